What follows belongs to an exercise in optimizing a design on an open flow for small area; a production flow would make more cautious choices.
Where RTL was checked, it was by simulation tests only, not by an equivalence proof against the original.
The runs stand in the order in which they began. Some may have run side by side, so a run need not build on the results above it, and the first need not be the original design.
Not every run is shown, and edits may drop behaviour that the tests do not exercise.
Function not checked in runs 2, 3, 5 to 15, 18 to 20, 24, 26, 27, 30 to 36, 40 to 42, 48, 50 and 53: the RTL went through the layout flow alone.
No activity file was given, so power comes from the tool's default toggle rates.

## flow/config.mk

```make
export PLATFORM = sky130hd
export DESIGN_NAME = cordic
export DESIGN_NICKNAME = cordic
export VERILOG_FILES = /design/flow/design.v
export SDC_FILE = /design/flow/constraint.sdc
export NUM_CORES = 4
export LEC_CHECK = 0
export CAP_MARGIN = 20
export CORE_MARGIN = 2
export CORE_UTILIZATION = 40
export PLACE_DENSITY = 0.6
export SLEW_MARGIN = 20
```

## flow/constraint.sdc

```tcl
create_clock -name core_clock -period 5.0 [get_ports {clock}]
set_input_delay 1.0000 -clock core_clock [delete_from_list [all_inputs] [get_ports {clock}]]
set_output_delay 1.0000 -clock core_clock [all_outputs]
set_load 0.01 [all_outputs]
```

## flow/design.v

```verilog
`timescale 1ns / 1ps
module rotator # (
    DATA_WIDTH = 12,
    ANGLE_WIDTH = 16,
    ITERATION = 0,
    TAN_ANGLE = 0
)
(
    input clock, 
    input reset,
    input [1:0] quarter_in,
    input signed [DATA_WIDTH:0] x_in,
    input signed [DATA_WIDTH:0] y_in,
    input signed [ANGLE_WIDTH:0] z_in,
    output [1:0] quarter_out,
    output signed [DATA_WIDTH:0] x_out,
    output signed [DATA_WIDTH:0] y_out,
    output signed [ANGLE_WIDTH:0] z_out
);
    function signed [DATA_WIDTH:0] shift_register(
        input signed [DATA_WIDTH:0] register, 
        input integer n
    );
        integer i;
        begin
            shift_register = register;
            for (i = 0; i < n; i++) begin
                shift_register = {register[DATA_WIDTH], shift_register[DATA_WIDTH:1]};
            end
        end
    endfunction
    logic signed [DATA_WIDTH:0] Xd, Yd;
    assign Xd = shift_register(x_in, ITERATION);
    assign Yd = shift_register(y_in, ITERATION);   
    logic signed [DATA_WIDTH:0] X, Y; 
    logic signed [ANGLE_WIDTH:0] Z; 
    logic [1:0] Q;
    always_ff @(posedge clock) begin
        Q <= quarter_in;
        if (z_in < 0) begin
            X <= x_in + Yd;
            Y <= y_in - Xd;
            Z <= z_in + TAN_ANGLE;
        end
        else begin
            X <= x_in - Yd;
            Y <= y_in + Xd;
            Z <= z_in - TAN_ANGLE;
        end   
    end    
    assign x_out = X;
    assign y_out = Y;
    assign z_out = Z;    
    assign quarter_out = Q;
endmodule
`timescale 1ns / 1ps
module cordic_chain #(
    DATA_WIDTH = 12,
    ANGLE_WIDTH = 16,
    ITERATIONS = 16
)
(
    input clock,
    input reset,
    input [1:0] quarter_in,
    input signed [DATA_WIDTH:0] x_in,
    input signed [DATA_WIDTH:0] y_in,
    input signed [DATA_WIDTH:0] angle_in,
    output signed [DATA_WIDTH:0] x_out,
    output signed [DATA_WIDTH:0] y_out, 
    output [1:0] quarter_out 
 );
    logic [1:0] quarters [ITERATIONS:0];
    logic signed [DATA_WIDTH:0] xs [ITERATIONS:0];
    logic signed [DATA_WIDTH:0] ys [ITERATIONS:0];
    logic signed [ANGLE_WIDTH:0] zs [ITERATIONS:0];   
    assign quarters[0] = quarter_in;
    assign xs[0] = x_in;
    assign ys[0] = y_in;
    assign zs[0] = {1'b0, angle_in[DATA_WIDTH-1:0], 4'b0000};
    function [ANGLE_WIDTH:0] tan_angle; 
        input [3:0] iteration;
        begin
            case (iteration)
            4'b0000: tan_angle = 17'd25736;  
            4'b0001: tan_angle = 17'd15192;  
            4'b0010: tan_angle = 17'd8028;  
            4'b0011: tan_angle = 17'd4074;  
            4'b0100: tan_angle = 17'd2045;  
            4'b0101: tan_angle = 17'd1024;  
            4'b0110: tan_angle = 17'd512;  
            4'b0111: tan_angle = 17'd256;  
            4'b1000: tan_angle = 17'd128;  
            4'b1001: tan_angle = 17'd64;  
            4'b1010: tan_angle = 17'd32;  
            4'b1011: tan_angle = 17'd16;  
            4'b1100: tan_angle = 17'd8;  
            4'b1101: tan_angle = 17'd4;  
            4'b1110: tan_angle = 17'd2;  
            4'b1111: tan_angle = 17'd1;  
            endcase
        end
    endfunction
    genvar i;
    generate 
    for (i = 0; i < ITERATIONS; i++) begin
        rotator # (
            .DATA_WIDTH(DATA_WIDTH),
            .ANGLE_WIDTH(ANGLE_WIDTH),
            .ITERATION(i),
            .TAN_ANGLE(tan_angle(i))
        ) rotator_dut (
            .clock(clock),
            .reset(reset),
            .quarter_in(quarters[i]),
            .x_in(xs[i]),
            .y_in(ys[i]),
            .z_in(zs[i]),
            .quarter_out(quarters[i+1]),
            .x_out(xs[i+1]),
            .y_out(ys[i+1]),
            .z_out(zs[i+1])        
        );   
    end
    endgenerate
    assign x_out = xs[ITERATIONS];
    assign y_out = ys[ITERATIONS];
    assign quarter_out = quarters[ITERATIONS];
endmodule
`timescale 1ns / 1ps
module quarter_selector # (
    DATA_WIDTH = 12
)
(
    input clock, 
    input reset,
    input [1:0] quarter,
    input signed [DATA_WIDTH:0] x_in,
    input signed [DATA_WIDTH:0] y_in,
    output signed [DATA_WIDTH:0] x_out,
    output signed [DATA_WIDTH:0] y_out
);
logic [DATA_WIDTH:0] x_up, x_down;
logic [DATA_WIDTH:0] y_up, y_down;
assign x_up = x_in + 13'h800;
assign x_down = 13'h800 - x_in;
assign y_up = y_in + 13'h800;
assign y_down = 13'h800 - y_in;
logic [DATA_WIDTH:0] X, Y;
always_ff @(posedge clock) begin
    if (reset) begin
        X <= '0;
        Y <= '0;    
    end
    else begin
        case (quarter)
            2'b00: begin
                X <= x_up;
                Y <= y_up; 
            end
            2'b01: begin
                X <= x_down;
                Y <= y_up;                        
            end
            2'b10: begin
                X <= x_down;
                Y <= y_down;                                    
            end
            2'b11: begin
                X <= x_up;
                Y <= y_down;                                               
            end
        endcase    
    end
end
assign x_out = X;
assign y_out = Y;
endmodule
`timescale 1ns / 1ps
module phase_controller # (
    PHASE_WIDTH = 13
) 
(
    input clock, 
    input reset,
    output [PHASE_WIDTH-1:0] phase,
    output [1:0] quadrant   
);
localparam frequence_fraction = 8'd56;
localparam frequence_reverse_fraction = 8'd100 - frequence_fraction;
localparam phase_90 = 13'd3216;
localparam base_step = 2'd1;
localparam extended_step = 2'd2;
typedef enum logic [1:0] {
    QUADRANT_I, 
    QUADRANT_II,
    QUADRANT_III,
    QUADRANT_IV
} quadrant_state;
logic [PHASE_WIDTH-1:0] phase_out;
logic inc_en; 
logic counter_reset;
logic [15:0] counter;
always_ff @(posedge clock) begin
    if (reset) begin
        counter <= '0;
        inc_en <= '0;
    end
    else if (counter_reset) begin
        counter <= '0;
    end
    else begin
        if (counter >= 8'd100) begin
            inc_en <= '1;
            counter <= counter - frequence_reverse_fraction;
        end
        else begin
            inc_en <= '0;
            counter <= counter + frequence_fraction;
        end
    end
end
quadrant_state quadrant_out;
logic [15:0] angle_counter;
assign quadrant = quadrant_out;
assign phase = phase_out;
always_ff @(posedge clock) begin
    if (reset) begin
        quadrant_out <= QUADRANT_I;
        phase_out <= '0;
        angle_counter <= '0;
    end
    else case (quadrant_out)
        QUADRANT_I: begin
            if (angle_counter >= phase_90) begin
                quadrant_out <= QUADRANT_II;
                angle_counter <= '0;                
            end
            else begin
                if (inc_en) begin
                    phase_out <= phase_out + extended_step;
                    angle_counter <= angle_counter + extended_step;
                end
                else begin
                    phase_out <= phase_out + base_step;
                    angle_counter <= angle_counter + base_step;
                end
            end
        end
        QUADRANT_II: begin
            if (angle_counter >= phase_90) begin
                quadrant_out <= QUADRANT_III;
                angle_counter <= '0;                
            end
            else begin
                if (inc_en) begin
                    phase_out <= phase_out - extended_step;
                    angle_counter <= angle_counter + extended_step;
                end
                else begin
                    phase_out <= phase_out - base_step;
                    angle_counter <= angle_counter + base_step;
                end
            end           
        end
        QUADRANT_III: begin
            if (angle_counter >= phase_90) begin
                quadrant_out <= QUADRANT_IV;
                angle_counter <= '0;                
            end
            else begin
                if (inc_en) begin
                    phase_out <= phase_out + extended_step;
                    angle_counter <= angle_counter + extended_step;
                end
                else begin
                    phase_out <= phase_out + base_step;
                    angle_counter <= angle_counter + base_step;
                end
            end        
        end
        QUADRANT_IV: begin
            if (angle_counter >= phase_90) begin
                quadrant_out <= QUADRANT_I;
                angle_counter <= '0;                
            end
            else begin
                if (inc_en) begin
                    phase_out <= phase_out - extended_step;
                    angle_counter <= angle_counter + extended_step;
                end
                else begin
                    phase_out <= phase_out - base_step;
                    angle_counter <= angle_counter + base_step;
                end
            end                                 
        end
    endcase
end
always_ff @(posedge clock) begin
    if (reset) begin
        counter_reset <= '0;
    end
    else if (angle_counter >= phase_90) begin
        counter_reset <= '1;
    end
    else begin
        counter_reset <= '0;
    end
end
endmodule
`timescale 1ns / 1ps
module cordic # (
    DATA_WIDTH = 12
)
(
    input clock,
    input reset,    
    output signed [DATA_WIDTH:0] sine,
    output signed [DATA_WIDTH:0] cosine
);
    localparam A = 16'h04DB;  
    logic [DATA_WIDTH:0] phase;
    logic [1:0] quarter;
    logic signed [DATA_WIDTH:0] x0;
    logic signed [DATA_WIDTH:0] y0;
    assign x0 = A;
    assign y0 = '0;
    phase_controller # (
        .PHASE_WIDTH(13)
    ) phase_controller_dut (
        .clock(clock),
        .reset(reset),
        .phase(phase),
        .quadrant(quarter)
    );
    logic signed [DATA_WIDTH:0] x_out;
    logic signed [DATA_WIDTH:0] y_out;
    logic [1:0] quarter_out;
    cordic_chain # (
        .DATA_WIDTH(12),
        .ANGLE_WIDTH(16),
        .ITERATIONS(16)
    ) cordic_chain_dut (
        .clock(clock),
        .reset(reset),
        .quarter_in(quarter),
        .x_in(x0),
        .y_in(y0),
        .angle_in(phase),        
        .x_out(x_out),
        .y_out(y_out),
        .quarter_out(quarter_out)        
    );
    quarter_selector # (
        .DATA_WIDTH(12)
    ) quarter_selector_dut (
        .clock(clock),
        .reset(reset),
        .quarter(quarter_out),
        .x_in(x_out),
        .y_in(y_out),
        .x_out(cosine),
        .y_out(sine)
    );
endmodule
```

## flow/run.sh

```bash
#!/bin/bash
# synth_recipe.tcl (not shown) runs the flow's synth.tcl, then flattens the netlist and writes it again
# the make line also repeats each setting of config.mk as NAME=value (left out here)
make -C /OpenROAD-flow-scripts/flow DESIGN_CONFIG=/design/flow/config.mk WORK_HOME=/design/flow/orfs CLKGATE_MAP_FILE= SYNTH_SCRIPT=/design/flow/synth_recipe.tcl finish
```

==> results of run 1 <==
[synthesized netlist by cell type, drive strengths merged (12+ instances only)]
| master | n | area [um2] |
|---|---|---|
| xnor2 | 344 | 3010 |
| o211ai | 17 | 128 |
| nand2b | 53 | 332 |
| o21ai | 220 | 1100 |
| or4 | 12 | 91.3 |
| o21a | 74 | 556 |
| mux2 | 14 | 158 |
| nor3 | 93 | 465 |
| nand4 | 18 | 113 |
| or3 | 35 | 219 |
| nor2 | 368 | 1380 |
| o41ai | 12 | 113 |
| a211oi | 62 | 465 |
| ha | 539 | 6740 |
| nor2b | 71 | 444 |
| mux2i | 27 | 270 |
| a21o | 109 | 818 |
| xor2 | 162 | 1420 |
| o21bai | 53 | 398 |
| inv | 242 | 908 |
| fa | 40 | 801 |
| and3 | 18 | 113 |
| o31ai | 20 | 150 |
| a2111oi | 16 | 143 |
| a311oi | 15 | 131 |
| dfxtp | 690 | 13800 |
| a31oi | 46 | 288 |
| nor4 | 19 | 119 |
| clkbuf | 52 | 195 |
| a21oi | 367 | 1840 |
| nand3 | 53 | 265 |
| o31a | 13 | 114 |
| nand2 | 172 | 646 |
[final timing paths]
path | startpoint | endpoint
worst max-delay path | cordic_chain_dut.genblk1[9].rotator_dut.Y[10] | cordic_chain_dut.genblk1[10].rotator_dut.X[12]
worst min-delay path | cordic_chain_dut.genblk1[8].rotator_dut.Z[5] | cordic_chain_dut.genblk1[9].rotator_dut.Z[5]
worst max register to register | cordic_chain_dut.genblk1[9].rotator_dut.Y[10] | cordic_chain_dut.genblk1[10].rotator_dut.X[12]
worst min register to register | cordic_chain_dut.genblk1[8].rotator_dut.Z[5] | cordic_chain_dut.genblk1[9].rotator_dut.Z[5]
[through the flow]
stage	std cells	hold slack, ps	worst slack [ps]
floorplan	4193	310	1740
global placement	5444	310	1700
detailed placement	5444	312	1670
CTS	5582	301	1660
global route	5582	300	1360
finish	5583	300	1670
[worst max-delay path, delay by kind of cell, from the launching register on]
family          cells  cell delay (ps)
xor+xnor            1              220
fa+ha+maj           3              720
flops               1              360
compound gates      5             1740
buf+inv             3              160
[layer usage]
layer  vias up  part of all wire [%]  wire length, um  track usage (%)
met5         -                     0                0                0
met4         0                   2.8             2190             4.74
met3       120                   2.9             2260             2.24
met2       335                    45            34600             25.6
met1     13100                    50            38600             21.0
li1      15000                     -                -                -
[registers in the layout, indices dropped and copies added (netlist names)]
| register | cells |
|---|---|
| phase_controller_dut.inc_en | 1 |
| phase_controller_dut.counter | 14 |
| cordic_chain_dut.genblk1.rotator_dut.Y | 185 |
| cordic_chain_dut.genblk1.rotator_dut.X | 185 |
| quarter_selector_dut.X | 13 |
| cordic_chain_dut.genblk1.rotator_dut.Q | 32 |
| phase_controller_dut.angle_counter | 16 |
| cordic_chain_dut.genblk1.rotator_dut.Z | 216 |
| phase_controller_dut.quadrant_out | 2 |
| phase_controller_dut.counter_reset | 1 |
| phase_controller_dut.phase_out | 12 |
| quarter_selector_dut.Y | 13 |
[cell type report]
| class | instances | area (um2) |
|---|---|---|
| Tap cell | 1276 | 1600 |
| Clock inverter | 30 | 335 |
| Clock buffer | 108 | 2280 |
| Inverter | 243 | 912 |
| Antenna cell | 1 | 2.50 |
| Fill cell | 9239 | 53300 |
| Sequential cell | 690 | 13800 |
| Timing Repair Buffer | 33 | 310 |
| Multi-Input combinational cell | 3202 | 24000 |
[cell families after synthesis]
group / count (synthesis) / synth area share (%)
flops: 690 / 35.5
compound gates: 1112 / 18.0
other cells: 1 / 0.00963
xor+xnor: 508 / 11.5
fa+ha+maj: 579 / 19.4
simple gates: 958 / 11.7
buf+inv: 301 / 2.90
mux: 41 / 1.10
==> summary.txt, run 1 <==
Drt
  – 1st-pass router iterations: 5
  – Avg WL per Cell: 13.9 um
  – Via density: 5.10
  – Via count: 28500
  – Final Routed Wirelength: 77700 um
  – Post-route ant nets: 0
  – Detailed Route Iter0 Violations: 1437
  – # DRC: 0

Floorplan
  – Die height: 316 um
  – Die footprint: 99900 um2
  – Placement Rows: 114
  – # IOs: 28
  – Core ar.: 96600 um2
  – Initial Utilization: 40.3%
  – Die width: 316 um

Timing
  – Worst slew pin tran: 951 ps
  – Clock skew: 30.5 ps
  – Final Hold Fails: 0
  – Endpoints failing setup: 0
  – Slew margin rel.: 34.8%
  – Tcrit/Tclk final: 66.7%
  – Final min period: 3330 ps
  – Setup_tns: 0 ps
  – Unrepaired setup endpoints after global routing: no
  – Max-slew violation count: 0
  – Max Clk Rate: 300 MHz

CTS
  – Cts bufs inserted: 77
  – CTS tree: yes
  – Longest Clk Path Bufs: 3
  – # hold bufs at CTS: 0
  – Setup Buffers After CTS: 0
  – Clk slew on worst S/H paths: 60 ps
  – CTS sink count: 690
  – H-Tree Depth: 3
  – Gates resized, CTS repair: 0
  – Clk Latency, worst-skew pair: 620 ps
  – Clock root buffer: clkbuf_16

Logic synthesis
  – Post-synth EDFFs: 0
  – Netlist cell types: 71
  – Seq/Total Area, Yosys: 35.5%
  – Synth Cell Area: 39000 um2
  – Synth Instances: 4190
  – Post-synthesis register bit count: 690
  – Async SR Flop Fraction: 0%
  – Synthesized area per cell: 9.30 um2
  – Yosys warning count: 27
  – Post-synth top flop: dfxtp_1

Cells and area
  – Commonest non-fill, non-tap cell in the layout: dfxtp_1
  – Fraction of layout cells with a size suffix above 1: 4.04%
  – Fin util: 44.8%
  – Most frequent cells in the layout: dfxtp_1, ha_1, nor2_1, a21oi_1, xnor2_1
  – Area grow syn2layout: 11.1%
  – Design area: 43300 um2
  – Nets: 4828

Placement
  – PortBufs: 27
  – Final GP Congestion: 0.839
  – Dpl cell area: 40700 um2
  – Final HPWL DP: 60300 um

Global routing
  – Largest net degree at the start of global routing: 45
  – Vias in the first global route: 27300
  – Initial antenna violation count: 1
  – Total GRT Usage: 15.5%
  – Global-route wire length before repair: 131000 um
  – Gr ovfl total: 0

Outcome
  – Status: complete, no violations

Worst setup path
  – CP peak stage delay: 610 ps
  – Crit-path max FO: 5
  – Crit end category: flip-flop
  – R2R depth: 12
  – Worst EP required: 5500 ps
  – Reg2reg setup slack: 1670 ps
  – Crit-path cells: inv_1, ha_1, inv_1, ha_1, inv_1, o21ai_0, ha_1, o21a_1, a2111oi_1, o41ai_1, a21oi_1, xnor3_1
  – Data arrival time of the worst path: 3840 ps
  – WS Path Type: reg -> reg
  – Worst setup SP type: flip-flop
  – CP max-delay cell: o21ai_0

Worst hold path
  – Hold Crit Depth: 0
  – Hold crit path type: reg -> reg

Flow run
  – Max-cap violations: 0
Power of run 1 is left out: the tool's default activity adds up to more than one toggle a clock period on the data nets, which glitch-free logic cannot reach.
==> run 2: too many edits to list; what changed since run 1 <==
flow/design.v: 366 -> 309 lines; modules unchanged: 0
  addsub: new, 20 lines, not shown
  addsmall: new, 33 lines, not shown
  addfast: new, 47 lines, not shown
  phase_controller: edited, 132 -> 49 lines, not shown
  cordic: edited, 54 -> 157 lines, shown in part
  removed: rotator, cordic_chain, quarter_selector
  code outside the modules changed too, not shown
==> module cordic, changes in run 2, first 28 of 209 lines <==
@@ -1,54 +1,157 @@
-module cordic # (
-    DATA_WIDTH = 12
-)
-(
+module cordic (
     input clock,
-    input reset,    
-    output signed [DATA_WIDTH:0] sine,
-    output signed [DATA_WIDTH:0] cosine
+    input reset,
+    output signed [12:0] sine,
+    output signed [12:0] cosine
 );
-    localparam A = 16'h04DB;  
-    logic [DATA_WIDTH:0] phase;
-    logic [1:0] quarter;
-    logic signed [DATA_WIDTH:0] x0;
-    logic signed [DATA_WIDTH:0] y0;
-    assign x0 = A;
-    assign y0 = '0;
-    phase_controller # (
-        .PHASE_WIDTH(13)
-    ) phase_controller_dut (
-        .clock(clock),
-        .reset(reset),
-        .phase(phase),
-        .quadrant(quarter)
==> summary.txt, run 2 <==
Logic synthesis
  – Seq/Total Area, Yosys: 19.1% (-16 points)
  – Dominant cells by area after synthesis: dfxtp_1, xnor2_1, fa_1
  – Async SR Flop Fraction: 0% (unchanged)
  – Synth Cell Area: 9110 um2 (-77%)
  – Top cell type's share of synthesized area: 19.1% (-16 points)
  – Top-count cell post-synth: xnor2_1
  – Yosys warning count: 17 (-37%)
  – Post-synth top flop: dfxtp_1
  – Post-synth EDFFs: 0 (unchanged)
  – Synthesized area per cell: 7.79 um2 (-16%)
  – Area leader, netlist: dfxtp_1
  – Synth Instances: 1170 (-72%)
  – Netlist cell types: 94 (+32%)
  – Post-synthesis register bit count: 87 (-87%)
  – Post-synth top cells: xnor2_1, nor2_1, dfxtp_1, nand2_1, a21oi_1

Timing
  – Clock skew: 8.01 ps (-22.5 ps)
  – Unrepaired setup endpoints after global routing: yes
  – Slew margin rel.: 26.8% (-8.0 points)
  – Max Clk Rate: 184 MHz (-39%)
  – Final Hold Fails: 0 (unchanged)
  – Worst slew pin tran: 1090 ps (+139 ps)
  – Tcrit/Tclk final: 109% (+42 points)
  – Final WS setup: -425 ps (-2090 ps)
  – Final min period: 5430 ps (+2090 ps)
  – Endpoints failing setup: 20 (+20)
  – Max-slew violation count: 0 (unchanged)

Cells and area
  – Non-Filler Instances: 1715 (-69%)
  – Nets: 1498 (-69%)
  – Largest regs: pc.p (12), x_r2 (12), y_r2 (12)
  – Commonest non-fill, non-tap cell in the layout: buf_4
  – Ant diodes: 0 (-1)
  – Most frequent cells in the layout: buf_4, xnor2_1, nor2_1, dfxtp_1, nand2_1
  – Area grow syn2layout: 42.3%
  – Fraction of layout cells with a size suffix above 1: 35.2% (+31 points)
  – Layout fillers: 2038 (-78%)

Worst setup path
  – CP max-delay cell: or4_4
  – Crit-path max FO: 8 (+3)
  – Crit end category: flip-flop
  – Data arrival time of the worst path: 5650 ps (+1810 ps)
  – WS Path Type: reg -> reg
  – CP bufs+invs: 2 (-1)
  – Cell family with the largest share of critical-path delay: simple AND/OR/NAND/NOR gates
  – Worst setup SP type: flip-flop
  – CP peak stage delay: 440 ps (-170 ps)
  – Worst EP required: 5220 ps (-280 ps)

Drt
  – Via count: 9254 (-68%)
  – Avg WL per Cell: 15.3 um (+10%)
  – 1st-pass router iterations: 6 (+1)
  – # DRC: 0 (unchanged)
  – Post-route ant nets: 0 (unchanged)
  – Detailed Route Iter0 Violations: 520 (-64%)
  – Final Routed Wirelength: 26300 um (-66%)
  – Via density: 5.40 (+5.8%)

CTS
  – CTS sink count: 87 (-87%)
  – Clk slew on worst S/H paths: 70 ps (about the same)
  – CTS tree: yes
  – H-Tree Depth: 3 (unchanged)
  – Clock root buffer: clkbuf_16
  – Clk Latency, worst-skew pair: 350 ps (-270 ps)
  – Cts bufs inserted: 9 (-88%)
  – Longest Clk Path Bufs: 2 (-1)

Flow run
  – Max-cap violations: 0 (unchanged)

Floorplan
  – Die width: 155 um (-51%)
  – Die footprint: 24000 um2 (-76%)
  – Initial Utilization: 40.5% (+0.15 points)
  – Placement Rows: 55 (-52%)
  – Die height: 155 um (-51%)
  – # IOs: 28 (unchanged)
  – Core ar.: 22500 um2 (-77%)

Outcome
  – Status: complete, but fails checks
  – SO Faults: setup timing

Global routing
  – Total GRT Usage: 21.2% (+5.6 points)
  – Vias in the first global route: 8670 (-68%)
  – Gr ovfl total: 0 (unchanged)
  – Initial antenna violation count: 0 (-1)
  – Global-route wire length before repair: 42100 um (-68%)
  – Largest net degree at the start of global routing: 38 (-16%)

Placement
  – Setup WS pre-CTS: -641 ps (-2310 ps)
  – Placed cell count: 1645 (-70%)
  – PortBufs: 25 (-7.4%)
  – Final GP Congestion: 0.925 (+10%)
  – Final HPWL DP: 19800 um (-67%)

Worst hold path
  – Hold crit path type: reg -> reg
==> run 2: cell count changes after synthesis, sizes merged, moves of 101 or more <==
cell,delta
a21oi,-288
xor2,-117
o21ai,-153
a21o,-101
xnor2,-233
inv,-172
dfxtp,-603
ha,-497
nor2,-265
==> run 2: layout make-up <==
| class | instances | area (um2) | area share (%) |
|---|---|---|---|
| clock buffer | 9 | 225 | 1.74 |
| clock inverter | 7 | 86.3 | 0.666 |
| inverter | 71 | 270 | 2.08 |
| multi-input combinational | 943 | 7740 | 59.7 |
| sequential | 87 | 1760 | 13.6 |
| tap | 285 | 357 | 2.75 |
| timing repair buffer | 313 | 2520 | 19.5 |
==> run 2: what timing repair did <==
| item | CTS | global route |
|---|---|---|
| hold buffers | 0 | 0 |
| setup endpoints to repair | 32 | 40 |
| resized for setup | 59 | 114 |
| endpoints found under the hold margin | 0 | 0 |
| pin swaps | 47 | 73 |
| buffers inserted | 35 | 20 |
| gates cloned | 0 | 1 |
==> run 2: worst paths after layout <==
check                           startpoint  endpoint  slack [ps]  cells past startpoint
worst min-delay path               q_r2[1]   q_r3[1]         320                      0
worst max register to register  dirs_r2[2]   y_r3[9]        -430                     26
worst min register to register     q_r2[1]   q_r3[1]         320                      0
worst max-delay path            dirs_r2[2]   y_r3[9]        -430                     26
==> run 2: cell families after synthesis <==
family | after synthesis | share of synthesized area, %
buf+inv | 141 | 6.47
fa+ha+maj | 71 | 12.1
compound gates | 300 | 22.5
xor+xnor | 156 | 15.3
simple gates | 393 | 22.1
flops | 87 | 19.1
mux | 21 | 2.33
other cells | 1 | 0.0412
==> run 2: per-stage QoR <==
stage / TNS [ps] / hold WS [ps] / utilization, % / cell area [um2]
2_1_floorplan: -6090 / 310 / - / 9510
3_3_place_gp: -5280 / 312 / 50.7 / 11400
3_5_place_dp: -7930 / 312 / 50.7 / 11400
4_1_cts: -3650 / 327 / 54.5 / 12300
5_1_grt: -10750 / 335 / 57.6 / 13000
6_report: -3490 / 323 / 57.6 / 13000
==> run 2: layer usage <==
metal | GRT usage (%) | wire length (um)
met2 | 38.1 | 13300
met1 | 26.5 | 11400
met5 | 0 | 0
met3 | 1.92 | 891
met4 | 7.54 | 647
Power of run 2 is left out for the same reason.
--- run 3: outline of the changes from run 2 ---
flow/design.v: 309 -> 262 lines; modules unchanged: 3
  cordic: edited, 157 -> 157 lines, not shown
  removed: addfast
==> summary.txt, run 3 <==
Worst hold path
  – Hold crit path type: reg -> reg
  – Hold path start: q_r2[1]
  – Worst Hold Path EP: q_r3[1]
  – Hold Crit Depth: 0 (unchanged)

Logic synthesis
  – Netlist cell types: 102 (+8.5%)
  – Synthesized area per cell: 8.35 um2 (+7.3%)
  – Synth Cell Area: 8780 um2 (-3.7%)
  – Top-count cell post-synth: xnor2_1
  – Dominant cells by area after synthesis: dfxtp_1, fa_1, xnor2_1
  – Synth Instances: 1051 (-10%)
  – Seq/Total Area, Yosys: 19.8% (+0.72 points)
  – Post-synth top flop: dfxtp_1
  – Post-synthesis register bit count: 87 (unchanged)
  – Post-synth EDFFs: 0 (unchanged)
  – Top cell type's share of synthesized area: 19.8% (+0.72 points)
  – Post-synth top cells: xnor2_1, dfxtp_1, nor2_1, nand2_1, a21oi_1
  – Async SR Flop Fraction: 0% (unchanged)
  – Area leader, netlist: dfxtp_1
  – Yosys warning count: 2 (-15)

CTS
  – Clk Latency, worst-skew pair: 350 ps (about the same)
  – Cts bufs inserted: 9 (unchanged)
  – H-Tree Depth: 3 (unchanged)
  – CTS sink count: 87 (unchanged)
  – Clock root buffer: clkbuf_16
  – Longest Clk Path Bufs: 2 (unchanged)
  – CTS tree: yes
  – Clk slew on worst S/H paths: 60 ps (about the same)

Timing
  – Unrepaired setup endpoints after global routing: yes
  – Max Clk Rate: 153 MHz (-17%)
  – Final min period: 6540 ps (+1120 ps)
  – Clock skew: 14.5 ps (+6.44 ps)
  – Hold Slack: 325 ps (+1.95 ps)
  – Final WS setup: -1540 ps (-1120 ps)
  – Max-slew violation count: 0 (unchanged)
  – Endpoints failing setup: 39 (+95%)
  – Slew margin rel.: 45.1% (+18 points)
  – Final Hold Fails: 0 (unchanged)
  – Tcrit/Tclk final: 131% (+22 points)
  – Worst slew pin tran: 818 ps (-272 ps)

Drt
  – 1st-pass router iterations: 5 (-1)
  – # DRC: 0 (unchanged)
  – Avg WL per Cell: 14.9 um (-2.4%)
  – Final Routed Wirelength: 23500 um (-10%)
  – Post-route ant nets: 0 (unchanged)
  – Detailed Route Iter0 Violations: 393 (-24%)
  – Via count: 8295 (-10%)
  – Via density: 5.27 (-2.3%)

Outcome
  – Status: complete, but fails checks
  – SO Faults: setup timing

Floorplan
  – # IOs: 28 (unchanged)
  – Die height: 152 um (-1.8%)
  – Initial Utilization: 40.5% (about the same)
  – Core ar.: 21700 um2 (-3.6%)
  – Die width: 152 um (-1.8%)
  – Placement Rows: 54 (-1.8%)
  – Tapcells: 280 (-1.8%)
  – Die footprint: 23100 um2 (-3.6%)

Cells and area
  – Multi-input combinational area share: 58.4% (-1.3 points)
  – Seq_cells: 87 (unchanged)
  – Fin util: 56.0% (-1.6 points)
  – Layout fillers: 1918 (-5.9%)
  – Buffering overhead: 19.8% (+0.30 points)
  – Commonest non-fill, non-tap cell in the layout: buf_4
  – Non-clk invs: 52 (-27%)
  – Ant diodes: 0 (unchanged)
  – Register fraction of the total cell area: 14.5% (+0.95 points)
  – Register area: 1770 um2 (+0.28%)
  – # clk buffers: 10 (+1)
  – ClkCell Share: 2.72% (+0.32 points)
  – Biggest Area Class: multi-input gates
  – Most frequent cells in the layout: buf_4, xnor2_1, dfxtp_1, nor2_1, nand2_1
  – Nets: 1348 (-10%)
  – Area grow syn2layout: 38.4%
  – Multi-input gate area: 7100 um2 (-8.3%)
  – Largest regs: pc.p (12), x_r2 (12), y_r2 (12)
  – Fraction of layout cells with a size suffix above 1: 37.7% (+2.6 points)
  – Repair and plain buffers: 300 (-4.2%)
  – Comb_multi_in: 838 (-11%)

Global routing
  – Global-route wire length before repair: 39300 um (-6.6%)
  – Gr ovfl total: 0 (unchanged)
  – Initial antenna violation count: 1 (+1)
  – Total GRT Usage: 20.3% (-0.94 points)
  – Largest net degree at the start of global routing: 22 (-42%)
  – Vias in the first global route: 8258 (-4.8%)

Placement
  – Final HPWL DP: 18000 um (-8.8%)
  – Setup WS pre-CTS: -1630 ps (-992 ps)
  – PortBufs: 25 (unchanged)
  – Final GP Congestion: 0.919 (-0.59%)

Worst setup path
  – WS Path Type: reg -> reg
  – CP peak stage delay: 430 ps (about the same)
  – R2R depth: 23 (-12%)
  – Data arrival time of the worst path: 6770 ps (+1120 ps)
  – Crit path top cell by count: fa_2
  – Worst reg2reg endpoint: x_r2[8]
  – Crit end category: flip-flop
  – Worst EP required: 5230 ps (about the same)
  – Reg2reg setup slack: -1540 ps (-1120 ps)
  – Worst setup SP type: flip-flop
  – Crit-path cells: buf_6, or3b_4, nor2_4, a211oi_4, xnor2_1, fa_2, fa_2, fa_2, fa_2, fa_2, o41ai_4, a2bb2oi_2, xor2_2, mux2_4, fa_2, fa_2, fa_2, fa_2, buf_4, or2_2, a21oi_2, a211oi_2, xnor2_1
  – R2r startpoint: dirs_r1[5]
  – CP max-delay cell: fa_2
  – Crit-path max FO: 6 (-2)

Flow run
  – Max-cap violations: 0 (unchanged)
[run 3: cell types whose count changed in the layout (fill, tap and decap cells not counted), moves of 8 or more]
| cell | delta |
|---|---|
| a21oi_2 | -15 |
| buf_4 | -17 |
| buf_6 | +8 |
| fa_2 | +16 |
| ha_1 | -21 |
| inv_1 | -26 |
| nand2_1 | -12 |
| nor2_1 | -25 |
| nor2b_1 | +8 |
| nor3_1 | -11 |
| o21ai_0 | -16 |
| xnor2_1 | -14 |
[run 3: stage by stage]
stage / instances / setup TNS (ps) / instance area [um2]
3_5_place_dp: 1520 / -44130 / 11100
5_1_grt: 1573 / -46820 / 12200
6_report: 1573 / -37120 / 12200
4_1_cts: 1570 / -35810 / 11900
2_1_floorplan: 1052 / -44730 / 9100
3_3_place_gp: 1520 / -41320 / 11100
[run 3: routing by layer]
layer	vias up	share of wire (%)	global-route usage, %
li1	4185	-	-
met1	3892	44	24.9
met2	169	51	36.4
met3	47	3.1	2.30
met4	2	2.7	7.43
met5	-	0.055	0
[run 3: logic make-up after synthesis]
kind of cell | synth area share (%)
fa+ha+maj | 11.9
other cells | 0.0427
flops | 19.8
compound gates | 19.9
mux | 3.51
simple gates | 22.3
xor+xnor | 15.8
buf+inv | 6.70
[run 3: worst max-delay path: cells and delay by family, from the launching register on]
kind | cells | cell delay (ps)
muxes | 1 | 320
and+or+nand+nor | 3 | 800
adders and majority gates | 9 | 3290
xor gates and xnor gates | 3 | 490
AOI/OAI and AO/OA | 5 | 860
buffers and inverters | 2 | 280
DFF | 1 | 390
[run 3: how the worst max path moves through the flow]
stage	startpoint	to	slack [ps]
2_1_floorplan	dirs_r1[7]	x_r2[11]	-1880
3_3_place_gp	dirs_r1[8]	x_r2[10]	-1510
3_5_place_dp	dirs_r1[5]	x_r2[10]	-1630
4_1_cts	dirs_r1[7]	x_r2[11]	-1460
5_1_grt	dirs_r1[6]	x_r2[10]	-1740
6_report	dirs_r1[5]	x_r2[8]	-1540
[run 3: timing repair]
| action | 4_1_cts | 5_1_grt |
|---|---|---|
| buffers inserted | 37 | 9 |
| pin swaps | 34 | 38 |
| hold buffers | 0 | 0 |
| setup endpoints to repair | 41 | 45 |
| cloned | 0 | 0 |
| resized for setup | 73 | 60 |
Power of run 3 is left out for the same reason.
==> run 4: too many edits to list; what changed since run 3 <==
flow/design.v: 262 -> 368 lines; modules unchanged: 2
  addfast: new, 47 lines, not shown
  phase_controller: edited, 49 -> 147 lines, shown in part
  cordic: edited, 157 -> 118 lines, not shown
==> module phase_controller, changes in run 4, first 27 of 155 lines <==
@@ -1,9 +1,10 @@
-module phase_controller #(
-    parameter PRE_ROLL = 1
-) (
+module phase_controller (
     input clock,
     input reset,
-    output [11:0] phase,
+    output [3:0] code,
+    output [7:0] w,
     output [1:0] quadrant
 );
+    logic [3:0] cd;
+    logic [7:0] wr;
     logic [5:0] c;
@@ -11,11 +12,98 @@
     logic [1:0] q;
-    logic [11:0] p;
-    wire pre  = &p[11:4];
-    wire ge25 = (c >= 6'd25);
-    logic [5:0] c_next;
-    logic [11:0] p_next;
-    addsub #(.W(6)) uc (.a(c), .b(ge25 ? 6'd11 : 6'd14), .sub(ge25), .s(c_next));
-    addsub #(.W(12)) up_ (.a(p), .b({10'd0, e, ~e}), .sub(q[0]), .s(p_next));
-    wire up   = ~q[0];
-    wire endq = up ? (p >= 12'd3216 && !pre) : (p <= 12'd1);
+    wire pre = (cd == 4'd0);
==> summary.txt, run 4 <==
Worst setup path
  – Worst EP required: 5210 ps (-20 ps)
  – Crit-path max FO: 11 (+5)
  – Worst setup SP type: flip-flop
  – CP peak stage delay: 460 ps (+30 ps)
  – WS Path Type: reg -> reg
  – Crit-path cells: buf_4, xnor2_1, ha_1, a31o_1, a21o_1, nand3_1, nor3_1, a21oi_1, xnor2_1, mux2_2, fa_1, nand3_1, nor4b_1, a211o_1, o41ai_1, or3_1, mux2i_1, xor2_1
  – Crit end category: flip-flop
  – Data arrival time of the worst path: 4780 ps (-1990 ps)
  – CP max-delay cell: fa_1

Timing
  – Final WS setup: 437 ps (+1980 ps)
  – Tcrit/Tclk final: 91.3% (-40 points)
  – Slew margin rel.: 37.1% (-8.0 points)
  – Unrepaired setup endpoints after global routing: no
  – Hold Slack: 324 ps (-1.47 ps)
  – Final min period: 4560 ps (-1980 ps)
  – Final Hold Fails: 0 (unchanged)
  – Setup_tns: 0 ps (+37120 ps)
  – Max Clk Rate: 219 MHz (+43%)
  – Worst slew pin tran: 942 ps (+124 ps)
  – Max-slew violation count: 0 (unchanged)
  – Endpoints failing setup: 0 (-100%)
  – Clock skew: 6.26 ps (-8.19 ps)

Global routing
  – Largest net degree at the start of global routing: 52 (+140%)
  – Gr ovfl total: 0 (unchanged)
  – Global-route wire length before repair: 38400 um (-2.3%)
  – Vias in the first global route: 7778 (-5.8%)
  – Initial antenna violation count: 0 (-1)
  – Total GRT Usage: 18.9% (-1.3 points)

Cells and area
  – Largest regs: x_r1 (12), y_r1 (12)
  – Nets: 1287 (-4.5%)
  – Most frequent cells in the layout: nor2_1, nand2_1, dfxtp_1, xnor2_1, a21oi_1
  – Fraction of layout cells with a size suffix above 1: 7.50% (-30 points)
  – Area grow syn2layout: 9.80%
  – Commonest non-fill, non-tap cell in the layout: nor2_1
  – Design area: 10400 um2 (-15%)
  – Ant diodes: 0 (unchanged)

CTS
  – CTS sink count: 102 (+17%)
  – Longest Clk Path Bufs: 2 (unchanged)
  – CTS tree: yes
  – Cts bufs inserted: 9 (unchanged)
  – Clk slew on worst S/H paths: 70 ps (about the same)
  – H-Tree Depth: 3 (unchanged)
  – Clk Latency, worst-skew pair: 340 ps (about the same)
  – Clock root buffer: clkbuf_16

Logic synthesis
  – Top cell type's share of synthesized area: 21.6% (+1.8 points)
  – Netlist cell types: 88 (-14%)
  – Seq/Total Area, Yosys: 21.6% (+1.8 points)
  – Post-synthesis register bit count: 102 (+17%)
  – Yosys warning count: 17 (+15)
  – Post-synth top cells: nor2_1, nand2_1, dfxtp_1, xnor2_1, a21oi_1
  – Dominant cells by area after synthesis: dfxtp_1, xnor2_1, xor2_1
  – Area leader, netlist: dfxtp_1
  – Synth Instances: 1228 (+17%)
  – Async SR Flop Fraction: 0% (unchanged)
  – Synthesized area per cell: 7.69 um2 (-8.0%)
  – Top-count cell post-synth: nor2_1
  – Post-synth EDFFs: 0 (unchanged)
  – Post-synth top flop: dfxtp_1
  – Synth Cell Area: 9440 um2 (+7.5%)

Outcome
  – Status: complete, no violations

Placement
  – PortBufs: 25 (unchanged)
  – Final GP Congestion: 0.966 (+5.1%)
  – Dpl cell area: 10000 um2 (-9.4%)
  – Final HPWL DP: 17600 um (-2.5%)
  – Setup WS pre-CTS: 376 ps (+2010 ps)

Drt
  – Via count: 8516 (+2.7%)
  – Avg WL per Cell: 14.8 um (-0.91%)
  – Via density: 5.51 (+4.5%)
  – # DRC: 0 (unchanged)
  – Post-route ant nets: 0 (unchanged)
  – Final Routed Wirelength: 22900 um (-2.7%)
  – 1st-pass router iterations: 6 (+1)
  – Detailed Route Iter0 Violations: 558 (+42%)

Worst hold path
  – Hold crit path type: reg -> reg

Floorplan
  – Die footprint: 24800 um2 (+7.3%)
  – Initial Utilization: 40.4% (about the same)
  – Die height: 158 um (+3.6%)
  – Core ar.: 23300 um2 (+7.6%)
  – Die width: 158 um (+3.6%)
  – Placement Rows: 56 (+3.7%)
  – # IOs: 28 (unchanged)

Power
  – Peak VDD IR: 0.000184 V
  – Pwr Density: 201 nW/um2
  – Power, Total: 2090 uW
  – Leak: 0.00427 uW

Flow run
  – Max-cap violations: 0 (unchanged)
[run 4: changes by cell type after synthesis, moves of 9 or more]
cell / change
nor2_1: +41
nand2_1: +39
ha_1: +27
a21oi_1: +23
fa_1: -21
o21ai_0: +21
xor2_1: +20
dfxtp_1: +15
nor2b_1: -15
nand3_1: +13
a21o_1: +9
clkbuf_1: +9
nor3b_1: -9
[run 4: worst paths after layout]
kind	slack (ps)	end	cells past startpoint	start
worst min-delay path	320	dirs_r2[1]	0	dirs_r1[1]
worst max-delay path	440	x_r3[10]	18	dirs_r2[1]
worst min register to register	320	dirs_r2[1]	0	dirs_r1[1]
worst max register to register	440	x_r3[10]	18	dirs_r2[1]
[run 4: worst max-delay path: cells and delay by family, from the launching register on]
family,cells,cell delay (ps)
AOI/OAI and AO/OA,5,1080
and+or+nand+nor,5,940
adders and majority gates,2,750
xor gates and xnor gates,3,660
muxes,2,470
DFF,1,350
buffers and inverters,1,190
[run 4: cell families (layout without fill, tap and decap cells)]
family,count (synthesis),count (layout),share of synthesized area [%]
flip-flops,102,102,21.6
other,1,2,0.0397
AND/OR/NAND/NOR,407,407,20.8
multiplexers,24,24,2.65
buffers and inverters,140,137,6.14
adder cells (fa/ha/maj),66,66,10.4
XOR/XNOR,165,165,15.8
AO/OA/AOI/OAI,323,323,22.5
[run 4: stage by stage]
step | util, % | cells
finish | 44.4 | 1545
global route | 44.4 | 1545
CTS | 44.2 | 1545
detailed placement | 42.9 | 1529
global placement | 42.9 | 1529
floorplan | - | 1229
[run 4: what timing repair did]
action | in CTS | in global routing
setup buffers | 0 | 0
resized for setup | 0 | 6
hold buffers | 0 | 0
endpoints found under the setup margin | 0 | 4
[run 4: area by class of cell]
class                           count  area [um2]
Fill cell                        2326       13000
Multi-Input combinational cell    987        6860
Sequential cell                   102        2040
Timing Repair Buffer               62         528
Tap cell                          319         399
Clock buffer                        9         225
Inverter                           59         224
Clock inverter                      7        81.3
[run 4: power by group]
part / internal [uW] / total, uW / switching (uW) / leakage, uW
sequential: 874 / 938 / 63.9 / 0.000825
combinational: 229 / 427 / 198 / 0.00330
clock: 395 / 723 / 327 / 0.000145
total: 1500 / 2090 / 590 / 0.00427
[run 4: per-layer routing]
layer	part of all wire [%]	wire [um]	vias up	GRT usage [%]
met2	46	10500	207	31.0
met4	2.4	547	0	7.10
met5	0	0	-	0
met1	47	10800	3943	25.6
met3	4.4	1010	41	2.33
li1	-	-	4325	-
==> run 5, diff against run 4 <==
--- a/flow/design.v
+++ b/flow/design.v
@@ -63,3 +63,3 @@
 );
-    localparam LG = (K + 1 > 8) ? 4 : (K + 1 > 4) ? 3 : (K + 1 > 2) ? 2 : 1;
+    localparam LG = $clog2(K + 1);
     logic [K-1:0] bb, pp, gg;
@@ -120,3 +120,3 @@
     logic [7:0] upw, dnw;              
-    assign up1 = ({8{cd == 0}} & 8'hd)
+    assign up1 = ({8{cd == 0}} & 8'he)
             | ({8{cd == 1}} & 8'h7e)
@@ -134,3 +134,3 @@
             | ({8{cd == 13}} & 8'h7e);
-    assign up2 = ({8{cd == 0}} & 8'hc)
+    assign up2 = ({8{cd == 0}} & 8'hd)
             | ({8{cd == 1}} & 8'h7d)
@@ -322,2 +322,5 @@
     addfast #(.W(12), .K(6)) uy7 (.a(12'(y6)), .b(6'(x6 >>> 6)), .sub(~dirs_a[4]), .s(y7));
+    logic signed [11:0] x8, y8;
+    addfast #(.W(12), .K(5)) ux8 (.a(12'(x7)), .b(5'(y7 >>> 7)), .sub(dirs_a[3]), .s(x8));
+    addfast #(.W(12), .K(5)) uy8 (.a(12'(y7)), .b(5'(x7 >>> 7)), .sub(~dirs_a[3]), .s(y8));
     logic [9:0] dirs_r1;
@@ -329,11 +332,11 @@
         q_r1 <= q;
-        x_r1 <= x7;
-        y_r1 <= y7;
+        x_r1 <= x8;
+        y_r1 <= y8;
     end
-    logic signed [11:0] x8, y8;
-    addfast #(.W(12), .K(5)) ux8 (.a(12'(x_r1)), .b(5'(y_r1 >>> 7)), .sub(dirs_r1[3]), .s(x8));
-    addfast #(.W(12), .K(5)) uy8 (.a(12'(y_r1)), .b(5'(x_r1 >>> 7)), .sub(~dirs_r1[3]), .s(y8));
     logic [10:0] x9, y9;
-    addfast #(.W(11), .K(4)) ux9 (.a(11'(x8)), .b(4'(y8 >>> 8)), .sub(dirs_r1[2]), .s(x9));
-    addfast #(.W(11), .K(4)) uy9 (.a(11'(y8)), .b(4'(x8 >>> 8)), .sub(~dirs_r1[2]), .s(y9));
+    addfast #(.W(11), .K(4)) ux9 (.a(11'(x_r1)), .b(4'(y_r1 >>> 8)), .sub(dirs_r1[2]), .s(x9));
+    addfast #(.W(11), .K(4)) uy9 (.a(11'(y_r1)), .b(4'(x_r1 >>> 8)), .sub(~dirs_r1[2]), .s(y9));
+    logic [10:0] x10, y10;
+    addfast #(.W(11), .K(3)) ux10 (.a(11'(x9)), .b(3'(y9 >> 9)), .sub(dirs_r1[1]), .s(x10));
+    addfast #(.W(11), .K(3)) uy10 (.a(11'(y9)), .b(3'(x9 >> 9)), .sub(~dirs_r1[1]), .s(y10));
     logic [9:0] dirs_r2;
@@ -345,24 +348,13 @@
         q_r2 <= q_r1;
-        x_r2 <= x9;
-        y_r2 <= y9;
+        x_r2 <= x10;
+        y_r2 <= y10;
     end
-    logic [10:0] x10, y10;
-    addfast #(.W(11), .K(3)) ux10 (.a(11'(x_r2)), .b(3'(y_r2 >> 9)), .sub(dirs_r2[1]), .s(x10));
-    addfast #(.W(11), .K(3)) uy10 (.a(11'(y_r2)), .b(3'(x_r2 >> 9)), .sub(~dirs_r2[1]), .s(y10));
     logic [10:0] x11, y11;
-    addfast #(.W(11), .K(2)) ux11 (.a(11'(x10)), .b(2'(y10 >> 10)), .sub(dirs_r2[0]), .s(x11));
-    addfast #(.W(11), .K(2)) uy11 (.a(11'(y10)), .b(2'(x10 >> 10)), .sub(~dirs_r2[0]), .s(y11));
-    logic [1:0] q_r3;
-    logic [10:0] x_r3;
-    logic [10:0] y_r3;
-    always_ff @(posedge clock) begin
-        q_r3 <= q_r2;
-        x_r3 <= x11;
-        y_r3 <= y11;
-    end
+    addfast #(.W(11), .K(2)) ux11 (.a(11'(x_r2)), .b(2'(y_r2 >> 10)), .sub(dirs_r2[0]), .s(x11));
+    addfast #(.W(11), .K(2)) uy11 (.a(11'(y_r2)), .b(2'(x_r2 >> 10)), .sub(~dirs_r2[0]), .s(y11));
     logic [10:0] xs, ys;
-    assign xs = x_r3[10:0];
-    assign ys = y_r3[10:0];
-    assign cosine = (q_r3[0] ^ q_r3[1]) ? {2'b00, 11'(-xs)} : {2'b01, xs};
-    assign sine = q_r3[1] ? {2'b00, 11'(-ys)} : {2'b01, ys};
+    assign xs = x11[10:0];
+    assign ys = y11[10:0];
+    assign cosine = (q_r2[0] ^ q_r2[1]) ? {2'b00, 11'(-xs)} : {2'b01, xs};
+    assign sine = q_r2[1] ? {2'b00, 11'(-ys)} : {2'b01, ys};
 endmodule
--- a/flow/config.mk
+++ b/flow/config.mk
@@ -10,2 +10,3 @@
 export CORE_UTILIZATION = 40
+export GPL_TIMING_DRIVEN = 0
 export PLACE_DENSITY = 0.6
==> summary.txt, run 5 <==
Outcome
  – Status: complete, but fails checks
  – SO Faults: setup timing

Timing
  – Slew margin rel.: 39.3% (+2.2 points)
  – Final min period: 5700 ps (+1130 ps)
  – Final Hold Fails: 0 (unchanged)
  – Clock skew: 18.7 ps (+12.4 ps)
  – Final WS setup: -696 ps (-1130 ps)
  – Unrepaired setup endpoints after global routing: yes
  – Setup_tns: -6480 ps (-6480 ps)
  – Tcrit/Tclk final: 114% (+23 points)
  – Endpoints failing setup: 16 (+16)
  – Hold Slack: 327 ps (+3.20 ps)
  – Max-slew violation count: 0 (unchanged)
  – Worst slew pin tran: 902 ps (-39.9 ps)
  – Max Clk Rate: 176 MHz (-20%)

Cells and area
  – Fraction of layout cells with a size suffix above 1: 20.9% (+13 points)
  – Commonest non-fill, non-tap cell in the layout: xnor2_1
  – Area grow syn2layout: 28.1%
  – Largest regs: x_r1 (12), y_r1 (12)
  – Nets: 1360 (+5.7%)
  – Most frequent cells in the layout: xnor2_1, nand2_1, nor2_1, buf_4, a21oi_1
  – Ant diodes: 0 (unchanged)
  – Non-Filler Instances: 1579 (+2.2%)

Power
  – Psw: 491 uW (-17%)
  – Pwr Density: 150 nW/um2 (-26%)
  – Combinational group share of total power: 22.0% (+1.5 points)
  – Switching Fraction: 28.9% (+0.68 points)
  – Peak VDD IR: 0.000143 V (-22%)
  – Internal Pwr Total: 1210 uW (-19%)
  – Clock network power share: 40.1% (+5.5 points)
  – Reg power frac: 37.9% (-7.0 points)
  – Leak: 0.00460 uW (+7.7%)

CTS
  – Clk slew on worst S/H paths: 80 ps (about the same)
  – Gates resized, CTS repair: 83 (+83)
  – CTS sink count: 76 (-25%)
  – Cts bufs inserted: 9 (unchanged)
  – Clock root buffer: clkbuf_16
  – # hold bufs at CTS: 0 (unchanged)
  – H-Tree Depth: 3 (unchanged)
  – Setup Buffers After CTS: 54 (+54)
  – CTS tree: yes
  – Longest Clk Path Bufs: 2 (unchanged)
  – Clk Latency, worst-skew pair: 350 ps (about the same)

Logic synthesis
  – Post-synth top flop: dfxtp_1
  – Netlist cell types: 94 (+6.8%)
  – Seq/Total Area, Yosys: 17.2% (-4.4 points)
  – Post-synth EDFFs: 0 (unchanged)
  – Synthesized area per cell: 7.57 um2 (-1.5%)
  – Post-synth top cells: xnor2_1, nand2_1, nor2_1, a21oi_1, dfxtp_1
  – Post-synthesis register bit count: 76 (-25%)
  – Area leader, netlist: dfxtp_1
  – Synth Cell Area: 8830 um2 (-6.4%)
  – Async SR Flop Fraction: 0% (unchanged)
  – Synth Instances: 1167 (-5.0%)
  – Yosys warning count: 17 (unchanged)
  – Dominant cells by area after synthesis: dfxtp_1, xnor2_1, ha_1
  – Top cell type's share of synthesized area: 17.2% (-4.4 points)
  – Top-count cell post-synth: xnor2_1

Drt
  – Post-route ant nets: 0 (unchanged)
  – Avg WL per Cell: 16.5 um (+11%)
  – # DRC: 0 (unchanged)
  – Final Routed Wirelength: 26000 um (+14%)
  – Via count: 8922 (+4.8%)
  – 1st-pass router iterations: 5 (-1)
  – Via density: 5.65 (+2.5%)
  – Detailed Route Iter0 Violations: 779 (+40%)

Placement
  – Final HPWL DP: 18500 um (+5.1%)
  – PortBufs: 25 (unchanged)
  – Placed cell count: 1473 (-3.7%)
  – Final GP Congestion: 0.944 (-2.2%)

Worst setup path
  – Crit end category: flip-flop
  – WS Path Type: reg -> reg
  – Data arrival time of the worst path: 5970 ps (+1190 ps)
  – Worst EP required: 5270 ps (+60 ps)
  – Crit-path max FO: 5 (-6)
  – Worst setup SP type: flip-flop

Global routing
  – Vias in the first global route: 8213 (+5.6%)
  – Initial antenna violation count: 0 (unchanged)
  – Total GRT Usage: 21.2% (+2.3 points)
  – Global-route wire length before repair: 41100 um (+7.1%)
  – Gr ovfl total: 0 (unchanged)
  – Largest net degree at the start of global routing: 20 (-62%)

Floorplan
  – Die width: 153 um (-3.2%)
  – # IOs: 28 (unchanged)
  – Core ar.: 21800 um2 (-6.8%)
  – Placement Rows: 54 (-3.6%)
  – Die footprint: 23300 um2 (-6.2%)
  – Initial Utilization: 40.6% (+0.16 points)
  – Die height: 153 um (-3.2%)

Flow run
  – Max-cap violations: 0 (unchanged)

Worst hold path
  – Hold crit path type: reg -> reg
[run 5: cell count changes after synthesis, sizes merged, moves of 7 or more]
cell,previous run,this run
clkbuf,48,37
dfxtp,102,76
inv,55,64
nand3,35,23
nor2,121,100
o211ai,8,15
xnor2,100,130
xor2,65,44
[run 5: stage by stage]
stage               total power [uW]  util (%)  worst slack, ps  cell area, um2
finish                          1700      52.0             -696           11300
global route                    1790      52.0             -869           11300
CTS                             1710      49.0             -561           10700
detailed placement              1020      44.1            -1300            9590
global placement                1020      44.1            -1310            9590
floorplan                        902         -             -499            8990
[run 5: power groups by stage]
stage          sequential [uW]  combinational (uW)  clock, uW
2_1_floorplan              652                 250          0
3_3_place_gp               657                 360          0
3_5_place_dp               658                 364          0
4_1_cts                    644                 366        699
5_1_grt                    646                 419        727
6_report                   643                 373        681
[run 5: cells by family after synthesis]
logic type / share of synthesized area [%]
AO/OA/AOI/OAI: 23.6
XOR/XNOR: 17.7
AND/OR/NAND/NOR: 21.1
flip-flops: 17.2
multiplexers: 2.85
buffers and inverters: 6.59
adder cells (fa/ha/maj): 10.9
other: 0.0424
[run 5: cell type report]
type / count / area [um2]
fill: 2054 / 10400
multi-input combinational: 957 / 7270
sequential: 76 / 1540
timing repair buffer: 120 / 1020
buffer: 66 / 587
tap: 280 / 350
inverter: 64 / 244
clock buffer: 9 / 225
clock inverter: 7 / 82.6
[run 5: path summary, 6_finish.rpt]
kind	start	endpoint	slack [ps]	cells past startpoint
min reg2reg	dirs_r1[0]	dirs_r2[0]	330	0
min	dirs_r1[0]	dirs_r2[0]	330	0
max	pc.cd[0]	x_r1[8]	-700	26
max reg2reg	pc.cd[0]	x_r1[8]	-700	26
[run 5: worst max-delay path, cell delays in order (launching register included)]
cell	delay, ps
dfxtp_4	360
buf_8	140
buf_8	130
nor2b_4	130
buf_6	110
o211ai_1	210
o2111ai_2	240
xnor2_2	210
ha_1	330
o21a_1	190
o211ai_1	190
and2_4	190
a211oi_4	40
or2_4	300
or3_4	370
mux2i_4	180
xnor2_2	160
xnor2_1	100
ha_1	340
o21a_1	120
o21a_1	180
o21ai_1	120
a21oi_1	50
or2_4	270
or4b_4	580
mux2i_2	200
xor2_1	160
[run 5: layer usage]
layer / share of wire, % / vias up / GRT usage [%]
met2: 48 / 384 / 36.1
met1: 42 / 4068 / 26.8
met5: 0 / - / 0
met3: 6.5 / 103 / 2.96
li1: - / 4367 / -
met4: 4.0 / 0 / 9.08
--- run 6: outline of the changes from run 5 ---
flow/design.v: 360 -> 429 lines; modules unchanged: 3
  addfast: edited, 47 -> 47 lines
  addfast2: new, 65 lines, not shown
  cordic: edited, 110 -> 114 lines, not shown
==> module addfast, changes in run 6 <==
@@ -9,3 +9,3 @@
 );
-    localparam LG = $clog2(K + 1);
+    localparam LG = (K + 1 > 8) ? 4 : (K + 1 > 4) ? 3 : (K + 1 > 2) ? 2 : 1;
     logic [K-1:0] bb, pp, gg;
--- a/flow/config.mk
+++ b/flow/config.mk
@@ -10,3 +10,2 @@
 export CORE_UTILIZATION = 40
-export GPL_TIMING_DRIVEN = 0
 export PLACE_DENSITY = 0.6
==> summary.txt, run 6 <==
Outcome
  – Status: complete, no violations

Power
  – Peak VDD IR: 0.000114 V (-20%)
  – Pwr Density: 154 nW/um2 (+2.6%)
  – Leak: 0.00444 uW (-3.6%)

Floorplan
  – Core ar.: 21700 um2 (-0.31%)
  – Placement Rows: 54 (unchanged)
  – Initial Utilization: 40.5% (-0.098 points)
  – Die width: 152 um (-0.27%)
  – Die footprint: 23200 um2 (-0.54%)
  – # IOs: 28 (unchanged)
  – Die height: 152 um (-0.27%)

Cells and area
  – Commonest non-fill, non-tap cell in the layout: xnor2_1
  – Ant diodes: 0 (unchanged)
  – Nets: 1226 (-9.9%)
  – Most frequent cells in the layout: xnor2_1, nor2_1, nand2_1, dfxtp_1, a21oi_1
  – Largest regs: x_r1 (12), y_r1 (12)
  – Area grow syn2layout: 13.8%
  – Fraction of layout cells with a size suffix above 1: 12.1% (-8.8 points)

Logic synthesis
  – Synthesized area per cell: 7.76 um2 (+2.5%)
  – Netlist cell types: 88 (-6.4%)
  – Synth Area in Compound Gates: 22.4% (-1.2 points)
  – Largest family of logic cells by synthesized area: compound AO/OA/AOI/OAI gates
  – Area leader, netlist: dfxtp_1
  – Synth Instances: 1132 (-3.0%)
  – Post-synth top cells: xnor2_1, nor2_1, nand2_1, dfxtp_1, a21oi_1
  – Mux cell area share after synthesis: 4.80% (+2.0 points)
  – Async SR Flop Fraction: 0% (unchanged)
  – Post-synth top flop: dfxtp_1
  – Simple-Gate Fraction of Synth Area: 21.1% (about the same)
  – Top-count cell post-synth: xnor2_1
  – Post-synthesis xor/xnor area fraction: 16.3% (-1.4 points)
  – Post-synthesis adder-cell area fraction: 11.6% (+0.63 points)
  – Post-synthesis register bit count: 78 (+2.6%)
  – Top cell type's share of synthesized area: 17.8% (+0.55 points)
  – Dominant cells by area after synthesis: dfxtp_1, xnor2_1, ha_1
  – Yosys warning count: 22 (+5)
  – Seq/Total Area, Yosys: 17.8% (+0.55 points)
  – Synth Cell Area: 8790 um2 (-0.55%)
  – Post-synth EDFFs: 0 (unchanged)

Drt
  – Via density: 5.46 (-3.3%)
  – Post-route ant nets: 0 (unchanged)
  – Final Routed Wirelength: 21700 um (-17%)
  – Detailed Route Iter0 Violations: 392 (-50%)
  – Avg WL per Cell: 15.1 um (-8.5%)
  – 1st-pass router iterations: 4 (-1)
  – # DRC: 0 (unchanged)
  – Via count: 7875 (-12%)

Worst setup path
  – CP bufs+invs: 2 (-1)
  – Data arrival time of the worst path: 3810 ps (-2160 ps)
  – R2r startpoint: dirs_r1[3]
  – Worst reg2reg endpoint: x_r2[10]
  – Reg2reg setup slack: 370 ps (+1070 ps)
  – WS Path Type: reg -> out
  – CP peak stage delay: 550 ps (-30 ps)
  – CP max-delay cell: clkdlybuf4s50_1
  – Worst EP required: 4000 ps (-1270 ps)
  – Crit-path max FO: 6 (+1)
  – Cell family with the largest share of critical-path delay: buffers and inverters
  – Crit end category: output pin
  – Crit-path cells: xor2_1, ha_1, nand2_1, o21ai_2, mux2i_1, buf_4, xnor2_2, nor2b_4, ha_1, a21o_1, a21oi_2, or2_4, nand2b_1, nand2_1, xnor2_1, clkdlybuf4s50_1
  – Worst setup SP type: flip-flop
  – R2R depth: 19 (-27%)

Worst hold path
  – Worst Hold Path EP: dirs_r2[0]
  – Hold crit path type: reg -> reg
  – Hold Crit Depth: 0 (unchanged)
  – Hold path start: dirs_r1[0]

Global routing
  – Initial antenna violation count: 0 (unchanged)
  – Global-route wire length before repair: 36500 um (-11%)
  – Largest net degree at the start of global routing: 51 (+160%)
  – Gr ovfl total: 0 (unchanged)
  – Vias in the first global route: 7494 (-8.8%)
  – Total GRT Usage: 18.6% (-2.6 points)

Timing
  – Slew margin rel.: 31.8% (-7.5 points)
  – Max-slew violation count: 0 (unchanged)
  – Final Hold Fails: 0 (unchanged)
  – Max Clk Rate: 208 MHz (+18%)
  – Final min period: 4810 ps (-882 ps)
  – Tcrit/Tclk final: 96.3% (-18 points)
  – Endpoints failing setup: 0 (-16)
  – Worst slew pin tran: 1020 ps (+119 ps)
  – Setup_tns: 0 ps (+6480 ps)
  – Clock skew: 8.77 ps (-9.92 ps)
  – Hold Slack: 326 ps (-1.09 ps)

CTS
  – CTS sink count: 78 (+2.6%)
  – Cts bufs inserted: 9 (unchanged)
  – # hold bufs at CTS: 0 (unchanged)
  – CTS tree: yes
  – H-Tree Depth: 3 (unchanged)
  – Clk slew on worst S/H paths: 60 ps (-20 ps)
  – Clk Latency, worst-skew pair: 340 ps (about the same)
  – Clock root buffer: clkbuf_16
  – Longest Clk Path Bufs: 2 (unchanged)

Flow run
  – Max-cap violations: 0 (unchanged)

Placement
  – Final GP Congestion: 0.879 (-6.9%)
  – Final HPWL DP: 16500 um (-11%)
  – PortBufs: 25 (unchanged)
run 6: repair_timing:
item | CTS | global route
endpoints found under the setup margin | 13 | 18
endpoints found under the hold margin | 0 | 0
cloned | 0 | 0
resized for setup | 13 | 32
pin swaps | 2 | 9
buffers inserted | 0 | 2
run 6: worst register-to-register path, delay by kind of cell, from the launching register on:
kind	cells	cell delay, ps
compound gates	6	1350
xor+xnor	4	630
fa+ha+maj	3	1050
buf+inv	1	170
flops	1	470
simple gates	5	860
run 6: how the worst max path moves through the flow:
stage               depth (start not counted)    endpoint       start  slack [ps]
global route                               17     sine[8]  dirs_r2[1]         -30
detailed placement                         17     sine[8]  dirs_r2[1]         -50
global placement                           17     sine[8]  dirs_r2[1]          60
finish                                     16     sine[4]  dirs_r2[1]         190
CTS                                        16  cosine[10]  dirs_r2[1]           2
floorplan                                  16    sine[10]  dirs_r2[1]           2
run 6: per-stage QoR:
| stage | utilization, % | cells | area, um2 | power, uW | setup slack (ps) |
|---|---|---|---|---|---|
| finish | 46.1 | 1441 | 10000 | 1540 | 185 |
| global route | 46.1 | 1441 | 10000 | 1600 | -29.7 |
| CTS | 45.7 | 1439 | 9900 | 1560 | 2.39 |
| detailed placement | 43.9 | 1423 | 9510 | 809 | -47.4 |
| global placement | 43.9 | 1423 | 9510 | 808 | 62.8 |
| floorplan | - | 1133 | 8790 | 751 | 2.14 |
run 6: area by class of cell:
| type | instances | area, um2 |
|---|---|---|
| clock inverter | 7 | 121 |
| tap | 280 | 350 |
| clock buffer | 9 | 225 |
| fill | 2144 | 11700 |
| sequential | 78 | 1570 |
| inverter | 56 | 210 |
| multi-input combinational | 926 | 6820 |
| timing repair buffer | 85 | 701 |
run 6: layer usage:
layer  global-route usage, %  wire length (um)  vias up  part of all wire [%]
li1                        -                 -     4058                     -
met4                    5.61               316        0                   1.5
met1                    25.2             10200     3602                    47
met2                    30.7             10200      191                    47
met3                    2.79               977       24                   4.5
met5                       0                 0        -                     0
run 6: cell families after synthesis:
logic type	count (synthesis)
AND/OR/NAND/NOR	368
AO/OA/AOI/OAI	283
XOR/XNOR	164
buffers and inverters	129
flip-flops	78
adder cells (fa/ha/maj)	68
multiplexers	41
other	1
run 6: report_power, final:
group / internal, uW / total (uW) / switching [uW]
clock network: 488 / 741 / 252
logic: 79.9 / 156 / 76.5
registers: 629 / 642 / 12.9
total: 1200 / 1540 / 342
==> run 7, diff against run 6 <==
--- a/flow/design.v
+++ b/flow/design.v
@@ -385,4 +385,4 @@
     logic signed [11:0] x7, y7;
-    addfast2 #(.W(12), .K(6)) ux7 (.a(12'(x6)), .b(6'(y6 >>> 6)), .sub(dirs_a[4]), .s(x7));
-    addfast2 #(.W(12), .K(6)) uy7 (.a(12'(y6)), .b(6'(x6 >>> 6)), .sub(~dirs_a[4]), .s(y7));
+    addsmall #(.W(12), .K(6)) ux7 (.a(12'(x6)), .b(6'(y6 >>> 6)), .sub(dirs_a[4]), .s(x7));
+    addsmall #(.W(12), .K(6)) uy7 (.a(12'(y6)), .b(6'(x6 >>> 6)), .sub(~dirs_a[4]), .s(y7));
     logic [9:0] dirs_r1;
@@ -398,4 +398,4 @@
     logic signed [11:0] x8, y8;
-    addfast2 #(.W(12), .K(5)) ux8 (.a(12'(x_r1)), .b(5'(y_r1 >>> 7)), .sub(dirs_r1[3]), .s(x8));
-    addfast2 #(.W(12), .K(5)) uy8 (.a(12'(y_r1)), .b(5'(x_r1 >>> 7)), .sub(~dirs_r1[3]), .s(y8));
+    addsmall #(.W(12), .K(5)) ux8 (.a(12'(x_r1)), .b(5'(y_r1 >>> 7)), .sub(dirs_r1[3]), .s(x8));
+    addsmall #(.W(12), .K(5)) uy8 (.a(12'(y_r1)), .b(5'(x_r1 >>> 7)), .sub(~dirs_r1[3]), .s(y8));
     logic [10:0] x9, y9;
==> summary.txt, run 7 <==
Timing
  – Worst slew pin tran: 1090 ps (+64.7 ps)
  – Tcrit/Tclk final: 98.1% (+1.8 points)
  – Max-slew violation count: 0 (unchanged)
  – Max Clk Rate: 204 MHz (-1.9%)
  – Unrepaired setup endpoints after global routing: yes
  – Clock skew: 12.7 ps (+3.91 ps)
  – Slew margin rel.: 27.1% (-4.7 points)
  – Endpoints failing setup: 0 (unchanged)
  – Final WS setup: 94.0 ps (-91.5 ps)
  – Final min period: 4910 ps (+91.5 ps)
  – Final Hold Fails: 0 (unchanged)

Global routing
  – Global-route wire length before repair: 34600 um (-5.4%)
  – Gr ovfl total: 0 (unchanged)
  – Initial antenna violation count: 0 (unchanged)
  – Total GRT Usage: 18.8% (+0.25 points)
  – Vias in the first global route: 7187 (-4.1%)
  – Largest net degree at the start of global routing: 37 (-27%)

Floorplan
  – Placement Rows: 52 (-3.7%)
  – Core ar.: 20400 um2 (-6.1%)
  – Die width: 148 um (-2.6%)
  – Die height: 148 um (-2.6%)
  – Initial Utilization: 40.9% (+0.38 points)
  – # IOs: 28 (unchanged)
  – Die footprint: 22000 um2 (-5.1%)

Drt
  – 1st-pass router iterations: 5 (+1)
  – Final Routed Wirelength: 21500 um (-1.0%)
  – Post-route ant nets: 0 (unchanged)
  – Via count: 7907 (+0.41%)
  – # DRC: 0 (unchanged)
  – Avg WL per Cell: 14.9 um (-0.96%)
  – Via density: 5.49 (+0.48%)
  – Detailed Route Iter0 Violations: 543 (+39%)

Logic synthesis
  – Top-count cell post-synth: xnor2_1
  – Post-synthesis adder-cell area fraction: 12.0% (+0.46 points)
  – Yosys warning count: 12 (-45%)
  – Post-synth top flop: dfxtp_1
  – Top cell type's share of synthesized area: 18.8% (+0.98 points)
  – Async SR Flop Fraction: 0% (unchanged)
  – Simple-Gate Fraction of Synth Area: 20.6% (-0.47 points)
  – Largest family of logic cells by synthesized area: simple AND/OR/NAND/NOR gates
  – Post-synth EDFFs: 0 (unchanged)
  – Seq/Total Area, Yosys: 18.8% (+0.98 points)
  – Dominant cells by area after synthesis: dfxtp_1, xnor2_1, fa_1
  – Post-synth top cells: xnor2_1, nor2_1, nand2_1, dfxtp_1, a21oi_1
  – Synth Instances: 1070 (-5.5%)
  – Post-synthesis xor/xnor area fraction: 17.5% (+1.2 points)
  – Post-synthesis register bit count: 78 (unchanged)
  – Mux cell area share after synthesis: 4.75% (-0.051 points)
  – Area leader, netlist: dfxtp_1
  – Synth Cell Area: 8330 um2 (-5.2%)
  – Synthesized area per cell: 7.78 um2 (+0.27%)
  – Synth Area in Compound Gates: 20.4% (-1.9 points)
  – Netlist cell types: 85 (-3.4%)

Cells and area
  – Fraction of layout cells with a size suffix above 1: 22.2% (+10 points)
  – Area grow syn2layout: 24.8%
  – Ant diodes: 0 (unchanged)
  – Largest regs: x_r1 (12), y_r1 (12)
  – Commonest non-fill, non-tap cell in the layout: buf_4
  – Most frequent cells in the layout: buf_4, xnor2_1, nor2_1, nand2_1, dfxtp_1
  – Fin util: 51.0% (+4.9 points)
  – Design area: 10400 um2 (+3.9%)
  – Nets: 1227 (+0.082%)

Power
  – Clock network power share: 45.9% (-2.2 points)
  – Psw: 330 uW (-3.5%)
  – Switching Fraction: 23.3% (+1.1 points)
  – Pwr Density: 136 nW/um2 (-11%)
  – Combinational group share of total power: 9.1% (-1.1 points)
  – Peak VDD IR: 0.000145 V (+28%)
  – Leak: 0.00422 uW (-4.8%)
  – Reg power frac: 45.0% (+3.3 points)
  – Internal Pwr Total: 1090 uW (-9.3%)

Placement
  – PortBufs: 25 (unchanged)
  – Setup WS pre-CTS: -171 ps (-124 ps)
  – Final HPWL DP: 16100 um (-2.7%)
  – Dpl cell area: 9530 um2 (+0.22%)
  – Final GP Congestion: 0.897 (+2.0%)

CTS
  – # hold bufs at CTS: 0 (unchanged)
  – Cts bufs inserted: 9 (unchanged)
  – Clk Latency, worst-skew pair: 340 ps (about the same)
  – Clock root buffer: clkbuf_16
  – H-Tree Depth: 3 (unchanged)
  – CTS sink count: 78 (unchanged)
  – Longest Clk Path Bufs: 2 (unchanged)
  – Clk slew on worst S/H paths: 60 ps (about the same)
  – CTS tree: yes

Worst setup path
  – WS Path Type: reg -> out
  – Data arrival time of the worst path: 3910 ps (+100 ps)
  – Crit end category: output pin
  – Worst EP required: 4000 ps (about the same)
  – Crit-path max FO: 6 (unchanged)
  – Worst setup SP type: flip-flop
  – Reg2reg setup slack: 260 ps (-110 ps)

Worst hold path
  – Hold crit path type: reg -> reg

Outcome
  – Status: complete, no violations

Flow run
  – Max-cap violations: 0 (unchanged)
-- run 7: cell count changes after synthesis, sizes merged, moves of 8 or more --
cell    delta
ha        -18
xor2      -17
xnor2     +15
fa        +10
o21ai     +10
a21oi      -9
a31oi      -9
and3       -9
nor2       +9
and2       -8
o211ai     -8
-- run 7: metrics by stage --
stage	setup TNS, ps	power, uW	hold slack, ps	cells
2_1_floorplan	-45.0	722	310	1071
3_3_place_gp	-78.7	767	312	1410
4_1_cts	-391	1420	329	1428
6_report	0	1420	325	1440
3_5_place_dp	-993	769	314	1410
5_1_grt	-635	1470	331	1440
-- run 7: metal layers --
metal  GRT usage, %  vias to the layer above  wire [um]
met5              0                        -          0
met4           5.05                        0        403
met3           1.93                       36       1110
met2           31.5                      231      10200
met1           26.0                     3680       9780
li1               -                     3960          -
-- run 7: power by group through the flow --
stage	Clock [uW]	Sequential, uW	Combinational, uW
floorplan	0	647	74.9
global placement	0	650	117
detailed placement	0	650	119
CTS	667	636	119
global route	691	637	142
finish	649	637	129
-- run 7: path summary, 6_finish.rpt --
| check | from | endpoint | cells after the start |
|---|---|---|---|
| hold reg to reg | q_r1[0] | q_r2[0] | 0 |
| setup reg to reg | dirs_r1[3] | x_r2[9] | 21 |
| hold / removal | q_r1[0] | q_r2[0] | 0 |
| setup / recovery | dirs_r2[1] | cosine[9] | 17 |
-- run 7: cells by family after synthesis --
group                    count (synthesis)
AND/OR/NAND/NOR                        351
AO/OA/AOI/OAI                          258
XOR/XNOR                               163
buffers and inverters                  122
flip-flops                              78
adder cells (fa/ha/maj)                 61
multiplexers                            36
other                                    1
-- run 7: area by class of cell --
type	count	area, um2
tap	270	338
timing repair buffer	154	1190
multi-input combinational	871	6800
inverter	51	194
sequential	78	1570
clock buffer	9	225
fill	1916	9970
clock inverter	7	78.8
-- run 7: critical path, stage by stage, from the launching register on --
cell and delay (ps):
dfxtp_2 330, buf_6 130, buf_6 130, xor2_2 180, buf_4 160, fa_1 520, xnor2_2 260, ha_4 240
a21o_1 180, a21oi_4 270, a211oi_2 60, o22a_1 260, o221ai_2 230, buf_4 160, nor3_2 40, a21oi_2 140
xor2_1 150, buf_2 150
-- run 7: timing repair --
action                     CTS  global route
pin swaps                    7            50
setup endpoints to repair   22            29
gates resized for setup     42           100
setup buffers                2            13
--- run 8: outline of the changes from run 7 ---
flow/design.v: 429 -> 468 lines; modules unchanged: 4
  phase_controller: edited, 147 -> 186 lines, shown in part
  cordic: edited, 114 -> 114 lines, not shown
==> module phase_controller, changes in run 8, first 15 of 143 lines <==
@@ -14,6 +14,6 @@
     wire up  = ~q[0];
-    wire endq = up ? (cd == 4'd14) && !wr[7] && (wr >= 8'h1d)
-                   : (cd == 4'd1) && wr[7] && (wr <= 8'he2);
-    logic [7:0] up1, up2, dn1, dn2;    
-    logic [7:0] upw, dnw;              
+    wire endq = up ? (cd == 4'd14) && (wr == 8'h1d || wr == 8'h1e)
+                   : (cd == 4'd1) && (wr == 8'he2 || wr == 8'he1);
+    logic [7:0] up1, dn1;                
+    logic [7:0] upw, upw1, dnw, dnw1;    
     assign up1 = ({8{cd == 0}} & 8'he)
@@ -32,16 +32,2 @@
             | ({8{cd == 13}} & 8'h7e);
-    assign up2 = ({8{cd == 0}} & 8'hd)
-            | ({8{cd == 1}} & 8'h7d)
--- a/flow/config.mk
+++ b/flow/config.mk
@@ -7,2 +7,3 @@
 export LEC_CHECK = 0
+export ABC_AREA = 1
 export CAP_MARGIN = 20
==> summary.txt, run 8 <==
Outcome
  – Status: complete, no violations

CTS
  – Clk slew on worst S/H paths: 60 ps (about the same)
  – Clock root buffer: clkbuf_16
  – CTS sink count: 76 (-2.6%)
  – CTS tree: yes
  – Longest Clk Path Bufs: 2 (unchanged)
  – Cts bufs inserted: 9 (unchanged)
  – H-Tree Depth: 3 (unchanged)
  – Clk Latency, worst-skew pair: 340 ps (about the same)

Floorplan
  – Die footprint: 22900 um2 (+4.4%)
  – # IOs: 28 (unchanged)
  – Core ar.: 21200 um2 (+3.9%)
  – Die height: 151 um (+2.2%)
  – Initial Utilization: 41.1% (+0.24 points)
  – Placement Rows: 53 (+1.9%)
  – Die width: 151 um (+2.2%)

Timing
  – Slew margin rel.: 47.0% (+20 points)
  – Final min period: 4670 ps (-239 ps)
  – Unrepaired setup endpoints after global routing: yes
  – Worst slew pin tran: 788 ps (-298 ps)
  – Final Hold Fails: 0 (unchanged)
  – Max-slew violation count: 0 (unchanged)
  – Tcrit/Tclk final: 93.3% (-4.8 points)
  – Endpoints failing setup: 0 (unchanged)
  – Clock skew: 12.4 ps (-0.316 ps)
  – Final WS setup: 333 ps (+239 ps)
  – Hold Slack: 327 ps (+1.43 ps)
  – Max Clk Rate: 214 MHz (+5.1%)

Power
  – Peak VDD IR: 0.000137 V (-5.9%)
  – Leak: 0.00550 uW (+30%)
  – Pwr Density: 141 nW/um2 (+3.4%)

Logic synthesis
  – Post-synthesis register bit count: 76 (-2.6%)
  – Dominant cells by area after synthesis: dfxtp_1, nand2_1, xor2_1
  – Seq/Total Area, Yosys: 17.5% (-1.3 points)
  – Post-synth top cells: nand2_1, inv_1, nor2_1, nand3_1, xor2_1
  – Async SR Flop Fraction: 0% (unchanged)
  – Synthesized area per cell: 6.45 um2 (-17%)
  – Top-count cell post-synth: nand2_1
  – Synth Instances: 1348 (+26%)
  – Netlist cell types: 57 (-33%)
  – Area leader, netlist: dfxtp_1
  – Top cell type's share of synthesized area: 17.5% (-1.3 points)
  – Synth Cell Area: 8700 um2 (+4.5%)
  – Post-synth top flop: dfxtp_1
  – Post-synth EDFFs: 0 (unchanged)
  – Yosys warning count: 22 (+10)

Global routing
  – Gr ovfl total: 0 (unchanged)
  – Initial antenna violation count: 0 (unchanged)
  – Total GRT Usage: 20.0% (+1.1 points)
  – Global-route wire length before repair: 36500 um (+5.5%)
  – Largest net degree at the start of global routing: 27 (-27%)
  – Vias in the first global route: 7648 (+6.4%)

Worst hold path
  – Hold Crit Depth: 0 (unchanged)
  – Hold crit path type: reg -> reg

Worst setup path
  – CP Capture Point: x_r1[10]
  – Worst reg2reg endpoint: x_r1[10]
  – CP max-delay cell: xnor3_2
  – Crit end category: flip-flop
  – Reg2reg setup slack: 330 ps (+70 ps)
  – Crit path top cell by count: nand2_1
  – R2R depth: 32 (+52%)
  – CP peak stage delay: 380 ps (-140 ps)
  – Data arrival time of the worst path: 4890 ps (+980 ps)
  – R2r startpoint: pc.cd[2]
  – Setup crit start: pc.cd[2]
  – WS Path Type: reg -> reg
  – Worst setup SP type: flip-flop
  – Worst EP required: 5220 ps (+1220 ps)
  – Crit-path max FO: 8 (+2)

Cells and area
  – Area grow syn2layout: 12.6%
  – Fin util: 46.3% (-4.7 points)
  – Largest regs: x_r1 (12), y_r1 (12)
  – Most frequent cells in the layout: nand2_1, inv_1, nor2_1, nand3_1, xor2_1
  – Fraction of layout cells with a size suffix above 1: 11.4% (-11 points)
  – Layout fillers: 2167 (+13%)
  – Nets: 1460 (+19%)
  – Commonest non-fill, non-tap cell in the layout: nand2_1
  – Ant diodes: 0 (unchanged)

Drt
  – Avg WL per Cell: 13.5 um (-9.7%)
  – WL met3: 989 um (-11%)
  – # DRC: 0 (unchanged)
  – Detailed Route Iter0 Violations: 410 (-24%)
  – Met2 WL post-DR: 10800 um (+5.7%)
  – Final Routed Wirelength: 22500 um (+4.9%)
  – 1st-pass router iterations: 5 (unchanged)
  – Via count: 8442 (+6.8%)
  – Via density: 5.05 (-8.1%)
  – Wl on met1: 9920 um (+1.5%)
  – Highest Signal Layer: met4
  – Post-route ant nets: 0 (unchanged)

Placement
  – Final HPWL DP: 18800 um (+17%)
  – Final GP Congestion: 0.970 (+8.2%)
  – PortBufs: 25 (unchanged)
  – Setup WS pre-CTS: -128 ps (+43.6 ps)

Flow run
  – Max-cap violations: 0 (unchanged)
run 8: worst max-delay path: cells and delay by family, from the launching register on:
| kind | cells | cell delay [ps] |
|---|---|---|
| AO/OA/AOI/OAI | 3 | 500 |
| adder cells (fa/ha/maj) | 2 | 640 |
| buffers and inverters | 7 | 730 |
| flip-flops | 1 | 340 |
| XOR/XNOR | 2 | 560 |
| AND/OR/NAND/NOR | 18 | 1760 |
run 8: area by class of cell:
type                            instances  area, um2  share of cell area, %
Clock inverter                          4       26.3                  0.268
Clock buffer                           11        243                   2.48
Inverter                              234        896                   9.15
Sequential cell                        76       1530                   15.6
Multi-Input combinational cell       1017       6270                   64.0
Timing Repair Buffer                   56        487                   4.97
Tap cell                              275        344                   3.51
run 8: metal layers:
layer  up-vias  track usage [%]
li1       4387                -
met1      3753             24.6
met2       238             35.0
met3        64             2.87
met4         0             8.08
met5         -                0
run 8: what timing repair did:
action,CTS,global route
hold buffers,0,0
resized for setup,2,30
endpoints found under the setup margin,9,20
cloned,0,0
pin swaps,0,1
hold endpoints to repair,0,0
buffers inserted,0,2
run 8: how the worst min path moves through the flow:
stage                          start      end
after detailed placement     q_r1[0]  q_r2[0]
after global routing         q_r1[1]  q_r2[1]
after CTS                    q_r1[0]  q_r2[0]
after global placement       q_r1[1]  q_r2[1]
final                        q_r1[1]  q_r2[1]
after floorplan           dirs_r1[0]  dirs_r2
run 8: kinds of logic after synthesis:
kind of cell             share of synthesized area [%]
flip-flops                                        17.5
adder cells (fa/ha/maj)                           11.2
buffers and inverters                             11.8
other                                           0.0431
AND/OR/NAND/NOR                                   36.0
XOR/XNOR                                          13.9
multiplexers                                     0.230
AO/OA/AOI/OAI                                     9.35
run 8: through the flow:
step / TNS, ps / std cells / total power, uW / cell area, um2
6_report: 0 / 1673 / 1380 / 9790
2_1_floorplan: 0 / 1349 / 754 / 8700
4_1_cts: 0 / 1671 / 1400 / 9660
3_3_place_gp: -1220 / 1656 / 807 / 9380
3_5_place_dp: -781 / 1656 / 810 / 9380
5_1_grt: -7.58 / 1673 / 1450 / 9790
run 8: power by group:
part	switching [uW]	total (uW)	leakage (uW)	internal (uW)
logic	83.1	158	0.00475	75.0
registers	14.2	638	0.000615	624
clock network	238	584	0.000131	345
total	336	1380	0.00550	1040
==> run 9, diff against run 8 <==
--- a/flow/design.v
+++ b/flow/design.v
@@ -424,7 +424,4 @@
     logic signed [11:0] x7, y7;
-    addfast2 #(.W(12), .K(6)) ux7 (.a(12'(x6)), .b(6'(y6 >>> 6)), .sub(dirs_a[4]), .s(x7));
-    addfast2 #(.W(12), .K(6)) uy7 (.a(12'(y6)), .b(6'(x6 >>> 6)), .sub(~dirs_a[4]), .s(y7));
-    logic signed [11:0] x8, y8;
-    addfast2 #(.W(12), .K(5)) ux8 (.a(12'(x7)), .b(5'(y7 >>> 7)), .sub(dirs_a[3]), .s(x8));
-    addfast2 #(.W(12), .K(5)) uy8 (.a(12'(y7)), .b(5'(x7 >>> 7)), .sub(~dirs_a[3]), .s(y8));
+    addsmall #(.W(12), .K(6)) ux7 (.a(12'(x6)), .b(6'(y6 >>> 6)), .sub(dirs_a[4]), .s(x7));
+    addsmall #(.W(12), .K(6)) uy7 (.a(12'(y6)), .b(6'(x6 >>> 6)), .sub(~dirs_a[4]), .s(y7));
     logic [9:0] dirs_r1;
@@ -436,11 +433,11 @@
         q_r1 <= q;
-        x_r1 <= x8;
-        y_r1 <= y8;
+        x_r1 <= x7;
+        y_r1 <= y7;
     end
+    logic signed [11:0] x8, y8;
+    addsmall #(.W(12), .K(5)) ux8 (.a(12'(x_r1)), .b(5'(y_r1 >>> 7)), .sub(dirs_r1[3]), .s(x8));
+    addsmall #(.W(12), .K(5)) uy8 (.a(12'(y_r1)), .b(5'(x_r1 >>> 7)), .sub(~dirs_r1[3]), .s(y8));
     logic [10:0] x9, y9;
-    addfast2 #(.W(11), .K(4)) ux9 (.a(11'(x_r1)), .b(4'(y_r1 >>> 8)), .sub(dirs_r1[2]), .s(x9));
-    addfast2 #(.W(11), .K(4)) uy9 (.a(11'(y_r1)), .b(4'(x_r1 >>> 8)), .sub(~dirs_r1[2]), .s(y9));
-    logic [10:0] x10, y10;
-    addfast2 #(.W(11), .K(3)) ux10 (.a(11'(x9)), .b(3'(y9 >> 9)), .sub(dirs_r1[1]), .s(x10));
-    addfast2 #(.W(11), .K(3)) uy10 (.a(11'(y9)), .b(3'(x9 >> 9)), .sub(~dirs_r1[1]), .s(y10));
+    addfast2 #(.W(11), .K(4)) ux9 (.a(11'(x8)), .b(4'(y8 >>> 8)), .sub(dirs_r1[2]), .s(x9));
+    addfast2 #(.W(11), .K(4)) uy9 (.a(11'(y8)), .b(4'(x8 >>> 8)), .sub(~dirs_r1[2]), .s(y9));
     logic [9:0] dirs_r2;
@@ -452,9 +449,12 @@
         q_r2 <= q_r1;
-        x_r2 <= x10;
-        y_r2 <= y10;
+        x_r2 <= x9;
+        y_r2 <= y9;
     end
+    logic [10:0] x10, y10;
+    addfast2 #(.W(11), .K(3)) ux10 (.a(11'(x_r2)), .b(3'(y_r2 >> 9)), .sub(dirs_r2[1]), .s(x10));
+    addfast2 #(.W(11), .K(3)) uy10 (.a(11'(y_r2)), .b(3'(x_r2 >> 9)), .sub(~dirs_r2[1]), .s(y10));
     wire mx = q_r2[0] ^ q_r2[1];
     wire my = q_r2[1];
-    wire bx = y_r2[10];
-    wire by = x_r2[10];
+    wire bx = y10[10];
+    wire by = x10[10];
     logic signed [2:0] ax, ay;
@@ -463,4 +463,4 @@
     logic [10:0] rx, ry;
-    addfast2 #(.W(11), .K(3)) ux11 (.a(x_r2 ^ {11{mx}}), .b(ax), .sub(1'b0), .s(rx));
-    addfast2 #(.W(11), .K(3)) uy11 (.a(y_r2 ^ {11{my}}), .b(ay), .sub(1'b0), .s(ry));
+    addfast2 #(.W(11), .K(3)) ux11 (.a(x10 ^ {11{mx}}), .b(ax), .sub(1'b0), .s(rx));
+    addfast2 #(.W(11), .K(3)) uy11 (.a(y10 ^ {11{my}}), .b(ay), .sub(1'b0), .s(ry));
     assign cosine = {1'b0, ~mx, rx};
==> summary.txt, run 9 <==
Floorplan
  – Die width: 151 um (-0.39%)
  – Die footprint: 22800 um2 (-0.77%)
  – Core ar.: 21100 um2 (-0.31%)
  – Die height: 151 um (-0.39%)
  – # IOs: 28 (unchanged)
  – Placement Rows: 53 (unchanged)
  – Initial Utilization: 40.9% (-0.20 points)

Worst setup path
  – Crit-path max FO: 6 (-2)
  – WS Path Type: reg -> out
  – Worst EP required: 4000 ps (-1220 ps)
  – Data arrival time of the worst path: 3780 ps (-1110 ps)
  – Worst setup SP type: flip-flop
  – Crit end category: output pin

Logic synthesis
  – Area leader, netlist: dfxtp_1
  – Post-synth EDFFs: 0 (unchanged)
  – Synthesized area per cell: 6.49 um2 (+0.55%)
  – Netlist cell types: 60 (+5.3%)
  – Seq/Total Area, Yosys: 18.1% (+0.60 points)
  – Post-synth top cells: nand2_1, inv_1, nor2_1, nand3_1, xor2_1
  – Post-synthesis register bit count: 78 (+2.6%)
  – Top cell type's share of synthesized area: 18.1% (+0.60 points)
  – Synth Cell Area: 8630 um2 (-0.79%)
  – Async SR Flop Fraction: 0% (unchanged)
  – Yosys warning count: 12 (-45%)
  – Dominant cells by area after synthesis: dfxtp_1, nand2_1, xor2_1
  – Synth Instances: 1330 (-1.3%)
  – Post-synth top flop: dfxtp_1
  – Top-count cell post-synth: nand2_1

Drt
  – Detailed Route Iter0 Violations: 493 (+20%)
  – Via density: 4.97 (-1.5%)
  – 1st-pass router iterations: 5 (unchanged)
  – # DRC: 0 (unchanged)
  – Avg WL per Cell: 13.2 um (-2.0%)
  – Final Routed Wirelength: 22400 um (-0.44%)
  – Via count: 8453 (+0.13%)
  – Post-route ant nets: 0 (unchanged)

Outcome
  – Status: complete, no violations

Global routing
  – Vias in the first global route: 7933 (+3.7%)
  – Total GRT Usage: 20.1% (+0.13 points)
  – Global-route wire length before repair: 37000 um (+1.5%)
  – Largest net degree at the start of global routing: 38 (+41%)
  – Gr ovfl total: 0 (unchanged)
  – Initial antenna violation count: 0 (unchanged)

Timing
  – Clock skew: 9.97 ps (-2.39 ps)
  – Slew margin rel.: 54.3% (+7.3 points)
  – Worst slew pin tran: 679 ps (-109 ps)
  – Final min period: 4780 ps (+110 ps)
  – Max Clk Rate: 209 MHz (-2.3%)
  – Final WS setup: 223 ps (-110 ps)
  – Endpoints failing setup: 0 (unchanged)
  – Tcrit/Tclk final: 95.5% (+2.2 points)
  – Final Hold Fails: 0 (unchanged)
  – Max-slew violation count: 0 (unchanged)

Placement
  – PortBufs: 25 (unchanged)
  – Final HPWL DP: 18300 um (-2.5%)
  – Dpl cell area: 9610 um2 (+2.5%)
  – Setup WS pre-CTS: -108 ps (+19.4 ps)
  – Final GP Congestion: 0.946 (-2.5%)

Cells and area
  – Commonest non-fill, non-tap cell in the layout: nand2_1
  – Most frequent cells in the layout: nand2_1, inv_1, nor2_1, nand3_1, xor2_1
  – Design area: 10200 um2 (+4.0%)
  – Largest regs: x_r1 (12), y_r1 (12)
  – Fraction of layout cells with a size suffix above 1: 15.9% (+4.5 points)
  – Nets: 1479 (+1.3%)
  – Ant diodes: 0 (unchanged)
  – Fin util: 48.3% (+2.0 points)
  – Area grow syn2layout: 18.0%

CTS
  – # hold bufs at CTS: 0 (unchanged)
  – Longest Clk Path Bufs: 2 (unchanged)
  – CTS tree: yes
  – Clk slew on worst S/H paths: 60 ps (about the same)
  – H-Tree Depth: 3 (unchanged)
  – Clock root buffer: clkbuf_16
  – Clk Latency, worst-skew pair: 340 ps (about the same)
  – Cts bufs inserted: 9 (unchanged)
  – CTS sink count: 78 (+2.6%)

Power
  – Pwr Density: 140 nW/um2 (-0.60%)
  – Leak: 0.00566 uW (+3.0%)
  – Peak VDD IR: 0.000147 V (+7.3%)

Flow run
  – Max-cap violations: 0 (unchanged)

Worst hold path
  – Hold crit path type: reg -> reg
==> run 9: changes by cell type after synthesis, moves of 7 or more <==
cell	change
nand2_1	+38
clkbuf_1	-8
fa_1	+10
inv_1	-7
buf_2	+9
ha_1	-17
nand3_1	+8
nor2_1	-29
==> run 9: per-stage QoR <==
step / cells / power (uW) / hold slack [ps] / setup TNS (ps)
CTS: 1694 / 1450 / 325 / 0
floorplan: 1331 / 726 / 310 / 0
global route: 1700 / 1490 / 326 / -44.5
finish: 1700 / 1430 / 326 / 0
detailed placement: 1678 / 763 / 313 / -295
global placement: 1678 / 761 / 313 / -9.06
==> run 9: timing repair <==
action | CTS | global route
endpoints found under the setup margin | 22 | 32
resized for setup | 10 | 59
setup buffers | 0 | 6
pin swaps | 1 | 19
endpoints found under the hold margin | 0 | 0
==> run 9: path summary, 6_finish.rpt <==
kind	end	cells after the start	from	slack, ps
worst max-delay path	sine[3]	20	dirs_r2[1]	220
worst min-delay path	dirs_r2[1]	0	dirs_r1[1]	330
worst min register to register	dirs_r2[1]	0	dirs_r1[1]	330
worst max register to register	y_r2[6]	28	y_r1[7]	280
==> run 9: critical path, cell delays in order, from the launching register on <==
cell and delay [ps]:
dfxtp_4 390, xor2_4 200, ha_1 220, a21oi_2 160, nand2_2 80, nand2_2 110, clkinv_2 100, nand2_1 90
nand3b_1 90, nand2_2 130, nor2_4 50, nand2_2 100, inv_1 50, ha_1 330, a21oi_1 150, nand2_1 130
nor2_4 140, buf_4 140, a21oi_1 60, a21oi_1 130, clkdlybuf4s50_1 560
==> run 9: power by group <==
part           internal, uW  total [uW]  switching, uW  leakage (uW)
registers               626         636           10.3      0.000632
clock network           400         677            278      0.000155
logic                  49.8         113           62.8       0.00487
==> run 9: logic make-up after synthesis <==
kind of cell | count (synthesis) | share of synthesized area [%]
fa+ha+maj | 57 | 11.1
buf+inv | 244 | 11.5
flops | 78 | 18.1
simple gates | 692 | 37.2
compound gates | 137 | 9.54
xor+xnor | 121 | 12.5
other cells | 1 | 0.0434
==> run 9: area by class of cell <==
type	count	area, um2
fill	2141	10900
multi-input combinational	1009	6240
sequential	78	1570
timing repair buffer	105	892
inverter	217	821
tap	275	344
clock buffer	9	225
clock inverter	7	87.6
==> run 9: metal layers <==
layer	GRT usage, %	part of all wire (%)
met1	24.9	45
met2	35.8	49
met3	2.86	3.7
met4	6.78	2.3
met5	0	0
==> run 10, diff against run 9 <==
==> flow/design.v: back to that of run 8 <==
--- a/flow/config.mk
+++ b/flow/config.mk
@@ -11,2 +11,4 @@
 export CORE_UTILIZATION = 40
+export CTS_BUF_LIST = sky130_fd_sc_hd__clkbuf_8
+export GPL_TIMING_DRIVEN = 0
 export PLACE_DENSITY = 0.6
==> summary.txt, run 10 <==
Cells and area
  – Fraction of layout cells with a size suffix above 1: 12.1% (-3.8 points)
  – Area grow syn2layout: 12.1%
  – Design area: 9760 um2 (-4.2%)
  – Non-Filler Instances: 1669 (-1.8%)
  – Most frequent cells in the layout: nand2_1, inv_1, nor2_1, nand3_1, xor2_1
  – Ant diodes: 0 (unchanged)
  – Nets: 1455 (-1.6%)
  – Commonest non-fill, non-tap cell in the layout: nand2_1
  – Largest regs: x_r1 (12), y_r1 (12)

Timing
  – Tcrit/Tclk final: 94.0% (-1.6 points)
  – Max Clk Rate: 213 MHz (+1.7%)
  – Final Hold Fails: 0 (unchanged)
  – Worst slew pin tran: 727 ps (+48.0 ps)
  – Endpoints failing setup: 0 (unchanged)
  – Final min period: 4700 ps (-79.1 ps)
  – Max-slew violation count: 0 (unchanged)
  – Clock skew: 23.6 ps (+13.6 ps)
  – Slew margin rel.: 51.1% (-3.2 points)

Worst setup path
  – Worst reg2reg endpoint: y_r1[3]
  – Crit path top cell by count: nand2_1
  – CP max-delay cell: fa_1
  – Crit-path max FO: 11 (+5)
  – Reg2reg setup slack: 300 ps (+20 ps)
  – CP peak stage delay: 470 ps (-90 ps)
  – R2r startpoint: pc.cd[0]
  – Worst setup SP type: flip-flop
  – Worst EP required: 5270 ps (+1270 ps)
  – Crit end category: flip-flop
  – Data arrival time of the worst path: 4960 ps (+1180 ps)
  – WS Path Type: reg -> reg
  – R2R depth: 30 (+7.1%)

Drt
  – Via density: 4.97 (about the same)
  – Post-route ant nets: 0 (unchanged)
  – # DRC: 0 (unchanged)
  – 1st-pass router iterations: 5 (unchanged)
  – Detailed Route Iter0 Violations: 393 (-20%)
  – Via count: 8298 (-1.8%)
  – Avg WL per Cell: 12.9 um (-2.2%)
  – Final Routed Wirelength: 21500 um (-4.0%)

Logic synthesis
  – Async SR Flop Fraction: 0% (unchanged)
  – Seq/Total Area, Yosys: 17.5% (-0.60 points)
  – Post-synth top cells: nand2_1, inv_1, nor2_1, nand3_1, xor2_1
  – Post-synthesis adder-cell area fraction: 11.2% (+0.056 points)
  – Largest family of logic cells by synthesized area: simple AND/OR/NAND/NOR gates
  – Netlist cell types: 57 (-5.0%)
  – Area leader, netlist: dfxtp_1
  – Synthesized area per cell: 6.45 um2 (-0.55%)
  – Top cell type's share of synthesized area: 17.5% (-0.60 points)
  – Simple-Gate Fraction of Synth Area: 36.0% (-1.1 points)
  – Synth Area in Compound Gates: 9.35% (-0.19 points)
  – Synth Cell Area: 8700 um2 (+0.80%)
  – Post-synthesis xor/xnor area fraction: 13.9% (+1.3 points)
  – Mux cell area share after synthesis: 0.230% (+0.23 points)
  – Top-count cell post-synth: nand2_1
  – Synth Instances: 1348 (+1.4%)
  – Post-synthesis register bit count: 76 (-2.6%)
  – Dominant cells by area after synthesis: dfxtp_1, nand2_1, xor2_1
  – Post-synth EDFFs: 0 (unchanged)
  – Yosys warning count: 22 (+10)
  – Post-synth top flop: dfxtp_1

CTS
  – H-Tree Depth: 3 (unchanged)
  – Clock root buffer: clkbuf_8
  – Longest Clk Path Bufs: 2 (unchanged)
  – Clk slew on worst S/H paths: 100 ps (+40 ps)
  – CTS tree: yes
  – CTS sink count: 76 (-2.6%)
  – # hold bufs at CTS: 0 (unchanged)
  – Cts bufs inserted: 9 (unchanged)
  – Clk Latency, worst-skew pair: 380 ps (+40 ps)

Placement
  – Final HPWL DP: 17800 um (-2.9%)
  – Placed cell count: 1648 (-1.8%)
  – Final GP Congestion: 0.919 (-2.9%)
  – PortBufs: 24 (-4.0%)
  – Dpl cell area: 9290 um2 (-3.4%)

Worst hold path
  – Hold Crit Depth: 0 (unchanged)
  – Worst Hold Path EP: q_r2[1]
  – Hold path start: q_r1[1]
  – Hold crit path type: reg -> reg

Flow run
  – Max-cap violations: 0 (unchanged)

Floorplan
  – Core ar.: 21200 um2 (+0.31%)
  – Die width: 151 um (+0.39%)
  – Die height: 151 um (+0.39%)
  – Placement Rows: 53 (unchanged)
  – Initial Utilization: 41.1% (+0.20 points)
  – Die footprint: 22900 um2 (+0.78%)
  – # IOs: 28 (unchanged)

Global routing
  – Gr ovfl total: 0 (unchanged)
  – Total GRT Usage: 19.7% (-0.41 points)
  – Initial antenna violation count: 0 (unchanged)
  – Global-route wire length before repair: 36600 um (-1.2%)
  – Vias in the first global route: 7910 (-0.29%)
  – Largest net degree at the start of global routing: 19 (-50%)

Power
  – Peak VDD IR: 0.0000971 V (-34%)
  – Leak: 0.00544 uW (-3.9%)
  – Pwr Density: 128 nW/um2 (-8.9%)

Outcome
  – Status: complete, no violations
run 10: changes by cell type in the layout (fill, tap and decap cells not counted), moves of 9 or more:
cell             delta
nor2_1             +26
inv_1               +9
dlymetal6s2s_1     -15
buf_4              -70
clkbuf_16           -9
nand2_1            -37
o21ai_0             +9
clkbuf_8            +9
ha_1               +17
clkdlybuf4s50_1    +14
run 10: per-stage QoR:
step / power (uW) / utilization, % / hold WS (ps) / setup slack [ps] / setup TNS, ps
floorplan: 754 / - / 310 / 628 / 0
CTS: 1270 / 44.9 / 337 / 45.6 / 0
global route: 1310 / 46.1 / 346 / -51.6 / -82.9
finish: 1250 / 46.1 / 336 / 302 / 0
detailed placement: 809 / 43.9 / 313 / -365 / -3790
global placement: 806 / 43.9 / 313 / -350 / -3720
run 10: worst max-delay path: cells and delay by family, from the launching register on:
family / cells / cell delay (ps)
compound gates: 1 / 200
xor+xnor: 2 / 380
fa+ha+maj: 3 / 1040
buf+inv: 8 / 700
flops: 1 / 390
simple gates: 16 / 1860
run 10: how the worst max path moves through the flow:
stage | start | end | slack [ps] | cells past startpoint
2_1_floorplan | pc.cd[1] | y_r1[5] | 630 | 24
6_report | pc.cd[0] | y_r1[3] | 300 | 30
3_5_place_dp | pc.cd[1] | y_r1[5] | -360 | 27
3_3_place_gp | pc.cd[1] | y_r1[5] | -350 | 27
4_1_cts | q_r2[1] | cosine[10] | 50 | 17
5_1_grt | pc.cd[2] | x_r1[6] | -50 | 34
run 10: routing by layer:
metal	part of all wire (%)	global-route usage [%]
met2	48	34.6
met3	4.0	2.66
met5	0	0
met1	46	24.9
met4	1.9	6.36
run 10: where the power goes:
group | switching [uW] | total [uW] | internal (uW) | leakage [uW]
logic | 83.7 | 159 | 75.2 | 0.00473
registers | 13.3 | 635 | 622 | 0.000615
clock network | 262 | 451 | 189 | 0.0000925
total | 359 | 1250 | 886 | 0.00544
run 10: area by class of cell:
type	count	area, um2
well taps	275	344
clock inverters	7	58.8
inverters	234	896
multi-input cells	1017	6380
flip-flops and latches	76	1530
clock buffers	9	124
fillers	2226	11400
plain buffers	21	143
repair buffers	30	285
run 10: repair_timing:
action	in CTS	in global routing
setup endpoints to repair	22	27
gates resized for setup	9	53
endpoints found under the hold margin	0	0
pin swaps	0	4
buffers inserted	0	6
--- run 11: outline of the changes from run 10 ---
flow/design.v: 468 -> 517 lines; modules unchanged: 5
  cordic: edited, 114 -> 163 lines, shown in part
==> module cordic as of run 11, first 18 of 163 lines <==
module cordic (
    input clock,
    input reset,
    output signed [12:0] sine,
    output signed [12:0] cosine
);
    logic [3:0] code;
    logic [7:0] w;
    logic [1:0] q;
    phase_controller pc (.clock(clock), .reset(reset), .code(code), .w(w), .quadrant(q));
    wire [9:0] dirs_a = {code, ~w[7], w[6:2]};
    logic signed [11:0] x7, y7;
    wire [5:0] ts = dirs_a[9:4];
    assign x7 = ({12{ts == 6'd5}} & 12'h7fd)
            | ({12{ts == 6'd6}} & 12'h7fd)
            | ({12{ts == 6'd7}} & 12'h7fb)
            | ({12{ts == 6'd8}} & 12'h7f4)
            | ({12{ts == 6'd9}} & 12'h7ee)
--- a/flow/config.mk
+++ b/flow/config.mk
@@ -11,4 +11,2 @@
 export CORE_UTILIZATION = 40
-export CTS_BUF_LIST = sky130_fd_sc_hd__clkbuf_8
-export GPL_TIMING_DRIVEN = 0
 export PLACE_DENSITY = 0.6
==> summary.txt, run 11 <==
Logic synthesis
  – Dominant cells by area after synthesis: dfxtp_1, nand2_1, inv_1
  – Area leader, netlist: dfxtp_1
  – Async SR Flop Fraction: 0% (unchanged)
  – Top-count cell post-synth: nand2_1
  – Synth Instances: 1335 (-0.96%)
  – Post-synth top cells: nand2_1, inv_1, nor2_1, nand3_1, dfxtp_1
  – Post-synthesis register bit count: 76 (unchanged)
  – Synthesized area per cell: 6.19 um2 (-4.2%)
  – Post-synth EDFFs: 0 (unchanged)
  – Top cell type's share of synthesized area: 18.4% (+0.94 points)
  – Yosys warning count: 2 (-91%)
  – Seq/Total Area, Yosys: 18.4% (+0.94 points)
  – Netlist cell types: 56 (-1.8%)
  – Synth Cell Area: 8260 um2 (-5.1%)
  – Post-synth top flop: dfxtp_1

Worst setup path
  – WS Path Type: reg -> reg
  – Crit end category: flip-flop
  – Crit path top cell by count: nand2_1
  – Crit-path cells: inv_1, ha_2, nand3_1, nor2_1, nor3_1, nand4_1, nor3_1, nand2_1, inv_1, nand2_1, nand2_1, fa_1, fa_1, fa_1, fa_1, nor2_1, nand4_1, nand2_1, nand2_1, xor2_1
  – Data arrival time of the worst path: 4920 ps (-40 ps)
  – Cell family with the largest share of critical-path delay: simple AND/OR/NAND/NOR gates
  – Worst setup SP type: flip-flop
  – Crit-path max FO: 6 (-5)
  – CP bufs+invs: 2 (-6)
  – CP max-delay cell: nor2_1
  – CP peak stage delay: 630 ps (+160 ps)
  – Worst EP required: 5220 ps (-50 ps)

Floorplan
  – Placement Rows: 52 (-1.9%)
  – Core ar.: 20200 um2 (-4.3%)
  – Initial Utilization: 40.8% (-0.31 points)
  – Die width: 148 um (-2.5%)
  – # IOs: 28 (unchanged)
  – Die footprint: 21800 um2 (-4.9%)
  – Die height: 148 um (-2.5%)

Power
  – Switching Fraction: 23.9% (-5.0 points)
  – Combinational group share of total power: 5.9% (-6.9 points)
  – Clock network power share: 48.5% (+12 points)
  – Power, Total: 1370 uW (+9.9%)
  – Internal Pwr Total: 1040 uW (+18%)
  – Peak VDD IR: 0.000136 V (+40%)
  – Psw: 327 uW (-9.1%)
  – Reg power frac: 45.6% (-5.4 points)
  – Leak: 0.00534 uW (-1.8%)
  – Pwr Density: 136 nW/um2 (+6.8%)

Drt
  – Final Routed Wirelength: 28500 um (+32%)
  – Via count: 8971 (+8.1%)
  – Post-route ant nets: 0 (unchanged)
  – # DRC: 0 (unchanged)
  – Avg WL per Cell: 16.3 um (+27%)
  – Detailed Route Iter0 Violations: 575 (+46%)
  – Via density: 5.15 (+3.5%)
  – 1st-pass router iterations: 5 (unchanged)

CTS
  – Longest Clk Path Bufs: 2 (unchanged)
  – Cts bufs inserted: 9 (unchanged)
  – Clock root buffer: clkbuf_16
  – Setup Buffers After CTS: 0 (unchanged)
  – Clk Latency, worst-skew pair: 340 ps (-40 ps)
  – CTS sink count: 76 (unchanged)
  – CTS tree: yes
  – # hold bufs at CTS: 0 (unchanged)
  – Clk slew on worst S/H paths: 70 ps (-30 ps)
  – H-Tree Depth: 3 (unchanged)

Global routing
  – Total GRT Usage: 26.5% (+6.8 points)
  – Largest net degree at the start of global routing: 25 (+6)
  – Global-route wire length before repair: 45100 um (+23%)
  – Gr ovfl total: 0 (unchanged)
  – Initial antenna violation count: 0 (unchanged)
  – Vias in the first global route: 8534 (+7.9%)

Placement
  – Final GP Congestion: 1.04 (+13%)
  – Placed cell count: 1727 (+4.8%)
  – PortBufs: 25 (+4.2%)
  – Final HPWL DP: 23900 um (+34%)
  – Setup WS pre-CTS: -37.2 ps (+327 ps)
  – Dpl cell area: 9640 um2 (+3.8%)

Timing
  – Setup_tns: 0 ps (unchanged)
  – Final Hold Fails: 0 (unchanged)
  – Slew margin rel.: 46.8% (-4.3 points)
  – Max-slew violation count: 0 (unchanged)
  – Worst slew pin tran: 795 ps (+68.6 ps)
  – Max Clk Rate: 212 MHz (-0.23%)
  – Hold Slack: 326 ps (-9.95 ps)
  – Clock skew: 12.9 ps (-10.7 ps)
  – Final min period: 4710 ps (+10.6 ps)
  – Endpoints failing setup: 0 (unchanged)
  – Final WS setup: 291 ps (-10.6 ps)
  – Tcrit/Tclk final: 94.2% (+0.21 points)

Cells and area
  – Commonest non-fill, non-tap cell in the layout: nand2_1
  – Non-Filler Instances: 1743 (+4.4%)
  – Most frequent cells in the layout: nand2_1, inv_1, nor2_1, buf_4, nand3_1
  – Layout fillers: 2126 (-4.5%)
  – Area grow syn2layout: 21.6%
  – Fin util: 49.6% (+3.5 points)
  – Nets: 1512 (+3.9%)
  – Ant diodes: 0 (unchanged)
  – Fraction of layout cells with a size suffix above 1: 15.2% (+3.1 points)
  – Largest regs: x_r1 (12), y_r1 (12)
  – Design area: 10000 um2 (+2.9%)

Flow run
  – Max-cap violations: 0 (unchanged)

Worst hold path
  – Hold crit path type: reg -> reg

Outcome
  – Status: complete, no violations
[run 11: cell types whose count changed after synthesis, sizes merged, moves of 9 or more]
| cell | change |
|---|---|
| nand3 | -12 |
| xor2 | -26 |
| ha | -28 |
| o21ai | +13 |
| inv | -22 |
| buf | +11 |
| nand2 | +9 |
| nand4 | +10 |
| nor2 | +25 |
[run 11: power groups by stage]
stage	Sequential (uW)	Combinational, uW	Clock (uW)
after floorplan	633	59.8	0
after global placement	637	80.7	0
after detailed placement	638	81.0	0
after CTS	624	81.3	679
after global routing	625	92.0	700
final	623	80.8	664
[run 11: repair_timing]
item | in CTS | in global routing
pin swaps | 0 | 2
resized for setup | 1 | 34
setup endpoints to repair | 2 | 22
[run 11: final cells by class]
class | count | area [um2] | area share [%]
Clock inverter | 7 | 75.1 | 0.748
Tap cell | 270 | 338 | 3.36
Inverter | 210 | 788 | 7.85
Timing Repair Buffer | 155 | 1240 | 12.3
Clock buffer | 9 | 225 | 2.24
Multi-Input combinational cell | 1016 | 5840 | 58.2
Sequential cell | 76 | 1530 | 15.2
[run 11: final timing paths]
check / start / end / slack, ps / cells past startpoint
setup / recovery: pc.cd[1] / x_r1[9] / 290 / 20
setup reg to reg: pc.cd[1] / x_r1[9] / 290 / 20
hold / removal: dirs_r1[0] / dirs_r2 / 330 / 0
hold reg to reg: dirs_r1[0] / dirs_r2 / 330 / 0
[run 11: worst register-to-register path: cells and delay by family, from the launching register on]
| kind | cells | cell delay (ps) |
|---|---|---|
| xor+xnor | 1 | 150 |
| simple gates | 12 | 1960 |
| fa+ha+maj | 5 | 1900 |
| buf+inv | 2 | 230 |
| flops | 1 | 340 |
[run 11: routing by layer]
metal,part of all wire (%),track usage [%]
met1,43,33.0
met2,47,46.3
met3,4.6,2.69
met4,4.8,12.1
met5,0,0
[run 11: cell families (layout without fill, tap and decap cells)]
kind of cell / after synthesis / after routing / share of synthesized area, %
XOR/XNOR: 111 / 111 / 11.8
buffers and inverters: 244 / 381 / 11.9
adder cells (fa/ha/maj): 42 / 42 / 9.00
multiplexers: 1 / 1 / 0.121
other: 1 / 2 / 0.0454
AND/OR/NAND/NOR: 707 / 707 / 38.1
flip-flops: 76 / 76 / 18.4
AO/OA/AOI/OAI: 153 / 153 / 10.6
==> run 12, diff against run 11 <==
--- a/flow/design.v
+++ b/flow/design.v
@@ -185,3 +185,3 @@
     logic [7:0] upw, upw1, dnw, dnw1;    
-    assign up1 = ({8{cd == 0}} & 8'he)
+    assign up1 = ({8{cd == 0}} & 8'hf)
             | ({8{cd == 1}} & 8'h7e)
@@ -476,8 +476,11 @@
     logic signed [11:0] x8, y8;
-    addsmall #(.W(12), .K(5)) ux8 (.a(12'(x7)), .b(5'(y7 >>> 7)), .sub(dirs_a[3]), .s(x8));
-    addsmall #(.W(12), .K(5)) uy8 (.a(12'(y7)), .b(5'(x7 >>> 7)), .sub(~dirs_a[3]), .s(y8));
+    addfast2 #(.W(12), .K(5)) ux8 (.a(12'(x7)), .b(5'(y7 >>> 7)), .sub(dirs_a[3]), .s(x8));
+    addfast2 #(.W(12), .K(5)) uy8 (.a(12'(y7)), .b(5'(x7 >>> 7)), .sub(~dirs_a[3]), .s(y8));
+    logic [10:0] x9, y9;
+    addfast2 #(.W(11), .K(4)) ux9 (.a(11'(x8)), .b(4'(y8 >>> 8)), .sub(dirs_a[2]), .s(x9));
+    addfast2 #(.W(11), .K(4)) uy9 (.a(11'(y8)), .b(4'(x8 >>> 8)), .sub(~dirs_a[2]), .s(y9));
     logic [9:0] dirs_r1;
     logic [1:0] q_r1;
-    logic signed [11:0] x_r1;
-    logic signed [11:0] y_r1;
+    logic [10:0] x_r1;
+    logic [10:0] y_r1;
     always_ff @(posedge clock) begin
@@ -485,31 +488,18 @@
         q_r1 <= q;
-        x_r1 <= x8;
-        y_r1 <= y8;
+        x_r1 <= x9;
+        y_r1 <= y9;
     end
-    logic [10:0] x9, y9;
-    addsmall #(.W(11), .K(4)) ux9 (.a(11'(x_r1)), .b(4'(y_r1 >>> 8)), .sub(dirs_r1[2]), .s(x9));
-    addsmall #(.W(11), .K(4)) uy9 (.a(11'(y_r1)), .b(4'(x_r1 >>> 8)), .sub(~dirs_r1[2]), .s(y9));
     logic [10:0] x10, y10;
-    addsmall #(.W(11), .K(3)) ux10 (.a(11'(x9)), .b(3'(y9 >> 9)), .sub(dirs_r1[1]), .s(x10));
-    addsmall #(.W(11), .K(3)) uy10 (.a(11'(y9)), .b(3'(x9 >> 9)), .sub(~dirs_r1[1]), .s(y10));
-    logic [9:0] dirs_r2;
-    logic [1:0] q_r2;
-    logic [10:0] x_r2;
-    logic [10:0] y_r2;
-    always_ff @(posedge clock) begin
-        dirs_r2 <= dirs_r1;
-        q_r2 <= q_r1;
-        x_r2 <= x10;
-        y_r2 <= y10;
-    end
-    wire mx = q_r2[0] ^ q_r2[1];
-    wire my = q_r2[1];
-    wire bx = y_r2[10];
-    wire by = x_r2[10];
+    addfast2 #(.W(11), .K(3)) ux10 (.a(11'(x_r1)), .b(3'(y_r1 >> 9)), .sub(dirs_r1[1]), .s(x10));
+    addfast2 #(.W(11), .K(3)) uy10 (.a(11'(y_r1)), .b(3'(x_r1 >> 9)), .sub(~dirs_r1[1]), .s(y10));
+    wire mx = q_r1[0] ^ q_r1[1];
+    wire my = q_r1[1];
+    wire bx = y10[10];
+    wire by = x10[10];
     logic signed [2:0] ax, ay;
-    assign ax = mx ? (dirs_r2[0] ? 3'd1 + {2'b00, bx} : 3'd1 - {2'b00, bx}) : (dirs_r2[0] ? 3'd0 - {2'b00, bx} : {2'b00, bx});
-    assign ay = my ? (dirs_r2[0] ? 3'd1 - {2'b00, by} : 3'd1 + {2'b00, by}) : (dirs_r2[0] ? {2'b00, by} : 3'd0 - {2'b00, by});
+    assign ax = mx ? (dirs_r1[0] ? 3'd1 + {2'b00, bx} : 3'd1 - {2'b00, bx}) : (dirs_r1[0] ? 3'd0 - {2'b00, bx} : {2'b00, bx});
+    assign ay = my ? (dirs_r1[0] ? 3'd1 - {2'b00, by} : 3'd1 + {2'b00, by}) : (dirs_r1[0] ? {2'b00, by} : 3'd0 - {2'b00, by});
     logic [10:0] rx, ry;
-    addsmall #(.W(11), .K(3)) ux11 (.a(x_r2 ^ {11{mx}}), .b(ax), .sub(1'b0), .s(rx));
-    addsmall #(.W(11), .K(3)) uy11 (.a(y_r2 ^ {11{my}}), .b(ay), .sub(1'b0), .s(ry));
+    addfast2 #(.W(11), .K(3)) ux11 (.a(x10 ^ {11{mx}}), .b(ax), .sub(1'b0), .s(rx));
+    addfast2 #(.W(11), .K(3)) uy11 (.a(y10 ^ {11{my}}), .b(ay), .sub(1'b0), .s(ry));
     assign cosine = {1'b0, ~mx, rx};
==> summary.txt, run 12 <==
Drt
  – Final Routed Wirelength: 34000 um (+19%)
  – Via count: 10600 (+18%)
  – Via density: 5.26 (+2.3%)
  – Post-route ant nets: 0 (unchanged)
  – Avg WL per Cell: 16.9 um (+3.5%)
  – Detailed Route Iter0 Violations: 889 (+55%)
  – 1st-pass router iterations: 5 (unchanged)
  – # DRC: 0 (unchanged)

Flow run
  – Max-cap violations: 0 (unchanged)

Cells and area
  – Fraction of layout cells with a size suffix above 1: 30.8% (+16 points)
  – Largest regs: x_r1 (11), y_r1 (11), pc.wr (8)
  – Multi-input gate area: 7100 um2 (+21%)
  – Most frequent cells in the layout: nand2_1, buf_4, inv_1, nor2_1, nand3_1
  – Non-Filler Instances: 2008 (+15%)
  – Area grow syn2layout: 42.7%
  – Register area: 980 um2 (-36%)
  – Commonest non-fill, non-tap cell in the layout: nand2_1
  – Ant diodes: 0 (unchanged)
  – Layout fillers: 2021 (-4.9%)
  – Nets: 1790 (+18%)

Logic synthesis
  – Yosys warning count: 17 (+15)
  – Synth Cell Area: 8340 um2 (+0.95%)
  – Top cell type's share of synthesized area: 15.6% (-2.8 points)
  – Synthesized area per cell: 5.81 um2 (-6.1%)
  – Top-count cell post-synth: nand2_1
  – Post-synthesis register bit count: 48 (-37%)
  – Synth Instances: 1435 (+7.5%)
  – Post-synth EDFFs: 0 (unchanged)
  – Post-synth top flop: dfxtp_1
  – Seq/Total Area, Yosys: 11.5% (-6.9 points)
  – Netlist cell types: 59 (+5.4%)
  – Dominant cells by area after synthesis: nand2_1, dfxtp_1, inv_1
  – Post-synth top cells: nand2_1, inv_1, nor2_1, nand3_1, xor2_1
  – Async SR Flop Fraction: 0% (unchanged)
  – Area leader, netlist: nand2_1

Global routing
  – Gr ovfl total: 0 (unchanged)
  – Total GRT Usage: 30.2% (+3.6 points)
  – Largest net degree at the start of global routing: 20 (-20%)
  – Global-route wire length before repair: 52000 um (+15%)
  – Initial antenna violation count: 0 (unchanged)
  – Vias in the first global route: 10100 (+18%)

Worst setup path
  – Worst EP required: 5200 ps (-20 ps)
  – CP peak stage delay: 390 ps (-240 ps)
  – Cell family with the largest share of critical-path delay: simple AND/OR/NAND/NOR gates
  – Crit path top cell by count: nand2_1
  – CP max-delay cell: dfxtp_4
  – Crit end category: flip-flop
  – Data arrival time of the worst path: 5110 ps (+190 ps)
  – CP bufs+invs: 6 (+4)
  – WS Path Type: reg -> reg
  – Crit-path max FO: 6 (unchanged)
  – Worst setup SP type: flip-flop

CTS
  – Clock root buffer: clkbuf_16
  – Clk Latency, worst-skew pair: 300 ps (-40 ps)
  – CTS sink count: 48 (-37%)
  – Cts bufs inserted: 5 (-4)
  – Clk slew on worst S/H paths: 70 ps (about the same)
  – H-Tree Depth: 2 (-1)
  – CTS tree: yes
  – # hold bufs at CTS: 0 (unchanged)
  – Longest Clk Path Bufs: 2 (unchanged)

Outcome
  – Status: complete, no violations

Floorplan
  – Initial Utilization: 40.9% (+0.13 points)
  – # IOs: 28 (unchanged)
  – Die height: 148 um (+0.46%)
  – Placement Rows: 52 (unchanged)
  – Core ar.: 20400 um2 (+0.64%)
  – Die width: 148 um (+0.46%)
  – Die footprint: 22000 um2 (+0.92%)

Timing
  – Final min period: 4910 ps (+204 ps)
  – Max-slew violation count: 0 (unchanged)
  – Slew margin rel.: 63.1% (+16 points)
  – Max Clk Rate: 204 MHz (-4.2%)
  – Endpoints failing setup: 0 (unchanged)
  – Final Hold Fails: 0 (unchanged)
  – Clock skew: 8.71 ps (-4.16 ps)
  – Tcrit/Tclk final: 98.3% (+4.1 points)
  – Unrepaired setup endpoints after global routing: yes
  – Worst slew pin tran: 552 ps (-243 ps)

Placement
  – PortBufs: 25 (unchanged)
  – Final HPWL DP: 28300 um (+19%)
  – Placed cell count: 1978 (+15%)
  – Final GP Congestion: 1.05 (+1.3%)

Worst hold path
  – Hold crit path type: reg -> reg
run 12: stage by stage:
stage	area (um2)	worst slack (ps)	hold WS, ps	utilization, %	setup TNS [ps]
floorplan	8340	157	331	-	0
global placement	10900	-408	338	53.3	-2840
detailed placement	10900	-389	348	53.3	-3330
CTS	11200	-6.36	360	54.9	-6.36
global route	11900	-246	368	58.4	-1630
finish	11900	87.0	360	58.4	0
run 12: layout make-up:
class / instances / area share [%]
clock buffers: 6 / 1.17
multi-input cells: 1143 / 59.7
well taps: 270 / 2.84
inverters: 220 / 7.03
flip-flops and latches: 48 / 8.24
repair buffers: 319 / 21.0
clock inverters: 2 / 0.126
run 12: worst paths after layout:
kind                                from  slack (ps)       to  depth (start not counted)
worst min register to register   pc.q[1]         360  q_r1[1]                          0
worst max register to register  pc.cd[0]          90  x_r1[6]                         33
worst max-delay path            pc.cd[0]          90  x_r1[6]                         33
worst min-delay path             pc.q[1]         360  q_r1[1]                          0
run 12: logic make-up (layout without fill, tap and decap cells):
logic type / count (synthesis) / after routing / share of synthesized area, %
simple gates: 857 / 857 / 47.5
buf+inv: 245 / 547 / 11.7
compound gates: 132 / 132 / 9.24
xor+xnor: 101 / 101 / 10.6
fa+ha+maj: 51 / 51 / 9.36
flops: 48 / 48 / 11.5
other cells: 1 / 2 / 0.0450
run 12: repair_timing:
action	in CTS	in global routing
endpoints found under the setup margin	30	33
resized for setup	49	166
pin swaps	16	65
setup buffers	5	17
run 12: metal layers:
metal | routed length [um] | track usage, %
met2 | 15800 | 50.9
met1 | 14300 | 38.2
met3 | 2130 | 4.33
met5 | 0 | 0
met4 | 1720 | 13.6
Power of run 12 is not shown: the default activity estimate is doubtful for this run.
==> run 13, diff against run 12 <==
==> flow/design.v: back to that of run 8 <==
--- a/flow/config.mk
+++ b/flow/config.mk
@@ -11,3 +11,5 @@
 export CORE_UTILIZATION = 40
-export PLACE_DENSITY = 0.6
+export CTS_BUF_LIST = sky130_fd_sc_hd__clkbuf_8
+export GPL_TIMING_DRIVEN = 0
+export PLACE_DENSITY = 0.8
 export SLEW_MARGIN = 20
==> summary.txt, run 13 <==
Outcome
  – Status: complete, no violations

Placement
  – Dpl cell area: 9290 um2 (-14%)
  – Final HPWL DP: 17500 um (-38%)
  – Final GP Congestion: 0.936 (-11%)
  – PortBufs: 24 (-4.0%)

Worst setup path
  – Worst setup SP type: flip-flop
  – Data arrival time of the worst path: 4970 ps (-140 ps)
  – Worst EP required: 5270 ps (+70 ps)
  – WS Path Type: reg -> reg
  – Crit-path max FO: 9 (+3)
  – Crit end category: flip-flop
  – Reg2reg setup slack: 300 ps (+210 ps)
  – CP peak stage delay: 370 ps (-20 ps)
  – CP max-delay cell: fa_1

Logic synthesis
  – Synth Cell Area: 8700 um2 (+4.4%)
  – Dominant cells by area after synthesis: dfxtp_1, nand2_1, xor2_1
  – Async SR Flop Fraction: 0% (unchanged)
  – Top-count cell post-synth: nand2_1
  – Post-synthesis register bit count: 76 (+58%)
  – Post-synth top flop: dfxtp_1
  – Area leader, netlist: dfxtp_1
  – Post-synth EDFFs: 0 (unchanged)
  – Post-synth top cells: nand2_1, inv_1, nor2_1, nand3_1, xor2_1
  – Netlist cell types: 57 (-3.4%)
  – Synthesized area per cell: 6.45 um2 (+11%)
  – Synth Instances: 1348 (-6.1%)
  – Yosys warning count: 22 (+5)
  – Top cell type's share of synthesized area: 17.5% (+1.9 points)
  – Seq/Total Area, Yosys: 17.5% (+6.0 points)

Timing
  – Setup_tns: 0 ps (unchanged)
  – Slew margin rel.: 50.8% (-12 points)
  – Worst slew pin tran: 732 ps (+180 ps)
  – Clock skew: 22.0 ps (+13.2 ps)
  – Final Hold Fails: 0 (unchanged)
  – Max-slew violation count: 0 (unchanged)
  – Final min period: 4700 ps (-213 ps)
  – Max Clk Rate: 213 MHz (+4.5%)
  – Endpoints failing setup: 0 (unchanged)
  – Hold Slack: 328 ps (-31.7 ps)
  – Tcrit/Tclk final: 94.0% (-4.3 points)

Floorplan
  – Initial Utilization: 41.1% (+0.19 points)
  – # IOs: 28 (unchanged)
  – Core ar.: 21200 um2 (+3.9%)
  – Die height: 151 um (+2.1%)
  – Placement Rows: 53 (+1.9%)
  – Die width: 151 um (+2.1%)
  – Die footprint: 22900 um2 (+4.2%)

Global routing
  – Top Usage Layer GRT: met2
  – Met2 Use GR: 33.6% (-17 points)
  – Met3 Usage GRT: 3.44% (-0.88 points)
  – Total GRT Usage: 19.0% (-11 points)
  – Vias in the first global route: 8081 (-20%)
  – Gr ovfl total: 0 (unchanged)
  – Initial antenna violation count: 0 (unchanged)
  – Met1 Use GR: 23.1% (-15 points)
  – Global-route wire length before repair: 35700 um (-31%)
  – Largest net degree at the start of global routing: 19 (-5.0%)

Drt
  – Detailed Route Iter0 Violations: 686 (-23%)
  – # DRC: 0 (unchanged)
  – 1st-pass router iterations: 6 (+1)
  – Via density: 5.14 (-2.4%)
  – Avg WL per Cell: 12.8 um (-24%)
  – Post-route ant nets: 0 (unchanged)
  – Via count: 8563 (-19%)
  – Final Routed Wirelength: 21300 um (-37%)

CTS
  – H-Tree Depth: 3 (+1)
  – Longest Clk Path Bufs: 2 (unchanged)
  – CTS sink count: 76 (+58%)
  – Clk Latency, worst-skew pair: 370 ps (+70 ps)
  – Cts bufs inserted: 9 (+4)
  – Clk slew on worst S/H paths: 90 ps (+20 ps)
  – Clock root buffer: clkbuf_8
  – CTS tree: yes
  – # hold bufs at CTS: 0 (unchanged)

Cells and area
  – Nets: 1453 (-19%)
  – Design area: 9740 um2 (-18%)
  – Fin util: 46.1% (-12 points)
  – Area grow syn2layout: 12.0%
  – Most frequent cells in the layout: nand2_1, inv_1, nor2_1, nand3_1, xor2_1
  – Commonest non-fill, non-tap cell in the layout: nand2_1
  – Largest regs: x_r1 (12), y_r1 (12)
  – Ant diodes: 0 (unchanged)
  – Fraction of layout cells with a size suffix above 1: 11.6% (-19 points)

Power
  – Leak: 0.00545 uW
  – Power, Total: 1290 uW
  – Peak VDD IR: 0.0000996 V
  – Pwr Density: 132 nW/um2

Worst hold path
  – Hold crit path type: reg -> reg

Flow run
  – Max-cap violations: 0 (unchanged)
## run 13: layer usage
metal	up-vias	part of all wire [%]
li1	4364	-
met3	58	5.9
met2	291	49
met4	0	2.7
met5	-	0
met1	3850	43
## run 13: stage by stage
step                      cells  worst slack (ps)
after CTS                  1663              24.1
after global routing       1667             -22.6
after global placement     1648              -241
after detailed placement   1648              -269
final                      1667               300
after floorplan            1349               628
## run 13: cells by family (layout without fill, tap and decap cells)
family,count (synthesis),after routing,synth area share [%]
simple gates,677,677,36.0
buf+inv,256,299,11.8
compound gates,141,141,9.35
xor+xnor,131,131,13.9
flops,76,76,17.5
fa+ha+maj,64,64,11.2
mux,2,2,0.230
other cells,1,2,0.0431
## run 13: worst paths after layout
check                           cells after the start     start       to
worst max-delay path                               31  pc.cd[2]  y_r1[4]
worst min-delay path                                0   q_r1[1]  q_r2[1]
worst max register to register                     31  pc.cd[2]  y_r1[4]
worst min register to register                      0   q_r1[1]  q_r2[1]
## run 13: what timing repair did
| action | 4_1_cts | 5_1_grt |
|---|---|---|
| setup buffers | 0 | 4 |
| pin swaps | 0 | 3 |
| gates resized for setup | 8 | 52 |
| setup endpoints to repair | 23 | 26 |
## run 13: cell type report
cell class | instances | area, um2
Sequential cell | 76 | 1530
Clock buffer | 11 | 151
Tap cell | 275 | 344
Timing Repair Buffer | 28 | 270
Buffer | 21 | 140
Clock inverter | 5 | 58.8
Inverter | 234 | 896
Fill cell | 2088 | 11400
Multi-Input combinational cell | 1017 | 6350
## run 13: report_power, final
| group | leakage [uW] | switching (uW) | internal [uW] |
|---|---|---|---|
| Clock | 0.000108 | 233 | 259 |
| Sequential | 0.000616 | 13.5 | 622 |
| Combinational | 0.00473 | 86.4 | 75.6 |
## run 13: worst max-delay path, delay by kind of cell (launching register included)
family | cells | cell delay, ps
simple gates | 17 | 2110
fa+ha+maj | 3 | 970
flops | 1 | 330
xor+xnor | 3 | 580
buf+inv | 8 | 620
==> run 14, diff against run 13 <==
--- a/flow/config.mk
+++ b/flow/config.mk
@@ -10,3 +10,3 @@
 export CORE_MARGIN = 2
-export CORE_UTILIZATION = 40
+export CORE_UTILIZATION = 60
 export CTS_BUF_LIST = sky130_fd_sc_hd__clkbuf_8
==> summary.txt, run 14 <==
CTS
  – Clk Latency, worst-skew pair: 370 ps (about the same)
  – H-Tree Depth: 3 (unchanged)
  – Clock root buffer: clkbuf_8
  – CTS tree: yes
  – Clk slew on worst S/H paths: 100 ps (about the same)
  – CTS sink count: 76 (unchanged)
  – # hold bufs at CTS: 0 (unchanged)
  – Longest Clk Path Bufs: 2 (unchanged)
  – Cts bufs inserted: 9 (unchanged)

Logic synthesis
  – Synth Area in Compound Gates: 9.35% (unchanged)
  – Post-synth EDFFs: 0 (unchanged)
  – Top cell type's share of synthesized area: 17.5% (unchanged)
  – Top-count cell post-synth: nand2_1
  – Post-synthesis register bit count: 76 (unchanged)
  – Synthesized area per cell: 6.45 um2 (unchanged)
  – Largest family of logic cells by synthesized area: simple AND/OR/NAND/NOR gates
  – Seq/Total Area, Yosys: 17.5% (unchanged)
  – Synth Cell Area: 8700 um2 (unchanged)
  – Synth Instances: 1348 (unchanged)
  – Post-synth top flop: dfxtp_1
  – Simple-Gate Fraction of Synth Area: 36.0% (unchanged)
  – Async SR Flop Fraction: 0% (unchanged)
  – Post-synthesis adder-cell area fraction: 11.2% (unchanged)
  – Yosys warning count: 22 (unchanged)
  – Post-synth top cells: nand2_1, inv_1, nor2_1, nand3_1, xor2_1
  – Post-synthesis xor/xnor area fraction: 13.9% (unchanged)
  – Dominant cells by area after synthesis: dfxtp_1, nand2_1, xor2_1
  – Mux cell area share after synthesis: 0.230% (unchanged)
  – Netlist cell types: 57 (unchanged)
  – Area leader, netlist: dfxtp_1

Global routing
  – Total GRT Usage: 28.2% (+9.3 points)
  – Vias in the first global route: 8131 (+0.62%)
  – Global-route wire length before repair: 36700 um (+2.9%)
  – Gr ovfl total: 0 (unchanged)
  – Largest net degree at the start of global routing: 19 (unchanged)
  – Initial antenna violation count: 0 (unchanged)

Floorplan
  – Die footprint: 15500 um2 (-33%)
  – Placement Rows: 44 (-17%)
  – # IOs: 28 (unchanged)
  – Die height: 124 um (-18%)
  – Initial Utilization: 60.6% (+19 points)
  – Core ar.: 14400 um2 (-32%)
  – Die width: 124 um (-18%)

Placement
  – Final GP Congestion: 0.989 (+5.7%)
  – Dpl cell area: 9180 um2 (-1.2%)
  – Placed cell count: 1557 (-5.5%)
  – PortBufs: 24 (unchanged)
  – Final HPWL DP: 17800 um (+1.7%)

Cells and area
  – Nets: 1458 (+0.34%)
  – Ant diodes: 0 (unchanged)
  – Area grow syn2layout: 12.0% (about the same)
  – Design area: 9740 um2 (about the same)
  – Largest regs: x_r1 (12), y_r1 (12)
  – Most frequent cells in the layout: nand2_1, inv_1, nor2_1, nand3_1, xor2_1
  – Commonest non-fill, non-tap cell in the layout: nand2_1
  – Non-Filler Instances: 1581 (-5.2%)
  – Fraction of layout cells with a size suffix above 1: 12.1% (+0.46 points)

Power
  – Leak: 0.00551 uW (+0.97%)
  – Pwr Density: 146 nW/um2 (+9.9%)
  – Peak VDD IR: 0.000122 V (+23%)
  – Power, Total: 1420 uW (+9.9%)

Worst hold path
  – Hold crit path type: reg -> reg

Timing
  – Final min period: 4720 ps (+19.4 ps)
  – Worst slew pin tran: 796 ps (+63.9 ps)
  – Clock skew: 21.1 ps (-0.816 ps)
  – Max Clk Rate: 212 MHz (-0.41%)
  – Final Hold Fails: 0 (unchanged)
  – Endpoints failing setup: 0 (unchanged)
  – Max-slew violation count: 0 (unchanged)
  – Setup_tns: 0 ps (unchanged)
  – Slew margin rel.: 46.9% (-3.8 points)
  – Tcrit/Tclk final: 94.4% (+0.39 points)

Drt
  – Via density: 5.44 (+5.9%)
  – 1st-pass router iterations: 5 (-1)
  – Via count: 8601 (+0.44%)
  – # DRC: 0 (unchanged)
  – Final Routed Wirelength: 22300 um (+4.6%)
  – Post-route ant nets: 0 (unchanged)
  – Avg WL per Cell: 14.1 um (+10%)
  – Detailed Route Iter0 Violations: 607 (-12%)

Worst setup path
  – Crit-path max FO: 9 (unchanged)
  – WS Path Type: reg -> reg
  – Data arrival time of the worst path: 4980 ps (about the same)
  – CP peak stage delay: 480 ps (+110 ps)
  – Worst EP required: 5260 ps (about the same)
  – Crit end category: flip-flop
  – Worst setup SP type: flip-flop
  – CP max-delay cell: fa_1
  – Crit path top cell by count: inv_1

Outcome
  – Status: complete, no violations

Flow run
  – Max-cap violations: 0 (unchanged)
==> run 14: power by group <==
group	internal (uW)	total [uW]	switching, uW
Clock	381	623	242
Combinational	75.3	160	85.0
Sequential	622	635	13.3
Total	1080	1420	340
==> run 14: worst paths after layout <==
kind | startpoint | endpoint | slack [ps] | cells after the start
max | pc.cd[2] | y_r1[3] | 280 | 31
min | q_r1[1] | q_r2[1] | 330 | 0
max reg2reg | pc.cd[2] | y_r1[3] | 280 | 31
min reg2reg | q_r1[1] | q_r2[1] | 330 | 0
==> run 14: layer usage <==
metal  track usage [%]  vias up  wire, um
met5                 0        -         0
met2              51.9      280     11300
met4              10.6        0       653
li1                  -     4381         -
met1              33.3     3883      9210
met3              3.65       57      1160
==> run 14: cells by family (layout without fill, tap and decap cells) <==
group           count (synthesis)  count (layout)
mux                             2               2
buf+inv                       256             304
compound gates                141             141
simple gates                  677             677
xor+xnor                      131             131
fa+ha+maj                      64              64
flops                          76              76
other cells                     1               2
==> run 14: layout make-up <==
class                      count  area, um2
clock inverter                 7        140
clock buffer                   9        124
inverter                     234        896
buffer                        21        143
multi-input combinational   1017       6370
sequential                    76       1530
timing repair buffer          33        308
fill                        1274       4630
tap                          184        230
==> run 14: critical path, delay by kind of cell, from the launching register on <==
family,cells,cell delay [ps]
simple gates,17,2140
fa+ha+maj,3,1070
buf+inv,9,660
xor+xnor,2,400
flops,1,340
==> run 14: metrics by stage <==
step	setup slack, ps	hold slack, ps	util (%)
floorplan	628	310	-
global placement	-305	311	63.9
detailed placement	-393	313	63.9
CTS	18.7	334	65.9
global route	-31.0	338	67.8
finish	280	333	67.8
==> run 14: timing repair <==
action,4_1_cts,5_1_grt
resized for setup,9,51
buffers inserted,0,9
endpoints found under the setup margin,22,26
pin swaps,0,5
--- run 15: outline of the changes from run 14 ---
flow/design.v: 468 -> 414 lines; modules unchanged: 4
  phase_controller: edited, 186 -> 49 lines, not shown
  cordic: edited, 114 -> 197 lines, shown in part
==> module cordic, changes in run 15, first 15 of 269 lines <==
@@ -6,75 +6,47 @@
 );
-    logic [3:0] code;
+    logic [11:0] p;
+    logic [1:0] q;
+    phase_controller #(.PRE_ROLL(15)) pc (.clock(clock), .reset(reset), .phase(p), .quadrant(q));
+    wire d1 = p >= 12'd1609;
+    wire d2 = d1 ? p >= 12'd2558 : p >= 12'd659;
+    logic d3, d4;
+    always_comb begin
+        case ({d1, d2})
+            2'd0: d3 = p >= 12'd158;
+            2'd1: d3 = p >= 12'd1161;
+            2'd2: d3 = p >= 12'd2057;
+            2'd3: d3 = p >= 12'd3060;
--- a/flow/config.mk
+++ b/flow/config.mk
@@ -10,6 +10,6 @@
 export CORE_MARGIN = 2
-export CORE_UTILIZATION = 60
+export CORE_UTILIZATION = 40
 export CTS_BUF_LIST = sky130_fd_sc_hd__clkbuf_8
 export GPL_TIMING_DRIVEN = 0
-export PLACE_DENSITY = 0.8
+export PLACE_DENSITY = 0.6
 export SLEW_MARGIN = 20
==> summary.txt, run 15 <==
Global routing
  – Met3 Usage GRT: 3.68% (+0.028 points)
  – Global-route wire length before repair: 37700 um (+2.6%)
  – Vias in the first global route: 7738 (-4.8%)
  – Initial antenna violation count: 0 (unchanged)
  – Met2 Use GR: 40.0% (-12 points)
  – Largest net degree at the start of global routing: 13 (-6)
  – Gr ovfl total: 0 (unchanged)
  – Met1 Use GR: 28.4% (-5.0 points)
  – Total GRT Usage: 23.4% (-4.8 points)
  – Top Usage Layer GRT: met2

Logic synthesis
  – Post-synth top flop: dfxtp_1
  – Async SR Flop Fraction: 0% (unchanged)
  – Top-count cell post-synth: nand2_1
  – Dominant cells by area after synthesis: dfxtp_1, nand2_1, inv_1
  – Synthesized area per cell: 6.14 um2 (-4.9%)
  – Seq/Total Area, Yosys: 15.9% (-1.6 points)
  – Post-synth EDFFs: 0 (unchanged)
  – Post-synthesis register bit count: 60 (-21%)
  – Netlist cell types: 48 (-16%)
  – Synth Cell Area: 7560 um2 (-13%)
  – Yosys warning count: 17 (-23%)
  – Top cell type's share of synthesized area: 15.9% (-1.6 points)
  – Area leader, netlist: dfxtp_1
  – Post-synth top cells: nand2_1, inv_1, nor2_1, nand3_1, xor2_1
  – Synth Instances: 1232 (-8.6%)

Timing
  – Final WS setup: -15.7 ps (-296 ps)
  – Endpoints failing setup: 4 (+4)
  – Hold Slack: 333 ps (+0.0630 ps)
  – Max Clk Rate: 199 MHz (-5.9%)
  – Max-slew violation count: 0 (unchanged)
  – Slew margin rel.: 58.3% (+11 points)
  – Unrepaired setup endpoints after global routing: yes
  – Worst slew pin tran: 623 ps (-173 ps)
  – Clock skew: 13.8 ps (-7.34 ps)
  – Final min period: 5020 ps (+296 ps)
  – Final Hold Fails: 0 (unchanged)
  – Tcrit/Tclk final: 100% (+5.9 points)

Worst setup path
  – Worst setup SP type: flip-flop
  – Reg2reg setup slack: -20 ps (-300 ps)
  – Crit-path max FO: 6 (-3)
  – Data arrival time of the worst path: 5300 ps (+320 ps)
  – CP Capture Point: y_r2[7]
  – Crit path top cell by count: nand2_4
  – R2R depth: 31 (unchanged)
  – CP max-delay cell: fa_2
  – Worst reg2reg endpoint: y_r2[7]
  – R2r startpoint: dirs_r1[5]
  – Setup crit start: dirs_r1[5]
  – WS Path Type: reg -> reg
  – Worst EP required: 5280 ps (+20 ps)
  – Crit end category: flip-flop
  – CP peak stage delay: 420 ps (-60 ps)

CTS
  – Clock root buffer: clkbuf_8
  – Clk Latency, worst-skew pair: 350 ps (-20 ps)
  – Cts bufs inserted: 9 (unchanged)
  – # hold bufs at CTS: 0 (unchanged)
  – CTS tree: yes
  – H-Tree Depth: 3 (unchanged)
  – Longest Clk Path Bufs: 2 (unchanged)
  – Clk slew on worst S/H paths: 70 ps (-30 ps)
  – CTS sink count: 60 (-21%)

Drt
  – Post-route ant nets: 0 (unchanged)
  – Via density: 5.41 (-0.61%)
  – Final Routed Wirelength: 24500 um (+9.6%)
  – # DRC: 0 (unchanged)
  – Via count: 8500 (-1.2%)
  – Detailed Route Iter0 Violations: 747 (+23%)
  – Avg WL per Cell: 15.6 um (+10%)
  – 1st-pass router iterations: 6 (+1)

Floorplan
  – Die footprint: 20000 um2 (+29%)
  – Die width: 141 um (+14%)
  – Placement Rows: 50 (+14%)
  – # IOs: 28 (unchanged)
  – Initial Utilization: 40.5% (-20 points)
  – Core ar.: 18600 um2 (+30%)
  – Die height: 141 um (+14%)

Placement
  – PortBufs: 25 (+4.2%)
  – Final HPWL DP: 18400 um (+3.5%)
  – Final GP Congestion: 1.05 (+6.2%)

Worst hold path
  – Worst Hold Path EP: q_r2[1]
  – Hold crit path type: reg -> reg
  – Hold path start: q_r1[1]
  – Hold Crit Depth: 0 (unchanged)

Cells and area
  – Largest regs: pc.p (12), x_r2 (11), y_r2 (11)
  – Largest register FFs: 12
  – Largest reg by FF count: pc.p
  – Commonest non-fill, non-tap cell in the layout: nand2_1
  – Ant diodes: 0 (unchanged)
  – Fraction of layout cells with a size suffix above 1: 27.4% (+15 points)
  – Nets: 1391 (-4.6%)
  – Most frequent cells in the layout: nand2_1, inv_1, nor2_1, nand3_1, xor2_1
  – Area grow syn2layout: 31.6%

Outcome
  – Status: complete, but fails checks
  – SO Faults: setup timing

Flow run
  – Max-cap violations: 0 (unchanged)
[run 15: changes by cell type after synthesis, sizes merged, moves of 9 or more]
cell / previous run / this run
nand3: 109 / 130
xnor2: 29 / 19
ha: 41 / 25
inv: 230 / 193
xor2: 100 / 75
o21ai: 61 / 35
clkbuf: 12 / 3
nand2: 309 / 332
dfxtp: 76 / 60
a21oi: 45 / 25
[run 15: area by class of cell]
type	count	area, um2
multi-input cells	964	6600
clock buffers	11	151
fillers	1834	8700
flip-flops and latches	60	1260
inverters	196	763
repair buffers	91	724
well taps	234	293
clock inverters	4	48.8
plain buffers	12	101
[run 15: through the flow]
stage | cell area, um2 | utilization, % | std cells | TNS, ps | setup slack (ps)
after floorplan | 7560 | - | 1233 | 0 | 127
after global placement | 8110 | 43.5 | 1492 | -15830 | -1070
after detailed placement | 8110 | 43.5 | 1492 | -16090 | -996
after CTS | 8840 | 47.4 | 1532 | -295 | -135
after global routing | 9940 | 53.3 | 1572 | -3050 | -285
final | 9940 | 53.3 | 1572 | -44.5 | -15.7
[run 15: layer usage]
| metal | share of wire [%] | wire length (um) | vias up |
|---|---|---|---|
| li1 | - | - | 4160 |
| met1 | 41 | 10000 | 3830 |
| met2 | 46 | 11300 | 380 |
| met3 | 6.7 | 1640 | 130 |
| met4 | 6.1 | 1500 | 0 |
| met5 | 0 | 0 | - |
[run 15: cells by family after synthesis]
family                     count (synthesis)  synth area share, %
AOI/OAI and AO/OA                         97                 7.55
xor gates and xnor gates                  94                 11.0
adders and majority gates                 55                 12.1
buffers and inverters                    209                 10.9
DFF                                       60                 15.9
muxes                                      1                0.132
other                                      1               0.0496
and+or+nand+nor                          715                 42.4
[run 15: worst max-delay path: cells and delay by family, from the launching register on]
family | cells | cell delay, ps
simple gates | 15 | 1790
fa+ha+maj | 3 | 1080
xor+xnor | 4 | 620
compound gates | 4 | 590
buf+inv | 5 | 450
flops | 1 | 400
[run 15: what timing repair did]
item                       4_1_cts  5_1_grt
pin swaps                       24       82
hold endpoints to repair         0        0
gates resized for setup        124      236
buffers inserted                25       41
setup endpoints to repair       39       38
Power of run 15 is left out: the tool's default activity adds up to more than one toggle a clock period on the data nets, which glitch-free logic cannot reach.
## Run 16: large edit since run 15, in outline
flow/design.v: 414 -> 493 lines; modules unchanged: 4
  phase_controller: edited, 49 -> 211 lines, shown in part
  cordic: edited, 197 -> 114 lines, not shown
==> module phase_controller, changes in run 16, first 24 of 215 lines <==
@@ -1,9 +1,10 @@
-module phase_controller #(
-    parameter PRE_ROLL = 1
-) (
+module phase_controller (
     input clock,
     input reset,
-    output [11:0] phase,
+    output [3:0] code,
+    output [7:0] w,
     output [1:0] quadrant
 );
+    logic [3:0] cd;
+    logic [7:0] wr;
     logic [5:0] c;
@@ -11,11 +12,166 @@
     logic [1:0] q;
-    logic [11:0] p;
-    wire pre  = &p[11:4];
-    wire ge25 = (c >= 6'd25);
+    wire pre = (cd == 4'd0);
+    wire up  = ~q[0];
+    wire endq = up ? (cd == 4'd14) && (wr == 8'h1d || wr == 8'h1e)
+                   : (cd == 4'd1) && (wr == 8'he2 || wr == 8'he1);
--- a/flow/config.mk
+++ b/flow/config.mk
@@ -13,3 +13,3 @@
 export GPL_TIMING_DRIVEN = 0
-export PLACE_DENSITY = 0.6
+export PLACE_DENSITY = 0.8
 export SLEW_MARGIN = 20
==> summary.txt, run 16 <==
Outcome
  – Status: complete, no violations

Drt
  – Final Routed Wirelength: 22400 um (-8.6%)
  – Via count: 8740 (+2.8%)
  – Detailed Route Iter0 Violations: 632 (-15%)
  – # DRC: 0 (unchanged)
  – Via density: 5.14 (-5.0%)
  – Avg WL per Cell: 13.1 um (-15%)
  – Post-route ant nets: 0 (unchanged)
  – 1st-pass router iterations: 7 (+1)

CTS
  – CTS tree: yes
  – Clock root buffer: clkbuf_8
  – CTS sink count: 76 (+27%)
  – Clk slew on worst S/H paths: 80 ps (about the same)
  – Clk Latency, worst-skew pair: 370 ps (+20 ps)
  – H-Tree Depth: 3 (unchanged)
  – Longest Clk Path Bufs: 2 (unchanged)
  – Cts bufs inserted: 9 (unchanged)
  – # hold bufs at CTS: 0 (unchanged)

Worst setup path
  – Crit-path max FO: 6 (unchanged)
  – Data arrival time of the worst path: 3700 ps (-1600 ps)
  – Worst EP required: 4000 ps (-1280 ps)
  – WS Path Type: reg -> out
  – Worst setup SP type: flip-flop
  – Crit end category: output pin

Worst hold path
  – Hold crit path type: reg -> reg

Logic synthesis
  – Post-synth top cells: nand2_1, inv_1, nor2_1, xor2_1, nand3_1
  – Seq/Total Area, Yosys: 17.2% (+1.3 points)
  – Area leader, netlist: dfxtp_1
  – Post-synthesis register bit count: 76 (+27%)
  – Top-count cell post-synth: nand2_1
  – Post-synth top flop: dfxtp_1
  – Netlist cell types: 63 (+31%)
  – Synthesized area per cell: 6.45 um2 (+5.2%)
  – Synth Instances: 1371 (+11%)
  – Yosys warning count: 22 (+5)
  – Dominant cells by area after synthesis: dfxtp_1, nand2_1, xor2_1
  – Post-synth EDFFs: 0 (unchanged)
  – Top cell type's share of synthesized area: 17.2% (+1.3 points)
  – Async SR Flop Fraction: 0% (unchanged)
  – Synth Cell Area: 8850 um2 (+17%)

Cells and area
  – Most frequent cells in the layout: nand2_1, inv_1, nor2_1, xor2_1, nand3_1
  – Ant diodes: 0 (unchanged)
  – Fin util: 45.6% (-7.8 points)
  – Area grow syn2layout: 12.0%
  – Non-Filler Instances: 1701 (+8.2%)
  – Fraction of layout cells with a size suffix above 1: 12.7% (-15 points)
  – Commonest non-fill, non-tap cell in the layout: nand2_1
  – Nets: 1476 (+6.1%)
  – Design area: 9910 um2 (-0.34%)
  – Largest regs: x_r1 (12), y_r1 (12)

Floorplan
  – Core ar.: 21800 um2 (+17%)
  – Die height: 153 um (+8.0%)
  – # IOs: 28 (unchanged)
  – Initial Utilization: 40.7% (+0.13 points)
  – Placement Rows: 54 (+8.0%)
  – Die footprint: 23300 um2 (+17%)
  – Die width: 153 um (+8.0%)

Power
  – Peak VDD IR: 0.000131 V
  – Leak: 0.00546 uW
  – Power, Total: 1320 uW
  – Pwr Density: 133 nW/um2

Timing
  – Final min period: 4700 ps (-313 ps)
  – Clock skew: 25.3 ps (+11.4 ps)
  – Setup_tns: 0 ps (+44.5 ps)
  – Worst slew pin tran: 754 ps (+132 ps)
  – Slew margin rel.: 49.7% (-8.6 points)
  – Tcrit/Tclk final: 94.1% (-6.3 points)
  – Hold Slack: 332 ps (-0.439 ps)
  – Final WS setup: 297 ps (+313 ps)
  – Max Clk Rate: 213 MHz (+6.7%)
  – Endpoints failing setup: 0 (-4)
  – Unrepaired setup endpoints after global routing: yes
  – Max-slew violation count: 0 (unchanged)
  – Final Hold Fails: 0 (unchanged)

Global routing
  – Largest net degree at the start of global routing: 14 (+1)
  – Total GRT Usage: 18.5% (-4.9 points)
  – Initial antenna violation count: 0 (unchanged)
  – Gr ovfl total: 0 (unchanged)
  – Global-route wire length before repair: 37000 um (-2.0%)
  – Vias in the first global route: 8111 (+4.8%)

Placement
  – PortBufs: 25 (unchanged)
  – Final HPWL DP: 18000 um (-2.3%)
  – Dpl cell area: 9450 um2 (+17%)
  – Final GP Congestion: 0.970 (-7.7%)
  – Placed cell count: 1677 (+12%)
  – Setup WS pre-CTS: -314 ps (+682 ps)

Flow run
  – Max-cap violations: 0 (unchanged)
[run 16: cell types whose count changed after synthesis, sizes merged, moves of 14 or more]
cell	previous run	this run
inv	193	233
o21ai	35	56
nand3	130	110
xor2	75	95
dfxtp	60	76
a21oi	25	40
nand4	31	46
nor2	155	170
xnor2	19	33
[run 16: cell type report]
class	instances	area, um2
Clock inverter	6	87.6
Buffer	21	144
Fill cell	2170	11800
Clock buffer	10	138
Timing Repair Buffer	34	320
Sequential cell	76	1520
Inverter	238	906
Tap cell	280	350
Multi-Input combinational cell	1036	6440
[run 16: power breakdown]
| part | leakage (uW) | switching, uW | internal [uW] |
|---|---|---|---|
| logic | 0.00473 | 80.3 | 73.8 |
| registers | 0.000614 | 10.9 | 623 |
| clock network | 0.000116 | 237 | 295 |
| total | 0.00546 | 329 | 991 |
[run 16: logic make-up (layout without fill, tap and decap cells)]
kind of cell	Yosys count	count (layout)	synth area share, %
AND/OR/NAND/NOR	713	713	38.9
buffers and inverters	260	309	11.8
AO/OA/AOI/OAI	133	133	8.81
XOR/XNOR	129	129	13.1
flip-flops	76	76	17.2
adder cells (fa/ha/maj)	58	58	10.1
other	1	2	0.0424
multiplexers	1	1	0.113
[run 16: worst max-delay path: stages, from the launching register on]
cell and delay, ps:
dfxtp_2 370, or2_2 320, nand2_1 140, buf_6 150, buf_4 110, xor2_1 160, inv_1 60, ha_1 190
inv_1 80, nor2_1 60, a211oi_2 160, nand2_1 110, inv_1 90, nand4_1 90, or2_2 310, nor2_1 110
nand2_1 100, nand2_1 80, xnor2_1 110, clkdlybuf4s50_1 540
[run 16: path summary, 6_finish.rpt]
kind / slack, ps / cells after the start / to / startpoint
worst max-delay path: 300 / 19 / cosine[9] / q_r2[1]
worst min-delay path: 330 / 0 / q_r2[1] / q_r1[1]
worst max register to register: 380 / 25 / x_r1[3] / pc.cd[2]
worst min register to register: 330 / 0 / q_r2[1] / q_r1[1]
[run 16: repair_timing]
action	4_1_cts	5_1_grt
buffers inserted	0	9
pin swaps	0	3
setup endpoints to repair	20	22
gates resized for setup	9	32
[run 16: metal layers]
layer / global-route usage [%] / wire length (um) / vias up
li1: - / - / 4461
met1: 23.2 / 9660 / 3969
met2: 33.2 / 11200 / 273
met3: 2.56 / 1130 / 37
met4: 5.34 / 420 / 0
met5: 0 / 0 / -
--- run 17: outline of the changes from run 16 ---
flow/design.v: 493 -> 542 lines; modules unchanged: 5
  cordic: edited, 114 -> 163 lines, shown in part
==> module cordic as of run 17, first 23 of 163 lines <==
module cordic (
    input clock,
    input reset,
    output signed [12:0] sine,
    output signed [12:0] cosine
);
    logic [3:0] code;
    logic [7:0] w;
    logic [1:0] q;
    phase_controller pc (.clock(clock), .reset(reset), .code(code), .w(w), .quadrant(q));
    wire [9:0] dirs_a = {code, ~w[7], w[6:2]};
    logic signed [11:0] x7, y7;
    wire [5:0] ts = dirs_a[9:4];
    assign x7 = ({12{ts == 6'd5}} & 12'h7fd)
            | ({12{ts == 6'd6}} & 12'h7fd)
            | ({12{ts == 6'd7}} & 12'h7fb)
            | ({12{ts == 6'd8}} & 12'h7f4)
            | ({12{ts == 6'd9}} & 12'h7ee)
            | ({12{ts == 6'd10}} & 12'h7e6)
            | ({12{ts == 6'd11}} & 12'h7dc)
            | ({12{ts == 6'd12}} & 12'h7ce)
            | ({12{ts == 6'd13}} & 12'h7c0)
            | ({12{ts == 6'd14}} & 12'h7b0)
==> summary.txt, run 17 <==
Logic synthesis
  – Post-synthesis adder-cell area fraction: 8.02% (-2.1 points)
  – Yosys warning count: 17 (-23%)
  – Post-synth top cells: nand2_1, nor2_1, inv_1, nand3_1, dfxtp_1
  – Synth Instances: 1420 (+3.6%)
  – Synthesized area per cell: 6.02 um2 (-6.7%)
  – Post-synth top flop: dfxtp_1
  – Largest family of logic cells by synthesized area: simple AND/OR/NAND/NOR gates
  – Post-synth EDFFs: 0 (unchanged)
  – Dominant cells by area after synthesis: dfxtp_1, nand2_1, nand3_1
  – Area leader, netlist: dfxtp_1
  – Seq/Total Area, Yosys: 17.8% (+0.59 points)
  – Top-count cell post-synth: nand2_1
  – Top cell type's share of synthesized area: 17.8% (+0.59 points)
  – Post-synthesis register bit count: 76 (unchanged)
  – Simple-Gate Fraction of Synth Area: 46.1% (+7.2 points)
  – Synth Area in Compound Gates: 7.86% (-0.95 points)
  – Mux cell area share after synthesis: 0.117% (+0.0039 points)
  – Post-synthesis xor/xnor area fraction: 8.81% (-4.3 points)
  – Async SR Flop Fraction: 0% (unchanged)
  – Netlist cell types: 51 (-19%)

Cells and area
  – Fraction of layout cells with a size suffix above 1: 8.77% (-3.9 points)
  – Seq_cells: 76 (unchanged)
  – Register area: 1520 um2 (-0.16%)
  – ClkCell Share: 2.05% (-0.23 points)
  – Register fraction of the total cell area: 16.3% (+0.88 points)
  – Area grow syn2layout: 9.39%
  – Nets: 1502 (+1.8%)
  – Buffering overhead: 4.51% (-0.18 points)
  – Non-Filler Instances: 1735 (+2.0%)
  – Most frequent cells in the layout: nand2_1, nor2_1, inv_1, nand3_1, dfxtp_1
  – Biggest Area Class: multi-input gates
  – Multi-input gate area: 6090 um2 (-5.5%)
  – Multi-input combinational area share: 65.1% (+0.066 points)
  – Comb_multi_in: 1105 (+6.7%)
  – Repair and plain buffers: 54 (-1.8%)
  – Largest regs: x_r1 (12), y_r1 (12)
  – Ant diodes: 0 (unchanged)
  – # clk buffers: 10 (unchanged)
  – Commonest non-fill, non-tap cell in the layout: nand2_1

Flow run
  – Max-cap violations: 0 (unchanged)

Worst setup path
  – Reg2reg setup slack: 480 ps (+100 ps)
  – Data arrival time of the worst path: 3690 ps (about the same)
  – CP Capture Point: cosine[10]
  – Crit end category: output pin
  – R2r startpoint: pc.q[0]
  – Worst reg2reg endpoint: pc.wr[6]
  – Crit-path max FO: 10 (+4)
  – WS Path Type: reg -> out
  – Worst EP required: 4000 ps (about the same)
  – R2R depth: 14 (-44%)
  – Worst setup SP type: flip-flop
  – Setup crit start: q_r2[1]

Timing
  – Unrepaired setup endpoints after global routing: no
  – Tcrit/Tclk final: 93.7% (-0.32 points)
  – Max Clk Rate: 213 MHz (+0.34%)
  – Final Hold Fails: 0 (unchanged)
  – Max-slew violation count: 0 (unchanged)
  – Endpoints failing setup: 0 (unchanged)
  – Slew margin rel.: 51.4% (+1.7 points)
  – Final min period: 4690 ps (-15.9 ps)
  – Worst slew pin tran: 729 ps (-25.2 ps)
  – Clock skew: 18.3 ps (-6.97 ps)
  – Setup_tns: 0 ps (unchanged)

CTS
  – CTS tree: yes
  – Setup Buffers After CTS: 0 (unchanged)
  – Longest Clk Path Bufs: 2 (unchanged)
  – Cts bufs inserted: 9 (unchanged)
  – Clk slew on worst S/H paths: 80 ps (about the same)
  – CTS sink count: 76 (unchanged)
  – Clock root buffer: clkbuf_8

Floorplan
  – Initial Utilization: 40.7% (about the same)
  – Placement Rows: 53 (-1.9%)
  – # IOs: 28 (unchanged)
  – Core ar.: 21000 um2 (-3.4%)
  – Die height: 150 um (-1.6%)
  – Tapcells: 275 (-1.8%)

Drt
  – Via count: 9427 (+7.9%)
  – Met2 WL post-DR: 12100 um (+8.0%)
  – Via density: 5.43 (+5.7%)
  – Wl on met1: 10700 um (+10%)
  – Final Routed Wirelength: 26300 um (+18%)
  – Detailed Route Iter0 Violations: 902 (+43%)
  – WL met3: 2150 um (+90%)
  – Post-route ant nets: 0 (unchanged)
  – Highest Signal Layer: met4
  – # DRC: 0 (unchanged)
  – Avg WL per Cell: 15.2 um (+15%)
  – 1st-pass router iterations: 6 (-1)

Power
  – Pwr Density: 123 nW/um2 (-7.3%)
  – Peak VDD IR: 0.0000952 V (-28%)
  – Leak: 0.00525 uW (-3.8%)

Outcome
  – Status: complete, no violations

Global routing
  – Vias in the first global route: 8782 (+8.3%)
  – Largest net degree at the start of global routing: 13 (-1)
  – Total GRT Usage: 24.0% (+5.5 points)
  – Initial antenna violation count: 0 (unchanged)
  – Gr ovfl total: 0 (unchanged)
  – Global-route wire length before repair: 43000 um (+16%)

Worst hold path
  – Hold crit path type: reg -> reg

Placement
  – PortBufs: 24 (-4.0%)
  – Final HPWL DP: 21200 um (+18%)
  – Final GP Congestion: 1.07 (+9.9%)
==> run 17: changes by cell type after synthesis, moves of 6 or more <==
cell and delta:
nor3_1 +10, buf_2 +9, o21ai_0 -7, nand3_1 +72, xor2_1 -31, xnor2_1 -9, nand3_2 -21, nor2_1 +35
a21oi_1 +9, ha_1 -10, inv_2 +6, nand2_1 +35, inv_1 -29
==> run 17: kinds of logic after synthesis <==
group                      count (synthesis)
buffers and inverters                    240
other                                      1
and+or+nand+nor                          852
DFF                                       76
muxes                                      1
adders and majority gates                 44
xor gates and xnor gates                  86
AOI/OAI and AO/OA                        120
==> run 17: worst min-delay path by stage <==
| stage | start | slack, ps | depth (start not counted) | endpoint |
|---|---|---|---|---|
| finish | q_r1[0] | 330 | 0 | q_r2[0] |
| global route | q_r1[1] | 340 | 0 | q_r2[1] |
| detailed placement | q_r1[0] | 310 | 0 | q_r2[0] |
| floorplan | dirs_r1[0] | 310 | 0 | dirs_r2 |
| global placement | q_r1[1] | 310 | 0 | q_r2[1] |
| CTS | q_r1[0] | 320 | 0 | q_r2[0] |
==> run 17: power breakdown <==
group	internal (uW)	switching [uW]	total, uW
Clock	239	224	463
Sequential	613	6.50	620
Combinational	32.3	40.4	72.7
==> run 17: what timing repair did <==
item / 4_1_cts / 5_1_grt
setup endpoints to repair: 0 / 5
hold buffers: 0 / 0
resized for setup: 0 / 6
==> run 17: worst max-delay path, cell delays in order, from the launching register on <==
cell             delay (ps)
dfxtp_1                 300
buf_2                   160
or2_2                   290
nand2_2                 120
buf_6                   180
xor2_1                  150
inv_1                    60
ha_1                    310
a21oi_1                 160
nand2_1                 120
nor2_2                  170
nand4_1                 140
nor2_1                  160
inv_1                    70
o21ai_0                 120
o21ai_0                 110
xor2_1                  150
clkdlybuf4s50_1         550
==> run 17: through the flow <==
step | total power (uW) | cell area [um2] | hold WS, ps | setup WS [ps] | util [%]
floorplan | 683 | 8560 | 310 | 973 | -
global placement | 704 | 9140 | 313 | 550 | 43.5
detailed placement | 707 | 9140 | 312 | 496 | 43.5
CTS | 1170 | 9330 | 321 | 87.8 | 44.4
global route | 1210 | 9360 | 342 | 9.85 | 44.5
finish | 1150 | 9360 | 329 | 313 | 44.5
==> run 17: per-layer routing <==
layer / track usage [%] / vias to the layer above
met5: 0 / -
met1: 29.3 / 4198
met2: 40.5 / 460
li1: - / 4659
met4: 12.6 / 0
met3: 3.97 / 110
## Run 18: large edit since run 17, in outline
flow/design.v: 542 -> 629 lines; modules unchanged: 4
  phase_controller: edited, 211 -> 211 lines
  cordic: edited, 163 -> 250 lines, shown in part
==> module phase_controller, changes in run 18 <==
@@ -18,3 +18,3 @@
     logic [7:0] upw, upw1, dnw, dnw1;    
-    assign up1 = ({8{cd == 0}} & 8'he)
+    assign up1 = ({8{cd == 0}} & 8'hf)
             | ({8{cd == 1}} & 8'h7e)
@@ -32,3 +32,3 @@
             | ({8{cd == 13}} & 8'h7e);
-    assign up2 = ({8{cd == 0}} & 8'hd)
+    assign up2 = ({8{cd == 0}} & 8'he)
             | ({8{cd == 1}} & 8'h7d)
==> module cordic as of run 18, first 13 of 250 lines <==
module cordic (
    input clock,
    input reset,
    output signed [12:0] sine,
    output signed [12:0] cosine
);
    logic [3:0] code;
    logic [7:0] w;
    logic [1:0] q;
    phase_controller pc (.clock(clock), .reset(reset), .code(code), .w(w), .quadrant(q));
    wire [9:0] dirs_a = {code, ~w[7], w[6:2]};
    logic signed [11:0] x8, y8;
    wire [6:0] ts = dirs_a[9:3];
==> summary.txt, run 18 <==
Outcome
  – Status: complete, but fails checks
  – SO Faults: setup timing

Logic synthesis
  – Seq/Total Area, Yosys: 11.7% (-6.1 points)
  – Yosys warning count: 12 (-5)
  – Post-synth top flop: dfxtp_1
  – Synth Instances: 1526 (+7.5%)
  – Async SR Flop Fraction: 0% (unchanged)
  – Dominant cells by area after synthesis: nand2_1, dfxtp_1, nor2_1
  – Synthesized area per cell: 5.38 um2 (-11%)
  – Top-count cell post-synth: nand2_1
  – Area leader, netlist: nand2_1
  – Post-synth top cells: nand2_1, nor2_1, inv_1, nand3_1, nor3_1
  – Post-synthesis register bit count: 48 (-37%)
  – Netlist cell types: 49 (-3.9%)
  – Post-synth EDFFs: 0 (unchanged)
  – Top cell type's share of synthesized area: 18.4% (+0.64 points)

Global routing
  – Gr ovfl total: 0 (unchanged)
  – Initial antenna violation count: 0 (unchanged)
  – Vias in the first global route: 10300 (+18%)
  – Global-route wire length before repair: 60400 um (+40%)
  – Total GRT Usage: 36.6% (+13 points)
  – Largest net degree at the start of global routing: 17 (+4)

Cells and area
  – Multi-input combinational area share: 70.2% (+5.2 points)
  – Biggest Area Class: multi-input gates
  – Buffering overhead: 5.74% (+1.2 points)
  – Repair and plain buffers: 69 (+28%)
  – Register area: 967 um2 (-36%)
  – Ant diodes: 0 (unchanged)
  – Non-Filler Instances: 1848 (+6.5%)
  – # clk buffers: 5 (-5)
  – Area grow syn2layout: 14.8%
  – Seq_cells: 48 (-37%)
  – Design area: 9420 um2 (+0.70%)
  – Largest regs: x_r1 (11), y_r1 (11), pc.wr (8)
  – ClkCell Share: 1.46% (-0.59 points)
  – Commonest non-fill, non-tap cell in the layout: nand2_1
  – Register fraction of the total cell area: 10.3% (-6.0 points)
  – Multi-input gate area: 6620 um2 (+8.7%)
  – Most frequent cells in the layout: nand2_1, nor2_1, inv_1, nand3_1, nand4_1
  – Fraction of layout cells with a size suffix above 1: 9.13% (+0.36 points)
  – Nets: 1611 (+7.3%)
  – Comb_multi_in: 1235 (+12%)

Placement
  – Setup WS pre-CTS: -291 ps (-787 ps)
  – PortBufs: 24 (unchanged)
  – Dpl cell area: 8790 um2 (-3.8%)
  – Final HPWL DP: 32100 um (+52%)
  – Final GP Congestion: 1.16 (+8.4%)

Worst setup path
  – WS Path Type: reg -> out
  – R2r startpoint: pc.cd[0]
  – Setup crit start: dirs_r1[1]
  – Crit end category: output pin
  – CP bufs+invs: 6 (+1)
  – Crit path top cell by count: nand2_1
  – Data arrival time of the worst path: 4010 ps (+320 ps)
  – Reg2reg setup slack: 190 ps (-290 ps)
  – Crit-path cells: buf_4, xor2_4, ha_4, nand3_1, nand2_2, nand2_4, inv_4, nand4_1, nand2_1, nand2_1, nand2_2, buf_4, xor2_1, ha_1, inv_1, nor2_1, a211oi_1, inv_1, nand2_1, or2_1, nand2_1, xor2_1, dlygate4sd2_1
  – Critical path depth in cells: 23 (+6)
  – Crit-path max FO: 5 (-5)
  – Worst EP required: 4000 ps (about the same)
  – Worst setup SP type: flip-flop
  – Cell family with the largest share of critical-path delay: simple AND/OR/NAND/NOR gates
  – R2R depth: 19 (+5)
  – CP Capture Point: sine[4]
  – CP peak stage delay: 390 ps (-160 ps)
  – Worst reg2reg endpoint: x_r1[7]
  – CP max-delay cell: dfxtp_4

Floorplan
  – Die height: 147 um (-2.0%)
  – Core ar.: 20200 um2 (-4.1%)
  – Initial Utilization: 40.7% (about the same)
  – Placement Rows: 52 (-1.9%)
  – # IOs: 28 (unchanged)
  – Tapcells: 270 (-1.8%)
  – Die width: 147 um

CTS
  – Longest Clk Path Bufs: 2 (unchanged)
  – Clock root buffer: clkbuf_8
  – CTS tree: yes
  – CTS sink count: 48 (-37%)
  – Clk slew on worst S/H paths: 90 ps (about the same)
  – # hold bufs at CTS: 0 (unchanged)
  – Cts bufs inserted: 5 (-4)

Timing
  – Clock skew: 21.8 ps (+3.48 ps)
  – Final Hold Fails: 0 (unchanged)
  – Final WS setup: -10.7 ps (-324 ps)
  – Max Clk Rate: 200 MHz (-6.5%)
  – Max-slew violation count: 0 (unchanged)
  – Slew margin rel.: 38.0% (-13 points)
  – Final min period: 5010 ps (+324 ps)
  – Unrepaired setup endpoints after global routing: yes
  – Tcrit/Tclk final: 100% (+6.5 points)
  – Worst slew pin tran: 921 ps (+192 ps)
  – Endpoints failing setup: 1 (+1)
  – Hold Slack: 374 ps (+45.6 ps)

Drt
  – Via count: 11400 (+21%)
  – Final Routed Wirelength: 41300 um (+57%)
  – Detailed Route Iter0 Violations: 1795 (+99%)
  – # DRC: 0 (unchanged)
  – Post-route ant nets: 0 (unchanged)
  – Via density: 6.17 (+14%)
  – Avg WL per Cell: 22.3 um (+47%)
  – 1st-pass router iterations: 9 (+3)

Flow run
  – Max-cap violations: 0 (unchanged)

Worst hold path
  – Hold crit path type: reg -> reg
==> run 18: cell count changes in the layout (fill, tap and decap cells not counted), sizes merged, moves of 6 or more <==
cell	before	now
buf	22	38
clkdlybuf4s50	24	8
dfxtp	76	48
dlymetal6s2s	0	9
ha	26	18
inv	210	216
nand2	355	409
nand3	164	139
nand4	47	63
nor2	210	262
nor3	47	67
nor4	14	37
or2	3	9
xor2	63	53
==> run 18: cells by family (layout without fill, tap and decap cells) <==
family	after synthesis	after routing	share of synthesized area, %
DFF	48	48	11.7
AOI/OAI and AO/OA	126	126	8.73
xor gates and xnor gates	74	74	7.90
other	1	2	0.0457
adders and majority gates	32	32	6.16
and+or+nand+nor	1001	1001	53.7
buffers and inverters	244	295	11.8
==> run 18: per-stage QoR <==
| step | setup TNS (ps) | util, % |
|---|---|---|
| floorplan | 0 | - |
| finish | -10.7 | 46.7 |
| detailed placement | -3750 | 43.6 |
| CTS | 0 | 45.1 |
| global route | -653 | 46.7 |
| global placement | -690 | 43.6 |
==> run 18: timing repair <==
action	4_1_cts	5_1_grt
setup endpoints to repair	19	31
resized for setup	36	78
setup buffers	6	13
pin swaps	8	18
endpoints found under the hold margin	0	0
==> run 18: worst register-to-register path: stages, from the launching register on <==
cell and delay [ps]:
dfxtp_1 500, clkinv_1 330, nand2_1 140, nor2_1 100
nand2_1 230, nand2_1 230, nor3_1 420, nand3_1 150
nor4_1 460, nand4_1 340, ha_1 390, nand3_1 80
nand2_1 100, fa_1 420, nor2_1 260, inv_1 110
nor2_1 160, nand2_1 70, nand2_1 80, xor2_1 160
==> run 18: worst min path at each step <==
stage	endpoint	depth (start not counted)	startpoint	slack [ps]
after floorplan	q_r1[1]	0	pc.q[1]	350
after global placement	q_r1[1]	0	pc.q[1]	350
after detailed placement	q_r1[1]	0	pc.q[1]	360
after CTS	q_r1[1]	0	pc.q[1]	380
after global routing	q_r1[1]	0	pc.q[1]	380
final	q_r1[1]	0	pc.q[1]	370
==> run 18: routing by layer <==
metal | routed length [um] | track usage (%) | part of all wire [%]
met1 | 14900 | 43.2 | 36
met2 | 18000 | 57.9 | 44
met3 | 4770 | 10.9 | 12
met4 | 3620 | 23.9 | 8.8
met5 | 0 | 0 | 0
Power of run 18 is not shown: the default activity estimate is doubtful for this run.
==> run 19, diff against run 18 <==
--- a/flow/design.v
+++ b/flow/design.v
@@ -185,3 +185,3 @@
     logic [7:0] upw, upw1, dnw, dnw1;    
-    assign up1 = ({8{cd == 0}} & 8'hf)
+    assign up1 = ({8{cd == 0}} & 8'he)
             | ({8{cd == 1}} & 8'h7e)
@@ -199,3 +199,3 @@
             | ({8{cd == 13}} & 8'h7e);
-    assign up2 = ({8{cd == 0}} & 8'he)
+    assign up2 = ({8{cd == 0}} & 8'hd)
             | ({8{cd == 1}} & 8'h7d)
@@ -600,9 +600,6 @@
             | ({12{ts == 7'd116}} & 12'h7fe);
-    logic [10:0] x9, y9;
-    addfast2 #(.W(11), .K(4)) ux9 (.a(11'(x8)), .b(4'(y8 >>> 8)), .sub(dirs_a[2]), .s(x9));
-    addfast2 #(.W(11), .K(4)) uy9 (.a(11'(y8)), .b(4'(x8 >>> 8)), .sub(~dirs_a[2]), .s(y9));
     logic [9:0] dirs_r1;
     logic [1:0] q_r1;
-    logic [10:0] x_r1;
-    logic [10:0] y_r1;
+    logic signed [11:0] x_r1;
+    logic signed [11:0] y_r1;
     always_ff @(posedge clock) begin
@@ -610,18 +607,31 @@
         q_r1 <= q;
-        x_r1 <= x9;
-        y_r1 <= y9;
+        x_r1 <= x8;
+        y_r1 <= y8;
     end
+    logic [10:0] x9, y9;
+    addfast2 #(.W(11), .K(4)) ux9 (.a(11'(x_r1)), .b(4'(y_r1 >>> 8)), .sub(dirs_r1[2]), .s(x9));
+    addfast2 #(.W(11), .K(4)) uy9 (.a(11'(y_r1)), .b(4'(x_r1 >>> 8)), .sub(~dirs_r1[2]), .s(y9));
     logic [10:0] x10, y10;
-    addfast2 #(.W(11), .K(3)) ux10 (.a(11'(x_r1)), .b(3'(y_r1 >> 9)), .sub(dirs_r1[1]), .s(x10));
-    addfast2 #(.W(11), .K(3)) uy10 (.a(11'(y_r1)), .b(3'(x_r1 >> 9)), .sub(~dirs_r1[1]), .s(y10));
-    wire mx = q_r1[0] ^ q_r1[1];
-    wire my = q_r1[1];
-    wire bx = y10[10];
-    wire by = x10[10];
+    addfast2 #(.W(11), .K(3)) ux10 (.a(11'(x9)), .b(3'(y9 >> 9)), .sub(dirs_r1[1]), .s(x10));
+    addfast2 #(.W(11), .K(3)) uy10 (.a(11'(y9)), .b(3'(x9 >> 9)), .sub(~dirs_r1[1]), .s(y10));
+    logic [9:0] dirs_r2;
+    logic [1:0] q_r2;
+    logic [10:0] x_r2;
+    logic [10:0] y_r2;
+    always_ff @(posedge clock) begin
+        dirs_r2 <= dirs_r1;
+        q_r2 <= q_r1;
+        x_r2 <= x10;
+        y_r2 <= y10;
+    end
+    wire mx = q_r2[0] ^ q_r2[1];
+    wire my = q_r2[1];
+    wire bx = y_r2[10];
+    wire by = x_r2[10];
     logic signed [2:0] ax, ay;
-    assign ax = mx ? (dirs_r1[0] ? 3'd1 + {2'b00, bx} : 3'd1 - {2'b00, bx}) : (dirs_r1[0] ? 3'd0 - {2'b00, bx} : {2'b00, bx});
-    assign ay = my ? (dirs_r1[0] ? 3'd1 - {2'b00, by} : 3'd1 + {2'b00, by}) : (dirs_r1[0] ? {2'b00, by} : 3'd0 - {2'b00, by});
+    assign ax = mx ? (dirs_r2[0] ? 3'd1 + {2'b00, bx} : 3'd1 - {2'b00, bx}) : (dirs_r2[0] ? 3'd0 - {2'b00, bx} : {2'b00, bx});
+    assign ay = my ? (dirs_r2[0] ? 3'd1 - {2'b00, by} : 3'd1 + {2'b00, by}) : (dirs_r2[0] ? {2'b00, by} : 3'd0 - {2'b00, by});
     logic [10:0] rx, ry;
-    addfast2 #(.W(11), .K(3)) ux11 (.a(x10 ^ {11{mx}}), .b(ax), .sub(1'b0), .s(rx));
-    addfast2 #(.W(11), .K(3)) uy11 (.a(y10 ^ {11{my}}), .b(ay), .sub(1'b0), .s(ry));
+    addfast2 #(.W(11), .K(3)) ux11 (.a(x_r2 ^ {11{mx}}), .b(ax), .sub(1'b0), .s(rx));
+    addfast2 #(.W(11), .K(3)) uy11 (.a(y_r2 ^ {11{my}}), .b(ay), .sub(1'b0), .s(ry));
     assign cosine = {1'b0, ~mx, rx};
==> summary.txt, run 19 <==
Drt
  – Met2 WL post-DR: 18400 um (+2.1%)
  – # DRC: 0 (unchanged)
  – Detailed Route Iter0 Violations: 1404 (-22%)
  – Wl on met1: 14500 um (-2.5%)
  – Post-route ant nets: 0 (unchanged)
  – Highest Signal Layer: met4
  – 1st-pass router iterations: 7 (-2)
  – Via density: 5.90 (-4.3%)
  – Final Routed Wirelength: 39900 um (-3.5%)
  – Avg WL per Cell: 22.2 um (-0.71%)
  – Via count: 10600 (-7.0%)
  – WL met3: 3400 um (-29%)

Worst setup path
  – Crit-path max FO: 10 (+5)
  – Worst setup SP type: flip-flop
  – Data arrival time of the worst path: 3660 ps (-350 ps)
  – Crit end category: output pin
  – WS Path Type: reg -> out
  – Worst EP required: 4000 ps (about the same)

CTS
  – Cts bufs inserted: 9 (+4)
  – CTS tree: yes
  – Clock root buffer: clkbuf_8
  – # hold bufs at CTS: 0 (unchanged)
  – H-Tree Depth: 3
  – CTS sink count: 74 (+54%)
  – Clk Latency, worst-skew pair: 350 ps
  – Longest Clk Path Bufs: 2 (unchanged)
  – Clk slew on worst S/H paths: 70 ps (-20 ps)

Global routing
  – Gr ovfl total: 0 (unchanged)
  – Vias in the first global route: 10100 (-2.2%)
  – Largest net degree at the start of global routing: 13 (-4)
  – Global-route wire length before repair: 59300 um (-1.8%)
  – Initial antenna violation count: 0 (unchanged)
  – Total GRT Usage: 35.8% (-0.89 points)

Cells and area
  – Area grow syn2layout: 10.1%
  – Ant diodes: 0 (unchanged)
  – Layout fillers: 2285
  – Nets: 1551 (-3.7%)
  – Fraction of layout cells with a size suffix above 1: 4.47% (-4.7 points)
  – Most frequent cells in the layout: nor2_1, nand2_1, inv_1, nand3_1, dfxtp_1
  – Commonest non-fill, non-tap cell in the layout: nor2_1
  – Fin util: 44.6% (-2.1 points)

Placement
  – Final GP Congestion: 1.13 (-2.0%)
  – Setup WS pre-CTS: 357 ps (+648 ps)
  – Final HPWL DP: 32100 um (about the same)
  – PortBufs: 24 (unchanged)

Outcome
  – Status: complete, no violations

Logic synthesis
  – Post-synth top flop: dfxtp_1
  – Dominant cells by area after synthesis: dfxtp_1, nor2_1, nand2_1
  – Top cell type's share of synthesized area: 17.4% (-0.99 points)
  – Post-synthesis register bit count: 74 (+54%)
  – Area leader, netlist: dfxtp_1
  – Netlist cell types: 54 (+10%)
  – Post-synth EDFFs: 0 (unchanged)
  – Top-count cell post-synth: nor2_1
  – Seq/Total Area, Yosys: 17.4% (+5.7 points)
  – Yosys warning count: 12 (unchanged)
  – Post-synth top cells: nor2_1, nand2_1, inv_1, nand3_1, dfxtp_1
  – Synth Cell Area: 8500 um2
  – Synthesized area per cell: 5.74 um2 (+6.7%)
  – Async SR Flop Fraction: 0% (unchanged)
  – Synth Instances: 1480 (-3.0%)

Timing
  – Setup_tns: 0 ps (+10.7 ps)
  – Final min period: 4660 ps (-346 ps)
  – Max-slew violation count: 0 (unchanged)
  – Slew margin rel.: 16.1% (-22 points)
  – Final Hold Fails: 0 (unchanged)
  – Worst slew pin tran: 1250 ps (+326 ps)
  – Final WS setup: 335 ps (+346 ps)
  – Unrepaired setup endpoints after global routing: no
  – Max Clk Rate: 214 MHz (+7.4%)
  – Tcrit/Tclk final: 93.3% (-6.9 points)
  – Endpoints failing setup: 0 (-1)
  – Clock skew: 9.88 ps (-11.9 ps)

Worst hold path
  – Hold crit path type: reg -> reg

Floorplan
  – Die height: 150 um (+1.7%)
  – Die footprint: 22400 um2
  – Core ar.: 21000 um2 (+3.9%)
  – Initial Utilization: 40.5% (-0.15 points)
  – # IOs: 28 (unchanged)
  – Placement Rows: 53 (+1.9%)
  – Die width: 150 um (+1.7%)

Flow run
  – Max-cap violations: 0 (unchanged)
-- run 19: changes by cell type after synthesis, moves of 6 or more --
cell	previous run	this run
o21ai_0	46	53
inv_2	12	6
inv_1	203	229
nand2_1	403	261
nor4_1	37	45
dfxtp_1	48	74
nand3_1	138	101
nor2_1	252	324
-- run 19: what timing repair did --
| item | CTS | global route |
|---|---|---|
| cloned | 0 | 0 |
| resized for setup | 1 | 8 |
| buffers inserted | 0 | 0 |
| setup endpoints to repair | 1 | 6 |
-- run 19: per-layer routing --
layer  GRT usage [%]  up-vias
met5               0        -
met2            61.1      696
li1                -     4916
met3            5.67      215
met4            25.8        0
met1            40.5     4774
-- run 19: critical path, cell delays in order, from the launching register on --
cell and delay (ps):
dfxtp_1 290, buf_2 160, or2_2 290, nand2_2 150, buf_6 190, xor2_1 150, inv_1 50, ha_1 320
nand2_1 80, nand2_1 40, a31oi_1 170, inv_1 70, nor2_2 140, nand3_2 120, nor2_2 120, nand2_1 70
o21ai_0 130, xor2_1 200, clkdlybuf4s50_1 560
-- run 19: logic make-up after synthesis --
group | count (synthesis) | synth area share (%)
other | 1 | 0.0441
adder cells (fa/ha/maj) | 32 | 5.95
flip-flops | 74 | 17.4
AND/OR/NAND/NOR | 893 | 46.7
AO/OA/AOI/OAI | 140 | 9.45
buffers and inverters | 261 | 12.2
XOR/XNOR | 79 | 8.23
-- run 19: through the flow --
step                instance area, um2  instances  hold WS (ps)
floorplan                         8500       1481           310
global placement                  9080       1780           311
detailed placement                9080       1780           312
CTS                               9300       1795           329
global route                      9350       1796           338
finish                            9350       1796           329
-- run 19: layout make-up --
class / instances / area (um2) / share of cell area, %
Clock buffer: 10 / 138 / 1.47
Buffer: 25 / 154 / 1.65
Timing Repair Buffer: 25 / 250 / 2.68
Inverter: 236 / 886 / 9.47
Tap cell: 275 / 344 / 3.68
Clock inverter: 5 / 78.8 / 0.843
Sequential cell: 74 / 1480 / 15.8
Multi-Input combinational cell: 1146 / 6020 / 64.4
-- run 19: final timing paths --
| path | from | to | slack, ps | depth (start not counted) |
|---|---|---|---|---|
| max reg2reg | pc.q[0] | pc.wr[6] | 600 | 16 |
| min reg2reg | dirs_r1[0] | dirs_r2 | 330 | 0 |
| min | dirs_r1[0] | dirs_r2 | 330 | 0 |
| max | q_r2[1] | cosine[8] | 340 | 18 |
Power of run 19 is not shown: the default activity estimate is doubtful for this run.
## Run 20: large edit since run 19, in outline
flow/design.v: 639 -> 542 lines; modules unchanged: 5
  cordic: edited, 260 -> 163 lines, shown in part
==> module cordic as of run 20, first 23 of 163 lines <==
module cordic (
    input clock,
    input reset,
    output signed [12:0] sine,
    output signed [12:0] cosine
);
    logic [3:0] code;
    logic [7:0] w;
    logic [1:0] q;
    phase_controller pc (.clock(clock), .reset(reset), .code(code), .w(w), .quadrant(q));
    wire [9:0] dirs_a = {code, ~w[7], w[6:2]};
    logic signed [11:0] x7, y7;
    wire [5:0] ts = dirs_a[9:4];
    assign x7 = ({12{ts == 6'd5}} & 12'h7fd)
            | ({12{ts == 6'd6}} & 12'h7fd)
            | ({12{ts == 6'd7}} & 12'h7fb)
            | ({12{ts == 6'd8}} & 12'h7f4)
            | ({12{ts == 6'd9}} & 12'h7ee)
            | ({12{ts == 6'd10}} & 12'h7e6)
            | ({12{ts == 6'd11}} & 12'h7dc)
            | ({12{ts == 6'd12}} & 12'h7ce)
            | ({12{ts == 6'd13}} & 12'h7c0)
            | ({12{ts == 6'd14}} & 12'h7b0)
==> summary.txt, run 20 <==
Placement
  – Dpl cell area: 8680 um2 (-4.4%)
  – Final HPWL DP: 21000 um (-35%)
  – Final GP Congestion: 1.06 (-6.1%)
  – PortBufs: 25 (+4.2%)

Drt
  – Detailed Route Iter0 Violations: 894 (-36%)
  – # DRC: 0 (unchanged)
  – Via density: 5.36 (-9.2%)
  – Final Routed Wirelength: 26100 um (-35%)
  – Post-route ant nets: 0 (unchanged)
  – Avg WL per Cell: 16.3 um (-27%)
  – 1st-pass router iterations: 6 (-1)
  – Via count: 8606 (-19%)

Floorplan
  – # IOs: 28 (unchanged)
  – Die height: 146 um (-2.3%)
  – Die width: 146 um (-2.3%)
  – Core ar.: 20000 um2 (-4.4%)
  – Die footprint: 21400 um2 (-4.6%)
  – Placement Rows: 52 (-1.9%)
  – Initial Utilization: 40.4% (-0.16 points)

Flow run
  – Max-cap violations: 0 (unchanged)

Cells and area
  – Layout fillers: 2108 (-7.7%)
  – Ant diodes: 0 (unchanged)
  – Commonest non-fill, non-tap cell in the layout: nand2_1
  – Most frequent cells in the layout: nand2_1, inv_1, nor2_1, nand3_1, dfxtp_1
  – Nets: 1373 (-11%)
  – Fin util: 45.4% (+0.76 points)
  – Design area: 9100 um2 (-2.7%)
  – Area grow syn2layout: 12.4%
  – Fraction of layout cells with a size suffix above 1: 11.5% (+7.1 points)

Logic synthesis
  – Synth Area in Compound Gates: 8.47% (-0.98 points)
  – Simple-Gate Fraction of Synth Area: 41.9% (-4.8 points)
  – Post-synthesis adder-cell area fraction: 8.38% (+2.4 points)
  – Yosys warning count: 12 (unchanged)
  – Dominant cells by area after synthesis: dfxtp_1, nand2_1, inv_1
  – Area leader, netlist: dfxtp_1
  – Netlist cell types: 54 (unchanged)
  – Post-synthesis register bit count: 74 (unchanged)
  – Synth Cell Area: 8090 um2 (-4.8%)
  – Synth Instances: 1290 (-13%)
  – Post-synthesis xor/xnor area fraction: 10.9% (+2.7 points)
  – Mux cell area share after synthesis: 0.124% (+0.12 points)
  – Post-synth EDFFs: 0 (unchanged)
  – Seq/Total Area, Yosys: 18.3% (+0.87 points)
  – Top cell type's share of synthesized area: 18.3% (+0.87 points)
  – Top-count cell post-synth: nand2_1
  – Async SR Flop Fraction: 0% (unchanged)
  – Synthesized area per cell: 6.27 um2 (+9.3%)
  – Post-synth top cells: nand2_1, inv_1, nor2_1, nand3_1, dfxtp_1
  – Largest family of logic cells by synthesized area: simple AND/OR/NAND/NOR gates
  – Post-synth top flop: dfxtp_1

Worst setup path
  – Data arrival time of the worst path: 5090 ps (+1430 ps)
  – Worst reg2reg endpoint: x_r1[9]
  – CP peak stage delay: 470 ps (-90 ps)
  – Crit path top cell by count: fa_1
  – WS Path Type: reg -> reg
  – Cell family with the largest share of critical-path delay: adder cells
  – Crit-path cells: inv_1, ha_1, nand3_2, nor2_2, inv_1, nand3_1, nor4_4, nand2_2, inv_1, nor2_1, nor2_1, fa_1, fa_1, fa_1, fa_1, nor2_2, nand3_1, o21ai_1, nand3_1, xnor2_1
  – Worst setup SP type: flip-flop
  – CP max-delay cell: nor2_2
  – R2R depth: 20 (+4)
  – CP bufs+invs: 3 (-2)
  – Worst EP required: 5230 ps (+1230 ps)
  – Reg2reg setup slack: 140 ps (-460 ps)
  – Crit-path max FO: 8 (-2)
  – Critical path depth in cells: 20 (+2)
  – Crit end category: flip-flop
  – R2r startpoint: pc.cd[0]

Global routing
  – Global-route wire length before repair: 41200 um (-30%)
  – Initial antenna violation count: 0 (unchanged)
  – Total GRT Usage: 24.1% (-12 points)
  – Vias in the first global route: 8048 (-20%)
  – Gr ovfl total: 0 (unchanged)
  – Largest net degree at the start of global routing: 14 (+1)

CTS
  – Clock root buffer: clkbuf_8
  – Clk slew on worst S/H paths: 90 ps (+20 ps)
  – Clk Latency, worst-skew pair: 360 ps (about the same)
  – CTS sink count: 74 (unchanged)
  – # hold bufs at CTS: 0 (unchanged)
  – H-Tree Depth: 3 (unchanged)
  – Longest Clk Path Bufs: 2 (unchanged)
  – Cts bufs inserted: 9 (unchanged)
  – CTS tree: yes

Timing
  – Worst slew pin tran: 1070 ps (-175 ps)
  – Endpoints failing setup: 0 (unchanged)
  – Unrepaired setup endpoints after global routing: no
  – Slew margin rel.: 26.7% (+11 points)
  – Tcrit/Tclk final: 97.2% (+3.9 points)
  – Setup_tns: 0 ps (unchanged)
  – Final Hold Fails: 0 (unchanged)
  – Max-slew violation count: 0 (unchanged)
  – Max Clk Rate: 206 MHz (-4.1%)
  – Clock skew: 21.8 ps (+12.0 ps)
  – Final min period: 4860 ps (+197 ps)

Power
  – Peak VDD IR: 0.000130 V
  – Leak: 0.00495 uW
  – Pwr Density: 146 nW/um2

Worst hold path
  – Hold crit path type: reg -> reg
  – Hold Crit Depth: 0 (unchanged)
  – Worst Hold Path EP: dirs_r2
  – Hold path start: dirs_r1[0]

Outcome
  – Status: complete, no violations
## run 20: how the worst max path moves through the flow
stage | end | start
2_1_floorplan | x_r1[9] | pc.cd[1]
3_3_place_gp | x_r1[9] | pc.cd[1]
3_5_place_dp | x_r1[9] | pc.cd[1]
4_1_cts | x_r1[9] | pc.cd[1]
5_1_grt | x_r1[9] | pc.cd[0]
6_report | x_r1[9] | pc.cd[0]
## run 20: final cells by class
type	instances	area (um2)	share of cell area (%)
multi-input cells	989	5780	63.5
flip-flops and latches	74	1480	16.3
inverters	202	767	8.43
well taps	270	338	3.71
repair buffers	28	273	3.00
plain buffers	26	196	2.16
clock inverters	7	141	1.55
clock buffers	9	124	1.36
## run 20: layer usage
layer	up-vias	routed length (um)	GRT usage (%)
li1	4227	-	-
met1	3862	10400	28.7
met2	415	12300	42.1
met3	102	1910	3.91
met4	0	1460	12.1
met5	-	0	0
## run 20: cells by family after synthesis
group / count (synthesis)
flops: 74
other cells: 1
buf+inv: 228
mux: 1
fa+ha+maj: 41
compound gates: 123
xor+xnor: 99
simple gates: 723
## run 20: repair_timing
item | CTS | global route
buffers inserted | 0 | 3
gates resized for setup | 7 | 25
setup endpoints to repair | 6 | 13
pin swaps | 0 | 3
## run 20: power by group
part,switching [uW],internal (uW),total [uW]
registers,7.95,602,609
logic,60.9,49.3,110
clock network,227,383,610
total,296,1030,1330
## run 20: metrics by stage
step / std cells / worst slack, ps / power (uW) / hold slack, ps
finish: 1605 / 138 / 1330 / 337
global route: 1605 / 8.04 / 1380 / 348
global placement: 1586 / -233 / 729 / 312
detailed placement: 1586 / -204 / 733 / 317
floorplan: 1291 / 864 / 697 / 310
CTS: 1602 / 11.4 / 1340 / 343
==> run 21, diff against run 20 <==
--- a/flow/design.v
+++ b/flow/design.v
@@ -501,4 +501,4 @@
     logic [10:0] x8, y8;
-    addsmall #(.W(11), .K(5)) ux8 (.a(11'(x7)), .b(5'(y7 >>> 7)), .sub(dirs_a[3]), .s(x8));
-    addsmall #(.W(11), .K(5)) uy8 (.a(11'(y7)), .b(5'(x7 >>> 7)), .sub(~dirs_a[3]), .s(y8));
+    addfast2 #(.W(11), .K(5)) ux8 (.a(11'(x7)), .b(5'(y7 >>> 7)), .sub(dirs_a[3]), .s(x8));
+    addfast2 #(.W(11), .K(5)) uy8 (.a(11'(y7)), .b(5'(x7 >>> 7)), .sub(~dirs_a[3]), .s(y8));
     logic [9:0] dirs_r1;
==> summary.txt, run 21 <==
Cells and area
  – Commonest non-fill, non-tap cell in the layout: nand2_1
  – Layout fillers: 2048 (-2.8%)
  – Area grow syn2layout: 9.62%
  – Non-Filler Instances: 1618 (+0.81%)
  – Ant diodes: 0 (unchanged)
  – Design area: 8790 um2 (-3.4%)
  – Nets: 1395 (+1.6%)
  – Fraction of layout cells with a size suffix above 1: 6.50% (-5.0 points)
  – Most frequent cells in the layout: nand2_1, inv_1, nor2_1, nand3_1, dfxtp_1

Logic synthesis
  – Synth Cell Area: 8020 um2 (-0.96%)
  – Netlist cell types: 51 (-5.6%)
  – Post-synth top cells: nand2_1, inv_1, nor2_1, nand3_1, dfxtp_1
  – Top cell type's share of synthesized area: 18.5% (+0.18 points)
  – Area leader, netlist: dfxtp_1
  – Seq/Total Area, Yosys: 18.5% (+0.18 points)
  – Dominant cells by area after synthesis: dfxtp_1, nand2_1, inv_1
  – Post-synthesis register bit count: 74 (unchanged)
  – Synth Area in Compound Gates: 9.52% (+1.0 points)
  – Synthesized area per cell: 6.10 um2 (-2.7%)
  – Top-count cell post-synth: nand2_1
  – Async SR Flop Fraction: 0% (unchanged)
  – Largest family of logic cells by synthesized area: simple AND/OR/NAND/NOR gates
  – Post-synth top flop: dfxtp_1
  – Post-synthesis xor/xnor area fraction: 10.4% (-0.52 points)
  – Post-synth EDFFs: 0 (unchanged)
  – Simple-Gate Fraction of Synth Area: 40.6% (-1.3 points)
  – Post-synthesis adder-cell area fraction: 8.71% (+0.33 points)
  – Yosys warning count: 17 (+5)
  – Synth Instances: 1313 (+1.8%)
  – Mux cell area share after synthesis: 0.125% (+0.0012 points)

Placement
  – PortBufs: 24 (-4.0%)
  – Final GP Congestion: 1.02 (-3.8%)
  – Final HPWL DP: 21200 um (+0.85%)
  – Placed cell count: 1603 (+1.1%)
  – Dpl cell area: 8590 um2 (-1.1%)

Timing
  – Final min period: 4740 ps (-117 ps)
  – Slew margin rel.: 47.4% (+21 points)
  – Setup_tns: 0 ps (unchanged)
  – Unrepaired setup endpoints after global routing: no
  – Endpoints failing setup: 0 (unchanged)
  – Max Clk Rate: 211 MHz (+2.5%)
  – Worst slew pin tran: 783 ps (-289 ps)
  – Tcrit/Tclk final: 94.9% (-2.3 points)
  – Final Hold Fails: 0 (unchanged)
  – Max-slew violation count: 0 (unchanged)
  – Clock skew: 25.5 ps (+3.64 ps)

CTS
  – Clk slew on worst S/H paths: 90 ps (about the same)
  – CTS sink count: 74 (unchanged)
  – Setup Buffers After CTS: 0 (unchanged)
  – CTS tree: yes
  – Cts bufs inserted: 9 (unchanged)
  – Clock root buffer: clkbuf_8
  – Clk Latency, worst-skew pair: 380 ps (+20 ps)
  – Longest Clk Path Bufs: 2 (unchanged)
  – H-Tree Depth: 3 (unchanged)

Global routing
  – Global-route wire length before repair: 41700 um (+1.2%)
  – Gr ovfl total: 0 (unchanged)
  – Largest net degree at the start of global routing: 16 (+2)
  – Initial antenna violation count: 0 (unchanged)
  – Vias in the first global route: 8196 (+1.8%)
  – Total GRT Usage: 24.7% (+0.60 points)

Worst setup path
  – Crit-path max FO: 10 (+2)
  – Crit end category: flip-flop
  – Worst setup SP type: flip-flop
  – Data arrival time of the worst path: 5040 ps (-50 ps)
  – Worst EP required: 5300 ps (+70 ps)
  – WS Path Type: reg -> reg

Drt
  – Detailed Route Iter0 Violations: 846 (-5.4%)
  – Final Routed Wirelength: 26300 um (+0.77%)
  – 1st-pass router iterations: 8 (+2)
  – # DRC: 0 (unchanged)
  – Avg WL per Cell: 16.2 um (about the same)
  – Via density: 5.48 (+2.1%)
  – Via count: 8859 (+2.9%)
  – Post-route ant nets: 0 (unchanged)

Floorplan
  – Die height: 146 um (-0.47%)
  – Initial Utilization: 40.9% (+0.53 points)
  – # IOs: 28 (unchanged)
  – Die footprint: 21200 um2 (-0.93%)
  – Core ar.: 19600 um2 (-2.2%)
  – Die width: 146 um (-0.47%)
  – Placement Rows: 51 (-1.9%)

Flow run
  – Max-cap violations: 0 (unchanged)

Outcome
  – Status: complete, no violations

Worst hold path
  – Hold crit path type: reg -> reg
## run 21: worst paths after layout
path | end | startpoint | slack [ps] | cells after the start
hold / removal | q_r2[1] | q_r1[1] | 330 | 0
setup reg to reg | pc.wr[7] | pc.q[0] | 260 | 14
hold reg to reg | q_r2[1] | q_r1[1] | 330 | 0
setup / recovery | pc.wr[7] | pc.q[0] | 260 | 14
## run 21: area by class of cell
class | instances | area (um2) | area share [%]
multi-input cells | 1001 | 5580 | 63.5
flip-flops and latches | 74 | 1480 | 16.9
inverters | 209 | 787 | 8.96
well taps | 265 | 332 | 3.77
repair buffers | 24 | 240 | 2.73
plain buffers | 29 | 185 | 2.11
clock buffers | 9 | 124 | 1.41
clock inverters | 7 | 58.8 | 0.669
## run 21: per-stage QoR
| stage | hold WS (ps) | utilization (%) | setup WS, ps |
|---|---|---|---|
| floorplan | 310 | - | 764 |
| global placement | 315 | 43.9 | 232 |
| detailed placement | 313 | 43.9 | 188 |
| CTS | 335 | 44.8 | 9.35 |
| global route | 340 | 44.8 | 5.27 |
| finish | 330 | 44.8 | 255 |
## run 21: logic make-up after synthesis
logic type / after synthesis
simple gates: 722
flops: 74
compound gates: 136
fa+ha+maj: 45
xor+xnor: 95
buf+inv: 239
other cells: 1
mux: 1
## run 21: timing repair
action | 4_1_cts | 5_1_grt
hold buffers | 0 | 0
endpoints found under the setup margin | 0 | 4
resized for setup | 0 | 7
## run 21: worst max-delay path: stages (launching register included)
cell	delay [ps]
dfxtp_1	650
clkbuf_2	350
clkbuf_1	480
xnor2_1	220
fa_1	220
inv_1	60
fa_1	410
fa_1	450
fa_1	430
fa_1	440
fa_1	380
or2_2	300
nand3_1	80
nand3_1	60
a21oi_1	140
## run 21: routing by layer
metal | vias to the layer above | track usage [%] | share of wire [%]
met4 | 0 | 14.3 | 6.3
li1 | 4326 | - | -
met3 | 105 | 3.54 | 7.0
met2 | 391 | 42.8 | 47
met5 | - | 0 | 0
met1 | 4037 | 29.2 | 40
Power of run 21 is not shown: the default activity estimate is doubtful for this run.
==> run 22, diff against run 21 <==
--- a/flow/config.mk
+++ b/flow/config.mk
@@ -11,3 +11,3 @@
 export CORE_UTILIZATION = 40
-export CTS_BUF_LIST = sky130_fd_sc_hd__clkbuf_8
+export CTS_BUF_LIST = sky130_fd_sc_hd__clkbuf_4 sky130_fd_sc_hd__clkbuf_8
 export GPL_TIMING_DRIVEN = 0
==> summary.txt, run 22 <==
Logic synthesis
  – Yosys warning count: 17 (unchanged)
  – Mux cell area share after synthesis: 0.125% (unchanged)
  – Post-synth EDFFs: 0 (unchanged)
  – Synth Area in Compound Gates: 9.52% (unchanged)
  – Top-count cell post-synth: nand2_1
  – Async SR Flop Fraction: 0% (unchanged)
  – Largest family of logic cells by synthesized area: simple AND/OR/NAND/NOR gates
  – Simple-Gate Fraction of Synth Area: 40.6% (unchanged)
  – Area leader, netlist: dfxtp_1
  – Synth Cell Area: 8020 um2 (unchanged)
  – Post-synth top flop: dfxtp_1
  – Post-synthesis adder-cell area fraction: 8.71% (unchanged)
  – Synth Instances: 1313 (unchanged)
  – Post-synthesis xor/xnor area fraction: 10.4% (unchanged)
  – Seq/Total Area, Yosys: 18.5% (unchanged)
  – Post-synth top cells: nand2_1, inv_1, nor2_1, nand3_1, dfxtp_1
  – Top cell type's share of synthesized area: 18.5% (unchanged)
  – Netlist cell types: 51 (unchanged)
  – Dominant cells by area after synthesis: dfxtp_1, nand2_1, inv_1
  – Synthesized area per cell: 6.10 um2 (unchanged)
  – Post-synthesis register bit count: 74 (unchanged)

Worst setup path
  – Critical path depth in cells: 14 (unchanged)
  – Crit-path cells: clkbuf_2, clkbuf_1, xnor2_1, fa_1, inv_1, fa_1, fa_1, fa_1, fa_1, fa_1, or2_2, nand3_1, nand3_1, a21oi_1
  – Data arrival time of the worst path: 5040 ps (about the same)
  – CP bufs+invs: 3 (unchanged)
  – Reg2reg setup slack: 260 ps (about the same)
  – Worst setup SP type: flip-flop
  – CP peak stage delay: 650 ps (about the same)
  – Cell family with the largest share of critical-path delay: adder cells
  – Crit-path max FO: 10 (unchanged)
  – R2R depth: 14 (unchanged)
  – CP max-delay cell: dfxtp_1
  – Crit path top cell by count: fa_1
  – Crit end category: flip-flop
  – WS Path Type: reg -> reg
  – Worst reg2reg endpoint: pc.wr[7]
  – R2r startpoint: pc.q[0]
  – Worst EP required: 5300 ps (about the same)

Floorplan
  – Die footprint: 21200 um2 (unchanged)
  – # IOs: 28 (unchanged)
  – Initial Utilization: 40.9% (unchanged)
  – Die height: 146 um (unchanged)
  – Core ar.: 19600 um2 (unchanged)
  – Die width: 146 um (unchanged)
  – Placement Rows: 51 (unchanged)

Timing
  – Final min period: 4740 ps (unchanged)
  – Final Hold Fails: 0 (unchanged)
  – Setup_tns: 0 ps (unchanged)
  – Max-slew violation count: 0 (unchanged)
  – Hold Slack: 330 ps (unchanged)
  – Max Clk Rate: 211 MHz (unchanged)
  – Slew margin rel.: 47.4% (unchanged)
  – Unrepaired setup endpoints after global routing: no
  – Endpoints failing setup: 0 (unchanged)
  – Final WS setup: 255 ps (unchanged)
  – Clock skew: 25.5 ps (unchanged)
  – Worst slew pin tran: 783 ps (unchanged)
  – Tcrit/Tclk final: 94.9% (unchanged)

CTS
  – Longest Clk Path Bufs: 2 (unchanged)
  – H-Tree Depth: 3 (unchanged)
  – Clk slew on worst S/H paths: 90 ps (about the same)
  – Cts bufs inserted: 9 (unchanged)
  – Clock root buffer: clkbuf_8
  – Clk Latency, worst-skew pair: 380 ps (about the same)
  – # hold bufs at CTS: 0 (unchanged)
  – CTS sink count: 74 (unchanged)
  – CTS tree: yes

Drt
  – # DRC: 0 (unchanged)
  – Via count: 8859 (unchanged)
  – Via density: 5.48 (unchanged)
  – Detailed Route Iter0 Violations: 846 (unchanged)
  – Final Routed Wirelength: 26300 um (unchanged)
  – Avg WL per Cell: 16.2 um (unchanged)
  – Post-route ant nets: 0 (unchanged)
  – 1st-pass router iterations: 8 (unchanged)

Cells and area
  – Layout fillers: 2048 (unchanged)
  – Commonest non-fill, non-tap cell in the layout: nand2_1
  – Ant diodes: 0 (unchanged)
  – Nets: 1395 (unchanged)
  – Fraction of layout cells with a size suffix above 1: 6.50% (unchanged)
  – Area grow syn2layout: 9.62% (unchanged)
  – Fin util: 44.8% (unchanged)
  – Most frequent cells in the layout: nand2_1, inv_1, nor2_1, nand3_1, dfxtp_1

Worst hold path
  – Hold path start: q_r1[1]
  – Worst Hold Path EP: q_r2[1]
  – Hold Crit Depth: 0 (unchanged)
  – Hold crit path type: reg -> reg

Global routing
  – Total GRT Usage: 24.7% (unchanged)
  – Global-route wire length before repair: 41700 um (unchanged)
  – Vias in the first global route: 8196 (unchanged)
  – Gr ovfl total: 0 (unchanged)
  – Largest net degree at the start of global routing: 16 (unchanged)
  – Initial antenna violation count: 0 (unchanged)

Placement
  – PortBufs: 24 (unchanged)
  – Final GP Congestion: 1.02 (unchanged)
  – Setup WS pre-CTS: 188 ps (unchanged)
  – Final HPWL DP: 21200 um (unchanged)

Flow run
  – Max-cap violations: 0 (unchanged)

Outcome
  – Status: complete, no violations
[run 22: cell counts in the layout (fill, tap and decap cells not counted)]
Identical to the previous run, type by type.
[run 22: final cells by class]
class | count | area (um2) | share of cell area (%)
Clock inverter | 7 | 58.8 | 0.669
Sequential cell | 74 | 1480 | 16.9
Buffer | 29 | 185 | 2.11
Inverter | 209 | 787 | 8.96
Timing Repair Buffer | 24 | 240 | 2.73
Tap cell | 265 | 332 | 3.77
Multi-Input combinational cell | 1001 | 5580 | 63.5
Clock buffer | 9 | 124 | 1.41
[run 22: stage by stage]
step	cells	area (um2)
after global placement	1603	8590
after CTS	1619	8770
after detailed placement	1603	8590
final	1618	8790
after global routing	1618	8790
after floorplan	1314	8020
[run 22: metal layers]
layer  track usage (%)  vias up  routed length, um
met4              14.3        0               1660
met5                 0        -                  0
met2              42.8      391              12400
met3              3.54      105               1830
li1                  -     4326                  -
met1              29.2     4037              10400
[run 22: how the worst max path moves through the flow]
stage	to	start
after floorplan	pc.wr[7]	pc.q[0]
after CTS	cosine[10]	q_r2[1]
final	pc.wr[7]	pc.q[0]
after detailed placement	pc.wr[7]	pc.q[0]
after global routing	pc.wr[7]	pc.q[0]
after global placement	pc.wr[7]	pc.q[0]
[run 22: logic make-up after synthesis]
kind of cell             Yosys count
buffers and inverters            239
multiplexers                       1
other                              1
XOR/XNOR                          95
adder cells (fa/ha/maj)           45
flip-flops                        74
AND/OR/NAND/NOR                  722
AO/OA/AOI/OAI                    136
[run 22: timing repair]
item	in CTS	in global routing
setup buffers	0	0
gates resized for setup	0	7
endpoints found under the setup margin	0	4
Power of run 22 is not shown: the default activity estimate is doubtful for this run.
==> run 23, diff against run 22 <==
--- a/flow/config.mk
+++ b/flow/config.mk
@@ -11,3 +11,5 @@
 export CORE_UTILIZATION = 40
-export CTS_BUF_LIST = sky130_fd_sc_hd__clkbuf_4 sky130_fd_sc_hd__clkbuf_8
+export CTS_BUF_LIST = sky130_fd_sc_hd__clkbuf_8
+export CTS_CLUSTER_DIAMETER = 150
+export CTS_CLUSTER_SIZE = 40
 export GPL_TIMING_DRIVEN = 0
==> summary.txt, run 23 <==
CTS
  – CTS tree: yes
  – CTS sink count: 74 (unchanged)
  – Clk Latency, worst-skew pair: 380 ps (about the same)
  – Longest Clk Path Bufs: 2 (unchanged)
  – Clk slew on worst S/H paths: 90 ps (about the same)
  – Clock root buffer: clkbuf_8
  – # hold bufs at CTS: 0 (unchanged)
  – Gates resized, CTS repair: 0 (unchanged)
  – H-Tree Depth: 3 (unchanged)
  – Setup Buffers After CTS: 0 (unchanged)
  – Cts bufs inserted: 9 (unchanged)

Worst setup path
  – R2r startpoint: pc.q[0]
  – CP peak stage delay: 650 ps (about the same)
  – Setup crit start: pc.q[0]
  – Crit path top cell by count: fa_1
  – CP bufs+invs: 3 (unchanged)
  – R2R depth: 14 (unchanged)
  – Reg2reg setup slack: 260 ps (about the same)
  – Data arrival time of the worst path: 5040 ps (about the same)
  – Worst setup SP type: flip-flop
  – Crit-path cells: clkbuf_2, clkbuf_1, xnor2_1, fa_1, inv_1, fa_1, fa_1, fa_1, fa_1, fa_1, or2_2, nand3_1, nand3_1, a21oi_1
  – Crit-path max FO: 10 (unchanged)
  – CP max-delay cell: dfxtp_1
  – Worst reg2reg endpoint: pc.wr[7]
  – WS Path Type: reg -> reg
  – Worst EP required: 5300 ps (about the same)
  – Crit end category: flip-flop
  – Cell family with the largest share of critical-path delay: adder cells

Drt
  – Post-route ant nets: 0 (unchanged)
  – # DRC: 0 (unchanged)
  – Avg WL per Cell: 16.2 um (unchanged)
  – Final Routed Wirelength: 26300 um (unchanged)
  – 1st-pass router iterations: 8 (unchanged)
  – Via density: 5.48 (unchanged)
  – Via count: 8859 (unchanged)
  – Detailed Route Iter0 Violations: 846 (unchanged)

Placement
  – PortBufs: 24 (unchanged)
  – Setup WS pre-CTS: 188 ps (unchanged)
  – Final HPWL DP: 21200 um (unchanged)
  – Final GP Congestion: 1.02 (unchanged)

Cells and area
  – Fin util: 44.8% (unchanged)
  – Register area: 1480 um2 (unchanged)
  – Layout fillers: 2048 (unchanged)
  – Most frequent cells in the layout: nand2_1, inv_1, nor2_1, nand3_1, dfxtp_1
  – Commonest non-fill, non-tap cell in the layout: nand2_1
  – Area grow syn2layout: 9.62% (unchanged)
  – Multi-input gate area: 5580 um2 (unchanged)
  – Ant diodes: 0 (unchanged)
  – Nets: 1395 (unchanged)
  – Fraction of layout cells with a size suffix above 1: 6.50% (unchanged)

Timing
  – Clock skew: 25.5 ps (unchanged)
  – Endpoints failing setup: 0 (unchanged)
  – Final min period: 4740 ps (unchanged)
  – Max-slew violation count: 0 (unchanged)
  – Setup_tns: 0 ps (unchanged)
  – Slew margin rel.: 47.4% (unchanged)
  – Unrepaired setup endpoints after global routing: no
  – Worst slew pin tran: 783 ps (unchanged)
  – Final WS setup: 255 ps (unchanged)
  – Final Hold Fails: 0 (unchanged)
  – Max Clk Rate: 211 MHz (unchanged)
  – Tcrit/Tclk final: 94.9% (unchanged)

Floorplan
  – # IOs: 28 (unchanged)
  – Die height: 146 um (unchanged)
  – Die width: 146 um (unchanged)
  – Core ar.: 19600 um2 (unchanged)
  – Placement Rows: 51 (unchanged)
  – Initial Utilization: 40.9% (unchanged)
  – Die footprint: 21200 um2 (unchanged)

Logic synthesis
  – Yosys warning count: 17 (unchanged)
  – Synthesized area per cell: 6.10 um2 (unchanged)
  – Top cell type's share of synthesized area: 18.5% (unchanged)
  – Area leader, netlist: dfxtp_1
  – Synth Area in Compound Gates: 9.52% (unchanged)
  – Async SR Flop Fraction: 0% (unchanged)
  – Synth Instances: 1313 (unchanged)
  – Seq/Total Area, Yosys: 18.5% (unchanged)
  – Largest family of logic cells by synthesized area: simple AND/OR/NAND/NOR gates
  – Post-synth EDFFs: 0 (unchanged)
  – Synth Cell Area: 8020 um2 (unchanged)
  – Post-synth top flop: dfxtp_1
  – Netlist cell types: 51 (unchanged)
  – Post-synth top cells: nand2_1, inv_1, nor2_1, nand3_1, dfxtp_1
  – Post-synthesis xor/xnor area fraction: 10.4% (unchanged)
  – Post-synthesis register bit count: 74 (unchanged)
  – Post-synthesis adder-cell area fraction: 8.71% (unchanged)
  – Simple-Gate Fraction of Synth Area: 40.6% (unchanged)
  – Dominant cells by area after synthesis: dfxtp_1, nand2_1, inv_1
  – Top-count cell post-synth: nand2_1
  – Mux cell area share after synthesis: 0.125% (unchanged)

Outcome
  – Status: complete, no violations

Global routing
  – Vias in the first global route: 8196 (unchanged)
  – Largest net degree at the start of global routing: 16 (unchanged)
  – Global-route wire length before repair: 41700 um (unchanged)
  – Initial antenna violation count: 0 (unchanged)
  – Total GRT Usage: 24.7% (unchanged)
  – Gr ovfl total: 0 (unchanged)

Worst hold path
  – Hold crit path type: reg -> reg
  – Worst Hold Path EP: q_r2[1]
  – Hold Crit Depth: 0 (unchanged)
  – Hold path start: q_r1[1]

Flow run
  – Max-cap violations: 0 (unchanged)
run 23: cell counts in the layout (fill, tap and decap cells not counted):
No cell type changed its count.
run 23: worst max path at each step:
stage                      end  cells after the start
global route          pc.wr[7]                     14
global placement      pc.wr[7]                     14
detailed placement    pc.wr[7]                     14
floorplan             pc.wr[7]                     14
finish                pc.wr[7]                     14
CTS                 cosine[10]                     18
run 23: cell families (layout without fill, tap and decap cells):
kind of cell	count (synthesis)	count (layout)
xor gates and xnor gates	95	95
buffers and inverters	239	278
and+or+nand+nor	722	722
DFF	74	74
other	1	2
AOI/OAI and AO/OA	136	136
adders and majority gates	45	45
muxes	1	1
run 23: routing by layer:
layer	part of all wire, %	vias to the layer above	global-route usage [%]	wire length, um
li1	-	4326	-	-
met1	40	4037	29.2	10400
met2	47	391	42.8	12400
met3	7.0	105	3.54	1830
met4	6.3	0	14.3	1660
met5	0	-	0	0
run 23: layout make-up:
cell class / instances / area share [%]
multi-input combinational: 1001 / 63.5
clock inverter: 7 / 0.669
inverter: 209 / 8.96
clock buffer: 9 / 1.41
tap: 265 / 3.77
sequential: 74 / 16.9
timing repair buffer: 24 / 2.73
buffer: 29 / 2.11
run 23: metrics by stage:
| step | instance area (um2) | instances | hold slack, ps |
|---|---|---|---|
| 2_1_floorplan | 8020 | 1314 | 310 |
| 3_3_place_gp | 8590 | 1603 | 315 |
| 3_5_place_dp | 8590 | 1603 | 313 |
| 4_1_cts | 8770 | 1619 | 335 |
| 5_1_grt | 8790 | 1618 | 340 |
| 6_report | 8790 | 1618 | 330 |
Power of run 23 is not shown: the default activity estimate is doubtful for this run.
--- run 24: outline of the changes from run 23 ---
flow/design.v: 542 -> 590 lines; modules unchanged: 4
  addfast3: new, 60 lines, not shown
  phase_controller: edited, 211 -> 211 lines, not shown
  cordic: edited, 163 -> 151 lines, shown in part
==> module cordic as of run 24, first 18 of 151 lines <==
module cordic (
    input clock,
    input reset,
    output signed [12:0] sine,
    output signed [12:0] cosine
);
    logic [3:0] code;
    logic [7:0] w;
    logic [1:0] q;
    phase_controller pc (.clock(clock), .reset(reset), .code(code), .w(w), .quadrant(q));
    wire [9:0] dirs_a = {code, ~w[7], w[6:2]};
    logic [10:0] x8, y8;
    wire [6:0] ts = dirs_a[9:3];
    wire sw = ts[6];
    wire [5:0] tj = ts[5:0] ^ {6{sw}};
    logic [10:0] ta, tb;
    assign ta = ({11{tj == 6'd11}} & 11'h7fe)
            | ({11{tj == 6'd12}} & 11'h7fd)
--- a/flow/config.mk
+++ b/flow/config.mk
@@ -12,4 +12,2 @@
 export CTS_BUF_LIST = sky130_fd_sc_hd__clkbuf_8
-export CTS_CLUSTER_DIAMETER = 150
-export CTS_CLUSTER_SIZE = 40
 export GPL_TIMING_DRIVEN = 0
==> summary.txt, run 24 <==
Timing
  – Final WS setup: 134 ps (-121 ps)
  – Final Hold Fails: 0 (unchanged)
  – Final min period: 4870 ps (+121 ps)
  – Max Clk Rate: 205 MHz (-2.5%)
  – Worst slew pin tran: 690 ps (-92.2 ps)
  – Max-slew violation count: 0 (unchanged)
  – Clock skew: 13.7 ps (-11.8 ps)
  – Slew margin rel.: 54.0% (+6.5 points)
  – Endpoints failing setup: 0 (unchanged)
  – Tcrit/Tclk final: 97.3% (+2.4 points)

Cells and area
  – Register area: 968 um2 (-35%)
  – Fraction of layout cells with a size suffix above 1: 12.5% (+6.0 points)
  – Layout fillers: 1827 (-11%)
  – Ant diodes: 0 (unchanged)
  – Nets: 1406 (+0.79%)
  – Area grow syn2layout: 16.0%
  – Multi-input gate area: 5920 um2 (+6.2%)
  – Most frequent cells in the layout: nand2_1, nor2_1, inv_1, nand3_1, xor2_1
  – Largest regs: x_r1 (11), y_r1 (11), pc.wr (8)
  – Commonest non-fill, non-tap cell in the layout: nand2_1

Worst setup path
  – Worst setup SP type: flip-flop
  – Crit end category: output pin
  – R2r startpoint: pc.cd[3]
  – Worst EP required: 4000 ps (-1300 ps)
  – Data arrival time of the worst path: 3870 ps (-1170 ps)
  – R2R depth: 25 (+11)
  – CP peak stage delay: 400 ps (-250 ps)
  – Reg2reg setup slack: 360 ps (+100 ps)
  – WS Path Type: reg -> out
  – Crit-path cells: xor2_4, ha_1, nand3_2, nand2_1, nor2_4, nand3_1, nand2_1, nand2_1, nand2_2, nor2_4, nand2_2, inv_1, ha_1, nand2_1, nor2_1, a211oi_1, inv_1, nor2_4, buf_4, nand3_1, nand2_1, xor2_1, clkbuf_2
  – Crit path top cell by count: nand2_1
  – Setup crit start: dirs_r1[1]
  – CP max-delay cell: dfxtp_4
  – CP Capture Point: sine[6]
  – Worst reg2reg endpoint: x_r1[6]
  – Crit-path max FO: 6 (-4)

Global routing
  – Largest net degree at the start of global routing: 17 (+1)
  – Global-route wire length before repair: 37600 um (-10%)
  – Total GRT Usage: 23.3% (-1.5 points)
  – Gr ovfl total: 0 (unchanged)
  – Vias in the first global route: 7733 (-5.6%)
  – Initial antenna violation count: 0 (unchanged)

Logic synthesis
  – Dominant cells by area after synthesis: nand2_1, dfxtp_1, nand3_1
  – Synth Cell Area: 7330 um2 (-8.6%)
  – Seq/Total Area, Yosys: 13.1% (-5.4 points)
  – Async SR Flop Fraction: 0% (unchanged)
  – Synth Instances: 1308 (-0.38%)
  – Post-synth top cells: nand2_1, nor2_1, inv_1, nand3_1, xor2_1
  – Synthesized area per cell: 5.60 um2 (-8.2%)
  – Post-synth top flop: dfxtp_1
  – Post-synthesis register bit count: 48 (-35%)
  – Yosys warning count: 12 (-5)
  – Area leader, netlist: nand2_1
  – Post-synth EDFFs: 0 (unchanged)
  – Top-count cell post-synth: nand2_1
  – Netlist cell types: 57 (+12%)
  – Top cell type's share of synthesized area: 23.1% (+4.6 points)

Floorplan
  – # IOs: 28 (unchanged)
  – Die footprint: 19400 um2 (-8.3%)
  – Placement Rows: 49 (-3.9%)
  – Core ar.: 18000 um2 (-8.3%)
  – Die width: 139 um (-4.3%)
  – Initial Utilization: 40.8% (-0.12 points)
  – Die height: 139 um (-4.3%)

Outcome
  – Status: complete, no violations

Placement
  – PortBufs: 25 (+4.2%)
  – Setup WS pre-CTS: -641 ps (-829 ps)
  – Final HPWL DP: 18400 um (-13%)
  – Final GP Congestion: 1.04 (+1.8%)

Drt
  – Via density: 5.44 (-0.66%)
  – Avg WL per Cell: 14.9 um (-8.5%)
  – Detailed Route Iter0 Violations: 752 (-11%)
  – Via count: 8686 (-2.0%)
  – Post-route ant nets: 0 (unchanged)
  – # DRC: 0 (unchanged)
  – 1st-pass router iterations: 8 (unchanged)
  – Final Routed Wirelength: 23700 um (-9.7%)

CTS
  – Clk Latency, worst-skew pair: 330 ps (-50 ps)
  – CTS tree: yes
  – # hold bufs at CTS: 0 (unchanged)
  – Cts bufs inserted: 5 (-4)
  – Longest Clk Path Bufs: 2 (unchanged)
  – H-Tree Depth: 2 (-1)
  – CTS sink count: 48 (-35%)
  – Clock root buffer: clkbuf_8
  – Clk slew on worst S/H paths: 100 ps (about the same)

Flow run
  – Max-cap violations: 0 (unchanged)

Worst hold path
  – Hold crit path type: reg -> reg
## run 24: area by class of cell
type,count,area share (%)
multi-input cells,1081,69.6
flip-flops and latches,48,11.4
inverters,153,6.81
repair buffers,52,5.59
well taps,229,3.37
plain buffers,26,1.84
clock buffers,5,0.809
clock inverters,3,0.544
## run 24: cell families (layout without fill, tap and decap cells)
group / after synthesis / in the layout / share of synthesized area (%)
simple gates: 857 / 857 / 50.7
buf+inv: 180 / 239 / 9.83
xor+xnor: 71 / 71 / 9.25
compound gates: 113 / 113 / 9.20
flops: 48 / 48 / 13.1
other cells: 1 / 2 / 0.0512
fa+ha+maj: 37 / 37 / 7.75
mux: 1 / 1 / 0.137
## run 24: per-layer routing
layer	vias to the layer above	global-route usage (%)	wire length, um
met5	-	0	0
met4	0	9.30	999
met3	88	2.89	1450
met2	397	39.7	11300
met1	3899	29.9	10000
li1	4302	-	-
## run 24: metrics by stage
stage          cells  TNS, ps  hold WS [ps]  util (%)  cell area (um2)
3_5_place_dp    1563    -7860           354      43.8             7870
2_1_floorplan   1309        0           331         -             7330
3_3_place_gp    1563    -7270           336      43.8             7870
4_1_cts         1573     -611           368      45.0             8090
5_1_grt         1597     -485           381      47.3             8500
6_report        1597        0           363      47.3             8500
## run 24: how the worst min path moves through the flow
stage | cells past startpoint | from | to
after floorplan | 0 | pc.q[1] | q_r1[1]
after global routing | 0 | pc.q[1] | q_r1[1]
after detailed placement | 0 | pc.q[1] | q_r1[1]
final | 0 | pc.q[1] | q_r1[1]
after global placement | 0 | pc.q[1] | q_r1[1]
after CTS | 0 | pc.q[1] | q_r1[1]
## run 24: timing repair
| item | CTS | global route |
|---|---|---|
| setup endpoints to repair | 31 | 30 |
| buffers inserted | 2 | 25 |
| cloned | 0 | 0 |
| pin swaps | 5 | 26 |
| gates resized for setup | 30 | 79 |
## run 24: critical path: cells and delay by family (launching register included)
kind            cells  cell delay (ps)
compound gates      1              170
xor+xnor            2              330
flops               1              400
simple gates       14             1500
buf+inv             4              500
fa+ha+maj           2              640
Power of run 24 is not shown: the default activity estimate is doubtful for this run.
==> run 25, diff against run 24 <==
--- a/flow/design.v
+++ b/flow/design.v
@@ -245,3 +245,3 @@
     logic [7:0] upw, upw1, dnw, dnw1;    
-    assign up1 = ({8{cd == 0}} & 8'hf)
+    assign up1 = ({8{cd == 0}} & 8'he)
             | ({8{cd == 1}} & 8'h7e)
@@ -259,3 +259,3 @@
             | ({8{cd == 13}} & 8'h7e);
-    assign up2 = ({8{cd == 0}} & 8'he)
+    assign up2 = ({8{cd == 0}} & 8'hd)
             | ({8{cd == 1}} & 8'h7d)
@@ -561,5 +561,2 @@
     assign y8 = sw ? ta : tb;
-    logic [10:0] x9, y9;
-    addfast2 #(.W(11), .K(4)) ux9 (.a(11'(x8)), .b(4'(y8 >> 8)), .sub(dirs_a[2]), .s(x9));
-    addfast2 #(.W(11), .K(4)) uy9 (.a(11'(y8)), .b(4'(x8 >> 8)), .sub(~dirs_a[2]), .s(y9));
     logic [9:0] dirs_r1;
@@ -571,18 +568,31 @@
         q_r1 <= q;
-        x_r1 <= x9;
-        y_r1 <= y9;
+        x_r1 <= x8;
+        y_r1 <= y8;
     end
+    logic [10:0] x9, y9;
+    addfast2 #(.W(11), .K(4)) ux9 (.a(11'(x_r1)), .b(4'(y_r1 >> 8)), .sub(dirs_r1[2]), .s(x9));
+    addfast2 #(.W(11), .K(4)) uy9 (.a(11'(y_r1)), .b(4'(x_r1 >> 8)), .sub(~dirs_r1[2]), .s(y9));
     logic [10:0] x10, y10;
-    addfast2 #(.W(11), .K(3)) ux10 (.a(11'(x_r1)), .b(3'(y_r1 >> 9)), .sub(dirs_r1[1]), .s(x10));
-    addfast2 #(.W(11), .K(3)) uy10 (.a(11'(y_r1)), .b(3'(x_r1 >> 9)), .sub(~dirs_r1[1]), .s(y10));
-    wire mx = q_r1[0] ^ q_r1[1];
-    wire my = q_r1[1];
-    wire bx = y10[10];
-    wire by = x10[10];
+    addfast2 #(.W(11), .K(3)) ux10 (.a(11'(x9)), .b(3'(y9 >> 9)), .sub(dirs_r1[1]), .s(x10));
+    addfast2 #(.W(11), .K(3)) uy10 (.a(11'(y9)), .b(3'(x9 >> 9)), .sub(~dirs_r1[1]), .s(y10));
+    logic [9:0] dirs_r2;
+    logic [1:0] q_r2;
+    logic [10:0] x_r2;
+    logic [10:0] y_r2;
+    always_ff @(posedge clock) begin
+        dirs_r2 <= dirs_r1;
+        q_r2 <= q_r1;
+        x_r2 <= x10;
+        y_r2 <= y10;
+    end
+    wire mx = q_r2[0] ^ q_r2[1];
+    wire my = q_r2[1];
+    wire bx = y_r2[10];
+    wire by = x_r2[10];
     logic signed [2:0] ax, ay;
-    assign ax = mx ? (dirs_r1[0] ? 3'd1 + {2'b00, bx} : 3'd1 - {2'b00, bx}) : (dirs_r1[0] ? 3'd0 - {2'b00, bx} : {2'b00, bx});
-    assign ay = my ? (dirs_r1[0] ? 3'd1 - {2'b00, by} : 3'd1 + {2'b00, by}) : (dirs_r1[0] ? {2'b00, by} : 3'd0 - {2'b00, by});
+    assign ax = mx ? (dirs_r2[0] ? 3'd1 + {2'b00, bx} : 3'd1 - {2'b00, bx}) : (dirs_r2[0] ? 3'd0 - {2'b00, bx} : {2'b00, bx});
+    assign ay = my ? (dirs_r2[0] ? 3'd1 - {2'b00, by} : 3'd1 + {2'b00, by}) : (dirs_r2[0] ? {2'b00, by} : 3'd0 - {2'b00, by});
     logic [10:0] rx, ry;
-    addfast2 #(.W(11), .K(3)) ux11 (.a(x10 ^ {11{mx}}), .b(ax), .sub(1'b0), .s(rx));
-    addfast2 #(.W(11), .K(3)) uy11 (.a(y10 ^ {11{my}}), .b(ay), .sub(1'b0), .s(ry));
+    addfast2 #(.W(11), .K(3)) ux11 (.a(x_r2 ^ {11{mx}}), .b(ax), .sub(1'b0), .s(rx));
+    addfast2 #(.W(11), .K(3)) uy11 (.a(y_r2 ^ {11{my}}), .b(ay), .sub(1'b0), .s(ry));
     assign cosine = {1'b0, ~mx, rx};
==> summary.txt, run 25 <==
Global routing
  – Largest net degree at the start of global routing: 12 (-5)
  – Initial antenna violation count: 0 (unchanged)
  – Gr ovfl total: 0 (unchanged)
  – Vias in the first global route: 7288 (-5.8%)
  – Total GRT Usage: 20.2% (-3.0 points)
  – Global-route wire length before repair: 33800 um (-10%)

Worst setup path
  – Worst setup SP type: flip-flop
  – CP peak stage delay: 550 ps (+150 ps)
  – Crit-path cells: clkbuf_1, or2_2, nand2_2, buf_6, xor2_1, inv_1, ha_1, nand2_1, nand2_1, a31oi_1, inv_1, nor2_1, inv_1, nor3_4, nand4_1, o21ai_2, xor2_1, clkdlybuf4s50_1
  – Data arrival time of the worst path: 3790 ps (-80 ps)
  – CP bufs+invs: 6 (+2)
  – Crit end category: output pin
  – Crit-path max FO: 10 (+4)
  – Worst EP required: 4000 ps (about the same)
  – Cell family with the largest share of critical-path delay: buffers and inverters
  – CP max-delay cell: clkdlybuf4s50_1
  – WS Path Type: reg -> out
  – Crit path top cell by count: inv_1

Floorplan
  – Die footprint: 19800 um2 (+2.0%)
  – Die height: 141 um (+1.0%)
  – Core ar.: 18500 um2 (+3.1%)
  – Die width: 141 um (+1.0%)
  – # IOs: 28 (unchanged)
  – Initial Utilization: 40.4% (-0.40 points)
  – Placement Rows: 50 (+2.0%)

Drt
  – # DRC: 0 (unchanged)
  – Via density: 5.39 (-0.97%)
  – Post-route ant nets: 0 (unchanged)
  – 1st-pass router iterations: 7 (-1)
  – Final Routed Wirelength: 20100 um (-15%)
  – Via count: 7993 (-8.0%)
  – Avg WL per Cell: 13.6 um (-8.6%)
  – Detailed Route Iter0 Violations: 792 (+5.3%)

Power
  – Reg power frac: 52.9%
  – Switching Fraction: 20.3%
  – Psw: 231 uW
  – Pwr Density: 138 nW/um2
  – Peak VDD IR: 0.000142 V
  – Leak: 0.00458 uW
  – Combinational group share of total power: 4.9%
  – Internal Pwr Total: 908 uW
  – Clock network power share: 42.2%

CTS
  – Clock root buffer: clkbuf_8
  – # hold bufs at CTS: 0 (unchanged)
  – Clk Latency, worst-skew pair: 340 ps (about the same)
  – H-Tree Depth: 3 (+1)
  – Cts bufs inserted: 9 (+4)
  – Clk slew on worst S/H paths: 70 ps (-30 ps)
  – CTS sink count: 74 (+54%)
  – Longest Clk Path Bufs: 2 (unchanged)
  – CTS tree: yes
  – Setup Buffers After CTS: 0 (-2)

Placement
  – Final GP Congestion: 1.03 (-1.4%)
  – Placed cell count: 1468 (-6.1%)
  – PortBufs: 24 (-4.0%)
  – Setup WS pre-CTS: 384 ps (+1030 ps)
  – Final HPWL DP: 16400 um (-11%)

Logic synthesis
  – Synth Cell Area: 7480 um2 (+2.1%)
  – Dominant cells by area after synthesis: dfxtp_1, nand2_1, inv_1
  – Post-synth top flop: dfxtp_1
  – Yosys warning count: 12 (unchanged)
  – Seq/Total Area, Yosys: 19.8% (+6.7 points)
  – Async SR Flop Fraction: 0% (unchanged)
  – Post-synth top cells: nand2_1, inv_1, nor2_1, nand3_1, dfxtp_1
  – Post-synth EDFFs: 0 (unchanged)
  – Top cell type's share of synthesized area: 19.8% (-3.3 points)
  – Area leader, netlist: dfxtp_1
  – Netlist cell types: 55 (-3.5%)
  – Synth Instances: 1209 (-7.6%)
  – Top-count cell post-synth: nand2_1
  – Post-synthesis register bit count: 74 (+54%)
  – Synthesized area per cell: 6.19 um2 (+10%)

Timing
  – Max Clk Rate: 209 MHz (+1.7%)
  – Final Hold Fails: 0 (unchanged)
  – Final min period: 4790 ps (-79.1 ps)
  – Max-slew violation count: 0 (unchanged)
  – Slew margin rel.: 48.7% (-5.3 points)
  – Worst slew pin tran: 759 ps (+69.0 ps)
  – Final WS setup: 213 ps (+79.1 ps)
  – Tcrit/Tclk final: 95.7% (-1.6 points)
  – Hold Slack: 330 ps (-33.7 ps)
  – Clock skew: 11.3 ps (-2.38 ps)
  – Endpoints failing setup: 0 (unchanged)

Worst hold path
  – Hold crit path type: reg -> reg

Cells and area
  – Fraction of layout cells with a size suffix above 1: 7.04% (-5.5 points)
  – Register area: 1480 um2 (+53%)
  – Nets: 1284 (-8.7%)
  – Layout fillers: 1920 (+5.1%)
  – Fin util: 44.6% (-2.8 points)
  – Ant diodes: 0 (unchanged)
  – Multi-input gate area: 5260 um2 (-11%)
  – Non-Filler Instances: 1484 (-7.1%)
  – Commonest non-fill, non-tap cell in the layout: nand2_1
  – Area grow syn2layout: 10.4%
  – Most frequent cells in the layout: nand2_1, inv_1, nor2_1, nand3_1, dfxtp_1

Outcome
  – Status: complete, no violations

Flow run
  – Max-cap violations: 0 (unchanged)
run 25: timing repair:
item	4_1_cts	5_1_grt
resized for setup	1	6
endpoints found under the setup margin	1	4
pin swaps	0	0
run 25: metal layers:
layer | global-route usage (%) | up-vias | share of wire (%)
met1 | 25.8 | 3519 | 42
met5 | 0 | - | 0
li1 | - | 3996 | -
met2 | 33.8 | 389 | 45
met4 | 9.37 | 0 | 4.4
met3 | 2.89 | 89 | 8.1
run 25: cells by family after synthesis:
kind of cell / synth area share, %
xor gates and xnor gates: 10.8
adders and majority gates: 7.59
and+or+nand+nor: 41.7
DFF: 19.8
buffers and inverters: 10.3
AOI/OAI and AO/OA: 9.80
other: 0.0501
run 25: power by group through the flow:
stage / clock network, uW / registers [uW] / logic, uW
6_report: 481 / 603 / 55.4
5_1_grt: 516 / 604 / 62.0
4_1_cts: 494 / 603 / 55.4
3_5_place_dp: 0 / 616 / 55.1
3_3_place_gp: 0 / 616 / 54.1
2_1_floorplan: 0 / 614 / 39.0
run 25: layout make-up:
type | instances | area share, %
flip-flops and latches | 74 | 17.9
clock inverters | 6 | 0.909
multi-input cells | 942 | 63.7
inverters | 167 | 7.59
repair buffers | 24 | 2.91
well taps | 234 | 3.55
clock buffers | 10 | 1.67
plain buffers | 27 | 1.77
run 25: worst register-to-register path, stage by stage, from the launching register on:
cell and delay (ps):
dfxtp_1 410, buf_2 230, inv_1 100, buf_2 210
buf_1 450, nor2_1 90, nor2_1 160, fa_1 200
inv_1 60, fa_1 420, fa_1 420, fa_1 420
fa_1 420, fa_1 410, xor2_1 170, nand2_1 60
nand2_1 50, nand2_1 50, a21oi_1 60
run 25: path summary, 6_finish.rpt:
check / start / cells past startpoint / end / slack [ps]
worst max register to register: pc.q[0] / 18 / pc.wr[7] / 460
worst min register to register: q_r1[1] / 0 / q_r2[1] / 330
worst min-delay path: q_r1[1] / 0 / q_r2[1] / 330
worst max-delay path: q_r2[1] / 18 / cosine[10] / 210
run 25: metrics by stage:
stage	total power (uW)	area [um2]	TNS (ps)
after floorplan	653	7480	0
after global placement	670	8020	0
after detailed placement	671	8020	0
after CTS	1150	8230	0
after global routing	1180	8260	-36.0
final	1140	8260	0
--- run 26: outline of the changes from run 25 ---
flow/design.v: 600 -> 689 lines; modules unchanged: 5
  phase_controller: edited, 211 -> 211 lines
  cordic: edited, 161 -> 250 lines, not shown
==> module phase_controller, changes in run 26 <==
@@ -18,3 +18,3 @@
     logic [7:0] upw, upw1, dnw, dnw1;    
-    assign up1 = ({8{cd == 0}} & 8'he)
+    assign up1 = ({8{cd == 0}} & 8'hf)
             | ({8{cd == 1}} & 8'h7e)
@@ -32,3 +32,3 @@
             | ({8{cd == 13}} & 8'h7e);
-    assign up2 = ({8{cd == 0}} & 8'hd)
+    assign up2 = ({8{cd == 0}} & 8'he)
             | ({8{cd == 1}} & 8'h7d)
==> summary.txt, run 26 <==
Logic synthesis
  – Top-count cell post-synth: nand2_1
  – Post-synth top flop: dfxtp_1
  – Area leader, netlist: nand2_1
  – Synthesized area per cell: 5.52 um2 (-11%)
  – Async SR Flop Fraction: 0% (unchanged)
  – Netlist cell types: 53 (-3.6%)
  – Dominant cells by area after synthesis: nand2_1, dfxtp_1, nand3_1
  – Synth Instances: 1350 (+12%)
  – Seq/Total Area, Yosys: 12.9% (-6.9 points)
  – Post-synth top cells: nand2_1, nor2_1, inv_1, nand3_1, nor3_1
  – Top cell type's share of synthesized area: 21.1% (+1.3 points)
  – Yosys warning count: 7 (-5)
  – Synth Cell Area: 7450 um2 (-0.38%)
  – Post-synth EDFFs: 0 (unchanged)
  – Post-synthesis register bit count: 48 (-35%)

Timing
  – Final Hold Fails: 0 (unchanged)
  – Tcrit/Tclk final: 98.7% (+2.9 points)
  – Worst slew pin tran: 1080 ps (+322 ps)
  – Final min period: 4930 ps (+147 ps)
  – Endpoints failing setup: 0 (unchanged)
  – Max-slew violation count: 0 (unchanged)
  – Slew margin rel.: 27.2% (-21 points)
  – Clock skew: 14.1 ps (+2.76 ps)
  – Final WS setup: 65.3 ps (-147 ps)
  – Max Clk Rate: 203 MHz (-3.0%)
  – Hold Slack: 378 ps (+47.9 ps)

Global routing
  – Total GRT Usage: 34.3% (+14 points)
  – Largest net degree at the start of global routing: 16 (+4)
  – Initial antenna violation count: 0 (unchanged)
  – Gr ovfl total: 0 (unchanged)
  – Vias in the first global route: 8935 (+23%)
  – Global-route wire length before repair: 51700 um (+53%)

Cells and area
  – Area grow syn2layout: 12.5%
  – Ant diodes: 0 (unchanged)
  – Fraction of layout cells with a size suffix above 1: 9.17% (+2.1 points)
  – Commonest non-fill, non-tap cell in the layout: nand2_1
  – Largest regs: x_r1 (11), y_r1 (11), pc.wr (8)
  – Non-Filler Instances: 1625 (+9.5%)
  – Most frequent cells in the layout: nand2_1, nor2_1, inv_1, nand3_1, nor3_1
  – Fin util: 46.2% (+1.6 points)
  – Nets: 1425 (+11%)

Outcome
  – Status: complete, no violations

CTS
  – Longest Clk Path Bufs: 2 (unchanged)
  – # hold bufs at CTS: 0 (unchanged)
  – Clock root buffer: clkbuf_8
  – Cts bufs inserted: 5 (-4)
  – Clk slew on worst S/H paths: 90 ps (+20 ps)
  – Clk Latency, worst-skew pair: 320 ps (-20 ps)
  – CTS tree: yes
  – H-Tree Depth: 2 (-1)
  – CTS sink count: 48 (-35%)

Drt
  – # DRC: 0 (unchanged)
  – Via density: 6.12 (+14%)
  – Final Routed Wirelength: 36100 um (+79%)
  – Avg WL per Cell: 22.2 um (+63%)
  – 1st-pass router iterations: 5 (-2)
  – Detailed Route Iter0 Violations: 1242 (+57%)
  – Via count: 9943 (+24%)
  – Post-route ant nets: 0 (unchanged)

Floorplan
  – Die footprint: 19700 um2 (-0.38%)
  – Die width: 140 um (-0.19%)
  – Die height: 140 um (-0.19%)
  – # IOs: 28 (unchanged)
  – Placement Rows: 49 (-2.0%)
  – Initial Utilization: 41.1% (+0.67 points)
  – Core ar.: 18100 um2 (-2.0%)

Worst setup path
  – CP bufs+invs: 6 (unchanged)
  – CP peak stage delay: 350 ps (-200 ps)
  – Crit path top cell by count: nand2_1
  – Cell family with the largest share of critical-path delay: simple AND/OR/NAND/NOR gates
  – CP max-delay cell: dfxtp_2
  – Crit-path max FO: 6 (-4)
  – Setup crit start: dirs_r1[1]
  – Critical path depth in cells: 25 (+7)
  – Worst setup SP type: flip-flop
  – Reg2reg setup slack: 320 ps (-140 ps)
  – R2R depth: 16 (-2)
  – WS Path Type: reg -> out
  – Worst reg2reg endpoint: pc.wr[7]
  – R2r startpoint: pc.q[0]
  – Crit end category: output pin
  – Data arrival time of the worst path: 3930 ps (+140 ps)
  – CP Capture Point: sine[9]
  – Worst EP required: 4000 ps (about the same)

Placement
  – Setup WS pre-CTS: -81.7 ps (-466 ps)
  – Final GP Congestion: 1.13 (+10%)
  – PortBufs: 25 (+4.2%)
  – Final HPWL DP: 28800 um (+75%)
  – Placed cell count: 1605 (+9.3%)

Flow run
  – Max-cap violations: 0 (unchanged)

Worst hold path
  – Hold crit path type: reg -> reg
run 26: cell types whose count changed in the layout (fill, tap and decap cells not counted), moves of 8 or more:
cell and change:
nand2_1 +106, nand3_1 +34, dfxtp_1 -27, nor2_1 +27, o21ai_0 -20, nor3_1 +17
inv_1 -16, clkdlybuf4s50_1 -15, nor4_1 +14, buf_4 +13, xor2_1 -13, nor2_2 +10
ha_1 -9, clkbuf_2 +8
run 26: cells by family after synthesis:
group / Yosys count / share of synthesized area (%)
fa+ha+maj: 28 / 5.71
other cells: 1 / 0.0503
flops: 48 / 12.9
simple gates: 901 / 53.9
xor+xnor: 70 / 8.43
buf+inv: 190 / 10.3
compound gates: 112 / 8.73
run 26: what timing repair did:
action                                 CTS  global route
buffers inserted                         7             6
endpoints found under the hold margin    0             0
pin swaps                                4             9
resized for setup                       26            47
setup endpoints to repair               16            18
run 26: final cells by class:
class | instances | area, um2
Fill cell | 1901 | 9760
Multi-Input combinational cell | 1113 | 5930
Sequential cell | 48 | 962
Inverter | 159 | 597
Timing Repair Buffer | 38 | 333
Tap cell | 229 | 287
Buffer | 30 | 176
Clock buffer | 6 | 82.6
Clock inverter | 2 | 13.8
run 26: routing by layer:
metal	global-route usage, %	vias up	part of all wire, %
li1	-	4530	-
met1	45.0	4555	40
met2	53.6	707	42
met3	11.4	151	13
met4	10.3	0	5.2
met5	0	-	0
run 26: worst register-to-register path, cell delays in order (launching register included):
cell and delay [ps]:
dfxtp_1 580, clkbuf_2 320, clkbuf_2 330, xnor2_1 190, fa_1 210, inv_1 60
fa_1 450, fa_1 460, fa_1 470, fa_1 460, fa_1 440, xnor2_1 140
xor2_1 150, a21oi_1 160, o21ai_1 80, nand2_1 60, inv_1 40
run 26: worst min-delay path by stage:
stage,start,end,depth (start not counted)
3_3_place_gp,pc.q[1],q_r1[1],0
5_1_grt,pc.q[1],q_r1[1],0
2_1_floorplan,pc.q[1],q_r1[1],0
4_1_cts,pc.q[1],q_r1[1],0
6_report,pc.q[1],q_r1[1],0
3_5_place_dp,pc.q[1],q_r1[1],0
run 26: stage by stage:
stage | TNS (ps) | area (um2)
after floorplan | 0 | 7450
after global placement | 0 | 7990
after detailed placement | -418 | 7990
after CTS | 0 | 8200
after global routing | -349 | 8380
final | 0 | 8380
Power of run 26 is not shown: the default activity estimate is doubtful for this run.
--- run 27: outline of the changes from run 26 ---
flow/design.v: 689 -> 646 lines; modules unchanged: 5
  phase_controller: edited, 211 -> 165 lines, shown in part
  cordic: edited, 250 -> 253 lines, not shown
==> module phase_controller as of run 27, first 26 of 165 lines <==
module phase_controller (
    input clock,
    input reset,
    output [3:0] code,
    output [7:0] w,
    output [1:0] quadrant
);
    logic [3:0] cd;
    logic [7:0] wr;
    logic [5:0] c;
    logic e, r;
    logic [1:0] q;
    wire pre = (cd == 4'd0);
    wire endq = (cd == 4'd14) && (wr == 8'h1d || wr == 8'h1e);
    logic [7:0] up1, up2;           
    logic [7:0] upw, upw1;          
    assign up1 = ({8{cd == 0}} & 8'hf)
            | ({8{cd == 1}} & 8'h7e)
            | ({8{cd == 2}} & 8'h7e)
            | ({8{cd == 3}} & 8'h76)
            | ({8{cd == 4}} & 8'h7f)
            | ({8{cd == 5}} & 8'h7e)
            | ({8{cd == 6}} & 8'h7f)
            | ({8{cd == 7}} & 8'h40)
            | ({8{cd == 8}} & 8'h7f)
            | ({8{cd == 9}} & 8'h7e)
==> summary.txt, run 27 <==
Worst hold path
  – Hold path start: pc.q[0]
  – Hold Crit Depth: 0 (unchanged)
  – Hold crit path type: reg -> reg
  – Worst Hold Path EP: q_r1[0]

Timing
  – Slew margin rel.: 40.7% (+13 points)
  – Final min period: 4830 ps (-102 ps)
  – Final WS setup: 167 ps (+102 ps)
  – Clock skew: 24.0 ps (+9.89 ps)
  – Endpoints failing setup: 0 (unchanged)
  – Tcrit/Tclk final: 96.7% (-2.0 points)
  – Final Hold Fails: 0 (unchanged)
  – Worst slew pin tran: 885 ps (-196 ps)
  – Max Clk Rate: 207 MHz (+2.1%)
  – Max-slew violation count: 0 (unchanged)

Floorplan
  – Placement Rows: 50 (+2.0%)
  – Die footprint: 20000 um2 (+1.3%)
  – Initial Utilization: 40.6% (-0.44 points)
  – Die width: 141 um (+0.63%)
  – Die height: 141 um (+0.63%)
  – # IOs: 28 (unchanged)
  – Core ar.: 18600 um2 (+2.4%)

Worst setup path
  – R2R depth: 18 (+2)
  – Worst reg2reg endpoint: y_r1[3]
  – WS Path Type: reg -> out
  – Crit end category: output pin
  – Worst EP required: 4000 ps (about the same)
  – R2r startpoint: pc.cd[0]
  – Worst setup SP type: flip-flop
  – Crit-path max FO: 5 (-1)
  – Reg2reg setup slack: 1180 ps (+860 ps)
  – Data arrival time of the worst path: 3830 ps (-100 ps)

Placement
  – Setup WS pre-CTS: -210 ps (-128 ps)
  – Placed cell count: 1560 (-2.8%)
  – Final GP Congestion: 1.16 (+2.2%)
  – Final HPWL DP: 29100 um (+0.99%)
  – PortBufs: 24 (-4.0%)
  – Dpl cell area: 8080 um2 (+1.2%)

Logic synthesis
  – Dominant cells by area after synthesis: nand2_1, dfxtp_1, nor2_1
  – Yosys warning count: 7 (unchanged)
  – Post-synth top flop: dfxtp_1
  – Async SR Flop Fraction: 0% (unchanged)
  – Synth Cell Area: 7550 um2 (+1.3%)
  – Area leader, netlist: nand2_1
  – Post-synthesis register bit count: 48 (unchanged)
  – Top-count cell post-synth: nand2_1
  – Post-synth EDFFs: 0 (unchanged)
  – Synth Instances: 1301 (-3.6%)
  – Top cell type's share of synthesized area: 18.1% (-3.0 points)
  – Post-synth top cells: nand2_1, nor2_1, inv_1, nand3_1, nor3_1
  – Netlist cell types: 57 (+7.5%)
  – Synthesized area per cell: 5.80 um2 (+5.1%)
  – Seq/Total Area, Yosys: 12.7% (-0.16 points)

Drt
  – Post-route ant nets: 0 (unchanged)
  – Final Routed Wirelength: 35600 um (-1.2%)
  – Via density: 5.93 (-3.0%)
  – Detailed Route Iter0 Violations: 1070 (-14%)
  – Via count: 9389 (-5.6%)
  – Avg WL per Cell: 22.5 um (+1.5%)
  – 1st-pass router iterations: 5 (unchanged)
  – # DRC: 0 (unchanged)

CTS
  – H-Tree Depth: 2 (unchanged)
  – CTS tree: yes
  – CTS sink count: 48 (unchanged)
  – Clk Latency, worst-skew pair: 340 ps (+20 ps)
  – Clock root buffer: clkbuf_8
  – Clk slew on worst S/H paths: 90 ps (about the same)
  – Cts bufs inserted: 5 (unchanged)
  – # hold bufs at CTS: 0 (unchanged)
  – Longest Clk Path Bufs: 2 (unchanged)

Cells and area
  – Nets: 1369 (-3.9%)
  – Commonest non-fill, non-tap cell in the layout: nand2_1
  – Fraction of layout cells with a size suffix above 1: 16.0% (+6.9 points)
  – Ant diodes: 0 (unchanged)
  – Non-Filler Instances: 1582 (-2.6%)
  – Area grow syn2layout: 12.9%
  – Design area: 8520 um2 (+1.7%)
  – Most frequent cells in the layout: nand2_1, nor2_1, inv_1, nand3_1, nor3_1
  – Largest regs: x_r1 (11), y_r1 (11), pc.wr (8)

Global routing
  – Largest net degree at the start of global routing: 17 (+1)
  – Vias in the first global route: 8701 (-2.6%)
  – Global-route wire length before repair: 52300 um (+1.1%)
  – Total GRT Usage: 35.0% (+0.65 points)
  – Initial antenna violation count: 0 (unchanged)
  – Gr ovfl total: 0 (unchanged)

Outcome
  – Status: complete, no violations

Flow run
  – Max-cap violations: 0 (unchanged)
-- run 27: routing by layer --
metal | GRT usage (%) | routed length [um] | part of all wire, % | vias to the layer above
li1 | - | - | - | 4350
met1 | 42.5 | 13800 | 39 | 4298
met2 | 57.4 | 16100 | 45 | 576
met3 | 6.18 | 3040 | 8.5 | 165
met4 | 21.9 | 2680 | 7.5 | 0
met5 | 0 | 0 | 0 | -
-- run 27: final cells by class --
class,instances,area (um2)
multi-input combinational,1058,5910
timing repair buffer,38,393
clock buffer,5,68.8
buffer,23,165
tap,234,293
fill,1960,10100
inverter,173,659
sequential,48,966
clock inverter,3,68.8
-- run 27: how the worst max path moves through the flow --
stage          cells after the start  slack, ps   endpoint  startpoint
2_1_floorplan                     20        750    sine[6]  dirs_r1[1]
5_1_grt                           22        -60    sine[5]  dirs_r1[1]
3_3_place_gp                      18        -40  cosine[7]  dirs_r1[1]
6_report                          16        170  cosine[1]  dirs_r1[1]
4_1_cts                           20       -130    sine[6]  dirs_r1[1]
3_5_place_dp                      19       -210  cosine[4]  dirs_r1[1]
-- run 27: worst max-delay path, stage by stage, from the launching register on --
cell and delay (ps):
dfxtp_4 400, buf_12 140, xnor2_4 140, ha_1 310, nand3_2 110, nand2_1 100, nor2_4 140, nand3_2 120
mux2i_4 230, xnor2_2 170, buf_4 170, xor2_1 190, ha_1 200, inv_1 60, fa_1 420, inv_1 60
clkdlybuf4s50_1 530
-- run 27: timing repair --
action                                  in CTS  in global routing
resized for setup                           19                 26
setup buffers                                6                  8
endpoints found under the setup margin      18                 17
pin swaps                                    5                  4
-- run 27: cell families (layout without fill, tap and decap cells) --
logic type	after synthesis	after routing	synth area share (%)
mux	1	1	0.133
flops	48	48	12.7
simple gates	868	868	57.1
fa+ha+maj	20	20	3.71
buf+inv	196	242	10.9
other cells	1	2	0.0497
xor+xnor	61	61	7.28
compound gates	106	106	8.12
-- run 27: metrics by stage --
stage	setup TNS (ps)	util, %	hold slack [ps]
floorplan	0	-	351
global placement	-139	43.5	355
detailed placement	-1780	43.5	360
CTS	-1020	45.0	380
global route	-62.1	45.9	388
finish	0	45.9	375
Power of run 27 is not shown: the default activity estimate is doubtful for this run.
==> run 28: too many edits to list; what changed since run 27 <==
flow/design.v: 646 -> 557 lines; modules unchanged: 5
  phase_controller: edited, 165 -> 165 lines
  cordic: edited, 253 -> 164 lines, not shown
==> module phase_controller, changes in run 28 <==
@@ -16,3 +16,3 @@
     logic [7:0] upw, upw1;          
-    assign up1 = ({8{cd == 0}} & 8'hf)
+    assign up1 = ({8{cd == 0}} & 8'he)
             | ({8{cd == 1}} & 8'h7e)
@@ -30,3 +30,3 @@
             | ({8{cd == 13}} & 8'h7e);
-    assign up2 = ({8{cd == 0}} & 8'he)
+    assign up2 = ({8{cd == 0}} & 8'hd)
             | ({8{cd == 1}} & 8'h7d)
==> summary.txt, run 28 <==
Outcome
  – Status: complete, no violations

Global routing
  – Total GRT Usage: 20.6% (-14 points)
  – Gr ovfl total: 0 (unchanged)
  – Largest net degree at the start of global routing: 14 (-3)
  – Vias in the first global route: 7127 (-18%)
  – Initial antenna violation count: 0 (unchanged)
  – Global-route wire length before repair: 33300 um (-36%)

Worst setup path
  – Worst setup SP type: flip-flop
  – Crit path top cell by count: nand2_1
  – Crit-path max FO: 10 (+5)
  – Worst EP required: 4000 ps (about the same)
  – Setup crit start: q_r2[1]
  – Crit end category: output pin
  – Cell family with the largest share of critical-path delay: simple AND/OR/NAND/NOR gates
  – WS Path Type: reg -> out
  – CP bufs+invs: 4 (-1)
  – Worst reg2reg endpoint: x_r2[5]
  – R2R depth: 21 (+3)
  – R2r startpoint: dirs_r1[2]
  – Crit-path cells: buf_2, or2_2, nand2_2, buf_6, xor2_1, inv_1, ha_1, nand2_1, nand2_1, a31oi_1, and2_4, nand4_1, nor2_1, nand2_1, a21oi_2, xor2_1, clkdlybuf4s50_1
  – CP Capture Point: cosine[10]
  – Data arrival time of the worst path: 3700 ps (-130 ps)
  – Critical path depth in cells: 17 (+1)
  – CP peak stage delay: 560 ps (+30 ps)
  – Reg2reg setup slack: 720 ps (-460 ps)
  – CP max-delay cell: clkdlybuf4s50_1

Drt
  – # DRC: 0 (unchanged)
  – 1st-pass router iterations: 5 (unchanged)
  – Final Routed Wirelength: 20000 um (-44%)
  – Via density: 5.28 (-11%)
  – Via count: 7705 (-18%)
  – Post-route ant nets: 0 (unchanged)
  – Detailed Route Iter0 Violations: 663 (-38%)
  – Avg WL per Cell: 13.7 um (-39%)

Logic synthesis
  – Synth Cell Area: 7330 um2 (-2.8%)
  – Post-synthesis register bit count: 74 (+54%)
  – Post-synth EDFFs: 0 (unchanged)
  – Netlist cell types: 55 (-3.5%)
  – Top cell type's share of synthesized area: 20.2% (+2.1 points)
  – Post-synth top cells: nand2_1, nor2_1, inv_1, nand3_1, dfxtp_1
  – Async SR Flop Fraction: 0% (unchanged)
  – Yosys warning count: 12 (+5)
  – Dominant cells by area after synthesis: dfxtp_1, nand2_1, nor2_1
  – Seq/Total Area, Yosys: 20.2% (+7.5 points)
  – Synth Instances: 1188 (-8.7%)
  – Area leader, netlist: dfxtp_1
  – Post-synth top flop: dfxtp_1
  – Top-count cell post-synth: nand2_1
  – Synthesized area per cell: 6.17 um2 (+6.4%)

CTS
  – CTS sink count: 74 (+54%)
  – H-Tree Depth: 3 (+1)
  – Clk slew on worst S/H paths: 80 ps (about the same)
  – Cts bufs inserted: 9 (+4)
  – CTS tree: yes
  – Clk Latency, worst-skew pair: 350 ps (about the same)
  – Longest Clk Path Bufs: 2 (unchanged)
  – Clock root buffer: clkbuf_8
  – Setup Buffers After CTS: 0 (-6)

Timing
  – Final min period: 4700 ps (-131 ps)
  – Clock skew: 16.3 ps (-7.70 ps)
  – Worst slew pin tran: 528 ps (-357 ps)
  – Final WS setup: 298 ps (+131 ps)
  – Setup_tns: 0 ps (unchanged)
  – Tcrit/Tclk final: 94.0% (-2.6 points)
  – Endpoints failing setup: 0 (unchanged)
  – Max Clk Rate: 213 MHz (+2.8%)
  – Hold Slack: 333 ps (-42.3 ps)
  – Max-slew violation count: 0 (unchanged)
  – Final Hold Fails: 0 (unchanged)
  – Slew margin rel.: 64.5% (+24 points)

Cells and area
  – Design area: 8130 um2 (-4.7%)
  – Ant diodes: 0 (unchanged)
  – Area grow syn2layout: 10.8%
  – Nets: 1255 (-8.3%)
  – Non-Filler Instances: 1459 (-7.8%)
  – Most frequent cells in the layout: nand2_1, nor2_1, inv_1, nand3_1, dfxtp_1
  – Commonest non-fill, non-tap cell in the layout: nand2_1
  – Fraction of layout cells with a size suffix above 1: 10.7% (-5.4 points)
  – Fin util: 45.2% (-0.65 points)

Worst hold path
  – Hold crit path type: reg -> reg

Placement
  – Dpl cell area: 7880 um2 (-2.6%)
  – Final GP Congestion: 1.06 (-8.2%)
  – Final HPWL DP: 16500 um (-43%)
  – Setup WS pre-CTS: 502 ps (+712 ps)
  – PortBufs: 25 (+4.2%)
  – Placed cell count: 1443 (-7.5%)

Floorplan
  – Die width: 139 um (-1.4%)
  – Die footprint: 19400 um2 (-2.7%)
  – Die height: 139 um (-1.4%)
  – # IOs: 28 (unchanged)
  – Core ar.: 18000 um2 (-3.3%)
  – Initial Utilization: 40.8% (+0.21 points)
  – Placement Rows: 49 (-2.0%)

Flow run
  – Max-cap violations: 0 (unchanged)
-- run 28: changes by cell type in the layout (fill, tap and decap cells not counted), moves of 15 or more --
cell	delta
nand2_1	-18
dlymetal6s2s_1	-15
nor2_4	-19
inv_2	-37
xnor2_1	+16
clkdlybuf4s50_1	+18
nor4_1	-17
nand4_1	-28
nor3_1	-26
dfxtp_1	+28
-- run 28: cell type report --
class,count,area [um2]
fillers,1877,9840
well taps,229,287
inverters,145,544
repair buffers,25,250
plain buffers,26,195
clock buffers,10,138
multi-input cells,944,5140
clock inverters,6,90.1
flip-flops and latches,74,1480
-- run 28: metal layers --
metal	up-vias	track usage, %	wire (um)
met4	0	10.5	863
met5	-	0	0
li1	3868	-	-
met3	84	3.92	1410
met2	353	34.8	9270
met1	3400	25.1	8430
-- run 28: logic make-up (layout without fill, tap and decap cells) --
logic type / count (synthesis) / count (layout) / share of synthesized area (%)
buffers and inverters: 171 / 212 / 10.0
multiplexers: 2 / 2 / 0.290
AO/OA/AOI/OAI: 96 / 96 / 7.86
XOR/XNOR: 88 / 88 / 11.1
other: 1 / 2 / 0.0511
AND/OR/NAND/NOR: 728 / 728 / 44.9
flip-flops: 74 / 74 / 20.2
adder cells (fa/ha/maj): 28 / 28 / 5.60
-- run 28: timing repair --
item / CTS / global route
gates resized for setup: 0 / 6
hold buffers: 0 / 0
setup endpoints to repair: 0 / 2
-- run 28: worst min path at each step --
stage                           from       to  cells past startpoint  slack [ps]
after floorplan           dirs_r1[0]  dirs_r2                      0         310
after global placement       q_r1[1]  q_r2[1]                      0         320
after detailed placement     q_r1[0]  q_r2[0]                      0         310
after CTS                    q_r1[0]  q_r2[0]                      0         330
after global routing         q_r1[0]  q_r2[0]                      0         330
final                        q_r1[0]  q_r2[0]                      0         330
-- run 28: worst reg2reg max path, stage by stage, from the launching register on --
cell and delay, ps:
dfxtp_1 310, buf_4 170, xnor2_1 300, ha_1 280
nand2_1 60, o21ai_0 160, fa_1 500, nor2_1 190
nand2_1 90, nor2_1 170, nand3_1 120, mux2i_1 190
xnor2_1 200, xor2_1 300, ha_1 300, nand4_1 90
nand2_1 90, nor2_1 260, o21ai_0 190, a21oi_1 150
nand2_1 60, nand2_1 60
Power of run 28 is not shown: the default activity estimate is doubtful for this run.
==> run 29, diff against run 28 <==
--- a/flow/design.v
+++ b/flow/design.v
@@ -532,4 +532,4 @@
     logic [10:0] x10, y10;
-    addfast2 #(.W(11), .K(3)) ux10 (.a(11'(x9)), .b(3'(y9 >> 9)), .sub(dirs_r1[1]), .s(x10));
-    addfast2 #(.W(11), .K(3)) uy10 (.a(11'(y9)), .b(3'(x9 >> 9)), .sub(~dirs_r1[1]), .s(y10));
+    addsmall #(.W(11), .K(3)) ux10 (.a(11'(x9)), .b(3'(y9 >> 9)), .sub(dirs_r1[1]), .s(x10));
+    addsmall #(.W(11), .K(3)) uy10 (.a(11'(y9)), .b(3'(x9 >> 9)), .sub(~dirs_r1[1]), .s(y10));
     logic [9:0] dirs_r2;
==> summary.txt, run 29 <==
Outcome
  – Status: complete, no violations

CTS
  – H-Tree Depth: 3 (unchanged)
  – CTS sink count: 74 (unchanged)
  – CTS tree: yes
  – # hold bufs at CTS: 0 (unchanged)
  – Clk slew on worst S/H paths: 80 ps (about the same)
  – Cts bufs inserted: 9 (unchanged)
  – Clock root buffer: clkbuf_8
  – Longest Clk Path Bufs: 2 (unchanged)
  – Clk Latency, worst-skew pair: 340 ps (about the same)

Drt
  – # DRC: 0 (unchanged)
  – Via density: 5.29 (about the same)
  – Detailed Route Iter0 Violations: 610 (-8.0%)
  – 1st-pass router iterations: 6 (+1)
  – Final Routed Wirelength: 19800 um (-0.88%)
  – Via count: 7352 (-4.6%)
  – Avg WL per Cell: 14.2 um (+4.0%)
  – Post-route ant nets: 0 (unchanged)

Timing
  – Clock skew: 12.2 ps (-4.06 ps)
  – Slew margin rel.: 58.4% (-6.1 points)
  – Final Hold Fails: 0 (unchanged)
  – Max Clk Rate: 217 MHz (+2.3%)
  – Tcrit/Tclk final: 92.0% (-2.1 points)
  – Final min period: 4600 ps (-104 ps)
  – Max-slew violation count: 0 (unchanged)
  – Hold Slack: 325 ps (-8.12 ps)
  – Final WS setup: 402 ps (+104 ps)
  – Setup_tns: 0 ps (unchanged)
  – Worst slew pin tran: 623 ps (+95.1 ps)
  – Endpoints failing setup: 0 (unchanged)

Logic synthesis
  – Post-synthesis xor/xnor area fraction: 11.7% (+0.61 points)
  – Dominant cells by area after synthesis: dfxtp_1, nand2_1, inv_1
  – Post-synth top flop: dfxtp_1
  – Async SR Flop Fraction: 0% (unchanged)
  – Synth Cell Area: 6960 um2 (-5.1%)
  – Post-synthesis register bit count: 74 (unchanged)
  – Synthesized area per cell: 6.18 um2 (+0.14%)
  – Post-synth EDFFs: 0 (unchanged)
  – Top cell type's share of synthesized area: 21.3% (+1.1 points)
  – Post-synth top cells: nand2_1, inv_1, nor2_1, nand3_1, dfxtp_1
  – Mux cell area share after synthesis: 0% (-0.29 points)
  – Seq/Total Area, Yosys: 21.3% (+1.1 points)
  – Simple-Gate Fraction of Synth Area: 38.7% (-6.3 points)
  – Synth Area in Compound Gates: 11.3% (+3.4 points)
  – Largest family of logic cells by synthesized area: simple AND/OR/NAND/NOR gates
  – Yosys warning count: 12 (unchanged)
  – Netlist cell types: 54 (-1.8%)
  – Top-count cell post-synth: nand2_1
  – Synth Instances: 1126 (-5.2%)
  – Area leader, netlist: dfxtp_1
  – Post-synthesis adder-cell area fraction: 5.75% (+0.16 points)

Worst setup path
  – R2R depth: 23 (+9.5%)
  – Crit path top cell by count: inv_1
  – Worst EP required: 4000 ps (about the same)
  – Worst setup SP type: flip-flop
  – CP peak stage delay: 540 ps (-20 ps)
  – Crit-path cells: or2_2, nand2_2, buf_8, xor2_1, inv_1, ha_1, nand2_1, nand2_1, a31oi_2, inv_1, nor2_1, nand3_1, nor2_1, inv_1, nor2_1, inv_1, nand2_1, xor2_1, clkdlybuf4s50_1
  – Crit-path max FO: 10 (unchanged)
  – Data arrival time of the worst path: 3600 ps (-100 ps)
  – Crit end category: output pin
  – Worst reg2reg endpoint: y_r2[10]
  – Reg2reg setup slack: 430 ps (-290 ps)
  – CP max-delay cell: clkdlybuf4s50_1
  – R2r startpoint: dirs_r1[2]
  – WS Path Type: reg -> out

Global routing
  – Met2 Use GR: 36.9% (+2.1 points)
  – Largest net degree at the start of global routing: 12 (-2)
  – Global-route wire length before repair: 32100 um (-3.8%)
  – Met1 Use GR: 27.1% (+2.0 points)
  – Top Usage Layer GRT: met2
  – Met3 Usage GRT: 3.17% (-0.75 points)
  – Initial antenna violation count: 0 (unchanged)
  – Gr ovfl total: 0 (unchanged)
  – Vias in the first global route: 6676 (-6.3%)
  – Total GRT Usage: 21.9% (+1.2 points)

Cells and area
  – Fraction of layout cells with a size suffix above 1: 8.23% (-2.4 points)
  – Area grow syn2layout: 11.2%
  – Ant diodes: 0 (unchanged)
  – Nets: 1190 (-5.2%)
  – Layout fillers: 1755 (-6.5%)
  – Design area: 7740 um2 (-4.7%)
  – Commonest non-fill, non-tap cell in the layout: nand2_1
  – Most frequent cells in the layout: nand2_1, inv_1, nor2_1, nand3_1, dfxtp_1

Flow run
  – Max-cap violations: 0 (unchanged)

Floorplan
  – Die width: 136 um (-2.5%)
  – Placement Rows: 48 (-2.0%)
  – Initial Utilization: 40.5% (-0.30 points)
  – # IOs: 28 (unchanged)
  – Core ar.: 17200 um2 (-4.4%)
  – Die height: 136 um (-2.5%)
  – Die footprint: 18500 um2 (-4.9%)

Power
  – Internal Pwr Total: 887 uW
  – Clock network power share: 41.7%

Placement
  – Dpl cell area: 7490 um2 (-4.9%)
  – Final GP Congestion: 1.05 (-1.4%)
  – Setup WS pre-CTS: 187 ps (-315 ps)
  – PortBufs: 24 (-4.0%)
  – Final HPWL DP: 16100 um (-2.3%)

Worst hold path
  – Hold Crit Depth: 0 (unchanged)
  – Hold path start: q_r1[0]
  – Hold crit path type: reg -> reg
  – Worst Hold Path EP: q_r2[0]
[run 29: cell types whose count changed after synthesis, moves of 5 or more]
cell      change
nor2_1        +8
nand3_1      -14
nand2_2      -11
o21ai_0      +15
nor2_2       -13
o211ai_1      +6
nand2_1      -53
inv_1        +18
xor2_1        +5
nor3_1       -10
[run 29: worst max-delay path: cells and delay by family, from the launching register on]
family,cells,cell delay [ps]
DFF,1,380
and+or+nand+nor,9,1130
AOI/OAI and AO/OA,1,190
buffers and inverters,6,950
adders and majority gates,1,330
xor gates and xnor gates,2,290
[run 29: cell type report]
class | count | area (um2) | area share (%)
clock buffers | 12 | 165 | 2.13
repair buffers | 25 | 251 | 3.25
multi-input cells | 862 | 4730 | 61.1
well taps | 225 | 282 | 3.64
inverters | 163 | 612 | 7.90
plain buffers | 27 | 183 | 2.36
flip-flops and latches | 74 | 1480 | 19.1
clock inverters | 3 | 38.8 | 0.501
[run 29: repair_timing]
item                                    in CTS  in global routing
pin swaps                                    0                  0
resized for setup                            4                 13
setup buffers                                0                  0
endpoints found under the setup margin       3                 10
[run 29: power groups by stage]
stage,Sequential [uW],Combinational [uW],Clock (uW)
2_1_floorplan,614,36.9,0
3_3_place_gp,615,51.4,0
3_5_place_dp,615,52.2,0
4_1_cts,602,52.4,481
5_1_grt,603,59.8,509
6_report,602,52.4,468
[run 29: per-stage QoR]
stage,cells,utilization [%]
after detailed placement,1377,43.6
after global routing,1391,45.1
after global placement,1376,43.6
final,1391,45.1
after floorplan,1127,-
after CTS,1392,44.9
[run 29: routing by layer]
metal	wire length [um]	part of all wire, %
met5	0	0
met3	1300	6.5
met1	8290	42
met2	9190	46
met4	1020	5.2
[run 29: worst max-delay path by stage]
stage	startpoint	to	slack, ps
6_report	q_r2[1]	cosine[7]	400
5_1_grt	dirs_r1[2]	x_r2[5]	30
4_1_cts	q_r2[1]	cosine[9]	4
3_5_place_dp	q_r2[1]	cosine[10]	190
3_3_place_gp	dirs_r1[2]	y_r2[10]	260
2_1_floorplan	dirs_r1[2]	y_r2[10]	720
==> run 30, diff against run 29 <==
--- a/flow/design.v
+++ b/flow/design.v
@@ -243,3 +243,3 @@
     logic [7:0] upw, upw1;          
-    assign up1 = ({8{cd == 0}} & 8'he)
+    assign up1 = ({8{cd == 0}} & 8'hf)
             | ({8{cd == 1}} & 8'h7e)
@@ -257,3 +257,3 @@
             | ({8{cd == 13}} & 8'h7e);
-    assign up2 = ({8{cd == 0}} & 8'hd)
+    assign up2 = ({8{cd == 0}} & 8'he)
             | ({8{cd == 1}} & 8'h7d)
@@ -518,2 +518,5 @@
     assign y8 = sw ? ta : tb;
+    logic [10:0] x9, y9;
+    addfast2 #(.W(11), .K(4)) ux9 (.a(11'(x8)), .b(4'(y8 >> 8)), .sub(dirs_a[2]), .s(x9));
+    addfast2 #(.W(11), .K(4)) uy9 (.a(11'(y8)), .b(4'(x8 >> 8)), .sub(~dirs_a[2]), .s(y9));
     logic [9:0] dirs_r1;
@@ -525,31 +528,18 @@
         q_r1 <= q;
-        x_r1 <= x8;
-        y_r1 <= y8;
+        x_r1 <= x9;
+        y_r1 <= y9;
     end
-    logic [10:0] x9, y9;
-    addfast2 #(.W(11), .K(4)) ux9 (.a(11'(x_r1)), .b(4'(y_r1 >> 8)), .sub(dirs_r1[2]), .s(x9));
-    addfast2 #(.W(11), .K(4)) uy9 (.a(11'(y_r1)), .b(4'(x_r1 >> 8)), .sub(~dirs_r1[2]), .s(y9));
     logic [10:0] x10, y10;
-    addsmall #(.W(11), .K(3)) ux10 (.a(11'(x9)), .b(3'(y9 >> 9)), .sub(dirs_r1[1]), .s(x10));
-    addsmall #(.W(11), .K(3)) uy10 (.a(11'(y9)), .b(3'(x9 >> 9)), .sub(~dirs_r1[1]), .s(y10));
-    logic [9:0] dirs_r2;
-    logic [1:0] q_r2;
-    logic [10:0] x_r2;
-    logic [10:0] y_r2;
-    always_ff @(posedge clock) begin
-        dirs_r2 <= dirs_r1;
-        q_r2 <= q_r1;
-        x_r2 <= x10;
-        y_r2 <= y10;
-    end
-    wire mx = q_r2[0] ^ q_r2[1];
-    wire my = q_r2[1];
-    wire bx = y_r2[10];
-    wire by = x_r2[10];
+    addfast2 #(.W(11), .K(3)) ux10 (.a(11'(x_r1)), .b(3'(y_r1 >> 9)), .sub(dirs_r1[1]), .s(x10));
+    addfast2 #(.W(11), .K(3)) uy10 (.a(11'(y_r1)), .b(3'(x_r1 >> 9)), .sub(~dirs_r1[1]), .s(y10));
+    wire mx = q_r1[0] ^ q_r1[1];
+    wire my = q_r1[1];
+    wire bx = y10[10];
+    wire by = x10[10];
     logic signed [2:0] ax, ay;
-    assign ax = mx ? (dirs_r2[0] ? 3'd1 + {2'b00, bx} : 3'd1 - {2'b00, bx}) : (dirs_r2[0] ? 3'd0 - {2'b00, bx} : {2'b00, bx});
-    assign ay = my ? (dirs_r2[0] ? 3'd1 - {2'b00, by} : 3'd1 + {2'b00, by}) : (dirs_r2[0] ? {2'b00, by} : 3'd0 - {2'b00, by});
+    assign ax = mx ? (dirs_r1[0] ? 3'd1 + {2'b00, bx} : 3'd1 - {2'b00, bx}) : (dirs_r1[0] ? 3'd0 - {2'b00, bx} : {2'b00, bx});
+    assign ay = my ? (dirs_r1[0] ? 3'd1 - {2'b00, by} : 3'd1 + {2'b00, by}) : (dirs_r1[0] ? {2'b00, by} : 3'd0 - {2'b00, by});
     logic [10:0] rx, ry;
-    addfast2 #(.W(11), .K(3)) ux11 (.a(x_r2 ^ {11{mx}}), .b(ax), .sub(1'b0), .s(rx));
-    addfast2 #(.W(11), .K(3)) uy11 (.a(y_r2 ^ {11{my}}), .b(ay), .sub(1'b0), .s(ry));
+    addfast2 #(.W(11), .K(3)) ux11 (.a(x10 ^ {11{mx}}), .b(ax), .sub(1'b0), .s(rx));
+    addfast2 #(.W(11), .K(3)) uy11 (.a(y10 ^ {11{my}}), .b(ay), .sub(1'b0), .s(ry));
     assign cosine = {1'b0, ~mx, rx};
==> summary.txt, run 30 <==
Cells and area
  – Layout fillers: 1642 (-6.4%)
  – Fin util: 50.0% (+5.0 points)
  – Area grow syn2layout: 22.7%
  – Commonest non-fill, non-tap cell in the layout: nand2_1
  – Fraction of layout cells with a size suffix above 1: 19.3% (+11 points)
  – Largest regs: x_r1 (11), y_r1 (11), pc.wr (8)
  – Non-Filler Instances: 1477 (+6.2%)
  – Ant diodes: 0 (unchanged)
  – Nets: 1286 (+8.1%)
  – Most frequent cells in the layout: nand2_1, nor2_1, inv_1, nand3_1, xor2_1

Logic synthesis
  – Post-synth top flop: dfxtp_1
  – Synthesized area per cell: 5.71 um2 (-7.7%)
  – Netlist cell types: 50 (-7.4%)
  – Area leader, netlist: nand2_1
  – Post-synthesis register bit count: 48 (-35%)
  – Top cell type's share of synthesized area: 18.8% (-2.4 points)
  – Seq/Total Area, Yosys: 14.3% (-7.0 points)
  – Top-count cell post-synth: nand2_1
  – Yosys warning count: 12 (unchanged)
  – Post-synth EDFFs: 0 (unchanged)
  – Synth Instances: 1181 (+4.9%)
  – Synth Cell Area: 6740 um2 (-3.2%)
  – Dominant cells by area after synthesis: nand2_1, dfxtp_1, xor2_1
  – Post-synth top cells: nand2_1, nor2_1, inv_1, nand3_1, xor2_1
  – Async SR Flop Fraction: 0% (unchanged)

Worst setup path
  – Reg2reg setup slack: 200 ps (-230 ps)
  – CP max-delay cell: dfxtp_4
  – Crit-path max FO: 5 (-5)
  – CP peak stage delay: 390 ps (-150 ps)
  – Worst EP required: 4000 ps (about the same)
  – WS Path Type: reg -> out
  – Worst setup SP type: flip-flop
  – Cell family with the largest share of critical-path delay: simple AND/OR/NAND/NOR gates
  – Data arrival time of the worst path: 4040 ps (+440 ps)
  – CP bufs+invs: 6 (unchanged)
  – Crit end category: output pin
  – Crit-path cells: buf_6, buf_6, xnor2_4, ha_4, nand3_4, a21oi_4, nand2_2, nor2_4, nand2_2, a21oi_2, xor2_2, buf_4, inv_2, nor2_4, ha_4, nand3_4, nand2_4, nor2_4, nand4_1, o21ai_2, inv_1, nand2_1, nand2_1, buf_6

CTS
  – Clk Latency, worst-skew pair: 320 ps (-20 ps)
  – Clock root buffer: clkbuf_8
  – # hold bufs at CTS: 0 (unchanged)
  – H-Tree Depth: 2 (-1)
  – CTS tree: yes
  – Clk slew on worst S/H paths: 90 ps (about the same)
  – Cts bufs inserted: 5 (-4)
  – Longest Clk Path Bufs: 2 (unchanged)
  – CTS sink count: 48 (-35%)

Timing
  – Final WS setup: -43.6 ps (-446 ps)
  – Clock skew: 14.4 ps (+2.21 ps)
  – Worst slew pin tran: 719 ps (+96.1 ps)
  – Tcrit/Tclk final: 101% (+8.9 points)
  – Max-slew violation count: 0 (unchanged)
  – Slew margin rel.: 51.7% (-6.7 points)
  – Endpoints failing setup: 1 (+1)
  – Max Clk Rate: 198 MHz (-8.8%)
  – Final Hold Fails: 0 (unchanged)
  – Final min period: 5040 ps (+446 ps)
  – Unrepaired setup endpoints after global routing: yes

Floorplan
  – Placement Rows: 47 (-2.1%)
  – # IOs: 28 (unchanged)
  – Die footprint: 17900 um2 (-3.1%)
  – Die width: 134 um (-1.6%)
  – Initial Utilization: 40.8% (+0.24 points)
  – Core ar.: 16500 um2 (-3.8%)
  – Die height: 134 um (-1.6%)

Placement
  – Placed cell count: 1427 (+3.6%)
  – Final HPWL DP: 16400 um (+2.1%)
  – Final GP Congestion: 1.05 (-0.33%)
  – PortBufs: 25 (+4.2%)

Flow run
  – Max-cap violations: 0 (unchanged)

Global routing
  – Total GRT Usage: 23.0% (+1.2 points)
  – Largest net degree at the start of global routing: 15 (+3)
  – Vias in the first global route: 7182 (+7.6%)
  – Gr ovfl total: 0 (unchanged)
  – Global-route wire length before repair: 34200 um (+6.6%)
  – Initial antenna violation count: 0 (unchanged)

Outcome
  – Status: complete, but fails checks
  – SO Faults: setup timing

Drt
  – Avg WL per Cell: 15.0 um (+5.3%)
  – Detailed Route Iter0 Violations: 744 (+22%)
  – Via count: 8100 (+10%)
  – 1st-pass router iterations: 7 (+1)
  – Via density: 5.48 (+3.8%)
  – Post-route ant nets: 0 (unchanged)
  – Final Routed Wirelength: 22100 um (+12%)
  – # DRC: 0 (unchanged)

Worst hold path
  – Hold crit path type: reg -> reg
[run 30: logic make-up after synthesis]
family	Yosys count	share of synthesized area [%]
xor gates and xnor gates	89	11.7
adders and majority gates	28	6.09
DFF	48	14.3
other	1	0.0557
and+or+nand+nor	722	46.8
AOI/OAI and AO/OA	118	10.4
buffers and inverters	174	10.5
muxes	1	0.149
[run 30: through the flow]
stage	setup slack [ps]	hold slack, ps	area [um2]	TNS, ps
CTS	-5.19	362	7710	-5.19
floorplan	450	331	6740	0
detailed placement	-563	345	7270	-10280
finish	-43.6	353	8270	-43.6
global route	-224	362	8270	-1570
global placement	-500	338	7270	-8470
[run 30: what timing repair did]
action / 4_1_cts / 5_1_grt
hold endpoints to repair: 0 / 0
gates resized for setup: 80 / 125
pin swaps: 22 / 45
gates cloned: 0 / 1
setup endpoints to repair: 34 / 34
setup buffers: 17 / 25
[run 30: cell type report]
type | count | area [um2] | share of cell area, %
Clock inverter | 3 | 38.8 | 0.469
Buffer | 25 | 156 | 1.89
Clock buffer | 5 | 68.8 | 0.832
Sequential cell | 48 | 976 | 11.8
Multi-Input combinational cell | 960 | 5640 | 68.3
Inverter | 149 | 559 | 6.76
Timing Repair Buffer | 67 | 549 | 6.64
Tap cell | 220 | 275 | 3.33
[run 30: worst paths after layout]
path / startpoint / to / depth (start not counted)
setup / recovery: dirs_r1[1] / cosine[10] / 24
setup reg to reg: pc.cd[1] / y_r1[4] / 28
hold reg to reg: pc.q[1] / q_r1[1] / 0
hold / removal: pc.q[1] / q_r1[1] / 0
[run 30: metal layers]
metal	part of all wire [%]	track usage, %	vias to the layer above	wire length (um)
met5	0	0	-	0
met4	3.9	8.75	0	860
met3	8.0	2.80	67	1770
met2	47	38.6	412	10300
met1	41	30.3	3657	9170
li1	-	-	3964	-
Power of run 30 is not shown: the default activity estimate is doubtful for this run.
==> run 31, diff against run 30 <==
--- a/flow/design.v
+++ b/flow/design.v
@@ -243,3 +243,3 @@
     logic [7:0] upw, upw1;          
-    assign up1 = ({8{cd == 0}} & 8'hf)
+    assign up1 = ({8{cd == 0}} & 8'he)
             | ({8{cd == 1}} & 8'h7e)
@@ -257,3 +257,3 @@
             | ({8{cd == 13}} & 8'h7e);
-    assign up2 = ({8{cd == 0}} & 8'he)
+    assign up2 = ({8{cd == 0}} & 8'hd)
             | ({8{cd == 1}} & 8'h7d)
@@ -518,5 +518,2 @@
     assign y8 = sw ? ta : tb;
-    logic [10:0] x9, y9;
-    addfast2 #(.W(11), .K(4)) ux9 (.a(11'(x8)), .b(4'(y8 >> 8)), .sub(dirs_a[2]), .s(x9));
-    addfast2 #(.W(11), .K(4)) uy9 (.a(11'(y8)), .b(4'(x8 >> 8)), .sub(~dirs_a[2]), .s(y9));
     logic [9:0] dirs_r1;
@@ -528,18 +525,31 @@
         q_r1 <= q;
-        x_r1 <= x9;
-        y_r1 <= y9;
+        x_r1 <= x8;
+        y_r1 <= y8;
     end
+    logic [10:0] x9, y9;
+    addfast #(.W(11), .K(4)) ux9 (.a(11'(x_r1)), .b(4'(y_r1 >> 8)), .sub(dirs_r1[2]), .s(x9));
+    addfast #(.W(11), .K(4)) uy9 (.a(11'(y_r1)), .b(4'(x_r1 >> 8)), .sub(~dirs_r1[2]), .s(y9));
     logic [10:0] x10, y10;
-    addfast2 #(.W(11), .K(3)) ux10 (.a(11'(x_r1)), .b(3'(y_r1 >> 9)), .sub(dirs_r1[1]), .s(x10));
-    addfast2 #(.W(11), .K(3)) uy10 (.a(11'(y_r1)), .b(3'(x_r1 >> 9)), .sub(~dirs_r1[1]), .s(y10));
-    wire mx = q_r1[0] ^ q_r1[1];
-    wire my = q_r1[1];
-    wire bx = y10[10];
-    wire by = x10[10];
+    addfast2 #(.W(11), .K(3)) ux10 (.a(11'(x9)), .b(3'(y9 >> 9)), .sub(dirs_r1[1]), .s(x10));
+    addfast2 #(.W(11), .K(3)) uy10 (.a(11'(y9)), .b(3'(x9 >> 9)), .sub(~dirs_r1[1]), .s(y10));
+    logic [9:0] dirs_r2;
+    logic [1:0] q_r2;
+    logic [10:0] x_r2;
+    logic [10:0] y_r2;
+    always_ff @(posedge clock) begin
+        dirs_r2 <= dirs_r1;
+        q_r2 <= q_r1;
+        x_r2 <= x10;
+        y_r2 <= y10;
+    end
+    wire mx = q_r2[0] ^ q_r2[1];
+    wire my = q_r2[1];
+    wire bx = y_r2[10];
+    wire by = x_r2[10];
     logic signed [2:0] ax, ay;
-    assign ax = mx ? (dirs_r1[0] ? 3'd1 + {2'b00, bx} : 3'd1 - {2'b00, bx}) : (dirs_r1[0] ? 3'd0 - {2'b00, bx} : {2'b00, bx});
-    assign ay = my ? (dirs_r1[0] ? 3'd1 - {2'b00, by} : 3'd1 + {2'b00, by}) : (dirs_r1[0] ? {2'b00, by} : 3'd0 - {2'b00, by});
+    assign ax = mx ? (dirs_r2[0] ? 3'd1 + {2'b00, bx} : 3'd1 - {2'b00, bx}) : (dirs_r2[0] ? 3'd0 - {2'b00, bx} : {2'b00, bx});
+    assign ay = my ? (dirs_r2[0] ? 3'd1 - {2'b00, by} : 3'd1 + {2'b00, by}) : (dirs_r2[0] ? {2'b00, by} : 3'd0 - {2'b00, by});
     logic [10:0] rx, ry;
-    addfast2 #(.W(11), .K(3)) ux11 (.a(x10 ^ {11{mx}}), .b(ax), .sub(1'b0), .s(rx));
-    addfast2 #(.W(11), .K(3)) uy11 (.a(y10 ^ {11{my}}), .b(ay), .sub(1'b0), .s(ry));
+    addfast2 #(.W(11), .K(3)) ux11 (.a(x_r2 ^ {11{mx}}), .b(ax), .sub(1'b0), .s(rx));
+    addfast2 #(.W(11), .K(3)) uy11 (.a(y_r2 ^ {11{my}}), .b(ay), .sub(1'b0), .s(ry));
     assign cosine = {1'b0, ~mx, rx};
==> summary.txt, run 31 <==
Outcome
  – Status: complete, no violations

Timing
  – Worst slew pin tran: 588 ps (-132 ps)
  – Unrepaired setup endpoints after global routing: no
  – Tcrit/Tclk final: 93.3% (-7.6 points)
  – Setup_tns: 0 ps (+43.6 ps)
  – Final Hold Fails: 0 (unchanged)
  – Clock skew: 14.3 ps (-0.133 ps)
  – Max Clk Rate: 214 MHz (+8.2%)
  – Final min period: 4660 ps (-381 ps)
  – Slew margin rel.: 60.8% (+9.1 points)
  – Endpoints failing setup: 0 (-1)
  – Max-slew violation count: 0 (unchanged)

Cells and area
  – Fraction of layout cells with a size suffix above 1: 9.44% (-9.8 points)
  – Area grow syn2layout: 10.9%
  – Ant diodes: 0 (unchanged)
  – Most frequent cells in the layout: nand2_1, inv_1, nor2_1, nand3_1, dfxtp_1
  – Nets: 1244 (-3.3%)
  – Commonest non-fill, non-tap cell in the layout: nand2_1
  – Layout fillers: 1868 (+14%)

Floorplan
  – # IOs: 28 (unchanged)
  – Core ar.: 17900 um2 (+8.3%)
  – Die height: 139 um (+3.9%)
  – Initial Utilization: 40.8% (about the same)
  – Die footprint: 19300 um2 (+8.0%)
  – Placement Rows: 49 (+4.3%)
  – Die width: 139 um (+3.9%)

Drt
  – Post-route ant nets: 0 (unchanged)
  – 1st-pass router iterations: 5 (-2)
  – Final Routed Wirelength: 19400 um (-12%)
  – Detailed Route Iter0 Violations: 576 (-23%)
  – # DRC: 0 (unchanged)
  – Avg WL per Cell: 13.4 um (-10%)
  – Via density: 5.19 (-5.4%)
  – Via count: 7507 (-7.3%)

Worst setup path
  – Data arrival time of the worst path: 3660 ps (-380 ps)
  – Worst setup SP type: flip-flop
  – Crit-path max FO: 10 (+5)
  – Crit end category: output pin
  – WS Path Type: reg -> out
  – Worst EP required: 4000 ps (about the same)

Logic synthesis
  – Top cell type's share of synthesized area: 20.3% (+1.5 points)
  – Synth Instances: 1178 (-0.25%)
  – Post-synthesis register bit count: 74 (+54%)
  – Seq/Total Area, Yosys: 20.3% (+6.0 points)
  – Synth Cell Area: 7300 um2 (+8.3%)
  – Dominant cells by area after synthesis: dfxtp_1, nand2_1, xor2_1
  – Netlist cell types: 50 (unchanged)
  – Post-synth top flop: dfxtp_1
  – Yosys warning count: 10 (-2)
  – Synthesized area per cell: 6.19 um2 (+8.6%)
  – Top-count cell post-synth: nand2_1
  – Post-synth EDFFs: 0 (unchanged)
  – Area leader, netlist: dfxtp_1
  – Async SR Flop Fraction: 0% (unchanged)
  – Post-synth top cells: nand2_1, inv_1, nor2_1, nand3_1, dfxtp_1

Placement
  – PortBufs: 25 (unchanged)
  – Final GP Congestion: 1.07 (+2.1%)
  – Final HPWL DP: 15700 um (-4.3%)

CTS
  – Setup Buffers After CTS: 0 (-17)
  – Clock root buffer: clkbuf_8
  – H-Tree Depth: 3 (+1)
  – # hold bufs at CTS: 0 (unchanged)
  – Clk slew on worst S/H paths: 70 ps (-20 ps)
  – Longest Clk Path Bufs: 2 (unchanged)
  – CTS sink count: 74 (+54%)
  – Cts bufs inserted: 9 (+4)
  – Clk Latency, worst-skew pair: 360 ps (+40 ps)
  – CTS tree: yes

Global routing
  – Gr ovfl total: 0 (unchanged)
  – Initial antenna violation count: 0 (unchanged)
  – Total GRT Usage: 20.0% (-3.1 points)
  – Global-route wire length before repair: 32400 um (-5.3%)
  – Largest net degree at the start of global routing: 13 (-2)
  – Vias in the first global route: 6985 (-2.7%)

Worst hold path
  – Hold crit path type: reg -> reg

Flow run
  – Max-cap violations: 0 (unchanged)
## run 31: routing by layer
layer,routed length (um),GRT usage (%)
met3,1510,3.80
met1,8360,25.3
met2,8840,32.9
met5,0,0
met4,725,9.25
## run 31: area by class of cell
cell class                 count  area [um2]  share of cell area [%]
tap                          229         287                    3.54
sequential                    74        1480                    18.3
clock inverter                 6         108                    1.33
inverter                     156         586                    7.24
multi-input combinational    924        5080                    62.8
timing repair buffer          25         253                    3.12
buffer                        24         175                    2.17
clock buffer                   9         124                    1.53
## run 31: final timing paths
| kind | startpoint | to | slack, ps | cells past startpoint |
|---|---|---|---|---|
| setup / recovery | q_r2[1] | cosine[9] | 340 | 18 |
| hold / removal | q_r1[1] | q_r2[1] | 330 | 0 |
| setup reg to reg | dirs_r1[2] | y_r2[9] | 470 | 24 |
| hold reg to reg | q_r1[1] | q_r2[1] | 330 | 0 |
## run 31: cells by family (layout without fill, tap and decap cells)
group	after synthesis	count (layout)	share of synthesized area, %
other	1	2	0.0514
and+or+nand+nor	695	695	43.6
buffers and inverters	181	220	10.4
xor gates and xnor gates	98	98	11.9
DFF	74	74	20.3
adders and majority gates	28	28	5.63
AOI/OAI and AO/OA	101	101	8.18
## run 31: per-stage QoR
stage / instances / cell area, um2 / util [%] / setup WS [ps] / hold slack, ps
6_report: 1447 / 8090 / 45.2 / 337 / 329
5_1_grt: 1447 / 8090 / 45.2 / 17.7 / 353
4_1_cts: 1448 / 8070 / 45.1 / 52.5 / 330
3_5_place_dp: 1433 / 7840 / 43.8 / 284 / 312
3_3_place_gp: 1433 / 7840 / 43.8 / 366 / 315
2_1_floorplan: 1179 / 7300 / - / 1040 / 310
## run 31: worst max-delay path, cell delays in order (launching register included)
cell and delay [ps]:
dfxtp_1 390, or2_2 330, nand2_4 110, buf_6 180
xor2_1 150, inv_1 50, ha_1 310, nand2_1 80
nand2_1 40, a31oi_1 190, inv_1 80, nor2_1 150
nand3b_1 140, nor2_1 110, nand2_1 70, nor2_1 120
o21bai_1 130, xnor2_1 130, clkdlybuf4s50_1 550
## run 31: timing repair
item | in CTS | in global routing
pin swaps | 0 | 0
cloned | 0 | 0
setup endpoints to repair | 2 | 7
resized for setup | 2 | 5
endpoints found under the hold margin | 0 | 0
Power of run 31 is not shown: the default activity estimate is doubtful for this run.
==> run 32, diff against run 31 <==
--- a/flow/design.v
+++ b/flow/design.v
@@ -529,7 +529,7 @@
     logic [10:0] x9, y9;
-    addfast #(.W(11), .K(4)) ux9 (.a(11'(x_r1)), .b(4'(y_r1 >> 8)), .sub(dirs_r1[2]), .s(x9));
-    addfast #(.W(11), .K(4)) uy9 (.a(11'(y_r1)), .b(4'(x_r1 >> 8)), .sub(~dirs_r1[2]), .s(y9));
+    addsmall #(.W(11), .K(4)) ux9 (.a(11'(x_r1)), .b(4'(y_r1 >> 8)), .sub(dirs_r1[2]), .s(x9));
+    addsmall #(.W(11), .K(4)) uy9 (.a(11'(y_r1)), .b(4'(x_r1 >> 8)), .sub(~dirs_r1[2]), .s(y9));
     logic [10:0] x10, y10;
-    addfast2 #(.W(11), .K(3)) ux10 (.a(11'(x9)), .b(3'(y9 >> 9)), .sub(dirs_r1[1]), .s(x10));
-    addfast2 #(.W(11), .K(3)) uy10 (.a(11'(y9)), .b(3'(x9 >> 9)), .sub(~dirs_r1[1]), .s(y10));
+    addsmall #(.W(11), .K(3)) ux10 (.a(11'(x9)), .b(3'(y9 >> 9)), .sub(dirs_r1[1]), .s(x10));
+    addsmall #(.W(11), .K(3)) uy10 (.a(11'(y9)), .b(3'(x9 >> 9)), .sub(~dirs_r1[1]), .s(y10));
     logic [9:0] dirs_r2;
==> summary.txt, run 32 <==
Floorplan
  – Core ar.: 17300 um2 (-3.4%)
  – Initial Utilization: 41.0% (+0.24 points)
  – Die height: 137 um (-1.4%)
  – Die footprint: 18800 um2 (-2.7%)
  – Die width: 137 um (-1.4%)
  – # IOs: 28 (unchanged)
  – Placement Rows: 48 (-2.0%)

Cells and area
  – Area grow syn2layout: 11.3%
  – Ant diodes: 0 (unchanged)
  – Commonest non-fill, non-tap cell in the layout: nand2_1
  – Multi-input gate area: 4940 um2 (-2.6%)
  – Non-Filler Instances: 1435 (-0.83%)
  – Fraction of layout cells with a size suffix above 1: 9.75% (+0.31 points)
  – Layout fillers: 1781 (-4.7%)
  – Nets: 1232 (-0.96%)
  – Most frequent cells in the layout: nand2_1, nor2_1, inv_1, dfxtp_1, nand3_1
  – Fin util: 45.6% (+0.42 points)
  – Register area: 1480 um2 (unchanged)

CTS
  – # hold bufs at CTS: 0 (unchanged)
  – Longest Clk Path Bufs: 2 (unchanged)
  – Cts bufs inserted: 9 (unchanged)
  – CTS tree: yes
  – Clk slew on worst S/H paths: 70 ps (about the same)
  – H-Tree Depth: 3 (unchanged)
  – CTS sink count: 74 (unchanged)
  – Clock root buffer: clkbuf_8
  – Clk Latency, worst-skew pair: 350 ps (about the same)

Drt
  – Avg WL per Cell: 13.4 um (-0.17%)
  – Via count: 7425 (-1.1%)
  – Final Routed Wirelength: 19200 um (-0.99%)
  – # DRC: 0 (unchanged)
  – 1st-pass router iterations: 6 (+1)
  – Detailed Route Iter0 Violations: 700 (+22%)
  – Post-route ant nets: 0 (unchanged)
  – Via density: 5.17 (-0.27%)

Worst setup path
  – Data arrival time of the worst path: 4920 ps (+1260 ps)
  – Reg2reg setup slack: 360 ps (-110 ps)
  – CP peak stage delay: 460 ps (-90 ps)
  – Worst setup SP type: flip-flop
  – CP max-delay cell: fa_1
  – Crit end category: flip-flop
  – CP bufs+invs: 9 (+5)
  – Crit path top cell by count: inv_1
  – Crit-path max FO: 10 (unchanged)
  – Worst EP required: 5280 ps (+1280 ps)
  – WS Path Type: reg -> reg
  – Cell family with the largest share of critical-path delay: adder cells

Power
  – Reg power frac: 57.7%
  – Combinational group share of total power: 5.3%
  – Clock network power share: 37.0%
  – Peak VDD IR: 0.000144 V
  – Psw: 234 uW
  – Internal Pwr Total: 805 uW
  – Leak: 0.00449 uW
  – Switching Fraction: 22.5%
  – Pwr Density: 132 nW/um2

Logic synthesis
  – Area leader, netlist: dfxtp_1
  – Post-synthesis adder-cell area fraction: 5.33% (-0.30 points)
  – Top cell type's share of synthesized area: 20.9% (+0.59 points)
  – Simple-Gate Fraction of Synth Area: 43.2% (-0.38 points)
  – Post-synth EDFFs: 0 (unchanged)
  – Synth Instances: 1168 (-0.85%)
  – Dominant cells by area after synthesis: dfxtp_1, nand2_1, xor2_1
  – Async SR Flop Fraction: 0% (unchanged)
  – Seq/Total Area, Yosys: 20.9% (+0.59 points)
  – Mux cell area share after synthesis: 0% (unchanged)
  – Yosys warning count: 7 (-3)
  – Post-synth top flop: dfxtp_1
  – Top-count cell post-synth: nand2_1
  – Largest family of logic cells by synthesized area: simple AND/OR/NAND/NOR gates
  – Synth Cell Area: 7090 um2 (-2.8%)
  – Post-synthesis xor/xnor area fraction: 11.5% (-0.40 points)
  – Post-synth top cells: nand2_1, nor2_1, inv_1, dfxtp_1, nand3_1
  – Synthesized area per cell: 6.07 um2 (-2.0%)
  – Synth Area in Compound Gates: 8.70% (+0.52 points)
  – Netlist cell types: 50 (unchanged)
  – Post-synthesis register bit count: 74 (unchanged)

Timing
  – Max-slew violation count: 0 (unchanged)
  – Worst slew pin tran: 747 ps (+159 ps)
  – Slew margin rel.: 49.7% (-11 points)
  – Final min period: 4640 ps (-17.9 ps)
  – Final Hold Fails: 0 (unchanged)
  – Max Clk Rate: 215 MHz (+0.38%)
  – Tcrit/Tclk final: 92.9% (-0.36 points)
  – Clock skew: 12.7 ps (-1.55 ps)
  – Endpoints failing setup: 0 (unchanged)

Outcome
  – Status: complete, no violations

Global routing
  – Largest net degree at the start of global routing: 12 (-1)
  – Gr ovfl total: 0 (unchanged)
  – Total GRT Usage: 21.1% (+1.2 points)
  – Global-route wire length before repair: 31800 um (-1.7%)
  – Vias in the first global route: 6841 (-2.1%)
  – Initial antenna violation count: 0 (unchanged)

Placement
  – Final GP Congestion: 0.994 (-6.9%)
  – Final HPWL DP: 15500 um (-1.3%)
  – PortBufs: 25 (unchanged)
  – Placed cell count: 1419 (-0.98%)

Worst hold path
  – Hold crit path type: reg -> reg

Flow run
  – Max-cap violations: 0 (unchanged)
## run 32: per-layer routing
metal | vias to the layer above | part of all wire, % | GRT usage (%)
met5 | - | 0 | 0
met4 | 0 | 3.1 | 8.59
met3 | 53 | 6.8 | 4.07
met2 | 297 | 46 | 35.8
met1 | 3323 | 44 | 26.2
li1 | 3752 | - | -
## run 32: kinds of logic (layout without fill, tap and decap cells)
| family | after synthesis | count (layout) |
|---|---|---|
| other | 1 | 2 |
| AO/OA/AOI/OAI | 109 | 109 |
| flip-flops | 74 | 74 |
| XOR/XNOR | 92 | 92 |
| buffers and inverters | 178 | 219 |
| AND/OR/NAND/NOR | 691 | 691 |
| adder cells (fa/ha/maj) | 23 | 23 |
## run 32: cell type report
type                            instances  share of cell area, %
Buffer                                 29                   2.47
Clock buffer                           10                   1.74
Clock inverter                          4                  0.270
Inverter                              148                   7.04
Multi-Input combinational cell        917                   62.7
Sequential cell                        74                   18.8
Tap cell                              225                   3.57
Timing Repair Buffer                   28                   3.46
## run 32: power by group through the flow
stage | logic (uW) | clock network, uW | registers (uW)
after floorplan | 37.0 | 0 | 612
after global placement | 52.9 | 0 | 613
after detailed placement | 53.9 | 0 | 613
after CTS | 53.9 | 396 | 600
after global routing | 61.5 | 422 | 600
final | 54.8 | 385 | 600
## run 32: per-stage QoR
stage | worst slack (ps) | hold WS [ps] | setup TNS (ps) | area [um2] | total power [uW]
global placement | -210 | 312 | -1040 | 7630 | 666
CTS | 17.9 | 331 | 0 | 7800 | 1050
global route | -49.2 | 335 | -52.1 | 7890 | 1080
finish | 355 | 328 | 0 | 7890 | 1040
detailed placement | -318 | 314 | -2150 | 7630 | 667
floorplan | 352 | 310 | 0 | 7090 | 649
## run 32: worst paths after layout
check / from / endpoint / depth (start not counted)
worst min register to register: dirs_r1[0] / dirs_r2 / 0
worst min-delay path: dirs_r1[0] / dirs_r2 / 0
worst max register to register: dirs_r1[2] / y_r2[10] / 26
worst max-delay path: dirs_r1[2] / y_r2[10] / 26
## run 32: what timing repair did
item	CTS	global route
hold endpoints to repair	0	0
pin swaps	0	1
setup buffers	0	3
endpoints found under the setup margin	11	17
gates resized for setup	4	20
==> run 33, diff against run 32 <==
--- a/flow/design.v
+++ b/flow/design.v
@@ -407,4 +407,10 @@
     wire [9:0] dirs_a = tie1 ? 10'b0100000010 : tie2 ? 10'b1100000010 : dirs_ac ^ {10{q[0]}};
+    logic [9:0] dirs_r1;
+    logic [1:0] q_r1;
+    always_ff @(posedge clock) begin
+        dirs_r1 <= dirs_a;
+        q_r1 <= q;
+    end
     logic [10:0] x8, y8;
-    wire [6:0] ts = dirs_a[9:3];
+    wire [6:0] ts = dirs_r1[9:3];
     wire sw = ts[6];
@@ -518,18 +524,5 @@
     assign y8 = sw ? ta : tb;
-    logic [9:0] dirs_r1;
-    logic [1:0] q_r1;
-    logic [10:0] x_r1;
-    logic [10:0] y_r1;
-    always_ff @(posedge clock) begin
-        dirs_r1 <= dirs_a;
-        q_r1 <= q;
-        x_r1 <= x8;
-        y_r1 <= y8;
-    end
     logic [10:0] x9, y9;
-    addsmall #(.W(11), .K(4)) ux9 (.a(11'(x_r1)), .b(4'(y_r1 >> 8)), .sub(dirs_r1[2]), .s(x9));
-    addsmall #(.W(11), .K(4)) uy9 (.a(11'(y_r1)), .b(4'(x_r1 >> 8)), .sub(~dirs_r1[2]), .s(y9));
-    logic [10:0] x10, y10;
-    addsmall #(.W(11), .K(3)) ux10 (.a(11'(x9)), .b(3'(y9 >> 9)), .sub(dirs_r1[1]), .s(x10));
-    addsmall #(.W(11), .K(3)) uy10 (.a(11'(y9)), .b(3'(x9 >> 9)), .sub(~dirs_r1[1]), .s(y10));
+    addfast #(.W(11), .K(4)) ux9 (.a(11'(x8)), .b(4'(y8 >> 8)), .sub(dirs_r1[2]), .s(x9));
+    addfast #(.W(11), .K(4)) uy9 (.a(11'(y8)), .b(4'(x8 >> 8)), .sub(~dirs_r1[2]), .s(y9));
     logic [9:0] dirs_r2;
@@ -541,9 +534,12 @@
         q_r2 <= q_r1;
-        x_r2 <= x10;
-        y_r2 <= y10;
+        x_r2 <= x9;
+        y_r2 <= y9;
     end
+    logic [10:0] x10, y10;
+    addfast2 #(.W(11), .K(3)) ux10 (.a(11'(x_r2)), .b(3'(y_r2 >> 9)), .sub(dirs_r2[1]), .s(x10));
+    addfast2 #(.W(11), .K(3)) uy10 (.a(11'(y_r2)), .b(3'(x_r2 >> 9)), .sub(~dirs_r2[1]), .s(y10));
     wire mx = q_r2[0] ^ q_r2[1];
     wire my = q_r2[1];
-    wire bx = y_r2[10];
-    wire by = x_r2[10];
+    wire bx = y10[10];
+    wire by = x10[10];
     logic signed [2:0] ax, ay;
@@ -552,4 +548,4 @@
     logic [10:0] rx, ry;
-    addfast2 #(.W(11), .K(3)) ux11 (.a(x_r2 ^ {11{mx}}), .b(ax), .sub(1'b0), .s(rx));
-    addfast2 #(.W(11), .K(3)) uy11 (.a(y_r2 ^ {11{my}}), .b(ay), .sub(1'b0), .s(ry));
+    addfast2 #(.W(11), .K(3)) ux11 (.a(x10 ^ {11{mx}}), .b(ax), .sub(1'b0), .s(rx));
+    addfast2 #(.W(11), .K(3)) uy11 (.a(y10 ^ {11{my}}), .b(ay), .sub(1'b0), .s(ry));
     assign cosine = {1'b0, ~mx, rx};
==> summary.txt, run 33 <==
Drt
  – 1st-pass router iterations: 5 (-1)
  – Final Routed Wirelength: 21400 um (+11%)
  – # DRC: 0 (unchanged)
  – Avg WL per Cell: 14.3 um (+6.9%)
  – Via density: 5.32 (+2.8%)
  – Detailed Route Iter0 Violations: 747 (+6.7%)
  – Post-route ant nets: 0 (unchanged)
  – Via count: 7938 (+6.9%)

Timing
  – Max Clk Rate: 204 MHz (-5.3%)
  – Clock skew: 7.41 ps (-5.32 ps)
  – Unrepaired setup endpoints after global routing: yes
  – Slew margin rel.: 54.4% (+4.6 points)
  – Worst slew pin tran: 685 ps (-62.5 ps)
  – Tcrit/Tclk final: 98.1% (+5.2 points)
  – Setup_tns: 0 ps (unchanged)
  – Max-slew violation count: 0 (unchanged)
  – Final Hold Fails: 0 (unchanged)
  – Final min period: 4900 ps (+259 ps)
  – Endpoints failing setup: 0 (unchanged)

Floorplan
  – Die height: 138 um (+0.50%)
  – Placement Rows: 48 (unchanged)
  – Die footprint: 19000 um2 (+0.99%)
  – Core ar.: 17400 um2 (+0.69%)
  – # IOs: 28 (unchanged)
  – Initial Utilization: 41.1% (+0.13 points)
  – Die width: 138 um (+0.50%)

Global routing
  – Vias in the first global route: 7243 (+5.9%)
  – Total GRT Usage: 22.9% (+1.8 points)
  – Initial antenna violation count: 0 (unchanged)
  – Largest net degree at the start of global routing: 12 (unchanged)
  – Global-route wire length before repair: 34700 um (+9.0%)
  – Gr ovfl total: 0 (unchanged)

Worst setup path
  – Crit-path cells: xnor2_2, ha_1, nand3_2, nand2_1, nor2_4, nand3_1, nand2_1, nand2_1, nand2_2, nor2_2, nand2_2, inv_1, ha_1, nand2_1, nor2_1, a211oi_2, inv_2, nand2_2, inv_2, nand3b_1, nand2_1, nand2_1, nand2_1, clkdlybuf4s50_1
  – Worst setup SP type: flip-flop
  – Crit path top cell by count: nand2_1
  – R2R depth: 29 (+12%)
  – WS Path Type: reg -> out
  – Worst EP required: 4000 ps (-1280 ps)
  – CP bufs+invs: 4 (-5)
  – CP max-delay cell: clkdlybuf4s50_1
  – Crit-path max FO: 6 (-4)
  – Cell family with the largest share of critical-path delay: simple AND/OR/NAND/NOR gates
  – Crit end category: output pin
  – Data arrival time of the worst path: 3900 ps (-1020 ps)
  – CP peak stage delay: 520 ps (+60 ps)
  – Critical path depth in cells: 24 (-7.7%)

Cells and area
  – Design area: 8200 um2 (+3.9%)
  – Nets: 1293 (+5.0%)
  – Most frequent cells in the layout: nand2_1, inv_1, nor2_1, nand3_1, dfxtp_1
  – Commonest non-fill, non-tap cell in the layout: nand2_1
  – Area grow syn2layout: 14.4%
  – Non-Filler Instances: 1493 (+4.0%)
  – Fin util: 47.1% (+1.4 points)
  – Largest regs: x_r2 (11), y_r2 (11), dirs_r1 (10)
  – Fraction of layout cells with a size suffix above 1: 14.0% (+4.3 points)
  – Ant diodes: 0 (unchanged)

Placement
  – Final HPWL DP: 16900 um (+8.8%)
  – Dpl cell area: 7700 um2 (+0.95%)
  – PortBufs: 25 (unchanged)
  – Final GP Congestion: 0.998 (+0.33%)
  – Placed cell count: 1460 (+2.9%)

Logic synthesis
  – Post-synthesis register bit count: 60 (-19%)
  – Yosys warning count: 10 (+3)
  – Post-synth top cells: nand2_1, inv_1, nor2_1, nand3_1, dfxtp_1
  – Netlist cell types: 57 (+14%)
  – Area leader, netlist: nand2_1
  – Synthesized area per cell: 5.92 um2 (-2.4%)
  – Dominant cells by area after synthesis: nand2_1, dfxtp_1, inv_1
  – Synth Cell Area: 7160 um2 (+1.0%)
  – Seq/Total Area, Yosys: 16.8% (-4.1 points)
  – Async SR Flop Fraction: 0% (unchanged)
  – Top-count cell post-synth: nand2_1
  – Post-synth EDFFs: 0 (unchanged)
  – Post-synth top flop: dfxtp_1
  – Synth Instances: 1209 (+3.5%)
  – Top cell type's share of synthesized area: 20.1% (-0.77 points)

CTS
  – # hold bufs at CTS: 0 (unchanged)
  – Clock root buffer: clkbuf_8
  – Clk Latency, worst-skew pair: 360 ps (about the same)
  – Longest Clk Path Bufs: 2 (unchanged)
  – CTS tree: yes
  – H-Tree Depth: 3 (unchanged)
  – Clk slew on worst S/H paths: 70 ps (about the same)
  – Cts bufs inserted: 9 (unchanged)
  – CTS sink count: 60 (-19%)

Flow run
  – Max-cap violations: 0 (unchanged)

Worst hold path
  – Hold Crit Depth: 0 (unchanged)
  – Hold crit path type: reg -> reg

Outcome
  – Status: complete, no violations
==> run 33: cell types whose count changed in the layout (fill, tap and decap cells not counted), sizes merged, moves of 10 or more <==
cell	delta
nand2	+50
xor2	-10
nor2	-15
dfxtp	-14
buf	+11
nand3	+29
clkdlybuf4s50	-15
o21ai	-13
nor4	+10
==> run 33: worst register-to-register path: cells and delay by family, from the launching register on <==
kind	cells	cell delay [ps]
AND/OR/NAND/NOR	17	1870
buffers and inverters	7	780
adder cells (fa/ha/maj)	2	730
AO/OA/AOI/OAI	2	450
flip-flops	1	310
XOR/XNOR	1	230
==> run 33: what timing repair did <==
item | CTS | global route
gates resized for setup | 28 | 33
setup endpoints to repair | 18 | 18
pin swaps | 9 | 9
buffers inserted | 7 | 10
==> run 33: kinds of logic after synthesis <==
logic type | synth area share, %
simple gates | 49.4
buf+inv | 10.3
compound gates | 8.05
xor+xnor | 9.48
flops | 16.8
fa+ha+maj | 5.73
mux | 0.279
other cells | 0.0524
==> run 33: layer usage <==
metal | global-route usage, % | part of all wire (%) | up-vias
met2 | 39.4 | 47 | 324
met1 | 28.4 | 42 | 3571
met3 | 3.53 | 6.8 | 72
met4 | 9.58 | 4.3 | 0
li1 | - | - | 3971
met5 | 0 | 0 | -
==> run 33: layout make-up <==
class                   count  area [um2]
fillers                  1777        9220
multi-input cells         976        5360
flip-flops and latches     60        1210
inverters                 150         573
repair buffers             42         358
well taps                 225         282
plain buffers              24         164
clock buffers              10         138
clock inverters             6         111
==> run 33: worst paths after layout <==
path / start / end / slack (ps)
setup / recovery: dirs_r2[1] / cosine[9] / 100
hold / removal: dirs_r1[1] / dirs_r2[1] / 320
setup reg to reg: dirs_r1[9] / x_r2[10] / 510
hold reg to reg: dirs_r1[1] / dirs_r2[1] / 320
==> run 33: per-stage QoR <==
| step | setup slack [ps] | hold slack (ps) |
|---|---|---|
| 5_1_grt | -207 | 336 |
| 2_1_floorplan | 867 | 310 |
| 4_1_cts | 1.23 | 325 |
| 6_report | 96.2 | 325 |
| 3_3_place_gp | -64.8 | 311 |
| 3_5_place_dp | -138 | 313 |
Power of run 33 is not shown: the default activity estimate is doubtful for this run.
==> run 34, diff against run 33 <==
--- a/flow/design.v
+++ b/flow/design.v
@@ -525,4 +525,4 @@
     logic [10:0] x9, y9;
-    addfast #(.W(11), .K(4)) ux9 (.a(11'(x8)), .b(4'(y8 >> 8)), .sub(dirs_r1[2]), .s(x9));
-    addfast #(.W(11), .K(4)) uy9 (.a(11'(y8)), .b(4'(x8 >> 8)), .sub(~dirs_r1[2]), .s(y9));
+    addfast2 #(.W(11), .K(4)) ux9 (.a(11'(x8)), .b(4'(y8 >> 8)), .sub(dirs_r1[2]), .s(x9));
+    addfast2 #(.W(11), .K(4)) uy9 (.a(11'(y8)), .b(4'(x8 >> 8)), .sub(~dirs_r1[2]), .s(y9));
     logic [9:0] dirs_r2;
==> summary.txt, run 34 <==
Worst setup path
  – Crit end category: output pin
  – CP max-delay cell: dfxtp_4
  – Data arrival time of the worst path: 3790 ps (-110 ps)
  – Worst setup SP type: flip-flop
  – Worst EP required: 4000 ps (about the same)
  – WS Path Type: reg -> out
  – Crit path top cell by count: nand2_1
  – Crit-path cells: buf_12, xor2_4, ha_2, a21oi_4, nand2_1, nor2_4, nand4_1, nand2_1, xnor2_2, nor2_2, nand2_2, inv_1, ha_4, nand2_1, nor2_1, a211oi_2, inv_1, nor2_4, buf_4, buf_4, nor2_1, o21a_1, dlygate4sd2_1
  – Cell family with the largest share of critical-path delay: simple AND/OR/NAND/NOR gates
  – CP bufs+invs: 6 (+2)
  – CP peak stage delay: 360 ps (-160 ps)
  – Crit-path max FO: 7 (+1)

Timing
  – Final min period: 4790 ps (-111 ps)
  – Worst slew pin tran: 1060 ps (+379 ps)
  – Clock skew: 12.4 ps (+4.98 ps)
  – Slew margin rel.: 27.2% (-27 points)
  – Endpoints failing setup: 0 (unchanged)
  – Setup_tns: 0 ps (unchanged)
  – Final Hold Fails: 0 (unchanged)
  – Tcrit/Tclk final: 95.8% (-2.2 points)
  – Max Clk Rate: 209 MHz (+2.3%)
  – Max-slew violation count: 0 (unchanged)

Cells and area
  – Design area: 8610 um2 (+5.0%)
  – Largest regs: x_r2 (11), y_r2 (11), dirs_r1 (10)
  – Most frequent cells in the layout: nand2_1, nor2_1, inv_1, nand3_1, dfxtp_1
  – Fraction of layout cells with a size suffix above 1: 13.1% (-0.93 points)
  – Fin util: 46.2% (-0.88 points)
  – Area grow syn2layout: 13.6%
  – Ant diodes: 0 (unchanged)
  – Commonest non-fill, non-tap cell in the layout: nand2_1
  – Nets: 1392 (+7.7%)
  – Layout fillers: 1933 (+8.8%)

Logic synthesis
  – Async SR Flop Fraction: 0% (unchanged)
  – Post-synth EDFFs: 0 (unchanged)
  – Synth Instances: 1312 (+8.5%)
  – Post-synthesis register bit count: 60 (unchanged)
  – Netlist cell types: 57 (unchanged)
  – Synthesized area per cell: 5.78 um2 (-2.5%)
  – Top-count cell post-synth: nand2_1
  – Yosys warning count: 12 (+2)
  – Seq/Total Area, Yosys: 15.8% (-0.92 points)
  – Dominant cells by area after synthesis: nand2_1, dfxtp_1, nor2_1
  – Area leader, netlist: nand2_1
  – Top cell type's share of synthesized area: 21.2% (+1.1 points)
  – Post-synth top cells: nand2_1, nor2_1, inv_1, nand3_1, dfxtp_1
  – Synth Cell Area: 7580 um2 (+5.8%)
  – Post-synth top flop: dfxtp_1

CTS
  – Longest Clk Path Bufs: 2 (unchanged)
  – CTS tree: yes
  – Cts bufs inserted: 9 (unchanged)
  – Clk Latency, worst-skew pair: 350 ps (about the same)
  – CTS sink count: 60 (unchanged)
  – Clk slew on worst S/H paths: 60 ps (about the same)
  – H-Tree Depth: 3 (unchanged)
  – Clock root buffer: clkbuf_8

Floorplan
  – Die width: 142 um (+2.8%)
  – Die height: 142 um (+2.8%)
  – Initial Utilization: 40.7% (-0.48 points)
  – Placement Rows: 50 (+4.2%)
  – Core ar.: 18600 um2 (+7.0%)
  – Die footprint: 20100 um2 (+5.6%)
  – # IOs: 28 (unchanged)

Global routing
  – Gr ovfl total: 0 (unchanged)
  – Vias in the first global route: 8067 (+11%)
  – Initial antenna violation count: 0 (unchanged)
  – Largest net degree at the start of global routing: 11 (-1)
  – Total GRT Usage: 23.5% (+0.61 points)
  – Global-route wire length before repair: 38200 um (+10%)

Placement
  – PortBufs: 24 (-4.0%)
  – Final HPWL DP: 18500 um (+9.3%)
  – Dpl cell area: 8120 um2 (+5.4%)
  – Final GP Congestion: 1.02 (+2.4%)

Drt
  – Avg WL per Cell: 14.8 um (+3.3%)
  – Via count: 8654 (+9.0%)
  – Final Routed Wirelength: 23700 um (+11%)
  – Detailed Route Iter0 Violations: 587 (-21%)
  – 1st-pass router iterations: 5 (unchanged)
  – Wl on met1: 9870 um (+10%)
  – Post-route ant nets: 0 (unchanged)
  – WL met3: 1790 um (+23%)
  – Via density: 5.41 (+1.7%)
  – Highest Signal Layer: met4
  – Met2 WL post-DR: 10800 um (+7.1%)
  – # DRC: 0 (unchanged)

Outcome
  – Status: complete, no violations

Flow run
  – Max-cap violations: 0 (unchanged)

Worst hold path
  – Hold crit path type: reg -> reg
-- run 34: cell count changes after synthesis, sizes merged, moves of 5 or more --
cell and delta:
nand2 +48, nand3 +11, nand4 -5, nor2 +43, o21ai +8, xor2 -7
-- run 34: per-stage QoR --
stage | hold slack, ps | instances | setup WS [ps]
finish | 330 | 1600 | 208
global route | 344 | 1600 | -29.7
CTS | 333 | 1595 | 6.04
detailed placement | 316 | 1571 | -248
global placement | 312 | 1571 | -91.1
floorplan | 310 | 1313 | 834
-- run 34: cell type report --
class	instances	area [um2]	area share [%]
Multi-Input combinational cell	1073	5810	67.5
Tap cell	234	293	3.40
Clock buffer	10	138	1.60
Buffer	26	191	2.22
Inverter	154	581	6.74
Timing Repair Buffer	38	340	3.95
Clock inverter	5	53.8	0.625
Sequential cell	60	1200	14.0
-- run 34: layer usage --
| layer | vias up | global-route usage, % |
|---|---|---|
| met1 | 3895 | 29.1 |
| met3 | 85 | 4.56 |
| li1 | 4288 | - |
| met4 | 0 | 11.8 |
| met5 | - | 0 |
| met2 | 386 | 39.1 |
-- run 34: path summary, 6_finish.rpt --
| check | start | endpoint | slack (ps) | cells past startpoint |
|---|---|---|---|---|
| min | q_r1[0] | q_r2[0] | 330 | 0 |
| min reg2reg | q_r1[0] | q_r2[0] | 330 | 0 |
| max reg2reg | dirs_r1[9] | y_r2[5] | 540 | 20 |
| max | dirs_r2[1] | sine[3] | 210 | 23 |
-- run 34: cell families (layout without fill, tap and decap cells) --
| group | count (synthesis) | in the layout | synth area share (%) |
|---|---|---|---|
| DFF | 60 | 60 | 15.8 |
| xor gates and xnor gates | 68 | 68 | 7.96 |
| other | 1 | 2 | 0.0495 |
| buffers and inverters | 180 | 233 | 10.0 |
| AOI/OAI and AO/OA | 116 | 116 | 8.95 |
| adders and majority gates | 28 | 28 | 5.42 |
| and+or+nand+nor | 859 | 859 | 51.8 |
-- run 34: repair_timing --
| action | in CTS | in global routing |
|---|---|---|
| hold buffers | 0 | 0 |
| gates resized for setup | 36 | 27 |
| buffers inserted | 9 | 5 |
| pin swaps | 7 | 5 |
| endpoints found under the setup margin | 16 | 27 |
Power of run 34 is not shown: the default activity estimate is doubtful for this run.
==> run 35, diff against run 34 <==
--- a/flow/design.v
+++ b/flow/design.v
@@ -407,10 +407,4 @@
     wire [9:0] dirs_a = tie1 ? 10'b0100000010 : tie2 ? 10'b1100000010 : dirs_ac ^ {10{q[0]}};
-    logic [9:0] dirs_r1;
-    logic [1:0] q_r1;
-    always_ff @(posedge clock) begin
-        dirs_r1 <= dirs_a;
-        q_r1 <= q;
-    end
     logic [10:0] x8, y8;
-    wire [6:0] ts = dirs_r1[9:3];
+    wire [6:0] ts = dirs_a[9:3];
     wire sw = ts[6];
@@ -524,5 +518,18 @@
     assign y8 = sw ? ta : tb;
+    logic [9:0] dirs_r1;
+    logic [1:0] q_r1;
+    logic [10:0] x_r1;
+    logic [10:0] y_r1;
+    always_ff @(posedge clock) begin
+        dirs_r1 <= dirs_a;
+        q_r1 <= q;
+        x_r1 <= x8;
+        y_r1 <= y8;
+    end
     logic [10:0] x9, y9;
-    addfast2 #(.W(11), .K(4)) ux9 (.a(11'(x8)), .b(4'(y8 >> 8)), .sub(dirs_r1[2]), .s(x9));
-    addfast2 #(.W(11), .K(4)) uy9 (.a(11'(y8)), .b(4'(x8 >> 8)), .sub(~dirs_r1[2]), .s(y9));
+    addfast #(.W(11), .K(4)) ux9 (.a(11'(x_r1)), .b(4'(y_r1 >> 8)), .sub(dirs_r1[2]), .s(x9));
+    addfast #(.W(11), .K(4)) uy9 (.a(11'(y_r1)), .b(4'(x_r1 >> 8)), .sub(~dirs_r1[2]), .s(y9));
+    logic [10:0] x10, y10;    
+    addfast2 #(.W(11), .K(3)) ux10 (.a(x9), .b({1'b0, y9[10:9]}), .sub(dirs_r1[1]), .s(x10));
+    addfast2 #(.W(11), .K(3)) uy10 (.a(y9), .b({1'b0, x9[10:9]}), .sub(~dirs_r1[1]), .s(y10));
     logic [9:0] dirs_r2;
@@ -531,2 +538,3 @@
     logic [10:0] y_r2;
+    logic [1:0] b10_r2;
     always_ff @(posedge clock) begin
@@ -536,16 +544,16 @@
         y_r2 <= y9;
+        b10_r2 <= {x10[10], y10[10]};
     end
-    logic [10:0] x10, y10;
-    addfast2 #(.W(11), .K(3)) ux10 (.a(11'(x_r2)), .b(3'(y_r2 >> 9)), .sub(dirs_r2[1]), .s(x10));
-    addfast2 #(.W(11), .K(3)) uy10 (.a(11'(y_r2)), .b(3'(x_r2 >> 9)), .sub(~dirs_r2[1]), .s(y10));
     wire mx = q_r2[0] ^ q_r2[1];
     wire my = q_r2[1];
-    wire bx = y10[10];
-    wire by = x10[10];
-    logic signed [2:0] ax, ay;
-    assign ax = mx ? (dirs_r2[0] ? 3'd1 + {2'b00, bx} : 3'd1 - {2'b00, bx}) : (dirs_r2[0] ? 3'd0 - {2'b00, bx} : {2'b00, bx});
-    assign ay = my ? (dirs_r2[0] ? 3'd1 - {2'b00, by} : 3'd1 + {2'b00, by}) : (dirs_r2[0] ? {2'b00, by} : 3'd0 - {2'b00, by});
+    wire x10b = b10_r2[1];
+    wire y10b = b10_r2[0];
+    logic [3:0] tx, ty, ax, ay;
+    assign tx = (dirs_r2[1] ? 4'd0 - {2'b00, y_r2[10:9]} : {2'b00, y_r2[10:9]}) + (dirs_r2[0] ? 4'd0 - {3'b000, y10b} : {3'b000, y10b});
+    assign ty = (dirs_r2[1] ? {2'b00, x_r2[10:9]} : 4'd0 - {2'b00, x_r2[10:9]}) + (dirs_r2[0] ? {3'b000, x10b} : 4'd0 - {3'b000, x10b});
+    assign ax = mx ? 4'd1 - tx : tx;
+    assign ay = my ? 4'd1 - ty : ty;
     logic [10:0] rx, ry;
-    addfast2 #(.W(11), .K(3)) ux11 (.a(x10 ^ {11{mx}}), .b(ax), .sub(1'b0), .s(rx));
-    addfast2 #(.W(11), .K(3)) uy11 (.a(y10 ^ {11{my}}), .b(ay), .sub(1'b0), .s(ry));
+    addfast2 #(.W(11), .K(4)) ux11 (.a(x_r2 ^ {11{mx}}), .b(ax), .sub(1'b0), .s(rx));
+    addfast2 #(.W(11), .K(4)) uy11 (.a(y_r2 ^ {11{my}}), .b(ay), .sub(1'b0), .s(ry));
     assign cosine = {1'b0, ~mx, rx};
==> summary.txt, run 35 <==
Worst setup path
  – Data arrival time of the worst path: 4080 ps (+290 ps)
  – Crit path top cell by count: nand2_1
  – R2R depth: 25 (+25%)
  – Worst setup SP type: flip-flop
  – WS Path Type: reg -> out
  – Crit-path cells: inv_2, ha_4, nand2_1, o21ai_2, inv_1, fa_2, xor2_2, ha_1, nor2_2, a21oi_2, ha_4, a21oi_2, nand2_1, fa_2, nor2_4, nand3_2, nor2_4, nand2_1, o21ai_2, xor2_1, buf_2
  – Crit-path max FO: 3 (-4)
  – CP max-delay cell: fa_2
  – CP peak stage delay: 400 ps (+40 ps)
  – Crit end category: output pin
  – Worst EP required: 4000 ps (about the same)

Logic synthesis
  – Synth Instances: 1108 (-16%)
  – Async SR Flop Fraction: 0% (unchanged)
  – Top-count cell post-synth: nand2_1
  – Netlist cell types: 47 (-18%)
  – Post-synth top flop: dfxtp_1
  – Post-synthesis register bit count: 77 (+28%)
  – Synth Cell Area: 6910 um2 (-8.8%)
  – Post-synth top cells: nand2_1, inv_1, nor2_1, dfxtp_1, nand3_1
  – Synthesized area per cell: 6.24 um2 (+8.0%)
  – Area leader, netlist: dfxtp_1
  – Yosys warning count: 15 (+3)
  – Post-synth EDFFs: 0 (unchanged)
  – Seq/Total Area, Yosys: 22.3% (+6.4 points)
  – Top cell type's share of synthesized area: 22.3% (+1.0 points)
  – Dominant cells by area after synthesis: dfxtp_1, nand2_1, inv_1

Floorplan
  – Die width: 135 um (-4.4%)
  – Die height: 135 um (-4.4%)
  – Initial Utilization: 40.4% (-0.26 points)
  – Die footprint: 18400 um2 (-8.5%)
  – # IOs: 28 (unchanged)
  – Core ar.: 17100 um2 (-8.2%)
  – Placement Rows: 48 (-4.0%)

Timing
  – Worst slew pin tran: 592 ps (-472 ps)
  – Final Hold Fails: 0 (unchanged)
  – Final min period: 5080 ps (+288 ps)
  – Final WS setup: -80.5 ps (-288 ps)
  – Unrepaired setup endpoints after global routing: yes
  – Max-slew violation count: 0 (unchanged)
  – Clock skew: 21.9 ps (+9.47 ps)
  – Max Clk Rate: 197 MHz (-5.7%)
  – Slew margin rel.: 60.5% (+33 points)
  – Endpoints failing setup: 1 (+1)
  – Tcrit/Tclk final: 102% (+5.8 points)
  – Hold Slack: 328 ps (-2.22 ps)

Placement
  – Setup WS pre-CTS: -476 ps (-229 ps)
  – Final GP Congestion: 1.01 (-1.5%)
  – PortBufs: 25 (+4.2%)
  – Final HPWL DP: 15500 um (-16%)
  – Dpl cell area: 7450 um2 (-8.2%)

Cells and area
  – Multi-input gate area: 4830 um2 (-17%)
  – Fin util: 46.1% (-0.093 points)
  – Most frequent cells in the layout: nand2_1, inv_1, nor2_1, nand3_1, dfxtp_1
  – Layout fillers: 1722 (-11%)
  – Nets: 1204 (-14%)
  – Ant diodes: 0 (unchanged)
  – Fraction of layout cells with a size suffix above 1: 12.3% (-0.83 points)
  – Register area: 1550 um2 (+28%)
  – Area grow syn2layout: 14.1%
  – Commonest non-fill, non-tap cell in the layout: nand2_1
  – Design area: 7890 um2 (-8.4%)

Global routing
  – Total GRT Usage: 21.5% (-2.1 points)
  – Largest net degree at the start of global routing: 12 (+1)
  – Vias in the first global route: 6776 (-16%)
  – Initial antenna violation count: 0 (unchanged)
  – Global-route wire length before repair: 31700 um (-17%)
  – Gr ovfl total: 0 (unchanged)

Drt
  – Final Routed Wirelength: 19600 um (-17%)
  – Detailed Route Iter0 Violations: 608 (+3.6%)
  – 1st-pass router iterations: 6 (+1)
  – # DRC: 0 (unchanged)
  – Via density: 5.30 (-2.0%)
  – Post-route ant nets: 0 (unchanged)
  – Via count: 7365 (-15%)
  – Avg WL per Cell: 14.1 um (-4.5%)

Outcome
  – SO Faults: setup timing
  – Status: complete, but fails checks

Worst hold path
  – Hold crit path type: reg -> reg
  – Hold Crit Depth: 0 (unchanged)

CTS
  – Longest Clk Path Bufs: 2 (unchanged)
  – CTS tree: yes
  – Clk Latency, worst-skew pair: 370 ps (+20 ps)
  – # hold bufs at CTS: 0 (unchanged)
  – CTS sink count: 77 (+28%)
  – Cts bufs inserted: 9 (unchanged)
  – H-Tree Depth: 3 (unchanged)
  – Clk slew on worst S/H paths: 70 ps (about the same)
  – Clock root buffer: clkbuf_8

Flow run
  – Max-cap violations: 0 (unchanged)
run 35: cell types whose count changed after synthesis, moves of 17 or more:
cell,before,now
nand3_1,113,75
dfxtp_1,60,77
nor2_2,23,3
nand2_2,34,14
nor2_1,162,123
nand2_1,429,305
run 35: cell type report:
type / instances / area share [%]
multi-input cells: 855 / 61.3
flip-flops and latches: 77 / 19.6
plain buffers: 24 / 1.84
clock inverters: 1 / 0.0635
well taps: 225 / 3.57
clock buffers: 13 / 2.27
repair buffers: 42 / 4.11
inverters: 153 / 7.28
run 35: worst max-delay path, delay by kind of cell, from the launching register on:
family	cells	cell delay, ps
compound gates	4	520
xor+xnor	2	330
fa+ha+maj	5	1570
buf+inv	3	290
flops	1	350
simple gates	7	670
run 35: layer usage:
| layer | GRT usage [%] | wire (um) | up-vias |
|---|---|---|---|
| met4 | 12.0 | 1010 | 0 |
| met3 | 3.11 | 1310 | 81 |
| met2 | 37.0 | 9300 | 340 |
| met1 | 25.6 | 8010 | 3277 |
| li1 | - | - | 3667 |
| met5 | 0 | 0 | - |
run 35: through the flow:
step / std cells / TNS (ps)
after floorplan: 1109 / 0
after global placement: 1359 / -2190
after detailed placement: 1359 / -3230
after CTS: 1386 / -109
after global routing: 1390 / -1340
final: 1390 / -80.5
run 35: kinds of logic after synthesis:
group | Yosys count | share of synthesized area [%]
compound gates | 118 | 9.81
flops | 77 | 22.3
fa+ha+maj | 40 | 8.32
other cells | 1 | 0.0542
xor+xnor | 84 | 10.7
buf+inv | 177 | 10.4
simple gates | 611 | 38.4
run 35: worst paths after layout:
check | start | end | slack (ps)
setup / recovery | y_r2[10] | cosine[10] | -80
hold / removal | dirs_r1[0] | dirs_r2[0] | 330
setup reg to reg | dirs_r1[2] | b10_r2[1] | 400
hold reg to reg | dirs_r1[0] | dirs_r2[0] | 330
run 35: repair_timing:
action,4_1_cts,5_1_grt
setup endpoints to repair,16,16
setup buffers,13,4
resized for setup,72,30
pin swaps,22,22
Power of run 35 is not shown: the default activity estimate is doubtful for this run.
==> run 36, diff against run 35 <==
--- a/flow/design.v
+++ b/flow/design.v
@@ -529,4 +529,4 @@
     logic [10:0] x9, y9;
-    addfast #(.W(11), .K(4)) ux9 (.a(11'(x_r1)), .b(4'(y_r1 >> 8)), .sub(dirs_r1[2]), .s(x9));
-    addfast #(.W(11), .K(4)) uy9 (.a(11'(y_r1)), .b(4'(x_r1 >> 8)), .sub(~dirs_r1[2]), .s(y9));
+    addfast2 #(.W(11), .K(4)) ux9 (.a(11'(x_r1)), .b(4'(y_r1 >> 8)), .sub(dirs_r1[2]), .s(x9));
+    addfast2 #(.W(11), .K(4)) uy9 (.a(11'(y_r1)), .b(4'(x_r1 >> 8)), .sub(~dirs_r1[2]), .s(y9));
     logic [10:0] x10, y10;    
==> summary.txt, run 36 <==
Timing
  – Setup_tns: -28.4 ps (+52.1 ps)
  – Hold Slack: 330 ps (+2.88 ps)
  – Worst slew pin tran: 927 ps (+335 ps)
  – Unrepaired setup endpoints after global routing: yes
  – Clock skew: 10.9 ps (-11.0 ps)
  – Slew margin rel.: 37.6% (-23 points)
  – Tcrit/Tclk final: 101% (-1.1 points)
  – Final Hold Fails: 0 (unchanged)
  – Final WS setup: -26.5 ps (+54.0 ps)
  – Endpoints failing setup: 2 (+1)
  – Max-slew violation count: 0 (unchanged)
  – Final min period: 5030 ps (-54.0 ps)
  – Max Clk Rate: 199 MHz (+1.1%)

Logic synthesis
  – Largest family of logic cells by synthesized area: simple AND/OR/NAND/NOR gates
  – Synth Instances: 1200 (+8.3%)
  – Synth Cell Area: 7350 um2 (+6.2%)
  – Seq/Total Area, Yosys: 21.0% (-1.3 points)
  – Simple-Gate Fraction of Synth Area: 43.2% (+4.8 points)
  – Netlist cell types: 47 (unchanged)
  – Synth Area in Compound Gates: 8.77% (-1.0 points)
  – Async SR Flop Fraction: 0% (unchanged)
  – Post-synthesis xor/xnor area fraction: 9.23% (-1.5 points)
  – Post-synth top cells: nand2_1, inv_1, nor2_1, nand3_1, dfxtp_1
  – Post-synth EDFFs: 0 (unchanged)
  – Dominant cells by area after synthesis: dfxtp_1, nand2_1, nand3_1
  – Top cell type's share of synthesized area: 21.0% (-1.3 points)
  – Post-synthesis register bit count: 77 (unchanged)
  – Mux cell area share after synthesis: 0% (unchanged)
  – Post-synthesis adder-cell area fraction: 7.84% (-0.49 points)
  – Synthesized area per cell: 6.12 um2 (-1.9%)
  – Post-synth top flop: dfxtp_1
  – Yosys warning count: 12 (-3)
  – Top-count cell post-synth: nand2_1
  – Area leader, netlist: dfxtp_1

Worst setup path
  – Crit-path max FO: 3 (unchanged)
  – Worst setup SP type: flip-flop
  – R2R depth: 21 (-16%)
  – Data arrival time of the worst path: 4030 ps (-50 ps)
  – WS Path Type: reg -> out
  – Worst reg2reg endpoint: b10_r2[1]
  – Reg2reg setup slack: 790 ps (+390 ps)
  – R2r startpoint: dirs_r1[2]
  – Worst EP required: 4000 ps (about the same)
  – Crit end category: output pin

Floorplan
  – Die footprint: 19500 um2 (+6.1%)
  – Die width: 140 um (+3.0%)
  – Core ar.: 18000 um2 (+4.9%)
  – Initial Utilization: 40.9% (+0.50 points)
  – # IOs: 28 (unchanged)
  – Die height: 140 um (+3.0%)
  – Placement Rows: 49 (+2.1%)

Global routing
  – Initial antenna violation count: 0 (unchanged)
  – Global-route wire length before repair: 34100 um (+7.5%)
  – Total GRT Usage: 21.2% (-0.30 points)
  – Vias in the first global route: 7228 (+6.7%)
  – Largest net degree at the start of global routing: 15 (+3)
  – Gr ovfl total: 0 (unchanged)

Cells and area
  – Most frequent cells in the layout: nand2_1, nor2_1, inv_1, nand3_1, dfxtp_1
  – Fin util: 46.3% (+0.26 points)
  – Ant diodes: 0 (unchanged)
  – Nets: 1297 (+7.7%)
  – Commonest non-fill, non-tap cell in the layout: nand2_1
  – Fraction of layout cells with a size suffix above 1: 12.6% (+0.34 points)
  – Non-Filler Instances: 1489 (+7.1%)
  – Layout fillers: 1763 (+2.4%)
  – Design area: 8320 um2 (+5.5%)
  – Area grow syn2layout: 13.3%

CTS
  – Clk slew on worst S/H paths: 70 ps (about the same)
  – Clk Latency, worst-skew pair: 370 ps (about the same)
  – CTS tree: yes
  – Cts bufs inserted: 9 (unchanged)
  – Longest Clk Path Bufs: 2 (unchanged)
  – CTS sink count: 77 (unchanged)
  – H-Tree Depth: 3 (unchanged)
  – Clock root buffer: clkbuf_8

Placement
  – Dpl cell area: 7880 um2 (+5.7%)
  – Setup WS pre-CTS: -578 ps (-101 ps)
  – Final HPWL DP: 16400 um (+6.1%)
  – Placed cell count: 1454 (+7.0%)
  – Final GP Congestion: 1.04 (+3.3%)
  – PortBufs: 24 (-4.0%)

Worst hold path
  – Hold crit path type: reg -> reg
  – Hold path start: q_r1[0]
  – Worst Hold Path EP: q_r2[0]
  – Hold Crit Depth: 0 (unchanged)

Drt
  – Avg WL per Cell: 14.1 um (about the same)
  – Post-route ant nets: 0 (unchanged)
  – Final Routed Wirelength: 21000 um (+7.1%)
  – Via count: 7977 (+8.3%)
  – Via density: 5.36 (+1.1%)
  – 1st-pass router iterations: 6 (unchanged)
  – Detailed Route Iter0 Violations: 956 (+57%)
  – # DRC: 0 (unchanged)

Outcome
  – Status: complete, but fails checks
  – SO Faults: setup timing

Flow run
  – Max-cap violations: 0 (unchanged)
-- run 36: changes by cell type in the layout (fill, tap and decap cells not counted), moves of 5 or more --
cell and delta:
nand2_1 +49, nand3b_1 +6, nor4_1 -5, nor2_1 +16, xor2_1 -6, nand3_1 +33
xnor2_1 -5, o21ai_0 +5, o211ai_1 +8, o31ai_1 -5, inv_1 -5
-- run 36: worst max-delay path: stages, from the launching register on --
cell	delay, ps
dfxtp_2	340
inv_2	50
ha_4	250
inv_2	30
o21ai_4	130
inv_2	60
fa_2	370
xor2_2	160
ha_1	270
nand2_1	60
o21ai_1	70
ha_1	340
a21oi_2	160
nand2_2	70
fa_2	370
nor2_4	140
nand4_1	140
nor2_1	130
nand2_1	80
o21ai_2	130
xor2_1	150
buf_2	150
-- run 36: per-layer routing --
metal / track usage (%) / share of wire, % / vias to the layer above / routed length [um]
li1: - / - / 3966 / -
met1: 26.2 / 41 / 3553 / 8720
met2: 35.6 / 47 / 385 / 9860
met3: 3.58 / 7.7 / 73 / 1620
met4: 10.3 / 4.0 / 0 / 845
met5: 0 / 0 / - / 0
-- run 36: cell type report --
cell class | count | area, um2 | area share [%]
tap | 229 | 287 | 3.44
clock inverter | 7 | 98.8 | 1.19
inverter | 149 | 559 | 6.72
sequential | 77 | 1550 | 18.6
clock buffer | 9 | 124 | 1.49
multi-input combinational | 949 | 5210 | 62.6
timing repair buffer | 43 | 328 | 3.94
buffer | 26 | 171 | 2.06
-- run 36: worst max-delay path by stage --
stage	start	depth (start not counted)	slack, ps	endpoint
2_1_floorplan	x_r2[9]	20	280	sine[10]
3_3_place_gp	x_r2[9]	20	-470	sine[10]
3_5_place_dp	x_r2[9]	21	-580	sine[10]
4_1_cts	x_r2[9]	21	-120	sine[10]
5_1_grt	x_r2[10]	21	-250	sine[9]
6_report	x_r2[9]	21	-30	sine[10]
-- run 36: what timing repair did --
action                                  CTS  global route
endpoints found under the setup margin   16            16
hold buffers                              0             0
setup buffers                            13             6
pin swaps                                21            20
resized for setup                        76            22
-- run 36: cells by family after synthesis --
kind of cell / count (synthesis)
AO/OA/AOI/OAI: 113
XOR/XNOR: 74
adder cells (fa/ha/maj): 40
buffers and inverters: 175
flip-flops: 77
other: 1
AND/OR/NAND/NOR: 720
Power of run 36 is not shown: the default activity estimate is doubtful for this run.
==> run 37, diff against run 36 <==
--- a/flow/design.v
+++ b/flow/design.v
@@ -531,5 +531,5 @@
     addfast2 #(.W(11), .K(4)) uy9 (.a(11'(y_r1)), .b(4'(x_r1 >> 8)), .sub(~dirs_r1[2]), .s(y9));
-    logic [10:0] x10, y10;    
-    addfast2 #(.W(11), .K(3)) ux10 (.a(x9), .b({1'b0, y9[10:9]}), .sub(dirs_r1[1]), .s(x10));
-    addfast2 #(.W(11), .K(3)) uy10 (.a(y9), .b({1'b0, x9[10:9]}), .sub(~dirs_r1[1]), .s(y10));
+    logic [10:0] x10, y10;
+    addsmall #(.W(11), .K(3)) ux10 (.a(11'(x9)), .b(3'(y9 >> 9)), .sub(dirs_r1[1]), .s(x10));
+    addsmall #(.W(11), .K(3)) uy10 (.a(11'(y9)), .b(3'(x9 >> 9)), .sub(~dirs_r1[1]), .s(y10));
     logic [9:0] dirs_r2;
@@ -538,3 +538,2 @@
     logic [10:0] y_r2;
-    logic [1:0] b10_r2;
     always_ff @(posedge clock) begin
@@ -542,5 +541,4 @@
         q_r2 <= q_r1;
-        x_r2 <= x9;
-        y_r2 <= y9;
-        b10_r2 <= {x10[10], y10[10]};
+        x_r2 <= x10;
+        y_r2 <= y10;
     end
@@ -548,12 +546,10 @@
     wire my = q_r2[1];
-    wire x10b = b10_r2[1];
-    wire y10b = b10_r2[0];
-    logic [3:0] tx, ty, ax, ay;
-    assign tx = (dirs_r2[1] ? 4'd0 - {2'b00, y_r2[10:9]} : {2'b00, y_r2[10:9]}) + (dirs_r2[0] ? 4'd0 - {3'b000, y10b} : {3'b000, y10b});
-    assign ty = (dirs_r2[1] ? {2'b00, x_r2[10:9]} : 4'd0 - {2'b00, x_r2[10:9]}) + (dirs_r2[0] ? {3'b000, x10b} : 4'd0 - {3'b000, x10b});
-    assign ax = mx ? 4'd1 - tx : tx;
-    assign ay = my ? 4'd1 - ty : ty;
+    wire bx = y_r2[10];
+    wire by = x_r2[10];
+    logic signed [2:0] ax, ay;
+    assign ax = mx ? (dirs_r2[0] ? 3'd1 + {2'b00, bx} : 3'd1 - {2'b00, bx}) : (dirs_r2[0] ? 3'd0 - {2'b00, bx} : {2'b00, bx});
+    assign ay = my ? (dirs_r2[0] ? 3'd1 - {2'b00, by} : 3'd1 + {2'b00, by}) : (dirs_r2[0] ? {2'b00, by} : 3'd0 - {2'b00, by});
     logic [10:0] rx, ry;
-    addfast2 #(.W(11), .K(4)) ux11 (.a(x_r2 ^ {11{mx}}), .b(ax), .sub(1'b0), .s(rx));
-    addfast2 #(.W(11), .K(4)) uy11 (.a(y_r2 ^ {11{my}}), .b(ay), .sub(1'b0), .s(ry));
+    addfast2 #(.W(11), .K(3)) ux11 (.a(x_r2 ^ {11{mx}}), .b(ax), .sub(1'b0), .s(rx));
+    addfast2 #(.W(11), .K(3)) uy11 (.a(y_r2 ^ {11{my}}), .b(ay), .sub(1'b0), .s(ry));
     assign cosine = {1'b0, ~mx, rx};
--- a/flow/config.mk
+++ b/flow/config.mk
@@ -13,3 +13,3 @@
 export GPL_TIMING_DRIVEN = 0
-export PLACE_DENSITY = 0.8
+export PLACE_DENSITY = 0.6
 export SLEW_MARGIN = 20
==> summary.txt, run 37 <==
Logic synthesis
  – Synth Instances: 1126 (-6.2%)
  – Area leader, netlist: dfxtp_1
  – Post-synthesis register bit count: 74 (-3.9%)
  – Post-synthesis xor/xnor area fraction: 11.7% (+2.5 points)
  – Post-synth top cells: nand2_1, inv_1, nor2_1, nand3_1, dfxtp_1
  – Top-count cell post-synth: nand2_1
  – Top cell type's share of synthesized area: 21.3% (+0.30 points)
  – Largest family of logic cells by synthesized area: simple AND/OR/NAND/NOR gates
  – Netlist cell types: 54 (+15%)
  – Seq/Total Area, Yosys: 21.3% (+0.30 points)
  – Async SR Flop Fraction: 0% (unchanged)
  – Synth Cell Area: 6960 um2 (-5.2%)
  – Post-synthesis adder-cell area fraction: 5.75% (-2.1 points)
  – Mux cell area share after synthesis: 0% (unchanged)
  – Simple-Gate Fraction of Synth Area: 38.7% (-4.5 points)
  – Post-synth EDFFs: 0 (unchanged)
  – Synth Area in Compound Gates: 11.3% (+2.5 points)
  – Yosys warning count: 12 (unchanged)
  – Synthesized area per cell: 6.18 um2 (+1.0%)
  – Post-synth top flop: dfxtp_1
  – Dominant cells by area after synthesis: dfxtp_1, nand2_1, inv_1

Global routing
  – Vias in the first global route: 6540 (-9.5%)
  – Total GRT Usage: 21.4% (+0.22 points)
  – Largest net degree at the start of global routing: 12 (-3)
  – Gr ovfl total: 0 (unchanged)
  – Global-route wire length before repair: 31500 um (-7.5%)
  – Initial antenna violation count: 0 (unchanged)

Drt
  – Detailed Route Iter0 Violations: 622 (-35%)
  – Via count: 7195 (-9.8%)
  – 1st-pass router iterations: 5 (-1)
  – Post-route ant nets: 0 (unchanged)
  – Final Routed Wirelength: 18900 um (-10%)
  – Via density: 5.17 (-3.6%)
  – Avg WL per Cell: 13.5 um (-4.1%)
  – # DRC: 0 (unchanged)

Floorplan
  – Die height: 136 um (-2.6%)
  – Placement Rows: 48 (-2.0%)
  – Initial Utilization: 40.5% (-0.36 points)
  – Die footprint: 18500 um2 (-5.1%)
  – Die width: 136 um (-2.6%)
  – Core ar.: 17200 um2 (-4.4%)
  – # IOs: 28 (unchanged)

CTS
  – CTS sink count: 74 (-3.9%)
  – CTS tree: yes
  – Clk Latency, worst-skew pair: 360 ps (about the same)
  – Clock root buffer: clkbuf_8
  – Clk slew on worst S/H paths: 80 ps (about the same)
  – Longest Clk Path Bufs: 2 (unchanged)
  – H-Tree Depth: 3 (unchanged)
  – Cts bufs inserted: 9 (unchanged)
  – Setup Buffers After CTS: 0 (-13)

Power
  – Peak VDD IR: 0.000103 V
  – Power, Total: 1040 uW
  – Leak: 0.00416 uW
  – Pwr Density: 136 nW/um2

Placement
  – Final GP Congestion: 1.12 (+7.4%)
  – Setup WS pre-CTS: 200 ps (+778 ps)
  – PortBufs: 24 (unchanged)
  – Final HPWL DP: 15200 um (-7.3%)

Cells and area
  – Commonest non-fill, non-tap cell in the layout: nand2_1
  – Nets: 1191 (-8.2%)
  – Ant diodes: 0 (unchanged)
  – Fraction of layout cells with a size suffix above 1: 8.13% (-4.5 points)
  – Fin util: 44.9% (-1.5 points)
  – Most frequent cells in the layout: nand2_1, inv_1, nor2_1, nand3_1, dfxtp_1
  – Area grow syn2layout: 10.7%

Timing
  – Max Clk Rate: 213 MHz (+6.8%)
  – Final Hold Fails: 0 (unchanged)
  – Worst slew pin tran: 619 ps (-308 ps)
  – Final min period: 4700 ps (-322 ps)
  – Clock skew: 12.4 ps (+1.50 ps)
  – Final WS setup: 295 ps (+322 ps)
  – Max-slew violation count: 0 (unchanged)
  – Tcrit/Tclk final: 94.1% (-6.4 points)
  – Slew margin rel.: 58.7% (+21 points)
  – Endpoints failing setup: 0 (-2)

Worst setup path
  – Worst setup SP type: flip-flop
  – Cell family with the largest share of critical-path delay: buffers and inverters
  – Crit-path max FO: 10 (+7)
  – Crit end category: output pin
  – Crit path top cell by count: inv_1
  – Data arrival time of the worst path: 3700 ps (-330 ps)
  – CP peak stage delay: 550 ps (+180 ps)
  – Setup crit start: q_r2[1]
  – CP bufs+invs: 7 (+3)
  – Reg2reg setup slack: 390 ps (-400 ps)
  – R2r startpoint: dirs_r1[2]
  – CP max-delay cell: clkdlybuf4s50_1
  – WS Path Type: reg -> out
  – Worst reg2reg endpoint: y_r2[10]
  – CP Capture Point: cosine[7]
  – Worst EP required: 4000 ps (about the same)
  – Critical path depth in cells: 20 (-4.8%)
  – Crit-path cells: clkbuf_1, or2_2, nand2_2, buf_8, xor2_1, inv_1, ha_1, nand2_1, nand2_1, a31oi_2, inv_1, nor2_1, nand3_1, nor2_1, inv_1, nor2_2, inv_1, nand2_1, xor2_1, clkdlybuf4s50_1
  – R2R depth: 23 (+9.5%)

Flow run
  – Max-cap violations: 0 (unchanged)

Worst hold path
  – Hold crit path type: reg -> reg

Outcome
  – Status: complete, no violations
-- run 37: per-stage QoR --
| step | hold slack [ps] | TNS, ps | instances | area [um2] |
|---|---|---|---|---|
| after detailed placement | 314 | 0 | 1377 | 7490 |
| after global routing | 337 | -6.43 | 1393 | 7710 |
| final | 329 | 0 | 1393 | 7710 |
| after global placement | 312 | 0 | 1376 | 7490 |
| after floorplan | 310 | 0 | 1127 | 6970 |
| after CTS | 331 | 0 | 1393 | 7670 |
-- run 37: cell families (layout without fill, tap and decap cells) --
kind of cell	count (synthesis)	after routing
other cells	1	2
fa+ha+maj	26	26
buf+inv	191	232
flops	74	74
xor+xnor	92	92
compound gates	129	129
simple gates	613	613
-- run 37: routing by layer --
metal,track usage (%),up-vias,part of all wire (%)
li1,-,3671,-
met1,28.4,3121,45
met2,33.3,324,43
met3,4.06,79,7.1
met4,10.4,0,4.5
met5,0,-,0
-- run 37: what timing repair did --
action                     CTS  global route
setup endpoints to repair    4             8
hold buffers                 0             0
gates resized for setup      5            13
pin swaps                    0             0
-- run 37: where the power goes --
| group | switching [uW] | leakage [uW] | internal (uW) | total [uW] |
|---|---|---|---|---|
| clock network | 205 | 0.0000996 | 185 | 390 |
| registers | 6.10 | 0.000597 | 596 | 602 |
| logic | 27.7 | 0.00347 | 24.6 | 52.3 |
| total | 239 | 0.00416 | 806 | 1040 |
-- run 37: cell type report --
type	instances	area, um2
plain buffers	28	186
clock buffers	10	138
repair buffers	25	251
fillers	1865	9470
well taps	225	282
multi-input cells	862	4730
flip-flops and latches	74	1480
clock inverters	6	26.3
inverters	163	612
-- run 37: worst min path at each step --
stage          startpoint  endpoint  slack (ps)  cells past startpoint
2_1_floorplan  dirs_r1[0]   dirs_r2         310                      0
3_3_place_gp      q_r1[1]   q_r2[1]         310                      0
3_5_place_dp      q_r1[1]   q_r2[1]         310                      0
4_1_cts           q_r1[0]   q_r2[0]         330                      0
5_1_grt        dirs_r1[0]   dirs_r2         340                      0
6_report       dirs_r1[0]   dirs_r2         330                      0
==> run 38, diff against run 37 <==
--- a/flow/config.mk
+++ b/flow/config.mk
@@ -12,4 +12,4 @@
 export CTS_BUF_LIST = sky130_fd_sc_hd__clkbuf_8
-export GPL_TIMING_DRIVEN = 0
-export PLACE_DENSITY = 0.6
+export GPL_TIMING_DRIVEN = 1
+export PLACE_DENSITY = 0.8
 export SLEW_MARGIN = 20
==> summary.txt, run 38 <==
Outcome
  – Status: complete, no violations

Timing
  – Final Hold Fails: 0 (unchanged)
  – Max-slew violation count: 0 (unchanged)
  – Max Clk Rate: 217 MHz (+1.9%)
  – Endpoints failing setup: 0 (unchanged)
  – Hold Slack: 336 ps (+6.99 ps)
  – Slew margin rel.: 49.0% (-9.6 points)
  – Final WS setup: 382 ps (+86.8 ps)
  – Worst slew pin tran: 765 ps (+145 ps)
  – Tcrit/Tclk final: 92.4% (-1.7 points)
  – Setup_tns: 0 ps (unchanged)
  – Unrepaired setup endpoints after global routing: no
  – Clock skew: 15.4 ps (+3.01 ps)
  – Final min period: 4620 ps (-86.8 ps)

Logic synthesis
  – Seq/Total Area, Yosys: 21.3% (unchanged)
  – Post-synthesis register bit count: 74 (unchanged)
  – Synthesized area per cell: 6.18 um2 (unchanged)
  – Netlist cell types: 54 (unchanged)
  – Yosys warning count: 12 (unchanged)
  – Synth Instances: 1126 (unchanged)
  – Dominant cells by area after synthesis: dfxtp_1, nand2_1, inv_1
  – Post-synth EDFFs: 0 (unchanged)
  – Top cell type's share of synthesized area: 21.3% (unchanged)
  – Area leader, netlist: dfxtp_1
  – Top-count cell post-synth: nand2_1
  – Post-synth top cells: nand2_1, inv_1, nor2_1, nand3_1, dfxtp_1
  – Async SR Flop Fraction: 0% (unchanged)
  – Synth Cell Area: 6960 um2 (unchanged)
  – Post-synth top flop: dfxtp_1

CTS
  – # hold bufs at CTS: 0 (unchanged)
  – Gates resized, CTS repair: 0 (-5)
  – H-Tree Depth: 3 (unchanged)
  – Cts bufs inserted: 9 (unchanged)
  – Longest Clk Path Bufs: 2 (unchanged)
  – Clk slew on worst S/H paths: 80 ps (about the same)
  – Setup Buffers After CTS: 0 (unchanged)
  – Clk Latency, worst-skew pair: 350 ps (about the same)
  – CTS sink count: 74 (unchanged)
  – Clock root buffer: clkbuf_8
  – CTS tree: yes

Worst setup path
  – Crit path top cell by count: nand2_1
  – Crit end category: flip-flop
  – Worst EP required: 5240 ps (+1240 ps)
  – Crit-path max FO: 10 (unchanged)
  – Data arrival time of the worst path: 4860 ps (+1160 ps)
  – Cell family with the largest share of critical-path delay: simple AND/OR/NAND/NOR gates
  – Crit-path cells: inv_1, o21ai_1, a21o_1, a21oi_1, fa_1, or2_2, nor3_1, nand3_1, o21ai_0, xor2_1, inv_1, nand2_1, nand2_1, fa_1, fa_1, nor2_1, nand3_1, nor2_1, nand2_1, nand2_1, a21oi_1, xnor2_1
  – CP peak stage delay: 470 ps (-80 ps)
  – WS Path Type: reg -> reg
  – CP bufs+invs: 2 (-5)
  – CP max-delay cell: fa_1
  – Worst setup SP type: flip-flop

Worst hold path
  – Hold crit path type: reg -> reg

Floorplan
  – Die footprint: 18500 um2 (unchanged)
  – Die height: 136 um (unchanged)
  – Placement Rows: 48 (unchanged)
  – # IOs: 28 (unchanged)
  – Core ar.: 17200 um2 (unchanged)
  – Die width: 136 um (unchanged)
  – Initial Utilization: 40.5% (unchanged)

Placement
  – Final GP Congestion: 1.05 (-6.2%)
  – Final HPWL DP: 15500 um (+1.5%)
  – Setup WS pre-CTS: 172 ps (-28.0 ps)
  – PortBufs: 25 (+4.2%)

Power
  – Clock network power share: 40.4% (+3.0 points)
  – Leak: 0.00402 uW (-3.4%)
  – Reg power frac: 55.0% (-2.6 points)
  – Pwr Density: 145 nW/um2 (+7.2%)
  – Switching Fraction: 22.0% (-0.87 points)
  – Psw: 241 uW (+0.97%)
  – Combinational group share of total power: 4.6% (-0.4 points)
  – Power, Total: 1100 uW (+5.0%)
  – Peak VDD IR: 0.0000947 V (-7.7%)
  – Internal Pwr Total: 856 uW (+6.2%)

Drt
  – # DRC: 0 (unchanged)
  – Detailed Route Iter0 Violations: 779 (+25%)
  – Via count: 7196 (+0.014%)
  – 1st-pass router iterations: 6 (+1)
  – Post-route ant nets: 0 (unchanged)
  – Final Routed Wirelength: 19300 um (+2.1%)
  – Avg WL per Cell: 14.1 um (+4.0%)
  – Via density: 5.26 (+1.8%)

Cells and area
  – Fraction of layout cells with a size suffix above 1: 6.82% (-1.3 points)
  – Area grow syn2layout: 8.48%
  – Commonest non-fill, non-tap cell in the layout: nand2_1
  – Fin util: 44.0% (-0.92 points)
  – Nets: 1167 (-2.0%)
  – Ant diodes: 0 (unchanged)
  – Most frequent cells in the layout: nand2_1, inv_1, nor2_1, nand3_1, dfxtp_1

Global routing
  – Initial antenna violation count: 0 (unchanged)
  – Largest net degree at the start of global routing: 35 (+23)
  – Vias in the first global route: 6729 (+2.9%)
  – Gr ovfl total: 0 (unchanged)
  – Total GRT Usage: 21.4% (about the same)
  – Global-route wire length before repair: 31700 um (+0.74%)

Flow run
  – Max-cap violations: 0 (unchanged)
[run 38: worst register-to-register path, stage by stage (launching register included)]
cell     delay [ps]
dfxtp_2         460
inv_1           150
o21ai_1         260
a21o_1          160
a21oi_1          90
fa_1            440
or2_2           320
nor3_1          210
nand3_1         120
o21ai_0         110
xor2_1          250
inv_1           110
nand2_1          80
nand2_1          60
fa_1            400
fa_1            480
nor2_1          190
nand3_1         130
nor2_1          150
nand2_1          70
nand2_1          60
a21oi_1          80
xnor2_1         120
[run 38: final timing paths]
path / startpoint / to / slack [ps] / cells past startpoint
worst max-delay path: dirs_r1[2] / y_r2[10] / 380 / 22
worst min-delay path: dirs_r1[0] / dirs_r2 / 340 / 0
worst max register to register: dirs_r1[2] / y_r2[10] / 380 / 22
worst min register to register: dirs_r1[0] / dirs_r2 / 340 / 0
[run 38: area by class of cell]
cell class	count	area [um2]
Multi-Input combinational cell	862	4710
Timing Repair Buffer	29	280
Clock inverter	5	47.5
Clock buffer	10	138
Sequential cell	74	1480
Fill cell	1808	9620
Inverter	163	612
Tap cell	225	282
[run 38: metrics by stage]
stage	instances	instance area, um2
after floorplan	1127	6970
after global placement	1353	7360
after detailed placement	1353	7360
after CTS	1368	7540
after global routing	1368	7550
final	1368	7550
[run 38: cells by family after synthesis]
logic type	after synthesis	synth area share (%)
flops	74	21.3
compound gates	129	11.3
buf+inv	191	11.3
other cells	1	0.0539
xor+xnor	92	11.7
fa+ha+maj	26	5.75
simple gates	613	38.7
[run 38: routing by layer]
layer  up-vias  track usage [%]  part of all wire [%]  routed length, um
met5         -                0                     0                  0
met4         0             11.1                   4.8                931
met3        69             3.65                   5.6               1090
met2       279             36.4                    46               8880
met1      3235             25.9                    43               8370
li1       3613                -                     -                  -
[run 38: power groups by stage]
stage | registers [uW] | logic (uW) | clock network (uW)
finish | 603 | 50.1 | 443
global route | 604 | 56.5 | 479
CTS | 603 | 50.3 | 453
detailed placement | 617 | 50.0 | 0
global placement | 616 | 48.9 | 0
floorplan | 614 | 36.9 | 0
==> run 39, diff against run 38 <==
--- a/flow/config.mk
+++ b/flow/config.mk
@@ -13,3 +13,3 @@
 export GPL_TIMING_DRIVEN = 1
-export PLACE_DENSITY = 0.8
+export PLACE_DENSITY = 0.6
 export SLEW_MARGIN = 20
==> summary.txt, run 39 <==
Timing
  – Slew margin rel.: 48.9% (-0.15 points)
  – Max Clk Rate: 220 MHz (+1.7%)
  – Worst slew pin tran: 767 ps (+2.31 ps)
  – Final Hold Fails: 0 (unchanged)
  – Setup_tns: 0 ps (unchanged)
  – Tcrit/Tclk final: 90.8% (-1.6 points)
  – Unrepaired setup endpoints after global routing: no
  – Endpoints failing setup: 0 (unchanged)
  – Clock skew: 12.2 ps (-3.20 ps)
  – Max-slew violation count: 0 (unchanged)
  – Final min period: 4540 ps (-77.5 ps)

Logic synthesis
  – Mux cell area share after synthesis: 0% (unchanged)
  – Post-synthesis xor/xnor area fraction: 11.7% (unchanged)
  – Synth Cell Area: 6960 um2 (unchanged)
  – Post-synth top cells: nand2_1, inv_1, nor2_1, nand3_1, dfxtp_1
  – Synth Instances: 1126 (unchanged)
  – Dominant cells by area after synthesis: dfxtp_1, nand2_1, inv_1
  – Synth Area in Compound Gates: 11.3% (unchanged)
  – Top cell type's share of synthesized area: 21.3% (unchanged)
  – Yosys warning count: 12 (unchanged)
  – Netlist cell types: 54 (unchanged)
  – Async SR Flop Fraction: 0% (unchanged)
  – Area leader, netlist: dfxtp_1
  – Seq/Total Area, Yosys: 21.3% (unchanged)
  – Largest family of logic cells by synthesized area: simple AND/OR/NAND/NOR gates
  – Post-synth top flop: dfxtp_1
  – Post-synthesis adder-cell area fraction: 5.75% (unchanged)
  – Simple-Gate Fraction of Synth Area: 38.7% (unchanged)
  – Synthesized area per cell: 6.18 um2 (unchanged)
  – Post-synth EDFFs: 0 (unchanged)
  – Top-count cell post-synth: nand2_1
  – Post-synthesis register bit count: 74 (unchanged)

Floorplan
  – Die width: 136 um (unchanged)
  – # IOs: 28 (unchanged)
  – Die footprint: 18500 um2 (unchanged)
  – Initial Utilization: 40.5% (unchanged)
  – Placement Rows: 48 (unchanged)
  – Core ar.: 17200 um2 (unchanged)
  – Die height: 136 um (unchanged)

Worst setup path
  – CP peak stage delay: 470 ps (about the same)
  – CP max-delay cell: fa_1
  – WS Path Type: reg -> reg
  – Crit path top cell by count: nand2_1
  – Cell family with the largest share of critical-path delay: adder cells
  – Worst EP required: 5230 ps (about the same)
  – Data arrival time of the worst path: 4770 ps (-90 ps)
  – Worst setup SP type: flip-flop
  – Crit end category: flip-flop
  – CP bufs+invs: 1 (-1)
  – Crit-path cells: xor2_1, ha_1, a21o_1, a21oi_1, fa_1, or2_2, nor3_1, nand3_1, o21ai_0, xor2_1, inv_1, nand2_1, nand2_1, fa_1, fa_1, nor2_1, nand3_1, nor2_1, nand2_1, nand2_1, a21oi_1, xnor2_1
  – Crit-path max FO: 10 (unchanged)

CTS
  – Cts bufs inserted: 9 (unchanged)
  – Clk slew on worst S/H paths: 70 ps (about the same)
  – # hold bufs at CTS: 0 (unchanged)
  – Clock root buffer: clkbuf_8
  – Longest Clk Path Bufs: 2 (unchanged)
  – H-Tree Depth: 3 (unchanged)
  – CTS tree: yes
  – CTS sink count: 74 (unchanged)
  – Clk Latency, worst-skew pair: 350 ps (about the same)

Global routing
  – Met2 Use GR: 35.5% (-0.90 points)
  – Top Usage Layer GRT: met2
  – Global-route wire length before repair: 31700 um (unchanged)
  – Vias in the first global route: 6324 (-6.0%)
  – Met3 Usage GRT: 2.20% (-1.5 points)
  – Gr ovfl total: 0 (unchanged)
  – Initial antenna violation count: 0 (unchanged)
  – Largest net degree at the start of global routing: 35 (unchanged)
  – Met1 Use GR: 28.4% (+2.5 points)
  – Total GRT Usage: 21.7% (+0.35 points)

Drt
  – # DRC: 0 (unchanged)
  – Via count: 6996 (-2.8%)
  – Post-route ant nets: 0 (unchanged)
  – Avg WL per Cell: 14.4 um (+2.0%)
  – Final Routed Wirelength: 19700 um (+2.0%)
  – Detailed Route Iter0 Violations: 565 (-27%)
  – Via density: 5.11 (-2.8%)
  – 1st-pass router iterations: 5 (-1)

Flow run
  – Max-cap violations: 0 (unchanged)

Power
  – Peak VDD IR: 0.000117 V (+24%)
  – Leak: 0.00403 uW (+0.17%)
  – Pwr Density: 152 nW/um2 (+4.5%)

Cells and area
  – Fraction of layout cells with a size suffix above 1: 6.82% (unchanged)
  – Ant diodes: 0 (unchanged)
  – Commonest non-fill, non-tap cell in the layout: nand2_1
  – Layout fillers: 1877 (+3.8%)
  – Most frequent cells in the layout: nand2_1, inv_1, nor2_1, nand3_1, dfxtp_1
  – Fin util: 44.1% (+0.12 points)
  – Nets: 1166 (-0.086%)
  – Area grow syn2layout: 8.77%

Placement
  – Final GP Congestion: 1.03 (-2.0%)
  – PortBufs: 25 (unchanged)
  – Final HPWL DP: 15900 um (+2.5%)

Outcome
  – Status: complete, no violations

Worst hold path
  – Hold crit path type: reg -> reg
[run 39: cell count changes in the layout (fill, tap and decap cells not counted), sizes merged]
cell / delta
buf: -1
bufinv: +1
clkbuf: -1
clkinv: +1
[run 39: what timing repair did]
action,4_1_cts,5_1_grt
setup buffers,0,0
endpoints found under the setup margin,0,7
gates resized for setup,0,5
[run 39: power breakdown]
part / switching [uW] / internal [uW]
Clock: 219 / 277
Combinational: 26.6 / 23.8
Sequential: 7.33 / 596
Total: 253 / 896
[run 39: cell families (layout without fill, tap and decap cells)]
logic type      Yosys count  after routing
simple gates            613            613
buf+inv                 191            207
compound gates          129            129
xor+xnor                 92             92
flops                    74             74
fa+ha+maj                26             26
other cells               1              2
[run 39: final timing paths]
path | slack, ps | cells past startpoint | from | endpoint
hold reg to reg | 330 | 0 | dirs_r1[0] | dirs_r2
setup / recovery | 460 | 22 | dirs_r1[2] | y_r2[10]
setup reg to reg | 460 | 22 | dirs_r1[2] | y_r2[10]
hold / removal | 330 | 0 | dirs_r1[0] | dirs_r2
[run 39: area by class of cell]
class | count | area (um2) | area share (%)
inverter | 163 | 612 | 8.08
tap | 225 | 282 | 3.72
clock buffer | 9 | 124 | 1.64
clock inverter | 7 | 86.3 | 1.14
multi-input combinational | 862 | 4710 | 62.2
timing repair buffer | 28 | 277 | 3.65
sequential | 74 | 1480 | 19.6
[run 39: metrics by stage]
step / area, um2 / hold WS [ps] / std cells / setup slack, ps / total power (uW)
6_report: 7570 / 330 / 1368 / 459 / 1150
5_1_grt: 7570 / 337 / 1368 / 3.16 / 1200
4_1_cts: 7560 / 332 / 1368 / 233 / 1160
2_1_floorplan: 6970 / 310 / 1127 / 715 / 650
3_3_place_gp: 7350 / 311 / 1352 / 290 / 667
3_5_place_dp: 7350 / 314 / 1352 / 262 / 667
[run 39: worst register-to-register path, delay by kind of cell, from the launching register on]
| kind | cells | cell delay, ps |
|---|---|---|
| fa+ha+maj | 4 | 1500 |
| buf+inv | 1 | 100 |
| simple gates | 10 | 1380 |
| xor+xnor | 3 | 620 |
| compound gates | 4 | 370 |
| flops | 1 | 450 |
[run 39: per-layer routing]
metal | vias up | wire length, um
li1 | 3624 | -
met1 | 3071 | 9030
met2 | 237 | 8770
met3 | 64 | 997
met4 | 0 | 870
met5 | - | 0
==> run 40, diff against run 39 <==
--- a/flow/design.v
+++ b/flow/design.v
@@ -529,7 +529,7 @@
     logic [10:0] x9, y9;
-    addfast2 #(.W(11), .K(4)) ux9 (.a(11'(x_r1)), .b(4'(y_r1 >> 8)), .sub(dirs_r1[2]), .s(x9));
-    addfast2 #(.W(11), .K(4)) uy9 (.a(11'(y_r1)), .b(4'(x_r1 >> 8)), .sub(~dirs_r1[2]), .s(y9));
-    logic [10:0] x10, y10;
-    addsmall #(.W(11), .K(3)) ux10 (.a(11'(x9)), .b(3'(y9 >> 9)), .sub(dirs_r1[1]), .s(x10));
-    addsmall #(.W(11), .K(3)) uy10 (.a(11'(y9)), .b(3'(x9 >> 9)), .sub(~dirs_r1[1]), .s(y10));
+    addfast #(.W(11), .K(4)) ux9 (.a(11'(x_r1)), .b(4'(y_r1 >> 8)), .sub(dirs_r1[2]), .s(x9));
+    addfast #(.W(11), .K(4)) uy9 (.a(11'(y_r1)), .b(4'(x_r1 >> 8)), .sub(~dirs_r1[2]), .s(y9));
+    logic [10:0] x10, y10;    
+    addfast2 #(.W(11), .K(3)) ux10 (.a(x9), .b({1'b0, y9[10:9]}), .sub(dirs_r1[1]), .s(x10));
+    addfast2 #(.W(11), .K(3)) uy10 (.a(y9), .b({1'b0, x9[10:9]}), .sub(~dirs_r1[1]), .s(y10));
     logic [9:0] dirs_r2;
@@ -538,2 +538,3 @@
     logic [10:0] y_r2;
+    logic [1:0] b10_r2;
     always_ff @(posedge clock) begin
@@ -541,4 +542,5 @@
         q_r2 <= q_r1;
-        x_r2 <= x10;
-        y_r2 <= y10;
+        x_r2 <= x9;
+        y_r2 <= y9;
+        b10_r2 <= {x10[10], y10[10]};
     end
@@ -546,10 +548,12 @@
     wire my = q_r2[1];
-    wire bx = y_r2[10];
-    wire by = x_r2[10];
-    logic signed [2:0] ax, ay;
-    assign ax = mx ? (dirs_r2[0] ? 3'd1 + {2'b00, bx} : 3'd1 - {2'b00, bx}) : (dirs_r2[0] ? 3'd0 - {2'b00, bx} : {2'b00, bx});
-    assign ay = my ? (dirs_r2[0] ? 3'd1 - {2'b00, by} : 3'd1 + {2'b00, by}) : (dirs_r2[0] ? {2'b00, by} : 3'd0 - {2'b00, by});
+    wire x10b = b10_r2[1];
+    wire y10b = b10_r2[0];
+    logic [3:0] tx, ty, ax, ay;
+    assign tx = (dirs_r2[1] ? 4'd0 - {2'b00, y_r2[10:9]} : {2'b00, y_r2[10:9]}) + (dirs_r2[0] ? 4'd0 - {3'b000, y10b} : {3'b000, y10b});
+    assign ty = (dirs_r2[1] ? {2'b00, x_r2[10:9]} : 4'd0 - {2'b00, x_r2[10:9]}) + (dirs_r2[0] ? {3'b000, x10b} : 4'd0 - {3'b000, x10b});
+    assign ax = mx ? 4'd1 - tx : tx;
+    assign ay = my ? 4'd1 - ty : ty;
     logic [10:0] rx, ry;
-    addfast2 #(.W(11), .K(3)) ux11 (.a(x_r2 ^ {11{mx}}), .b(ax), .sub(1'b0), .s(rx));
-    addfast2 #(.W(11), .K(3)) uy11 (.a(y_r2 ^ {11{my}}), .b(ay), .sub(1'b0), .s(ry));
+    addfast2 #(.W(11), .K(4)) ux11 (.a(x_r2 ^ {11{mx}}), .b(ax), .sub(1'b0), .s(rx));
+    addfast2 #(.W(11), .K(4)) uy11 (.a(y_r2 ^ {11{my}}), .b(ay), .sub(1'b0), .s(ry));
     assign cosine = {1'b0, ~mx, rx};
--- a/flow/config.mk
+++ b/flow/config.mk
@@ -13,3 +13,3 @@
 export GPL_TIMING_DRIVEN = 1
-export PLACE_DENSITY = 0.6
+export PLACE_DENSITY = 0.8
 export SLEW_MARGIN = 20
==> summary.txt, run 40 <==
CTS
  – Clock root buffer: clkbuf_8
  – CTS sink count: 77 (+4.1%)
  – CTS tree: yes
  – Cts bufs inserted: 9 (unchanged)
  – # hold bufs at CTS: 0 (unchanged)
  – H-Tree Depth: 3 (unchanged)
  – Clk slew on worst S/H paths: 70 ps (about the same)
  – Clk Latency, worst-skew pair: 350 ps (about the same)
  – Longest Clk Path Bufs: 2 (unchanged)

Logic synthesis
  – Top cell type's share of synthesized area: 22.3% (+1.0 points)
  – Post-synth top cells: nand2_1, inv_1, nor2_1, dfxtp_1, nand3_1
  – Yosys warning count: 15 (+3)
  – Async SR Flop Fraction: 0% (unchanged)
  – Synth Cell Area: 6910 um2 (-0.68%)
  – Area leader, netlist: dfxtp_1
  – Top-count cell post-synth: nand2_1
  – Netlist cell types: 47 (-13%)
  – Synth Instances: 1108 (-1.6%)
  – Seq/Total Area, Yosys: 22.3% (+1.0 points)
  – Dominant cells by area after synthesis: dfxtp_1, nand2_1, inv_1
  – Synthesized area per cell: 6.24 um2 (+0.93%)
  – Post-synth EDFFs: 0 (unchanged)
  – Post-synth top flop: dfxtp_1
  – Post-synthesis register bit count: 77 (+4.1%)

Global routing
  – Global-route wire length before repair: 32700 um (+3.2%)
  – Initial antenna violation count: 0 (unchanged)
  – Largest net degree at the start of global routing: 35 (unchanged)
  – Total GRT Usage: 22.3% (+0.58 points)
  – Gr ovfl total: 0 (unchanged)
  – Vias in the first global route: 6972 (+10%)

Worst setup path
  – Crit-path cells: inv_2, ha_4, nand2_1, o21ai_2, inv_2, fa_2, xor2_2, ha_1, nor2_2, a21oi_2, ha_4, a21oi_2, nand2_1, fa_2, nor2_4, nand3_4, nor2_4, nand2_2, o21ai_2, xor2_1, buf_2
  – Data arrival time of the worst path: 4010 ps (-760 ps)
  – Worst reg2reg endpoint: b10_r2[1]
  – WS Path Type: reg -> out
  – Worst setup SP type: flip-flop
  – CP bufs+invs: 3 (+2)
  – Cell family with the largest share of critical-path delay: adder cells
  – Reg2reg setup slack: 670 ps (+210 ps)
  – Crit-path max FO: 3 (-7)
  – R2R depth: 22 (unchanged)
  – Setup crit start: y_r2[10]
  – R2r startpoint: dirs_r1[2]
  – Worst EP required: 4000 ps (-1230 ps)
  – Crit end category: output pin
  – CP peak stage delay: 400 ps (-70 ps)
  – CP max-delay cell: fa_2

Drt
  – # DRC: 0 (unchanged)
  – Post-route ant nets: 0 (unchanged)
  – Detailed Route Iter0 Violations: 674 (+19%)
  – 1st-pass router iterations: 7 (+2)
  – Avg WL per Cell: 14.6 um (+1.5%)
  – Via count: 7348 (+5.0%)
  – Final Routed Wirelength: 20200 um (+2.9%)
  – Via density: 5.30 (+3.6%)

Worst hold path
  – Hold Crit Depth: 0 (unchanged)
  – Hold crit path type: reg -> reg
  – Worst Hold Path EP: q_r2[0]
  – Hold path start: q_r1[0]

Floorplan
  – Die width: 135 um (-0.33%)
  – Core ar.: 17100 um2 (-0.35%)
  – Initial Utilization: 40.4% (-0.14 points)
  – Die height: 135 um (-0.33%)
  – Placement Rows: 48 (unchanged)
  – Die footprint: 18400 um2 (-0.66%)
  – # IOs: 28 (unchanged)

Timing
  – Slew margin rel.: 46.5% (-2.3 points)
  – Hold Slack: 329 ps (-1.35 ps)
  – Endpoints failing setup: 1 (+1)
  – Unrepaired setup endpoints after global routing: yes
  – Final min period: 5010 ps (+466 ps)
  – Final WS setup: -6.08 ps (-466 ps)
  – Clock skew: 15.7 ps (+3.53 ps)
  – Final Hold Fails: 0 (unchanged)
  – Max-slew violation count: 0 (unchanged)
  – Tcrit/Tclk final: 100% (+9.3 points)
  – Worst slew pin tran: 802 ps (+34.9 ps)
  – Max Clk Rate: 200 MHz (-9.3%)

Placement
  – PortBufs: 25 (unchanged)
  – Setup WS pre-CTS: -358 ps (-620 ps)
  – Final HPWL DP: 15700 um (-0.83%)
  – Final GP Congestion: 1.04 (+1.1%)

Cells and area
  – Fraction of layout cells with a size suffix above 1: 13.2% (+6.3 points)
  – Commonest non-fill, non-tap cell in the layout: nand2_1
  – Most frequent cells in the layout: nand2_1, inv_1, nor2_1, nand3_1, dfxtp_1
  – Area grow syn2layout: 14.7%
  – Layout fillers: 1743 (-7.1%)
  – Nets: 1200 (+2.9%)
  – Ant diodes: 0 (unchanged)

Outcome
  – SO Faults: setup timing
  – Status: complete, but fails checks

Flow run
  – Max-cap violations: 0 (unchanged)
-- run 40: cell count changes after synthesis, moves of 6 or more --
cell | previous run | this run
ha_1 | 16 | 30
inv_1 | 153 | 144
or2_2 | 3 | 9
o211ai_1 | 9 | 1
xor2_1 | 63 | 55
nor2_1 | 146 | 123
a21oi_1 | 27 | 35
nand2_1 | 291 | 305
nor3_1 | 22 | 33
-- run 40: layer usage --
| layer | up-vias | wire length (um) | global-route usage, % |
|---|---|---|---|
| li1 | 3646 | - | - |
| met1 | 3333 | 8310 | 26.5 |
| met2 | 292 | 9690 | 38.9 |
| met3 | 77 | 1230 | 3.14 |
| met4 | 0 | 1010 | 12.2 |
| met5 | - | 0 | 0 |
-- run 40: layout make-up --
| cell class | instances | area [um2] | area share [%] |
|---|---|---|---|
| clock buffer | 10 | 138 | 1.74 |
| clock inverter | 5 | 76.3 | 0.962 |
| inverter | 153 | 574 | 7.24 |
| multi-input combinational | 855 | 4850 | 61.2 |
| sequential | 77 | 1550 | 19.5 |
| tap | 225 | 282 | 3.55 |
| timing repair buffer | 62 | 462 | 5.82 |
-- run 40: worst max-delay path by stage --
| stage | end | slack (ps) | depth (start not counted) |
|---|---|---|---|
| 2_1_floorplan | sine[10] | 300 | 20 |
| 3_3_place_gp | sine[10] | -170 | 21 |
| 3_5_place_dp | sine[10] | -360 | 21 |
| 4_1_cts | sine[10] | -10 | 21 |
| 5_1_grt | sine[10] | -210 | 21 |
| 6_report | cosine[10] | -6 | 21 |
-- run 40: through the flow --
step	instances	utilization (%)	setup TNS, ps	cell area, um2
6_report	1387	46.3	-6.08	7930
5_1_grt	1387	46.3	-745	7930
3_5_place_dp	1357	43.6	-2200	7470
3_3_place_gp	1357	43.6	-575	7470
4_1_cts	1384	45.6	-14.6	7810
2_1_floorplan	1109	-	0	6920
-- run 40: cell families after synthesis --
logic type / count (synthesis) / synth area share, %
other cells: 1 / 0.0542
buf+inv: 177 / 10.4
fa+ha+maj: 40 / 8.32
simple gates: 611 / 38.4
xor+xnor: 84 / 10.7
compound gates: 118 / 9.81
flops: 77 / 22.3
-- run 40: repair_timing --
item	CTS	global route
pin swaps	23	22
setup endpoints to repair	14	16
setup buffers	12	4
gates resized for setup	66	46
Power of run 40 is not shown: the default activity estimate is doubtful for this run.
==> run 41, diff against run 40 <==
--- a/flow/design.v
+++ b/flow/design.v
@@ -529,7 +529,7 @@
     logic [10:0] x9, y9;
-    addfast #(.W(11), .K(4)) ux9 (.a(11'(x_r1)), .b(4'(y_r1 >> 8)), .sub(dirs_r1[2]), .s(x9));
-    addfast #(.W(11), .K(4)) uy9 (.a(11'(y_r1)), .b(4'(x_r1 >> 8)), .sub(~dirs_r1[2]), .s(y9));
-    logic [10:0] x10, y10;    
-    addfast2 #(.W(11), .K(3)) ux10 (.a(x9), .b({1'b0, y9[10:9]}), .sub(dirs_r1[1]), .s(x10));
-    addfast2 #(.W(11), .K(3)) uy10 (.a(y9), .b({1'b0, x9[10:9]}), .sub(~dirs_r1[1]), .s(y10));
+    addsmall #(.W(11), .K(4)) ux9 (.a(11'(x_r1)), .b(4'(y_r1 >> 8)), .sub(dirs_r1[2]), .s(x9));
+    addsmall #(.W(11), .K(4)) uy9 (.a(11'(y_r1)), .b(4'(x_r1 >> 8)), .sub(~dirs_r1[2]), .s(y9));
+    logic [10:0] x10, y10;
+    addsmall #(.W(11), .K(3)) ux10 (.a(11'(x9)), .b(3'(y9 >> 9)), .sub(dirs_r1[1]), .s(x10));
+    addsmall #(.W(11), .K(3)) uy10 (.a(11'(y9)), .b(3'(x9 >> 9)), .sub(~dirs_r1[1]), .s(y10));
     logic [9:0] dirs_r2;
@@ -538,3 +538,2 @@
     logic [10:0] y_r2;
-    logic [1:0] b10_r2;
     always_ff @(posedge clock) begin
@@ -542,5 +541,4 @@
         q_r2 <= q_r1;
-        x_r2 <= x9;
-        y_r2 <= y9;
-        b10_r2 <= {x10[10], y10[10]};
+        x_r2 <= x10;
+        y_r2 <= y10;
     end
@@ -548,12 +546,10 @@
     wire my = q_r2[1];
-    wire x10b = b10_r2[1];
-    wire y10b = b10_r2[0];
-    logic [3:0] tx, ty, ax, ay;
-    assign tx = (dirs_r2[1] ? 4'd0 - {2'b00, y_r2[10:9]} : {2'b00, y_r2[10:9]}) + (dirs_r2[0] ? 4'd0 - {3'b000, y10b} : {3'b000, y10b});
-    assign ty = (dirs_r2[1] ? {2'b00, x_r2[10:9]} : 4'd0 - {2'b00, x_r2[10:9]}) + (dirs_r2[0] ? {3'b000, x10b} : 4'd0 - {3'b000, x10b});
-    assign ax = mx ? 4'd1 - tx : tx;
-    assign ay = my ? 4'd1 - ty : ty;
+    wire bx = y_r2[10];
+    wire by = x_r2[10];
+    logic signed [2:0] ax, ay;
+    assign ax = mx ? (dirs_r2[0] ? 3'd1 + {2'b00, bx} : 3'd1 - {2'b00, bx}) : (dirs_r2[0] ? 3'd0 - {2'b00, bx} : {2'b00, bx});
+    assign ay = my ? (dirs_r2[0] ? 3'd1 - {2'b00, by} : 3'd1 + {2'b00, by}) : (dirs_r2[0] ? {2'b00, by} : 3'd0 - {2'b00, by});
     logic [10:0] rx, ry;
-    addfast2 #(.W(11), .K(4)) ux11 (.a(x_r2 ^ {11{mx}}), .b(ax), .sub(1'b0), .s(rx));
-    addfast2 #(.W(11), .K(4)) uy11 (.a(y_r2 ^ {11{my}}), .b(ay), .sub(1'b0), .s(ry));
+    addfast2 #(.W(11), .K(3)) ux11 (.a(x_r2 ^ {11{mx}}), .b(ax), .sub(1'b0), .s(rx));
+    addfast2 #(.W(11), .K(3)) uy11 (.a(y_r2 ^ {11{my}}), .b(ay), .sub(1'b0), .s(ry));
     assign cosine = {1'b0, ~mx, rx};
==> summary.txt, run 41 <==
Logic synthesis
  – Yosys warning count: 7 (-8)
  – Area leader, netlist: dfxtp_1
  – Synth Instances: 1168 (+5.4%)
  – Top-count cell post-synth: nand2_1
  – Seq/Total Area, Yosys: 20.9% (-1.4 points)
  – Netlist cell types: 50 (+6.4%)
  – Synth Cell Area: 7090 um2 (+2.6%)
  – Post-synthesis register bit count: 74 (-3.9%)
  – Async SR Flop Fraction: 0% (unchanged)
  – Top cell type's share of synthesized area: 20.9% (-1.4 points)
  – Dominant cells by area after synthesis: dfxtp_1, nand2_1, xor2_1
  – Post-synth top flop: dfxtp_1
  – Synthesized area per cell: 6.07 um2 (-2.7%)
  – Post-synth EDFFs: 0 (unchanged)
  – Post-synth top cells: nand2_1, nor2_1, inv_1, dfxtp_1, nand3_1

Worst setup path
  – R2r startpoint: dirs_r1[2]
  – WS Path Type: reg -> out
  – Crit-path max FO: 11 (+8)
  – Worst EP required: 4000 ps (about the same)
  – Worst setup SP type: flip-flop
  – CP Capture Point: cosine[10]
  – R2R depth: 26 (+18%)
  – Reg2reg setup slack: 430 ps (-240 ps)
  – Setup crit start: q_r2[0]
  – Worst reg2reg endpoint: y_r2[10]
  – Crit end category: output pin
  – Data arrival time of the worst path: 3660 ps (-350 ps)

Drt
  – Avg WL per Cell: 13.0 um (-11%)
  – Via density: 5.22 (-1.5%)
  – Final Routed Wirelength: 18300 um (-9.6%)
  – # DRC: 0 (unchanged)
  – Via count: 7361 (+0.18%)
  – Post-route ant nets: 0 (unchanged)
  – Detailed Route Iter0 Violations: 502 (-26%)
  – 1st-pass router iterations: 5 (-2)

Timing
  – Tcrit/Tclk final: 93.2% (-6.9 points)
  – Worst slew pin tran: 787 ps (-14.6 ps)
  – Final Hold Fails: 0 (unchanged)
  – Slew margin rel.: 47.0% (+0.49 points)
  – Max Clk Rate: 215 MHz (+7.4%)
  – Final min period: 4660 ps (-345 ps)
  – Final WS setup: 339 ps (+345 ps)
  – Endpoints failing setup: 0 (-1)
  – Setup_tns: 0 ps (+6.08 ps)
  – Max-slew violation count: 0 (unchanged)
  – Unrepaired setup endpoints after global routing: no
  – Clock skew: 29.5 ps (+13.7 ps)

Cells and area
  – Nets: 1205 (+0.42%)
  – Design area: 7700 um2 (-2.9%)
  – Layout fillers: 1795 (+3.0%)
  – Register area: 1480 um2 (-4.1%)
  – Commonest non-fill, non-tap cell in the layout: nand2_1
  – Most frequent cells in the layout: nand2_1, nor2_1, inv_1, nand3_1, dfxtp_1
  – Ant diodes: 0 (unchanged)
  – Area grow syn2layout: 8.58%
  – Multi-input gate area: 4900 um2 (+0.90%)
  – Fraction of layout cells with a size suffix above 1: 7.93% (-5.2 points)
  – Fin util: 44.5% (-1.8 points)

CTS
  – CTS sink count: 74 (-3.9%)
  – Clk slew on worst S/H paths: 70 ps (about the same)
  – Longest Clk Path Bufs: 2 (unchanged)
  – H-Tree Depth: 3 (unchanged)
  – Cts bufs inserted: 9 (unchanged)
  – Clk Latency, worst-skew pair: 360 ps (about the same)
  – CTS tree: yes
  – Clock root buffer: clkbuf_8

Power
  – P_clk: 452 uW
  – Psw: 256 uW
  – Reg power frac: 54.7%
  – Leak: 0.00439 uW
  – Switching Fraction: 23.2%
  – Combinational group share of total power: 4.4%
  – Power Sequential: 604 uW
  – Peak VDD IR: 0.000154 V
  – Internal Pwr Total: 848 uW
  – Top pwr grp: sequential cells
  – Logic power comb: 48.7 uW
  – Pwr Density: 143 nW/um2
  – Clock network power share: 40.9%

Floorplan
  – Die footprint: 18800 um2 (+2.5%)
  – Die height: 137 um (+1.2%)
  – # IOs: 28 (unchanged)
  – Initial Utilization: 41.0% (+0.60 points)
  – Die width: 137 um (+1.2%)
  – Placement Rows: 48 (unchanged)
  – Core ar.: 17300 um2 (+1.1%)

Placement
  – Final GP Congestion: 1.07 (+3.0%)
  – Final HPWL DP: 14700 um (-6.5%)
  – PortBufs: 25 (unchanged)
  – Setup WS pre-CTS: 332 ps (+690 ps)
  – Dpl cell area: 7490 um2 (+0.23%)

Global routing
  – Gr ovfl total: 0 (unchanged)
  – Largest net degree at the start of global routing: 35 (unchanged)
  – Global-route wire length before repair: 30200 um (-7.8%)
  – Initial antenna violation count: 0 (unchanged)
  – Vias in the first global route: 6659 (-4.5%)
  – Total GRT Usage: 19.9% (-2.5 points)

Outcome
  – Status: complete, no violations

Worst hold path
  – Hold crit path type: reg -> reg

Flow run
  – Max-cap violations: 0 (unchanged)
run 41: cell count changes in the layout (fill, tap and decap cells not counted), moves of 10 or more:
| cell | change |
|---|---|
| nand2_1 | +47 |
| clkdlybuf4s50_1 | +14 |
| o21ai_2 | -10 |
| nor3_1 | -10 |
| nor2_1 | +25 |
| ha_1 | -15 |
| nor2_2 | +13 |
| xor2_1 | +12 |
| buf_4 | -31 |
run 41: cell families (layout without fill, tap and decap cells):
kind of cell / Yosys count / after routing / share of synthesized area [%]
compound gates: 109 / 109 / 8.70
buf+inv: 178 / 194 / 10.3
xor+xnor: 92 / 92 / 11.5
simple gates: 691 / 691 / 43.2
other cells: 1 / 2 / 0.0529
flops: 74 / 74 / 20.9
fa+ha+maj: 23 / 23 / 5.33
run 41: layout make-up:
cell class,count,area share [%]
Clock buffer,9,1.61
Tap cell,225,3.66
Clock inverter,7,0.894
Multi-Input combinational cell,917,63.6
Inverter,148,7.22
Sequential cell,74,19.3
Timing Repair Buffer,30,3.74
run 41: worst max-delay path, stage by stage, from the launching register on:
cell and delay (ps):
dfxtp_1 350, or2_1 210, nand2_1 390, inv_1 150, nor2_1 170, ha_1 290, a21oi_1 170, nand2_1 110
nor2_1 230, nand4_1 140, nor2_1 150, nand2_1 80, o21ai_1 160, xor2_1 170, clkdlybuf4s50_1 550
run 41: worst min path at each step:
| stage | from | to | slack (ps) | cells past startpoint |
|---|---|---|---|---|
| 4_1_cts | q_r1[1] | q_r2[1] | 330 | 0 |
| 5_1_grt | dirs_r1[0] | dirs_r2 | 350 | 0 |
| 6_report | q_r1[1] | q_r2[1] | 330 | 0 |
| 3_5_place_dp | q_r1[1] | q_r2[1] | 320 | 0 |
| 3_3_place_gp | q_r1[0] | q_r2[0] | 310 | 0 |
| 2_1_floorplan | dirs_r1[0] | dirs_r2 | 310 | 0 |
run 41: layer usage:
metal	vias up	track usage (%)	part of all wire, %
met1	3286	24.3	43
met5	-	0	0
met2	319	33.8	46
met3	59	3.19	7.3
met4	0	9.45	3.3
li1	3697	-	-
run 41: timing repair:
item                       CTS  global route
buffers inserted             0             0
setup endpoints to repair    0             6
hold buffers                 0             0
gates resized for setup      0             5
run 41: stage by stage:
step | std cells | power, uW | hold WS [ps]
final | 1410 | 1100 | 333
after global placement | 1394 | 664 | 313
after global routing | 1410 | 1150 | 349
after floorplan | 1169 | 649 | 310
after detailed placement | 1394 | 665 | 316
after CTS | 1410 | 1120 | 335
==> run 42, diff against run 41 <==
--- a/flow/design.v
+++ b/flow/design.v
@@ -271,32 +271,22 @@
             | ({8{cd == 13}} & 8'h7d);
-    assign upw = ({8{cd == 0}} & 8'he1)
-            | ({8{cd == 1}} & 8'h81)
-            | ({8{cd == 2}} & 8'h80)
-            | ({8{cd == 3}} & 8'h88)
-            | ({8{cd == 4}} & 8'h81)
-            | ({8{cd == 5}} & 8'h81)
-            | ({8{cd == 6}} & 8'h80)
-            | ({8{cd == 7}} & 8'hbf)
-            | ({8{cd == 8}} & 8'h80)
-            | ({8{cd == 9}} & 8'h81)
-            | ({8{cd == 10}} & 8'h80)
-            | ({8{cd == 11}} & 8'h88)
-            | ({8{cd == 12}} & 8'h81)
-            | ({8{cd == 13}} & 8'h81);
-    assign upw1 = ({8{cd == 0}} & 8'he2)
-            | ({8{cd == 1}} & 8'h82)
-            | ({8{cd == 2}} & 8'h81)
-            | ({8{cd == 3}} & 8'h89)
-            | ({8{cd == 4}} & 8'h82)
-            | ({8{cd == 5}} & 8'h82)
-            | ({8{cd == 6}} & 8'h81)
-            | ({8{cd == 7}} & 8'hc0)
-            | ({8{cd == 8}} & 8'h81)
-            | ({8{cd == 9}} & 8'h82)
-            | ({8{cd == 10}} & 8'h81)
-            | ({8{cd == 11}} & 8'h89)
-            | ({8{cd == 12}} & 8'h82)
-            | ({8{cd == 13}} & 8'h82);
-    wire hit1 = (wr == up1);
-    wire hit2 = (wr == up2);
+    assign upw = ({8{cd == 4'd2 || cd == 4'd6 || cd == 4'd8 || cd == 4'd10}} & 8'h80)
+            | ({8{cd == 4'd1 || cd == 4'd4 || cd == 4'd5 || cd == 4'd9 || cd == 4'd12 || cd == 4'd13}} & 8'h81)
+            | ({8{cd == 4'd3 || cd == 4'd11}} & 8'h88)
+            | ({8{cd == 4'd7}} & 8'hbf)
+            | ({8{cd == 4'd0}} & 8'he1);
+    assign upw1 = ({8{cd == 4'd2 || cd == 4'd6 || cd == 4'd8 || cd == 4'd10}} & 8'h81)
+            | ({8{cd == 4'd1 || cd == 4'd4 || cd == 4'd5 || cd == 4'd9 || cd == 4'd12 || cd == 4'd13}} & 8'h82)
+            | ({8{cd == 4'd3 || cd == 4'd11}} & 8'h89)
+            | ({8{cd == 4'd7}} & 8'hc0)
+            | ({8{cd == 4'd0}} & 8'he2);
+    wire hit1 = ((wr == 8'h0e) && (cd == 4'd0))
+        || ((wr == 8'h40) && (cd == 4'd7))
+        || ((wr == 8'h76) && (cd == 4'd3 || cd == 4'd11))
+        || ((wr == 8'h7e) && (cd == 4'd1 || cd == 4'd2 || cd == 4'd5 || cd == 4'd9 || cd == 4'd10 || cd == 4'd13))
+        || ((wr == 8'h7f) && (cd == 4'd4 || cd == 4'd6 || cd == 4'd8 || cd == 4'd12));
+    wire hit2 = ((wr == 8'h0d) && (cd == 4'd0))
+        || ((wr == 8'h3f) && (cd == 4'd7))
+        || ((wr == 8'h75) && (cd == 4'd3 || cd == 4'd11))
+        || ((wr == 8'h7d) && (cd == 4'd1 || cd == 4'd2 || cd == 4'd5 || cd == 4'd9 || cd == 4'd10 || cd == 4'd13))
+        || ((wr == 8'h7e) && (cd == 4'd4 || cd == 4'd6 || cd == 4'd8 || cd == 4'd12));
     wire xing = (cd != 4'd14) && (hit1 || (e && hit2));
@@ -529,7 +519,7 @@
     logic [10:0] x9, y9;
-    addsmall #(.W(11), .K(4)) ux9 (.a(11'(x_r1)), .b(4'(y_r1 >> 8)), .sub(dirs_r1[2]), .s(x9));
-    addsmall #(.W(11), .K(4)) uy9 (.a(11'(y_r1)), .b(4'(x_r1 >> 8)), .sub(~dirs_r1[2]), .s(y9));
+    addfast2 #(.W(11), .K(4)) ux9 (.a(11'(x_r1)), .b(4'(y_r1 >> 8)), .sub(dirs_r1[2]), .s(x9));
+    addfast2 #(.W(11), .K(4)) uy9 (.a(11'(y_r1)), .b(4'(x_r1 >> 8)), .sub(~dirs_r1[2]), .s(y9));
     logic [10:0] x10, y10;
-    addsmall #(.W(11), .K(3)) ux10 (.a(11'(x9)), .b(3'(y9 >> 9)), .sub(dirs_r1[1]), .s(x10));
-    addsmall #(.W(11), .K(3)) uy10 (.a(11'(y9)), .b(3'(x9 >> 9)), .sub(~dirs_r1[1]), .s(y10));
+    addfast2 #(.W(11), .K(3)) ux10 (.a(11'(x9)), .b(3'(y9 >> 9)), .sub(dirs_r1[1]), .s(x10));
+    addfast2 #(.W(11), .K(3)) uy10 (.a(11'(y9)), .b(3'(x9 >> 9)), .sub(~dirs_r1[1]), .s(y10));
     logic [9:0] dirs_r2;
==> summary.txt, run 42 <==
Outcome
  – Status: complete, no violations

Worst setup path
  – Crit-path cells: inv_1, nand2_1, nand2_1, xor2_1, inv_1, ha_1, a31oi_1, inv_1, nor2_1, nand3_1, nor2_1, inv_1, nor2_1, nand2_1, o21ai_0, o21ai_0, xor2_1, clkdlybuf4s50_1
  – WS Path Type: reg -> out
  – Crit end category: output pin
  – Worst setup SP type: flip-flop
  – R2r startpoint: dirs_r1[2]
  – Crit path top cell by count: inv_1
  – Data arrival time of the worst path: 3500 ps (-160 ps)
  – Worst EP required: 4000 ps (about the same)
  – CP max-delay cell: clkdlybuf4s50_1
  – CP peak stage delay: 540 ps (about the same)
  – Crit-path max FO: 6 (-5)
  – Setup crit start: q_r2[1]

Flow run
  – Max-cap violations: 0 (unchanged)

Logic synthesis
  – Async SR Flop Fraction: 0% (unchanged)
  – Post-synth top cells: nand2_1, inv_1, nor2_1, nand3_1, dfxtp_1
  – Top-count cell post-synth: nand2_1
  – Area leader, netlist: dfxtp_1
  – Netlist cell types: 49 (-2.0%)
  – Post-synth EDFFs: 0 (unchanged)
  – Synth Instances: 1164 (-0.34%)
  – Post-synth top flop: dfxtp_1
  – Synth Cell Area: 6940 um2 (-2.2%)
  – Dominant cells by area after synthesis: dfxtp_1, nand2_1, inv_1
  – Top cell type's share of synthesized area: 21.4% (+0.46 points)
  – Synthesized area per cell: 5.96 um2 (-1.8%)
  – Yosys warning count: 12 (+5)
  – Seq/Total Area, Yosys: 21.4% (+0.46 points)
  – Post-synthesis register bit count: 74 (unchanged)

CTS
  – Cts bufs inserted: 9 (unchanged)
  – Longest Clk Path Bufs: 2 (unchanged)
  – # hold bufs at CTS: 0 (unchanged)
  – Clock root buffer: clkbuf_8
  – Clk slew on worst S/H paths: 70 ps (about the same)
  – Setup Buffers After CTS: 0 (unchanged)
  – Gates resized, CTS repair: 0 (unchanged)
  – H-Tree Depth: 3 (unchanged)
  – CTS sink count: 74 (unchanged)
  – CTS tree: yes
  – Clk Latency, worst-skew pair: 360 ps (about the same)

Cells and area
  – Commonest non-fill, non-tap cell in the layout: nand2_1
  – Layout fillers: 1779 (-0.89%)
  – Area grow syn2layout: 9.24%
  – Most frequent cells in the layout: nand2_1, inv_1, nor2_1, nand3_1, dfxtp_1
  – Fin util: 44.3% (-0.24 points)
  – Non-Filler Instances: 1410 (unchanged)
  – Design area: 7580 um2 (-1.6%)
  – Ant diodes: 0 (unchanged)
  – Nets: 1210 (+0.41%)
  – Fraction of layout cells with a size suffix above 1: 5.23% (-2.7 points)

Drt
  – Via density: 5.26 (+0.76%)
  – Avg WL per Cell: 12.9 um (-0.51%)
  – Via count: 7417 (+0.76%)
  – 1st-pass router iterations: 5 (unchanged)
  – # DRC: 0 (unchanged)
  – Detailed Route Iter0 Violations: 780 (+55%)
  – Post-route ant nets: 0 (unchanged)
  – Final Routed Wirelength: 18200 um (-0.51%)

Worst hold path
  – Hold crit path type: reg -> reg
  – Hold path start: dirs_r1[0]

Floorplan
  – Die footprint: 18400 um2 (-2.1%)
  – Placement Rows: 48 (unchanged)
  – Initial Utilization: 40.5% (-0.47 points)
  – # IOs: 28 (unchanged)
  – Core ar.: 17100 um2 (-1.0%)
  – Die width: 136 um (-1.1%)
  – Die height: 136 um (-1.1%)

Timing
  – Clock skew: 15.2 ps (-14.3 ps)
  – Endpoints failing setup: 0 (unchanged)
  – Max Clk Rate: 222 MHz (+3.5%)
  – Final min period: 4500 ps (-158 ps)
  – Slew margin rel.: 52.1% (+5.1 points)
  – Worst slew pin tran: 716 ps (-71.0 ps)
  – Setup_tns: 0 ps (unchanged)
  – Max-slew violation count: 0 (unchanged)
  – Unrepaired setup endpoints after global routing: no
  – Tcrit/Tclk final: 90.0% (-3.2 points)
  – Final Hold Fails: 0 (unchanged)

Global routing
  – Total GRT Usage: 20.0% (+0.16 points)
  – Largest net degree at the start of global routing: 36 (+2.9%)
  – Vias in the first global route: 6630 (-0.44%)
  – Global-route wire length before repair: 30300 um (+0.25%)
  – Initial antenna violation count: 0 (unchanged)
  – Gr ovfl total: 0 (unchanged)

Placement
  – Placed cell count: 1394 (unchanged)
  – Final GP Congestion: 1.07 (about the same)
  – Final HPWL DP: 14600 um (-0.43%)
  – PortBufs: 25 (unchanged)
  – Dpl cell area: 7360 um2 (-1.7%)
run 42: cell types whose count changed after synthesis, moves of 7 or more:
cell	before	now
nor2_1	144	130
ha_1	11	20
nand3_1	73	96
nor2_2	17	6
nand2_4	9	1
nand2_2	20	12
a21oi_1	31	24
nand2_1	349	364
nand4_1	28	39
xor2_1	66	51
run 42: layout make-up:
class,count,area (um2),share of cell area (%)
Multi-Input combinational cell,913,4740,62.5
Sequential cell,74,1480,19.6
Inverter,152,571,7.53
Timing Repair Buffer,30,288,3.80
Tap cell,225,282,3.72
Clock buffer,10,138,1.82
Clock inverter,6,80.1,1.06
run 42: metrics by stage:
step	hold slack, ps	setup slack, ps
2_1_floorplan	310	1160
3_3_place_gp	317	966
3_5_place_dp	324	850
4_1_cts	341	458
5_1_grt	346	123
6_report	336	498
run 42: kinds of logic after synthesis:
family,synth area share [%]
XOR/XNOR,9.58
buffers and inverters,10.4
AND/OR/NAND/NOR,44.0
other,0.0541
flip-flops,21.4
AO/OA/AOI/OAI,8.73
adder cells (fa/ha/maj),5.92
run 42: final timing paths:
kind / endpoint / slack (ps) / depth (start not counted)
worst max register to register: y_r2[7] / 830 / 19
worst min register to register: dirs_r2 / 340 / 0
worst max-delay path: cosine[10] / 500 / 18
worst min-delay path: dirs_r2 / 340 / 0
run 42: worst max-delay path: cells and delay by family, from the launching register on:
family | cells | cell delay [ps]
flops | 1 | 330
simple gates | 7 | 750
xor+xnor | 2 | 430
compound gates | 3 | 480
buf+inv | 5 | 850
fa+ha+maj | 1 | 300
run 42: routing by layer:
metal	share of wire, %	global-route usage (%)	vias to the layer above
li1	-	-	3768
met1	43	25.2	3250
met2	46	33.0	324
met3	6.4	3.11	75
met4	4.2	10.5	0
met5	0	0	-
Power of run 42 is not shown: the default activity estimate is doubtful for this run.
==> run 43, diff against run 42 <==
--- a/flow/design.v
+++ b/flow/design.v
@@ -522,4 +522,4 @@
     logic [10:0] x10, y10;
-    addfast2 #(.W(11), .K(3)) ux10 (.a(11'(x9)), .b(3'(y9 >> 9)), .sub(dirs_r1[1]), .s(x10));
-    addfast2 #(.W(11), .K(3)) uy10 (.a(11'(y9)), .b(3'(x9 >> 9)), .sub(~dirs_r1[1]), .s(y10));
+    addsmall #(.W(11), .K(3)) ux10 (.a(11'(x9)), .b(3'(y9 >> 9)), .sub(dirs_r1[1]), .s(x10));
+    addsmall #(.W(11), .K(3)) uy10 (.a(11'(y9)), .b(3'(x9 >> 9)), .sub(~dirs_r1[1]), .s(y10));
     logic [9:0] dirs_r2;
==> summary.txt, run 43 <==
Outcome
  – Status: complete, no violations

Timing
  – Worst slew pin tran: 781 ps (+64.4 ps)
  – Unrepaired setup endpoints after global routing: no
  – Final min period: 4630 ps (+132 ps)
  – Max Clk Rate: 216 MHz (-2.9%)
  – Hold Slack: 338 ps (+2.21 ps)
  – Clock skew: 16.5 ps (+1.34 ps)
  – Endpoints failing setup: 0 (unchanged)
  – Setup_tns: 0 ps (unchanged)
  – Final Hold Fails: 0 (unchanged)
  – Slew margin rel.: 46.6% (-5.5 points)
  – Tcrit/Tclk final: 92.7% (+2.6 points)
  – Max-slew violation count: 0 (unchanged)

Drt
  – Detailed Route Iter0 Violations: 613 (-21%)
  – Final Routed Wirelength: 18900 um (+3.6%)
  – # DRC: 0 (unchanged)
  – Via density: 5.30 (+0.78%)
  – Via count: 7162 (-3.4%)
  – Avg WL per Cell: 14.0 um (+8.1%)
  – 1st-pass router iterations: 7 (+2)
  – Post-route ant nets: 0 (unchanged)

Worst hold path
  – Hold crit path type: reg -> reg

Logic synthesis
  – Seq/Total Area, Yosys: 21.7% (+0.33 points)
  – Mux cell area share after synthesis: 0% (unchanged)
  – Dominant cells by area after synthesis: dfxtp_1, nand2_1, xor2_1
  – Largest family of logic cells by synthesized area: simple AND/OR/NAND/NOR gates
  – Yosys warning count: 12 (unchanged)
  – Post-synth top flop: dfxtp_1
  – Simple-Gate Fraction of Synth Area: 41.5% (-2.5 points)
  – Post-synthesis adder-cell area fraction: 5.86% (-0.056 points)
  – Synth Cell Area: 6830 um2 (-1.5%)
  – Area leader, netlist: dfxtp_1
  – Post-synth EDFFs: 0 (unchanged)
  – Top cell type's share of synthesized area: 21.7% (+0.33 points)
  – Post-synth top cells: nand2_1, inv_1, nor2_1, dfxtp_1
  – Post-synthesis register bit count: 74 (unchanged)
  – Top-count cell post-synth: nand2_1
  – Synth Area in Compound Gates: 9.84% (+1.1 points)
  – Post-synthesis xor/xnor area fraction: 11.6% (+2.1 points)
  – Async SR Flop Fraction: 0% (unchanged)
  – Netlist cell types: 51 (+4.1%)
  – Synth Instances: 1106 (-5.0%)
  – Synthesized area per cell: 6.18 um2 (+3.6%)

Floorplan
  – Die height: 135 um (-0.74%)
  – Initial Utilization: 41.0% (+0.52 points)
  – Die footprint: 18100 um2 (-1.5%)
  – Die width: 135 um (-0.74%)
  – Placement Rows: 47 (-2.1%)
  – Core ar.: 16600 um2 (-2.8%)
  – # IOs: 28 (unchanged)

Power
  – Combinational group share of total power: 5.6%
  – Switching Fraction: 21.0%
  – Psw: 240 uW
  – Internal Pwr Total: 905 uW
  – Reg power frac: 52.7%
  – Peak VDD IR: 0.000104 V
  – Power, Total: 1150 uW
  – Clock network power share: 41.7%
  – Pwr Density: 153 nW/um2
  – Leak: 0.00417 uW

CTS
  – Clock root buffer: clkbuf_8
  – Longest Clk Path Bufs: 2 (unchanged)
  – Clk Latency, worst-skew pair: 350 ps (about the same)
  – H-Tree Depth: 3 (unchanged)
  – Cts bufs inserted: 9 (unchanged)
  – Clk slew on worst S/H paths: 70 ps (about the same)
  – CTS tree: yes
  – CTS sink count: 74 (unchanged)

Worst setup path
  – Crit-path cells: buf_4, nand2_1, nand2_4, xor2_2, inv_1, ha_1, nand2_1, nor2_1, a211oi_1, nand2_1, inv_1, nand4_1, or2_1, nor2_1, nand2_1, a21oi_1, xor2_1, clkdlybuf4s50_1
  – Crit-path max FO: 14 (+8)
  – Worst setup SP type: flip-flop
  – Data arrival time of the worst path: 3630 ps (+130 ps)
  – WS Path Type: reg -> out
  – CP peak stage delay: 540 ps (about the same)
  – Worst EP required: 4000 ps (about the same)
  – Crit path top cell by count: nand2_1
  – Reg2reg setup slack: 440 ps (-390 ps)
  – CP bufs+invs: 4 (-1)
  – Cell family with the largest share of critical-path delay: simple AND/OR/NAND/NOR gates
  – Crit end category: output pin
  – CP max-delay cell: clkdlybuf4s50_1

Cells and area
  – Nets: 1154 (-4.6%)
  – Non-Filler Instances: 1351 (-4.2%)
  – Ant diodes: 0 (unchanged)
  – Design area: 7500 um2 (-1.0%)
  – Most frequent cells in the layout: nand2_1, inv_1, nor2_1, dfxtp_1, nand3_1
  – Fraction of layout cells with a size suffix above 1: 7.87% (+2.6 points)
  – Area grow syn2layout: 9.76%
  – Commonest non-fill, non-tap cell in the layout: nand2_1

Global routing
  – Total GRT Usage: 21.0% (+0.97 points)
  – Global-route wire length before repair: 31000 um (+2.6%)
  – Vias in the first global route: 6564 (-1.0%)
  – Initial antenna violation count: 0 (unchanged)
  – Gr ovfl total: 0 (unchanged)
  – Largest net degree at the start of global routing: 34 (-5.6%)

Placement
  – Dpl cell area: 7250 um2 (-1.5%)
  – Placed cell count: 1333 (-4.4%)
  – PortBufs: 25 (unchanged)
  – Final GP Congestion: 0.991 (-7.2%)
  – Final HPWL DP: 15300 um (+4.7%)

Flow run
  – Max-cap violations: 0 (unchanged)
==> run 43: cell count changes after synthesis, moves of 5 or more <==
cell / delta
nand3_1: -35
nand2_1: -27
nor2_1: -18
inv_1: -15
nand2_2: +12
nor2_2: +11
xor2_1: +10
o21ai_0: +7
nand4_1: -6
xnor2_1: +5
==> run 43: repair_timing <==
action                                  in CTS  in global routing
hold buffers                                 0                  0
endpoints found under the setup margin       0                 10
buffers inserted                             0                  2
gates resized for setup                      0                  5
==> run 43: cell families (layout without fill, tap and decap cells) <==
logic type / Yosys count / in the layout
compound gates: 114 / 114
xor+xnor: 90 / 90
fa+ha+maj: 26 / 26
buf+inv: 159 / 183
flops: 74 / 74
other cells: 1 / 2
simple gates: 642 / 642
==> run 43: cell type report <==
class / count / area, um2
Inverter: 138 / 518
Sequential cell: 74 / 1480
Fill cell: 1725 / 9140
Clock inverter: 7 / 86.3
Timing Repair Buffer: 29 / 280
Tap cell: 220 / 275
Multi-Input combinational cell: 874 / 4730
Clock buffer: 9 / 124
==> run 43: per-layer routing <==
| layer | routed length [um] | up-vias | track usage [%] |
|---|---|---|---|
| met5 | 0 | - | 0 |
| met3 | 1480 | 71 | 3.34 |
| met1 | 7640 | 3145 | 25.0 |
| met2 | 8960 | 363 | 36.5 |
| met4 | 789 | 0 | 10.6 |
| li1 | - | 3583 | - |
==> run 43: power by group through the flow <==
stage | registers [uW] | logic, uW | clock network (uW)
2_1_floorplan | 615 | 42.2 | 0
3_3_place_gp | 617 | 62.6 | 0
3_5_place_dp | 617 | 63.7 | 0
4_1_cts | 604 | 64.1 | 491
5_1_grt | 604 | 72.0 | 521
6_report | 604 | 64.1 | 478
==> run 43: worst paths after layout <==
check        startpoint         end  cells past startpoint
min reg2reg  dirs_r1[0]     dirs_r2                      0
max             q_r2[1]  cosine[10]                     18
max reg2reg  dirs_r1[2]     y_r2[9]                     22
min          dirs_r1[0]     dirs_r2                      0
==> run 43: per-stage QoR <==
stage	setup slack, ps	util, %
floorplan	712	-
global placement	403	43.6
detailed placement	249	43.6
CTS	113	44.8
global route	30.2	45.1
finish	365	45.1
==> run 44, diff against run 43 <==
--- a/flow/design.v
+++ b/flow/design.v
@@ -304,42 +304,4 @@
     logic [5:0] c_next;
-    assign c_next = ({6{c == 6'd0}} & 6'he)
-            | ({6{c == 6'd1}} & 6'hf)
-            | ({6{c == 6'd2}} & 6'h10)
-            | ({6{c == 6'd3}} & 6'h11)
-            | ({6{c == 6'd4}} & 6'h12)
-            | ({6{c == 6'd5}} & 6'h13)
-            | ({6{c == 6'd6}} & 6'h14)
-            | ({6{c == 6'd7}} & 6'h15)
-            | ({6{c == 6'd8}} & 6'h16)
-            | ({6{c == 6'd9}} & 6'h17)
-            | ({6{c == 6'd10}} & 6'h18)
-            | ({6{c == 6'd11}} & 6'h19)
-            | ({6{c == 6'd12}} & 6'h1a)
-            | ({6{c == 6'd13}} & 6'h1b)
-            | ({6{c == 6'd14}} & 6'h1c)
-            | ({6{c == 6'd15}} & 6'h1d)
-            | ({6{c == 6'd16}} & 6'h1e)
-            | ({6{c == 6'd17}} & 6'h1f)
-            | ({6{c == 6'd18}} & 6'h20)
-            | ({6{c == 6'd19}} & 6'h21)
-            | ({6{c == 6'd20}} & 6'h22)
-            | ({6{c == 6'd21}} & 6'h23)
-            | ({6{c == 6'd22}} & 6'h24)
-            | ({6{c == 6'd23}} & 6'h25)
-            | ({6{c == 6'd24}} & 6'h26)
-            | ({6{c == 6'd25}} & 6'he)
-            | ({6{c == 6'd26}} & 6'hf)
-            | ({6{c == 6'd27}} & 6'h10)
-            | ({6{c == 6'd28}} & 6'h11)
-            | ({6{c == 6'd29}} & 6'h12)
-            | ({6{c == 6'd30}} & 6'h13)
-            | ({6{c == 6'd31}} & 6'h14)
-            | ({6{c == 6'd32}} & 6'h15)
-            | ({6{c == 6'd33}} & 6'h16)
-            | ({6{c == 6'd34}} & 6'h17)
-            | ({6{c == 6'd35}} & 6'h18)
-            | ({6{c == 6'd36}} & 6'h19)
-            | ({6{c == 6'd37}} & 6'h1a)
-            | ({6{c == 6'd38}} & 6'h1b);
     wire c_big = (c >= 6'd25);
+    addsub #(.W(6)) uc (.a(c), .b(c_big ? 6'd11 : 6'd14), .sub(c_big), .s(c_next));
     always_ff @(posedge clock) begin
==> summary.txt, run 44 <==
Outcome
  – Status: complete, no violations

Worst setup path
  – Worst EP required: 4000 ps (about the same)
  – Crit-path max FO: 10 (-4)
  – Data arrival time of the worst path: 3660 ps (+30 ps)
  – CP peak stage delay: 550 ps (about the same)
  – Crit-path cells: buf_4, or2_2, nand2_2, buf_6, xor2_1, inv_1, ha_1, nand2_1, nor2_1, a211oi_2, nand2_1, inv_1, nand4_1, o21ai_1, xor2_1, clkdlybuf4s50_1
  – CP max-delay cell: clkdlybuf4s50_1
  – Worst setup SP type: flip-flop
  – Crit end category: output pin
  – WS Path Type: reg -> out

CTS
  – CTS sink count: 74 (unchanged)
  – # hold bufs at CTS: 0 (unchanged)
  – Cts bufs inserted: 9 (unchanged)
  – CTS tree: yes
  – H-Tree Depth: 3 (unchanged)
  – Clk Latency, worst-skew pair: 360 ps (about the same)
  – Clock root buffer: clkbuf_8
  – Longest Clk Path Bufs: 2 (unchanged)
  – Clk slew on worst S/H paths: 70 ps (about the same)

Cells and area
  – Most frequent cells in the layout: nand2_1, nor2_1, inv_1, dfxtp_1, nand3_1
  – Commonest non-fill, non-tap cell in the layout: nand2_1
  – Register area: 1490 um2 (+0.17%)
  – Ant diodes: 0 (unchanged)
  – Area grow syn2layout: 11.0%
  – Nets: 1094 (-5.2%)
  – Layout fillers: 1625 (-5.8%)
  – Multi-input gate area: 4460 um2 (-5.8%)
  – Fin util: 45.4% (+0.31 points)
  – Non-Filler Instances: 1282 (-5.1%)
  – Fraction of layout cells with a size suffix above 1: 6.57% (-1.3 points)

Drt
  – Detailed Route Iter0 Violations: 688 (+12%)
  – # DRC: 0 (unchanged)
  – Final Routed Wirelength: 17800 um (-5.4%)
  – 1st-pass router iterations: 7 (unchanged)
  – Post-route ant nets: 0 (unchanged)
  – Via density: 5.13 (-3.2%)
  – Avg WL per Cell: 13.9 um (-0.32%)
  – Via count: 6581 (-8.1%)

Floorplan
  – # IOs: 28 (unchanged)
  – Die width: 131 um (-2.4%)
  – Placement Rows: 46 (-2.1%)
  – Core ar.: 15900 um2 (-4.5%)
  – Initial Utilization: 40.9% (-0.16 points)
  – Die footprint: 17300 um2 (-4.8%)
  – Die height: 131 um (-2.4%)

Timing
  – Endpoints failing setup: 0 (unchanged)
  – Final min period: 4660 ps (+27.9 ps)
  – Slew margin rel.: 42.2% (-4.4 points)
  – Tcrit/Tclk final: 93.3% (+0.56 points)
  – Clock skew: 14.3 ps (-2.26 ps)
  – Max-slew violation count: 0 (unchanged)
  – Worst slew pin tran: 865 ps (+84.7 ps)
  – Final Hold Fails: 0 (unchanged)
  – Max Clk Rate: 214 MHz (-0.60%)

Global routing
  – Global-route wire length before repair: 29700 um (-4.3%)
  – Total GRT Usage: 20.8% (-0.18 points)
  – Gr ovfl total: 0 (unchanged)
  – Largest net degree at the start of global routing: 34 (unchanged)
  – Initial antenna violation count: 0 (unchanged)
  – Vias in the first global route: 6380 (-2.8%)

Logic synthesis
  – Netlist cell types: 46 (-9.8%)
  – Synth Cell Area: 6490 um2 (-4.9%)
  – Async SR Flop Fraction: 0% (unchanged)
  – Seq/Total Area, Yosys: 22.8% (+1.1 points)
  – Dominant cells by area after synthesis: dfxtp_1, nand2_1, nor2_1
  – Post-synth EDFFs: 0 (unchanged)
  – Top-count cell post-synth: nand2_1
  – Post-synthesis register bit count: 74 (unchanged)
  – Top cell type's share of synthesized area: 22.8% (+1.1 points)
  – Yosys warning count: 12 (unchanged)
  – Synth Instances: 1043 (-5.7%)
  – Post-synth top flop: dfxtp_1
  – Post-synth top cells: nand2_1, nor2_1, inv_1, dfxtp_1, nand3_1
  – Area leader, netlist: dfxtp_1
  – Synthesized area per cell: 6.23 um2 (+0.82%)

Placement
  – Final GP Congestion: 1.03 (+4.0%)
  – Final HPWL DP: 14400 um (-6.0%)
  – PortBufs: 25 (unchanged)
  – Placed cell count: 1266 (-5.0%)

Power
  – Peak VDD IR: 0.000133 V (+27%)
  – Combinational group share of total power: 3.9% (-1.7 points)
  – Leak: 0.00397 uW (-4.9%)
  – Pwr Density: 165 nW/um2 (+8.1%)
  – Clock network power share: 45.7% (+4.0 points)
  – Power, Total: 1190 uW (+3.9%)
  – Switching Fraction: 20.5% (-0.51 points)
  – Psw: 244 uW (+1.4%)
  – Reg power frac: 50.4% (-2.3 points)
  – Internal Pwr Total: 947 uW (+4.6%)

Flow run
  – Max-cap violations: 0 (unchanged)

Worst hold path
  – Hold crit path type: reg -> reg
==> run 44: cell types whose count changed in the layout (fill, tap and decap cells not counted), sizes merged, moves of 5 or more <==
cell,before,now
inv,138,119
nand2,363,328
nor2,131,140
o21ai,50,42
xor2,62,57
nor4,10,2
==> run 44: logic make-up after synthesis <==
kind of cell | synth area share (%)
other cells | 0.0577
compound gates | 8.30
fa+ha+maj | 7.47
flops | 22.8
mux | 0.154
buf+inv | 9.17
xor+xnor | 12.1
simple gates | 39.9
==> run 44: stage by stage <==
step | setup TNS, ps | setup slack (ps) | hold WS (ps) | instance area [um2]
after global routing | -27.3 | -19.7 | 345 | 7210
final | 0 | 337 | 331 | 7210
after global placement | 0 | 318 | 311 | 6920
after CTS | 0 | 137 | 332 | 7160
after detailed placement | 0 | 154 | 315 | 6920
after floorplan | 0 | 512 | 310 | 6500
==> run 44: per-layer routing <==
layer	share of wire [%]	track usage [%]
met1	42	24.0
met2	48	36.9
met3	5.6	3.51
met4	4.3	10.8
met5	0	0
==> run 44: critical path: cells and delay by family (launching register included) <==
kind | cells | cell delay [ps]
AO/OA/AOI/OAI | 2 | 440
XOR/XNOR | 2 | 320
adder cells (fa/ha/maj) | 1 | 330
buffers and inverters | 5 | 1080
flip-flops | 1 | 310
AND/OR/NAND/NOR | 6 | 840
==> run 44: cell type report <==
class,count,area share (%)
repair buffers,32,4.25
clock buffers,9,1.72
well taps,216,3.75
clock inverters,7,1.63
flip-flops and latches,74,20.6
inverters,119,6.20
multi-input cells,825,61.8
==> run 44: worst paths after layout <==
path | slack [ps] | to | start | cells past startpoint
min | 330 | dirs_r2 | dirs_r1[0] | 0
max | 340 | cosine[10] | q_r2[1] | 16
min reg2reg | 330 | dirs_r2 | dirs_r1[0] | 0
max reg2reg | 420 | y_r2[5] | dirs_r1[2] | 21
==> run 44: what timing repair did <==
| item | CTS | global route |
|---|---|---|
| setup endpoints to repair | 0 | 12 |
| buffers inserted | 0 | 0 |
| resized for setup | 0 | 11 |
==> run 44: power by group through the flow <==
stage                     clock network [uW]  registers (uW)  logic [uW]
final                                    544             600        46.6
after global routing                     578             600        52.6
after CTS                                557             601        46.5
after detailed placement                   0             614        46.3
after global placement                     0             614        45.1
after floorplan                            0             612        32.6
==> run 45: too many edits to list; what changed since run 44 <==
flow/design.v: 509 -> 427 lines; modules unchanged: 6
  cordic: edited, 164 -> 82 lines, shown in part
==> module cordic as of run 45, first 19 of 82 lines <==
module cordic (
    input clock,
    input reset,
    output signed [12:0] sine,
    output signed [12:0] cosine
);
    logic [3:0] code;
    logic [7:0] w;
    logic [1:0] q;
    phase_controller pc (.clock(clock), .reset(reset), .code(code), .w(w), .quadrant(q));
    wire [9:0] dirs_ac = {code, ~w[7], w[6:2]};
    wire tie1 = q[0] && (code == 4'd12) && (w == 8'h88);
    wire tie2 = q[0] && (code == 4'd4) && (w == 8'h88);
    wire [9:0] dirs_a = tie1 ? 10'b0100000010 : tie2 ? 10'b1100000010 : dirs_ac ^ {10{q[0]}};
    logic [10:0] x8, y8;
    wire [6:0] ts = dirs_a[9:3];
    wire sw = ts[6];
    wire [5:0] tj = ts[5:0] ^ {6{sw}};
    logic [10:0] ta, tb;
==> summary.txt, run 45 <==
Cells and area
  – Most frequent cells in the layout: nand2_1, inv_1, nor2_1, dfxtp_1, nand3_1
  – Area grow syn2layout: 8.89%
  – Fraction of layout cells with a size suffix above 1: 6.96% (+0.40 points)
  – Commonest non-fill, non-tap cell in the layout: nand2_1
  – Design area: 7050 um2 (-2.2%)
  – Ant diodes: 0 (unchanged)
  – Layout fillers: 1661 (+2.2%)
  – Register area: 1480 um2 (-0.25%)
  – Nets: 1062 (-2.9%)
  – Multi-input gate area: 4280 um2 (-3.9%)

CTS
  – Longest Clk Path Bufs: 2 (unchanged)
  – CTS tree: yes
  – Cts bufs inserted: 9 (unchanged)
  – H-Tree Depth: 3 (unchanged)
  – Clk slew on worst S/H paths: 70 ps (about the same)
  – CTS sink count: 74 (unchanged)
  – Clock root buffer: clkbuf_8
  – Clk Latency, worst-skew pair: 350 ps (about the same)

Worst hold path
  – Hold path start: q_r1[0]
  – Hold crit path type: reg -> reg

Logic synthesis
  – Post-synth top flop: dfxtp_1
  – Post-synth top cells: nand2_1, inv_1, nor2_1, dfxtp_1, nand3_1
  – Seq/Total Area, Yosys: 22.9% (+0.075 points)
  – Yosys warning count: 12 (unchanged)
  – Post-synth EDFFs: 0 (unchanged)
  – Area leader, netlist: dfxtp_1
  – Dominant cells by area after synthesis: dfxtp_1, nand2_1, xor2_1
  – Synthesized area per cell: 6.35 um2 (+2.0%)
  – Top-count cell post-synth: nand2_1
  – Synth Cell Area: 6470 um2 (-0.33%)
  – Top cell type's share of synthesized area: 22.9% (+0.075 points)
  – Async SR Flop Fraction: 0% (unchanged)
  – Post-synthesis register bit count: 74 (unchanged)
  – Netlist cell types: 46 (unchanged)
  – Synth Instances: 1019 (-2.3%)

Timing
  – Clock skew: 16.3 ps (+1.98 ps)
  – Unrepaired setup endpoints after global routing: no
  – Setup_tns: 0 ps (unchanged)
  – Final WS setup: 428 ps (+90.8 ps)
  – Slew margin rel.: 57.2% (+15 points)
  – Max Clk Rate: 219 MHz (+2.0%)
  – Max-slew violation count: 0 (unchanged)
  – Final Hold Fails: 0 (unchanged)
  – Tcrit/Tclk final: 91.4% (-1.8 points)
  – Endpoints failing setup: 0 (unchanged)
  – Final min period: 4570 ps (-90.8 ps)
  – Worst slew pin tran: 641 ps (-225 ps)

Worst setup path
  – Setup crit start: dirs_r1[2]
  – Worst EP required: 5230 ps (+1230 ps)
  – Worst setup SP type: flip-flop
  – R2r startpoint: dirs_r1[2]
  – WS Path Type: reg -> reg
  – Crit path top cell by count: nand2_1
  – Data arrival time of the worst path: 4800 ps (+1140 ps)
  – CP peak stage delay: 450 ps (-100 ps)
  – Crit end category: flip-flop
  – CP max-delay cell: dfxtp_1
  – Crit-path max FO: 8 (-2)

Power
  – Peak VDD IR: 0.000145 V (+9.0%)
  – Clock network power share: 45.2% (-0.5 points)
  – Combinational group share of total power: 4.7% (+0.8 points)
  – Pwr Density: 169 nW/um2 (+2.3%)
  – Psw: 244 uW (+0.25%)
  – Reg power frac: 50.2% (-0.2 points)
  – Switching Fraction: 20.5% (+0.033 points)
  – Internal Pwr Total: 947 uW (about the same)
  – Leak: 0.00359 uW (-9.5%)

Floorplan
  – Die width: 131 um (-0.16%)
  – Placement Rows: 46 (unchanged)
  – Die height: 131 um (-0.16%)
  – Initial Utilization: 40.9% (about the same)
  – Die footprint: 17200 um2 (-0.32%)
  – Core ar.: 15800 um2 (-0.36%)
  – # IOs: 28 (unchanged)

Placement
  – PortBufs: 25 (unchanged)
  – Final GP Congestion: 1.01 (-1.7%)
  – Final HPWL DP: 11900 um (-17%)
  – Setup WS pre-CTS: 433 ps (+280 ps)
  – Dpl cell area: 6810 um2 (-1.7%)

Global routing
  – Initial antenna violation count: 0 (unchanged)
  – Vias in the first global route: 5759 (-9.7%)
  – Largest net degree at the start of global routing: 35 (+2.9%)
  – Total GRT Usage: 18.4% (-2.5 points)
  – Global-route wire length before repair: 26500 um (-11%)
  – Gr ovfl total: 0 (unchanged)

Drt
  – Avg WL per Cell: 12.4 um (-11%)
  – Via density: 4.97 (-3.1%)
  – Via count: 6215 (-5.6%)
  – 1st-pass router iterations: 5 (-2)
  – Detailed Route Iter0 Violations: 557 (-19%)
  – # DRC: 0 (unchanged)
  – Post-route ant nets: 0 (unchanged)
  – Final Routed Wirelength: 15400 um (-13%)

Outcome
  – Status: complete, no violations

Flow run
  – Max-cap violations: 0 (unchanged)
run 45: power groups by stage:
stage	Sequential [uW]	Clock [uW]	Combinational [uW]
after global placement	612	0	54.5
after floorplan	610	0	36.6
after detailed placement	612	0	55.9
after CTS	598	553	56.2
after global routing	598	576	62.5
final	598	538	55.4
run 45: worst paths after layout:
check                  end  slack, ps  cells after the start
setup / recovery  x_r2[10]        430                     28
hold / removal     q_r2[0]        340                      0
setup reg to reg  x_r2[10]        430                     28
hold reg to reg    q_r2[0]        340                      0
run 45: per-stage QoR:
step	cells	hold slack [ps]	utilization [%]	total power, uW
floorplan	1020	310	-	647
global placement	1234	312	43.0	666
detailed placement	1234	316	43.0	668
CTS	1250	335	44.5	1210
global route	1250	347	44.5	1240
finish	1250	335	44.5	1190
run 45: metal layers:
metal	GRT usage, %	part of all wire (%)	vias up
met5	0	0	-
met4	6.70	2.5	0
met3	3.63	6.7	35
met2	31.1	46	203
met1	23.1	44	2771
li1	-	-	3206
run 45: critical path, delay by kind of cell (launching register included):
| family | cells | cell delay (ps) |
|---|---|---|
| xor+xnor | 2 | 400 |
| buf+inv | 5 | 550 |
| compound gates | 2 | 370 |
| simple gates | 15 | 1550 |
| fa+ha+maj | 4 | 1140 |
| flops | 1 | 450 |
run 45: cell families (layout without fill, tap and decap cells):
logic type	count (synthesis)	count (layout)	synth area share [%]
mux	2	2	0.309
xor+xnor	87	87	12.1
compound gates	110	110	9.43
simple gates	551	551	36.6
other cells	1	2	0.0579
fa+ha+maj	31	31	7.50
flops	74	74	22.9
buf+inv	163	177	11.2
run 45: area by class of cell:
type | instances | area share (%)
flip-flops and latches | 74 | 21.0
multi-input cells | 783 | 60.8
clock buffers | 9 | 1.76
repair buffers | 30 | 4.08
inverters | 131 | 6.98
well taps | 216 | 3.83
clock inverters | 7 | 1.56
run 45: repair_timing:
item | CTS | global route
hold buffers | 0 | 0
buffers inserted | 0 | 0
gates resized for setup | 0 | 2
setup endpoints to repair | 0 | 3
==> run 46, diff against run 45 <==
--- a/flow/config.mk
+++ b/flow/config.mk
@@ -13,3 +13,3 @@
 export GPL_TIMING_DRIVEN = 1
-export PLACE_DENSITY = 0.8
+export PLACE_DENSITY = 0.7
 export SLEW_MARGIN = 20
==> summary.txt, run 46 <==
Outcome
  – Status: complete, no violations

Worst setup path
  – Crit-path cells: buf_4, nand2_1, nand2_1, buf_4, xnor2_1, inv_1, ha_1, nand2_1, nor2_1, a211oi_1, nand2_1, inv_1, nand4_1, o21ai_0, nand2_1, nand2_1, clkdlybuf4s50_1
  – Cell family with the largest share of critical-path delay: buffers and inverters
  – Reg2reg setup slack: 520 ps (+90 ps)
  – CP bufs+invs: 5 (unchanged)
  – Worst setup SP type: flip-flop
  – R2R depth: 19 (-32%)
  – WS Path Type: reg -> out
  – CP Capture Point: cosine[10]
  – Crit path top cell by count: nand2_1
  – Worst EP required: 4000 ps (-1230 ps)
  – Worst reg2reg endpoint: y_r2[5]
  – Data arrival time of the worst path: 3570 ps (-1230 ps)
  – CP max-delay cell: clkdlybuf4s50_1
  – Crit end category: output pin
  – Critical path depth in cells: 17 (-39%)
  – R2r startpoint: dirs_r1[2]
  – CP peak stage delay: 520 ps (+70 ps)
  – Setup crit start: q_r2[1]
  – Crit-path max FO: 14 (+6)

Global routing
  – Global-route wire length before repair: 25700 um (-2.9%)
  – Largest net degree at the start of global routing: 35 (unchanged)
  – Initial antenna violation count: 0 (unchanged)
  – Gr ovfl total: 0 (unchanged)
  – Total GRT Usage: 17.7% (-0.65 points)
  – Vias in the first global route: 5517 (-4.2%)

Floorplan
  – Placement Rows: 46 (unchanged)
  – Initial Utilization: 40.9% (unchanged)
  – # IOs: 28 (unchanged)
  – Core ar.: 15800 um2 (unchanged)
  – Die height: 131 um (unchanged)
  – Die width: 131 um (unchanged)
  – Die footprint: 17200 um2 (unchanged)

Logic synthesis
  – Synth Instances: 1019 (unchanged)
  – Top-count cell post-synth: nand2_1
  – Post-synthesis register bit count: 74 (unchanged)
  – Post-synthesis adder-cell area fraction: 7.50% (unchanged)
  – Dominant cells by area after synthesis: dfxtp_1, nand2_1, xor2_1
  – Async SR Flop Fraction: 0% (unchanged)
  – Post-synth top cells: nand2_1, inv_1, nor2_1, dfxtp_1, nand3_1
  – Area leader, netlist: dfxtp_1
  – Yosys warning count: 12 (unchanged)
  – Synthesized area per cell: 6.35 um2 (unchanged)
  – Simple-Gate Fraction of Synth Area: 36.6% (unchanged)
  – Largest family of logic cells by synthesized area: simple AND/OR/NAND/NOR gates
  – Post-synthesis xor/xnor area fraction: 12.1% (unchanged)
  – Seq/Total Area, Yosys: 22.9% (unchanged)
  – Mux cell area share after synthesis: 0.309% (unchanged)
  – Post-synth top flop: dfxtp_1
  – Top cell type's share of synthesized area: 22.9% (unchanged)
  – Synth Area in Compound Gates: 9.43% (unchanged)
  – Post-synth EDFFs: 0 (unchanged)
  – Netlist cell types: 46 (unchanged)
  – Synth Cell Area: 6470 um2 (unchanged)

Drt
  – Via count: 6112 (-1.7%)
  – Via density: 4.89 (-1.6%)
  – 1st-pass router iterations: 5 (unchanged)
  – Detailed Route Iter0 Violations: 453 (-19%)
  – Avg WL per Cell: 12.1 um (-2.0%)
  – Post-route ant nets: 0 (unchanged)
  – # DRC: 0 (unchanged)
  – Final Routed Wirelength: 15100 um (-2.1%)

CTS
  – Setup Buffers After CTS: 0 (unchanged)
  – CTS tree: yes
  – Clk slew on worst S/H paths: 80 ps (about the same)
  – Cts bufs inserted: 9 (unchanged)
  – H-Tree Depth: 3 (unchanged)
  – Longest Clk Path Bufs: 2 (unchanged)
  – Clk Latency, worst-skew pair: 350 ps (about the same)
  – Clock root buffer: clkbuf_8
  – CTS sink count: 74 (unchanged)

Placement
  – Final HPWL DP: 11700 um (-2.0%)
  – PortBufs: 25 (unchanged)
  – Final GP Congestion: 1.03 (+1.8%)

Timing
  – Final Hold Fails: 0 (unchanged)
  – Unrepaired setup endpoints after global routing: no
  – Max-slew violation count: 0 (unchanged)
  – Worst slew pin tran: 799 ps (+159 ps)
  – Tcrit/Tclk final: 91.4% (about the same)
  – Slew margin rel.: 46.6% (-11 points)
  – Endpoints failing setup: 0 (unchanged)
  – Final min period: 4570 ps (-0.676 ps)
  – Clock skew: 16.3 ps (+0.0851 ps)
  – Max Clk Rate: 219 MHz (about the same)
  – Setup_tns: 0 ps (unchanged)

Power
  – Leak: 0.00356 uW (-0.83%)
  – Pwr Density: 165 nW/um2 (-2.1%)
  – Peak VDD IR: 0.000133 V (-7.9%)

Cells and area
  – Nets: 1061 (-0.094%)
  – Most frequent cells in the layout: nand2_1, inv_1, nor2_1, dfxtp_1, nand3_1
  – Fin util: 44.4% (-0.15 points)
  – Area grow syn2layout: 8.52%
  – Ant diodes: 0 (unchanged)
  – Commonest non-fill, non-tap cell in the layout: nand2_1
  – Fraction of layout cells with a size suffix above 1: 6.97% (about the same)

Worst hold path
  – Hold crit path type: reg -> reg

Flow run
  – Max-cap violations: 0 (unchanged)
[run 46: cell counts after synthesis]
No cell type changed its count.
[run 46: worst min-delay path by stage]
stage | from | to | slack, ps | cells past startpoint
finish | q_r1[0] | q_r2[0] | 330 | 0
global route | q_r1[0] | q_r2[0] | 340 | 0
CTS | q_r1[0] | q_r2[0] | 330 | 0
detailed placement | q_r1[0] | q_r2[0] | 310 | 0
global placement | q_r1[1] | q_r2[1] | 310 | 0
floorplan | dirs_r1[0] | dirs_r2 | 310 | 0
[run 46: final cells by class]
class                   count  area (um2)
inverters                 131         492
well taps                 216         270
fillers                  1658        8800
clock buffers               9         124
multi-input cells         783        4280
repair buffers             29         280
clock inverters             7         101
flip-flops and latches     74        1480
[run 46: routing by layer]
metal	global-route usage, %	wire length (um)	up-vias
li1	-	-	3196
met1	23.4	6810	2670
met2	28.5	6790	213
met3	3.05	1120	33
met4	7.49	410	0
met5	0	0	-
[run 46: per-stage QoR]
stage	cell area, um2	total power (uW)	instances	hold slack [ps]	setup WS, ps
global placement	6800	667	1233	311	587
global route	7030	1210	1249	344	71.1
floorplan	6480	647	1020	310	723
detailed placement	6800	668	1233	313	437
finish	7030	1160	1249	333	429
CTS	7020	1180	1249	333	375
[run 46: power breakdown]
part           internal (uW)  switching (uW)  total, uW
registers                594            4.16        598
logic                   26.5            29.2       55.7
clock network            285             224        509
[run 46: logic make-up (layout without fill, tap and decap cells)]
logic type / count (synthesis) / after routing
buffers and inverters: 163 / 176
multiplexers: 2 / 2
adder cells (fa/ha/maj): 31 / 31
AND/OR/NAND/NOR: 551 / 551
XOR/XNOR: 87 / 87
flip-flops: 74 / 74
other: 1 / 2
AO/OA/AOI/OAI: 110 / 110
[run 46: what timing repair did]
| item | CTS | global route |
|---|---|---|
| hold buffers | 0 | 0 |
| endpoints found under the hold margin | 0 | 0 |
| endpoints found under the setup margin | 0 | 1 |
| gates resized for setup | 0 | 1 |
==> run 47, diff against run 46 <==
--- a/flow/config.mk
+++ b/flow/config.mk
@@ -13,3 +13,3 @@
 export GPL_TIMING_DRIVEN = 1
-export PLACE_DENSITY = 0.7
+export PLACE_DENSITY = 0.6
 export SLEW_MARGIN = 20
==> summary.txt, run 47 <==
Timing
  – Max Clk Rate: 224 MHz (+2.2%)
  – Tcrit/Tclk final: 89.5% (-2.0 points)
  – Endpoints failing setup: 0 (unchanged)
  – Worst slew pin tran: 651 ps (-148 ps)
  – Clock skew: 20.2 ps (+3.84 ps)
  – Setup_tns: 0 ps (unchanged)
  – Unrepaired setup endpoints after global routing: no
  – Hold Slack: 333 ps (+0.267 ps)
  – Final WS setup: 527 ps (+98.2 ps)
  – Final Hold Fails: 0 (unchanged)
  – Max-slew violation count: 0 (unchanged)
  – Slew margin rel.: 56.5% (+9.9 points)
  – Final min period: 4470 ps (-98.2 ps)

Worst setup path
  – Worst setup SP type: flip-flop
  – Worst EP required: 5270 ps (+1270 ps)
  – Crit end category: flip-flop
  – Data arrival time of the worst path: 4740 ps (+1170 ps)
  – Crit-path max FO: 7 (-7)
  – WS Path Type: reg -> reg

Global routing
  – Global-route wire length before repair: 26200 um (+1.8%)
  – Gr ovfl total: 0 (unchanged)
  – Total GRT Usage: 18.2% (+0.45 points)
  – Initial antenna violation count: 0 (unchanged)
  – Vias in the first global route: 5601 (+1.5%)
  – Largest net degree at the start of global routing: 35 (unchanged)

CTS
  – Clock root buffer: clkbuf_8
  – Clk slew on worst S/H paths: 90 ps (about the same)
  – CTS tree: yes
  – CTS sink count: 74 (unchanged)
  – Clk Latency, worst-skew pair: 350 ps (about the same)
  – Longest Clk Path Bufs: 2 (unchanged)
  – # hold bufs at CTS: 0 (unchanged)
  – Cts bufs inserted: 9 (unchanged)
  – H-Tree Depth: 3 (unchanged)

Cells and area
  – Fraction of layout cells with a size suffix above 1: 7.07% (+0.097 points)
  – Register area: 1480 um2 (about the same)
  – Ant diodes: 0 (unchanged)
  – Multi-input gate area: 4280 um2 (unchanged)
  – Layout fillers: 1727 (+4.2%)
  – Most frequent cells in the layout: nand2_1, inv_1, nor2_1, dfxtp_1, nand3_1
  – Commonest non-fill, non-tap cell in the layout: nand2_1
  – Area grow syn2layout: 7.94%
  – Nets: 1062 (+0.094%)

Power
  – Reg power frac: 55.8% (+4.4 points)
  – Leak: 0.00354 uW (-0.48%)
  – Switching Fraction: 23.1% (+0.97 points)
  – Pwr Density: 153 nW/um2 (-7.3%)
  – Peak VDD IR: 0.000121 V (-8.9%)
  – Internal Pwr Total: 824 uW (-9.0%)
  – Psw: 247 uW (-3.8%)
  – Clock network power share: 39.0% (-4.8 points)
  – Combinational group share of total power: 5.1% (+0.3 points)

Logic synthesis
  – Post-synth EDFFs: 0 (unchanged)
  – Dominant cells by area after synthesis: dfxtp_1, nand2_1, xor2_1
  – Top cell type's share of synthesized area: 22.9% (unchanged)
  – Synthesized area per cell: 6.35 um2 (unchanged)
  – Top-count cell post-synth: nand2_1
  – Async SR Flop Fraction: 0% (unchanged)
  – Seq/Total Area, Yosys: 22.9% (unchanged)
  – Synth Instances: 1019 (unchanged)
  – Post-synth top flop: dfxtp_1
  – Area leader, netlist: dfxtp_1
  – Synth Cell Area: 6470 um2 (unchanged)
  – Yosys warning count: 12 (unchanged)
  – Netlist cell types: 46 (unchanged)
  – Post-synthesis register bit count: 74 (unchanged)
  – Post-synth top cells: nand2_1, inv_1, nor2_1, dfxtp_1, nand3_1

Drt
  – Via density: 4.89 (unchanged)
  – Final Routed Wirelength: 15400 um (+1.8%)
  – # DRC: 0 (unchanged)
  – 1st-pass router iterations: 5 (unchanged)
  – Avg WL per Cell: 12.3 um (+1.8%)
  – Detailed Route Iter0 Violations: 446 (-1.5%)
  – Post-route ant nets: 0 (unchanged)
  – Via count: 6112 (unchanged)

Worst hold path
  – Hold crit path type: reg -> reg

Floorplan
  – Die width: 131 um (unchanged)
  – Die footprint: 17200 um2 (unchanged)
  – Initial Utilization: 40.9% (unchanged)
  – Placement Rows: 46 (unchanged)
  – Core ar.: 15800 um2 (unchanged)
  – # IOs: 28 (unchanged)
  – Die height: 131 um (unchanged)

Placement
  – PortBufs: 25 (unchanged)
  – Setup WS pre-CTS: 427 ps (-9.92 ps)
  – Final HPWL DP: 12100 um (+3.3%)
  – Final GP Congestion: 0.946 (-8.2%)

Outcome
  – Status: complete, no violations

Flow run
  – Max-cap violations: 0 (unchanged)
[run 47: area by class of cell]
class                      instances  area share [%]
multi-input combinational        783            61.2
timing repair buffer              30            4.12
inverter                         131            7.04
clock buffer                      11            2.17
sequential                        74            21.2
tap                              216            3.87
clock inverter                     4           0.394
[run 47: metrics by stage]
stage / util (%) / std cells / cell area [um2] / power, uW
global placement: 43.0 / 1234 / 6810 / 667
global route: 44.2 / 1249 / 6990 / 1120
CTS: 44.1 / 1249 / 6980 / 1080
floorplan: - / 1020 / 6480 / 647
finish: 44.2 / 1249 / 6990 / 1070
detailed placement: 43.0 / 1234 / 6810 / 667
[run 47: cells by family (layout without fill, tap and decap cells)]
| kind of cell | after synthesis | after routing | synth area share (%) |
|---|---|---|---|
| other cells | 1 | 2 | 0.0579 |
| simple gates | 551 | 551 | 36.6 |
| xor+xnor | 87 | 87 | 12.1 |
| compound gates | 110 | 110 | 9.43 |
| buf+inv | 163 | 176 | 11.2 |
| mux | 2 | 2 | 0.309 |
| fa+ha+maj | 31 | 31 | 7.50 |
| flops | 74 | 74 | 22.9 |
[run 47: worst max-delay path, stage by stage, from the launching register on]
cell,delay [ps]
dfxtp_2,360
xnor2_1,260
inv_1,80
ha_1,290
nand2_1,50
o21ai_0,110
fa_1,480
nor2_1,280
nand3_1,180
nor2_1,150
nor3_1,80
nor2b_2,240
o21ai_0,150
fa_1,450
fa_1,520
nor2_1,190
inv_1,80
o31ai_1,270
xor2_1,160
[run 47: power by group through the flow]
stage / clock network [uW] / registers, uW / logic [uW]
6_report: 418 / 598 / 55.1
5_1_grt: 458 / 598 / 62.2
4_1_cts: 430 / 598 / 55.7
3_5_place_dp: 0 / 612 / 55.5
3_3_place_gp: 0 / 612 / 55.2
2_1_floorplan: 0 / 610 / 36.6
[run 47: repair_timing]
item | in CTS | in global routing
endpoints found under the setup margin | 0 | 3
buffers inserted | 0 | 0
resized for setup | 0 | 2
[run 47: path summary, 6_finish.rpt]
check,start,to,slack [ps],cells after the start
setup reg to reg,dirs_r1[2],y_r2[5],530,18
hold reg to reg,q_r1[1],q_r2[1],330,0
setup / recovery,dirs_r1[2],y_r2[5],530,18
hold / removal,q_r1[1],q_r2[1],330,0
[run 47: per-layer routing]
metal	part of all wire [%]	up-vias	track usage (%)	routed length, um
met5	0	-	0	0
met1	46	2674	23.7	7140
met4	2.6	0	7.31	399
met2	45	208	29.7	6870
li1	-	3199	-	-
met3	6.4	31	3.16	988
==> run 48, diff against run 47 <==
--- a/flow/design.v
+++ b/flow/design.v
@@ -271,12 +271,18 @@
             | ({8{cd == 13}} & 8'h7d);
-    assign upw = ({8{cd == 4'd2 || cd == 4'd6 || cd == 4'd8 || cd == 4'd10}} & 8'h80)
-            | ({8{cd == 4'd1 || cd == 4'd4 || cd == 4'd5 || cd == 4'd9 || cd == 4'd12 || cd == 4'd13}} & 8'h81)
-            | ({8{cd == 4'd3 || cd == 4'd11}} & 8'h88)
-            | ({8{cd == 4'd7}} & 8'hbf)
-            | ({8{cd == 4'd0}} & 8'he1);
-    assign upw1 = ({8{cd == 4'd2 || cd == 4'd6 || cd == 4'd8 || cd == 4'd10}} & 8'h81)
-            | ({8{cd == 4'd1 || cd == 4'd4 || cd == 4'd5 || cd == 4'd9 || cd == 4'd12 || cd == 4'd13}} & 8'h82)
-            | ({8{cd == 4'd3 || cd == 4'd11}} & 8'h89)
-            | ({8{cd == 4'd7}} & 8'hc0)
-            | ({8{cd == 4'd0}} & 8'he2);
+    assign upw[0] = (~cd[1] & ~cd[3]) | (cd[0] & ~cd[1]) | (cd[0] & cd[2]) | (~cd[1] & cd[2]);
+    assign upw[1] = (cd[0] & cd[1] & cd[2]);
+    assign upw[2] = (cd[0] & cd[1] & cd[2]);
+    assign upw[3] = (cd[0] & cd[1]);
+    assign upw[4] = (cd[0] & cd[1] & cd[2]);
+    assign upw[5] = (~cd[0] & ~cd[1] & ~cd[2] & ~cd[3]) | (cd[0] & cd[1] & cd[2]);
+    assign upw[6] = (~cd[0] & ~cd[1] & ~cd[2] & ~cd[3]);
+    assign upw[7] = 1'b1;
+    assign upw1[0] = (cd[1] & ~cd[2]) | (~cd[0] & ~cd[2] & cd[3]) | (~cd[0] & cd[1]);
+    assign upw1[1] = (~cd[1] & ~cd[3]) | (cd[0] & ~cd[1]) | (~cd[1] & cd[2]);
+    assign upw1[2] = 1'b0;
+    assign upw1[3] = (cd[0] & cd[1] & ~cd[2]);
+    assign upw1[4] = 1'b0;
+    assign upw1[5] = (~cd[0] & ~cd[1] & ~cd[2] & ~cd[3]);
+    assign upw1[6] = (~cd[0] & ~cd[1] & ~cd[2] & ~cd[3]) | (cd[0] & cd[1] & cd[2]);
+    assign upw1[7] = 1'b1;
     wire hit1 = ((wr == 8'h0e) && (cd == 4'd0))
==> summary.txt, run 48 <==
Drt
  – Detailed Route Iter0 Violations: 392 (-12%)
  – Post-route ant nets: 0 (unchanged)
  – 1st-pass router iterations: 5 (unchanged)
  – Via density: 4.93 (+0.79%)
  – Via count: 6185 (+1.2%)
  – # DRC: 0 (unchanged)
  – Avg WL per Cell: 12.2 um (-1.1%)
  – Final Routed Wirelength: 15300 um (-0.75%)

Worst setup path
  – CP max-delay cell: clkdlybuf4s50_1
  – R2r startpoint: dirs_r1[2]
  – Crit-path max FO: 13 (+6)
  – Worst setup SP type: flip-flop
  – Reg2reg setup slack: 520 ps (about the same)
  – Worst reg2reg endpoint: y_r2[5]
  – CP peak stage delay: 550 ps (+30 ps)
  – WS Path Type: reg -> out
  – R2R depth: 24 (+6)
  – Worst EP required: 4000 ps (-1270 ps)
  – Crit end category: output pin
  – Data arrival time of the worst path: 3560 ps (-1180 ps)
  – Crit-path cells: xnor2_4, xor2_1, inv_1, ha_1, nand3_1, nand2_1, nor2_1, nand3b_1, nor2_1, nand2_1, o21ai_1, xnor2_1, clkdlybuf4s50_1

Logic synthesis
  – Yosys warning count: 12 (unchanged)
  – Synth Instances: 1025 (+0.59%)
  – Synth Area in Compound Gates: 10.1% (+0.69 points)
  – Top-count cell post-synth: nand2_1
  – Post-synthesis xor/xnor area fraction: 12.4% (+0.30 points)
  – Post-synthesis register bit count: 74 (unchanged)
  – Area leader, netlist: dfxtp_1
  – Mux cell area share after synthesis: 0% (-0.31 points)
  – Netlist cell types: 44 (-4.3%)
  – Top cell type's share of synthesized area: 23.0% (+0.16 points)
  – Async SR Flop Fraction: 0% (unchanged)
  – Post-synth EDFFs: 0 (unchanged)
  – Synth Cell Area: 6430 um2 (-0.70%)
  – Post-synthesis adder-cell area fraction: 7.94% (+0.44 points)
  – Post-synth top cells: nand2_1, inv_1, nor2_1, nand3_1, dfxtp_1
  – Dominant cells by area after synthesis: dfxtp_1, nand2_1, xor2_1
  – Largest family of logic cells by synthesized area: simple AND/OR/NAND/NOR gates
  – Simple-Gate Fraction of Synth Area: 35.6% (-1.0 points)
  – Synthesized area per cell: 6.27 um2 (-1.3%)
  – Seq/Total Area, Yosys: 23.0% (+0.16 points)
  – Post-synth top flop: dfxtp_1

Worst hold path
  – Hold path start: dirs_r1[0]
  – Worst Hold Path EP: dirs_r2
  – Hold crit path type: reg -> reg
  – Hold Crit Depth: 0 (unchanged)

Power
  – Peak VDD IR: 0.000102 V (-16%)
  – Pwr Density: 164 nW/um2 (+7.2%)
  – Leak: 0.00358 uW (+0.99%)

CTS
  – CTS sink count: 74 (unchanged)
  – CTS tree: yes
  – Clock root buffer: clkbuf_8
  – Longest Clk Path Bufs: 2 (unchanged)
  – Cts bufs inserted: 9 (unchanged)
  – # hold bufs at CTS: 0 (unchanged)
  – Clk slew on worst S/H paths: 80 ps (about the same)
  – H-Tree Depth: 3 (unchanged)
  – Clk Latency, worst-skew pair: 350 ps (about the same)

Placement
  – Final GP Congestion: 0.952 (+0.57%)
  – Final HPWL DP: 11900 um (-1.2%)
  – Placed cell count: 1236 (+0.16%)
  – Dpl cell area: 6770 um2 (-0.51%)
  – PortBufs: 25 (unchanged)
  – Setup WS pre-CTS: 241 ps (-186 ps)

Timing
  – Worst slew pin tran: 788 ps (+137 ps)
  – Slew margin rel.: 47.4% (-9.2 points)
  – Final WS setup: 438 ps (-89.3 ps)
  – Max Clk Rate: 219 MHz (-2.0%)
  – Endpoints failing setup: 0 (unchanged)
  – Tcrit/Tclk final: 91.2% (+1.8 points)
  – Max-slew violation count: 0 (unchanged)
  – Final min period: 4560 ps (+89.3 ps)
  – Clock skew: 12.7 ps (-7.48 ps)
  – Final Hold Fails: 0 (unchanged)
  – Setup_tns: 0 ps (unchanged)
  – Unrepaired setup endpoints after global routing: no

Floorplan
  – Core ar.: 15800 um2 (-0.36%)
  – Placement Rows: 46 (unchanged)
  – Initial Utilization: 40.8% (-0.14 points)
  – # IOs: 28 (unchanged)
  – Die footprint: 17100 um2 (-0.67%)
  – Die width: 131 um (-0.34%)
  – Die height: 131 um (-0.34%)

Cells and area
  – Area grow syn2layout: 9.32%
  – Layout fillers: 1739 (+0.69%)
  – Non-Filler Instances: 1254 (+0.40%)
  – Commonest non-fill, non-tap cell in the layout: nand2_1
  – Nets: 1068 (+0.56%)
  – Fraction of layout cells with a size suffix above 1: 5.49% (-1.6 points)
  – Ant diodes: 0 (unchanged)
  – Most frequent cells in the layout: nand2_1, inv_1, nor2_1, nand3_1, dfxtp_1
  – Fin util: 44.6% (+0.41 points)
  – Design area: 7030 um2 (+0.57%)

Global routing
  – Gr ovfl total: 0 (unchanged)
  – Vias in the first global route: 5633 (+0.57%)
  – Global-route wire length before repair: 25900 um (-1.3%)
  – Initial antenna violation count: 0 (unchanged)
  – Largest net degree at the start of global routing: 35 (unchanged)
  – Total GRT Usage: 18.7% (+0.56 points)

Outcome
  – Status: complete, no violations

Flow run
  – Max-cap violations: 0 (unchanged)
## run 48: cell count changes in the layout (fill, tap and decap cells not counted), moves of 4 or more
| cell | before | now |
|---|---|---|
| o21ai_0 | 44 | 60 |
| nor2_1 | 108 | 120 |
| nor3_1 | 17 | 13 |
| nand2_1 | 294 | 288 |
| o21ai_1 | 13 | 7 |
| nor2_2 | 16 | 3 |
| nand3_1 | 70 | 79 |
## run 48: final cells by class
cell class,instances,area [um2],share of cell area (%)
Clock buffer,9,124,1.76
Inverter,132,495,7.05
Tap cell,216,270,3.85
Clock inverter,7,93.8,1.34
Multi-Input combinational cell,786,4270,60.8
Sequential cell,74,1490,21.1
Timing Repair Buffer,30,288,4.09
## run 48: worst max-delay path: cells and delay by family, from the launching register on
family	cells	cell delay [ps]
fa+ha+maj	1	290
xor+xnor	3	1000
flops	1	450
compound gates	1	160
buf+inv	2	630
simple gates	6	690
## run 48: how the worst max path moves through the flow
stage          startpoint          to  slack (ps)  cells past startpoint
2_1_floorplan  dirs_r1[2]     y_r2[5]         610                     25
3_3_place_gp   dirs_r1[2]    x_r2[10]         340                     25
3_5_place_dp   dirs_r1[2]    x_r2[10]         240                     25
4_1_cts           q_r2[1]  cosine[10]         200                     13
5_1_grt        dirs_r1[2]     y_r2[5]          10                     24
6_report          q_r2[1]   cosine[9]         440                     13
## run 48: stage by stage
step	hold slack [ps]	total power [uW]
floorplan	310	650
global placement	311	672
detailed placement	315	673
CTS	331	1170
global route	334	1200
finish	328	1150
## run 48: cell families after synthesis
kind of cell | Yosys count
adders and majority gates | 33
xor gates and xnor gates | 89
DFF | 74
and+or+nand+nor | 542
buffers and inverters | 166
other | 1
AOI/OAI and AO/OA | 120
## run 48: routing by layer
metal	routed length [um]	track usage, %
met1	7180	24.7
met2	6910	30.8
met3	948	3.54
met4	249	6.45
met5	0	0
## run 48: what timing repair did
action                     4_1_cts  5_1_grt
buffers inserted                 0        2
setup endpoints to repair        0       12
resized for setup                0        5
## run 48: where the power goes
| part | total [uW] | internal, uW | switching (uW) |
|---|---|---|---|
| Combinational | 59.3 | 28.4 | 30.9 |
| Clock | 497 | 280 | 217 |
| Sequential | 598 | 594 | 4.88 |
| Total | 1150 | 902 | 253 |
## Run 49: large edit since run 48, in outline
flow/design.v: 433 -> 414 lines; modules unchanged: 5
  phase_controller: edited, 123 -> 117 lines, not shown
  cordic: edited, 82 -> 69 lines, shown in part
==> module cordic, changes in run 49, first 12 of 104 lines <==
@@ -14,31 +14,34 @@
     wire [9:0] dirs_a = tie1 ? 10'b0100000010 : tie2 ? 10'b1100000010 : dirs_ac ^ {10{q[0]}};
-    logic [10:0] x8, y8;
-    wire [6:0] ts = dirs_a[9:3];
-    wire sw = ts[6];
-    wire [5:0] tj = ts[5:0] ^ {6{sw}};
+    logic [10:0] x9, y9;
+    wire [7:0] ts = dirs_a[9:2];
+    wire sw = ts[7];
+    wire [6:0] tj = ts[6:0] ^ {7{sw}};
     logic [10:0] ta, tb;
-    assign ta[0] = (~tj[2] & tj[4] & ~tj[5]) | (~tj[2] & ~tj[3] & ~tj[4]) | (tj[1] & tj[2] & tj[3] & ~tj[4]) | (tj[2] & ~tj[3] & tj[4] & tj[5]) | (~tj[1] & ~tj[2] & ~tj[3]) | (~tj[1] & ~tj[4] & ~tj[5]);
==> summary.txt, run 49 <==
Outcome
  – Status: complete, no violations

Logic synthesis
  – Post-synthesis register bit count: 47 (-36%)
  – Dominant cells by area after synthesis: nand2_1, dfxtp_1, nor2_1
  – Yosys warning count: 7 (-5)
  – Post-synth top cells: nand2_1, nor2_1, inv_1, nand3_1, xor2_1
  – Async SR Flop Fraction: 0% (unchanged)
  – Post-synth EDFFs: 0 (unchanged)
  – Netlist cell types: 52 (+18%)
  – Post-synth top flop: dfxtp_1
  – Synth Cell Area: 6250 um2 (-2.7%)
  – Seq/Total Area, Yosys: 15.0% (-8.0 points)
  – Synth Instances: 1100 (+7.3%)
  – Top-count cell post-synth: nand2_1
  – Top cell type's share of synthesized area: 18.1% (-5.0 points)
  – Area leader, netlist: nand2_1
  – Synthesized area per cell: 5.69 um2 (-9.3%)

CTS
  – CTS tree: yes
  – Longest Clk Path Bufs: 2 (unchanged)
  – Gates resized, CTS repair: 0 (unchanged)
  – Clk Latency, worst-skew pair: 330 ps (-20 ps)
  – CTS sink count: 47 (-36%)
  – Setup Buffers After CTS: 0 (unchanged)
  – Clock root buffer: clkbuf_8
  – Clk slew on worst S/H paths: 100 ps (+20 ps)
  – # hold bufs at CTS: 0 (unchanged)
  – Cts bufs inserted: 5 (-4)
  – H-Tree Depth: 2 (-1)

Power
  – Psw: 191 uW (-25%)
  – Internal Pwr Total: 568 uW (-37%)
  – Switching Fraction: 25.2% (+3.2 points)
  – Combinational group share of total power: 10.0% (+4.9 points)
  – Power, Total: 759 uW (-34%)
  – Peak VDD IR: 0.0000948 V (-7.3%)
  – Pwr Density: 108 nW/um2 (-34%)
  – Clock network power share: 39.4% (-3.6 points)
  – Reg power frac: 50.6% (-1.2 points)
  – Leak: 0.00340 uW (-5.0%)

Placement
  – Final GP Congestion: 1.12 (+18%)
  – PortBufs: 25 (unchanged)
  – Final HPWL DP: 19500 um (+64%)

Worst setup path
  – CP Capture Point: y_r1[3]
  – Worst reg2reg endpoint: y_r1[3]
  – Worst setup SP type: flip-flop
  – CP max-delay cell: nor2_1
  – Data arrival time of the worst path: 4950 ps (+1390 ps)
  – Reg2reg setup slack: 280 ps (-240 ps)
  – Crit path top cell by count: nand2_1
  – CP bufs+invs: 5 (+3)
  – Crit end category: flip-flop
  – Crit-path max FO: 23 (+10)
  – Worst EP required: 5220 ps (+1220 ps)
  – WS Path Type: reg -> reg
  – Critical path depth in cells: 24 (+11)
  – R2r startpoint: pc.cd[0]
  – Setup crit start: pc.cd[0]
  – Cell family with the largest share of critical-path delay: simple AND/OR/NAND/NOR gates
  – R2R depth: 24 (unchanged)
  – Crit-path cells: inv_1, ha_1, inv_1, nor2_1, nand3_4, nand2_1, nand2_1, nand2_2, nand2_1, nor2_1, nand2_1, o211ai_1, a21oi_1, nand3_1, nand2_1, nand2_1, fa_1, inv_1, fa_1, inv_1, nor2_2, or2_2, xor2_1, inv_1
  – CP peak stage delay: 440 ps (-110 ps)

Cells and area
  – Nets: 1162 (+8.8%)
  – Fraction of layout cells with a size suffix above 1: 10.0% (+4.5 points)
  – Register area: 941 um2 (-37%)
  – Largest regs: x_r1 (11), y_r1 (11), pc.wr (8)
  – Layout fillers: 1706 (-1.9%)
  – Commonest non-fill, non-tap cell in the layout: nand2_1
  – Most frequent cells in the layout: nand2_1, nor2_1, inv_1, nand3_1, xor2_1
  – Multi-input gate area: 4600 um2 (+7.6%)
  – Area grow syn2layout: 12.0%
  – Ant diodes: 0 (unchanged)

Timing
  – Endpoints failing setup: 0 (unchanged)
  – Final min period: 4720 ps (+161 ps)
  – Worst slew pin tran: 548 ps (-239 ps)
  – Max Clk Rate: 212 MHz (-3.4%)
  – Unrepaired setup endpoints after global routing: no
  – Max-slew violation count: 0 (unchanged)
  – Clock skew: 15.2 ps (+2.53 ps)
  – Slew margin rel.: 63.3% (+16 points)
  – Setup_tns: 0 ps (unchanged)
  – Tcrit/Tclk final: 94.5% (+3.2 points)
  – Hold Slack: 421 ps (+93.5 ps)
  – Final Hold Fails: 0 (unchanged)

Drt
  – 1st-pass router iterations: 6 (+1)
  – Via count: 7381 (+19%)
  – # DRC: 0 (unchanged)
  – Avg WL per Cell: 17.7 um (+45%)
  – Detailed Route Iter0 Violations: 773 (+97%)
  – Via density: 5.47 (+11%)
  – Post-route ant nets: 0 (unchanged)
  – Final Routed Wirelength: 23900 um (+56%)

Floorplan
  – Die width: 129 um (-1.3%)
  – # IOs: 28 (unchanged)
  – Core ar.: 15300 um2 (-3.2%)
  – Initial Utilization: 41.0% (+0.23 points)
  – Die footprint: 16700 um2 (-2.6%)
  – Placement Rows: 45 (-2.2%)
  – Die height: 129 um (-1.3%)

Global routing
  – Vias in the first global route: 6661 (+18%)
  – Total GRT Usage: 29.0% (+10 points)
  – Global-route wire length before repair: 37000 um (+43%)
  – Initial antenna violation count: 0 (unchanged)
  – Gr ovfl total: 0 (unchanged)
  – Largest net degree at the start of global routing: 24 (-31%)

Worst hold path
  – Hold crit path type: reg -> reg
  – Hold Crit Depth: 0 (unchanged)

Flow run
  – Max-cap violations: 0 (unchanged)
-- run 49: worst min-delay path by stage --
stage              end    start  slack (ps)
4_1_cts        q_r1[1]  pc.q[1]         420
6_report       q_r1[1]  pc.q[1]         420
3_3_place_gp   q_r1[1]  pc.q[1]         390
5_1_grt        q_r1[1]  pc.q[1]         410
3_5_place_dp   q_r1[1]  pc.q[1]         390
2_1_floorplan  q_r1[1]  pc.q[1]         350
-- run 49: area by class of cell --
| cell class | count | area share (%) |
|---|---|---|
| Tap cell | 211 | 3.77 |
| Timing Repair Buffer | 73 | 8.77 |
| Clock buffer | 5 | 0.982 |
| Sequential cell | 47 | 13.4 |
| Clock inverter | 3 | 0.678 |
| Inverter | 127 | 6.80 |
| Multi-Input combinational cell | 884 | 65.6 |
-- run 49: cells by family after synthesis --
group,share of synthesized area (%)
AOI/OAI and AO/OA,12.1
xor gates and xnor gates,9.22
adders and majority gates,5.48
buffers and inverters,12.0
DFF,15.0
muxes,0.500
other,0.0600
and+or+nand+nor,45.6
-- run 49: power groups by stage --
stage,clock (uW),combinational [uW],sequential (uW)
after floorplan,0,47.9,391
after global placement,0,74.0,393
after detailed placement,0,74.2,393
after CTS,314,74.6,384
after global routing,324,84.9,385
final,299,75.7,384
-- run 49: per-layer routing --
layer	track usage [%]	part of all wire [%]	vias to the layer above
met5	0	0	-
li1	-	-	3592
met3	5.90	9.4	99
met2	44.7	43	424
met4	13.5	5.1	0
met1	39.0	42	3266
-- run 49: metrics by stage --
step / worst slack [ps] / instances / utilization (%) / instance area, um2
after floorplan: 1020 / 1101 / - / 6260
after global routing: 19.5 / 1350 / 45.9 / 7010
final: 276 / 1350 / 45.9 / 7010
after CTS: 165 / 1350 / 45.7 / 6980
after detailed placement: 194 / 1342 / 45.0 / 6860
after global placement: 82.6 / 1342 / 45.0 / 6860
==> run 50, diff against run 49 <==
--- a/flow/design.v
+++ b/flow/design.v
@@ -389,4 +389,4 @@
     logic [10:0] x10, y10;
-    addsmall #(.W(11), .K(3)) ux10 (.a(11'(x9)), .b(3'(y9 >> 9)), .sub(dirs_a[1]), .s(x10));
-    addsmall #(.W(11), .K(3)) uy10 (.a(11'(y9)), .b(3'(x9 >> 9)), .sub(~dirs_a[1]), .s(y10));
+    addfast2 #(.W(11), .K(3)) ux10 (.a(11'(x9)), .b(3'(y9 >> 9)), .sub(dirs_a[1]), .s(x10));
+    addfast2 #(.W(11), .K(3)) uy10 (.a(11'(y9)), .b(3'(x9 >> 9)), .sub(~dirs_a[1]), .s(y10));
     logic [9:0] dirs_r1;
==> summary.txt, run 50 <==
CTS
  – Longest Clk Path Bufs: 2 (unchanged)
  – Clk slew on worst S/H paths: 100 ps (about the same)
  – H-Tree Depth: 2 (unchanged)
  – Setup Buffers After CTS: 0 (unchanged)
  – Clock root buffer: clkbuf_8
  – CTS sink count: 47 (unchanged)
  – Cts bufs inserted: 5 (unchanged)
  – Clk Latency, worst-skew pair: 340 ps (about the same)
  – CTS tree: yes

Floorplan
  – Die width: 132 um (+2.0%)
  – Die footprint: 17300 um2 (+4.0%)
  – Placement Rows: 46 (+2.2%)
  – Initial Utilization: 41.0% (about the same)
  – Die height: 132 um (+2.0%)
  – # IOs: 28 (unchanged)
  – Core ar.: 15900 um2 (+4.1%)

Placement
  – PortBufs: 25 (unchanged)
  – Final HPWL DP: 19400 um (-0.47%)
  – Final GP Congestion: 1.06 (-6.1%)
  – Dpl cell area: 6970 um2 (+1.6%)

Cells and area
  – Design area: 7100 um2 (+1.4%)
  – Nets: 1207 (+3.9%)
  – Largest regs: x_r1 (11), y_r1 (11), pc.wr (8)
  – Commonest non-fill, non-tap cell in the layout: nand2_1
  – Ant diodes: 0 (unchanged)
  – Fin util: 44.7% (-1.2 points)
  – Most frequent cells in the layout: nand2_1, nor2_1, inv_1, nand3_1, dfxtp_1
  – Fraction of layout cells with a size suffix above 1: 8.88% (-1.1 points)
  – Area grow syn2layout: 9.07%

Worst setup path
  – Crit end category: flip-flop
  – CP max-delay cell: dfxtp_1
  – Crit-path max FO: 23 (unchanged)
  – Worst setup SP type: flip-flop
  – Data arrival time of the worst path: 4770 ps (-180 ps)
  – CP bufs+invs: 4 (-1)
  – Cell family with the largest share of critical-path delay: simple AND/OR/NAND/NOR gates
  – Worst EP required: 5230 ps (about the same)
  – WS Path Type: reg -> reg
  – CP peak stage delay: 360 ps (-80 ps)
  – Crit-path cells: inv_1, ha_1, inv_1, nor2_1, nand3_4, nand2_1, nand2_1, nand2_2, buf_4, nor2_2, nand2_1, nor3_1, a221oi_1, o21ai_0, nor4_1, buf_4, o21ai_0, ha_1, a21oi_1, nand2_2, nor2_4, nand3_1, nand3_1, nand2_1
  – Crit path top cell by count: nand2_1

Logic synthesis
  – Post-synth top cells: nand2_1, nor2_1, inv_1, nand3_1, dfxtp_1
  – Post-synth EDFFs: 0 (unchanged)
  – Post-synth top flop: dfxtp_1
  – Async SR Flop Fraction: 0% (unchanged)
  – Top cell type's share of synthesized area: 20.9% (+2.8 points)
  – Synth Instances: 1162 (+5.6%)
  – Post-synthesis register bit count: 47 (unchanged)
  – Seq/Total Area, Yosys: 14.4% (-0.60 points)
  – Dominant cells by area after synthesis: nand2_1, dfxtp_1, nand3_1
  – Netlist cell types: 49 (-5.8%)
  – Synthesized area per cell: 5.60 um2 (-1.4%)
  – Synth Cell Area: 6510 um2 (+4.1%)
  – Top-count cell post-synth: nand2_1
  – Area leader, netlist: nand2_1
  – Yosys warning count: 7 (unchanged)

Drt
  – # DRC: 0 (unchanged)
  – Via count: 7639 (+3.5%)
  – Final Routed Wirelength: 24000 um (+0.43%)
  – Via density: 5.46 (about the same)
  – Post-route ant nets: 0 (unchanged)
  – 1st-pass router iterations: 5 (-1)
  – Avg WL per Cell: 17.1 um (-3.0%)
  – Detailed Route Iter0 Violations: 794 (+2.7%)

Timing
  – Clock skew: 16.8 ps (+1.58 ps)
  – Tcrit/Tclk final: 90.8% (-3.6 points)
  – Max-slew violation count: 0 (unchanged)
  – Final Hold Fails: 0 (unchanged)
  – Slew margin rel.: 65.0% (+1.7 points)
  – Max Clk Rate: 220 MHz (+4.0%)
  – Final min period: 4540 ps (-182 ps)
  – Unrepaired setup endpoints after global routing: no
  – Endpoints failing setup: 0 (unchanged)
  – Worst slew pin tran: 519 ps (-29.3 ps)
  – Setup_tns: 0 ps (unchanged)

Global routing
  – Initial antenna violation count: 0 (unchanged)
  – Total GRT Usage: 27.4% (-1.6 points)
  – Global-route wire length before repair: 37300 um (+0.90%)
  – Gr ovfl total: 0 (unchanged)
  – Vias in the first global route: 6840 (+2.7%)
  – Largest net degree at the start of global routing: 39 (+63%)

Flow run
  – Max-cap violations: 0 (unchanged)

Outcome
  – Status: complete, no violations

Worst hold path
  – Hold crit path type: reg -> reg
## run 50: metal layers
metal / vias to the layer above / track usage (%) / routed length (um)
met5: - / 0 / 0
met4: 0 / 12.8 / 1180
met3: 88 / 4.48 / 2130
met2: 373 / 43.5 / 10600
met1: 3429 / 36.2 / 10100
li1: 3749 / - / -
## run 50: kinds of logic (layout without fill, tap and decap cells)
kind of cell,Yosys count,after routing,share of synthesized area [%]
xor+xnor,56,56,7.53
flops,47,47,14.4
buf+inv,183,202,12.8
fa+ha+maj,24,24,5.42
other cells,1,2,0.0576
simple gates,723,723,47.9
compound gates,128,128,11.8
## run 50: stage by stage
step / instances / hold slack (ps) / setup WS (ps)
6_report: 1398 / 385 / 458
3_3_place_gp: 1390 / 357 / 513
2_1_floorplan: 1163 / 351 / 1360
3_5_place_dp: 1390 / 374 / 380
5_1_grt: 1398 / 399 / 77.3
4_1_cts: 1398 / 389 / 333
## run 50: repair_timing
action                                  4_1_cts  5_1_grt
hold buffers                                  0        0
endpoints found under the setup margin        0       16
resized for setup                             0        4
## run 50: cell type report
cell class	count	area, um2
sequential	47	941
multi-input combinational	933	4770
tap	216	270
timing repair buffer	55	488
clock buffer	5	68.8
inverter	139	522
clock inverter	3	47.5
fill	1790	8780
## run 50: worst paths after layout
check	end	startpoint	slack, ps	depth (start not counted)
setup reg to reg	x_r1[6]	pc.cd[0]	460	24
hold / removal	q_r1[1]	pc.q[1]	390	0
setup / recovery	x_r1[6]	pc.cd[0]	460	24
hold reg to reg	q_r1[1]	pc.q[1]	390	0
Power of run 50 is not shown: the default activity estimate is doubtful for this run.
==> run 51, diff against run 50 <==
--- a/flow/design.v
+++ b/flow/design.v
@@ -389,4 +389,4 @@
     logic [10:0] x10, y10;
-    addfast2 #(.W(11), .K(3)) ux10 (.a(11'(x9)), .b(3'(y9 >> 9)), .sub(dirs_a[1]), .s(x10));
-    addfast2 #(.W(11), .K(3)) uy10 (.a(11'(y9)), .b(3'(x9 >> 9)), .sub(~dirs_a[1]), .s(y10));
+    addsmall #(.W(11), .K(3)) ux10 (.a(11'(x9)), .b(3'(y9 >> 9)), .sub(dirs_a[1]), .s(x10));
+    addsmall #(.W(11), .K(3)) uy10 (.a(11'(y9)), .b(3'(x9 >> 9)), .sub(~dirs_a[1]), .s(y10));
     logic [9:0] dirs_r1;
--- a/flow/config.mk
+++ b/flow/config.mk
@@ -12,4 +12,4 @@
 export CTS_BUF_LIST = sky130_fd_sc_hd__clkbuf_8
-export GPL_TIMING_DRIVEN = 1
-export PLACE_DENSITY = 0.6
+export GPL_TIMING_DRIVEN = 0
+export PLACE_DENSITY = 0.8
 export SLEW_MARGIN = 20
==> summary.txt, run 51 <==
Outcome
  – Status: complete, no violations

Power
  – Psw: 192 uW
  – Clock network power share: 35.3%
  – Switching Fraction: 27.0%
  – Leak: 0.00336 uW
  – Pwr Density: 103 nW/um2
  – Peak VDD IR: 0.0000951 V
  – Reg power frac: 53.7%
  – Internal Pwr Total: 520 uW
  – Combinational group share of total power: 11.0%
  – Power, Total: 712 uW

Logic synthesis
  – Synth Instances: 1100 (-5.3%)
  – Post-synth EDFFs: 0 (unchanged)
  – Yosys warning count: 7 (unchanged)
  – Post-synth top cells: nand2_1, nor2_1, inv_1, nand3_1, xor2_1
  – Netlist cell types: 52 (+6.1%)
  – Top-count cell post-synth: nand2_1
  – Async SR Flop Fraction: 0% (unchanged)
  – Dominant cells by area after synthesis: nand2_1, dfxtp_1, nor2_1
  – Seq/Total Area, Yosys: 15.0% (+0.60 points)
  – Top cell type's share of synthesized area: 18.1% (-2.8 points)
  – Post-synthesis register bit count: 47 (unchanged)
  – Post-synth top flop: dfxtp_1
  – Synthesized area per cell: 5.69 um2 (+1.5%)
  – Synth Cell Area: 6250 um2 (-4.0%)
  – Area leader, netlist: nand2_1

Cells and area
  – Design area: 6940 um2 (-2.3%)
  – Ant diodes: 0 (unchanged)
  – Nets: 1156 (-4.2%)
  – Most frequent cells in the layout: nand2_1, nor2_1, inv_1, nand3_1, xor2_1
  – Area grow syn2layout: 11.0%
  – Largest regs: x_r1 (11), y_r1 (11), pc.wr (8)
  – Fin util: 45.5% (+0.77 points)
  – Fraction of layout cells with a size suffix above 1: 9.97% (+1.1 points)
  – Commonest non-fill, non-tap cell in the layout: nand2_1
  – Non-Filler Instances: 1344 (-3.9%)

Timing
  – Clock skew: 9.30 ps (-7.51 ps)
  – Max-slew violation count: 0 (unchanged)
  – Final Hold Fails: 0 (unchanged)
  – Max Clk Rate: 207 MHz (-6.1%)
  – Setup_tns: 0 ps (unchanged)
  – Hold Slack: 379 ps (-6.43 ps)
  – Tcrit/Tclk final: 96.7% (+5.9 points)
  – Worst slew pin tran: 623 ps (+104 ps)
  – Unrepaired setup endpoints after global routing: yes
  – Endpoints failing setup: 0 (unchanged)
  – Final WS setup: 164 ps (-294 ps)
  – Final min period: 4840 ps (+294 ps)
  – Slew margin rel.: 58.5% (-6.5 points)

Placement
  – Final HPWL DP: 19000 um (-1.9%)
  – Dpl cell area: 6770 um2 (-2.8%)
  – Final GP Congestion: 1.08 (+2.4%)
  – Placed cell count: 1337 (-3.8%)
  – Setup WS pre-CTS: -68.0 ps (-448 ps)
  – PortBufs: 25 (unchanged)

Floorplan
  – Placement Rows: 45 (-2.2%)
  – Die footprint: 16700 um2 (-3.8%)
  – Initial Utilization: 41.0% (about the same)
  – # IOs: 28 (unchanged)
  – Core ar.: 15300 um2 (-3.9%)
  – Die height: 129 um (-1.9%)
  – Die width: 129 um (-1.9%)

Global routing
  – Largest net degree at the start of global routing: 18 (-54%)
  – Total GRT Usage: 28.8% (+1.4 points)
  – Gr ovfl total: 0 (unchanged)
  – Initial antenna violation count: 0 (unchanged)
  – Global-route wire length before repair: 36900 um (-1.0%)
  – Vias in the first global route: 6806 (-0.50%)

Worst setup path
  – Worst reg2reg endpoint: y_r1[3]
  – Worst EP required: 5220 ps (about the same)
  – Data arrival time of the worst path: 5060 ps (+290 ps)
  – Crit end category: flip-flop
  – Worst setup SP type: flip-flop
  – R2R depth: 25 (+4.2%)
  – CP Capture Point: y_r1[3]
  – CP peak stage delay: 440 ps (+80 ps)
  – Crit-path max FO: 10 (-57%)
  – CP bufs+invs: 8 (+4)
  – Cell family with the largest share of critical-path delay: simple AND/OR/NAND/NOR gates
  – Reg2reg setup slack: 160 ps (-290 ps)
  – Setup crit start: pc.cd[0]
  – R2r startpoint: pc.cd[0]
  – Crit path top cell by count: inv_1
  – WS Path Type: reg -> reg
  – CP max-delay cell: dfxtp_1
  – Critical path depth in cells: 25 (+4.2%)

CTS
  – Setup Buffers After CTS: 0 (unchanged)
  – CTS sink count: 47 (unchanged)
  – Longest Clk Path Bufs: 2 (unchanged)
  – CTS tree: yes
  – Clk Latency, worst-skew pair: 320 ps (-20 ps)
  – Clk slew on worst S/H paths: 100 ps (about the same)
  – Cts bufs inserted: 5 (unchanged)
  – Clock root buffer: clkbuf_8
  – H-Tree Depth: 2 (unchanged)

Drt
  – Final Routed Wirelength: 24200 um (+0.98%)
  – 1st-pass router iterations: 6 (+1)
  – Post-route ant nets: 0 (unchanged)
  – Avg WL per Cell: 18.0 um (+5.0%)
  – Via count: 7506 (-1.7%)
  – Via density: 5.58 (+2.2%)
  – # DRC: 0 (unchanged)
  – Detailed Route Iter0 Violations: 948 (+19%)

Flow run
  – Max-cap violations: 0 (unchanged)

Worst hold path
  – Hold crit path type: reg -> reg
-- run 51: logic make-up (layout without fill, tap and decap cells) --
kind of cell             count (synthesis)  in the layout  synth area share [%]
AO/OA/AOI/OAI                          128            128                  12.1
XOR/XNOR                                65             65                  9.22
adder cells (fa/ha/maj)                 22             22                  5.48
buffers and inverters                  170            202                  12.0
flip-flops                              47             47                  15.0
multiplexers                             3              3                 0.500
other                                    1              2                0.0600
AND/OR/NAND/NOR                        664            664                  45.6
-- run 51: power by group through the flow --
stage / clock, uW / combinational [uW] / sequential [uW]
after floorplan: 0 / 47.9 / 391
after global placement: 0 / 74.0 / 392
after detailed placement: 0 / 75.9 / 392
after CTS: 258 / 77.4 / 383
after global routing: 275 / 85.4 / 383
final: 251 / 78.0 / 383
-- run 51: metal layers --
layer | track usage, % | wire length (um) | vias to the layer above | share of wire, %
met3 | 5.49 | 2550 | 87 | 11
met2 | 44.8 | 10400 | 425 | 43
met4 | 12.4 | 1100 | 0 | 4.5
met5 | 0 | 0 | - | 0
met1 | 38.9 | 10200 | 3410 | 42
li1 | - | - | 3584 | -
-- run 51: worst reg2reg max path, cell delays in order (launching register included) --
cell and delay [ps]:
dfxtp_1 440, inv_1 140, ha_1 260, inv_1 130
nor2_1 80, nand3_2 110, buf_2 220, nand3_1 100
nand2_1 120, buf_2 310, nand2_1 290, nor2_4 280
nor4_1 90, and2_1 190, nand2_1 70, o21ai_0 130
mux2_2 300, inv_1 70, fa_1 170, inv_1 60
fa_1 440, inv_1 150, nor2_2 70, or2_2 320
xor2_1 150, inv_1 50
-- run 51: worst min path at each step --
stage,cells after the start,to,from,slack [ps]
floorplan,0,q_r1[1],pc.q[1],350
global placement,0,q_r1[1],pc.q[1],360
detailed placement,0,q_r1[1],pc.q[1],360
CTS,0,q_r1[1],pc.q[1],390
global route,0,q_r1[1],pc.q[1],390
finish,0,q_r1[1],pc.q[1],380
-- run 51: area by class of cell --
cell class | instances | area, um2
Fill cell | 1669 | 8320
Multi-Input combinational cell | 884 | 4630
Sequential cell | 47 | 945
Inverter | 127 | 477
Buffer | 42 | 280
Tap cell | 211 | 264
Timing Repair Buffer | 25 | 250
Clock buffer | 5 | 68.8
Clock inverter | 3 | 27.5
-- run 51: what timing repair did --
item                                    4_1_cts  5_1_grt
resized for setup                             2       24
hold buffers                                  0        0
endpoints found under the setup margin        6       19
cloned                                        0        0
==> run 52, diff against run 51 <==
--- a/flow/config.mk
+++ b/flow/config.mk
@@ -13,3 +13,3 @@
 export GPL_TIMING_DRIVEN = 0
-export PLACE_DENSITY = 0.8
+export PLACE_DENSITY = 0.6
 export SLEW_MARGIN = 20
==> summary.txt, run 52 <==
Drt
  – Via count: 7416 (-1.2%)
  – Final Routed Wirelength: 24300 um (+0.31%)
  – Via density: 5.52 (-1.2%)
  – 1st-pass router iterations: 6 (unchanged)
  – # DRC: 0 (unchanged)
  – Post-route ant nets: 0 (unchanged)
  – Detailed Route Iter0 Violations: 985 (+3.9%)
  – Avg WL per Cell: 18.1 um (+0.31%)

CTS
  – Cts bufs inserted: 5 (unchanged)
  – # hold bufs at CTS: 0 (unchanged)
  – Longest Clk Path Bufs: 2 (unchanged)
  – Clk Latency, worst-skew pair: 330 ps (about the same)
  – Clk slew on worst S/H paths: 100 ps (about the same)
  – Setup Buffers After CTS: 0 (unchanged)
  – Clock root buffer: clkbuf_8
  – Gates resized, CTS repair: 2 (unchanged)
  – H-Tree Depth: 2 (unchanged)
  – CTS tree: yes
  – CTS sink count: 47 (unchanged)

Worst setup path
  – R2R depth: 23 (-8.0%)
  – Crit-path cells: inv_1, ha_1, inv_1, nor2_1, nand3_2, buf_2, nand3_1, nand2_2, buf_2, nor2_1, nand2_1, o22ai_1, or2_2, nor4_1, nand3_1, mux2i_1, fa_1, inv_1, nor2_2, inv_1, nand2_1, o21ai_0, xor2_1
  – CP bufs+invs: 6 (-2)
  – Crit-path max FO: 10 (unchanged)
  – CP peak stage delay: 430 ps (about the same)
  – Worst setup SP type: flip-flop
  – WS Path Type: reg -> reg
  – Data arrival time of the worst path: 4910 ps (-150 ps)
  – Crit end category: flip-flop
  – Critical path depth in cells: 23 (-8.0%)
  – Worst EP required: 5210 ps (about the same)
  – Crit path top cell by count: inv_1
  – CP max-delay cell: dfxtp_1
  – Cell family with the largest share of critical-path delay: simple AND/OR/NAND/NOR gates

Worst hold path
  – Hold crit path type: reg -> reg
  – Hold Crit Depth: 0 (unchanged)

Cells and area
  – Most frequent cells in the layout: nand2_1, nor2_1, inv_1, nand3_1, xor2_1
  – Commonest non-fill, non-tap cell in the layout: nand2_1
  – Nets: 1156 (unchanged)
  – Fraction of layout cells with a size suffix above 1: 9.62% (-0.35 points)
  – Area grow syn2layout: 10.6%
  – Design area: 6920 um2 (-0.31%)
  – Layout fillers: 1737 (+4.1%)
  – Ant diodes: 0 (unchanged)
  – Largest regs: x_r1 (11), y_r1 (11), pc.wr (8)
  – Fin util: 45.3% (-0.14 points)

Logic synthesis
  – Top-count cell post-synth: nand2_1
  – Dominant cells by area after synthesis: nand2_1, dfxtp_1, nor2_1
  – Synthesized area per cell: 5.69 um2 (unchanged)
  – Area leader, netlist: nand2_1
  – Top cell type's share of synthesized area: 18.1% (unchanged)
  – Post-synthesis register bit count: 47 (unchanged)
  – Synth Cell Area: 6250 um2 (unchanged)
  – Netlist cell types: 52 (unchanged)
  – Synth Instances: 1100 (unchanged)
  – Post-synth top cells: nand2_1, nor2_1, inv_1, nand3_1, xor2_1
  – Yosys warning count: 7 (unchanged)
  – Async SR Flop Fraction: 0% (unchanged)
  – Post-synth top flop: dfxtp_1
  – Seq/Total Area, Yosys: 15.0% (unchanged)
  – Post-synth EDFFs: 0 (unchanged)

Global routing
  – Largest net degree at the start of global routing: 18 (unchanged)
  – Gr ovfl total: 0 (unchanged)
  – Total GRT Usage: 28.9% (+0.16 points)
  – Met3 Usage GRT: 6.15% (+0.66 points)
  – Vias in the first global route: 6506 (-4.4%)
  – Top Usage Layer GRT: met2
  – Met2 Use GR: 44.8% (about the same)
  – Initial antenna violation count: 0 (unchanged)
  – Global-route wire length before repair: 36500 um (-1.3%)
  – Met1 Use GR: 39.1% (+0.19 points)

Timing
  – Clock skew: 8.11 ps (-1.19 ps)
  – Max Clk Rate: 213 MHz (+2.9%)
  – Hold Slack: 363 ps (-15.8 ps)
  – Slew margin rel.: 48.9% (-9.6 points)
  – Endpoints failing setup: 0 (unchanged)
  – Max-slew violation count: 0 (unchanged)
  – Unrepaired setup endpoints after global routing: no
  – Final min period: 4700 ps (-137 ps)
  – Tcrit/Tclk final: 94.0% (-2.7 points)
  – Setup_tns: 0 ps (unchanged)
  – Final Hold Fails: 0 (unchanged)
  – Worst slew pin tran: 764 ps (+141 ps)

Placement
  – Dpl cell area: 6770 um2 (unchanged)
  – Final HPWL DP: 19300 um (+1.2%)
  – Final GP Congestion: 1.08 (-0.19%)
  – PortBufs: 25 (unchanged)

Floorplan
  – Die height: 129 um (unchanged)
  – # IOs: 28 (unchanged)
  – Die footprint: 16700 um2 (unchanged)
  – Initial Utilization: 41.0% (unchanged)
  – Placement Rows: 45 (unchanged)
  – Core ar.: 15300 um2 (unchanged)
  – Die width: 129 um (unchanged)

Power
  – Power, Total: 713 uW (+0.17%)
  – Pwr Density: 103 nW/um2 (+0.47%)
  – Peak VDD IR: 0.000124 V (+31%)
  – Leak: 0.00335 uW (-0.36%)

Outcome
  – Status: complete, no violations

Flow run
  – Max-cap violations: 0 (unchanged)
run 52: cell counts after synthesis:
No cell type changed its count.
run 52: metal layers:
metal	wire, um	vias to the layer above
met5	0	-
met4	1030	0
met3	2500	83
met2	10300	396
met1	10400	3355
li1	-	3582
run 52: through the flow:
step	worst slack, ps	cells
5_1_grt	11.4	1344
3_3_place_gp	14.8	1337
4_1_cts	77.6	1344
3_5_place_dp	-22.1	1337
6_report	301	1344
2_1_floorplan	1020	1101
run 52: final timing paths:
path | start | end | slack, ps
max | pc.cd[0] | y_r1[4] | 300
min | pc.q[1] | q_r1[1] | 360
max reg2reg | pc.cd[0] | y_r1[4] | 300
min reg2reg | pc.q[1] | q_r1[1] | 360
run 52: power breakdown:
| part | switching [uW] | leakage (uW) | internal [uW] |
|---|---|---|---|
| Clock | 151 | 0.0000491 | 103 |
| Sequential | 3.39 | 0.000381 | 380 |
| Combinational | 39.7 | 0.00292 | 36.8 |
run 52: cell families (layout without fill, tap and decap cells):
logic type	after synthesis	after routing	synth area share, %
other	1	2	0.0600
DFF	47	47	15.0
adders and majority gates	22	22	5.48
AOI/OAI and AO/OA	128	128	12.1
xor gates and xnor gates	65	65	9.22
and+or+nand+nor	664	664	45.6
buffers and inverters	170	202	12.0
muxes	3	3	0.500
run 52: layout make-up:
type | instances | area (um2) | area share, %
Buffer | 42 | 283 | 4.09
Clock buffer | 5 | 68.8 | 0.995
Clock inverter | 3 | 26.3 | 0.380
Inverter | 127 | 477 | 6.89
Multi-Input combinational cell | 884 | 4610 | 66.6
Sequential cell | 47 | 942 | 13.6
Tap cell | 211 | 264 | 3.82
Timing Repair Buffer | 25 | 250 | 3.62
run 52: worst register-to-register path, delay by kind of cell (launching register included):
family          cells  cell delay (ps)
xor+xnor            1              150
mux                 1              250
compound gates      2              180
simple gates       11             2040
buf+inv             6             1000
fa+ha+maj           2              540
flops               1              430
==> run 53, diff against run 52 <==
--- a/flow/design.v
+++ b/flow/design.v
@@ -389,4 +389,4 @@
     logic [10:0] x10, y10;
-    addsmall #(.W(11), .K(3)) ux10 (.a(11'(x9)), .b(3'(y9 >> 9)), .sub(dirs_a[1]), .s(x10));
-    addsmall #(.W(11), .K(3)) uy10 (.a(11'(y9)), .b(3'(x9 >> 9)), .sub(~dirs_a[1]), .s(y10));
+    addfast #(.W(11), .K(3)) ux10 (.a(11'(x9)), .b(3'(y9 >> 9)), .sub(dirs_a[1]), .s(x10));
+    addfast #(.W(11), .K(3)) uy10 (.a(11'(y9)), .b(3'(x9 >> 9)), .sub(~dirs_a[1]), .s(y10));
     logic [9:0] dirs_r1;
==> summary.txt, run 53 <==
Outcome
  – Status: complete, no violations

Drt
  – Via count: 7390 (-0.35%)
  – Detailed Route Iter0 Violations: 913 (-7.3%)
  – Avg WL per Cell: 17.7 um (-1.9%)
  – Final Routed Wirelength: 24100 um (-0.69%)
  – # DRC: 0 (unchanged)
  – Via density: 5.43 (-1.6%)
  – Post-route ant nets: 0 (unchanged)
  – 1st-pass router iterations: 5 (-1)

Cells and area
  – Fraction of layout cells with a size suffix above 1: 10.3% (+0.69 points)
  – Largest regs: x_r1 (11), y_r1 (11), pc.wr (8)
  – Area grow syn2layout: 10.4%
  – Most frequent cells in the layout: nand2_1, nor2_1, inv_1, nand3_1, dfxtp_1
  – Non-Filler Instances: 1361 (+1.3%)
  – Commonest non-fill, non-tap cell in the layout: nand2_1
  – Nets: 1170 (+1.2%)
  – Ant diodes: 0 (unchanged)

Worst setup path
  – R2R depth: 24 (+4.3%)
  – Worst setup SP type: flip-flop
  – Worst EP required: 5220 ps (about the same)
  – R2r startpoint: pc.cd[0]
  – Crit end category: flip-flop
  – Reg2reg setup slack: 200 ps (-100 ps)
  – Crit-path max FO: 10 (unchanged)
  – Data arrival time of the worst path: 5020 ps (+110 ps)
  – Worst reg2reg endpoint: y_r1[10]
  – WS Path Type: reg -> reg

Timing
  – Unrepaired setup endpoints after global routing: no
  – Max-slew violation count: 0 (unchanged)
  – Final Hold Fails: 0 (unchanged)
  – Max Clk Rate: 208 MHz (-2.0%)
  – Endpoints failing setup: 0 (unchanged)
  – Tcrit/Tclk final: 95.9% (+1.9 points)
  – Final min period: 4800 ps (+97.1 ps)
  – Worst slew pin tran: 777 ps (+13.7 ps)
  – Clock skew: 15.7 ps (+7.56 ps)
  – Slew margin rel.: 48.0% (-0.91 points)
  – Hold Slack: 348 ps (-15.0 ps)
  – Setup_tns: 0 ps (unchanged)

Power
  – Psw: 186 uW (-4.0%)
  – Reg power frac: 51.2% (-2.5 points)
  – P_clk: 296 uW (+17%)
  – Clock network power share: 39.4% (+3.8 points)
  – Leak: 0.00332 uW (-0.74%)
  – Combinational group share of total power: 9.3% (-1.4 points)
  – Peak VDD IR: 0.000115 V (-7.1%)
  – Top pwr grp: sequential cells
  – Power Sequential: 384 uW (about the same)
  – Pwr Density: 107 nW/um2 (+3.8%)
  – Power, Total: 750 uW (+5.1%)
  – Logic power comb: 70.0 uW (-8.5%)
  – Internal Pwr Total: 564 uW (+8.5%)
  – Switching Fraction: 24.8% (-2.4 points)

CTS
  – Setup Buffers After CTS: 0 (unchanged)
  – Clk Latency, worst-skew pair: 330 ps (about the same)
  – H-Tree Depth: 2 (unchanged)
  – CTS sink count: 47 (unchanged)
  – Clk slew on worst S/H paths: 100 ps (about the same)
  – Clock root buffer: clkbuf_8
  – Cts bufs inserted: 5 (unchanged)
  – CTS tree: yes
  – Longest Clk Path Bufs: 2 (unchanged)

Global routing
  – Total GRT Usage: 28.9% (-0.038 points)
  – Initial antenna violation count: 0 (unchanged)
  – Largest net degree at the start of global routing: 17 (-1)
  – Vias in the first global route: 6716 (+3.2%)
  – Gr ovfl total: 0 (unchanged)
  – Global-route wire length before repair: 37100 um (+1.6%)

Logic synthesis
  – Synthesized area per cell: 5.70 um2 (+0.33%)
  – Synth Instances: 1112 (+1.1%)
  – Post-synthesis register bit count: 47 (unchanged)
  – Post-synth top flop: dfxtp_1
  – Seq/Total Area, Yosys: 14.8% (-0.21 points)
  – Post-synth top cells: nand2_1, nor2_1, inv_1, nand3_1, dfxtp_1
  – Post-synth EDFFs: 0 (unchanged)
  – Area leader, netlist: nand2_1
  – Netlist cell types: 55 (+5.8%)
  – Dominant cells by area after synthesis: nand2_1, dfxtp_1, nor2_1
  – Async SR Flop Fraction: 0% (unchanged)
  – Synth Cell Area: 6340 um2 (+1.4%)
  – Top cell type's share of synthesized area: 19.2% (+1.1 points)
  – Top-count cell post-synth: nand2_1
  – Yosys warning count: 10 (+3)

Placement
  – Final GP Congestion: 1.06 (-2.0%)
  – PortBufs: 25 (unchanged)
  – Final HPWL DP: 19000 um (-1.4%)
  – Placed cell count: 1354 (+1.3%)

Floorplan
  – Die height: 130 um (+0.69%)
  – Die footprint: 16900 um2 (+1.4%)
  – Placement Rows: 46 (+2.2%)
  – Initial Utilization: 40.4% (-0.62 points)
  – Core ar.: 15700 um2 (+3.0%)
  – # IOs: 28 (unchanged)
  – Die width: 130 um (+0.69%)

Worst hold path
  – Worst Hold Path EP: q_r1[1]
  – Hold crit path type: reg -> reg
  – Hold Crit Depth: 0 (unchanged)
  – Hold path start: pc.q[1]

Flow run
  – Max-cap violations: 0 (unchanged)
run 53: cell types whose count changed after synthesis, sizes merged, moves of 4 or more:
cell / change
nand2: +31
inv: +7
nand4: -6
nand3: -5
ha: +4
a31oi: +4
nor3: +5
nor2: -23
run 53: cell type report:
class                           instances  area, um2
Buffer                                 39        274
Clock buffer                            5       68.8
Clock inverter                          3       47.5
Fill cell                            1801       8710
Inverter                              135        507
Multi-Input combinational cell        891       4640
Sequential cell                        47        942
Tap cell                              216        270
Timing Repair Buffer                   25        250
run 53: critical path, stage by stage, from the launching register on:
cell and delay [ps]:
dfxtp_1 460, inv_1 110, ha_1 240, inv_1 110, nor2_1 70, nand3_2 120, buf_2 230, nand3_1 120
nand2_1 270, buf_4 250, buf_2 340, o211ai_1 180, a2111oi_1 440, o211ai_1 250, nand2_1 110, nand2_1 60
ha_1 320, a21oi_1 230, nand2_1 130, nor2_2 180, nand3_1 170, nand2_1 120, nand2_1 60, nand2_1 50
nand2_1 40
run 53: what timing repair did:
item / 4_1_cts / 5_1_grt
resized for setup: 2 / 6
endpoints found under the setup margin: 2 / 21
hold buffers: 0 / 0
run 53: kinds of logic (layout without fill, tap and decap cells):
family,after synthesis,in the layout,share of synthesized area [%]
compound gates,137,137,13.4
xor+xnor,63,63,8.82
fa+ha+maj,24,24,5.56
buf+inv,175,207,12.3
flops,47,47,14.8
mux,1,1,0.158
other cells,1,2,0.0591
simple gates,664,664,44.9
run 53: how the worst max path moves through the flow:
stage                        start    endpoint
final                     pc.cd[0]    y_r1[10]
after global placement    pc.cd[0]    y_r1[10]
after floorplan            q_r1[1]  cosine[10]
after detailed placement  pc.cd[0]    y_r1[10]
after CTS                  q_r1[1]  cosine[10]
after global routing      pc.cd[0]    y_r1[10]
run 53: per-layer routing:
layer  part of all wire [%]  GRT usage [%]
met5                      0              0
met4                    4.8           12.8
met3                     10           7.59
met2                     43           45.4
met1                     41           37.3
run 53: stage by stage:
step / utilization (%) / worst slack (ps) / cell area, um2
final: 44.6 / 204 / 7000
after global routing: 44.6 / 6.49 / 7000
after CTS: 44.5 / 76.4 / 6990
after detailed placement: 43.7 / 220 / 6870
after global placement: 43.7 / 19.4 / 6870
after floorplan: - / 1260 / 6350

re-timing with driven ports:
The flow's constraints put no driver on any port. The routed layouts listed below were extracted and timed again, unchanged, in two steps. Step 1: set_driving_cell puts a clkbuf_16 on clock and a buf_2 on each other input, an assumption about the parent block. Step 2 also shifts input and output timing later by t, the mid clock arrival at the registers, as if the neighbouring blocks saw the same clock. Three values: ideal, step 1, step 2; two values: the first two.
run | t, ns | setup WS [ns] | worst setup path at the end | clock arrival spread, ns | worst slew at a driven data input, ns
run 1 | 0.677 | 1.666 / 1.666 / 1.666 | register to register | 0.030 / 0.030 | 0.02
run 2 | 0.387 | -0.425 / -0.425 / -0.425 | register to register | 0.010 / 0.010 | 0.03
run 3 | 0.389 | -1.543 / -1.543 / -1.543 | register to register | 0.014 / 0.014 | 0.03
run 4 | 0.385 | 0.437 / 0.437 / 0.437 | register to register | 0.007 / 0.007 | 0.03
run 5 | 0.388 | -0.696 / -0.696 / -0.696 | register to register | 0.019 / 0.019 | 0.03
run 6 | 0.374 | 0.185 / 0.149 / 0.375 | register to register | 0.008 / 0.008 | 0.03
run 7 | 0.368 | 0.094 / 0.055 / 0.258 | register to register | 0.014 / 0.013 | 0.03
run 8 | 0.381 | 0.333 / 0.292 / 0.333 | register to register | 0.013 / 0.013 | 0.03
run 9 | 0.376 | 0.223 / 0.182 / 0.276 | register to register | 0.010 / 0.010 | 0.03
run 10 | 0.407 | 0.302 / 0.302 / 0.302 | register to register | 0.023 / 0.023 | 0.03
run 11 | 0.379 | 0.291 / 0.291 / 0.291 | register to register | 0.013 / 0.013 | 0.03
run 12 | 0.346 | 0.087 / 0.087 / 0.087 | register to register | 0.010 / 0.010 | 0.04
run 13 | 0.397 | 0.300 / 0.290 / 0.300 | register to register | 0.022 / 0.022 | 0.03
run 14 | 0.400 | 0.280 / 0.280 / 0.280 | register to register | 0.022 / 0.022 | 0.03
run 15 | 0.390 | -0.016 / -0.016 / -0.016 | register to register | 0.017 / 0.017 | 0.03
run 16 | 0.397 | 0.297 / 0.257 / 0.376 | register to register | 0.025 / 0.025 | 0.03
run 17 | 0.385 | 0.313 / 0.274 / 0.483 | register to register | 0.019 / 0.018 | 0.03
run 18 | 0.363 | -0.011 / -0.057 / 0.193 | register to register | 0.022 / 0.021 | 0.02
run 19 | 0.383 | 0.335 / 0.298 / 0.601 | register to register | 0.013 / 0.012 | 0.03
run 20 | 0.391 | 0.138 / 0.138 / 0.138 | register to register | 0.022 / 0.022 | 0.03
run 21 | 0.404 | 0.255 / 0.255 / 0.255 | register to register | 0.026 / 0.025 | 0.03
run 22 | 0.404 | 0.255 / 0.255 / 0.255 | register to register | 0.026 / 0.025 | 0.03
run 23 | 0.404 | 0.255 / 0.255 / 0.255 | register to register | 0.026 / 0.025 | 0.03
run 24 | 0.356 | 0.134 / 0.102 / 0.361 | register to register | 0.014 / 0.013 | 0.03
run 25 | 0.367 | 0.213 / 0.183 / 0.456 | register to register | 0.011 / 0.012 | 0.03
run 26 | 0.340 | 0.065 / 0.037 / 0.316 | register to register | 0.014 / 0.014 | 0.03
run 27 | 0.368 | 0.167 / 0.123 / 0.491 | register to output | 0.024 / 0.024 | 0.03
run 28 | 0.375 | 0.298 / 0.266 / 0.641 | register to output | 0.016 / 0.016 | 0.03
run 29 | 0.376 | 0.402 / 0.363 / 0.428 | register to register | 0.013 / 0.013 | 0.03
run 30 | 0.337 | -0.044 / -0.072 / 0.197 | register to register | 0.015 / 0.015 | 0.03
run 31 | 0.388 | 0.337 / 0.302 / 0.466 | register to register | 0.015 / 0.015 | 0.03
run 32 | 0.380 | 0.355 / 0.355 / 0.355 | register to register | 0.014 / 0.014 | 0.03
run 33 | 0.390 | 0.096 / 0.063 / 0.453 | register to output | 0.007 / 0.007 | 0.03
run 34 | 0.379 | 0.208 / 0.175 / 0.537 | register to register | 0.012 / 0.013 | 0.03
run 35 | 0.394 | -0.081 / -0.117 / 0.277 | register to output | 0.022 / 0.021 | 0.03
run 36 | 0.401 | -0.026 / -0.064 / 0.337 | register to output | 0.011 / 0.011 | 0.03
run 37 | 0.393 | 0.295 / 0.259 / 0.386 | register to register | 0.015 / 0.015 | 0.03
run 38 | 0.386 | 0.382 / 0.359 / 0.382 | register to register | 0.016 / 0.017 | 0.03
run 39 | 0.380 | 0.459 / 0.428 / 0.459 | register to register | 0.013 / 0.013 | 0.04
run 40 | 0.373 | -0.006 / -0.039 / 0.334 | register to output | 0.015 / 0.016 | 0.03
run 41 | 0.383 | 0.339 / 0.303 / 0.430 | register to register | 0.029 / 0.030 | 0.03
run 42 | 0.384 | 0.498 / 0.462 / 0.827 | register to register | 0.015 / 0.015 | 0.03
run 43 | 0.371 | 0.365 / 0.333 / 0.441 | register to register | 0.017 / 0.016 | 0.03
run 44 | 0.390 | 0.337 / 0.299 / 0.422 | register to register | 0.017 / 0.017 | 0.03
run 45 | 0.380 | 0.428 / 0.428 / 0.428 | register to register | 0.021 / 0.021 | 0.03
run 46 | 0.382 | 0.429 / 0.390 / 0.521 | register to register | 0.018 / 0.018 | 0.03
run 47 | 0.371 | 0.527 / 0.527 / 0.527 | register to register | 0.021 / 0.020 | 0.03
run 48 | 0.378 | 0.438 / 0.401 / 0.515 | register to register | 0.012 / 0.013 | 0.03
run 49 | 0.359 | 0.276 / 0.276 / 0.276 | register to register | 0.015 / 0.015 | 0.03
run 50 | 0.372 | 0.458 / 0.456 / 0.458 | register to register | 0.017 / 0.016 | 0.03
run 51 | 0.351 | 0.164 / 0.164 / 0.164 | register to register | 0.010 / 0.009 | 0.03
run 52 | 0.361 | 0.301 / 0.301 / 0.301 | register to register | 0.008 / 0.008 | 0.03
run 53 | 0.357 | 0.204 / 0.204 / 0.204 | register to register | 0.016 / 0.016 | 0.03
